This is an optimization exercise on Yosys and OpenROAD, whose aim is small area, a short achievable clock period and few clock cycles, not a production implementation. At most, simulation tests tie the RTL to the original design; equivalence was not proved. The runs stand in the order in which they began. Some may have run side by side, so a run need not build on the results above it, and the first need not be the original design. Some runs may be left out. An edit can pass the tests and still lose a function that they never use. Function not checked in runs 3 to 12, 14 to 16, 19, 23 to 28, 57 to 61, 65 and 66: the RTL went through the layout flow alone. Power and IR drop assume default switching activity.

[design/flow/design.v]
module ALU (op_1, op_2, opcode, result);
  input [3:0] opcode;
  input [255:0] op_1, op_2;
  output reg [255:0] result;
  localparam VADD = 4'b0000;
  localparam VDOT = 4'b0001;
  localparam SMUL = 4'b0010;
  localparam SST = 4'b0011;
  localparam VLD = 4'b0100;
  localparam VST = 4'b0101;
  localparam SLL = 4'b0110;
  localparam SLH = 4'b0111;
  localparam J   = 4'b1000;
  localparam NOP = 4'b1111;
  always @(*)
    case(opcode)
      VADD:
        begin
          result = float_add(op_1, op_2);
        end
      VDOT:
        begin
          result = float_mult(op_1, op_2);
        end
      SMUL:
        begin
          result = float_mult(op_1, op_2);
        end
      SST:
        begin
          result = op_1 + op_2;
        end
      VLD:
        begin
          result = op_1 + op_2;
        end
      VST:
        begin
          result = op_1 + op_2;
        end
      SLL:
        begin
          result = {240'd0, ScalarLoadLow(op_1[15:0], op_2[7:0])};
        end
      SLH:
        begin
          result = {240'd0, ScalarLoadHigh(op_1[15:0], op_2[7:0])};
        end     
      J:
        begin
          result = op_1 + op_2;
        end                                     
      default:  
        begin 
          result = 255'd0;
        end
    endcase
function [15:0] float_add;
  input [15:0] float_1, float_2;
  parameter inf_exponent =  5'b11111,
            inf_mantissa = 10'b0;
  parameter hidden_bit_high = 1'b1,
            hidden_bit_low  = 1'b0;
  parameter sign_bit     = 15,
            exponent_msb = 14,
            exponent_lsb = 10, 
            mantissa_msb = 9,
            mantissa_lsb = 0;
  parameter GRS_zero_fill = 15'b0,
            overflow_bit  = 26,
            hidden_bit    = 25,
            sum_msb       = 24,
            sum_lsb       = 15,
            guard_bit     = 14,
            round_bit     = 13,
            sticky_msb    = 12,
	          sticky_lsb    = 0;
  reg [4:0] exp_1, exp_2, exp_shifted, exp_diff;
  reg [25:0] mantissa_1, mantissa_2;  
  reg [26:0] mantissa_sum;            
  reg sign, overflow;
  reg [3:0] leadingZeros;
  begin
    overflow = 0;
    exp_shifted = 0;
    mantissa_sum = 0;
    exp_1 = float_1[exponent_msb : exponent_lsb];
    exp_2 = float_2[exponent_msb : exponent_lsb];
    if (exp_1 == inf_exponent) begin
      overflow = 1;
      sign = float_1[sign_bit];
    end else if (exp_2 == inf_exponent) begin
      overflow = 1;
      sign = float_2[sign_bit];
    end else begin
      exp_diff = exp_1 - exp_2;
      mantissa_1 = {(|exp_1 ? hidden_bit_high : hidden_bit_low), float_1[mantissa_msb : mantissa_lsb], GRS_zero_fill};
      mantissa_2 = {(|exp_2 ? hidden_bit_high : hidden_bit_low), float_2[mantissa_msb : mantissa_lsb], GRS_zero_fill};   
      if (exp_2 > exp_1) begin      
        exp_shifted = exp_2;
        mantissa_1 = mantissa_1 >> exp_diff;
        sign = float_2[sign_bit];
        mantissa_sum = (float_1[sign_bit] ~^ float_2[sign_bit]) ? mantissa_1 + mantissa_2 : mantissa_2 - mantissa_1;
      end else begin
        exp_shifted = exp_1;
        mantissa_2 = mantissa_2 >> exp_diff;
        sign = float_1[sign_bit];
        mantissa_sum = (float_1[sign_bit] ~^ float_2[sign_bit]) ? mantissa_1 + mantissa_2 : mantissa_1 - mantissa_2;  
      end
      if (~|mantissa_sum[overflow_bit : sum_lsb]) begin  
        exp_shifted = 0;
        mantissa_sum = mantissa_sum;
      end else if (mantissa_sum[overflow_bit]) begin  
        mantissa_sum = mantissa_sum >> 1;
        exp_shifted  = exp_shifted + 1;
        if (&exp_shifted) begin  
          overflow = 1;
        end else begin
          overflow = overflow;
        end
      end else if (~mantissa_sum[hidden_bit]) begin  
        leadingZeros = numLeadingZeros(mantissa_sum[sum_msb : sum_lsb]);
        mantissa_sum[hidden_bit : round_bit] = mantissa_sum[hidden_bit : round_bit] << leadingZeros;
        exp_shifted  = exp_shifted - leadingZeros;
      end else begin
        mantissa_sum = mantissa_sum;
        exp_shifted  = exp_shifted;
        overflow = overflow;
      end
      if (~overflow) begin
        if (mantissa_sum[guard_bit] & (|mantissa_sum[round_bit : sticky_lsb] | mantissa_sum[sum_lsb])) begin
          mantissa_sum = mantissa_sum + 1;
          exp_shifted  = |mantissa_sum[sum_msb : sum_lsb] ? exp_shifted : exp_shifted + 1;  
          if (&exp_shifted) begin  
            overflow = 1;
          end else begin
            overflow = overflow;
          end
        end
      end
      if (~|mantissa_sum[overflow_bit : sum_lsb]) begin  
        exp_shifted = 0;
        mantissa_sum = mantissa_sum;
      end else if (mantissa_sum[overflow_bit]) begin  
        mantissa_sum = mantissa_sum >> 1;
        exp_shifted  = exp_shifted + 1;
        if (&exp_shifted) begin  
          overflow = 1;
        end else begin
          overflow = overflow;
        end
      end else if (~mantissa_sum[hidden_bit]) begin  
        leadingZeros = numLeadingZeros(mantissa_sum[sum_msb : sum_lsb]);
        mantissa_sum[hidden_bit : round_bit] = mantissa_sum[hidden_bit : round_bit] << leadingZeros;
        exp_shifted  = exp_shifted - leadingZeros;
      end else begin
        mantissa_sum = mantissa_sum;
        exp_shifted  = exp_shifted;
        overflow = overflow;
      end
    end
    float_add = overflow ? {sign, inf_exponent, inf_mantissa} : {sign, exp_shifted, mantissa_sum[sum_msb : sum_lsb]};
  end
endfunction
function [3:0] numLeadingZeros;
  input [10:0] mantissa;
  casex(mantissa)
    11'b1xxxxxxxxxx: numLeadingZeros = 4'd0;
    11'b01xxxxxxxxx: numLeadingZeros = 4'd1;
    11'b001xxxxxxxx: numLeadingZeros = 4'd2;
    11'b0001xxxxxxx: numLeadingZeros = 4'd3;
    11'b00001xxxxxx: numLeadingZeros = 4'd4;
    11'b000001xxxxx: numLeadingZeros = 4'd5;
    11'b0000001xxxx: numLeadingZeros = 4'd6;
    11'b00000001xxx: numLeadingZeros = 4'd7;
    11'b000000001xx: numLeadingZeros = 4'd8;
    11'b0000000001x: numLeadingZeros = 4'd9;
    11'b00000000001: numLeadingZeros = 4'd10;
    default:         numLeadingZeros = 4'd0;
  endcase
endfunction
function [15:0] float_mult;
  input [15:0] float_1, float_2;
  parameter sign_bit     = 15,
            exponent_msb = 14,
            exponent_lsb = 10, 
            mantissa_msb = 9,
            mantissa_lsb = 0,
            overflow     = 21,
            hidden       = 20,
            exponent_bias   = 5'b01111,
            hidden_bit      = 1'b1;
  reg [4:0] exp_1, exp_2;
  reg [5:0] exp_sum;
  reg [10:0] mantissa_1, mantissa_2;  
  reg [21:0] mantissa_prod;
  reg sign;
  reg [3:0] leadingZeros;
  reg [1:0] signs;
  begin
    exp_1 = float_1[exponent_msb : exponent_lsb];
    exp_2 = float_2[exponent_msb : exponent_lsb];
    mantissa_1 = {hidden_bit, float_1[mantissa_msb : mantissa_lsb]};
    mantissa_2 = {hidden_bit, float_2[mantissa_msb : mantissa_lsb]};
    if((~|exp_1 && ~|mantissa_1[9:0]) || (~|exp_2 && ~|mantissa_2[9:0])) begin
      sign = 0;
      exp_sum = 6'b110001;
      mantissa_prod = 0;
    end else begin
      signs[1] = float_1[sign_bit];
      signs[0] = float_2[sign_bit];
      sign = ^(signs);
      mantissa_prod = mantissa_1 * mantissa_2;
      if (mantissa_prod[overflow]) begin
        mantissa_prod = mantissa_prod >> 1;
        if(exp_1>exponent_bias)begin
          exp_1 = exp_1 - exponent_bias;
          if(exp_2>exponent_bias)begin
            exp_2 = exp_2 - exponent_bias;
            exp_sum = exp_1 + exp_2+1;
          end else begin
            exp_sum = exp_1 - exp_2;
          end
        end else begin
          if(exp_2>exponent_bias)begin
            exp_2 = exp_2 - exponent_bias;
            exp_sum = exp_2 - exp_1;
          end else begin
            exp_sum = 6'b110001;
          end
        end
      end else begin
        if(exp_1>exponent_bias)begin
          exp_1 = exp_1 - exponent_bias;
          if(exp_2>exponent_bias)begin
            exp_2 = exp_2 - exponent_bias;
            exp_sum = exp_1 + exp_2;
          end else begin
            exp_sum = exp_1 - exp_2;
          end
        end else begin
          if(exp_2>exponent_bias)begin
            exp_2 = exp_2 - exponent_bias;
            exp_sum = exp_2 - exp_1;
          end else begin
            exp_sum = 6'b110001;
          end
        end
      end
    end
    exp_sum = exp_sum + exponent_bias;
    if (exp_sum[5])  
        exp_sum[4:0] = 5'b11111;
    float_mult = {sign, exp_sum[4:0], mantissa_prod[19 : 10]};
  end
endfunction
function [15:0] ScalarLoadLow;
  input [15:0] op_1;  
  input [7:0] op_2;   
  reg [15:0] masked;
  begin
    masked = op_1 & 16'hFF00;  
    ScalarLoadLow = masked | {8'h00, op_2};
  end
endfunction
function [15:0] ScalarLoadHigh;
  input [15:0] op_1;  
  input [7:0] op_2;   
  reg [15:0] masked;
  begin
    masked = op_1 & 16'h00FF;  
    ScalarLoadHigh = masked | {op_2, 8'h00};
  end
endfunction
endmodule
module decode(instr, cycleCount, functype, v_en,  s_en,
               offset, dstAddr, addr1, addr2, immediate, jumpOffset);
input [15:0] instr;
output reg v_en, s_en;
output reg [2:0] addr1, addr2, dstAddr;
output [3:0] functype;
output reg [4:0] cycleCount;
output reg [5:0] offset;
output reg [7:0] immediate;
output reg [11:0] jumpOffset;
localparam VADD = 4'b0000;
localparam VDOT = 4'b0001;
localparam SMUL = 4'b0010;
localparam SST = 4'b0011;
localparam VLD = 4'b0100;
localparam VST = 4'b0101;
localparam SLL = 4'b0110;
localparam SLH = 4'b0111;
localparam J = 4'b1000;
localparam NOP = 4'b1111;
assign functype = instr[15:12];
always @(*) begin  
  v_en = 1'b0;
  s_en = 1'b0;
  addr1 = 3'b000;
  addr2 = 3'b000;
  dstAddr = 3'b000;
  cycleCount = 4'h0;  
  offset = 6'd0;
  immediate = 8'h00;
  jumpOffset = 12'h000;
  case(functype)  
    VADD:
      begin
        cycleCount = 5'd15;      
        v_en = 1'b1;
        addr1 = instr[8:6];
        addr2 = instr[5:3];
        dstAddr = instr[11:9];
      end
    VDOT:
      begin
        s_en = 1'b1;             
        dstAddr = instr[11:9];    
        addr1 = instr[8:6];       
        addr2 = instr[5:3];       
        cycleCount = 4'd15;      
      end
    VLD:
      begin
        v_en = 1'b1;
        addr1 =  instr[8:6];
        dstAddr = instr[11:9];
        cycleCount = 5'd16;  
        offset = instr[5:0];
      end
    VST:
      begin
        addr1 = instr[8:6];    
        addr2 = instr[11:9];   
        cycleCount = 4'd15; 
        offset = instr[5:0];
      end
    SST:
      begin
        addr1 = instr[8:6];    
        addr2 = instr[11:9];   
        offset = instr[5:0];
      end
    SMUL:
      begin
        v_en = 1'b1;             
        dstAddr = instr[11:9];   
        addr1 = instr[8:6];      
        addr2 = instr[5:3];      
        cycleCount = 5'd15;      
      end
    SLL:
      begin
        s_en = 1'b1;
        addr1 = instr[11:9];
        dstAddr = instr[11:9];
        immediate = instr[7:0];
      end
    SLH:
      begin
        s_en = 1'b1;
        addr1 = instr[11:9];
        dstAddr = instr[11:9];
        immediate = instr[7:0];
      end
    J:
      begin
        jumpOffset = instr[11:0];
      end
    default: begin end  
  endcase
end
endmodule
module picker(functype, vectorData1, vectorData2, scalarData1,
               scalarData2, immediate, offset, jumpOffset, PC, op1, op2);
  input [3:0] functype;
  input [5:0] offset;
  input [7:0] immediate;
  input [11:0] jumpOffset;
  input [15:0] scalarData1, scalarData2;
  input [255:0] vectorData1, vectorData2;
  input [15:0] PC;
  output reg [255:0] op1, op2;
  localparam VADD = 4'b0000;
  localparam VDOT = 4'b0001;
  localparam SMUL = 4'b0010;
  localparam SST  = 4'b0011;
  localparam VLD  = 4'b0100;
  localparam VST  = 4'b0101;
  localparam SLL  = 4'b0110;
  localparam SLH  = 4'b0111;
  localparam J    = 4'b1000;
  localparam NOP  = 4'b1111;
  always @(*) begin
  case(functype)  
    VADD:
      begin
        op1 = vectorData1;
        op2 = vectorData2;
      end
    VLD:
      begin
        op1 = {240'd0, scalarData1};
        op2 = {240'd0, {{10{offset[5]}}, offset}};  
      end
    VDOT:
      begin
        op1 = vectorData1;
        op2 = vectorData2;
      end
    VST:
      begin
        op1 = {240'd0, scalarData1};
        op2 = {240'd0, {{10{offset[5]}}, offset}};  
      end
    SST:
      begin
        op1 = {240'd0, scalarData1};
        op2 = {240'd0, {{10{offset[5]}}, offset}};  
      end
    SMUL:
      begin
        op1 = vectorData1;                         
        op2 = {240'd0, scalarData2};               
      end
    SLL:
      begin
        op1 = {240'd0, scalarData1};
        op2 = {248'd0, immediate};
      end
    SLH:
      begin
        op1 = {240'd0, scalarData1};
        op2 = {248'd0, immediate};
      end
    J:
      begin
        op1 = {240'd0, PC};
        op2 = {240'd0, {{4{jumpOffset[11]}}, jumpOffset}};
      end
    default:
      begin
        op1 = 255'd0;
        op2 = 255'd0;
      end
  endcase
end
endmodule
module ScalarRegFile (clk, rst, rd_addr_1, rd_addr_2, wr_dst, wr_data, wr_en, data_1, data_2);
input clk, wr_en, rst;
input [2:0] rd_addr_1, rd_addr_2, wr_dst;
input [15:0] wr_data;
output [15:0] data_1, data_2;
wire [15:0] regTable [0:7];
assign data_1 = regTable[rd_addr_1];
assign data_2 = regTable[rd_addr_2];
genvar g;
generate
  for (g = 0; g < 8; g = g + 1) begin : entry
    reg [15:0] q;
    assign regTable[g] = q;
    always @(posedge clk)
      if (rst)  
        q <= 16'h0000;
      else if (wr_en && wr_dst == g)
        q <= wr_data;
  end
endgenerate
endmodule
module VectorRegFile (clk, rst, rd_addr_1, rd_addr_2, wr_dst, wr_data, wr_en, data_1, data_2);
input clk, wr_en, rst;
input [2:0] rd_addr_1, rd_addr_2, wr_dst;
input [255:0] wr_data;
output [255:0] data_1, data_2;
wire [255:0] regTable [0:7];
assign data_1 = regTable[rd_addr_1];
assign data_2 = regTable[rd_addr_2];
genvar g;
generate
  for (g = 0; g < 8; g = g + 1) begin : entry
    reg [255:0] q;
    assign regTable[g] = q;
    always @(posedge clk)
      if (rst)  
        q <= 256'd0;
      else if (wr_en && wr_dst == g)
        q <= wr_data;
  end
endgenerate
endmodule
module CVP14(output [15:0] Addr, output RD, output WR, output V, output [15:0] dataOut, 
            input Reset, input Clk1, input [15:0] DataIn);
localparam Fetch = 4'd0;
localparam Decode = 4'd1;
localparam Execute = 4'd2;
localparam WriteBack = 4'd3;
localparam Load = 4'd4;
localparam Store = 4'd5;
localparam Jump = 4'd6;
localparam ScalarMultiply = 4'd7;
localparam VectorDot = 4'd8;
localparam VectorAdd = 4'd9;
localparam VADD = 4'b0000;
localparam VDOT = 4'b0001;
localparam SMUL = 4'b0010;
localparam SST = 4'b0011;
localparam VLD = 4'b0100;
localparam VST = 4'b0101;
localparam SLL = 4'b0110;
localparam SLH = 4'b0111;
localparam J = 4'b1000;
localparam NOP = 4'b1111;
localparam INFINITY = 16'h7C00;
reg flow, overflow, read, write;
reg [3:0] state;
reg [3:0] func;
reg [4:0] cycles;
reg [15:0] scalarToLoad, nextInstrAddr, memAddr, data, instrIn;
reg [15:0] op1, op2;
reg [255:0] vectorToLoad;
reg n_flow, n_overflow, n_read, n_write;
reg [3:0] nextState;
reg [3:0] n_func;
reg [4:0] n_cycles;
reg [15:0] n_scalarToLoad, n_nextInstrAddr, n_memAddr, n_data, n_instrIn;
reg [15:0] n_op1, n_op2;
reg [255:0] n_vectorToLoad;
reg vector_en, scalar_en;
reg [2:0] wrAddr;
reg [15:0] scalarWrData;
reg [255:0] vectorWrData;
wire wr_vector, wr_scalar;
wire [2:0] addr1, addr2, addrDst;
wire [3:0] code;
wire [4:0] count;
wire [5:0] offset;
wire [7:0] immediate;
wire [11:0] jumpOffset;
wire [15:0] scalarData1, scalarData2;
wire [255:0] data1, data2, vectorData1, vectorData2, result;
wire [15:0] lane1, lane2, storeLane;
VectorRegFile vrf(.clk(Clk1),
                  .rst(Reset),
                  .rd_addr_1(addr1), 
                  .rd_addr_2(addr2), 
                  .wr_dst(wrAddr),
                  .wr_data(vectorWrData), 
                  .wr_en(vector_en), 
                  .data_1(vectorData1), 
                  .data_2(vectorData2));
ScalarRegFile srf(.clk(Clk1),
                  .rst(Reset),
                  .rd_addr_1(addr1), 
                  .rd_addr_2(addr2), 
                  .wr_dst(wrAddr),
                  .wr_data(scalarWrData), 
                  .wr_en(scalar_en), 
                  .data_1(scalarData1), 
                  .data_2(scalarData2));
ALU alu(.op_1({240'd0, op1}), 
        .op_2({240'd0, op2}), 
        .opcode(func), 
        .result(result));
decode instr(.instr(instrIn),  
              .v_en(wr_vector),  
              .s_en(wr_scalar),
              .dstAddr(addrDst),
              .addr1(addr1), 
              .addr2(addr2),
              .immediate(immediate), 
              .offset(offset),
              .cycleCount(count),
              .jumpOffset(jumpOffset),
              .functype(code));
picker ofOps(.functype(code),   
             .vectorData1(vectorData1),
             .vectorData2(vectorData2),
             .scalarData1(scalarData1),
             .scalarData2(scalarData2),
             .immediate(immediate),
             .offset(offset),
             .jumpOffset(jumpOffset),
             .PC(memAddr),
             .op1(data1),  
             .op2(data2));  
assign lane1 = data1[{cycles[3:0] + 4'd1, 4'd0} +: 16];
assign lane2 = data2[{cycles[3:0] + 4'd1, 4'd0} +: 16];
assign storeLane = vectorData2[{cycles[3:0], 4'd0} +: 16];
assign RD = read;
assign WR = write;
assign V = flow;
assign Addr = memAddr;
assign dataOut = data;          
always @(posedge Clk1)
  if(Reset) begin
    state <= Fetch;
    nextInstrAddr <= 16'h0000;
    flow <= 1'b0;
    overflow <= 1'b0;
    read <= 1'b0;
    write <= 1'b0;
    memAddr <= 16'h0000;
    data <= 16'h0000;
  end else begin
    state <= nextState;
    nextInstrAddr <= n_nextInstrAddr;
    flow <= n_flow;
    overflow <= n_overflow;
    read <= n_read;
    write <= n_write;
    memAddr <= n_memAddr;
    data <= n_data;
  end
always @(posedge Clk1) begin
  instrIn <= n_instrIn;
  cycles <= n_cycles;
  op1 <= n_op1;
  op2 <= n_op2;
  func <= n_func;
  vectorToLoad <= n_vectorToLoad;
  scalarToLoad <= n_scalarToLoad;
end
always @(*) begin
  nextState = Fetch;
  n_nextInstrAddr = nextInstrAddr;
  n_memAddr = memAddr;
  n_flow = flow;
  n_overflow = overflow;
  n_instrIn = instrIn;
  n_cycles = cycles;
  n_op1 = op1;
  n_op2 = op2;
  n_func = func;
  n_vectorToLoad = vectorToLoad;
  n_scalarToLoad = scalarToLoad;
  n_read = 1'b0;
  n_write = 1'b0;
  n_data = 16'h0000;
  vector_en = 1'b0;
  scalar_en = 1'b0;
  wrAddr = 3'd0;
  vectorWrData = 256'd0;
  scalarWrData = 16'd0;
  case(state)
    Fetch: begin
      n_memAddr = nextInstrAddr;
      n_nextInstrAddr = nextInstrAddr + 16'd1;
      n_flow = overflow;
      n_read = 1'b1;
      nextState = Decode;
    end
    Decode: begin
      n_instrIn = DataIn; 
      n_cycles = 5'd0;  
      nextState = Execute;
    end
    Execute: begin
      n_op1 = data1[15:0];
      n_op2 = data2[15:0];  
      n_overflow = 1'b0;  
      n_func = code;
      if(code == VADD)
        nextState = VectorAdd;      
      else if(code == VDOT)
        nextState = VectorDot;
      else if(code == SMUL)
        nextState = ScalarMultiply;  
      else if(code == J)
        nextState = Jump;
      else if(code == VLD)
        nextState = Load;
      else if(code == VST || code == SST)
        nextState = Store;
      else  
        nextState = WriteBack;
    end
    VectorAdd: begin
      n_op1 = lane1;
      n_op2 = lane2;
      if(result[15:0] == INFINITY) begin  
        n_overflow = 1'b1;
        scalar_en = 1'b1;
        wrAddr = 3'd7;
        scalarWrData = memAddr;
        n_nextInstrAddr = 16'hfff0;  
      end
      if(cycles > 0)
        n_vectorToLoad = vectorToLoad | ({240'd0, result[15:0]} << {cycles[3:0], 4'd0});
      else
        n_vectorToLoad = {240'd0, result[15:0]};
      if(cycles == count)
        nextState = WriteBack;
      else begin
        n_cycles = cycles + 5'd1;
        nextState = VectorAdd;  
      end
    end
    VectorDot: begin
      n_op1 = lane1;
      n_op2 = lane2;
      if(result[15:0] == INFINITY) begin  
        n_overflow = 1'b1;
        scalar_en = 1'b1;
        wrAddr = 3'd7;
        scalarWrData = memAddr;
        n_nextInstrAddr = 16'hfff0;  
      end
      if(cycles > 0)
        n_scalarToLoad = float_add(scalarToLoad, result[15:0]);
      else
        n_scalarToLoad = result[15:0];
      if(cycles == count)
        nextState = WriteBack;
      else begin
        n_cycles = cycles + 5'd1;
        nextState = VectorDot;  
      end
    end
    ScalarMultiply: begin
      n_op1 = lane1;  
      if(cycles > 0)
        n_vectorToLoad = vectorToLoad | ({240'd0, result[15:0]} << {cycles[3:0], 4'd0});
      else
        n_vectorToLoad = {240'd0, result[15:0]};  
      if(result[15:0] == INFINITY) begin  
        n_overflow = 1'b1;
        scalar_en = 1'b1;
        wrAddr = 3'd7;
        scalarWrData = memAddr;
        n_nextInstrAddr = 16'hfff0;  
      end
      if(cycles == count)
        nextState = WriteBack;
      else begin
        n_cycles = cycles + 5'd1;
        nextState = ScalarMultiply;  
      end
    end
    Jump: begin
      n_nextInstrAddr = result[15:0];
      nextState = Fetch;
    end
    Load: begin  
      n_memAddr = result[15:0] + {11'd0, cycles};
      n_read = 1'b1;
      if(cycles > 0)  
        n_vectorToLoad = vectorToLoad | ({240'd0, DataIn} << {cycles[3:0] - 4'd1, 4'd0});
      else
        n_vectorToLoad = 256'd0;  
      if(cycles == count)
        nextState = WriteBack;
      else begin
        nextState = Load;
        n_cycles = cycles + 5'd1;
      end
    end
    Store: begin  
      n_memAddr = result[15:0] + {11'd0, cycles};
      n_write = 1'b1;
      if(cycles == 0 && code == SST)
        n_data = scalarData2;
      else
        n_data = storeLane;
      if(cycles == count)
        nextState = Fetch;
      else begin
        nextState = Store;
        n_cycles = cycles + 5'd1;
      end
    end
    WriteBack: begin
      if(wr_vector) begin
        vector_en = 1'b1;
        wrAddr = addrDst;
        vectorWrData = vectorToLoad;
      end else if(wr_scalar) begin
        scalar_en = 1'b1;
        wrAddr = addrDst;
        if(code == VDOT)
          scalarWrData = scalarToLoad;
        else
          scalarWrData = result[15:0];
      end
      nextState = Fetch;
    end
    default:
      nextState = Fetch;
  endcase
end
function [15:0] float_add;
  input [15:0] float_1, float_2;
  parameter inf_exponent =  5'b11111,
            inf_mantissa = 10'b0;
  parameter hidden_bit_high = 1'b1,
            hidden_bit_low  = 1'b0;
  parameter sign_bit     = 15,
            exponent_msb = 14,
            exponent_lsb = 10, 
            mantissa_msb = 9,
            mantissa_lsb = 0;
  parameter GRS_zero_fill = 15'b0,
            overflow_bit  = 26,
            hidden_bit    = 25,
            sum_msb       = 24,
            sum_lsb       = 15,
            guard_bit     = 14,
            round_bit     = 13,
            sticky_msb    = 12,
	          sticky_lsb    = 0;
  reg [4:0] exp_1, exp_2, exp_shifted, exp_diff;
  reg [25:0] mantissa_1, mantissa_2;  
  reg [26:0] mantissa_sum;            
  reg sign, overflow;
  reg [3:0] leadingZeros;
  begin
    overflow = 0;
    mantissa_sum = 0;
    exp_shifted  = 0;
    exp_1 = float_1[exponent_msb : exponent_lsb];
    exp_2 = float_2[exponent_msb : exponent_lsb];
    if (exp_1 == inf_exponent) begin
      overflow = 1;
      sign = float_1[sign_bit];
    end else if (exp_2 == inf_exponent) begin
      overflow = 1;
      sign = float_2[sign_bit];
    end else begin
      exp_diff = exp_1 - exp_2;
      mantissa_1 = {(|exp_1 ? hidden_bit_high : hidden_bit_low), float_1[mantissa_msb : mantissa_lsb], GRS_zero_fill};
      mantissa_2 = {(|exp_2 ? hidden_bit_high : hidden_bit_low), float_2[mantissa_msb : mantissa_lsb], GRS_zero_fill};   
      if (exp_2 > exp_1) begin      
        exp_shifted = exp_2;
        mantissa_1 = mantissa_1 >> exp_diff;
        sign = float_2[sign_bit];
        mantissa_sum = (float_1[sign_bit] ~^ float_2[sign_bit]) ? mantissa_1 + mantissa_2 : mantissa_2 - mantissa_1;
      end else begin
        exp_shifted = exp_1;
        mantissa_2 = mantissa_2 >> exp_diff;
        sign = float_1[sign_bit];
        mantissa_sum = (float_1[sign_bit] ~^ float_2[sign_bit]) ? mantissa_1 + mantissa_2 : mantissa_1 - mantissa_2;  
      end
      if (~|mantissa_sum[overflow_bit : sum_lsb]) begin  
        exp_shifted = 0;
        mantissa_sum = mantissa_sum;
      end else if (mantissa_sum[overflow_bit]) begin  
        mantissa_sum = mantissa_sum >> 1;
        exp_shifted  = exp_shifted + 1;
        if (&exp_shifted) begin  
          overflow = 1;
        end else begin
          overflow = overflow;
        end
      end else if (~mantissa_sum[hidden_bit]) begin  
        leadingZeros = numLeadingZeros(mantissa_sum[sum_msb : sum_lsb]);
        mantissa_sum[hidden_bit : round_bit] = mantissa_sum[hidden_bit : round_bit] << leadingZeros;
        exp_shifted  = exp_shifted - leadingZeros;
      end else begin
        mantissa_sum = mantissa_sum;
        exp_shifted  = exp_shifted;
        overflow = overflow;
      end
      if (~overflow) begin
        if (mantissa_sum[guard_bit] & (|mantissa_sum[round_bit : sticky_lsb] | mantissa_sum[sum_lsb])) begin
          mantissa_sum = mantissa_sum + 1;
          exp_shifted  = |mantissa_sum[sum_msb : sum_lsb] ? exp_shifted : exp_shifted + 1;  
          if (&exp_shifted) begin  
            overflow = 1;
          end else begin
            overflow = overflow;
          end
        end
      end
      if (~|mantissa_sum[overflow_bit : sum_lsb]) begin  
        exp_shifted = 0;
        mantissa_sum = mantissa_sum;
      end else if (mantissa_sum[overflow_bit]) begin  
        mantissa_sum = mantissa_sum >> 1;
        exp_shifted  = exp_shifted + 1;
        if (&exp_shifted) begin  
          overflow = 1;
        end else begin
          overflow = overflow;
        end
      end else if (~mantissa_sum[hidden_bit]) begin  
        leadingZeros = numLeadingZeros(mantissa_sum[sum_msb : sum_lsb]);
        mantissa_sum[hidden_bit : round_bit] = mantissa_sum[hidden_bit : round_bit] << leadingZeros;
        exp_shifted  = exp_shifted - leadingZeros;
      end else begin
        mantissa_sum = mantissa_sum;
        exp_shifted  = exp_shifted;
        overflow = overflow;
      end
    end
    float_add = overflow ? {sign, inf_exponent, inf_mantissa} : {sign, exp_shifted, mantissa_sum[sum_msb : sum_lsb]};
  end
endfunction
function [3:0] numLeadingZeros;
  input [10:0] mantissa;
  casex(mantissa)
    11'b1xxxxxxxxxx: numLeadingZeros = 4'd0;
    11'b01xxxxxxxxx: numLeadingZeros = 4'd1;
    11'b001xxxxxxxx: numLeadingZeros = 4'd2;
    11'b0001xxxxxxx: numLeadingZeros = 4'd3;
    11'b00001xxxxxx: numLeadingZeros = 4'd4;
    11'b000001xxxxx: numLeadingZeros = 4'd5;
    11'b0000001xxxx: numLeadingZeros = 4'd6;
    11'b00000001xxx: numLeadingZeros = 4'd7;
    11'b000000001xx: numLeadingZeros = 4'd8;
    11'b0000000001x: numLeadingZeros = 4'd9;
    11'b00000000001: numLeadingZeros = 4'd10;
    default:  numLeadingZeros = 4'd0;
  endcase
endfunction
endmodule
[design/flow/run.sh]
#!/bin/bash
# synth_recipe.tcl (not shown) runs the flow's synth.tcl, then flattens the netlist and writes it again
# the make line also repeats each setting of config.mk as NAME=value (left out here)
make -C /OpenROAD-flow-scripts/flow DESIGN_CONFIG=/design/flow/config.mk WORK_HOME=/design/flow/orfs CLKGATE_MAP_FILE= SYNTH_SCRIPT=/design/flow/synth_recipe.tcl finish
[design/flow/config.mk]
export PLATFORM = sky130hd
export DESIGN_NAME = CVP14
export DESIGN_NICKNAME = CVP14
export VERILOG_FILES = /design/flow/design.v
export SDC_FILE = /design/flow/constraint.sdc
export NUM_CORES = 8
export LEC_CHECK = 0
export CAP_MARGIN = 30
export CORE_MARGIN = 2
export CORE_UTILIZATION = 40
export SLEW_MARGIN = 30
[design/flow/constraint.sdc]
create_clock -name core_clock -period 20.0 [get_ports {Clk1}]
set_input_delay 4.0000 -clock core_clock [delete_from_list [all_inputs] [get_ports {Clk1}]]
set_output_delay 4.0000 -clock core_clock [all_outputs]
set_load 0.01 [all_outputs]
==> run summary, run 1 <==
status=finished clean; layout cells sized above 1=8.150%; relative max-transition margin=12.23%; critical path's slowest cell=fa_2; final worst-path cycle share=95.89%; crit path kind=register to register; initial antenna violation count=92; Post-synth EDFFs=329; num ports=53; pin count of the biggest net entering global routing=188; Max Freq=52.14 MHz; placed cell area=160,600 µm²; Routed Wire Length=846.5 mm; Synthesis Warnings=6; final non-filler cell total=26,370; Post-synth ARST share=0%; clock slew at reported path FFs=0.06 ns; CP Capture Type=register; Via Count=177,600; most frequent cells in the layout=nand2_1, a21oi_1, dfxtp_1, nor2_1, buf_4; crit-path max FO=17; Final min period=19.18 ns; Final Max Tran Viols=0; CP top delay family=compound AO/OA/AOI/OAI gates; WP buf/inv=10; largest area contributor in the netlist=dfxtp_1; final setup violation count=0; num rows=228; Hold Buf Count CTS=0; placed cells=25,710; DRC Markers=0; CP peak stage delay=0.59 ns; Clock Skew=0.08125 ns; final instance area=171,300 µm²; crit-path most repeated cell=nor2_1; clk sinks=2,561; Initial DRC Count=32,930; core area=385,700 µm²; via count of the first global-routing pass=157,000; DPL Wire Length=498.6 mm; HP Class=register to register; Final nets=21,190; CP arrival=19.88 ns; IO Port Bufs=52; most common cell after layout, fill and taps aside=nand2_1; Final Wtd Congestion=0.9993; P&R area growth vs syn=10.44%; total grt overflow=0; Clock Tree Root=clkbuf_16; Starting Density=40.21%; final hold vios=0; Most flops, register=vrf.entry.q; Synth area leaders=dfxtp_1, nand2_1, a21oi_1; type of origin of the critical path=register; first-pass GRT wire length=1184 mm; Distinct cells, synth=151; Avg WL per Cell=32.10 µm; max reg flops=2,048; max_cap viols=0; drt first pass iters=7; GRT Overall Usage=41.08%; top_reg_cell synth=dfxtp_1; Mapped Area=155,100 µm²; Clock Latency Late Sink=0.99 ns; post-synthesis sequential area ratio=35.19%; Vias per Instance=6.733; Worst EP required=20.70 ns; Syn Inst Count=21,960; die width=626.6 µm; H-tree depth=5; CTS Buffer Depth=4; Die Y=626.6 µm; share of the synthesized area in the top cell type=28.81%; ANT nets after route=0; top flop regs=vrf.entry.q: 2048 flops, vectorToLoad: 256 flops, srf.entry.q: 128 flops; utilization after layout=44.40%; die area=392,700 µm²; CTS Buf Count=296; CTS tree=built; Avg Cell Area, Syn=7.063 µm²; Worst-Margin Slew=1.317 ns; #FFs+latches synth=2,561; fillers=39,280
[per-layer routing]
layer  part of all wire, %  routed length [µm]  up-vias  track usage, %
li1                      -                   -    74340               -
met1                    35              298700    83690           50.38
met2                    40              336100    15390           57.32
met3                    16              134300     4061           16.11
met4                   9.1               76880       70           31.55
met5                 0.060                 506        -               0
[cells by family (layout without fill, tap and decap cells)]
group	count (synthesis)	count (layout)	share of synthesized area, %
AO/OA/AOI/OAI	6647	6647	26.38
XOR/XNOR	154	154	0.8795
multiplexers	403	403	3.985
adder cells (fa/ha/maj)	326	326	3.090
buffers and inverters	2432	1569	5.951
AND/OR/NAND/NOR	9432	9432	24.53
flip-flops	2561	2561	35.19
other	0	102	0
[cell usage after synthesis (all sizes together) (35+ instances only)]
cell and n:
nand4 57, nand2 6665, nor3 168, a311oi 139, o22ai 137, clkbuf 1838
o22a 68, xor2 54, a21o 87, or2 52, fa 95, edfxtp 329
a22oi 192, ha 231, a22o 59, a221o 49, a21oi 3674, inv 301
o32a 69, mux4 166, nor4 57, buf 290, a31oi 158, o21ai 628
a211oi 380, a221oi 372, and3 84, nand2b 53, o31ai 35, o211ai 146
and2 114, or3 37, nand3 514, mux2i 208, nor2 1524, dfxtp 2232
o32ai 89, xnor2 100, o221ai 64
[final timing paths]
check,startpoint,end,slack (ns),cells past startpoint
setup / recovery,op1[10]$_DFFE_PP_,scalarToLoad[14]$_DFFE_PP_,0.82,90
hold / removal,vrf.entry[2].q[97]$_SDFFE_PP0P_,vrf.entry[2].q[97]$_SDFFE_PP0P_,0.46,2
setup reg to reg,op1[10]$_DFFE_PP_,scalarToLoad[14]$_DFFE_PP_,0.82,90
hold reg to reg,vrf.entry[2].q[97]$_SDFFE_PP0P_,vrf.entry[2].q[97]$_SDFFE_PP0P_,0.46,2
[timing repair]
| item | CTS | global route |
|---|---|---|
| resized for setup | 0 | 81 |
| setup buffers | 0 | 8 |
| setup endpoints to repair | 0 | 15 |
[worst min-delay path: cells and delay by family (launching register included)]
family,cells,cell delay (ns)
simple gates,1,0.05
flops,1,0.31
compound gates,1,0.05
[layout make-up]
cell class                      count  area [µm²]  area share (%)
Tap cell                         5175        6475           3.781
Timing Repair Buffer              724        6331           3.697
Clock inverter                     98        1039          0.6064
Inverter                          304        1162          0.6787
Antenna cell                      102       255.2          0.1490
Clock buffer                      443        8742           5.105
Multi-Input combinational cell  16960       92700           54.12
Sequential cell                  2561       54560           31.86
[per-stage QoR]
stage                     setup TNS [ns]  hold WS (ns)  setup WS [ns]
after floorplan                        0        0.4244          1.336
after global placement                 0        0.4465        0.01379
after detailed placement               0        0.4563         0.2561
after CTS                              0        0.4643         0.1737
after global routing             -0.3719        0.4802        -0.1768
final                                  0        0.4628         0.8216
Testbench counts, summed over its fixed seeds: cycles 141,848.
Power of run 1 is not shown: the default activity estimate is doubtful for this run.
## Run 2: large edit since run 1, in outline
design/flow/design.v: 915 -> 421 lines; modules unchanged: 0
  fadd_s1: new, 17 lines, not shown
  fadd_s2: new, 80 lines, not shown
  fmul_s1: new, 27 lines, not shown
  fmul_s2: new, 6 lines
  ScalarRegFile: edited, 21 -> 36 lines, not shown
  VectorRegFile: edited, 21 -> 16 lines, not shown
  CVP14: edited, 424 -> 239 lines, shown in part
  removed: ALU, decode, picker
==> module fmul_s2 as of run 2 <==
module fmul_s2(input [23:0] p, output [15:0] y);
  wire zero = p[23], sign = p[22];
  wire [4:0] x1 = p[21:17], x0 = p[16:12];
  wire [11:0] ph = p[11:0];    
  assign y = zero ? 16'd0 : (ph[11] ? {sign, x1, ph[10:1]} : {sign, x0, ph[9:0]});
endmodule
==> module CVP14 as of run 2, first 22 of 239 lines <==
module CVP14(output [15:0] Addr, output RD, output WR, output V, output [15:0] dataOut,
             input Reset, input Clk1, input [15:0] DataIn);
localparam MU_IDLE = 2'd0, MU_VLD = 2'd1, MU_VSTW = 2'd2, MU_VSTR = 2'd3;
localparam AU_VADD = 2'd0, AU_VDOT = 2'd1, AU_SMUL = 2'd2;
reg [3:0] ph;                        
reg [7:0] zf;                        
reg [15:0] addr_q, dout_q;
reg rd_q, wr_q, v_q;
reg [15:0] ir, ib, ir_pc, fpc;
reg ir_v, ib_v, f_act;               
reg [1:0] mu_st;
reg [3:0] mu_cnt;
reg [15:0] base;
reg [2:0] mu_reg;
reg ld_now;                          
reg [15:0] ld1, ld2;
reg ld1_v, ld2_v;
reg [2:0] ld1_r, ld2_r;
reg au_busy, au_fin, vdot_wait, rd_act, ovf;
reg [1:0] au_op;
reg [2:0] au_ra, au_rb, au_rd;
reg [15:0] au_pc;
==> run 2 against run 1 <==
Against the previous run: final area decreased by 43%; largest cell class is now registers; wire length is 74% lower; sequential share of layout area increased by 26 points; flip-flop and latch count grew 78; utilization is 2.0 points higher; die area decreased by 45%; final cell count down 61%; count of clock-buffer cells in the layout shrank 47; highest routed layer unchanged; synthesized area is 46% lower; first-iteration DRC count down 84%.
==> run summary, run 2 <==
status=finished clean; Most flops, register=vrf.entry.q; CP arrival=9.27 ns; worst hold slack=0.2781 ns; worst reg2reg path startpoint=fa_p[8]$_DFFE_PP_; share of the synthesized area in the top cell type=55.57%; Synthesis Warnings=5; Final min period=8.556 ns; H-tree depth=5; #FFs+latches synth=2,639; most frequent cells in the layout=dfxtp_1, nand2_1, nor2_1, a21oi_1, edfxtp_1; num tapcells=2,805; Avg Cell Area, Syn=11.82 µm²; Non-CTS buffers=168; clk tree area frac=9.119%; most common cell after layout, fill and taps aside=dfxtp_1; Final Wtd Congestion=0.9068; Synth area leaders=dfxtp_1, edfxtp_1, nand2_1; sequential cell area=55,840 µm²; pin count of the biggest net entering global routing=84; CTS Buf Count=274; start point of the critical path=fa_p[8]$_DFFE_PP_; max reg flops=2,048; count leader, synth=dfxtp_1; final setup violation count=0; fraction of area in multi-input gates=27.54%; DRC Markers=0; final non-filler cell total=10,240; Starting Density=40.21%; compound-gate portion of the synthesized area=9.299%; layout cells sized above 1=10.35%; Clock Tree Root=clkbuf_16; crit path kind=register to register; critical path's slowest cell=edfxtp_1; Worst EP required=20.71 ns; CTS Buffer Depth=4; Commonest cells post-synth=dfxtp_1, nand2_1, nor2_1; Multi-input gate area=26,780 µm²; clk sinks=2,639; Endpoint, Worst Hold=vrf.entry[3].q[231]$_DFF_P_; multi-input logic cell count=3,936; Distinct cells, synth=101; placed cells=9,761; HP Class=register to register; Via Count=53,650; Vias per Instance=5.240; final instance area=97,260 µm²; cts repair resizes=0; flop-to-flop setup slack=11.44 ns; Final nets=7,534; final hold vios=0; utilization after layout=46.41%; CP peak stage delay=0.61 ns; Post-synth ARST share=0%; Avg WL per Cell=21.51 µm; IO Port Bufs=52; Hold Crit Start=vrf.entry[3].q[247]$_DFF_P_; Post-synth EDFFs=300; setup ws final=11.44 ns; Die Y=463.0 µm; crit-path max FO=13; Final Max Tran Viols=0; Worst-Margin Slew=1.088 ns; relative max-transition margin=27.48%; die width=463.0 µm; top_reg_cell synth=dfxtp_1; setup repair bufs after CTS=0; simple-gate area share of the yosys netlist=10.90%; num rows=168; DPL Wire Length=144.6 mm; Worst Reg-to-Reg Cells=27
-- run 2: cell count changes after synthesis, moves of 108 or more --
| cell | delta |
|---|---|
| buf_1 | -217 |
| a31oi_1 | -109 |
| a22oi_1 | -158 |
| nand3_1 | -269 |
| clkbuf_1 | -1538 |
| nand2_1 | -5828 |
| mux4_2 | -118 |
| a211oi_1 | -290 |
| a221oi_1 | -335 |
| o21ai_0 | -368 |
| nor2_1 | -1036 |
| o211ai_1 | -127 |
| o22ai_1 | -108 |
| a21oi_1 | -3362 |
-- run 2: critical path: cells and delay by family, from the launching register on --
family | cells | cell delay [ns]
flops | 1 | 0.61
mux | 1 | 0.59
simple gates | 4 | 2.01
buf+inv | 5 | 0.98
xor+xnor | 1 | 0.12
compound gates | 12 | 2.61
fa+ha+maj | 4 | 1.49
-- run 2: metal layers --
metal  routed length, µm  global-route usage, %  vias up
met5                  33                      0        -
met4               11610                  10.47        4
met3               15570                  3.731      582
met2               95750                  30.46     2227
met1               97220                  27.23    25930
li1                    -                      -    24910
-- run 2: power groups by stage --
stage,registers [mW],clock network [mW],logic (mW)
final,5.70,4.98,2.56
after global routing,5.71,5.29,2.82
after CTS,5.70,5.07,2.55
after detailed placement,5.82,0,2.51
after global placement,5.81,0,2.49
after floorplan,5.76,0,1.80
-- run 2: logic make-up after synthesis --
family	Yosys count
flops	2639
simple gates	2033
compound gates	1170
buf+inv	554
mux	303
fa+ha+maj	284
xor+xnor	146
Testbench counts for the RTL of run 2, summed over its fixed seeds: cycles 124,561.
## Run 3: large edit since run 2, in outline
design/flow/design.v: 421 -> 506 lines; modules unchanged: 4
  ScalarRegFile: edited, 36 -> 36 lines, not shown
  VectorRegFile: edited, 16 -> 17 lines
  CVP14: edited, 239 -> 323 lines, shown in part
==> module VectorRegFile as of run 3 <==
module VectorRegFile (clk, we_l, wd_l, we_a, wd_a, heads);
  input clk;
  input [7:0] we_l, we_a;
  input [15:0] wd_l, wd_a;
  output [127:0] heads;
  genvar g;
  generate
    for (g = 0; g < 8; g = g + 1) begin : entry
      reg [255:0] q;
      wire [255:0] rot = {q[15:0], q[255:16]};
      wire [15:0] w = we_l[g] ? wd_l : (we_a[g] ? wd_a : rot[223:208]);
      always @(posedge clk)
        q <= {rot[255:224], w, rot[207:0]};
      assign heads[16*g +: 16] = q[15:0];
    end
  endgenerate
endmodule
==> module CVP14, changes in run 3, first 19 of 376 lines <==
@@ -1,28 +1,50 @@
 module CVP14(output [15:0] Addr, output RD, output WR, output V, output [15:0] dataOut,
              input Reset, input Clk1, input [15:0] DataIn);
+localparam QD = 4;                   
 localparam MU_IDLE = 2'd0, MU_VLD = 2'd1, MU_VSTW = 2'd2, MU_VSTR = 2'd3;
 localparam AU_VADD = 2'd0, AU_VDOT = 2'd1, AU_SMUL = 2'd2;
+function ok_add;
+  input [15:0] x;
+  ok_add = (x[14:0] == 15'd0) | (x[14:10] >= 5'd10 && x[14:10] <= 5'd27);
+endfunction
+function ok_mul;
+  input [15:0] x;
+  ok_mul = (x[14:10] <= 5'd22);
+endfunction
 reg [3:0] ph;                        
 reg [7:0] zf;                        
+reg [7:0] sa, sm;                    
 reg [15:0] addr_q, dout_q;
-reg rd_q, wr_q, v_q;
==> run 3 against run 2 <==
Against the previous run: worst setup slack worse by 0.59 ns; hold slack got worse by 0.015 ns; die area grew 13%; utilization decreased by 0.41 points; critical endpoint is now sa[1]$_SDFF_PP1_; final area rose by 11%.
==> run summary, run 3 <==
largest area contributor in the netlist=dfxtp_1; Commonest cells post-synth=dfxtp_1, nand2_1, nor2_1; Worst EP required=20.83 ns; most frequent cells in the layout=dfxtp_1, nand2_1, nor2_1, a21oi_1, edfxtp_1; Post-synth EDFFs=310; inverters=309; IO Port Bufs=52; Routed met3 length=16.08 mm; H-tree depth=5; core area=235,600 µm²; routed metal-1 wire length=117.9 mm; Synth area leaders=dfxtp_1, edfxtp_1, nand2_1; Die Y=491.3 µm; Initial DRC Count=5,644; Most flops, register=vrf.entry.q; final worst-path cycle share=45.71%; CTS Buffer Depth=4; #FFs+latches synth=2,741; cts repair resizes=0; DRC Markers=0; grt met1 use=28.95%; fraction of area in multi-input gates=31.76%; Post-synth ARST share=0%; worst hold slack=0.2632 ns; placed cells=11,430; die width=491.3 µm; num ports=53; metal2 WL=116.7 mm; fillers=21,480; Hold Buf Count CTS=0; WP buf/inv=2; status=finished clean; count leader, synth=dfxtp_1; total grt overflow=0; Multi-input gate area=34,420 µm²; setup repair bufs after CTS=0; Routed Wire Length=260.0 mm; Final Max Tran Viols=0; HP Class=register to register; max_cap viols=0; GR Layer Usage met3=3.438%; post-synthesis sequential area ratio=61.04%; RSZ-0062 raised after global routing=no; Vias per Instance=5.321; most used routing layer=met2; DPL Wire Length=174.5 mm; clock slew at reported path FFs=0.06 ns; GRT Overall Usage=20.95%; top_reg_cell synth=dfxtp_1; Seq area share=53.49%; crit path kind=register to register; CP top delay family=compound AO/OA/AOI/OAI gates; layout cells sized above 1=10.41%; sequential cell area=57,980 µm²; Clock Skew=0.09013 ns; Avg WL per Cell=21.79 µm; CP peak stage delay=0.88 ns; drt first pass iters=8; Via Count=63,500; final hold vios=0; Clock Tree Root=clkbuf_16; Max Freq=109.4 MHz; Non-CTS buffers=183; critical path's slowest cell=a32oi_1; Synthesis Warnings=6; non-clk buf share=1.412%; max reg flops=2,048; Clock Latency Late Sink=0.93 ns; pin count of the biggest net entering global routing=74; number of diodes=23; TNS Setup=0 ns; type of origin of the critical path=register; met2 GRT Util=32.84%; Final Wtd Congestion=0.8954; die area=241,300 µm²; relative max-transition margin=30.41%; CTS Buf Count=281; multi-input logic cell count=5,048; num rows=178; Top Layer Used=met5; Final min period=9.142 ns; via count of the first global-routing pass=61,370; top flop regs=vrf.entry.q: 2048 flops, fq: 128 flops, srf.entry.q: 128 flops; num tapcells=3,150; FF+latch count=2,741; crit-path max FO=14; Final nets=8,935; Syn Inst Count=8,553; P&R area growth vs syn=14.13%; clk tree area frac=8.578%; CTS tree=built; clk sinks=2,741; Worst-Margin Slew=1.038 ns; Distinct cells, synth=111; final setup violation count=0; Mapped Area=94,970 µm²; initial antenna violation count=14; Avg Cell Area, Syn=11.10 µm²; final non-filler cell total=11,930; CP Capture Type=register; Starting Density=40.31%; clock buf count=381
## run 3: cell count changes in the layout (fill, tap and decap cells not counted), sizes merged, moves of 82 or more
| cell | before | now |
|---|---|---|
| a211oi | 83 | 225 |
| a21oi | 310 | 442 |
| nand2 | 834 | 960 |
| nor2 | 487 | 594 |
| dfxtp | 2339 | 2431 |
| inv | 220 | 308 |
| xnor2 | 81 | 163 |
## run 3: final timing paths
path	cells past startpoint	slack (ns)	endpoint	start
max	30	10.86	sa[1]$_SDFF_PP1_	fa_p[8]$_DFF_P_
min	0	0.26	vrf.entry[2].q[73]$_DFF_P_	vrf.entry[2].q[89]$_DFF_P_
max reg2reg	30	10.86	sa[1]$_SDFF_PP1_	fa_p[8]$_DFF_P_
min reg2reg	0	0.26	vrf.entry[2].q[73]$_DFF_P_	vrf.entry[2].q[89]$_DFF_P_
## run 3: cell families after synthesis
family / Yosys count / synth area share (%)
and+or+nand+nor: 2424 / 11.58
AOI/OAI and AO/OA: 1642 / 11.40
adders and majority gates: 353 / 5.378
xor gates and xnor gates: 272 / 2.508
DFF: 2741 / 61.04
buffers and inverters: 764 / 3.084
muxes: 357 / 5.004
## run 3: metrics by stage
stage	setup slack (ns)	cell area, µm²	util [%]
6_report	10.86	108400	46.00
2_1_floorplan	12.66	94970	-
3_3_place_gp	10.90	98860	41.96
3_5_place_dp	10.82	98980	42.01
5_1_grt	10.26	108400	45.99
4_1_cts	10.87	108300	45.95
Power of run 3 is not shown: the default activity estimate is doubtful for this run.
==> run 4, diff against run 3 <==
--- a/design/flow/config.mk
+++ b/design/flow/config.mk
@@ -6,6 +6,6 @@
 export NUM_CORES = 8
 export LEC_CHECK = 0
-export CAP_MARGIN = 30
+export CAP_MARGIN = 80
 export CORE_MARGIN = 2
 export CORE_UTILIZATION = 40
-export SLEW_MARGIN = 30
+export SLEW_MARGIN = 80
==> run 4 against run 3 <==
Against the previous run: register-to-register slack improved by 1.2 ns; maximum frequency increased by 16%; first-iteration DRC count decreased by 3.9%; die area unchanged; final area increased by 11%; flip-flop and latch count unchanged; clock skew decreased by 0.0090 ns; critical path depth increased by 5; via count increased by 4.2%; synthesized cell count unchanged.
==> run summary, run 4 <==
status=finished clean; Via Count=66,160; H-tree depth=5; Mapped Area=94,970 µm²; initial antenna violation count=6; critical path's slowest cell=or4_1; Avg WL per Cell=21.54 µm; worst reg2reg path startpoint=fa_p[9]$_DFF_P_; Clock Latency Late Sink=0.96 ns; Commonest cells post-synth=dfxtp_1, nand2_1, nor2_1; Worst-Margin Slew=0.3344 ns; CTS Buf Count=282; die area=241,300 µm²; met2 GRT Util=34.56%; Final Wtd Congestion=0.8954; Starting Density=40.31%; most frequent cells in the layout=dfxtp_1, nand2_1, nor2_1, a21oi_1, edfxtp_1; setup repair bufs after CTS=0; top flop regs=vrf.entry.q: 2048 flops, fq: 128 flops, srf.entry.q: 128 flops; most used routing layer=met2; ANT nets after route=0; type of origin of the critical path=register; core area=235,600 µm²; Worst Reg-to-Reg Cells=35; num rows=178; Post-synth ARST share=0%; crit path to=sa[0]$_SDFF_PP1_; DPL Wire Length=191.9 mm; largest area contributor in the netlist=dfxtp_1; via count of the first global-routing pass=64,990; P&R area growth vs syn=26.52%; die width=491.3 µm; Final Max Tran Viols=0; DRC Markers=0; start point of the critical path=fa_p[9]$_DFF_P_; Most flops, register=vrf.entry.q; fillers=20,230; Clock Tree Root=clkbuf_16; cts repair resizes=0; Routed met3 length=15.37 mm; HP Class=register to register; CTS Buffer Depth=4; RSZ-0062 raised after global routing=no; CP arrival=8.73 ns; Endpoint, Worst Hold=vrf.entry[3].q[5]$_DFF_P_; flop-to-flop setup slack=12.09 ns; clock slew at reported path FFs=0.07 ns; top_reg_cell synth=dfxtp_1; relative max-transition margin=77.58%; CP Capture Type=register; crit path kind=register to register; routed metal-1 wire length=120.8 mm; final setup violation count=0; crit-path most repeated cell=buf_2; Hold Buf Count CTS=0; Synthesis Warnings=6; worst hold slack=0.2727 ns; Worst Hold Depth=0; RR Endpoint=sa[0]$_SDFF_PP1_; #FFs+latches synth=2,741; Distinct cells, synth=111; Initial DRC Count=5,425; Vias per Instance=5.299; TNS Setup=0 ns; Die Y=491.3 µm; final hold vios=0; share of the synthesized area in the top cell type=51.24%; Top Layer Used=met4; Hold Crit Start=vrf.entry[3].q[21]$_DFF_P_; Post-synth EDFFs=310; grt met1 use=29.64%
run 4: cell counts after synthesis:
No cell type changed its count.
run 4: worst max-delay path, delay by kind of cell, from the launching register on:
kind | cells | cell delay, ns
and+or+nand+nor | 11 | 2.61
DFF | 1 | 0.41
xor gates and xnor gates | 1 | 0.13
adders and majority gates | 4 | 1.40
AOI/OAI and AO/OA | 12 | 2.14
buffers and inverters | 7 | 1.15
run 4: metrics by stage:
stage               std cells  instance area, µm²  worst slack (ns)  utilization (%)
finish                  12480              120200             12.09            50.99
global route            12480              120100             11.62            50.99
CTS                     12400              118500             12.10            50.28
detailed placement      11920              109300             12.10            46.37
global placement        11420               98860             10.90            41.96
floorplan                8553               94970             12.66                -
run 4: logic make-up (layout without fill, tap and decap cells):
family / Yosys count / count (layout) / synth area share (%)
xor+xnor: 272 / 272 / 2.508
buf+inv: 764 / 1530 / 3.084
other cells: 0 / 15 / 0
mux: 357 / 357 / 5.004
compound gates: 1642 / 1642 / 11.40
simple gates: 2424 / 2424 / 11.58
fa+ha+maj: 353 / 353 / 5.378
flops: 2741 / 2741 / 61.04
run 4: final cells by class:
| cell class | count | area [µm²] | share of cell area [%] |
|---|---|---|---|
| clock buffer | 386 | 8080 | 6.725 |
| timing repair buffer | 739 | 6873 | 5.720 |
| sequential | 2741 | 58150 | 48.40 |
| clock inverter | 96 | 1135 | 0.9445 |
| tap | 3150 | 3941 | 3.280 |
| inverter | 309 | 1234 | 1.027 |
| antenna | 15 | 37.54 | 0.03124 |
| multi-input combinational | 5048 | 40700 | 33.87 |
Power of run 4 is not shown: the default activity estimate is doubtful for this run.
==> run 5: too many edits to list; what changed since run 4 <==
design/flow/design.v: 506 -> 548 lines; modules unchanged: 1
  fadd_a: new, 15 lines, not shown
  fadd_b: new, 20 lines, not shown
  fadd_c: new, 77 lines, not shown
  fmul_a: new, 31 lines, not shown
  fmul_b: new, 4 lines
  fmul_c: new, 6 lines, not shown
  VectorRegFile: edited, 17 -> 17 lines, not shown
  CVP14: edited, 323 -> 342 lines, not shown
  removed: fadd_s1, fadd_s2, fmul_s1, fmul_s2
==> module fmul_b as of run 5 <==
module fmul_b(input [66:0] p, output [23:0] q);
  wire [21:0] prod = {p[54:42], 9'd0} + {2'd0, p[41:28], 6'd0} + {5'd0, p[27:14], 3'd0} + {8'd0, p[13:0]};
  assign q = {p[66:55], prod[21:10]};
endmodule
--- a/design/flow/config.mk
+++ b/design/flow/config.mk
@@ -6,6 +6,6 @@
 export NUM_CORES = 8
 export LEC_CHECK = 0
-export CAP_MARGIN = 80
+export CAP_MARGIN = 30
 export CORE_MARGIN = 2
 export CORE_UTILIZATION = 40
-export SLEW_MARGIN = 80
+export SLEW_MARGIN = 30
==> run 5 against run 4 <==
Against the previous run: flip-flop and latch count grew 238; count of clock-buffer cells in the layout grew 5; register-to-register slack gained 1.4 ns; synthesized area grew 5.7%; die area grew 5.6%; final cell count shrank 5.4%; worst setup slack gained 1.4 ns; hold slack gained 0.0029 ns; first-iteration DRC count grew 5.0%; sequential share of layout area grew 7.0 points; largest cell class unchanged; maximum frequency grew 21%.
==> run summary, run 5 <==
status=finished clean; drt first pass iters=6; top_reg_cell synth=dfxtp_1; Hold Crit Start=vrf.entry[6].q[64]$_DFF_P_; Post-synth EDFFs=389; Vias per Instance=5.276; CTS Buffer Depth=4; relative max-transition margin=22.81%; Final Max Tran Viols=0; Max Freq=153.0 MHz; initial antenna violation count=13; ANT nets after route=0; Avg Cell Area, Syn=12.29 µm²; routed metal-1 wire length=122.3 mm; Routed Wire Length=267.8 mm; WP buf/inv=3; Final nets=8,608; crit path to=ca_p[0]$_DFF_P_; Endpoint, Worst Hold=vrf.entry[6].q[48]$_DFF_P_; most common cell after layout, fill and taps aside=dfxtp_1; Top Layer Used=met4; type of origin of the critical path=register; Die Y=504.9 µm; core area=249,100 µm²; Distinct cells, synth=95; pin count of the biggest net entering global routing=152; die width=504.9 µm; count leader, synth=dfxtp_1; placed cells=11,270; Initial DRC Count=5,698; first-pass GRT wire length=397.9 mm; RSZ-0062 raised after global routing=no; Commonest cells post-synth=dfxtp_1, nand2_1, nor2_1; post-synthesis sequential area ratio=63.31%; utilization after layout=46.01%; die area=254,900 µm²; setup repair bufs after CTS=0; CP Capture Type=register; num ports=53; Worst Hold Depth=0; Worst EP required=20.78 ns; Final Wtd Congestion=0.9133; CP arrival=7.32 ns; TNS Setup=0 ns; HP Class=register to register; metal2 WL=119.8 mm; CP peak stage delay=0.70 ns; Mapped Area=100,400 µm²; cell count along the critical path=17; sequential cell area=63,540 µm²; largest area contributor in the netlist=dfxtp_1; RR Endpoint=ca_p[0]$_DFF_P_; clk sinks=2,979; total grt overflow=0; final worst-path cycle share=32.69%; #FFs+latches synth=2,979; Clock Tree Root=clkbuf_16; crit-path max FO=45; P&R area growth vs syn=14.21%; Avg WL per Cell=22.69 µm; Multi-input gate area=34,740 µm²; clock slew at reported path FFs=0.06 ns; Hold Buf Count CTS=0; Synth area leaders=dfxtp_1, edfxtp_1, mux2_2; CP top delay family=compound AO/OA/AOI/OAI gates; final setup violation count=0; cts repair resizes=0; fillers=22,380; GRT Overall Usage=20.53%; top flop regs=vrf.entry.q: 2048 flops, fq: 192 flops, srf.entry.q: 128 flops; Syn Inst Count=8,164
run 5: metal layers:
metal  vias up  track usage, %
met1     30690           28.74
met5         -               0
met4         0           7.498
li1      28990               -
met3       464           3.390
met2      2130           31.94
run 5: logic make-up after synthesis:
kind of cell / after synthesis / share of synthesized area [%]
simple gates: 1832 / 8.368
buf+inv: 618 / 2.378
compound gates: 1341 / 8.888
xor+xnor: 303 / 2.644
mux: 752 / 9.709
flops: 2979 / 63.31
fa+ha+maj: 339 / 4.705
run 5: power groups by stage:
stage | sequential, mW | combinational [mW] | clock, mW
after floorplan | 7.21 | 4.46 | 0
after global placement | 7.54 | 6.29 | 0
after detailed placement | 7.55 | 6.38 | 0
after CTS | 7.43 | 6.43 | 5.72
after global routing | 7.49 | 7.04 | 5.98
final | 7.42 | 6.47 | 5.62
run 5: final cells by class:
type	instances	area share [%]
Inverter	243	0.7958
Timing Repair Buffer	154	1.157
Clock buffer	391	7.367
Antenna cell	11	0.02402
Multi-Input combinational cell	4567	30.31
Clock inverter	130	1.274
Tap cell	3330	3.635
Sequential cell	2979	55.44
run 5: through the flow:
step                area, µm²  hold slack, ns  setup WS, ns
finish                 114600          0.2756         13.46
global route           114600          0.2702         13.04
CTS                    114600          0.2674         13.38
detailed placement     104600          0.3121         13.44
global placement       104500          0.3097         13.56
floorplan              100400          0.3096         14.49
==> run 6, diff against run 5 <==
--- a/design/flow/config.mk
+++ b/design/flow/config.mk
@@ -6,6 +6,6 @@
 export NUM_CORES = 8
 export LEC_CHECK = 0
-export CAP_MARGIN = 30
+export CAP_MARGIN = 80
 export CORE_MARGIN = 2
 export CORE_UTILIZATION = 40
-export SLEW_MARGIN = 30
+export SLEW_MARGIN = 80
==> run 6 against run 5 <==
Against the previous run: die area unchanged; wire length rose by 2.3%; synthesized cell count is the same; largest cell class unchanged; synthesized area stayed put; sequential power is 1% lower; worst setup slack better by 0.53 ns; critical path depth increased by 11; clock skew fell by 0.0038 ns; register-to-register slack better by 0.53 ns.
==> run summary, run 6 <==
status=finished clean; Syn Inst Count=8,164; clk sinks=2,979; Clock Tree Root=clkbuf_16; Worst EP required=20.77 ns; post-synthesis sequential area ratio=63.31%; Distinct cells, synth=95; layout cells sized above 1=24.66%; start point of the critical path=q[0][15]$_DFFE_PP_; RR Endpoint=fpc[15]$_SDFF_PP0_; max reg flops=2,048; HP Class=register to register; Worst Hold Depth=0; DPL Wire Length=195.1 mm; cell count along the critical path=28; Worst Reg-to-Reg Cells=28; die area=254,900 µm²; total grt overflow=0; final setup violation count=0; Final Max Tran Viols=0; flop-to-flop setup slack=13.99 ns; crit path to=fpc[15]$_SDFF_PP0_; Non-CTS buffers=663; Multi-input gate area=39,260 µm²; largest class=registers; top flop regs=vrf.entry.q: 2048 flops, fq: 192 flops, srf.entry.q: 128 flops; Final Wtd Congestion=0.9133; Endpoint, Worst Hold=vrf.entry[0].q[144]$_DFF_P_; TNS Setup=0 ns; final instance area=124,700 µm²; num ports=53; P&R area growth vs syn=24.22%; final worst-path cycle share=30.06%; crit-path most repeated cell=ha_1; Hold Crit Start=vrf.entry[0].q[160]$_DFF_P_; sequential cell area=63,760 µm²; Synthesis Warnings=8; setup ws final=13.99 ns; max_cap viols=0; final hold vios=0; placed cells=11,730; RSZ-0062 raised after global routing=no; pre-CTS WS=13.36 ns; CP peak stage delay=0.53 ns; CP top delay family=simple AND/OR/NAND/NOR gates; top_reg_cell synth=dfxtp_1; CTS Buf Count=306; Starting Density=40.28%; setup repair bufs after CTS=0; inverters=243; most common cell after layout, fill and taps aside=dfxtp_1; most frequent cells in the layout=dfxtp_1, nand2_1, nor2_1, edfxtp_1, mux2_2; Initial DRC Count=5,372; number of diodes=8; Via Count=64,550; via count of the first global-routing pass=63,990; first-pass GRT wire length=407.5 mm; placed cell area=113,200 µm²; Post-synth EDFFs=389; Avg Cell Area, Syn=12.29 µm²; utilization after layout=50.04%; initial antenna violation count=12; WP buf/inv=8; worst hold slack=0.2778 ns; drt first pass iters=6; Hold Buf Count CTS=0; num tapcells=3,330; critical path's slowest cell=or4_1; type of origin of the critical path=register; share of the synthesized area in the top cell type=51.67%; cts repair resizes=0; Clock Latency Late Sink=0.92 ns; multi-input logic cell count=4,567; CTS tree=built; DRC Markers=0; crit-path max FO=20; CP Capture Type=register; Final nets=9,117; count leader, synth=dfxtp_1; CTS Buffer Depth=4; clk tree area frac=8.138%; final non-filler cell total=12,330; #FFs+latches synth=2,979; core area=249,100 µm²; ANT nets after route=0; largest area contributor in the netlist=dfxtp_1; Worst-Margin Slew=0.3135 ns; non-clk buf share=5.103%; GRT Overall Usage=20.92%; crit path kind=register to register; pin count of the biggest net entering global routing=46; Die Y=504.9 µm; clock buf count=434; Final min period=6.011 ns; Most flops, register=vrf.entry.q; Commonest cells post-synth=dfxtp_1, nand2_1, nor2_1; FF+latch count=2,979; Synth area leaders=dfxtp_1, edfxtp_1, mux2_2; Routed Wire Length=273.9 mm; H-tree depth=5; Clock Skew=0.06981 ns; num rows=183
## run 6: cell count changes in the layout (fill, tap and decap cells not counted), moves of 43 or more
cell,before,now
buf_16,0,43
buf_2,0,154
buf_8,3,60
buf_4,97,53
dfxtp_4,1,49
nor2_1,486,413
buf_1,0,111
dfxtp_1,2584,2508
a21oi_1,284,232
o21ai_0,261,191
clkdlybuf4s18_2,0,51
buf_6,2,54
## run 6: kinds of logic after synthesis
kind of cell	Yosys count	share of synthesized area, %
compound gates	1341	8.888
xor+xnor	303	2.644
fa+ha+maj	339	4.705
buf+inv	618	2.378
flops	2979	63.31
mux	752	9.709
simple gates	1832	8.368
## run 6: power by group
part | switching [mW] | internal [mW] | total [mW]
sequential | 0.498 | 6.85 | 7.34
clock | 2.27 | 3.40 | 5.68
combinational | 4.93 | 3.39 | 8.32
## run 6: routing by layer
metal | routed length, µm | GRT usage, % | up-vias
li1 | - | - | 30070
met1 | 122400 | 28.79 | 31770
met2 | 124500 | 32.94 | 2201
met3 | 16760 | 3.536 | 511
met4 | 10140 | 7.913 | 0
met5 | 0 | 0 | -
## run 6: worst reg2reg max path: cells and delay by family (launching register included)
family	cells	cell delay, ns
xor gates and xnor gates	1	0.20
AOI/OAI and AO/OA	7	1.12
buffers and inverters	8	1.48
adders and majority gates	4	1.11
and+or+nand+nor	8	1.54
DFF	1	0.44
==> run 7, diff against run 6 <==
--- a/design/flow/design.v
+++ b/design/flow/design.v
@@ -208,5 +208,5 @@
              input Reset, input Clk1, input [15:0] DataIn);
 localparam QD = 4;                   
-localparam FQ = 12;                  
+localparam FQ = 11;                  
 localparam MU_IDLE = 2'd0, MU_VLD = 2'd1, MU_VSTW = 2'd2, MU_VSTR = 2'd3;
 localparam AU_VADD = 2'd0, AU_VDOT = 2'd1, AU_SMUL = 2'd2;
@@ -215,11 +215,17 @@
   ok_add = (x[14:0] == 15'd0) | (x[14:10] >= 5'd10 && x[14:10] <= 5'd27);
 endfunction
-function ok_mul;
+function [4:0] emax;
+  input [4:0] m;
   input [15:0] x;
-  ok_mul = (x[14:10] <= 5'd22);
+  emax = (x[14:10] > m) ? x[14:10] : m;
+endfunction
+function ok_mul;
+  input [4:0] ea, eb;
+  ok_mul = (ea != 5'd31) & (eb != 5'd31) & ({1'b0, ea} + {1'b0, eb} <= 6'd44);
 endfunction
 reg [3:0] ph;                        
 reg [7:0] zf;                        
-reg [7:0] sa, sm;                    
+reg [7:0] sa;                        
+reg [4:0] mx [0:7];                  
 reg [15:0] addr_q, dout_q;
 reg rd_q, wr_q, v_q, vflag;
@@ -235,5 +241,6 @@
 reg [2:0] mu_reg;
 reg ld_now, ld_last;                 
-reg l_oka, l_okm;
+reg l_oka;
+reg [4:0] l_mx;
 reg [15:0] ld1;
 reg ld1_v;
@@ -252,9 +259,15 @@
 reg [23:0] mb_p;
 reg [15:0] wres;
-reg a_oka, a_okm;
+reg a_oka;
+reg [4:0] a_mx;
+reg f5_v, f5_oka;                    
+reg [2:0] f5_rd;
+reg [4:0] f5_mx;
 reg us_busy, us_fin, us_vdot, ovf;
 reg [15:0] us_pc;
 reg [15:0] fq [0:FQ-1];
 reg [3:0] fq_wp, fq_rp, fq_cnt;
+reg [15:0] np;                       
+reg np_v;
 reg [15:0] acc;
 reg [4:0] acc_k;
@@ -264,4 +277,5 @@
 reg [45:0] ca_p;
 reg [23:0] cb_p;
+integer k;
 wire [3:0] op = ir[15:12];
 wire is_vadd = (op == 4'd0);
@@ -284,9 +298,17 @@
 function pend_w;
   input [2:0] r;
-  pend_w = (rd_busy & (rd_op != AU_VDOT) & (rd_rd == r)) |
-           (sv[1] & (sop[1] != AU_VDOT) & (srd[1] == r)) |
-           (sv[2] & (sop[2] != AU_VDOT) & (srd[2] == r)) |
-           (sv[3] & (sop[3] != AU_VDOT) & (srd[3] == r)) |
-           (s4_vec & (srd[4] == r));
+  pend_w = rd_busy & (rd_op != AU_VDOT) & (rd_rd == r);
+endfunction
+function au_wpend;
+  input [2:0] r;
+  au_wpend = (rd_busy & (rd_op != AU_VDOT) & (rd_rd == r)) |
+             (sv[1] & (sop[1] != AU_VDOT) & (srd[1] == r)) |
+             (sv[2] & (sop[2] != AU_VDOT) & (srd[2] == r)) |
+             (sv[3] & (sop[3] != AU_VDOT) & (srd[3] == r)) |
+             (s4_vec & (srd[4] == r)) | (f5_v & (f5_rd == r));
+endfunction
+function flags_pend;
+  input [2:0] r;
+  flags_pend = au_wpend(r);
 endfunction
 function pend_s;
@@ -296,10 +318,14 @@
 wire mu_free = (mu_st == MU_IDLE);
 wire vld_act = (mu_st == MU_VLD) | ld_now;            
-wire au_haz = (vld_act & (mu_reg == f_a | (mu_reg == f_b & ~is_smul) | (mu_reg == f_d & ~is_vdot))) |
+wire au_haz = (vld_act & (mu_reg == f_a | (mu_reg == f_b & ~is_smul))) |
               ((mu_st == MU_VSTW) & (mu_reg == f_d) & ~is_vdot);
 wire wait_rd_d = vdot_wait & (rd_ra == f_d | rd_rb == f_d);
+wire issue_safe = is_vadd ? (sa[f_a] & sa[f_b]) :
+                  is_vdot ? ok_mul(mx[f_a], mx[f_b]) :
+                            ok_mul(mx[f_a], ry[14:10]);
 reg issue_ok;
 always @(*) begin
-  if (is_au)       issue_ok = ~rd_busy & ~au_haz & (~is_vdot | ~vd_pend) & (~is_smul | ~pend_s(f_b));
+  if (is_au)       issue_ok = ~rd_busy & ~au_haz & (~is_vdot | ~vd_pend) & (~is_smul | ~pend_s(f_b)) &
+                              (issue_safe | ~(flags_pend(f_a) | (~is_smul & flags_pend(f_b))));
   else if (is_vld) issue_ok = mu_free & ~pend_s(f_a) & ~pend_w(f_d) & ~wait_rd_d;
   else if (is_vst) issue_ok = mu_free & ~ld_now & ~pend_s(f_a) & ~pend_w(f_d);
@@ -310,7 +336,4 @@
 wire au_issue = issue & is_au;
 wire mu_issue = issue & is_mu;
-wire issue_safe = is_vadd ? (sa[f_a] & sa[f_b]) :
-                  is_vdot ? (sm[f_a] & sm[f_b]) :
-                            (sm[f_a] & (ry[14:10] <= 5'd22));
 wire sll_vd = issue & is_sll & vd_pend & (vd_rd == f_d);
 wire slh_vd = issue & is_slh & vd_pend & (vd_rd == f_d);
@@ -391,20 +414,22 @@
   if (s4_vec) begin
     a_oka <= (a_oka | sfirst[4]) & ok_add(wres);
-    a_okm <= (a_okm | sfirst[4]) & ok_mul(wres);
+    a_mx <= emax(sfirst[4] ? 5'd0 : a_mx, wres);
   end
 end
 wire push = sv[4] & (sop[4] == AU_VDOT);
 wire fq_has = (fq_cnt != 4'd0);
-wire step = vd_pend & fq_has & (acc_st == 2'd0) & (acc_k != 5'd16);
-wire [15:0] fq_head = fq[fq_rp];
+wire step = vd_pend & np_v & (acc_st == 2'd0) & (acc_k != 5'd16);
+wire np_load_q = step & fq_has;                        
+wire np_load_p = push & (step ? ~fq_has : ~np_v);       
+wire fq_push = push & ~np_load_p;
 wire [45:0] ca_pn;
 wire [23:0] cb_pn;
 wire [15:0] cc_y;
-fadd_a uc1(.a(acc), .b(fq_head), .p(ca_pn));
+fadd_a uc1(.a(acc), .b(np), .p(ca_pn));
 fadd_b uc2(.p(ca_p), .q(cb_pn));
 fadd_c uc3(.p(cb_p), .y(cc_y));
 always @(posedge Clk1) begin
   if (Reset) begin
-    vd_pend <= 1'b0; acc_st <= 2'd0; vd_wr <= 1'b0;
+    vd_pend <= 1'b0; acc_st <= 2'd0; vd_wr <= 1'b0; np_v <= 1'b0;
   end else begin
     if (sll_vd | r7_vd) vd_wlo <= 1'b0;
@@ -412,10 +437,12 @@
     if (au_issue & is_vdot) begin
       vd_pend <= 1'b1; vd_rd <= f_d; vd_wlo <= 1'b1; vd_whi <= 1'b1;
-      acc_k <= 5'd0; fq_cnt <= 4'd0; fq_wp <= 4'd0; fq_rp <= 4'd0;
+      acc_k <= 5'd0; fq_cnt <= 4'd0; fq_wp <= 4'd0; fq_rp <= 4'd0; np_v <= 1'b0;
     end else begin
-      if (push) fq_wp <= (fq_wp == FQ - 1) ? 4'd0 : fq_wp + 4'd1;
-      if (step) fq_rp <= (fq_rp == FQ - 1) ? 4'd0 : fq_rp + 4'd1;
-      fq_cnt <= fq_cnt + {3'd0, push} - {3'd0, step};
+      if (fq_push) fq_wp <= (fq_wp == FQ - 1) ? 4'd0 : fq_wp + 4'd1;
+      if (np_load_q) fq_rp <= (fq_rp == FQ - 1) ? 4'd0 : fq_rp + 4'd1;
+      fq_cnt <= fq_cnt + {3'd0, fq_push} - {3'd0, np_load_q};
       if (step) acc_k <= acc_k + 5'd1;
+      if (np_load_q | np_load_p) np_v <= 1'b1;
+      else if (step) np_v <= 1'b0;
     end
     acc_st <= {acc_st[0], step & (acc_k != 5'd0)};
@@ -425,8 +452,10 @@
 end
 always @(posedge Clk1) begin
-  if (push) fq[fq_wp] <= wres;
+  if (fq_push) fq[fq_wp] <= wres;
+  if (np_load_q) np <= fq[fq_rp];
+  else if (np_load_p) np <= wres;
   ca_p <= ca_pn;
   cb_p <= cb_pn;
-  if (step & (acc_k == 5'd0)) acc <= fq_head;
+  if (step & (acc_k == 5'd0)) acc <= np;
   else if (acc_st[1]) acc <= cc_y;
 end
@@ -474,5 +503,9 @@
 wire [15:0] n_mu_addr = n_first ? addr_now : base + {12'd0, n_eoff};
 wire flush = redirect | (issue & is_j);
-wire [15:0] target = redirect ? 16'hFFF0 : (ir_pc + {{4{ir[11]}}, ir[11:0]});
+wire [15:0] jt = ir_pc + {{4{ir[11]}}, ir[11:0]};
+wire [15:0] jt1 = ir_pc + {{4{ir[11]}}, ir[11:0]} + 16'd1;
+wire [15:0] target = redirect ? 16'hFFF0 : jt;
+wire [15:0] target1 = redirect ? 16'hFFF1 : jt1;
+wire [15:0] fpc1 = fpc + 16'd1;
 wire arrive = f_act & ~flush;
 wire [2:0] qn_pop = qn - {2'd0, issue};
@@ -484,13 +517,15 @@
   if (Reset) begin
     ph <= 4'd0;
-    zf <= 8'hFF; sa <= 8'hFF; sm <= 8'hFF;
+    zf <= 8'hFF; sa <= 8'hFF;
+    for (k = 0; k < 8; k = k + 1) mx[k] <= 5'd0;
     qn <= 3'd0; ir_pc <= 16'd0; fpc <= 16'd1; f_act <= 1'b1;
     addr_q <= 16'd0; rd_q <= 1'b1; wr_q <= 1'b0; v_q <= 1'b0; vflag <= 1'b0;
     mu_st <= MU_IDLE; ld_now <= 1'b0; ld_last <= 1'b0; ld1_v <= 1'b0;
+    f5_v <= 1'b0;
   end else begin
     ph <= ph + 4'd1;
     qn <= n_qn;
     ir_pc <= flush ? target : (issue ? ir_pc + 16'd1 : ir_pc);
-    fpc <= fetch_addr + {15'd0, n_f_act};
+    fpc <= flush ? (n_f_act ? target1 : target) : (n_f_act ? fpc1 : fpc);
     f_act <= n_f_act;
     addr_q <= n_mu_port ? n_mu_addr : fetch_addr;
@@ -504,31 +539,36 @@
     if (ld_now) begin
       l_oka <= l_oka & ok_add(DataIn);
-      l_okm <= l_okm & ok_mul(DataIn);
+      l_mx <= emax(l_mx, DataIn);
     end
     if (ld_last) begin
       zf[mu_reg] <= 1'b0;
-      sa[mu_reg] <= l_oka & ok_add(DataIn);
-      sm[mu_reg] <= l_okm & ok_mul(DataIn);
-    end
-    if (s4_vec & slast[4]) begin
-      if (~((rd_busy & (rd_op != AU_VDOT) & (rd_rd == srd[4])) |
-            (sv[1] & (sop[1] != AU_VDOT) & (srd[1] == srd[4])) |
-            (sv[2] & (sop[2] != AU_VDOT) & (srd[2] == srd[4])) |
-            (sv[3] & (sop[3] != AU_VDOT) & (srd[3] == srd[4])))) begin
-        sa[srd[4]] <= (a_oka | sfirst[4]) & ok_add(wres);
-        sm[srd[4]] <= (a_okm | sfirst[4]) & ok_mul(wres);
+      if (~au_wpend(mu_reg)) begin
+        sa[mu_reg] <= l_oka & ok_add(DataIn);
+        mx[mu_reg] <= emax(l_mx, DataIn);
       end
     end
+    f5_v <= s4_vec & slast[4];
+    f5_rd <= srd[4];
+    f5_oka <= (a_oka | sfirst[4]) & ok_add(wres);
+    f5_mx <= emax(sfirst[4] ? 5'd0 : a_mx, wres);
+    if (f5_v & ~((rd_busy & (rd_op != AU_VDOT) & (rd_rd == f5_rd)) |
+                 (sv[1] & (sop[1] != AU_VDOT) & (srd[1] == f5_rd)) |
+                 (sv[2] & (sop[2] != AU_VDOT) & (srd[2] == f5_rd)) |
+                 (sv[3] & (sop[3] != AU_VDOT) & (srd[3] == f5_rd)) |
+                 (s4_vec & (srd[4] == f5_rd)) |
+                 (vld_act & (mu_reg == f5_rd)) | (ld1_v & (ld1_r == f5_rd)))) begin
+      sa[f5_rd] <= f5_oka;
+      mx[f5_rd] <= f5_mx;
+    end
     if (read_last & (rd_op != AU_VDOT)) zf[rd_rd] <= 1'b0;
     if (mu_issue & is_vld) begin
-      sa[f_d] <= 1'b0; sm[f_d] <= 1'b0;
-      l_oka <= 1'b1; l_okm <= 1'b1;
+      sa[f_d] <= 1'b0; mx[f_d] <= 5'd31;
+      l_oka <= 1'b1; l_mx <= 5'd0;
     end
     if (au_issue & ~is_vdot) begin
-      sa[f_d] <= 1'b0; sm[f_d] <= 1'b0;
+      sa[f_d] <= 1'b0; mx[f_d] <= 5'd31;
     end
   end
 end
-integer k;
 always @(posedge Clk1) begin
   for (k = 0; k < QD; k = k + 1)
--- a/design/flow/config.mk
+++ b/design/flow/config.mk
@@ -6,6 +6,6 @@
 export NUM_CORES = 8
 export LEC_CHECK = 0
-export CAP_MARGIN = 80
+export CAP_MARGIN = 30
 export CORE_MARGIN = 2
 export CORE_UTILIZATION = 40
-export SLEW_MARGIN = 80
+export SLEW_MARGIN = 30
==> run 7 against run 6 <==
Against the previous run: critical path depth fell by 1; hold slack got worse by 0.0051 ns; clock power rose by 3%; synthesized area rose by 5.0%; via count rose by 4.1%; sequential share of layout area rose by 2.8 points; utilization fell by 4.2 points; largest cell class unchanged; highest routed layer is now met5.
==> run summary, run 7 <==
first-pass GRT wire length=432.8 mm; crit-path most repeated cell=ha_1; final non-filler cell total=12,600; pin count of the biggest net entering global routing=82; largest family of logic cells by synthesized area=multiplexers; Synthesis Warnings=8; Sw Ratio=36.48%; most common cell after layout, fill and taps aside=dfxtp_1; via count of the first global-routing pass=66,290; P_clk=5.84 mW; pre-CTS WS=12.00 ns; HP Class=register to register; largest area contributor in the netlist=dfxtp_1; Syn Inst Count=8,782; H-tree depth=5; share of the synthesized area in the top cell type=49.97%; top flop regs=vrf.entry.q: 2048 flops, fq: 176 flops, srf.entry.q: 128 flops; final worst-path cycle share=40.34%; Initial DRC Count=6,336; compound-gate portion of the synthesized area=9.126%; top_reg_cell synth=dfxtp_1; CTS Buffer Depth=4; Reg power frac=37.0%; Avg WL per Cell=23.25 µm; CP arrival=8.91 ns; critical path's slowest cell=edfxtp_1; Distinct cells, synth=101; Avg Cell Area, Syn=12.00 µm²; DPL Wire Length=195.4 mm; relative max-transition margin=29.55%; total grt overflow=0; Worst EP required=20.84 ns; Final min period=8.068 ns; Hold Buf Count CTS=0; Final Wtd Congestion=0.9442; final instance area=120,300 µm²; initial antenna violation count=18; core area=262,300 µm²; ANT nets after route=0; num rows=188; Post-synth ARST share=0%; placed cell area=109,800 µm²; DRC Markers=0; layout cells sized above 1=13.71%; Commonest cells post-synth=dfxtp_1, nand2_1, nor2_1; die area=267,500 µm²; TNS Setup=0 ns; clock slew at reported path FFs=0.06 ns; P&R area growth vs syn=14.19%; Max Freq=124.0 MHz; Clock Skew=0.09752 ns; Die Y=517.2 µm; status=finished clean; Via Count=67,200; max reg flops=2,048; drt first pass iters=10; CP peak stage delay=0.77 ns; worst hold slack=0.2726 ns; Final Max Tran Viols=0; CTS tree=built; num ports=53; crit path kind=register to register; Seq power=7.65 mW; Starting Density=40.17%; Routed Wire Length=293.0 mm; CTS Buf Count=315; final hold vios=0; Most flops, register=vrf.entry.q; GRT Overall Usage=21.50%; internal power=13.15 mW; Post-synth EDFFs=406
[run 7: critical path: cells and delay by family (launching register included)]
family                   cells  cell delay (ns)
adder cells (fa/ha/maj)      5             1.43
multiplexers                 1             0.74
buffers and inverters        4             1.53
AO/OA/AOI/OAI                8             1.71
XOR/XNOR                     2             0.30
AND/OR/NAND/NOR              7             1.41
flip-flops                   1             0.77
[run 7: worst paths after layout]
path,start,endpoint,slack [ns],depth (start not counted)
max,q[0][3]$_DFFE_PN_,fpc[6]$_SDFFE_PP0P_,11.93,27
min,vrf.entry[6].q[170]$_DFF_P_,vrf.entry[6].q[154]$_DFF_P_,0.27,0
max reg2reg,q[0][3]$_DFFE_PN_,fpc[6]$_SDFFE_PP0P_,11.93,27
min reg2reg,vrf.entry[6].q[170]$_DFF_P_,vrf.entry[6].q[154]$_DFF_P_,0.27,0
[run 7: through the flow]
stage | utilization, % | power [mW]
finish | 45.87 | 20.70
global route | 45.87 | 21.77
detailed placement | 41.88 | 14.90
global placement | 41.86 | 14.77
CTS | 45.86 | 20.76
floorplan | - | 12.45
[run 7: metal layers]
layer  vias up  track usage, %  share of wire [%]
met3       564           3.812                6.3
li1      31150               -                  -
met1     33210           29.41                 45
met2      2276           33.76                 45
met4         6           8.440                3.8
met5         -               0              0.015
[run 7: layout make-up]
class,instances,area (µm²)
Inverter,290,1089
Fill cell,23550,142000
Tap cell,3515,4398
Sequential cell,3036,64850
Timing Repair Buffer,187,1563
Multi-Input combinational cell,5022,37980
Antenna cell,2,5.005
Clock inverter,121,1326
Clock buffer,427,9099
==> run 8, diff against run 7 <==
--- a/design/flow/config.mk
+++ b/design/flow/config.mk
@@ -6,6 +6,6 @@
 export NUM_CORES = 8
 export LEC_CHECK = 0
-export CAP_MARGIN = 30
+export CAP_MARGIN = 80
 export CORE_MARGIN = 2
 export CORE_UTILIZATION = 40
-export SLEW_MARGIN = 30
+export SLEW_MARGIN = 80
==> run 8 against run 7 <==
Against the previous run: final area grew 7.5%; global-route usage rose by 0.55 points; synthesized area unchanged; utilization is 3.4 points higher; synthesized cell count unchanged; maximum frequency up 2.5%.
==> run summary, run 8 <==
DRC Markers=0; Clock Latency Late Sink=0.99 ns; crit-path most repeated cell=ha_1; Initial DRC Count=6,156; Hold Buf Count CTS=0; drt first pass iters=6; Power Combinational=8.91 mW; #FFs+latches synth=3,036; Clock Skew=0.1083 ns; final hold vios=0; P_clk=5.79 mW; final instance area=129,300 µm²; ANT nets after route=0; post-synthesis sequential area ratio=61.54%; Clock Tree Root=clkbuf_16; Post-synth ARST share=0%; CTS Buffer Depth=4; crit path kind=register to register; Worst EP required=20.81 ns; final setup violation count=0; relative max-transition margin=77.02%; Mapped Area=105,400 µm²; Die Y=517.2 µm; Routed Wire Length=299.3 mm; most frequent cells in the layout=dfxtp_1, nand2_1, nor2_1, edfxtp_1; first-pass GRT wire length=446.2 mm; pin count of the biggest net entering global routing=37; die area=267,500 µm²; Sw Ratio=36.75%; IO Port Bufs=52; status=finished clean; final worst-path cycle share=39.36%; Combinational Power Share=40.1%; type of origin of the critical path=register; Commonest cells post-synth=dfxtp_1, nand2_1, nor2_1; total grt overflow=0; max_cap viols=0; Vias per Instance=5.304; largest area contributor in the netlist=dfxtp_1; pre-CTS WS=12.21 ns; share of the synthesized area in the top cell type=49.97%; setup ws final=12.13 ns; clk sinks=3,036; most common cell after layout, fill and taps aside=dfxtp_1; critical path's slowest cell=or4b_1; Starting Density=40.17%; HP Class=register to register; layout cells sized above 1=23.47%; Most flops, register=vrf.entry.q; Largest Pwr Group=combinational cells; Total Power=22.24 mW; count leader, synth=dfxtp_1; die width=517.2 µm; Post-synth EDFFs=406; placed cells=12,520; setup repair bufs after CTS=0; clock slew at reported path FFs=0.07 ns; WP buf/inv=10; CP peak stage delay=0.51 ns; placed cell area=117,800 µm²; initial antenna violation count=12; TNS Setup=0 ns; DPL Wire Length=215.3 mm; worst hold slack=0.2617 ns; crit-path max FO=19; Reg power frac=33.9%; fillers=22,660; Synth area leaders=dfxtp_1, edfxtp_1, mux4_2; CTS Buf Count=314; sequential cell area=65,080 µm²; CP Capture Type=register; Max Freq=127.0 MHz; GRT Overall Usage=22.05%; Seq power=7.54 mW; Final nets=9,729; Avg WL per Cell=22.84 µm; CTS tree=built; Worst-Margin Slew=0.3435 ns; via count of the first global-routing pass=68,990; Switch Pwr=8.174 mW; final non-filler cell total=13,100; CP top delay family=compound AO/OA/AOI/OAI gates; Multi-input gate area=41,640 µm²; Avg Cell Area, Syn=12.00 µm²; internal power=14.07 mW; Via Count=69,510; utilization after layout=49.31%; core area=262,300 µm²; Distinct cells, synth=101; num rows=188; CP arrival=8.69 ns; top flop regs=vrf.entry.q: 2048 flops, fq: 176 flops, srf.entry.q: 128 flops; RSZ-0062 raised after global routing=no; Final Wtd Congestion=0.9442; Clk pwr share=26.0%; max reg flops=2,048; num ports=53; top_reg_cell synth=dfxtp_1; cts repair resizes=0; P&R area growth vs syn=22.74%; Final Max Tran Viols=0; H-tree depth=5
## run 8: cells by family (layout without fill, tap and decap cells)
| group | Yosys count | after routing | share of synthesized area [%] |
|---|---|---|---|
| other cells | 0 | 5 | 0 |
| fa+ha+maj | 360 | 360 | 4.745 |
| xor+xnor | 372 | 372 | 3.092 |
| mux | 733 | 733 | 9.516 |
| buf+inv | 724 | 1526 | 2.654 |
| compound gates | 1451 | 1451 | 9.126 |
| simple gates | 2106 | 2106 | 9.322 |
| flops | 3036 | 3036 | 61.54 |
## run 8: worst paths after layout
check | from | end | slack (ns) | depth (start not counted)
setup reg to reg | q[0][14]$_DFFE_PN_ | fpc[8]$_SDFFE_PP0P_ | 12.13 | 34
hold reg to reg | vrf.entry[6].q[74]$_DFF_P_ | vrf.entry[6].q[58]$_DFF_P_ | 0.26 | 0
setup / recovery | q[0][14]$_DFFE_PN_ | fpc[8]$_SDFFE_PP0P_ | 12.13 | 34
hold / removal | vrf.entry[6].q[74]$_DFF_P_ | vrf.entry[6].q[58]$_DFF_P_ | 0.26 | 0
## run 8: area by class of cell
class	instances	area share, %
flip-flops and latches	3036	50.33
multi-input cells	5022	32.20
clock buffers	428	7.037
repair buffers	687	5.197
well taps	3515	3.401
clock inverters	121	0.9588
inverters	290	0.8689
diodes	5	0.009675
## run 8: per-layer routing
| metal | global-route usage (%) | routed length [µm] |
|---|---|---|
| met1 | 30.07 | 132300 |
| met2 | 34.58 | 135600 |
| met3 | 3.785 | 18430 |
| met4 | 9.191 | 12970 |
| met5 | 0 | 30 |
==> run 9, diff against run 8 <==
--- a/design/flow/design.v
+++ b/design/flow/design.v
@@ -220,7 +220,11 @@
   emax = (x[14:10] > m) ? x[14:10] : m;
 endfunction
+function [4:0] lim_of;
+  input [4:0] m;
+  lim_of = (m == 5'd31) ? 5'd0 : ((m <= 5'd14) ? 5'd30 : 5'd44 - m);   
+endfunction
 function ok_mul;
-  input [4:0] ea, eb;
-  ok_mul = (ea != 5'd31) & (eb != 5'd31) & ({1'b0, ea} + {1'b0, eb} <= 6'd44);
+  input [4:0] lim, e;
+  ok_mul = (lim != 5'd0) & (e <= lim);
 endfunction
 reg [3:0] ph;                        
@@ -228,4 +232,5 @@
 reg [7:0] sa;                        
 reg [4:0] mx [0:7];                  
+reg [4:0] lm [0:7];                  
 reg [15:0] addr_q, dout_q;
 reg rd_q, wr_q, v_q, vflag;
@@ -246,4 +251,8 @@
 reg ld1_v;
 reg [2:0] ld1_r;
+reg sl_v, sl_safe;
+reg [1:0] sl_op;
+reg [2:0] sl_ra, sl_rb, sl_rd;
+reg [15:0] sl_sc;
 reg rd_busy, rd_act, vdot_wait, rd_us;
 reg [1:0] rd_op;
@@ -261,4 +270,7 @@
 reg a_oka;
 reg [4:0] a_mx;
+reg ldf_v, ldf_oka;                  
+reg [2:0] ldf_r;
+reg [4:0] ldf_mx;
 reg f5_v, f5_oka;                    
 reg [2:0] f5_rd;
@@ -308,27 +320,37 @@
              (s4_vec & (srd[4] == r)) | (f5_v & (f5_rd == r));
 endfunction
+function sl_w;
+  input [2:0] r;
+  sl_w = sl_v & (sl_op != AU_VDOT) & (sl_rd == r);
+endfunction
+function sl_r;
+  input [2:0] r;
+  sl_r = sl_v & ((sl_ra == r) | ((sl_op != AU_SMUL) & (sl_rb == r)));
+endfunction
 function flags_pend;
   input [2:0] r;
-  flags_pend = au_wpend(r);
+  flags_pend = au_wpend(r) | sl_w(r) | (ldf_v & (ldf_r == r));
 endfunction
 function pend_s;
   input [2:0] r;
-  pend_s = vd_pend & (vd_rd == r);
+  pend_s = (vd_pend & (vd_rd == r)) | (sl_v & (sl_op == AU_VDOT) & (sl_rd == r));
 endfunction
 wire mu_free = (mu_st == MU_IDLE);
 wire vld_act = (mu_st == MU_VLD) | ld_now;            
-wire au_haz = (vld_act & (mu_reg == f_a | (mu_reg == f_b & ~is_smul))) |
-              ((mu_st == MU_VSTW) & (mu_reg == f_d) & ~is_vdot);
+wire sl_haz = (vld_act & (mu_reg == sl_ra | (mu_reg == sl_rb & (sl_op != AU_SMUL)))) |
+              ((mu_st == MU_VSTW) & (mu_reg == sl_rd) & (sl_op != AU_VDOT));
 wire wait_rd_d = vdot_wait & (rd_ra == f_d | rd_rb == f_d);
+wire sl_start = sl_v & ~rd_busy & ~sl_haz & ((sl_op != AU_VDOT) | ~vd_pend);
 wire issue_safe = is_vadd ? (sa[f_a] & sa[f_b]) :
-                  is_vdot ? ok_mul(mx[f_a], mx[f_b]) :
-                            ok_mul(mx[f_a], ry[14:10]);
+                  is_vdot ? ok_mul(lm[f_a], mx[f_b]) :
+                            ok_mul(lm[f_a], ry[14:10]);
 reg issue_ok;
 always @(*) begin
-  if (is_au)       issue_ok = ~rd_busy & ~au_haz & (~is_vdot | ~vd_pend) & (~is_smul | ~pend_s(f_b)) &
+  if (is_au)       issue_ok = (~sl_v | sl_start) & (~is_smul | ~pend_s(f_b)) &
                               (issue_safe | ~(flags_pend(f_a) | (~is_smul & flags_pend(f_b))));
-  else if (is_vld) issue_ok = mu_free & ~pend_s(f_a) & ~pend_w(f_d) & ~wait_rd_d;
-  else if (is_vst) issue_ok = mu_free & ~ld_now & ~pend_s(f_a) & ~pend_w(f_d);
+  else if (is_vld) issue_ok = mu_free & ~pend_s(f_a) & ~pend_w(f_d) & ~wait_rd_d & ~sl_r(f_d) & ~sl_w(f_d);
+  else if (is_vst) issue_ok = mu_free & ~ld_now & ~pend_s(f_a) & ~pend_w(f_d) & ~sl_w(f_d);
   else if (is_sst) issue_ok = mu_free & ~pend_s(f_a) & ~pend_s(f_d);
+  else if (is_sll | is_slh) issue_ok = ~(sl_v & (sl_op == AU_VDOT) & (sl_rd == f_d));
   else issue_ok = 1'b1;
 end
@@ -349,6 +371,6 @@
 wire [7:0] we_a = s4_vec ? (8'd1 << srd[4]) : 8'd0;
 VectorRegFile vrf(.clk(Clk1), .we_l(we_l), .wd_l(ld1), .we_a(we_a), .wd_a(wres), .heads(heads));
-wire [2:0] sel_a = rd_busy ? rd_ra : f_a;
-wire [2:0] sel_b = rd_busy ? rd_rb : f_b;
+wire [2:0] sel_a = rd_busy ? rd_ra : sl_ra;
+wire [2:0] sel_b = rd_busy ? rd_rb : sl_rb;
 wire [2:0] sel_c = mu_free ? f_d : mu_reg;
 wire [15:0] va = zf[sel_a] ? 16'd0 : heads[16*sel_a +: 16];
@@ -356,9 +378,10 @@
 wire [15:0] vc = zf[sel_c] ? 16'd0 : heads[16*sel_c +: 16];
 wire [1:0] i_op = is_vadd ? AU_VADD : (is_vdot ? AU_VDOT : AU_SMUL);
-wire first_read = (au_issue & (~is_vdot | ph == 4'd0)) | (vdot_wait & ph == 4'd0);
+wire sl_vdot = (sl_op == AU_VDOT);
+wire first_read = (sl_start & (~sl_vdot | ph == 4'd0)) | (vdot_wait & ph == 4'd0);
 wire read_now = first_read | rd_act;
 wire read_last = rd_act & (rd_cnt == 4'd15);
-wire [1:0] cur_op = au_issue ? i_op : rd_op;
-wire [2:0] cur_rd = au_issue ? f_d : rd_rd;
+wire [1:0] cur_op = sl_start ? sl_op : rd_op;
+wire [2:0] cur_rd = sl_start ? sl_rd : rd_rd;
 wire [45:0] fa_pn;
 wire [23:0] fb_pn;
@@ -374,5 +397,5 @@
 always @(posedge Clk1) begin
   if (Reset) begin
-    rd_busy <= 1'b0; rd_act <= 1'b0; vdot_wait <= 1'b0;
+    rd_busy <= 1'b0; rd_act <= 1'b0; vdot_wait <= 1'b0; sl_v <= 1'b0;
     sv <= 4'd0;
     us_busy <= 1'b0; us_fin <= 1'b0; ovf <= 1'b0;
@@ -380,12 +403,17 @@
     if (us_fin) begin us_fin <= 1'b0; us_busy <= 1'b0; end
     else if (sv[4] & slast[4] & sus[4]) us_fin <= 1'b1;
+    if (sl_start) sl_v <= 1'b0;
     if (au_issue) begin
-      rd_busy <= 1'b1;
-      rd_op <= i_op; rd_ra <= f_a; rd_rb <= f_b; rd_rd <= f_d; rd_us <= ~issue_safe;
-      vdot_wait <= is_vdot & (ph != 4'd0);
+      sl_v <= 1'b1;
+      sl_op <= i_op; sl_ra <= f_a; sl_rb <= f_b; sl_rd <= f_d; sl_safe <= issue_safe; sl_sc <= ry;
       if (~issue_safe) begin
         us_busy <= 1'b1; us_vdot <= is_vdot; us_pc <= ir_pc; ovf <= 1'b0;
       end
     end
+    if (sl_start) begin
+      rd_busy <= 1'b1;
+      rd_op <= sl_op; rd_ra <= sl_ra; rd_rb <= sl_rb; rd_rd <= sl_rd; rd_us <= ~sl_safe;
+      vdot_wait <= sl_vdot & (ph != 4'd0);
+    end
     if (vdot_wait & ph == 4'd0) vdot_wait <= 1'b0;
     if (first_read) begin rd_act <= 1'b1; rd_cnt <= 4'd1; end
@@ -400,9 +428,9 @@
     x1 <= va;
     if (cur_op != AU_SMUL) y1 <= vb;
-    else if (au_issue) y1 <= ry;
+    else if (sl_start) y1 <= sl_sc;
   end
   sfirst <= {sfirst[3:1], first_read};
   slast <= {slast[3:1], read_last};
-  sus <= {sus[3:1], au_issue ? ~issue_safe : rd_us};
+  sus <= {sus[3:1], sl_start ? ~sl_safe : rd_us};
   sop[1] <= cur_op; sop[2] <= sop[1]; sop[3] <= sop[2]; sop[4] <= sop[3];
   srd[1] <= cur_rd; srd[2] <= srd[1]; srd[3] <= srd[2]; srd[4] <= srd[3];
@@ -435,6 +463,6 @@
     if (sll_vd | r7_vd) vd_wlo <= 1'b0;
     if (slh_vd | r7_vd) vd_whi <= 1'b0;
-    if (au_issue & is_vdot) begin
-      vd_pend <= 1'b1; vd_rd <= f_d; vd_wlo <= 1'b1; vd_whi <= 1'b1;
+    if (sl_start & sl_vdot) begin
+      vd_pend <= 1'b1; vd_rd <= sl_rd; vd_wlo <= 1'b1; vd_whi <= 1'b1;
       acc_k <= 5'd0; fq_cnt <= 4'd0; fq_wp <= 4'd0; fq_rp <= 4'd0; np_v <= 1'b0;
     end else begin
@@ -509,7 +537,9 @@
 wire [15:0] fpc1 = fpc + 16'd1;
 wire arrive = f_act & ~flush;
-wire [2:0] qn_pop = qn - {2'd0, issue};
-wire [2:0] n_qn = flush ? 3'd0 : qn_pop + {2'd0, arrive};
-wire n_f_act = ~n_mu_port & (n_qn != QD);
+wire [2:0] qn_a = qn + {2'd0, arrive};                
+wire [2:0] qn_b = qn - {2'd0, ~arrive};               
+wire [2:0] n_qn = flush ? 3'd0 : (issue ? qn_b : qn_a);
+wire room_a = (qn_a != QD);
+wire n_f_act = ~n_mu_port & (issue | flush | room_a);
 wire [15:0] fetch_addr = flush ? target : fpc;
 wire n_vflag = redirect | (vflag & ~issue);
@@ -518,5 +548,6 @@
     ph <= 4'd0;
     zf <= 8'hFF; sa <= 8'hFF;
-    for (k = 0; k < 8; k = k + 1) mx[k] <= 5'd0;
+    for (k = 0; k < 8; k = k + 1) begin mx[k] <= 5'd0; lm[k] <= 5'd30; end
+    ldf_v <= 1'b0;
     qn <= 3'd0; ir_pc <= 16'd0; fpc <= 16'd1; f_act <= 1'b1;
     addr_q <= 16'd0; rd_q <= 1'b1; wr_q <= 1'b0; v_q <= 1'b0; vflag <= 1'b0;
@@ -541,10 +572,13 @@
       l_mx <= emax(l_mx, DataIn);
     end
-    if (ld_last) begin
-      zf[mu_reg] <= 1'b0;
-      if (~au_wpend(mu_reg)) begin
-        sa[mu_reg] <= l_oka & ok_add(DataIn);
-        mx[mu_reg] <= emax(l_mx, DataIn);
-      end
+    if (ld_last) zf[mu_reg] <= 1'b0;
+    ldf_v <= ld_last & ~au_wpend(mu_reg) & ~sl_w(mu_reg);
+    ldf_r <= mu_reg;
+    ldf_oka <= l_oka & ok_add(DataIn);
+    ldf_mx <= emax(l_mx, DataIn);
+    if (ldf_v & ~au_wpend(ldf_r) & ~sl_w(ldf_r)) begin
+      sa[ldf_r] <= ldf_oka;
+      mx[ldf_r] <= ldf_mx;
+      lm[ldf_r] <= lim_of(ldf_mx);
     end
     f5_v <= s4_vec & slast[4];
@@ -557,21 +591,24 @@
                  (sv[3] & (sop[3] != AU_VDOT) & (srd[3] == f5_rd)) |
                  (s4_vec & (srd[4] == f5_rd)) |
-                 (vld_act & (mu_reg == f5_rd)) | (ld1_v & (ld1_r == f5_rd)))) begin
+                 (vld_act & (mu_reg == f5_rd)) | (ld1_v & (ld1_r == f5_rd)) | sl_w(f5_rd))) begin
       sa[f5_rd] <= f5_oka;
       mx[f5_rd] <= f5_mx;
+      lm[f5_rd] <= lim_of(f5_mx);
     end
     if (read_last & (rd_op != AU_VDOT)) zf[rd_rd] <= 1'b0;
     if (mu_issue & is_vld) begin
-      sa[f_d] <= 1'b0; mx[f_d] <= 5'd31;
+      sa[f_d] <= 1'b0; mx[f_d] <= 5'd31; lm[f_d] <= 5'd0;
       l_oka <= 1'b1; l_mx <= 5'd0;
     end
     if (au_issue & ~is_vdot) begin
-      sa[f_d] <= 1'b0; mx[f_d] <= 5'd31;
+      sa[f_d] <= 1'b0; mx[f_d] <= 5'd31; lm[f_d] <= 5'd0;
     end
   end
 end
+wire [QD-1:0] at_a = arrive ? (1 << qn) : {QD{1'b0}};
+wire [QD-1:0] at_b = arrive ? (1 << (qn - 3'd1)) : {QD{1'b0}};
 always @(posedge Clk1) begin
   for (k = 0; k < QD; k = k + 1)
-    if (arrive && k == qn_pop) q[k] <= DataIn;
+    if (issue ? at_b[k] : at_a[k]) q[k] <= DataIn;
     else if (issue && k < QD - 1) q[k] <= q[k + 1];
 end
--- a/design/flow/config.mk
+++ b/design/flow/config.mk
@@ -6,6 +6,6 @@
 export NUM_CORES = 8
 export LEC_CHECK = 0
-export CAP_MARGIN = 80
+export CAP_MARGIN = 30
 export CORE_MARGIN = 2
 export CORE_UTILIZATION = 40
-export SLEW_MARGIN = 80
+export SLEW_MARGIN = 30
==> run 9 against run 8 <==
Against the previous run: non-clock buffer count is 497 lower; count of clock-buffer cells in the layout shrank 10; maximum frequency grew 4.3%; synthesized area up 2.9%; utilization shrank 3.7 points; critical endpoint is now q[1][0]$_DFFE_PP_; highest routed layer unchanged.
==> run summary, run 9 <==
status=finished clean; CTS Buf Count=307; compound-gate portion of the synthesized area=9.305%; CP Capture Type=register; drt first pass iters=9; Worst Hold Depth=0; setup ws final=12.45 ns; HP Class=register to register; top_reg_cell synth=dfxtp_1; Routed Wire Length=298.2 mm; cts repair resizes=0; placed cells=12,290; CTS tree=built; Final min period=7.551 ns; WP buf/inv=4; final non-filler cell total=12,840; Starting Density=40.11%; relative max-transition margin=27.71%; Post-Synth XOR/XNOR Area=3.369%; DPL Wire Length=199.7 mm; layout cells sized above 1=13.41%; flop-to-flop setup slack=12.45 ns; Synth area leaders=dfxtp_1, edfxtp_1, mux4_2; final setup violation count=0; Final Max Tran Viols=0; crit path kind=register to register; most used routing layer=met2; IO Port Bufs=52; Initial DRC Count=6,107; die width=524.6 µm; most common cell after layout, fill and taps aside=dfxtp_1; type of origin of the critical path=register; mux contribution to synthesized area=9.736%; pre-CTS WS=12.42 ns; Hold Crit Start=vrf.entry[6].q[238]$_DFF_P_; met2 GRT Util=33.28%; total grt overflow=0; Post-synth EDFFs=440; CP arrival=8.11 ns; H-tree depth=5; CTS Buffer Depth=4; post-synthesis sequential area ratio=61.53%; Post-synth ARST share=0%; clock slew at reported path FFs=0.06 ns; Final nets=9,415; CP top delay family=compound AO/OA/AOI/OAI gates; GR Layer Usage met3=3.652%; setup repair bufs after CTS=0; P&R area growth vs syn=13.67%; worst hold slack=0.2632 ns; via count of the first global-routing pass=67,940; Avg WL per Cell=23.23 µm; placed cell area=113,000 µm²; critical path's slowest cell=nand3_1; simple-gate area share of the yosys netlist=8.770%; largest area contributor in the netlist=dfxtp_1; initial antenna violation count=12; RR Endpoint=q[1][0]$_DFFE_PP_; Max Freq=132.4 MHz; share of the synthesized area in the top cell type=49.34%; count leader, synth=dfxtp_1; grt met1 use=28.82%; most frequent cells in the layout=dfxtp_1, nand2_1, nor2_1, edfxtp_1, a21oi_1; Clock Tree Root=clkbuf_16; crit-path max FO=39; Vias per Instance=5.361; final hold vios=0; Die Y=524.6 µm; Endpoint, Worst Hold=vrf.entry[6].q[222]$_DFF_P_; #FFs+latches synth=3,112; first-pass GRT wire length=443.4 mm
## run 9: changes by cell type after synthesis, sizes merged, moves of 24 or more
cell and change:
a21oi +33, o221ai +24, inv -25, mux2i +52, dfxtp +42, xor2 +29
nor3b -24, nor4 +25, edfxtp +34, a221oi -28
## run 9: report_power, final
part / switching (mW) / leakage (nW) / total [mW] / internal, mW
sequential: 0.620 / 25.7 / 7.73 / 7.11
combinational: 3.96 / 17.9 / 6.29 / 2.33
clock: 2.42 / 4.94 / 5.76 / 3.34
total: 6.99 / 48.5 / 19.8 / 12.8
## run 9: cells by family after synthesis
kind of cell / count (synthesis)
AO/OA/AOI/OAI: 1517
XOR/XNOR: 417
adder cells (fa/ha/maj): 369
buffers and inverters: 719
flip-flops: 3112
multiplexers: 788
AND/OR/NAND/NOR: 2063
## run 9: how the worst max path moves through the flow
stage                                        end  slack (ns)  cells after the start
after floorplan           sl_op[0]$_SDFFCE_PP0P_       13.34                     22
after global placement         q[3][9]$_DFFE_PP_       12.46                     20
after CTS                      q[3][8]$_DFFE_PP_       12.41                     20
final                          q[1][0]$_DFFE_PP_       12.45                     20
after detailed placement       q[3][0]$_DFFE_PP_       12.42                     20
after global routing           q[1][4]$_DFFE_PP_       12.09                     20
## run 9: layout make-up
type / instances / area (µm²)
fillers: 24170 / 147100
flip-flops and latches: 3112 / 66710
multi-input cells: 5154 / 39290
clock buffers: 418 / 8725
well taps: 3570 / 4467
repair buffers: 190 / 1640
clock inverters: 127 / 1398
inverters: 263 / 988.4
diodes: 5 / 12.51
==> run 10, diff against run 9 <==
--- a/design/flow/config.mk
+++ b/design/flow/config.mk
@@ -6,6 +6,6 @@
 export NUM_CORES = 8
 export LEC_CHECK = 0
-export CAP_MARGIN = 30
+export CAP_MARGIN = 80
 export CORE_MARGIN = 2
 export CORE_UTILIZATION = 40
-export SLEW_MARGIN = 30
+export SLEW_MARGIN = 80
==> run 10 against run 9 <==
Against the previous run: still clean on timing, DRC and antenna; sequential power fell by 2%; flip-flop and latch count did not move; utilization rose by 3.9 points; power rose by 7.8%; critical endpoint is now q[2][0]$_DFFE_PP_; largest power group is now combinational cells.
==> run summary, run 10 <==
top_reg_cell synth=dfxtp_1; cell count along the critical path=29; final hold vios=0; share of the synthesized area in the top cell type=49.34%; P&R area growth vs syn=23.28%; largest area contributor in the netlist=dfxtp_1; Worst Reg-to-Reg Cells=29; Worst-Margin Slew=0.3579 ns; #FFs+latches synth=3,112; Final min period=7.001 ns; final setup violation count=0; Hold Buf Count CTS=0; RSZ-0062 raised after global routing=no; CTS Buf Count=308; start point of the critical path=q[0][13]$_DFFE_PN_; via count of the first global-routing pass=71,920; DPL Wire Length=219.9 mm; setup repair bufs after CTS=0; CP peak stage delay=0.45 ns; crit path kind=register to register; layout cells sized above 1=23.98%; Sw Ratio=35.79%; CP arrival=7.56 ns; most used routing layer=met2; Final Max Tran Viols=0; Max Freq=142.8 MHz; ANT nets after route=0; CP top delay family=buffers and inverters; Final nets=10,020; total grt overflow=0; Starting Density=40.11%; type of origin of the critical path=register; core area=270,300 µm²; Commonest cells post-synth=dfxtp_1, nand2_1, nor2_1; clk sinks=3,112; Clock Skew=0.07446 ns; CP Capture Type=register; utilization after layout=49.45%; Post-synth EDFFs=440; worst reg2reg path startpoint=q[0][13]$_DFFE_PN_; Worst Hold Depth=0; crit-path most repeated cell=buf_2; Synth area leaders=dfxtp_1, edfxtp_1, mux4_2; most frequent cells in the layout=dfxtp_1, nand2_1, edfxtp_1, nor2_1, mux2_2; crit-path max FO=27; Largest Pwr Group=combinational cells; Avg WL per Cell=22.79 µm; Initial DRC Count=5,890; Worst EP required=20.56 ns; WP buf/inv=13; clock slew at reported path FFs=0.06 ns; Seq power=7.60 mW; status=finished clean; crit path to=q[2][0]$_DFFE_PP_; drt first pass iters=10; relative max-transition margin=76.14%; Avg Cell Area, Syn=12.07 µm²; met2 GRT Util=34.28%; initial antenna violation count=12; Via Count=71,740; CTS Buffer Depth=4; max_cap viols=0; Hold Crit Start=vrf.entry[5].q[143]$_DFF_P_; first-pass GRT wire length=457.6 mm; Combinational Power Share=36.9%; die width=524.6 µm; Power Combinational=7.87 mW; Switch Pwr=7.630 mW; GRT Overall Usage=21.65%; die area=275,200 µm²; Mapped Area=108,400 µm²; post-synthesis sequential area ratio=61.53%; Die Y=524.6 µm; Distinct cells, synth=102; TNS Setup=0 ns; Routed Wire Length=306.3 mm; DRC Markers=0; Clock Tree Root=clkbuf_16; most common cell after layout, fill and taps aside=dfxtp_1; max reg flops=2,048; Syn Inst Count=8,985; critical path's slowest cell=edfxtp_1; final instance area=133,700 µm²; flop-to-flop setup slack=13.00 ns; placed cell area=121,900 µm²; Reg power frac=35.7%; num ports=53; RR Endpoint=q[2][0]$_DFFE_PP_; count leader, synth=dfxtp_1; Endpoint, Worst Hold=vrf.entry[5].q[127]$_DFF_P_; Clk pwr share=27.4%; GR Layer Usage met3=3.696%; Vias per Instance=5.336; num rows=191; HP Class=register to register; H-tree depth=5; CTS tree=built; Post-synth ARST share=0%; pin count of the biggest net entering global routing=34; P_clk=5.85 mW; Final Wtd Congestion=0.9170; IO Port Bufs=52
[run 10: cells by family after synthesis]
logic type / Yosys count / share of synthesized area, %
simple gates: 2063 / 8.770
buf+inv: 719 / 2.590
fa+ha+maj: 369 / 4.702
mux: 788 / 9.736
flops: 3112 / 61.53
compound gates: 1517 / 9.305
xor+xnor: 417 / 3.369
[run 10: area by class of cell]
type / instances / area, µm² / share of cell area [%]
Timing Repair Buffer: 789 / 7213 / 5.397
Antenna cell: 2 / 5.005 / 0.003745
Multi-Input combinational cell: 5154 / 43680 / 32.68
Inverter: 263 / 1021 / 0.7639
Sequential cell: 3112 / 66940 / 50.08
Clock buffer: 424 / 8871 / 6.637
Clock inverter: 130 / 1456 / 1.090
Tap cell: 3570 / 4467 / 3.342
[run 10: metal layers]
layer / part of all wire (%) / vias up
li1: - / 33190
met1: 44 / 35410
met2: 45 / 2460
met3: 6.2 / 674
met4: 4.5 / 6
met5: 0.014 / -
[run 10: metrics by stage]
stage / power, mW / cells / hold WS (ns) / setup slack [ns]
after floorplan: 11.92 / 8985 / 0.3096 / 13.34
after global placement: 13.98 / 12280 / 0.3095 / 12.46
after detailed placement: 15.19 / 12860 / 0.3121 / 13.05
after CTS: 21.04 / 13410 / 0.2512 / 13.00
after global routing: 22.33 / 13440 / 0.2517 / 12.69
final: 21.32 / 13440 / 0.2663 / 13.00
==> run 11, diff against run 10 <==
--- a/design/flow/design.v
+++ b/design/flow/design.v
@@ -251,5 +251,6 @@
 reg ld1_v;
 reg [2:0] ld1_r;
-reg sl_v, sl_safe;
+reg sl_v, sl_wlo, sl_whi;
+reg [15:0] sl_pc;
 reg [1:0] sl_op;
 reg [2:0] sl_ra, sl_rb, sl_rd;
@@ -306,5 +307,5 @@
 wire [127:0] heads;
 wire redirect = us_fin & ovf;
-wire blocking = us_busy & ~(us_fin & ~ovf);           
+wire blocking_us = us_busy & ~(us_fin & ~ovf);        
 wire s4_vec = sv[4] & (sop[4] != AU_VDOT);
 function pend_w;
@@ -330,9 +331,10 @@
 function flags_pend;
   input [2:0] r;
-  flags_pend = au_wpend(r) | sl_w(r) | (ldf_v & (ldf_r == r));
+  flags_pend = au_wpend(r) | ((vld_act | ldf_v) & (mu_reg == r)) | (ldf_v & (ldf_r == r));
 endfunction
 function pend_s;
   input [2:0] r;
-  pend_s = (vd_pend & (vd_rd == r)) | (sl_v & (sl_op == AU_VDOT) & (sl_rd == r));
+  pend_s = (vd_pend & (vd_wlo | vd_whi) & (vd_rd == r)) |
+           (sl_v & (sl_op == AU_VDOT) & (sl_wlo | sl_whi) & (sl_rd == r));
 endfunction
 wire mu_free = (mu_st == MU_IDLE);
@@ -341,16 +343,16 @@
               ((mu_st == MU_VSTW) & (mu_reg == sl_rd) & (sl_op != AU_VDOT));
 wire wait_rd_d = vdot_wait & (rd_ra == f_d | rd_rb == f_d);
-wire sl_start = sl_v & ~rd_busy & ~sl_haz & ((sl_op != AU_VDOT) | ~vd_pend);
-wire issue_safe = is_vadd ? (sa[f_a] & sa[f_b]) :
-                  is_vdot ? ok_mul(lm[f_a], mx[f_b]) :
-                            ok_mul(lm[f_a], ry[14:10]);
+wire sl_safe = (sl_op == AU_VADD) ? (sa[sl_ra] & sa[sl_rb]) :
+               (sl_op == AU_VDOT) ? ok_mul(lm[sl_ra], mx[sl_rb]) :
+                                    ok_mul(lm[sl_ra], sl_sc[14:10]);
+wire sl_fp = flags_pend(sl_ra) | ((sl_op != AU_SMUL) & flags_pend(sl_rb));
+wire blocking = blocking_us | (sl_v & ~sl_safe);
+wire sl_start = sl_v & ~rd_busy & ~sl_haz & ((sl_op != AU_VDOT) | ~vd_pend) & (sl_safe | ~sl_fp);
 reg issue_ok;
 always @(*) begin
-  if (is_au)       issue_ok = (~sl_v | sl_start) & (~is_smul | ~pend_s(f_b)) &
-                              (issue_safe | ~(flags_pend(f_a) | (~is_smul & flags_pend(f_b))));
+  if (is_au)       issue_ok = (~sl_v | sl_start) & (~is_smul | ~pend_s(f_b));
   else if (is_vld) issue_ok = mu_free & ~pend_s(f_a) & ~pend_w(f_d) & ~wait_rd_d & ~sl_r(f_d) & ~sl_w(f_d);
   else if (is_vst) issue_ok = mu_free & ~ld_now & ~pend_s(f_a) & ~pend_w(f_d) & ~sl_w(f_d);
   else if (is_sst) issue_ok = mu_free & ~pend_s(f_a) & ~pend_s(f_d);
-  else if (is_sll | is_slh) issue_ok = ~(sl_v & (sl_op == AU_VDOT) & (sl_rd == f_d));
   else issue_ok = 1'b1;
 end
@@ -360,4 +362,6 @@
 wire sll_vd = issue & is_sll & vd_pend & (vd_rd == f_d);
 wire slh_vd = issue & is_slh & vd_pend & (vd_rd == f_d);
+wire sll_sl = issue & is_sll & sl_v & (sl_op == AU_VDOT) & (sl_rd == f_d);
+wire slh_sl = issue & is_slh & sl_v & (sl_op == AU_VDOT) & (sl_rd == f_d);
 wire r7_en = redirect & ~(us_vdot & vd_rd == 3'd7);
 wire r7_vd = r7_en & vd_pend & (vd_rd == 3'd7);
@@ -404,14 +408,17 @@
     else if (sv[4] & slast[4] & sus[4]) us_fin <= 1'b1;
     if (sl_start) sl_v <= 1'b0;
+    if (sll_sl) sl_wlo <= 1'b0;
+    if (slh_sl) sl_whi <= 1'b0;
     if (au_issue) begin
       sl_v <= 1'b1;
-      sl_op <= i_op; sl_ra <= f_a; sl_rb <= f_b; sl_rd <= f_d; sl_safe <= issue_safe; sl_sc <= ry;
-      if (~issue_safe) begin
-        us_busy <= 1'b1; us_vdot <= is_vdot; us_pc <= ir_pc; ovf <= 1'b0;
-      end
+      sl_op <= i_op; sl_ra <= f_a; sl_rb <= f_b; sl_rd <= f_d; sl_sc <= ry; sl_pc <= ir_pc;
+      sl_wlo <= 1'b1; sl_whi <= 1'b1;
     end
     if (sl_start) begin
       rd_busy <= 1'b1;
       rd_op <= sl_op; rd_ra <= sl_ra; rd_rb <= sl_rb; rd_rd <= sl_rd; rd_us <= ~sl_safe;
+      if (~sl_safe) begin
+        us_busy <= 1'b1; us_vdot <= sl_vdot; us_pc <= sl_pc; ovf <= 1'b0;
+      end
       vdot_wait <= sl_vdot & (ph != 4'd0);
     end
@@ -464,5 +471,5 @@
     if (slh_vd | r7_vd) vd_whi <= 1'b0;
     if (sl_start & sl_vdot) begin
-      vd_pend <= 1'b1; vd_rd <= sl_rd; vd_wlo <= 1'b1; vd_whi <= 1'b1;
+      vd_pend <= 1'b1; vd_rd <= sl_rd; vd_wlo <= sl_wlo & ~sll_sl; vd_whi <= sl_whi & ~slh_sl;
       acc_k <= 5'd0; fq_cnt <= 4'd0; fq_wp <= 4'd0; fq_rp <= 4'd0; np_v <= 1'b0;
     end else begin
@@ -601,6 +608,6 @@
       l_oka <= 1'b1; l_mx <= 5'd0;
     end
-    if (au_issue & ~is_vdot) begin
-      sa[f_d] <= 1'b0; mx[f_d] <= 5'd31; lm[f_d] <= 5'd0;
+    if (sl_start & ~sl_vdot) begin
+      sa[sl_rd] <= 1'b0; mx[sl_rd] <= 5'd31; lm[sl_rd] <= 5'd0;
     end
   end
--- a/design/flow/config.mk
+++ b/design/flow/config.mk
@@ -6,6 +6,6 @@
 export NUM_CORES = 8
 export LEC_CHECK = 0
-export CAP_MARGIN = 80
+export CAP_MARGIN = 30
 export CORE_MARGIN = 2
 export CORE_UTILIZATION = 40
-export SLEW_MARGIN = 80
+export SLEW_MARGIN = 30
==> run 11 against run 10 <==
Against the previous run: largest power group is now registers; worst setup slack better by 0.047 ns; clock skew grew 0.019 ns; still clean on timing, DRC and antenna; final area down 6.9%.
==> run summary, run 11 <==
status=finished clean; non-clk buf share=1.370%; Worst-Margin Slew=1.064 ns; most used routing layer=met2; inverters=268; critical path's slowest cell=dfxtp_1; TNS Setup=0 ns; Sw Ratio=34.17%; pin count of the biggest net entering global routing=152; Final Wtd Congestion=0.9168; crit path to=fpc[7]$_SDFFE_PP0P_; CTS Buffer Depth=4; Avg Cell Area, Syn=11.90 µm²; clock slew at reported path FFs=0.07 ns; CTS Buf Count=308; CP Capture Type=register; final setup violation count=0; Clock Tree Root=clkbuf_16; Multi-input gate area=39,770 µm²; Synth area leaders=dfxtp_1, edfxtp_1, mux4_2; Switch Pwr=6.500 mW; DPL Wire Length=197.8 mm; Non-CTS buffers=197; Endpoint, Worst Hold=vrf.entry[6].q[69]$_DFF_P_; Commonest cells post-synth=dfxtp_1, nand2_1, nor2_1; Clock Latency Late Sink=0.89 ns; setup repair bufs after CTS=0; num rows=192; CP arrival=7.64 ns; Worst Hold Depth=0; crit-path max FO=33; drt first pass iters=7; top_reg_cell synth=dfxtp_1; CP peak stage delay=0.75 ns; Routed met3 length=20.26 mm; Avg WL per Cell=22.99 µm; via count of the first global-routing pass=69,010; relative max-transition margin=28.58%; cts repair resizes=0; post-synthesis sequential area ratio=61.34%; clock buf count=423; fillers=24,210; GRT Overall Usage=21.06%; flop-to-flop setup slack=13.05 ns; Most flops, register=vrf.entry.q; layout cells sized above 1=13.69%; core area=273,100 µm²; Combinational Power Share=29.0%; internal power=12.52 mW; metal2 WL=135.9 mm; routed metal-1 wire length=133.9 mm; most frequent cells in the layout=dfxtp_1, nand2_1, nor2_1, edfxtp_1, a21oi_1; FF+latch count=3,129; Starting Density=40.12%; count leader, synth=dfxtp_1; Syn Inst Count=9,211; Distinct cells, synth=92; HP Class=register to register; Worst EP required=20.69 ns; placed cell area=114,100 µm²; H-tree depth=5; num tapcells=3,589; Clock Skew=0.09353 ns; Mapped Area=109,600 µm²; Final min period=6.954 ns; most common cell after layout, fill and taps aside=dfxtp_1; met2 GRT Util=33.35%; RSZ-0062 raised after global routing=no; max_cap viols=0; multi-input logic cell count=5,319; share of the synthesized area in the top cell type=48.82%; grt met1 use=29.04%; CTS tree=built; Final nets=9,613; initial antenna violation count=22; num ports=53; ANT nets after route=0; final hold vios=0; final instance area=124,500 µm²; Hold Crit Start=vrf.entry[6].q[85]$_DFF_P_; P&R area growth vs syn=13.62%; CP top delay family=simple AND/OR/NAND/NOR gates; Reg power frac=40.2%; Initial DRC Count=6,291; crit path kind=register to register; Synthesis Warnings=9; largest area contributor in the netlist=dfxtp_1; WP buf/inv=3; Seq area share=53.99%; GR Layer Usage met3=3.603%; largest class=registers; Hold Buf Count CTS=0; DRC Markers=0; die area=278,100 µm²; Vias per Instance=5.399; die width=527.4 µm; fraction of area in multi-input gates=31.94%; max reg flops=2,048; cell count along the critical path=24; IO Port Bufs=52; Final Max Tran Viols=0; Routed Wire Length=300.2 mm
==> run 11: changes by cell type after synthesis, sizes merged, moves of 26 or more <==
cell / delta
mux2i: -134
nor2: +94
a311oi: +67
a21oi: +60
a211oi: -52
nor3: +50
a222oi: -49
nand3: +48
nor3b: +47
clkbuf: +36
o221ai: -32
o211ai: +27
o21ai: -26
==> run 11: kinds of logic (layout without fill, tap and decap cells) <==
family / after synthesis / in the layout / share of synthesized area, %
XOR/XNOR: 409 / 409 / 3.269
other: 0 / 7 / 0
multiplexers: 689 / 689 / 8.988
AND/OR/NAND/NOR: 2312 / 2312 / 9.840
flip-flops: 3129 / 3129 / 61.34
AO/OA/AOI/OAI: 1537 / 1537 / 9.173
adder cells (fa/ha/maj): 372 / 372 / 4.686
buffers and inverters: 763 / 1016 / 2.702
==> run 11: per-stage QoR <==
step / cells / util [%] / hold slack [ns] / power (mW) / setup slack, ns
floorplan: 9211 / - / 0.3096 / 11.30 / 13.76
global placement: 12490 / 41.72 / 0.3097 / 13.14 / 13.05
detailed placement: 12500 / 41.79 / 0.3121 / 13.25 / 12.94
CTS: 13050 / 45.55 / 0.2388 / 19.11 / 12.95
global route: 13050 / 45.57 / 0.2335 / 19.94 / 12.57
finish: 13060 / 45.58 / 0.2501 / 19.02 / 13.05
==> run 11: power groups by stage <==
stage	sequential (mW)	clock, mW	combinational [mW]
after floorplan	7.44	0	3.86
after global placement	7.77	0	5.38
after detailed placement	7.78	0	5.47
after CTS	7.65	5.96	5.50
after global routing	7.71	6.21	6.02
final	7.65	5.85	5.52
==> run 12, diff against run 11 <==
--- a/design/flow/config.mk
+++ b/design/flow/config.mk
@@ -6,6 +6,6 @@
 export NUM_CORES = 8
 export LEC_CHECK = 0
-export CAP_MARGIN = 30
+export CAP_MARGIN = 80
 export CORE_MARGIN = 2
 export CORE_UTILIZATION = 40
-export SLEW_MARGIN = 30
+export SLEW_MARGIN = 80
==> run 12 against run 11 <==
Against the previous run: synthesized area unchanged; critical path depth decreased by 1; largest cell class unchanged; combinational power is 26% higher; flip-flop and latch count unchanged.
==> run summary, run 12 <==
Endpoint, Worst Hold=vrf.entry[6].q[53]$_DFF_P_; Hold Buf Count CTS=0; Combinational Power Share=34.2%; ANT nets after route=0; largest area contributor in the netlist=dfxtp_1; DRC Markers=0; Initial DRC Count=6,739; Clk pwr share=28.7%; Post-Synth XOR/XNOR Area=3.269%; drt first pass iters=8; relative max-transition margin=78.88%; mux contribution to synthesized area=8.988%; Post-Synth Adder-Cell Area=4.686%; CP arrival=7.25 ns; top_reg_cell synth=dfxtp_1; num rows=192; cts repair resizes=0; Clock Skew=0.09862 ns; worst hold slack=0.2616 ns; TNS Setup=0 ns; status=finished clean; CTS Buf Count=308; simple-gate area share of the yosys netlist=9.840%; final setup violation count=0; final instance area=134,700 µm²; Starting Density=40.12%; first-pass GRT wire length=459.4 mm; count leader, synth=dfxtp_1; clock slew at reported path FFs=0.07 ns; Avg WL per Cell=22.44 µm; RR Endpoint=addr_q[15]$_SDFF_PP0_; core area=273,100 µm²; P&R area growth vs syn=22.92%; clk sinks=3,129; CTS Buffer Depth=4; initial antenna violation count=13; placed cells=13,060; P_clk=5.82 mW; Post-synth EDFFs=457; Die Y=527.4 µm; utilization after layout=49.31%; final worst-path cycle share=32.61%; CP peak stage delay=0.56 ns; Sw Ratio=34.47%; Max Freq=153.3 MHz; Avg Cell Area, Syn=11.90 µm²; Clock Tree Root=clkbuf_16; die width=527.4 µm; Switch Pwr=6.990 mW; Worst Reg-to-Reg Cells=23; H-tree depth=5; via count of the first global-routing pass=71,910; CTS tree=built; largest family of logic cells by synthesized area=simple AND/OR/NAND/NOR gates; CP Capture Type=register; crit-path max FO=11; pin count of the biggest net entering global routing=49; setup ws final=13.48 ns; Most flops, register=vrf.entry.q; HP Class=register to register; most frequent cells in the layout=dfxtp_1, nand2_1, nor2_1, edfxtp_1, a21oi_1; Final Wtd Congestion=0.9168; Worst EP required=20.73 ns; Hold Crit Start=vrf.entry[6].q[69]$_DFF_P_; crit-path most repeated cell=clkdlybuf4s50_1; final non-filler cell total=13,650; internal power=13.29 mW; Largest Pwr Group=registers; Total Power=20.28 mW; Seq power=7.53 mW; RSZ-0062 raised after global routing=no
==> run 12: how the worst max path moves through the flow <==
stage / start / to / slack [ns] / depth (start not counted)
after floorplan: Reset / register / 13.76 / 4
final: q[0][14]$_DFFE_PP_ / addr_q[15]$_SDFF_PP0_ / 13.48 / 23
after global placement: register / fpc[7]$_SDFFE_PP0P_ / 13.05 / 24
after detailed placement: Reset / lm[5][2]$_SDFFE_PP0P_ / 13.48 / 13
after global routing: q[0][14]$_DFFE_PP_ / addr_q[15]$_SDFF_PP0_ / 13.16 / 23
after CTS: q[0][14]$_DFFE_PP_ / addr_q[15]$_SDFF_PP0_ / 13.52 / 23
==> run 12: routing by layer <==
metal  track usage, %  vias to the layer above  wire length (µm)
li1                 -                    33810                 -
met1            29.66                    35970            136100
met2            34.41                     2533            140800
met3            3.349                      572             19140
met4            7.310                        2             10340
met5                0                        -                13
==> run 12: kinds of logic after synthesis <==
logic type / count (synthesis)
buffers and inverters: 763
AND/OR/NAND/NOR: 2312
adder cells (fa/ha/maj): 372
flip-flops: 3129
multiplexers: 689
AO/OA/AOI/OAI: 1537
XOR/XNOR: 409
==> run 12: area by class of cell <==
class	count	area (µm²)
inverters	268	1025
repair buffers	790	7820
fillers	23320	138500
diodes	3	7.507
flip-flops and latches	3129	67450
well taps	3589	4491
clock inverters	123	1271
multi-input cells	5319	43630
clock buffers	430	9002
--- run 13: outline of the changes from run 12 ---
design/flow/design.v: 632 -> 548 lines; modules unchanged: 8
  CVP14: edited, 426 -> 342 lines, shown in part
==> module CVP14, changes in run 13, first 29 of 388 lines <==
@@ -2,5 +2,5 @@
              input Reset, input Clk1, input [15:0] DataIn);
 localparam QD = 4;                   
-localparam FQ = 11;                  
+localparam FQ = 12;                  
 localparam MU_IDLE = 2'd0, MU_VLD = 2'd1, MU_VSTW = 2'd2, MU_VSTR = 2'd3;
 localparam AU_VADD = 2'd0, AU_VDOT = 2'd1, AU_SMUL = 2'd2;
@@ -9,22 +9,11 @@
   ok_add = (x[14:0] == 15'd0) | (x[14:10] >= 5'd10 && x[14:10] <= 5'd27);
 endfunction
-function [4:0] emax;
-  input [4:0] m;
-  input [15:0] x;
-  emax = (x[14:10] > m) ? x[14:10] : m;
-endfunction
-function [4:0] lim_of;
-  input [4:0] m;
-  lim_of = (m == 5'd31) ? 5'd0 : ((m <= 5'd14) ? 5'd30 : 5'd44 - m);   
-endfunction
 function ok_mul;
-  input [4:0] lim, e;
-  ok_mul = (lim != 5'd0) & (e <= lim);
+  input [15:0] x;
+  ok_mul = (x[14:10] <= 5'd22);
 endfunction
 reg [3:0] ph;                        
 reg [7:0] zf;                        
-reg [7:0] sa;                        
-reg [4:0] mx [0:7];                  
--- a/design/flow/config.mk
+++ b/design/flow/config.mk
@@ -6,6 +6,6 @@
 export NUM_CORES = 8
 export LEC_CHECK = 0
-export CAP_MARGIN = 80
+export CAP_MARGIN = 30
 export CORE_MARGIN = 2
 export CORE_UTILIZATION = 40
-export SLEW_MARGIN = 80
+export SLEW_MARGIN = 30
==> run 13 against run 12 <==
Against the previous run: global-route usage fell by 0.91 points; largest cell class unchanged; register-to-register slack is essentially flat; sequential share of layout area increased by 5.1 points; critical path type unchanged; clock power fell by 2%.
==> run summary, run 13 <==
via count of the first global-routing pass=61,930; WP buf/inv=2; final non-filler cell total=11,920; Worst Reg-to-Reg Cells=21; RR Endpoint=fpc[15]$_SDFF_PP0_; initial antenna violation count=17; Routed Wire Length=269.1 mm; Starting Density=40.29%; CP peak stage delay=0.73 ns; num rows=183; fillers=22,480; top flop regs=vrf.entry.q: 2048 flops, fq: 192 flops, srf.entry.q: 128 flops; clock buf count=417; sequential cell area=63,540 µm²; Initial DRC Count=4,848; share of the synthesized area in the top cell type=51.65%; most common cell after layout, fill and taps aside=dfxtp_1; post-synthesis sequential area ratio=63.29%; worst reg2reg path startpoint=mu_st[1]$_SDFFE_PP0P_; Die Y=504.9 µm; Vias per Instance=5.266; num tapcells=3,330; Most flops, register=vrf.entry.q; crit-path max FO=23; fraction of area in multi-input gates=30.24%; die width=504.9 µm; Clock Latency Late Sink=0.95 ns; status=finished clean; inverters=249; Commonest cells post-synth=dfxtp_1, nand2_1, nor2_1; clk sinks=2,979; CP arrival=7.37 ns; Post-synth ARST share=0%; layout cells sized above 1=14.19%; P&R area growth vs syn=14.64%; routed metal-1 wire length=120.5 mm; Seq area share=55.22%; max reg flops=2,048; Clock Tree Root=clkbuf_16; utilization after layout=46.19%; CTS Buffer Depth=4; Final Wtd Congestion=0.9204; Post-synth EDFFs=389; multi-input logic cell count=4,643; metal2 WL=121.5 mm; flop-to-flop setup slack=13.46 ns; Hold Buf Count CTS=0; largest area contributor in the netlist=dfxtp_1; setup repair bufs after CTS=0; DPL Wire Length=177.7 mm; CP Capture Type=register; crit-path most repeated cell=ha_1; Worst EP required=20.83 ns; Non-CTS buffers=178; final setup violation count=0; type of origin of the critical path=register; pin count of the biggest net entering global routing=61; Endpoint, Worst Hold=vrf.entry[4].q[131]$_DFF_P_; Top Layer Used=met5; relative max-transition margin=31.28%; Routed met3 length=16.90 mm; non-clk buf share=1.311%; first-pass GRT wire length=399.7 mm; cts repair resizes=0; Worst-Margin Slew=1.028 ns; CTS Buf Count=310; die area=255,000 µm²; Hold Crit Start=vrf.entry[4].q[147]$_DFF_P_; H-tree depth=5; CP top delay family=simple AND/OR/NAND/NOR gates; Via Count=62,780
==> run 13: cell types whose count changed in the layout (fill, tap and decap cells not counted), moves of 61 or more <==
cell,before,now
a21oi_1,373,298
buf_1,102,0
buf_2,184,0
buf_6,67,5
clkdlybuf4s18_2,85,0
edfxtp_1,457,389
mux4_2,201,140
xor2_1,199,118
==> run 13: cell families (layout without fill, tap and decap cells) <==
kind of cell	count (synthesis)	after routing	share of synthesized area [%]
AO/OA/AOI/OAI	1318	1318	8.694
flip-flops	2979	2979	63.29
XOR/XNOR	298	298	2.600
adder cells (fa/ha/maj)	339	339	4.704
AND/OR/NAND/NOR	2007	2007	9.154
buffers and inverters	629	962	2.433
other	0	8	0
multiplexers	681	681	9.122
==> run 13: how the worst max path moves through the flow <==
stage | from | endpoint | cells after the start
6_report | mu_st[1]$_SDFFE_PP0P_ | fpc[15]$_SDFF_PP0_ | 21
4_1_cts | mu_st[1]$_SDFFE_PP0P_ | fpc[15]$_SDFF_PP0_ | 21
3_5_place_dp | DataIn[3] | sa[3]$_SDFF_PP1_ | 8
5_1_grt | mu_st[1]$_SDFFE_PP0P_ | fpc[15]$_SDFF_PP0_ | 21
3_3_place_gp | DataIn[3] | sa[6]$_SDFF_PP1_ | 8
2_1_floorplan | Reset | us_pc[0]$_DFFE_PP_ | 4
==> run 13: where the power goes <==
part           switching (mW)  total [mW]  internal [mW]  leakage, nW
logic                    4.46        7.05           2.59         15.7
clock network            2.30        5.69           3.39         4.94
registers               0.568        7.41           6.84         24.5
Testbench counts for the RTL of run 13, summed over its fixed seeds: cycles 98,196.
==> run 14: too many edits to list; what changed since run 13 <==
design/flow/design.v: 548 -> 637 lines; modules unchanged: 8
  CVP14: edited, 342 -> 431 lines, shown in part
==> module CVP14, changes in run 14, first 40 of 386 lines <==
@@ -2,5 +2,5 @@
              input Reset, input Clk1, input [15:0] DataIn);
 localparam QD = 4;                   
-localparam FQ = 12;                  
+localparam FQ = 11;                  
 localparam MU_IDLE = 2'd0, MU_VLD = 2'd1, MU_VSTW = 2'd2, MU_VSTR = 2'd3;
 localparam AU_VADD = 2'd0, AU_VDOT = 2'd1, AU_SMUL = 2'd2;
@@ -9,11 +9,22 @@
   ok_add = (x[14:0] == 15'd0) | (x[14:10] >= 5'd10 && x[14:10] <= 5'd27);
 endfunction
-function ok_mul;
+function [4:0] emax;
+  input [4:0] m;
   input [15:0] x;
-  ok_mul = (x[14:10] <= 5'd22);
+  emax = (x[14:10] > m) ? x[14:10] : m;
+endfunction
+function [4:0] lim_of;
+  input [4:0] m;
+  lim_of = (m == 5'd31) ? 5'd0 : ((m <= 5'd14) ? 5'd30 : 5'd44 - m);   
+endfunction
+function ok_mul;
+  input [4:0] lim, e;
+  ok_mul = (lim != 5'd0) & (e <= lim);
 endfunction
 reg [3:0] ph;                        
 reg [7:0] zf;                        
-reg [7:0] sa, sm;                    
+reg [7:0] sa;                        
+reg [4:0] mx [0:7];                  
+reg [4:0] lm [0:7];                  
 reg [15:0] addr_q, dout_q;
 reg rd_q, wr_q, v_q, vflag;
@@ -29,8 +40,15 @@
 reg [2:0] mu_reg;
 reg ld_now, ld_last;                 
-reg l_oka, l_okm;
+reg l_oka;
+reg [4:0] l_mx;
 reg [15:0] ld1;
==> run 14 against run 13 <==
Against the previous run: synthesized area increased by 9.7%; sequential power shrank 1%; combinational power is 37% lower; power down 12%; synthesized cell count is 13% higher; via count is 14% higher; wire length up 13%; sequential share of layout area down 1.5 points; clock power increased by 4.4%; global-route usage grew 0.68 points; still clean; die area up 9.6%; register-to-register slack improved by 0.18 ns.
==> run summary, run 14 <==
layout cells sized above 1=13.20%; largest class=registers; utilization after layout=45.77%; WP buf/inv=2; Die Y=528.6 µm; final hold vios=0; Starting Density=40.23%; Post-synth EDFFs=460; Avg WL per Cell=23.07 µm; largest area contributor in the netlist=dfxtp_1; clk sinks=3,132; Max Freq=157.3 MHz; H-tree depth=5; Final Max Tran Viols=0; status=finished clean; num tapcells=3,589; most frequent cells in the layout=dfxtp_1, nand2_1, nor2_1, edfxtp_1, mux2_2; setup repair bufs after CTS=0; Reg power frac=41.4%; DPL Wire Length=203.7 mm; max_cap viols=0; critical path's slowest cell=and3_1; total grt overflow=0; relative max-transition margin=28.37%; die area=279,400 µm²; share of the synthesized area in the top cell type=48.59%; drt first pass iters=9; CP arrival=7.08 ns; die width=528.6 µm; Worst-Margin Slew=1.070 ns; Non-CTS buffers=192; Clock Skew=0.07265 ns; CP Capture Type=register; count leader, synth=dfxtp_1; via count of the first global-routing pass=70,890; first-pass GRT wire length=453.6 mm; Post-synth ARST share=0%; P&R area growth vs syn=13.76%; most common cell after layout, fill and taps aside=dfxtp_1; Vias per Instance=5.431; TNS Setup=0 ns; max reg flops=2,048; sequential cell area=67,310 µm²; IO Port Bufs=52; Most flops, register=vrf.entry.q; top flop regs=vrf.entry.q: 2048 flops, fq: 176 flops, srf.entry.q: 128 flops; CTS tree=built; Multi-input gate area=40,220 µm²; non-clk buf share=1.325%; Clk pwr share=33.6%; placed cells=12,650; Final nets=9,765; Switch Pwr=5.736 mW; Final min period=6.357 ns; final setup violation count=0; Via Count=71,800; CTS Buf Count=310; pin count of the biggest net entering global routing=74; placed cell area=114,600 µm²; Mapped Area=110,100 µm²; setup ws final=13.64 ns; P_clk=5.94 mW; Clock Tree Root=clkbuf_16; final non-filler cell total=13,220; final instance area=125,200 µm²; crit-path max FO=61; Initial DRC Count=7,216; DRC Markers=0; post-synthesis sequential area ratio=61.14%; GRT Overall Usage=21.29%; multi-input logic cell count=5,467; final worst-path cycle share=31.79%; RSZ-0062 raised after global routing=no; Final Wtd Congestion=0.8970; Commonest cells post-synth=dfxtp_1, nand2_1, nor2_1; CP peak stage delay=0.70 ns; #FFs+latches synth=3,132; met2 GRT Util=33.87%; clock buf count=437; num ports=53; cts repair resizes=0; worst hold slack=0.2787 ns; Synthesis Warnings=9; inverters=272; Seq power=7.31 mW; initial antenna violation count=16; Largest Pwr Group=registers; fillers=24,470; Distinct cells, synth=97; Routed Wire Length=305.0 mm; Synth area leaders=dfxtp_1, edfxtp_1, ha_1; type of origin of the critical path=register; Seq area share=53.75%; ANT nets after route=0; grt met1 use=28.82%; CTS Buffer Depth=4; Clock Latency Late Sink=0.89 ns; Syn Inst Count=9,356; num rows=192; Combinational Power Share=25.0%; top_reg_cell synth=dfxtp_1; Sw Ratio=32.46%
## run 14: changes by cell type in the layout (fill, tap and decap cells not counted), moves of 32 or more
cell | previous run | this run
dfxtp_1 | 2586 | 2668
a21oi_1 | 298 | 335
a222oi_1 | 1 | 44
o21ai_0 | 272 | 312
ha_1 | 275 | 307
edfxtp_1 | 389 | 460
nor2_1 | 490 | 567
nand2_1 | 746 | 950
xor2_1 | 118 | 211
## run 14: path summary, 6_finish.rpt
path	endpoint	from	depth (start not counted)
setup / recovery	fpc[3]$_SDFFE_PP0P_	q[0][7]$_DFFE_PP_	18
hold / removal	vrf.entry[6].q[149]$_DFF_P_	vrf.entry[6].q[165]$_DFF_P_	0
setup reg to reg	fpc[3]$_SDFFE_PP0P_	q[0][7]$_DFFE_PP_	18
hold reg to reg	vrf.entry[6].q[149]$_DFF_P_	vrf.entry[6].q[165]$_DFF_P_	0
## run 14: logic make-up (layout without fill, tap and decap cells)
family	Yosys count	in the layout	share of synthesized area [%]
DFF	3132	3132	61.14
and+or+nand+nor	2442	2442	10.26
AOI/OAI and AO/OA	1571	1571	9.678
buffers and inverters	757	1024	2.698
muxes	675	675	8.322
xor gates and xnor gates	407	407	3.238
adders and majority gates	372	372	4.665
other	0	7	0
## run 14: layer usage
metal / wire length [µm] / vias to the layer above
met3: 21020 / 665
met5: 27 / -
met2: 138100 / 2758
met4: 12230 / 4
li1: - / 33230
met1: 133600 / 35140
==> run 15, diff against run 14 <==
--- a/design/flow/design.v
+++ b/design/flow/design.v
@@ -504,42 +504,39 @@
 wire [15:0] addr_now = rx + {{9{soff[6]}}, soff};
 wire [15:0] base_now = rx + {{10{ir[5]}}, ir[5:0]};
-reg n_mu_port, n_mu_rd, n_mu_wr, n_ld, n_ld_last, n_first;
-reg [15:0] n_dout;
-reg [3:0] n_eoff, n_mu_cnt;
-reg [1:0] n_mu_st;
+reg c_port, c_rd, c_wr, c_ld, c_ld_last;
+reg [3:0] c_eoff, c_cnt;
+reg [1:0] c_st;
 always @(*) begin
-  n_mu_port = 1'b0; n_mu_rd = 1'b0; n_mu_wr = 1'b0; n_ld = 1'b0; n_ld_last = 1'b0;
-  n_first = 1'b0; n_eoff = 4'd0; n_dout = vc;
-  n_mu_st = mu_st; n_mu_cnt = mu_cnt;
+  c_port = 1'b0; c_rd = 1'b0; c_wr = 1'b0; c_ld = 1'b0; c_ld_last = 1'b0;
+  c_eoff = 4'd0; c_st = mu_st; c_cnt = mu_cnt;
   case (mu_st)
-    MU_IDLE:
-      if (mu_issue) begin
-        n_first = 1'b1;
-        if (is_vld) begin
-          n_mu_port = 1'b1; n_mu_rd = 1'b1; n_ld = 1'b1;
-          n_mu_st = MU_VLD; n_mu_cnt = 4'd1;
-        end else if (is_sst) begin
-          n_mu_port = 1'b1; n_mu_wr = 1'b1; n_dout = ry;
-        end else if (ph == 4'd0) begin
-          n_mu_port = 1'b1; n_mu_wr = 1'b1; n_mu_st = MU_VSTR;
-        end else
-          n_mu_st = MU_VSTW;
-      end
     MU_VLD: begin
-      n_mu_port = 1'b1; n_mu_rd = 1'b1; n_ld = 1'b1; n_eoff = ph + 4'd1;
-      n_mu_cnt = mu_cnt + 4'd1;
-      if (mu_cnt == 4'd15) begin n_mu_st = MU_IDLE; n_ld_last = 1'b1; end
+      c_port = 1'b1; c_rd = 1'b1; c_ld = 1'b1; c_eoff = ph + 4'd1;
+      c_cnt = mu_cnt + 4'd1;
+      if (mu_cnt == 4'd15) begin c_st = MU_IDLE; c_ld_last = 1'b1; end
     end
     MU_VSTW:
       if (ph == 4'd0) begin
-        n_mu_port = 1'b1; n_mu_wr = 1'b1; n_mu_st = MU_VSTR;
+        c_port = 1'b1; c_wr = 1'b1; c_st = MU_VSTR;
       end
     MU_VSTR: begin
-      n_mu_port = 1'b1; n_mu_wr = 1'b1; n_eoff = ph;
-      if (ph == 4'd15) n_mu_st = MU_IDLE;
+      c_port = 1'b1; c_wr = 1'b1; c_eoff = ph;
+      if (ph == 4'd15) c_st = MU_IDLE;
     end
+    default: ;
   endcase
 end
-wire [15:0] n_mu_addr = n_first ? addr_now : base + {12'd0, n_eoff};
+wire [15:0] c_addr = base + {12'd0, c_eoff};
+wire i_port = is_vld | is_sst | (is_vst & (ph == 4'd0));
+wire [1:0] i_st = is_vld ? MU_VLD : (is_vst ? ((ph == 4'd0) ? MU_VSTR : MU_VSTW) : MU_IDLE);
+wire n_mu_port = mu_issue ? i_port : c_port;
+wire n_mu_rd = mu_issue ? is_vld : c_rd;
+wire n_mu_wr = mu_issue ? (is_sst | is_vst) : c_wr;
+wire n_ld = mu_issue ? is_vld : c_ld;
+wire n_ld_last = ~mu_issue & c_ld_last;
+wire [1:0] n_mu_st = mu_issue ? i_st : c_st;
+wire [3:0] n_mu_cnt = mu_issue ? 4'd1 : c_cnt;
+wire [15:0] n_dout = (mu_issue & is_sst) ? ry : vc;
+wire [15:0] n_mu_addr = mu_issue ? addr_now : c_addr;
 wire flush = redirect | (issue & is_j);
 wire [15:0] jt = ir_pc + {{4{ir[11]}}, ir[11:0]};
@@ -553,5 +550,7 @@
 wire [2:0] n_qn = flush ? 3'd0 : (issue ? qn_b : qn_a);
 wire room_a = (qn_a != QD);
-wire n_f_act = ~n_mu_port & (issue | flush | room_a);
+wire f_if_issue = ~c_port & ~(is_mu & i_port);        
+wire f_no_issue = ~c_port & (redirect | room_a);
+wire n_f_act = issue ? f_if_issue : f_no_issue;
 wire [15:0] fetch_addr = flush ? target : fpc;
 wire n_vflag = redirect | (vflag & ~issue);
==> run 15 against run 14 <==
Against the previous run: wire length shrank 4.3%; flip-flop and latch count is the same; synthesized cell count shrank 2.2%; critical path type is now input port to register; utilization shrank 0.15 points; critical path depth shrank 11.
==> run summary, run 15 <==
status=finished clean; worst reg2reg path startpoint=q[0][15]$_DFFE_PP_; crit path kind=input port to register; core area=273,100 µm²; die area=278,100 µm²; RSZ-0062 raised after global routing=no; Worst Reg-to-Reg Cells=18; Post-synth EDFFs=460; DPL Wire Length=193.7 mm; Routed met3 length=18.33 mm; Synthesis Warnings=9; CP peak stage delay=0.79 ns; Worst VDD drop=101.7 µV; Hold Crit Start=vrf.entry[5].q[91]$_DFF_P_; final worst-path cycle share=34.97%; Mapped Area=109,500 µm²; Commonest cells post-synth=dfxtp_1, nand2_1, nor2_1; num ports=53; CTS Buffer Depth=4; clk sinks=3,132; post-synthesis sequential area ratio=61.44%; flop-to-flop setup slack=14.35 ns; CTS Buf Count=307; most common cell after layout, fill and taps aside=dfxtp_1; setup ws final=13.01 ns; drt first pass iters=7; Clock Skew=0.07191 ns; WP buf/inv=4; clock slew at reported path FFs=0.06 ns; DRC Markers=0; Post-synth ARST share=0%; first-pass GRT wire length=437.5 mm; Final nets=9,563; Routed Wire Length=291.9 mm; critical path's slowest cell=buf_4; Distinct cells, synth=89; type of origin of the critical path=input port; IO Port Bufs=52; final hold vios=0; Worst-Margin Slew=1.070 ns; GRT Overall Usage=20.51%; num rows=192; layout cells sized above 1=13.35%; Final min period=6.994 ns; Starting Density=40.11%; routed metal-1 wire length=130.4 mm; largest area contributor in the netlist=dfxtp_1; Final Wtd Congestion=0.9097; Worst Hold Depth=0; most frequent cells in the layout=dfxtp_1, nand2_1, nor2_1, edfxtp_1, a21oi_1; Avg WL per Cell=22.43 µm; CP top delay family=buffers and inverters; pre-CTS WS=12.27 ns; CP Capture Type=register; sequential cell area=67,310 µm²; Final Max Tran Viols=0; die width=527.3 µm; P&R area growth vs syn=13.75%; Avg Cell Area, Syn=11.97 µm²; CTS tree=built; Synth area leaders=dfxtp_1, edfxtp_1, mux4_2; most used routing layer=met2; Multi-input gate area=39,830 µm²; crit-path max FO=75; worst hold slack=0.2788 ns; Endpoint, Worst Hold=vrf.entry[5].q[75]$_DFF_P_; total grt overflow=0; grt met1 use=28.02%; fillers=24,130; Most flops, register=vrf.entry.q; CP arrival=7.73 ns; Via Count=69,850; metal2 WL=132.1 mm; pin count of the biggest net entering global routing=76; share of the synthesized area in the top cell type=48.83%; top flop regs=vrf.entry.q: 2048 flops, fq: 176 flops, srf.entry.q: 128 flops; GR Layer Usage met3=3.460%; max reg flops=2,048; via count of the first global-routing pass=68,650; Top Layer Used=met4; Max Freq=143.0 MHz; Clock Tree Root=clkbuf_16; utilization after layout=45.62%; initial antenna violation count=20; crit-path most repeated cell=buf_4; HP Class=register to register; max_cap viols=0; Vias per Instance=5.367; setup repair bufs after CTS=0; Worst EP required=20.73 ns; Die Y=527.3 µm; count leader, synth=dfxtp_1; #FFs+latches synth=3,132; top_reg_cell synth=dfxtp_1; Hold Buf Count CTS=0; relative max-transition margin=28.08%; Initial DRC Count=5,997; final setup violation count=0; RR Endpoint=fpc[4]$_SDFFE_PP0P_; met2 GRT Util=32.62%; Syn Inst Count=9,150; TNS Setup=0 ns
-- run 15: cells by family after synthesis --
kind of cell    count (synthesis)  synth area share, %
fa+ha+maj                     372                4.687
flops                        3132                61.44
mux                           777                9.634
compound gates               1525                9.122
simple gates                 2206                9.302
buf+inv                       729                2.546
xor+xnor                      409                3.270
-- run 15: stage by stage --
stage / cells / power, mW / area [µm²]
after global routing: 13010 / 18.20 / 124600
after global placement: 12440 / 11.55 / 113900
after detailed placement: 12450 / 11.63 / 114000
final: 13010 / 17.44 / 124600
after CTS: 13000 / 17.53 / 124500
after floorplan: 9150 / 10.09 / 109500
-- run 15: final cells by class --
type                            count  area share, %
Sequential cell                  3132          54.02
Multi-Input combinational cell   5289          31.96
Clock buffer                      436          7.236
Tap cell                         3589          3.604
Timing Repair Buffer              177          1.228
Clock inverter                    120          1.142
Inverter                          266         0.8013
Antenna cell                        5        0.01004
-- run 15: where the power goes --
part           total, mW  switching (mW)  internal (mW)
combinational       4.15            2.66           1.49
clock               5.89            2.43           3.46
sequential          7.40           0.413           6.98
total               17.4            5.50           11.9
-- run 15: worst max path at each step --
stage	endpoint	cells past startpoint	start	slack, ns
floorplan	register	4	Reset	12.94
global placement	register	7	Reset	12.32
detailed placement	register	7	Reset	12.27
CTS	register	7	Reset	13.19
global route	register	7	Reset	12.92
finish	register	7	Reset	13.01
==> run 16, diff against run 15 <==
--- a/design/flow/config.mk
+++ b/design/flow/config.mk
@@ -6,6 +6,6 @@
 export NUM_CORES = 8
 export LEC_CHECK = 0
-export CAP_MARGIN = 30
+export CAP_MARGIN = 50
 export CORE_MARGIN = 2
 export CORE_UTILIZATION = 40
-export SLEW_MARGIN = 30
+export SLEW_MARGIN = 50
==> run 16 against run 15 <==
Against the previous run: sequential share of layout area fell by 0.25 points; count of clock-buffer cells in the layout decreased by 28; via count about the same; clock power rose by 0.7%; wire length up 0.32%; largest power group unchanged; combinational power is 1% higher; synthesized area unchanged; power is 0.37% higher; critical path type unchanged.
==> run summary, run 16 <==
status=finished clean; pre-CTS WS=12.73 ns; relative max-transition margin=48.19%; Post-synth EDFFs=460; Total Power=17.51 mW; Sw Ratio=31.67%; IO Port Bufs=52; Starting Density=40.11%; Seq power=7.39 mW; final setup violation count=0; H-tree depth=5; DPL Wire Length=194.6 mm; CP arrival=6.98 ns; Post-Synth Adder-Cell Area=4.687%; DRC Markers=0; largest area contributor in the netlist=dfxtp_1; critical path's slowest cell=buf_6; Synth area leaders=dfxtp_1, edfxtp_1, mux4_2; mux contribution to synthesized area=9.634%; first-pass GRT wire length=439.1 mm; CTS Buf Count=308; Clock Tree Root=clkbuf_16; Max Freq=159.8 MHz; drt first pass iters=6; worst hold slack=0.2532 ns; pin count of the biggest net entering global routing=76; CTS Buffer Depth=4; total grt overflow=0; Reg power frac=42.2%; HP Class=register to register; CP top delay family=buffers and inverters; Combinational Power Share=23.9%; P&R area growth vs syn=14.32%; Top Layer Used=met5; Clock Skew=0.09964 ns; setup repair bufs after CTS=0; CP Capture Type=register; Via Count=69,830; utilization after layout=45.85%; top_reg_cell synth=dfxtp_1; via count of the first global-routing pass=68,890; placed cells=12,470; final worst-path cycle share=31.30%; share of the synthesized area in the top cell type=48.83%; Final Wtd Congestion=0.9097; crit-path max FO=75; internal power=11.96 mW; max reg flops=2,048; metal2 WL=133.2 mm; clk sinks=3,132; RSZ-0062 raised after global routing=no; ANT nets after route=0; Vias per Instance=5.353; Post-synth ARST share=0%; compound-gate portion of the synthesized area=9.122%; Final Max Tran Viols=0; Distinct cells, synth=89; Avg WL per Cell=22.45 µm; Worst VDD drop=117.7 µV; Hold Buf Count CTS=0; Switch Pwr=5.544 mW; Routed Wire Length=292.8 mm; type of origin of the critical path=input port; final instance area=125,200 µm²; CTS tree=built; cell count along the critical path=7; Worst Reg-to-Reg Cells=18; P_clk=5.93 mW; die width=527.3 µm; final hold vios=0; GRT Overall Usage=20.60%
-- run 16: cell counts after synthesis --
No cell type changed its count.
-- run 16: path summary, 6_finish.rpt --
path	from	to
worst min-delay path	vrf.entry[5].q[235]$_DFF_P_	vrf.entry[5].q[219]$_DFF_P_
worst max-delay path	Reset	register
worst max register to register	q[0][15]$_DFFE_PP_	fpc[5]$_SDFFE_PP0P_
worst min register to register	vrf.entry[5].q[235]$_DFF_P_	vrf.entry[5].q[219]$_DFF_P_
-- run 16: kinds of logic after synthesis --
group | after synthesis
flops | 3132
simple gates | 2206
compound gates | 1525
mux | 777
buf+inv | 729
xor+xnor | 409
fa+ha+maj | 372
-- run 16: per-layer routing --
layer	GRT usage, %	vias to the layer above
li1	-	32460
met1	28.28	34390
met2	32.91	2429
met3	3.314	561
met4	7.152	2
met5	0	-
-- run 16: worst reg2reg max path, cell delays in order, from the launching register on --
cell and delay, ns:
edfxtp_1 0.59, a211oi_1 0.52, nand2_1 0.09, nor4_1 0.51, nor2_1 0.15, and4b_1 0.23
buf_4 0.24, nor2_2 0.36, buf_4 0.33, nand2_1 0.24, inv_1 0.11, ha_1 0.14
ha_1 0.23, or4_1 0.67, nand2b_1 0.26, nand2_1 0.46, nor2_1 0.13, xor2_1 0.17
a221oi_1 0.24
-- run 16: layout make-up --
type / count / area (µm²)
inverter: 266 / 999.7
tap: 3589 / 4491
timing repair buffer: 211 / 1838
fill: 24280 / 147900
clock inverter: 142 / 1742
clock buffer: 408 / 8753
multi-input combinational: 5289 / 40060
antenna: 8 / 20.02
sequential: 3132 / 67330
==> run 17, diff against run 16 <==
--- a/design/flow/design.v
+++ b/design/flow/design.v
@@ -228,4 +228,6 @@
   ok_mul = (lim != 5'd0) & (e <= lim);
 endfunction
+reg rst;
+always @(posedge Clk1) rst <= Reset;
 reg [3:0] ph;                        
 reg [7:0] zf;                        
@@ -249,5 +251,5 @@
 reg [4:0] l_mx;
 reg [15:0] ld1;
-reg ld1_v;
+reg ld1_v, ld_first, ld1_first, ld1_last;
 reg [2:0] ld1_r;
 reg sl_v, sl_wlo, sl_whi;
@@ -332,5 +334,5 @@
 function flags_pend;
   input [2:0] r;
-  flags_pend = au_wpend(r) | ((vld_act | ldf_v) & (mu_reg == r)) | (ldf_v & (ldf_r == r));
+  flags_pend = au_wpend(r) | (vld_act & (mu_reg == r)) | (ld1_v & (ld1_r == r)) | (ldf_v & (ldf_r == r));
 endfunction
 function pend_s;
@@ -368,5 +370,5 @@
 wire r7_en = redirect & ~(us_vdot & vd_rd == 3'd7);
 wire r7_vd = r7_en & vd_pend & (vd_rd == 3'd7);
-ScalarRegFile srf(.clk(Clk1), .rst(Reset),
+ScalarRegFile srf(.clk(Clk1), .rst(rst),
                   .ra1(f_a), .ra2(is_smul ? f_b : f_d), .rd1(rx), .rd2(ry),
                   .bw_en(issue & (is_sll | is_slh)), .bw_hi(is_slh), .bw_dst(f_d), .bw_data(ir[7:0]),
@@ -402,5 +404,5 @@
 fmul_c um3(.p(mb_p), .y(mc_y));
 always @(posedge Clk1) begin
-  if (Reset) begin
+  if (rst) begin
     rd_busy <= 1'b0; rd_act <= 1'b0; vdot_wait <= 1'b0; sl_v <= 1'b0;
     sv <= 4'd0;
@@ -470,5 +472,5 @@
 fadd_c uc3(.p(cb_p), .y(cc_y));
 always @(posedge Clk1) begin
-  if (Reset) begin
+  if (rst) begin
     vd_pend <= 1'b0; acc_st <= 2'd0; vd_wr <= 1'b0; np_v <= 1'b0;
   end else begin
@@ -556,5 +558,5 @@
 wire n_vflag = redirect | (vflag & ~issue);
 always @(posedge Clk1) begin
-  if (Reset) begin
+  if (rst) begin
     ph <= 4'd0;
     zf <= 8'hFF; sa <= 8'hFF;
@@ -563,5 +565,5 @@
     qn <= 3'd0; ir_pc <= 16'd0; fpc <= 16'd1; f_act <= 1'b1;
     addr_q <= 16'd0; rd_q <= 1'b1; wr_q <= 1'b0; v_q <= 1'b0; vflag <= 1'b0;
-    mu_st <= MU_IDLE; ld_now <= 1'b0; ld_last <= 1'b0; ld1_v <= 1'b0;
+    mu_st <= MU_IDLE; ld_now <= 1'b0; ld_last <= 1'b0; ld1_v <= 1'b0; ld1_last <= 1'b0;
     f5_v <= 1'b0;
   end else begin
@@ -579,13 +581,15 @@
     ld_now <= n_ld; ld_last <= n_ld_last;
     ld1_v <= ld_now; ld1_r <= mu_reg;
-    if (ld_now) begin
-      l_oka <= l_oka & ok_add(DataIn);
-      l_mx <= emax(l_mx, DataIn);
+    ld_first <= mu_issue & is_vld;
+    ld1_first <= ld_first; ld1_last <= ld_last;
+    if (ld1_v) begin
+      l_oka <= (l_oka | ld1_first) & ok_add(ld1);
+      l_mx <= emax(ld1_first ? 5'd0 : l_mx, ld1);
     end
     if (ld_last) zf[mu_reg] <= 1'b0;
-    ldf_v <= ld_last & ~au_wpend(mu_reg) & ~sl_w(mu_reg);
-    ldf_r <= mu_reg;
-    ldf_oka <= l_oka & ok_add(DataIn);
-    ldf_mx <= emax(l_mx, DataIn);
+    ldf_v <= ld1_last & ~au_wpend(ld1_r) & ~sl_w(ld1_r);
+    ldf_r <= ld1_r;
+    ldf_oka <= (l_oka | ld1_first) & ok_add(ld1);
+    ldf_mx <= emax(ld1_first ? 5'd0 : l_mx, ld1);
     if (ldf_v & ~au_wpend(ldf_r) & ~sl_w(ldf_r)) begin
       sa[ldf_r] <= ldf_oka;
@@ -610,5 +614,4 @@
     if (mu_issue & is_vld) begin
       sa[f_d] <= 1'b0; mx[f_d] <= 5'd31; lm[f_d] <= 5'd0;
-      l_oka <= 1'b1; l_mx <= 5'd0;
     end
     if (sl_start & ~sl_vdot) begin
==> run 17 against run 16 <==
Against the previous run: highest routed layer is now met4; sequential share of layout area about the same; flip-flop and latch count up 7; clock skew up 0.0038 ns; via count decreased by 0.59%; synthesized cell count decreased by 0.52%; utilization increased by 0.11 points; die area up 0.28%; largest power group unchanged; sequential power increased by 1%; combinational power up 9.3%; final cell count down 0.29%; largest cell class unchanged; power rose by 2.6%.
==> run summary, run 17 <==
CTS Buffer Depth=4; Initial DRC Count=6,292; count leader, synth=dfxtp_1; CP Capture Type=output pin; core area=273,400 µm²; grt met1 use=29.31%; Clock Tree Root=clkbuf_16; pin count of the biggest net entering global routing=124; type of origin of the critical path=register; share of the synthesized area in the top cell type=48.73%; Avg WL per Cell=22.66 µm; final worst-path cycle share=28.72%; #FFs+latches synth=3,139; status=finished clean; num rows=192; DPL Wire Length=198.7 mm; Post-synth EDFFs=465; max reg flops=2,048; Commonest cells post-synth=dfxtp_1, nand2_1, nor2_1; Reg power frac=41.6%; Max Freq=174.1 MHz; clk sinks=3,139; most common cell after layout, fill and taps aside=dfxtp_1; top flop regs=vrf.entry.q: 2048 flops, fq: 176 flops, srf.entry.q: 128 flops; Mapped Area=109,900 µm²; metal2 WL=130.4 mm; Die Y=528.1 µm; Synthesis Warnings=9; Post-synth ARST share=0%; clock slew at reported path FFs=0.06 ns; relative max-transition margin=50.03%; Final min period=5.743 ns; pre-CTS WS=14.49 ns; CP peak stage delay=0.54 ns; setup ws final=14.26 ns; crit path kind=register to output pin; Top Layer Used=met4; Most flops, register=vrf.entry.q; H-tree depth=5; placed cell area=115,000 µm²; Via Count=69,420; max_cap viols=0; Total Power=17.97 mW; P&R area growth vs syn=14.37%; Worst EP required=16.00 ns; final hold vios=0; Syn Inst Count=9,102; GRT Overall Usage=20.73%; CTS Buf Count=308; drt first pass iters=9; largest area contributor in the netlist=dfxtp_1; most used routing layer=met2; num ports=53; Vias per Instance=5.337; Avg Cell Area, Syn=12.07 µm²; final setup violation count=0; Final nets=9,550; Clk pwr share=33.0%; first-pass GRT wire length=442.1 mm; Sw Ratio=32.20%; critical path's slowest cell=clkdlybuf4s50_1; routed metal-1 wire length=134.7 mm; Routed met3 length=19.35 mm; crit-path max FO=1; internal power=12.18 mW; Distinct cells, synth=114; HP Class=register to register; GR Layer Usage met3=3.599%; met2 GRT Util=31.87%; most frequent cells in the layout=dfxtp_1, nand2_1, nor2_1, edfxtp_1, a21oi_1; worst hold slack=0.2927 ns
## run 17: power by group through the flow
stage / Combinational (mW) / Sequential (mW) / Clock, mW
after floorplan: 3.06 / 7.41 / 0
after global placement: 4.41 / 7.60 / 0
after detailed placement: 4.54 / 7.60 / 0
after CTS: 4.57 / 7.47 / 6.03
after global routing: 4.96 / 7.52 / 6.30
final: 4.58 / 7.47 / 5.92
## run 17: cell families (layout without fill, tap and decap cells)
logic type | count (synthesis) | after routing | synth area share (%)
other | 0 | 6 | 0
muxes | 749 | 749 | 9.394
adders and majority gates | 368 | 368 | 4.629
buffers and inverters | 735 | 1045 | 2.678
and+or+nand+nor | 2189 | 2189 | 9.336
DFF | 3139 | 3139 | 61.44
xor gates and xnor gates | 427 | 427 | 3.404
AOI/OAI and AO/OA | 1495 | 1495 | 9.122
## run 17: worst paths after layout
kind	start	to	slack, ns	depth (start not counted)
hold reg to reg	vrf.entry[6].q[41]$_DFF_P_	vrf.entry[6].q[25]$_DFF_P_	0.29	0
setup reg to reg	q[0][11]$_DFFE_PP_	fpc[7]$_SDFFE_PP0P_	14.49	19
setup / recovery	dout_q[1]$_DFF_P_	dataOut[1]	14.26	1
hold / removal	vrf.entry[6].q[41]$_DFF_P_	vrf.entry[6].q[25]$_DFF_P_	0.29	0
## run 17: layout make-up
cell class	instances	area (µm²)
clock buffers	410	8795
clock inverters	148	1680
multi-input cells	5228	40160
repair buffers	232	2026
inverters	255	957.2
diodes	6	15.01
well taps	3589	4491
fillers	24300	147700
flip-flops and latches	3139	67520
Testbench counts for the RTL of run 17, summed over its fixed seeds: cycles 88,620.
==> run 18, diff against run 17 <==
--- a/design/flow/config.mk
+++ b/design/flow/config.mk
@@ -6,6 +6,6 @@
 export NUM_CORES = 8
 export LEC_CHECK = 0
-export CAP_MARGIN = 50
+export CAP_MARGIN = 30
 export CORE_MARGIN = 2
 export CORE_UTILIZATION = 40
-export SLEW_MARGIN = 50
+export SLEW_MARGIN = 30
==> run 18 against run 17 <==
Against the previous run: clock power barely moved; global-route usage barely moved; maximum frequency rose by 0.24%; still clean; flip-flop and latch count did not move; hold slack improved by 0.0062 ns; final cell count fell by 0.25%; critical endpoint is now Addr[14]; register-to-register slack got worse by 0.20 ns; largest power group unchanged; die area did not move; sequential share of layout area rose by 0.24 points; utilization fell by 0.21 points; synthesized area did not move; non-clock buffer count fell by 34.
==> run summary, run 18 <==
metal2 WL=130.0 mm; CTS Buffer Depth=4; initial antenna violation count=10; final setup violation count=0; Worst-Margin Slew=1.079 ns; Top Layer Used=met5; final instance area=125,100 µm²; clock slew at reported path FFs=0.06 ns; count leader, synth=dfxtp_1; setup ws final=14.27 ns; P&R area growth vs syn=13.84%; type of origin of the critical path=register; final worst-path cycle share=28.65%; DRC Markers=0; DPL Wire Length=198.1 mm; Mapped Area=109,900 µm²; Routed Wire Length=295.2 mm; CP arrival=1.73 ns; placed cells=12,400; max reg flops=2,048; top flop regs=vrf.entry.q: 2048 flops, fq: 176 flops, srf.entry.q: 128 flops; IO Port Bufs=52; cts repair resizes=0; Hold Buf Count CTS=0; Post-synth EDFFs=465; non-clk buf share=1.392%; CP Capture Type=output pin; Max Freq=174.5 MHz; Worst EP required=16.00 ns; Distinct cells, synth=114; core area=273,400 µm²; Total Power=17.94 mW; routed metal-1 wire length=135.2 mm; largest area contributor in the netlist=dfxtp_1; GRT Overall Usage=20.71%; clk sinks=3,139; Avg WL per Cell=22.75 µm; pin count of the biggest net entering global routing=124; Syn Inst Count=9,102; Post-synth ARST share=0%; status=finished clean; WP buf/inv=1; drt first pass iters=7; Initial DRC Count=6,327; placed cell area=114,400 µm²; Vias per Instance=5.350; most frequent cells in the layout=dfxtp_1, nand2_1, nor2_1, edfxtp_1, a21oi_1; top_reg_cell synth=dfxtp_1; HP Class=register to register; Seq area share=53.98%; worst hold slack=0.2988 ns; utilization after layout=45.75%; num rows=192; #FFs+latches synth=3,139; Avg Cell Area, Syn=12.07 µm²; Die Y=528.1 µm; die width=528.1 µm; final non-filler cell total=12,970; layout cells sized above 1=13.97%; crit path kind=register to output pin; CP peak stage delay=0.56 ns; ANT nets after route=0; die area=278,900 µm²; RSZ-0062 raised after global routing=no; Worst VDD drop=130.9 µV; post-synthesis sequential area ratio=61.44%; final hold vios=0; CTS tree=built; largest class=registers; Clock Tree Root=clkbuf_16; FF+latch count=3,139
## run 18: changes by cell type in the layout (fill, tap and decap cells not counted), sizes merged
cell      previous run  this run
clkbuf             412       443
bufinv              27        21
diode                6         8
inv                269       268
clkinvlp            14        13
clkinv              93        68
buf                178       145
## run 18: final timing paths
path / from / end / slack [ns] / cells after the start
hold reg to reg: vrf.entry[1].q[63]$_DFF_P_ / vrf.entry[1].q[47]$_DFF_P_ / 0.30 / 0
hold / removal: vrf.entry[1].q[63]$_DFF_P_ / vrf.entry[1].q[47]$_DFF_P_ / 0.30 / 0
setup reg to reg: rd_busy$_SDFFE_PP0P_ / fpc[7]$_SDFFE_PP0P_ / 14.29 / 17
setup / recovery: addr_q[14]$_SDFF_PP0_ / Addr[14] / 14.27 / 1
## run 18: layer usage
metal	GRT usage [%]	vias up
met5	0	-
met4	7.389	2
met3	3.804	492
met2	31.86	2259
met1	29.08	34380
li1	-	32270
## run 18: logic make-up (layout without fill, tap and decap cells)
logic type               count (synthesis)  in the layout  synth area share (%)
AO/OA/AOI/OAI                         1495           1495                 9.122
XOR/XNOR                               427            427                 3.404
adder cells (fa/ha/maj)                368            368                 4.629
buffers and inverters                  735           1010                 2.678
flip-flops                            3139           3139                 61.44
multiplexers                           749            749                 9.394
other                                    0              8                     0
AND/OR/NAND/NOR                       2189           2189                 9.336
## run 18: where the power goes
part	internal, mW	total, mW	switching (mW)
registers	7.06	7.48	0.418
logic	1.63	4.52	2.90
clock network	3.50	5.94	2.44
total	12.2	17.9	5.75
==> run 19, diff against run 18 <==
--- a/design/flow/design.v
+++ b/design/flow/design.v
@@ -291,6 +291,4 @@
 reg vd_pend, vd_wlo, vd_whi, vd_wr;
 reg [2:0] vd_rd;
-reg [45:0] ca_p;
-reg [23:0] cb_p;
 integer k;
 wire [3:0] op = ir[15:12];
@@ -397,5 +395,6 @@
 wire [23:0] mb_pn;
 wire [15:0] fc_y, mc_y;
-fadd_a ua1(.a(x1), .b(y1), .p(fa_pn));
+wire acc_go;
+fadd_a ua1(.a(acc_go ? acc : x1), .b(acc_go ? np : y1), .p(fa_pn));
 fadd_b ua2(.p(fa_p), .q(fb_pn));
 fadd_c ua3(.p(fb_p), .y(fc_y));
@@ -461,14 +460,10 @@
 wire push = sv[4] & (sop[4] == AU_VDOT);
 wire fq_has = (fq_cnt != 4'd0);
-wire step = vd_pend & np_v & (acc_st == 2'd0) & (acc_k != 5'd16);
+wire step = vd_pend & np_v & (acc_st == 2'd0) & (acc_k != 5'd16) &
+            ((acc_k == 5'd0) | ~(sv[1] & (sop[1] == AU_VADD)));
+assign acc_go = step & (acc_k != 5'd0);
 wire np_load_q = step & fq_has;                        
 wire np_load_p = push & (step ? ~fq_has : ~np_v);       
 wire fq_push = push & ~np_load_p;
-wire [45:0] ca_pn;
-wire [23:0] cb_pn;
-wire [15:0] cc_y;
-fadd_a uc1(.a(acc), .b(np), .p(ca_pn));
-fadd_b uc2(.p(ca_p), .q(cb_pn));
-fadd_c uc3(.p(cb_p), .y(cc_y));
 always @(posedge Clk1) begin
   if (rst) begin
@@ -497,8 +492,6 @@
   if (np_load_q) np <= fq[fq_rp];
   else if (np_load_p) np <= wres;
-  ca_p <= ca_pn;
-  cb_p <= cb_pn;
   if (step & (acc_k == 5'd0)) acc <= np;
-  else if (acc_st[1]) acc <= cc_y;
+  else if (acc_st[1]) acc <= fc_y;
 end
 wire [3:0] eoff0 = is_vld ? ph + 4'd1 : 4'd0;
--- a/design/flow/config.mk
+++ b/design/flow/config.mk
@@ -6,6 +6,8 @@
 export NUM_CORES = 8
 export LEC_CHECK = 0
-export CAP_MARGIN = 30
+export CAP_MARGIN = 50
 export CORE_MARGIN = 2
 export CORE_UTILIZATION = 40
-export SLEW_MARGIN = 30
+export CTS_BUF_LIST = sky130_fd_sc_hd__clkbuf_8
+export CTS_CLUSTER_SIZE = 30
+export SLEW_MARGIN = 50
==> run 19 against run 18 <==
Against the previous run: still clean on timing, DRC and antenna; register-to-register slack got worse by 0.48 ns; power fell by 5.6%; worst setup slack got worse by 0.47 ns; critical path depth rose by 17; count of clock-buffer cells in the layout rose by 134; final cell count fell by 1.6%; wire length fell by 1.1%; first-iteration DRC count rose by 0.43%; utilization rose by 0.28 points; largest power group unchanged.
==> run summary, run 19 <==
die width=515.8 µm; Combinational Power Share=26.3%; setup ws final=13.81 ns; Total Power=16.95 mW; Mapped Area=104,800 µm²; Top Layer Used=met5; sequential cell area=66,130 µm²; final worst-path cycle share=30.97%; Hold Crit Start=vrf.entry[5].q[221]$_DFF_P_; internal power=11.30 mW; share of the synthesized area in the top cell type=49.76%; CTS tree=built; Via Count=67,240; Synthesis Warnings=9; num ports=53; Distinct cells, synth=105; GRT Overall Usage=21.47%; Final Max Tran Viols=0; Avg WL per Cell=22.88 µm; Clk pwr share=30.9%; Worst EP required=20.83 ns; Worst Hold Depth=0; crit path kind=register to register; most common cell after layout, fill and taps aside=dfxtp_1; most used routing layer=met2; RR Endpoint=fa_p[0]$_DFF_P_; placed cells=11,930; Vias per Instance=5.268; Worst Reg-to-Reg Cells=18; CP Capture Type=register; cts repair resizes=0; critical path's slowest cell=buf_4; CP top delay family=compound AO/OA/AOI/OAI gates; status=finished clean; final non-filler cell total=12,770; final hold vios=0; top flop regs=vrf.entry.q: 2048 flops, fq: 176 flops, srf.entry.q: 128 flops; clk sinks=3,070; Worst-Margin Slew=0.8213 ns; Post-synth ARST share=0%; pin count of the biggest net entering global routing=97; post-synthesis sequential area ratio=63.09%; Seq power=7.26 mW; CTS Buffer Depth=4; clock slew at reported path FFs=0.07 ns; HP Class=register to register; layout cells sized above 1=16.07%; Die Y=515.8 µm; Routed met3 length=19.36 mm; P&R area growth vs syn=14.27%; Clock Skew=0.08693 ns; Sw Ratio=33.31%; Final min period=6.195 ns; routed metal-1 wire length=133.6 mm; DPL Wire Length=195.7 mm; Clock Latency Late Sink=1.00 ns; grt met1 use=30.49%; final setup violation count=0; WP buf/inv=3; metal2 WL=130.3 mm; RSZ-0062 raised after global routing=no; CTS Buf Count=459; Commonest cells post-synth=dfxtp_1, nand2_1, nor2_1; Largest Pwr Group=registers; Clock Tree Root=clkbuf_8; fillers=23,570; Power Combinational=4.45 mW; Reg power frac=42.9%; max reg flops=2,048; max_cap viols=0; final instance area=119,700 µm²
[run 19: kinds of logic (layout without fill, tap and decap cells)]
logic type / count (synthesis) / in the layout / synth area share (%)
compound gates: 1350 / 1350 / 8.613
flops: 3070 / 3070 / 63.09
mux: 697 / 697 / 9.040
other cells: 0 / 5 / 0
fa+ha+maj: 321 / 321 / 4.255
simple gates: 2142 / 2142 / 9.392
xor+xnor: 367 / 367 / 3.067
buf+inv: 693 / 1317 / 2.543
[run 19: worst max path at each step]
| stage | startpoint | endpoint | slack [ns] | depth (start not counted) |
|---|---|---|---|---|
| after floorplan | acc_k[0]$_SDFFCE_PP0P_ | fa_p[0]$_DFF_P_ | 14.58 | 23 |
| after global placement | vd_pend$_SDFFE_PP0P_ | fa_p[0]$_DFF_P_ | 13.92 | 18 |
| after detailed placement | vd_pend$_SDFFE_PP0P_ | fa_p[0]$_DFF_P_ | 13.90 | 18 |
| after CTS | vd_pend$_SDFFE_PP0P_ | fa_p[0]$_DFF_P_ | 13.91 | 18 |
| after global routing | vd_pend$_SDFFE_PP0P_ | fa_p[0]$_DFF_P_ | 13.38 | 18 |
| final | vd_pend$_SDFFE_PP0P_ | fa_p[0]$_DFF_P_ | 13.81 | 18 |
[run 19: final cells by class]
cell class | instances | share of cell area (%)
Antenna cell | 5 | 0.01045
Multi-Input combinational cell | 4877 | 30.62
Clock buffer | 576 | 6.620
Tap cell | 3496 | 3.653
Clock inverter | 250 | 1.397
Inverter | 247 | 0.7742
Timing Repair Buffer | 244 | 1.698
Sequential cell | 3070 | 55.23
==> run 20, diff against run 19 <==
--- a/design/flow/design.v
+++ b/design/flow/design.v
@@ -188,9 +188,10 @@
   endgenerate
 endmodule
-module VectorRegFile (clk, we_l, wd_l, we_a, wd_a, heads);
+module VectorRegFile (clk, we_l, wd_l, we_a, wd_a, heads, taps);
   input clk;
   input [7:0] we_l, we_a;
   input [15:0] wd_l, wd_a;
   output [127:0] heads;
+  output [127:0] taps;                 
   genvar g;
   generate
@@ -202,4 +203,5 @@
               we_a[g] ? wd_a : rot[191:176], rot[175:0]};
       assign heads[16*g +: 16] = q[15:0];
+      assign taps[16*g +: 16] = q[143:128];
     end
   endgenerate
@@ -220,11 +222,7 @@
   emax = (x[14:10] > m) ? x[14:10] : m;
 endfunction
-function [4:0] lim_of;
-  input [4:0] m;
-  lim_of = (m == 5'd31) ? 5'd0 : ((m <= 5'd14) ? 5'd30 : 5'd44 - m);   
-endfunction
 function ok_mul;
-  input [4:0] lim, e;
-  ok_mul = (lim != 5'd0) & (e <= lim);
+  input [4:0] ea, eb;
+  ok_mul = (ea != 5'd31) & (eb != 5'd31) & ({1'b0, ea} + {1'b0, eb} <= 6'd44);
 endfunction
 reg rst;
@@ -234,5 +232,4 @@
 reg [7:0] sa;                        
 reg [4:0] mx [0:7];                  
-reg [4:0] lm [0:7];                  
 reg [15:0] addr_q, dout_q;
 reg rd_q, wr_q, v_q, vflag;
@@ -247,4 +244,5 @@
 reg [15:0] base;
 reg [2:0] mu_reg;
+reg mu_tap;                          
 reg ld_now, ld_last;                 
 reg l_oka;
@@ -260,4 +258,5 @@
 reg [15:0] sl_sc;
 reg rd_busy, rd_act, vdot_wait, rd_us;
+reg rd_tap;                          
 reg [1:0] rd_op;
 reg [2:0] rd_ra, rd_rb, rd_rd;
@@ -281,5 +280,4 @@
 reg [4:0] f5_mx;
 reg us_busy, us_fin, us_vdot, ovf;
-reg [15:0] us_pc;
 reg [15:0] fq [0:FQ-1];
 reg [3:0] fq_wp, fq_rp, fq_cnt;
@@ -291,4 +289,6 @@
 reg vd_pend, vd_wlo, vd_whi, vd_wr;
 reg [2:0] vd_rd;
+reg [45:0] ca_p;
+reg [23:0] cb_p;
 integer k;
 wire [3:0] op = ir[15:12];
@@ -306,5 +306,5 @@
 wire [2:0] f_d = ir[11:9], f_a = ir[8:6], f_b = ir[5:3];
 wire [15:0] rx, ry;
-wire [127:0] heads;
+wire [127:0] heads, taps;
 wire redirect = us_fin & ovf;
 wire blocking_us = us_busy & ~(us_fin & ~ovf);        
@@ -342,9 +342,9 @@
 wire vld_act = (mu_st == MU_VLD) | ld_now;            
 wire sl_haz = (vld_act & (mu_reg == sl_ra | (mu_reg == sl_rb & (sl_op != AU_SMUL)))) |
-              ((mu_st == MU_VSTW) & (mu_reg == sl_rd) & (sl_op != AU_VDOT));
-wire wait_rd_d = vdot_wait & (rd_ra == f_d | rd_rb == f_d);
+              (((mu_st == MU_VSTW) | ((mu_st == MU_VSTR) & mu_tap)) & (mu_reg == sl_rd) & (sl_op != AU_VDOT));
+wire wait_rd_d = (vdot_wait | (rd_busy & rd_tap)) & (rd_ra == f_d | rd_rb == f_d);
 wire sl_safe = (sl_op == AU_VADD) ? (sa[sl_ra] & sa[sl_rb]) :
-               (sl_op == AU_VDOT) ? ok_mul(lm[sl_ra], mx[sl_rb]) :
-                                    ok_mul(lm[sl_ra], sl_sc[14:10]);
+               (sl_op == AU_VDOT) ? ok_mul(mx[sl_ra], mx[sl_rb]) :
+                                    ok_mul(mx[sl_ra], sl_sc[14:10]);
 wire sl_fp = flags_pend(sl_ra) | ((sl_op != AU_SMUL) & flags_pend(sl_rb));
 wire sl_ok = sl_known & sl_safe_q;
@@ -373,21 +373,24 @@
                   .ww_lo(vd_wr & vd_wlo & ~sll_vd & ~r7_vd), .ww_hi(vd_wr & vd_whi & ~slh_vd & ~r7_vd),
                   .ww_dst(vd_rd), .ww_data(acc),
-                  .r7_en(r7_en), .r7_data(us_pc));
+                  .r7_en(r7_en), .r7_data(sl_pc));    
 wire [7:0] we_l = ld1_v ? (8'd1 << ld1_r) : 8'd0;
 wire [7:0] we_a = s4_vec ? (8'd1 << srd[4]) : 8'd0;
-VectorRegFile vrf(.clk(Clk1), .we_l(we_l), .wd_l(ld1), .we_a(we_a), .wd_a(wres), .heads(heads));
+VectorRegFile vrf(.clk(Clk1), .we_l(we_l), .wd_l(ld1), .we_a(we_a), .wd_a(wres), .heads(heads), .taps(taps));
 wire [2:0] sel_a = rd_busy ? rd_ra : sl_ra;
 wire [2:0] sel_b = rd_busy ? rd_rb : sl_rb;
 wire [2:0] sel_c = mu_free ? f_d : mu_reg;
-wire [15:0] va = zf[sel_a] ? 16'd0 : heads[16*sel_a +: 16];
-wire [15:0] vb = zf[sel_b] ? 16'd0 : heads[16*sel_b +: 16];
-wire [15:0] vc = zf[sel_c] ? 16'd0 : heads[16*sel_c +: 16];
+wire tap_now;
+wire [15:0] va = zf[sel_a] ? 16'd0 : (tap_now ? taps[16*sel_a +: 16] : heads[16*sel_a +: 16]);
+wire [15:0] vb = zf[sel_b] ? 16'd0 : (tap_now ? taps[16*sel_b +: 16] : heads[16*sel_b +: 16]);
+wire c_tap = (mu_st == MU_VSTR) ? mu_tap : ph[3];
+wire [15:0] vc = zf[sel_c] ? 16'd0 : (c_tap ? taps[16*sel_c +: 16] : heads[16*sel_c +: 16]);
 wire [1:0] i_op = is_vadd ? AU_VADD : (is_vdot ? AU_VDOT : AU_SMUL);
 wire sl_vdot = (sl_op == AU_VDOT);
-wire first_read = (sl_start & (~sl_vdot | ph == 4'd0)) | (vdot_wait & ph == 4'd0);
+wire first_read = (sl_start & (~sl_vdot | ph[2:0] == 3'd0)) | (vdot_wait & ph[2:0] == 3'd0);
 wire read_now = first_read | rd_act;
 wire read_last = rd_act & (rd_cnt == 4'd15);
 wire [1:0] cur_op = sl_start ? sl_op : rd_op;
 wire [2:0] cur_rd = sl_start ? sl_rd : rd_rd;
+assign tap_now = first_read ? (ph[3] & (cur_op == AU_VDOT)) : rd_tap;
 wire [45:0] fa_pn;
 wire [23:0] fb_pn;
@@ -395,6 +398,5 @@
 wire [23:0] mb_pn;
 wire [15:0] fc_y, mc_y;
-wire acc_go;
-fadd_a ua1(.a(acc_go ? acc : x1), .b(acc_go ? np : y1), .p(fa_pn));
+fadd_a ua1(.a(x1), .b(y1), .p(fa_pn));
 fadd_b ua2(.p(fa_p), .q(fb_pn));
 fadd_c ua3(.p(fb_p), .y(fc_y));
@@ -404,5 +406,5 @@
 always @(posedge Clk1) begin
   if (rst) begin
-    rd_busy <= 1'b0; rd_act <= 1'b0; vdot_wait <= 1'b0; sl_v <= 1'b0;
+    rd_busy <= 1'b0; rd_act <= 1'b0; vdot_wait <= 1'b0; sl_v <= 1'b0; rd_tap <= 1'b0;
     sv <= 4'd0;
     us_busy <= 1'b0; us_fin <= 1'b0; ovf <= 1'b0;
@@ -425,10 +427,10 @@
       rd_op <= sl_op; rd_ra <= sl_ra; rd_rb <= sl_rb; rd_rd <= sl_rd; rd_us <= ~sl_safe_q;
       if (~sl_safe_q) begin
-        us_busy <= 1'b1; us_vdot <= sl_vdot; us_pc <= sl_pc; ovf <= 1'b0;
+        us_busy <= 1'b1; us_vdot <= sl_vdot; ovf <= 1'b0;
       end
-      vdot_wait <= sl_vdot & (ph != 4'd0);
+      vdot_wait <= sl_vdot & (ph[2:0] != 3'd0);
     end
-    if (vdot_wait & ph == 4'd0) vdot_wait <= 1'b0;
-    if (first_read) begin rd_act <= 1'b1; rd_cnt <= 4'd1; end
+    if (vdot_wait & ph[2:0] == 3'd0) vdot_wait <= 1'b0;
+    if (first_read) begin rd_act <= 1'b1; rd_cnt <= 4'd1; rd_tap <= ph[3] & (cur_op == AU_VDOT); end
     else if (rd_act) begin rd_cnt <= rd_cnt + 4'd1; if (rd_cnt == 4'd15) rd_act <= 1'b0; end
     if (read_last) rd_busy <= 1'b0;
@@ -460,10 +462,14 @@
 wire push = sv[4] & (sop[4] == AU_VDOT);
 wire fq_has = (fq_cnt != 4'd0);
-wire step = vd_pend & np_v & (acc_st == 2'd0) & (acc_k != 5'd16) &
-            ((acc_k == 5'd0) | ~(sv[1] & (sop[1] == AU_VADD)));
-assign acc_go = step & (acc_k != 5'd0);
+wire step = vd_pend & np_v & (acc_st == 2'd0) & (acc_k != 5'd16);
 wire np_load_q = step & fq_has;                        
 wire np_load_p = push & (step ? ~fq_has : ~np_v);       
 wire fq_push = push & ~np_load_p;
+wire [45:0] ca_pn;
+wire [23:0] cb_pn;
+wire [15:0] cc_y;
+fadd_a uc1(.a(acc), .b(np), .p(ca_pn));
+fadd_b uc2(.p(ca_p), .q(cb_pn));
+fadd_c uc3(.p(cb_p), .y(cc_y));
 always @(posedge Clk1) begin
   if (rst) begin
@@ -492,6 +498,8 @@
   if (np_load_q) np <= fq[fq_rp];
   else if (np_load_p) np <= wres;
+  ca_p <= ca_pn;
+  cb_p <= cb_pn;
   if (step & (acc_k == 5'd0)) acc <= np;
-  else if (acc_st[1]) acc <= fc_y;
+  else if (acc_st[1]) acc <= cc_y;
 end
 wire [3:0] eoff0 = is_vld ? ph + 4'd1 : 4'd0;
@@ -512,10 +520,10 @@
     end
     MU_VSTW:
-      if (ph == 4'd0) begin
+      if (ph[2:0] == 3'd0) begin
         c_port = 1'b1; c_wr = 1'b1; c_st = MU_VSTR;
       end
     MU_VSTR: begin
-      c_port = 1'b1; c_wr = 1'b1; c_eoff = ph;
-      if (ph == 4'd15) c_st = MU_IDLE;
+      c_port = 1'b1; c_wr = 1'b1; c_eoff = {ph[3] ^ mu_tap, ph[2:0]};
+      if (ph[2:0] == 3'd7 && (ph[3] ^ mu_tap)) c_st = MU_IDLE;
     end
     default: ;
@@ -523,6 +531,6 @@
 end
 wire [15:0] c_addr = base + {12'd0, c_eoff};
-wire i_port = is_vld | is_sst | (is_vst & (ph == 4'd0));
-wire [1:0] i_st = is_vld ? MU_VLD : (is_vst ? ((ph == 4'd0) ? MU_VSTR : MU_VSTW) : MU_IDLE);
+wire i_port = is_vld | is_sst | (is_vst & (ph[2:0] == 3'd0));
+wire [1:0] i_st = is_vld ? MU_VLD : (is_vst ? ((ph[2:0] == 3'd0) ? MU_VSTR : MU_VSTW) : MU_IDLE);
 wire n_mu_port = mu_issue ? i_port : c_port;
 wire n_mu_rd = mu_issue ? is_vld : c_rd;
@@ -554,5 +562,5 @@
     ph <= 4'd0;
     zf <= 8'hFF; sa <= 8'hFF;
-    for (k = 0; k < 8; k = k + 1) begin mx[k] <= 5'd0; lm[k] <= 5'd30; end
+    for (k = 0; k < 8; k = k + 1) begin mx[k] <= 5'd0; end
     ldf_v <= 1'b0;
     qn <= 3'd0; ir_pc <= 16'd0; fpc <= 16'd1; f_act <= 1'b1;
@@ -588,5 +596,4 @@
       sa[ldf_r] <= ldf_oka;
       mx[ldf_r] <= ldf_mx;
-      lm[ldf_r] <= lim_of(ldf_mx);
     end
     f5_v <= s4_vec & slast[4];
@@ -602,12 +609,11 @@
       sa[f5_rd] <= f5_oka;
       mx[f5_rd] <= f5_mx;
-      lm[f5_rd] <= lim_of(f5_mx);
     end
     if (read_last & (rd_op != AU_VDOT)) zf[rd_rd] <= 1'b0;
     if (mu_issue & is_vld) begin
-      sa[f_d] <= 1'b0; mx[f_d] <= 5'd31; lm[f_d] <= 5'd0;
+      sa[f_d] <= 1'b0; mx[f_d] <= 5'd31;
     end
     if (sl_start & ~sl_vdot) begin
-      sa[sl_rd] <= 1'b0; mx[sl_rd] <= 5'd31; lm[sl_rd] <= 5'd0;
+      sa[sl_rd] <= 1'b0; mx[sl_rd] <= 5'd31;
     end
   end
@@ -622,4 +628,5 @@
 always @(posedge Clk1) begin
   if (mu_issue) begin base <= base_now; mu_reg <= f_d; end
+  if (mu_st != MU_VSTR) mu_tap <= ph[3];
   dout_q <= n_dout;
   ld1 <= DataIn;
==> design/flow/config.mk (replaced) <==
export PLATFORM = sky130hd
export DESIGN_NAME = CVP14
export DESIGN_NICKNAME = CVP14
export VERILOG_FILES = /design/flow/design.v
export SDC_FILE = /design/flow/constraint.sdc
export NUM_CORES = 8
export LEC_CHECK = 0
export CAP_MARGIN = 30
export CORE_MARGIN = 2
export CORE_UTILIZATION = 40
export SLEW_MARGIN = 30
==> run 20 against run 19 <==
Against the previous run: maximum frequency up 7.1%; critical endpoint is now dataOut[13]; first-iteration DRC count increased by 16%; register-to-register slack improved by 0.41 ns; flip-flop and latch count increased by 15; worst setup slack improved by 0.41 ns; sequential power up 1%.
==> run summary, run 20 <==
Final min period=5.785 ns; CTS Buffer Depth=4; DRC Markers=0; Clock Skew=0.08555 ns; utilization after layout=45.49%; Post-Synth XOR/XNOR Area=3.267%; final setup violation count=0; share of the synthesized area in the top cell type=46.96%; setup repair bufs after CTS=0; RR Endpoint=x1[6]$_SDFFCE_PP0P_; #FFs+latches synth=3,085; most common cell after layout, fill and taps aside=dfxtp_1; CP arrival=1.78 ns; GRT Overall Usage=22.36%; Vias per Instance=5.454; clock slew at reported path FFs=0.06 ns; Commonest cells post-synth=dfxtp_1, nand2_1, nor2_1; placed cells=13,660; Avg WL per Cell=23.13 µm; die area=285,100 µm²; TNS Setup=0 ns; Worst EP required=16.00 ns; total grt overflow=0; Avg Cell Area, Syn=10.88 µm²; clk sinks=3,085; Most flops, register=vrf.entry.q; Final Wtd Congestion=0.9176; max reg flops=2,048; first-pass GRT wire length=485.8 mm; top_reg_cell synth=dfxtp_1; Synthesis Warnings=8; Starting Density=40.21%; Mapped Area=112,300 µm²; num ports=53; H-tree depth=5; Syn Inst Count=10,330; critical path's slowest cell=clkdlybuf4s50_1; most frequent cells in the layout=dfxtp_1, nand2_1, nor2_1, edfxtp_1, a21oi_1; Clk pwr share=32.8%; Via Count=77,590; Worst Hold Depth=0; die width=534.0 µm; crit path to=dataOut[13]; CTS Buf Count=310; flop-to-flop setup slack=14.22 ns; Worst Reg-to-Reg Cells=12; crit-path max FO=1; largest family of logic cells by synthesized area=simple AND/OR/NAND/NOR gates; RSZ-0062 raised after global routing=no; relative max-transition margin=27.35%; initial antenna violation count=15; status=finished clean; via count of the first global-routing pass=74,960; HP Class=register to register; Distinct cells, synth=105; final hold vios=0; Post-synth ARST share=0%; Switch Pwr=6.045 mW; layout cells sized above 1=10.99%; Final nets=10,630; final worst-path cycle share=28.93%; compound-gate portion of the synthesized area=10.01%; Final Max Tran Viols=0; cell count along the critical path=1; Post-Synth Adder-Cell Area=4.506%; P&R area growth vs syn=13.13%; post-synthesis sequential area ratio=58.98%; Hold Crit Start=vrf.entry[7].q[216]$_DFF_P_; Endpoint, Worst Hold=vrf.entry[7].q[200]$_DFF_P_; internal power=11.77 mW; Sw Ratio=33.94%
[run 20: cell count changes after synthesis, moves of 48 or more]
cell      change
nand3_1     +200
clkbuf_1    +105
nand2_1     +608
a222oi_1     -48
a31oi_1      +50
a311oi_1     +49
mux4_2       -87
a21oi_1     +146
nor2_1      +166
[run 20: per-stage QoR]
| stage | setup WS (ns) | power [mW] | area, µm² | hold WS, ns |
|---|---|---|---|---|
| after global routing | 13.94 | 18.54 | 127100 | 0.2964 |
| after detailed placement | 14.36 | 12.02 | 116700 | 0.3121 |
| final | 14.22 | 17.81 | 127100 | 0.2790 |
| after floorplan | 15.46 | 10.16 | 112300 | 0.3096 |
| after CTS | 14.09 | 17.85 | 127100 | 0.2770 |
| after global placement | 14.49 | 11.95 | 116600 | 0.3095 |
[run 20: area by class of cell]
cell class,instances,area (µm²)
antenna,2,5.005
multi-input combinational,6365,42950
clock buffer,430,8852
fill,25370,152300
inverter,266,1002
clock inverter,132,1494
sequential,3085,66280
tap,3724,4659
timing repair buffer,222,1837
[run 20: routing by layer]
metal  up-vias  part of all wire, %  GRT usage [%]
met5         -                0.021              0
met4        10                  4.2          9.192
met3       755                  6.5          3.422
met2      3108                   46          36.20
met1     37800                   44          29.84
li1      35920                    -              -
[run 20: power by group through the flow]
stage                     logic [mW]  registers, mW  clock network, mW
after floorplan                 2.93           7.23                  0
after global placement          4.46           7.48                  0
after detailed placement        4.52           7.50                  0
after CTS                       4.55           7.36               5.94
after global routing            4.95           7.41               6.18
final                           4.61           7.36               5.84
Testbench counts for the RTL of run 20, summed over its fixed seeds: cycles 82,567.
==> run 21, diff against run 20 <==
--- a/design/flow/config.mk
+++ b/design/flow/config.mk
@@ -6,6 +6,6 @@
 export NUM_CORES = 8
 export LEC_CHECK = 0
-export CAP_MARGIN = 30
+export CAP_MARGIN = 50
 export CORE_MARGIN = 2
 export CORE_UTILIZATION = 40
-export SLEW_MARGIN = 30
+export SLEW_MARGIN = 50
==> run 21 against run 20 <==
Against the previous run: die area stayed put; sequential power about the same; synthesized area stayed put; flip-flop and latch count is the same; highest routed layer unchanged; wire length is 0.33% higher.
==> run summary, run 21 <==
pre-CTS WS=14.61 ns; Clk pwr share=32.7%; placed cells=13,690; Reg power frac=41.0%; Worst VDD drop=182.6 µV; drt first pass iters=7; share of the synthesized area in the top cell type=46.96%; Syn Inst Count=10,330; HP Class=register to register; Final Max Tran Viols=0; Avg WL per Cell=23.16 µm; CP arrival=1.81 ns; TNS Setup=0 ns; setup repair bufs after CTS=0; P&R area growth vs syn=13.77%; Avg Cell Area, Syn=10.88 µm²; final instance area=127,800 µm²; Sw Ratio=33.85%; Clock Latency Late Sink=0.92 ns; Total Power=17.90 mW; top flop regs=vrf.entry.q: 2048 flops, fq: 176 flops, srf.entry.q: 128 flops; utilization after layout=45.75%; worst hold slack=0.2822 ns; DRC Markers=0; final setup violation count=0; Switch Pwr=6.060 mW; total grt overflow=0; Power Combinational=4.70 mW; placed cell area=117,200 µm²; num rows=194; Clock Tree Root=clkbuf_16; Seq power=7.35 mW; Synthesis Warnings=8; final worst-path cycle share=29.06%; Commonest cells post-synth=dfxtp_1, nand2_1, nor2_1; final non-filler cell total=14,260; H-tree depth=5; CTS Buf Count=308; most common cell after layout, fill and taps aside=dfxtp_1; #FFs+latches synth=3,085; Distinct cells, synth=105; Final Wtd Congestion=0.9176; largest area contributor in the netlist=dfxtp_1; top_reg_cell synth=dfxtp_1; CP Capture Type=output pin; CP top delay family=buffers and inverters; clock slew at reported path FFs=0.06 ns; Post-Synth XOR/XNOR Area=3.267%; Routed Wire Length=330.2 mm; Max Freq=172.1 MHz; num ports=53; Clock Skew=0.09148 ns; CP peak stage delay=0.55 ns; Combinational Power Share=26.3%; core area=279,400 µm²; Worst EP required=16.00 ns; critical path's slowest cell=clkdlybuf4s50_1; final hold vios=0; status=finished clean; pin count of the biggest net entering global routing=137; setup ws final=14.19 ns; Starting Density=40.21%; relative max-transition margin=47.76%; layout cells sized above 1=12.04%; IO Port Bufs=52; Vias per Instance=5.452; crit path kind=register to output pin; count leader, synth=dfxtp_1; Worst-Margin Slew=0.7836 ns; Most flops, register=vrf.entry.q; die area=285,100 µm²; Post-Synth Adder-Cell Area=4.506%; initial antenna violation count=18; ANT nets after route=0; CTS Buffer Depth=4; Final nets=10,660; Largest Pwr Group=registers; Final min period=5.811 ns; P_clk=5.85 mW; DPL Wire Length=220.7 mm; max reg flops=2,048; Synth area leaders=dfxtp_1, edfxtp_1, nand2_1; Initial DRC Count=7,478; WP buf/inv=1; Mapped Area=112,300 µm²; mux contribution to synthesized area=7.148%; max_cap viols=0; largest family of logic cells by synthesized area=simple AND/OR/NAND/NOR gates; fillers=25,350; most frequent cells in the layout=dfxtp_1, nand2_1, nor2_1, edfxtp_1, a21oi_1; type of origin of the critical path=register; simple-gate area share of the yosys netlist=12.99%; CTS tree=built; via count of the first global-routing pass=75,480; Post-synth ARST share=0%; RSZ-0062 raised after global routing=no; Via Count=77,730; first-pass GRT wire length=488.2 mm; Post-synth EDFFs=450; post-synthesis sequential area ratio=58.98%; clk sinks=3,085; internal power=11.84 mW
run 21: changes by cell type in the layout (fill, tap and decap cells not counted), sizes merged:
| cell | delta |
|---|---|
| clkbuf | +2 |
| diode | +4 |
| clkinvlp | -1 |
| buf | +29 |
| clkinv | +7 |
| inv | -9 |
run 21: cell type report:
cell class / instances / area (µm²) / area share (%)
diodes: 6 / 15.01 / 0.01175
clock buffers: 432 / 8982 / 7.028
clock inverters: 129 / 1430 / 1.119
inverters: 266 / 1005 / 0.7861
multi-input cells: 6365 / 43200 / 33.80
flip-flops and latches: 3085 / 66310 / 51.88
well taps: 3724 / 4659 / 3.645
repair buffers: 251 / 2208 / 1.728
run 21: path summary, 6_finish.rpt:
kind                              start                   endpoint  slack (ns)  cells after the start
max                  dout_q[13]$_DFF_P_                dataOut[13]       14.19                      1
min          vrf.entry[5].q[19]$_DFF_P_  vrf.entry[5].q[3]$_DFF_P_        0.28                      0
max reg2reg      sl_op[1]$_SDFFCE_PP0P_        x1[6]$_SDFFCE_PP0P_       14.69                     14
min reg2reg  vrf.entry[5].q[19]$_DFF_P_  vrf.entry[5].q[3]$_DFF_P_        0.28                      0
run 21: per-layer routing:
metal	global-route usage, %	up-vias	share of wire (%)
li1	-	35990	-
met1	30.02	37900	44
met2	36.09	3102	45
met3	3.251	738	6.5
met4	10.11	6	4.6
met5	0	-	0.0088
==> run 22, diff against run 21 <==
--- a/design/flow/config.mk
+++ b/design/flow/config.mk
@@ -8,4 +8,4 @@
 export CAP_MARGIN = 50
 export CORE_MARGIN = 2
-export CORE_UTILIZATION = 40
+export CORE_UTILIZATION = 55
 export SLEW_MARGIN = 50
==> run 22 against run 21 <==
Against the previous run: die area fell by 27%; first-iteration DRC count rose by 4.9%; utilization rose by 17 points; sequential share of layout area rose by 0.48 points; sequential power fell by 0.7%; critical path type unchanged; critical endpoint is now dataOut[12].
==> run summary, run 22 <==
worst hold slack=0.2661 ns; Avg WL per Cell=24.43 µm; RSZ-0062 raised after global routing=no; ANT nets after route=0; grt met1 use=40.56%; Syn Inst Count=10,330; sequential cell area=66,290 µm²; die width=456.0 µm; Clock Latency Late Sink=0.98 ns; Die Y=456.0 µm; num ports=53; Avg Cell Area, Syn=10.88 µm²; post-synthesis sequential area ratio=58.98%; Commonest cells post-synth=dfxtp_1, nand2_1, nor2_1; TNS Setup=0 ns; clk sinks=3,085; RR Endpoint=x1[3]$_SDFFCE_PP0P_; GRT Overall Usage=30.31%; cell count along the critical path=1; Routed met3 length=23.60 mm; H-tree depth=5; Combinational Power Share=26.5%; crit-path max FO=1; status=finished clean; WP buf/inv=1; Clock Tree Root=clkbuf_16; Max Freq=171.3 MHz; metal2 WL=144.4 mm; drt first pass iters=6; #FFs+latches synth=3,085; Synthesis Warnings=8; type of origin of the critical path=register; Clock Skew=0.1215 ns; CP arrival=1.84 ns; routed metal-1 wire length=137.5 mm; layout cells sized above 1=12.02%; relative max-transition margin=43.83%; max reg flops=2,048; Final nets=10,680; final worst-path cycle share=29.19%; most common cell after layout, fill and taps aside=dfxtp_1; DRC Markers=0; flop-to-flop setup slack=14.53 ns; CP Capture Type=output pin; Vias per Instance=5.897; Endpoint, Worst Hold=vrf.entry[2].q[130]$_DFF_P_; max_cap viols=0; cts repair resizes=0; Hold Buf Count CTS=0; Switch Pwr=5.986 mW; Worst EP required=16.00 ns; critical path's slowest cell=clkdlybuf4s50_1; HP Class=register to register; Initial DRC Count=7,845; Final Max Tran Viols=0; Post-synth EDFFs=450; met2 GRT Util=47.56%; crit path to=dataOut[12]; Post-synth ARST share=0%; Most flops, register=vrf.entry.q; CP peak stage delay=0.53 ns; Synth area leaders=dfxtp_1, edfxtp_1, nand2_1; via count of the first global-routing pass=75,140; Final Wtd Congestion=0.9212; crit path kind=register to output pin; Multi-input gate area=43,180 µm²; top flop regs=vrf.entry.q: 2048 flops, fq: 176 flops, srf.entry.q: 128 flops; CP top delay family=buffers and inverters; Routed Wire Length=322.9 mm; num rows=165; share of the synthesized area in the top cell type=46.96%
run 22: cell types whose count changed in the layout (fill, tap and decap cells not counted), sizes merged:
cell | before | now
clkbuf | 432 | 450
inv | 279 | 280
clkinvlp | 12 | 9
clkinv | 87 | 71
clkdlybuf4s18 | 0 | 1
bufinv | 17 | 22
buf | 199 | 204
run 22: cells by family (layout without fill, tap and decap cells):
family,after synthesis,in the layout,synth area share (%)
and+or+nand+nor,3241,3241,12.99
DFF,3085,3085,58.98
AOI/OAI and AO/OA,1682,1682,10.01
buffers and inverters,876,1089,3.095
muxes,658,658,7.148
xor gates and xnor gates,419,419,3.267
adders and majority gates,365,365,4.506
other,0,6,0
run 22: power by group through the flow:
stage               Clock, mW  Combinational [mW]  Sequential [mW]
CTS                      5.99                4.65             7.29
floorplan                   0                2.93             7.23
global placement            0                4.52             7.43
global route             6.23                5.07             7.34
finish                   5.89                4.75             7.30
detailed placement          0                4.62             7.43
run 22: through the flow:
step                      instance area (µm²)  utilization, %  instances
after global placement                 115200           56.88      12600
after CTS                              126400           62.39      13200
after detailed placement               115900           57.22      12640
after floorplan                        112300               -      10330
final                                  126600           62.51      13220
after global routing                   126600           62.50      13210
run 22: final cells by class:
type                    count  area share, %
inverters                 266         0.7946
clock buffers             445          7.306
multi-input cells        6365          34.11
repair buffers            262          1.797
flip-flops and latches   3085          52.36
diodes                      6        0.01186
well taps                2672          2.641
clock inverters           116         0.9785
==> run 23, diff against run 22 <==
--- a/design/flow/design.v
+++ b/design/flow/design.v
@@ -210,5 +210,5 @@
              input Reset, input Clk1, input [15:0] DataIn);
 localparam QD = 4;                   
-localparam FQ = 11;                  
+localparam FQ = 9;                   
 localparam MU_IDLE = 2'd0, MU_VLD = 2'd1, MU_VSTW = 2'd2, MU_VSTR = 2'd3;
 localparam AU_VADD = 2'd0, AU_VDOT = 2'd1, AU_SMUL = 2'd2;
@@ -344,4 +344,12 @@
               (((mu_st == MU_VSTW) | ((mu_st == MU_VSTR) & mu_tap)) & (mu_reg == sl_rd) & (sl_op != AU_VDOT));
 wire wait_rd_d = (vdot_wait | (rd_busy & rd_tap)) & (rd_ra == f_d | rd_rb == f_d);
+wire [4:0] sl_mxa = mx[sl_ra];
+wire [4:0] sl_mxb = (sl_op == AU_SMUL) ? sl_sc[14:10] : mx[sl_rb];
+wire [4:0] sl_mxab = (sl_mxa > sl_mxb) ? sl_mxa : sl_mxb;
+wire [5:0] sl_sum = {1'b0, sl_mxa} + {1'b0, sl_mxb};
+wire [5:0] sl_add3 = {1'b0, sl_mxab} + 6'd3;
+wire [4:0] sl_bound = ~sl_safe_q ? 5'd31 :
+                      (sl_op == AU_VADD) ? (sl_add3[5] ? 5'd31 : sl_add3[4:0]) :
+                      ((sl_sum >= 6'd14 && sl_sum - 6'd14 > {1'b0, sl_mxab}) ? sl_sum[4:0] - 5'd14 : sl_mxab);
 wire sl_safe = (sl_op == AU_VADD) ? (sa[sl_ra] & sa[sl_rb]) :
                (sl_op == AU_VDOT) ? ok_mul(mx[sl_ra], mx[sl_rb]) :
@@ -615,5 +623,5 @@
     end
     if (sl_start & ~sl_vdot) begin
-      sa[sl_rd] <= 1'b0; mx[sl_rd] <= 5'd31;
+      sa[sl_rd] <= 1'b0; mx[sl_rd] <= sl_bound;
     end
   end
--- a/design/flow/config.mk
+++ b/design/flow/config.mk
@@ -8,4 +8,4 @@
 export CAP_MARGIN = 50
 export CORE_MARGIN = 2
-export CORE_UTILIZATION = 55
+export CORE_UTILIZATION = 40
 export SLEW_MARGIN = 50
==> run 23 against run 22 <==
Against the previous run: sequential power down 1%; largest power group unchanged; maximum frequency is 9.9% lower; count of clock-buffer cells in the layout decreased by 35; first-iteration DRC count decreased by 17%; via count fell by 7.3%; power decreased by 2.1%; die area up 36%; combinational power is 1% lower.
==> run summary, run 23 <==
via count of the first global-routing pass=70,930; DPL Wire Length=211.5 mm; final non-filler cell total=13,280; Die Y=531.4 µm; Max Freq=154.3 MHz; CP arrival=7.03 ns; CTS tree=built; Largest Pwr Group=registers; count leader, synth=dfxtp_1; Starting Density=40.24%; Worst-Margin Slew=0.7820 ns; GRT Overall Usage=21.60%; Most flops, register=vrf.entry.q; top_reg_cell synth=dfxtp_1; Syn Inst Count=9,288; die width=531.4 µm; post-synthesis sequential area ratio=59.05%; fillers=24,710; num ports=53; Reg power frac=41.0%; most common cell after layout, fill and taps aside=dfxtp_1; CP top delay family=compound AO/OA/AOI/OAI gates; Avg WL per Cell=23.69 µm; Synth area leaders=dfxtp_1, edfxtp_1, mux4_2; Clk pwr share=32.3%; Post-synth ARST share=0%; crit-path max FO=10; Multi-input gate area=43,080 µm²; placed cells=12,740; relative max-transition margin=47.68%; final instance area=126,600 µm²; clock slew at reported path FFs=0.06 ns; clk sinks=3,053; ANT nets after route=0; Clock Latency Late Sink=0.87 ns; crit path kind=register to register; Final Max Tran Viols=0; TNS Setup=0 ns; Combinational Power Share=26.7%; Initial DRC Count=6,539; layout cells sized above 1=15.14%; met2 GRT Util=33.76%; Final Wtd Congestion=0.8881; CP peak stage delay=0.58 ns; most used routing layer=met2; final worst-path cycle share=32.40%; GR Layer Usage met3=3.710%; Mapped Area=111,300 µm²; cts repair resizes=0; setup ws final=13.52 ns; max reg flops=2,048; HP Class=register to register; Via Count=72,250; Clock Skew=0.08648 ns; grt met1 use=29.76%; num rows=193; Final min period=6.480 ns; final setup violation count=0; Routed Wire Length=314.5 mm; Post-synth EDFFs=458; share of the synthesized area in the top cell type=46.69%; IO Port Bufs=52; Final nets=9,739; Power Combinational=4.70 mW; RSZ-0062 raised after global routing=no; utilization after layout=45.78%; Hold Buf Count CTS=0; top flop regs=vrf.entry.q: 2048 flops, fq: 144 flops, srf.entry.q: 128 flops; setup repair bufs after CTS=0; die area=282,400 µm²; CTS Buffer Depth=4; P_clk=5.67 mW; max_cap viols=0; placed cell area=116,500 µm²; Synthesis Warnings=8; critical path's slowest cell=mux4_2; core area=276,500 µm²; Sw Ratio=32.85%; total grt overflow=0; #FFs+latches synth=3,053; most frequent cells in the layout=dfxtp_1, nand2_1, nor2_1, edfxtp_1, a21oi_1; type of origin of the critical path=register; Switch Pwr=5.771 mW; largest area contributor in the netlist=dfxtp_1; Seq power=7.20 mW; DRC Markers=0; crit-path most repeated cell=o21ai_0; internal power=11.80 mW; Distinct cells, synth=102; initial antenna violation count=25; P&R area growth vs syn=13.76%; status=finished clean; Commonest cells post-synth=dfxtp_1, nand2_1, nor2_1; WP buf/inv=1; Total Power=17.57 mW; Worst EP required=20.55 ns; CTS Buf Count=294; Avg Cell Area, Syn=11.98 µm²; worst hold slack=0.2897 ns; CP Capture Type=register; drt first pass iters=6; first-pass GRT wire length=464.7 mm
[run 23: changes by cell type in the layout (fill, tap and decap cells not counted), moves of 100 or more]
cell / delta
nand3_1: -285
a311oi_1: -110
nand2_1: -693
mux4_2: +183
mux2i_1: +108
nor2_1: -100
[run 23: worst paths after layout]
| kind | cells after the start | end | from | slack (ns) |
|---|---|---|---|---|
| worst max register to register | 21 | mx[1][3]$_DFFE_PP_ | register | 13.52 |
| worst max-delay path | 21 | mx[1][3]$_DFFE_PP_ | register | 13.52 |
| worst min-delay path | 0 | vrf.entry[3].q[47]$_DFF_P_ | vrf.entry[3].q[63]$_DFF_P_ | 0.29 |
| worst min register to register | 0 | vrf.entry[3].q[47]$_DFF_P_ | vrf.entry[3].q[63]$_DFF_P_ | 0.29 |
[run 23: layout make-up]
type                       count  share of cell area, %
timing repair buffer         252                  1.676
inverter                     284                 0.8451
antenna                        8                0.01582
clock buffer                 410                  6.788
clock inverter               116                  1.057
multi-input combinational   5450                  34.03
tap                         3705                  3.662
sequential                  3053                  51.93
[run 23: cell families after synthesis]
logic type      Yosys count  synth area share [%]
compound gates         1528                 8.974
xor+xnor                434                 3.416
fa+ha+maj               386                 4.793
buf+inv                 785                 2.807
flops                  3053                 59.05
mux                     967                 12.03
simple gates           2135                 8.925
[run 23: layer usage]
metal | up-vias | part of all wire (%)
met4 | 4 | 3.8
met3 | 600 | 7.2
met1 | 35750 | 44
met5 | - | 0.0086
met2 | 2803 | 45
li1 | 33100 | -
==> run 24, diff against run 23 <==
--- a/design/flow/design.v
+++ b/design/flow/design.v
@@ -356,4 +356,8 @@
                                     ok_mul(mx[sl_ra], sl_sc[14:10]);
 wire sl_fp = flags_pend(sl_ra) | ((sl_op != AU_SMUL) & flags_pend(sl_rb));
+wire d_safe = is_vadd ? (sa[f_a] & sa[f_b]) :
+              is_vdot ? ok_mul(mx[f_a], mx[f_b]) :
+                        ok_mul(mx[f_a], ry[14:10]);
+wire d_fp = flags_pend(f_a) | (~is_smul & flags_pend(f_b));
 wire sl_ok = sl_known & sl_safe_q;
 wire blocking = blocking_us | (sl_v & ~sl_ok);
@@ -421,7 +425,7 @@
     else if (sv[4] & slast[4] & sus[4]) us_fin <= 1'b1;
     if (sl_start) sl_v <= 1'b0;
-    sl_known <= sl_v & ~sl_start;
-    sl_safe_q <= sl_safe;
-    sl_fp_q <= sl_fp;
+    sl_known <= au_issue | (sl_v & ~sl_start);
+    sl_safe_q <= au_issue ? d_safe : sl_safe;
+    sl_fp_q <= au_issue ? d_fp : sl_fp;
     if (sll_sl) sl_wlo <= 1'b0;
     if (slh_sl) sl_whi <= 1'b0;
==> run 24 against run 23 <==
Against the previous run: synthesized cell count up 14%; power up 5.7%; combinational power increased by 13%; clock skew is 0.016 ns higher; wire length up 13%; die area is 3.1% higher; non-clock buffer count grew 27; critical path type is now register to output pin; clock power rose by 4.6%; maximum frequency is 9.9% higher; sequential share of layout area down 1.6 points; via count up 13%; count of clock-buffer cells in the layout is 6 higher.
==> run summary, run 24 <==
clk sinks=3,059; pre-CTS WS=14.27 ns; flop-to-flop setup slack=14.26 ns; max_cap viols=0; grt met1 use=30.69%; Final Wtd Congestion=0.9167; Clock Tree Root=clkbuf_16; setup ws final=14.10 ns; CP top delay family=buffers and inverters; Clock Latency Late Sink=0.96 ns; clock slew at reported path FFs=0.06 ns; num rows=196; DRC Markers=0; final worst-path cycle share=29.50%; cts repair resizes=0; metal2 WL=159.1 mm; top flop regs=vrf.entry.q: 2048 flops, fq: 144 flops, srf.entry.q: 128 flops; met2 GRT Util=36.86%; CTS Buffer Depth=4; max reg flops=2,048; Worst VDD drop=107.8 µV; simple-gate area share of the yosys netlist=12.66%; P&R area growth vs syn=14.02%; Synthesis Warnings=8; Initial DRC Count=8,073; core area=285,200 µm²; Hold Buf Count CTS=0; Starting Density=40.24%; Distinct cells, synth=99; Post-synth EDFFs=458; CP peak stage delay=0.60 ns; GRT Overall Usage=23.55%; DPL Wire Length=241.3 mm; num ports=53; pin count of the biggest net entering global routing=95; WP buf/inv=1; #FFs+latches synth=3,059; TNS Setup=0 ns; final setup violation count=0; Endpoint, Worst Hold=vrf.entry[2].q[47]$_DFF_P_; top_reg_cell synth=dfxtp_1; most used routing layer=met2; most common cell after layout, fill and taps aside=dfxtp_1; Post-Synth Adder-Cell Area=4.801%; crit-path max FO=1; GR Layer Usage met3=5.113%; Vias per Instance=5.573; placed cells=14,020; ANT nets after route=0; HP Class=register to register; initial antenna violation count=26; IO Port Bufs=52; compound-gate portion of the synthesized area=9.835%; Worst Hold Depth=0; critical path's slowest cell=clkdlybuf4s50_1; Total Power=18.57 mW; Syn Inst Count=10,570; crit path kind=register to output pin; drt first pass iters=6; final non-filler cell total=14,610; H-tree depth=5; mux contribution to synthesized area=8.691%; total grt overflow=0; Worst Reg-to-Reg Cells=21; type of origin of the critical path=register; Post-Synth XOR/XNOR Area=3.716%; count leader, synth=dfxtp_1; Routed Wire Length=354.4 mm; status=finished clean; Avg Cell Area, Syn=10.86 µm²; via count of the first global-routing pass=78,990
run 24: changes by cell type after synthesis, moves of 58 or more:
| cell | change |
|---|---|
| nand2_1 | +676 |
| nand3_1 | +220 |
| a311oi_1 | +95 |
| a21oi_1 | +108 |
| mux2i_1 | -60 |
| mux4_2 | -134 |
| clkbuf_1 | +109 |
| nor2_1 | +70 |
| a211oi_1 | -115 |
| a22oi_1 | +58 |
run 24: worst max path at each step:
stage | from | endpoint | slack [ns] | cells after the start
2_1_floorplan | register | mx[3][2]$_DFFE_PP_ | 15.04 | 20
3_3_place_gp | register | mx[3][2]$_DFFE_PP_ | 14.28 | 21
3_5_place_dp | register | mx[3][2]$_DFFE_PP_ | 14.27 | 21
4_1_cts | dout_q[11]$_DFF_P_ | dataOut[11] | 14.02 | 1
5_1_grt | register | mx[5][1]$_DFFE_PP_ | 13.79 | 20
6_report | dout_q[11]$_DFF_P_ | dataOut[11] | 14.10 | 1
run 24: layout make-up:
| class | instances | share of cell area, % |
|---|---|---|
| timing repair buffer | 279 | 1.809 |
| clock inverter | 148 | 1.492 |
| multi-input combinational | 6632 | 35.29 |
| inverter | 291 | 0.8347 |
| tap | 3762 | 3.597 |
| antenna | 22 | 0.04207 |
| sequential | 3059 | 50.33 |
| clock buffer | 416 | 6.607 |
run 24: power by group:
| group | internal (mW) | switching [mW] | leakage [nW] |
|---|---|---|---|
| Sequential | 6.84 | 0.471 | 25.4 |
| Combinational | 1.90 | 3.44 | 19.8 |
| Clock | 3.38 | 2.55 | 5.16 |
==> run 25, diff against run 24 <==
--- a/design/flow/design.v
+++ b/design/flow/design.v
@@ -253,4 +253,5 @@
 reg sl_v, sl_wlo, sl_whi;
 reg sl_known, sl_safe_q, sl_fp_q;    
+reg [4:0] sl_bnd_q;                  
 reg [15:0] sl_pc;
 reg [1:0] sl_op;
@@ -344,4 +345,7 @@
               (((mu_st == MU_VSTW) | ((mu_st == MU_VSTR) & mu_tap)) & (mu_reg == sl_rd) & (sl_op != AU_VDOT));
 wire wait_rd_d = (vdot_wait | (rd_busy & rd_tap)) & (rd_ra == f_d | rd_rb == f_d);
+wire sl_safe = (sl_op == AU_VADD) ? (sa[sl_ra] & sa[sl_rb]) :
+               (sl_op == AU_VDOT) ? ok_mul(mx[sl_ra], mx[sl_rb]) :
+                                    ok_mul(mx[sl_ra], sl_sc[14:10]);
 wire [4:0] sl_mxa = mx[sl_ra];
 wire [4:0] sl_mxb = (sl_op == AU_SMUL) ? sl_sc[14:10] : mx[sl_rb];
@@ -349,15 +353,8 @@
 wire [5:0] sl_sum = {1'b0, sl_mxa} + {1'b0, sl_mxb};
 wire [5:0] sl_add3 = {1'b0, sl_mxab} + 6'd3;
-wire [4:0] sl_bound = ~sl_safe_q ? 5'd31 :
+wire [4:0] sl_bound = ~sl_safe ? 5'd31 :
                       (sl_op == AU_VADD) ? (sl_add3[5] ? 5'd31 : sl_add3[4:0]) :
                       ((sl_sum >= 6'd14 && sl_sum - 6'd14 > {1'b0, sl_mxab}) ? sl_sum[4:0] - 5'd14 : sl_mxab);
-wire sl_safe = (sl_op == AU_VADD) ? (sa[sl_ra] & sa[sl_rb]) :
-               (sl_op == AU_VDOT) ? ok_mul(mx[sl_ra], mx[sl_rb]) :
-                                    ok_mul(mx[sl_ra], sl_sc[14:10]);
 wire sl_fp = flags_pend(sl_ra) | ((sl_op != AU_SMUL) & flags_pend(sl_rb));
-wire d_safe = is_vadd ? (sa[f_a] & sa[f_b]) :
-              is_vdot ? ok_mul(mx[f_a], mx[f_b]) :
-                        ok_mul(mx[f_a], ry[14:10]);
-wire d_fp = flags_pend(f_a) | (~is_smul & flags_pend(f_b));
 wire sl_ok = sl_known & sl_safe_q;
 wire blocking = blocking_us | (sl_v & ~sl_ok);
@@ -404,5 +401,5 @@
 wire [1:0] cur_op = sl_start ? sl_op : rd_op;
 wire [2:0] cur_rd = sl_start ? sl_rd : rd_rd;
-assign tap_now = first_read ? (ph[3] & (cur_op == AU_VDOT)) : rd_tap;
+assign tap_now = rd_act ? rd_tap : (ph[3] & (vdot_wait | sl_vdot));
 wire [45:0] fa_pn;
 wire [23:0] fb_pn;
@@ -425,7 +422,8 @@
     else if (sv[4] & slast[4] & sus[4]) us_fin <= 1'b1;
     if (sl_start) sl_v <= 1'b0;
-    sl_known <= au_issue | (sl_v & ~sl_start);
-    sl_safe_q <= au_issue ? d_safe : sl_safe;
-    sl_fp_q <= au_issue ? d_fp : sl_fp;
+    sl_known <= sl_v & ~sl_start;
+    sl_safe_q <= sl_safe;
+    sl_bnd_q <= sl_bound;
+    sl_fp_q <= sl_fp;
     if (sll_sl) sl_wlo <= 1'b0;
     if (slh_sl) sl_whi <= 1'b0;
@@ -627,5 +625,5 @@
     end
     if (sl_start & ~sl_vdot) begin
-      sa[sl_rd] <= 1'b0; mx[sl_rd] <= sl_bound;
+      sa[sl_rd] <= 1'b0; mx[sl_rd] <= sl_bnd_q;
     end
   end
==> run 25 against run 24 <==
Against the previous run: still clean; hold slack lost 0.0077 ns; die area shrank 2.7%; clock skew grew 0.0059 ns; largest cell class unchanged; largest power group unchanged; highest routed layer unchanged.
==> run summary, run 25 <==
status=finished clean; Syn Inst Count=9,805; start point of the critical path=dout_q[1]$_DFF_P_; fillers=25,190; DRC Markers=0; Synthesis Warnings=8; CTS Buffer Depth=4; final hold vios=0; final non-filler cell total=13,790; Post-synth ARST share=0%; Routed Wire Length=330.2 mm; Clock Tree Root=clkbuf_16; ANT nets after route=0; Hold Crit Start=ca_p[41]$_DFF_P_; total grt overflow=0; Most flops, register=vrf.entry.q; mux contribution to synthesized area=8.286%; Post-Synth XOR/XNOR Area=3.413%; worst hold slack=0.2783 ns; GR Layer Usage met3=3.740%; internal power=12.01 mW; most frequent cells in the layout=dfxtp_1, nand2_1, nor2_1, edfxtp_1, a21oi_1; max_cap viols=0; pin count of the biggest net entering global routing=150; Clock Skew=0.1085 ns; sequential cell area=65,900 µm²; Final min period=5.737 ns; Avg Cell Area, Syn=11.39 µm²; final setup violation count=0; Worst EP required=16.00 ns; Combinational Power Share=27.4%; Commonest cells post-synth=dfxtp_1, nand2_1, nor2_1; Worst Hold Depth=0; Distinct cells, synth=104; post-synthesis sequential area ratio=58.99%; initial antenna violation count=28; num rows=193; largest area contributor in the netlist=dfxtp_1; final worst-path cycle share=28.69%; die width=532.3 µm; Final Wtd Congestion=0.9064; placed cell area=116,700 µm²; HP Class=register to register; setup ws final=14.26 ns; crit-path max FO=1; CP peak stage delay=0.54 ns; DPL Wire Length=221.1 mm; Starting Density=40.31%; first-pass GRT wire length=487.6 mm; CP top delay family=buffers and inverters; relative max-transition margin=48.28%; Initial DRC Count=7,644; utilization after layout=46.03%; Mapped Area=111,600 µm²; drt first pass iters=6; max reg flops=2,048; Switch Pwr=6.142 mW; Total Power=18.15 mW; crit path kind=register to output pin; Post-synth EDFFs=463; crit path to=dataOut[1]; met2 GRT Util=36.03%; Via Count=76,380; Die Y=532.3 µm; H-tree depth=5; via count of the first global-routing pass=74,580; Synth area leaders=dfxtp_1, edfxtp_1, nand2_1; Max Freq=174.3 MHz; #FFs+latches synth=3,058; clk sinks=3,058; setup repair bufs after CTS=0; CP Capture Type=output pin; TNS Setup=0 ns; cts repair resizes=0; Post-Synth Adder-Cell Area=4.777%; Clk pwr share=32.6%; Multi-input gate area=43,190 µm²; num ports=53; Endpoint, Worst Hold=cb_p[19]$_DFF_P_; RR Endpoint=sl_bnd_q[2]$_SDFFCE_PN1N_; grt met1 use=30.26%; RSZ-0062 raised after global routing=no; Hold Buf Count CTS=0; largest family of logic cells by synthesized area=simple AND/OR/NAND/NOR gates; Worst Reg-to-Reg Cells=19; count leader, synth=dfxtp_1; GRT Overall Usage=22.59%; final instance area=127,500 µm²; Final Max Tran Viols=0; top_reg_cell synth=dfxtp_1; critical path's slowest cell=clkdlybuf4s50_1; die area=283,300 µm²; Vias per Instance=5.537; Avg WL per Cell=23.94 µm; Worst VDD drop=118.0 µV; CTS tree=built; CTS Buf Count=310; Worst-Margin Slew=0.7711 ns; top flop regs=vrf.entry.q: 2048 flops, fq: 144 flops, srf.entry.q: 128 flops; core area=277,000 µm²; flop-to-flop setup slack=14.29 ns; clock slew at reported path FFs=0.07 ns
run 25: kinds of logic (layout without fill, tap and decap cells):
logic type               Yosys count  after routing
AO/OA/AOI/OAI                   1587           1587
XOR/XNOR                         435            435
adder cells (fa/ha/maj)          386            386
buffers and inverters            822           1094
flip-flops                      3058           3058
multiplexers                     671            671
other                              0             12
AND/OR/NAND/NOR                 2846           2846
run 25: layout make-up:
type                    instances  share of cell area [%]
clock inverters               120                   1.158
well taps                    3705                   3.636
repair buffers                258                   1.756
flip-flops and latches       3058                   51.69
clock buffers                 445                   7.052
inverters                     271                  0.8097
diodes                         12                 0.02355
multi-input cells            5925                   33.88
run 25: power groups by stage:
stage / sequential, mW / clock [mW] / combinational [mW]
finish: 7.26 / 5.91 / 4.98
global route: 7.30 / 6.25 / 5.36
CTS: 7.25 / 6.01 / 4.90
detailed placement: 7.38 / 0 / 4.87
global placement: 7.40 / 0 / 4.75
floorplan: 7.13 / 0 / 3.24
run 25: layer usage:
layer  share of wire (%)  wire length (µm)
met5               0.019                64
met2                  46            150400
met1                  43            142100
met3                 7.0             23210
met4                 4.4             14450
==> run 26, diff against run 25 <==
--- a/design/flow/design.v
+++ b/design/flow/design.v
@@ -353,6 +353,5 @@
 wire [5:0] sl_sum = {1'b0, sl_mxa} + {1'b0, sl_mxb};
 wire [5:0] sl_add3 = {1'b0, sl_mxab} + 6'd3;
-wire [4:0] sl_bound = ~sl_safe ? 5'd31 :
-                      (sl_op == AU_VADD) ? (sl_add3[5] ? 5'd31 : sl_add3[4:0]) :
+wire [4:0] sl_bound = (sl_op == AU_VADD) ? (sl_add3[5] ? 5'd31 : sl_add3[4:0]) :
                       ((sl_sum >= 6'd14 && sl_sum - 6'd14 > {1'b0, sl_mxab}) ? sl_sum[4:0] - 5'd14 : sl_mxab);
 wire sl_fp = flags_pend(sl_ra) | ((sl_op != AU_SMUL) & flags_pend(sl_rb));
@@ -625,5 +624,5 @@
     end
     if (sl_start & ~sl_vdot) begin
-      sa[sl_rd] <= 1'b0; mx[sl_rd] <= sl_bnd_q;
+      sa[sl_rd] <= 1'b0; mx[sl_rd] <= sl_safe_q ? sl_bnd_q : 5'd31;
     end
   end
@@ -637,5 +636,5 @@
 end
 always @(posedge Clk1) begin
-  if (mu_issue) begin base <= base_now; mu_reg <= f_d; end
+  if (mu_free) begin base <= base_now; mu_reg <= f_d; end
   if (mu_st != MU_VSTR) mu_tap <= ph[3];
   dout_q <= n_dout;
==> run 26 against run 25 <==
Against the previous run: largest cell class unchanged; non-clock buffer count down 18; synthesized cell count decreased by 0.99%; power shrank 1.5%; still clean on timing, DRC and antenna.
==> run summary, run 26 <==
status=finished clean; Final Wtd Congestion=0.9236; CTS Buf Count=306; most common cell after layout, fill and taps aside=dfxtp_1; type of origin of the critical path=register; Post-synth EDFFs=460; CP top delay family=compound AO/OA/AOI/OAI gates; Final min period=6.094 ns; top flop regs=vrf.entry.q: 2048 flops, fq: 144 flops, srf.entry.q: 128 flops; Vias per Instance=5.445; Non-CTS buffers=240; sequential cell area=65,860 µm²; #FFs+latches synth=3,058; max_cap viols=0; Via Count=74,410; Final nets=10,120; CTS tree=built; Die Y=530.9 µm; clk sinks=3,058; number of diodes=8; routed metal-1 wire length=140.1 mm; Post-Synth Adder-Cell Area=4.822%; Clock Latency Late Sink=0.86 ns; simple-gate area share of the yosys netlist=11.23%; Clock Skew=0.07944 ns; RSZ-0062 raised after global routing=no; Synth area leaders=dfxtp_1, edfxtp_1, nand2_1; count leader, synth=dfxtp_1; clk tree area frac=7.978%; first-pass GRT wire length=470.6 mm; largest family of logic cells by synthesized area=simple AND/OR/NAND/NOR gates; DPL Wire Length=212.5 mm; crit path kind=register to register; fillers=24,980; Mapped Area=111,100 µm²; crit-path max FO=36; Switch Pwr=5.936 mW; Top Layer Used=met4; initial antenna violation count=9; pin count of the biggest net entering global routing=107; Multi-input gate area=42,730 µm²; final instance area=126,500 µm²; internal power=11.94 mW; Synthesis Warnings=8; clock buf count=439; mux contribution to synthesized area=8.945%; compound-gate portion of the synthesized area=9.562%; GRT Overall Usage=22.01%; final worst-path cycle share=30.47%; core area=276,300 µm²; CP arrival=6.76 ns; share of the synthesized area in the top cell type=46.83%; top_reg_cell synth=dfxtp_1; Power Combinational=4.84 mW; final hold vios=0; Avg WL per Cell=23.22 µm; met2 GRT Util=34.47%; total grt overflow=0; Distinct cells, synth=101; setup repair bufs after CTS=0; post-synthesis sequential area ratio=59.27%; Routed Wire Length=317.4 mm; critical path's slowest cell=o41ai_1; Worst EP required=20.66 ns; ANT nets after route=0; P&R area growth vs syn=13.92%; DRC Markers=0; Sw Ratio=33.20%; Initial DRC Count=6,613; Max Freq=164.1 MHz; max reg flops=2,048; Worst-Margin Slew=0.8364 ns; placed cell area=116,200 µm²; clock slew at reported path FFs=0.06 ns; Seq area share=52.05%; Clock Tree Root=clkbuf_16; Clk pwr share=32.0%; relative max-transition margin=43.90%; multi-input logic cell count=5,831; most frequent cells in the layout=dfxtp_1, nand2_1, nor2_1, edfxtp_1; H-tree depth=5; num ports=53; final setup violation count=0; Largest Pwr Group=registers; HP Class=register to register; grt met1 use=30.32%; non-clk buf share=1.682%; layout cells sized above 1=13.43%; via count of the first global-routing pass=72,430; num rows=193; die area=281,900 µm²; fraction of area in multi-input gates=33.78%; FF+latch count=3,058; die width=530.9 µm; P_clk=5.72 mW; num tapcells=3,705; largest class=registers; TNS Setup=0 ns; most used routing layer=met2; CP peak stage delay=0.61 ns; Most flops, register=vrf.entry.q; Commonest cells post-synth=dfxtp_1, nand2_1, nor2_1
[run 26: changes by cell type in the layout (fill, tap and decap cells not counted), sizes merged, moves of 35 or more]
cell / previous run / this run
mux2i: 185 / 277
a211oi: 98 / 157
nor2: 577 / 541
a221oi: 97 / 50
a22oi: 61 / 96
nor3: 209 / 123
a21oi: 359 / 300
xnor2: 239 / 199
[run 26: metrics by stage]
stage	util, %	total power [mW]	cells	hold WS [ns]	setup WS (ns)
global route	45.79	18.65	13670	0.2943	13.54
finish	45.80	17.88	13670	0.3003	13.91
CTS	45.73	17.92	13650	0.2977	13.96
global placement	41.80	12.05	13070	0.3096	13.52
detailed placement	42.08	12.20	13100	0.3121	14.01
floorplan	-	10.40	9708	0.3096	15.22
[run 26: path summary, 6_finish.rpt]
check	start	endpoint	slack, ns	depth (start not counted)
setup / recovery	q[0][9]$_DFFE_PP_	fpc[3]$_SDFFE_PP0P_	13.91	20
hold / removal	sus[3]$_DFF_P_	sus[4]$_DFF_P_	0.30	0
setup reg to reg	q[0][9]$_DFFE_PP_	fpc[3]$_SDFFE_PP0P_	13.91	20
hold reg to reg	sus[3]$_DFF_P_	sus[4]$_DFF_P_	0.30	0
[run 26: logic make-up (layout without fill, tap and decap cells)]
logic type      Yosys count  after routing
buf+inv                 819           1065
flops                  3058           3058
compound gates         1567           1567
fa+ha+maj               388            388
mux                     751            751
xor+xnor                419            419
other cells               0              8
simple gates           2706           2706
==> run 27, diff against run 26 <==
--- a/design/flow/design.v
+++ b/design/flow/design.v
@@ -236,5 +236,5 @@
 reg [15:0] q [0:QD-1];
 reg [2:0] qn;                        
-reg [15:0] ir_pc, fpc;
+reg [15:0] ir_pc, fpc, fpc1;         
 reg f_act;                           
 wire [15:0] ir = q[0];
@@ -254,4 +254,6 @@
 reg sl_known, sl_safe_q, sl_fp_q;    
 reg [4:0] sl_bnd_q;                  
+reg [4:0] sl_mxa_q, sl_mxb_q;        
+reg sl_b1, sl_bv;
 reg [15:0] sl_pc;
 reg [1:0] sl_op;
@@ -348,6 +350,6 @@
                (sl_op == AU_VDOT) ? ok_mul(mx[sl_ra], mx[sl_rb]) :
                                     ok_mul(mx[sl_ra], sl_sc[14:10]);
-wire [4:0] sl_mxa = mx[sl_ra];
-wire [4:0] sl_mxb = (sl_op == AU_SMUL) ? sl_sc[14:10] : mx[sl_rb];
+wire [4:0] sl_mxa = sl_mxa_q;
+wire [4:0] sl_mxb = sl_mxb_q;
 wire [4:0] sl_mxab = (sl_mxa > sl_mxb) ? sl_mxa : sl_mxb;
 wire [5:0] sl_sum = {1'b0, sl_mxa} + {1'b0, sl_mxb};
@@ -423,10 +425,14 @@
     sl_known <= sl_v & ~sl_start;
     sl_safe_q <= sl_safe;
+    sl_mxa_q <= mx[sl_ra];
+    sl_mxb_q <= (sl_op == AU_SMUL) ? sl_sc[14:10] : mx[sl_rb];
     sl_bnd_q <= sl_bound;
+    sl_b1 <= sl_v & ~sl_start;
+    sl_bv <= sl_b1 & sl_v & ~sl_start;
     sl_fp_q <= sl_fp;
     if (sll_sl) sl_wlo <= 1'b0;
     if (slh_sl) sl_whi <= 1'b0;
-    if (au_issue) begin
-      sl_v <= 1'b1;
+    if (au_issue) sl_v <= 1'b1;
+    if (~sl_v & ~blocking_us) begin
       sl_op <= i_op; sl_ra <= f_a; sl_rb <= f_b; sl_rd <= f_d; sl_sc <= ry; sl_pc <= ir_pc;
       sl_wlo <= 1'b1; sl_whi <= 1'b1;
@@ -556,5 +562,6 @@
 wire [15:0] target = redirect ? 16'hFFF0 : jt;
 wire [15:0] target1 = redirect ? 16'hFFF1 : jt1;
-wire [15:0] fpc1 = fpc + 16'd1;
+wire [15:0] target2 = target1 + 16'd1;
+wire [15:0] fpc2 = fpc1 + 16'd1;
 wire arrive = f_act & ~flush;
 wire [2:0] qn_a = qn + {2'd0, arrive};                
@@ -573,5 +580,5 @@
     for (k = 0; k < 8; k = k + 1) begin mx[k] <= 5'd0; end
     ldf_v <= 1'b0;
-    qn <= 3'd0; ir_pc <= 16'd0; fpc <= 16'd1; f_act <= 1'b1;
+    qn <= 3'd0; ir_pc <= 16'd0; fpc <= 16'd1; fpc1 <= 16'd2; f_act <= 1'b1;
     addr_q <= 16'd0; rd_q <= 1'b1; wr_q <= 1'b0; v_q <= 1'b0; vflag <= 1'b0;
     mu_st <= MU_IDLE; ld_now <= 1'b0; ld_last <= 1'b0; ld1_v <= 1'b0; ld1_last <= 1'b0;
@@ -582,4 +589,5 @@
     ir_pc <= flush ? target : (issue ? ir_pc + 16'd1 : ir_pc);
     fpc <= flush ? (n_f_act ? target1 : target) : (n_f_act ? fpc1 : fpc);
+    fpc1 <= flush ? (n_f_act ? target2 : target1) : (n_f_act ? fpc2 : fpc1);
     f_act <= n_f_act;
     addr_q <= n_mu_port ? n_mu_addr : fetch_addr;
@@ -624,5 +632,5 @@
     end
     if (sl_start & ~sl_vdot) begin
-      sa[sl_rd] <= 1'b0; mx[sl_rd] <= sl_safe_q ? sl_bnd_q : 5'd31;
+      sa[sl_rd] <= 1'b0; mx[sl_rd] <= (sl_safe_q & sl_bv) ? sl_bnd_q : 5'd31;
     end
   end
==> run 27 against run 26 <==
Against the previous run: clock power rose by 6.6%; sequential share of layout area shrank 0.70 points; critical path depth fell by 19; die area rose by 1.7%; critical endpoint is now RD; largest power group unchanged.
==> run summary, run 27 <==
worst hold slack=0.2834 ns; Most flops, register=vrf.entry.q; Syn Inst Count=10,060; crit path kind=register to output pin; critical path's slowest cell=clkdlybuf4s50_1; status=finished clean; Worst Hold Depth=0; GR Layer Usage met3=3.725%; Avg Cell Area, Syn=11.23 µm²; ANT nets after route=0; layout cells sized above 1=13.42%; number of diodes=9; FF+latch count=3,085; multi-input logic cell count=6,124; Worst EP required=16.00 ns; Max Freq=172.1 MHz; Via Count=77,240; final worst-path cycle share=29.05%; fillers=25,540; placed cell area=118,300 µm²; clock buf count=431; die area=286,800 µm²; count leader, synth=dfxtp_1; Final Max Tran Viols=0; Post-synth ARST share=0%; pre-CTS WS=14.15 ns; GRT Overall Usage=22.43%; drt first pass iters=8; Post-synth EDFFs=471; Clock Tree Root=clkbuf_16; worst reg2reg path startpoint=q[0][7]$_DFFE_PP_; grt met1 use=29.57%; setup ws final=14.19 ns; RR Endpoint=fpc[6]$_SDFFE_PP0P_; cts repair resizes=0; CP arrival=1.81 ns; initial antenna violation count=16; Worst-Margin Slew=0.8008 ns; Synthesis Warnings=8; Total Power=19.76 mW; most common cell after layout, fill and taps aside=dfxtp_1; final instance area=129,500 µm²; Vias per Instance=5.484; inverters=301; RSZ-0062 raised after global routing=no; Avg WL per Cell=23.47 µm; core area=281,600 µm²; IO Port Bufs=52; H-tree depth=5; CP top delay family=buffers and inverters; flop-to-flop setup slack=14.20 ns; Final min period=5.810 ns; Starting Density=40.14%; internal power=12.76 mW; final setup violation count=0; share of the synthesized area in the top cell type=46.31%; top_reg_cell synth=dfxtp_1; max reg flops=2,048; via count of the first global-routing pass=75,640; Endpoint, Worst Hold=vrf.entry[1].q[203]$_DFF_P_; die width=535.5 µm; Hold Crit Start=vrf.entry[1].q[219]$_DFF_P_; post-synthesis sequential area ratio=58.82%; utilization after layout=46.00%; Final nets=10,480; Worst VDD drop=135.0 µV; num ports=53; Seq area share=51.36%; type of origin of the critical path=register; num rows=195; CP Capture Type=output pin; Combinational Power Share=31.1%; crit-path max FO=1; DRC Markers=0; placed cells=13,500; largest class=registers; Distinct cells, synth=109; final hold vios=0; Non-CTS buffers=254; clk sinks=3,085; P&R area growth vs syn=14.60%; Switch Pwr=7.009 mW; clk tree area frac=8.445%; relative max-transition margin=46.61%; non-clk buf share=1.772%; start point of the critical path=rd_q$_SDFF_PP1_; most frequent cells in the layout=dfxtp_1, nand2_1, nor2_1, edfxtp_1, a21oi_1; largest area contributor in the netlist=dfxtp_1; met2 GRT Util=36.26%; Worst Reg-to-Reg Cells=18; Clock Skew=0.1317 ns; CTS Buf Count=312; total grt overflow=0; Initial DRC Count=7,506; CTS tree=built; Die Y=535.5 µm; Routed Wire Length=330.6 mm; Mapped Area=113,000 µm²; Clk pwr share=30.8%; WP buf/inv=1; DPL Wire Length=220.6 mm; final non-filler cell total=14,080
-- run 27: cell count changes in the layout (fill, tap and decap cells not counted), sizes merged, moves of 18 or more --
cell / previous run / this run
a311oi: 108 / 133
nand2: 1128 / 1213
o21ai: 336 / 377
nor2: 541 / 613
mux2i: 277 / 210
xnor2: 199 / 226
inv: 284 / 321
a22o: 45 / 26
a21oi: 300 / 391
o22ai: 35 / 53
-- run 27: worst max path at each step --
stage | cells after the start | endpoint
finish | 1 | RD
global route | 19 | fpc1[3]$_SDFFE_PP0P_
CTS | 1 | RD
detailed placement | 19 | fpc1[3]$_SDFFE_PP0P_
global placement | 17 | fpc[7]$_SDFFE_PP0P_
floorplan | 21 | fpc[3]$_SDFFE_PP0P_
-- run 27: kinds of logic after synthesis --
family,after synthesis,synth area share (%)
multiplexers,694,8.321
flip-flops,3085,58.82
AO/OA/AOI/OAI,1725,10.17
adder cells (fa/ha/maj),389,4.750
buffers and inverters,852,2.915
XOR/XNOR,435,3.378
AND/OR/NAND/NOR,2881,11.64
-- run 27: power by group through the flow --
| stage | clock [mW] | sequential (mW) | combinational (mW) |
|---|---|---|---|
| floorplan | 0 | 7.39 | 3.92 |
| global placement | 0 | 7.67 | 5.82 |
| detailed placement | 0 | 7.66 | 5.99 |
| CTS | 6.19 | 7.53 | 6.03 |
| global route | 6.44 | 7.58 | 6.58 |
| finish | 6.10 | 7.53 | 6.14 |
-- run 27: routing by layer --
layer	up-vias	wire, µm
met5	-	0
met1	37980	141500
met3	727	22980
met4	0	15230
li1	35500	-
met2	3034	150900
==> run 28, diff against run 27 <==
--- a/design/flow/design.v
+++ b/design/flow/design.v
@@ -235,9 +235,9 @@
 reg rd_q, wr_q, v_q, vflag;
 reg [15:0] q [0:QD-1];
-reg [2:0] qn;                        
+reg [QD:0] qs;                       
 reg [15:0] ir_pc, fpc, fpc1;         
 reg f_act;                           
 wire [15:0] ir = q[0];
-wire ir_v = (qn != 3'd0);
+wire ir_v = ~qs[0];
 reg [1:0] mu_st;
 reg [3:0] mu_cnt;
@@ -520,5 +520,8 @@
 wire [3:0] eoff0 = is_vld ? ph + 4'd1 : 4'd0;
 wire [6:0] soff = {ir[5], ir[5:0]} + {3'd0, eoff0};
-wire [15:0] addr_now = rx + {{9{soff[6]}}, soff};
+wire [7:0] an_lo = {1'b0, rx[6:0]} + {1'b0, soff};
+wire [8:0] an_hm = rx[15:7] - 9'd1, an_hp = rx[15:7] + 9'd1;
+wire [8:0] an_hi = soff[6] ? (an_lo[7] ? rx[15:7] : an_hm) : (an_lo[7] ? an_hp : rx[15:7]);
+wire [15:0] addr_now = {an_hi, an_lo[6:0]};
 wire [15:0] base_now = rx + {{10{ir[5]}}, ir[5:0]};
 reg c_port, c_rd, c_wr, c_ld, c_ld_last;
@@ -565,8 +568,8 @@
 wire [15:0] fpc2 = fpc1 + 16'd1;
 wire arrive = f_act & ~flush;
-wire [2:0] qn_a = qn + {2'd0, arrive};                
-wire [2:0] qn_b = qn - {2'd0, ~arrive};               
-wire [2:0] n_qn = flush ? 3'd0 : (issue ? qn_b : qn_a);
-wire room_a = (qn_a != QD);
+wire [QD:0] qs_a = arrive ? {qs[QD-1:0], 1'b0} : qs;           
+wire [QD:0] qs_b = arrive ? qs : {1'b0, qs[QD:1]};             
+wire [QD:0] n_qs = flush ? {{QD{1'b0}}, 1'b1} : (issue ? qs_b : qs_a);
+wire room_a = ~qs_a[QD];
 wire f_if_issue = ~c_port & ~(is_mu & i_port);        
 wire f_no_issue = ~c_port & (redirect | room_a);
@@ -580,5 +583,5 @@
     for (k = 0; k < 8; k = k + 1) begin mx[k] <= 5'd0; end
     ldf_v <= 1'b0;
-    qn <= 3'd0; ir_pc <= 16'd0; fpc <= 16'd1; fpc1 <= 16'd2; f_act <= 1'b1;
+    qs <= {{QD{1'b0}}, 1'b1}; ir_pc <= 16'd0; fpc <= 16'd1; fpc1 <= 16'd2; f_act <= 1'b1;
     addr_q <= 16'd0; rd_q <= 1'b1; wr_q <= 1'b0; v_q <= 1'b0; vflag <= 1'b0;
     mu_st <= MU_IDLE; ld_now <= 1'b0; ld_last <= 1'b0; ld1_v <= 1'b0; ld1_last <= 1'b0;
@@ -586,5 +589,5 @@
   end else begin
     ph <= ph + 4'd1;
-    qn <= n_qn;
+    qs <= n_qs;
     ir_pc <= flush ? target : (issue ? ir_pc + 16'd1 : ir_pc);
     fpc <= flush ? (n_f_act ? target1 : target) : (n_f_act ? fpc1 : fpc);
@@ -636,6 +639,6 @@
   end
 end
-wire [QD-1:0] at_a = arrive ? (1 << qn) : {QD{1'b0}};
-wire [QD-1:0] at_b = arrive ? (1 << (qn - 3'd1)) : {QD{1'b0}};
+wire [QD-1:0] at_a = arrive ? qs[QD-1:0] : {QD{1'b0}};
+wire [QD-1:0] at_b = arrive ? qs[QD:1] : {QD{1'b0}};
 always @(posedge Clk1) begin
   for (k = 0; k < QD; k = k + 1)
==> run 28 against run 27 <==
Against the previous run: still clean; flip-flop and latch count grew 2; register-to-register slack gained 0.37 ns; non-clock buffer count shrank 3; worst setup slack gained 0.069 ns; final area shrank 0.92%; global-route usage shrank 0.81 points; utilization shrank 0.42 points; clock skew shrank 0.049 ns; sequential power shrank 2%; critical endpoint is now dataOut[7]; highest routed layer is now met5.
==> run summary, run 28 <==
cell count along the critical path=1; pin count of the biggest net entering global routing=68; IO Port Bufs=52; critical path's slowest cell=clkdlybuf4s50_1; status=finished clean; CTS Buffer Depth=4; Starting Density=40.09%; setup repair bufs after CTS=0; TNS Setup=0 ns; Final Max Tran Viols=0; Routed met3 length=22.06 mm; via count of the first global-routing pass=74,950; Combinational Power Share=28.5%; #FFs+latches synth=3,087; Synth area leaders=dfxtp_1, edfxtp_1, nand2_1; cts repair resizes=0; Clock Skew=0.08321 ns; RSZ-0062 raised after global routing=no; Post-synth EDFFs=471; die width=535.2 µm; multi-input logic cell count=6,038; Top Layer Used=met5; type of origin of the critical path=register; HP Class=register to register; most frequent cells in the layout=dfxtp_1, nand2_1, nor2_1, edfxtp_1, mux2_2; Largest Pwr Group=registers; Mapped Area=112,900 µm²; final setup violation count=0; Commonest cells post-synth=dfxtp_1, nand2_1, nor2_1; Power Combinational=5.20 mW; share of the synthesized area in the top cell type=46.39%; Non-CTS buffers=251; placed cell area=118,100 µm²; Sw Ratio=33.80%; sequential cell area=66,540 µm²; worst reg2reg path startpoint=sl_op[1]$_SDFFCE_PP0P_; CP arrival=1.74 ns; max reg flops=2,048; utilization after layout=45.58%; layout cells sized above 1=13.43%; GRT Overall Usage=21.62%; setup ws final=14.26 ns; num tapcells=3,743; total grt overflow=0; Final min period=5.741 ns; Switch Pwr=6.181 mW; Avg WL per Cell=22.78 µm; Multi-input gate area=43,820 µm²; clock buf count=422; Worst VDD drop=111.2 µV; RR Endpoint=x1[13]$_SDFFCE_PP0P_; number of diodes=9; GR Layer Usage met3=3.543%; relative max-transition margin=48.26%; Worst-Margin Slew=0.7761 ns; inverters=282; largest area contributor in the netlist=dfxtp_1; FF+latch count=3,087; Hold Buf Count CTS=0; num rows=195; Total Power=18.29 mW; fraction of area in multi-input gates=34.15%; Final nets=10,360; initial antenna violation count=15; final hold vios=0; internal power=12.10 mW; DRC Markers=0; top_reg_cell synth=dfxtp_1; P&R area growth vs syn=13.68%; CTS tree=built; Distinct cells, synth=97
run 28: cell types whose count changed in the layout (fill, tap and decap cells not counted), sizes merged, moves of 18 or more:
cell / previous run / this run
mux2: 320 / 338
a21oi: 391 / 341
nor2: 613 / 536
a21o: 81 / 56
o31ai: 18 / 37
o21ai: 377 / 353
mux2i: 210 / 238
inv: 321 / 289
run 28: cells by family (layout without fill, tap and decap cells):
group,count (synthesis),count (layout),share of synthesized area [%]
fa+ha+maj,378,378,4.633
xor+xnor,432,432,3.365
compound gates,1639,1639,9.734
simple gates,2839,2839,11.54
other cells,0,9,0
mux,750,750,8.953
buf+inv,845,1075,2.857
flops,3087,3087,58.92
run 28: worst min-delay path by stage:
stage | from | end | slack (ns) | cells past startpoint
floorplan | ca_p[39]$_DFF_P_ | cb_p[17]$_DFF_P_ | 0.31 | 0
global placement | vrf.entry[2].q[211]$_DFF_P_ | vrf.entry[2].q[195]$_DFF_P_ | 0.31 | 0
detailed placement | vrf.entry[0].q[113]$_DFF_P_ | vrf.entry[0].q[97]$_DFF_P_ | 0.31 | 0
CTS | vrf.entry[1].q[177]$_DFF_P_ | vrf.entry[1].q[161]$_DFF_P_ | 0.26 | 0
global route | vrf.entry[1].q[177]$_DFF_P_ | vrf.entry[1].q[161]$_DFF_P_ | 0.27 | 0
finish | vrf.entry[1].q[177]$_DFF_P_ | vrf.entry[1].q[161]$_DFF_P_ | 0.26 | 0
==> run 29, diff against run 28 <==
--- a/design/flow/design.v
+++ b/design/flow/design.v
@@ -355,6 +355,9 @@
 wire [5:0] sl_sum = {1'b0, sl_mxa} + {1'b0, sl_mxb};
 wire [5:0] sl_add3 = {1'b0, sl_mxab} + 6'd3;
-wire [4:0] sl_bound = (sl_op == AU_VADD) ? (sl_add3[5] ? 5'd31 : sl_add3[4:0]) :
-                      ((sl_sum >= 6'd14 && sl_sum - 6'd14 > {1'b0, sl_mxab}) ? sl_sum[4:0] - 5'd14 : sl_mxab);
+wire [5:0] sl_m14 = sl_sum - 6'd14;
+wire [4:0] sl_bound = (sl_mxab == 5'd31) ? 5'd31 :
+                      (sl_op == AU_VADD) ? ((sl_add3 >= 6'd31) ? 5'd31 : sl_add3[4:0]) :
+                      (sl_sum < 6'd14 || sl_m14 <= {1'b0, sl_mxab}) ? sl_mxab :
+                      (sl_m14 >= 6'd31) ? 5'd31 : sl_m14[4:0];
 wire sl_fp = flags_pend(sl_ra) | ((sl_op != AU_SMUL) & flags_pend(sl_rb));
 wire sl_ok = sl_known & sl_safe_q;
==> design/flow/flow/run.sh (new file) <==
#!/bin/bash
# Layout flow: the standard flow (standard.sh, all steps), except that the
# buffers buffer_ports puts on every input and output port are
# sky130_fd_sc_hd__buf_4 cells instead of the resizer's default choice.
# The make output goes to standard.log; ORFS keeps each step's log under orfs/logs.
set -e
export BUFFER_PORTS_ARGS="-buffer_cell sky130_fd_sc_hd__buf_4"
bash standard.sh > standard.log 2>&1
==> design/flow/standard.sh (new file) <==
#!/bin/bash
# synth_recipe.tcl (not shown) runs the flow's synth.tcl, then flattens the netlist and writes it again
# the make line also repeats each setting of config.mk as NAME=value (left out here)
make -C /OpenROAD-flow-scripts/flow DESIGN_CONFIG=/design/flow/config.mk WORK_HOME=/design/flow/orfs CLKGATE_MAP_FILE= SYNTH_SCRIPT=/design/flow/synth_recipe.tcl "${@:-finish}"
removed: design/flow/run.sh
==> run 29 against run 28 <==
Against the previous run: synthesized area is 0.35% lower; clock power is 3% higher; still clean on timing, DRC and antenna; largest cell class unchanged; sequential power is 0.7% higher; final cell count is 0.49% lower; synthesized cell count is 0.72% lower; power is 1.4% higher; largest power group unchanged; final area hardly changed; non-clock buffer count is 11 higher.
==> run summary, run 29 <==
DPL Wire Length=213.0 mm; final instance area=128,300 µm²; Multi-input gate area=43,430 µm²; type of origin of the critical path=register; Total Power=18.54 mW; RR Endpoint=addr_q[14]$_SDFF_PP0_; final hold vios=0; CP peak stage delay=0.56 ns; Clock Latency Late Sink=0.90 ns; Final Wtd Congestion=0.8888; share of the synthesized area in the top cell type=46.55%; Clock Tree Root=clkbuf_16; non-clk buf share=1.723%; inverters=280; largest area contributor in the netlist=dfxtp_1; relative max-transition margin=47.87%; GRT Overall Usage=21.80%; top_reg_cell synth=dfxtp_1; core area=279,600 µm²; setup ws final=14.35 ns; layout cells sized above 1=14.15%; clock buf count=438; clock slew at reported path FFs=0.06 ns; CP top delay family=flip-flops; via count of the first global-routing pass=73,800; Commonest cells post-synth=dfxtp_1, nand2_1, nor2_1; die area=285,500 µm²; Post-Synth XOR/XNOR Area=3.402%; metal2 WL=142.3 mm; Vias per Instance=5.448; final non-filler cell total=13,880; GR Layer Usage met3=3.844%; pre-CTS WS=14.75 ns; multi-input logic cell count=5,972; final setup violation count=0; Final min period=5.647 ns; most used routing layer=met2; utilization after layout=45.88%; CTS tree=built; Worst-Margin Slew=0.7809 ns; HP Class=register to register; CTS Buf Count=307; Post-synth ARST share=0%; critical path's slowest cell=dfxtp_1; #FFs+latches synth=3,087; Hold Buf Count CTS=0; crit path kind=register to output pin; Endpoint, Worst Hold=vrf.entry[6].q[60]$_DFF_P_; largest class=registers; Top Layer Used=met5; FF+latch count=3,087; placed cell area=117,700 µm²; num tapcells=3,724; Avg Cell Area, Syn=11.37 µm²; sequential cell area=66,550 µm²; flop-to-flop setup slack=14.87 ns; simple-gate area share of the yosys netlist=11.33%; Clock Skew=0.1012 ns; die width=534.3 µm; max_cap viols=0; first-pass GRT wire length=475.8 mm; count leader, synth=dfxtp_1; CTS Buffer Depth=4; RSZ-0062 raised after global routing=no; Most flops, register=vrf.entry.q; met2 GRT Util=33.89%; Starting Density=40.23%; TNS Setup=0 ns; mux contribution to synthesized area=9.009%; status=finished clean; fraction of area in multi-input gates=33.85%
-- run 29: changes by cell type in the layout (fill, tap and decap cells not counted), moves of 25 or more --
cell | previous run | this run
a22o_1 | 35 | 69
a311oi_1 | 137 | 101
and2_1 | 68 | 101
buf_4 | 174 | 214
clkdlybuf4s50_1 | 52 | 0
mux2i_1 | 224 | 252
nand2_1 | 1227 | 1152
nand2b_1 | 79 | 54
nor2_1 | 522 | 552
-- run 29: worst max-delay path by stage --
stage,start,endpoint,depth (start not counted)
2_1_floorplan,q[0][6]$_DFFE_PP_,addr_q[14]$_SDFF_PP0_,22
3_3_place_gp,q[0][15]$_DFFE_PP_,addr_q[14]$_SDFF_PP0_,17
3_5_place_dp,q[0][15]$_DFFE_PP_,addr_q[14]$_SDFF_PP0_,17
4_1_cts,dout_q[13]$_DFF_P_,dataOut[13],1
5_1_grt,dout_q[13]$_DFF_P_,dataOut[13],1
6_report,dout_q[13]$_DFF_P_,dataOut[13],1
-- run 29: logic make-up (layout without fill, tap and decap cells) --
group,Yosys count,after routing
other,0,4
XOR/XNOR,437,437
multiplexers,755,755
flip-flops,3087,3087
AND/OR/NAND/NOR,2783,2783
AO/OA/AOI/OAI,1615,1615
adder cells (fa/ha/maj),382,382
buffers and inverters,839,1097
-- run 29: power by group --
part           switching, mW  leakage, nW  total (mW)  internal (mW)
registers              0.455         25.7        7.41           6.95
logic                   3.40         19.4        5.26           1.87
clock network           2.43         5.13        5.87           3.44
total                   6.28         50.2        18.5           12.3
Testbench counts for the RTL of run 29, summed over its fixed seeds: cycles 81,953.
==> run 30, diff against run 29 <==
--- a/design/flow/config.mk
+++ b/design/flow/config.mk
@@ -9,3 +9,5 @@
 export CORE_MARGIN = 2
 export CORE_UTILIZATION = 40
+export CTS_CLUSTER_DIAMETER = 100
+export CTS_CLUSTER_SIZE = 30
 export SLEW_MARGIN = 50
==> run 30 against run 29 <==
Against the previous run: maximum frequency rose by 0.83%; register-to-register slack barely moved; wire length fell by 1.6%; first-iteration DRC count fell by 0.19%; flip-flop and latch count did not move; worst setup slack improved by 0.046 ns; power fell by 14%.
==> run summary, run 30 <==
status=finished clean; H-tree depth=4; Worst-Margin Slew=0.7810 ns; Synthesis Warnings=8; num rows=194; Commonest cells post-synth=dfxtp_1, nand2_1, nor2_1; Combinational Power Share=32.9%; Syn Inst Count=9,898; Clock Tree Root=clkbuf_16; utilization after layout=43.68%; CP arrival=1.60 ns; start point of the critical path=dout_q[13]$_DFF_P_; type of origin of the critical path=register; total grt overflow=0; final worst-path cycle share=28.00%; worst reg2reg path startpoint=q[0][15]$_DFFE_PP_; Avg Cell Area, Syn=11.37 µm²; CTS Buffer Depth=4; clk sinks=3,087; HP Class=register to register; P_clk=3.36 mW; Max Freq=178.6 MHz; CP Capture Type=output pin; share of the synthesized area in the top cell type=46.55%; CTS Buf Count=141; via count of the first global-routing pass=71,510; final setup violation count=0; most frequent cells in the layout=dfxtp_1, nand2_1, nor2_1, edfxtp_1, a21oi_1; flop-to-flop setup slack=14.86 ns; RR Endpoint=addr_q[14]$_SDFF_PP0_; Post-synth EDFFs=471; P&R area growth vs syn=8.568%; WP buf/inv=1; CP top delay family=flip-flops; Seq power=7.40 mW; Largest Pwr Group=registers; Post-synth ARST share=0%; Synth area leaders=dfxtp_1, edfxtp_1, nand2_1; first-pass GRT wire length=466.4 mm; GRT Overall Usage=21.40%; TNS Setup=0 ns; largest area contributor in the netlist=dfxtp_1; Hold Crit Start=vrf.entry[2].q[174]$_DFF_P_; count leader, synth=dfxtp_1; Final nets=10,140; CP peak stage delay=0.57 ns; layout cells sized above 1=11.36%; Initial DRC Count=7,322; Final Wtd Congestion=0.8888; Worst Reg-to-Reg Cells=17; die width=534.3 µm; fillers=25,730; core area=279,600 µm²; critical path's slowest cell=dfxtp_1; crit-path max FO=1; Switch Pwr=5.826 mW; max reg flops=2,048; top flop regs=vrf.entry.q: 2048 flops, fq: 144 flops, srf.entry.q: 128 flops; Final Max Tran Viols=0; Final min period=5.600 ns; sequential cell area=66,550 µm²; clock slew at reported path FFs=0.11 ns; cell count along the critical path=1; Clk pwr share=21.0%; Hold Buf Count CTS=0; internal power=10.19 mW; Reg power frac=46.2%; Clock Skew=0.1030 ns; num ports=53; Routed Wire Length=315.4 mm; Power Combinational=5.26 mW
## run 30: cells by family after synthesis
family,Yosys count,synth area share [%]
adder cells (fa/ha/maj),382,4.691
buffers and inverters,839,2.864
AND/OR/NAND/NOR,2783,11.33
flip-flops,3087,59.13
AO/OA/AOI/OAI,1615,9.575
multiplexers,755,9.009
XOR/XNOR,437,3.402
## run 30: stage by stage
stage | total power, mW | hold WS [ns] | std cells | worst slack [ns] | cell area, µm²
floorplan | 10.76 | 0.3096 | 9898 | 14.21 | 112500
global placement | 12.54 | 0.3095 | 13260 | 14.52 | 116900
detailed placement | 12.69 | 0.3121 | 13320 | 14.75 | 117700
CTS | 16.02 | 0.2211 | 13530 | 14.27 | 121900
global route | 16.77 | 0.2326 | 13540 | 14.34 | 122100
finish | 16.01 | 0.2412 | 13550 | 14.40 | 122100
## run 30: layout make-up
class | instances | share of cell area (%)
Antenna cell | 7 | 0.01434
Clock inverter | 32 | 0.3944
Tap cell | 3724 | 3.815
Inverter | 280 | 0.8647
Timing Repair Buffer | 263 | 1.830
Clock buffer | 183 | 3.044
Multi-Input combinational cell | 5972 | 35.55
Sequential cell | 3087 | 54.49
## run 30: metal layers
layer	global-route usage [%]	wire, µm
met2	33.68	141500
met1	30.14	142600
met4	7.250	11120
met5	0	20
met3	3.073	20110
## run 30: worst register-to-register path: cells and delay by family, from the launching register on
kind / cells / cell delay, ns
compound gates: 8 / 1.77
xor+xnor: 1 / 0.16
fa+ha+maj: 2 / 0.89
buf+inv: 1 / 0.07
flops: 1 / 0.57
simple gates: 5 / 1.56
==> run 31, diff against run 30 <==
--- a/design/flow/config.mk
+++ b/design/flow/config.mk
@@ -9,5 +9,5 @@
 export CORE_MARGIN = 2
 export CORE_UTILIZATION = 40
-export CTS_CLUSTER_DIAMETER = 100
-export CTS_CLUSTER_SIZE = 30
+export CTS_CLUSTER_DIAMETER = 60
+export CTS_CLUSTER_SIZE = 25
 export SLEW_MARGIN = 50
==> run 31 against run 30 <==
Against the previous run: still clean on timing, DRC and antenna; synthesized cell count did not move; clock power rose by 22%; final area rose by 1.5%; first-iteration DRC count rose by 3.0%; worst setup slack got worse by 0.062 ns; critical path type unchanged; largest power group unchanged.
==> run summary, run 31 <==
Initial DRC Count=7,538; cts repair resizes=0; Clock Tree Root=clkbuf_16; largest class=registers; Clock Latency Late Sink=0.90 ns; largest area contributor in the netlist=dfxtp_1; Most flops, register=vrf.entry.q; worst hold slack=0.2908 ns; CTS Buf Count=188; CTS tree=built; Avg Cell Area, Syn=11.37 µm²; utilization after layout=44.32%; simple-gate area share of the yosys netlist=11.33%; ANT nets after route=0; die area=285,500 µm²; Post-Synth Adder-Cell Area=4.691%; num ports=53; Worst Hold Depth=0; final hold vios=0; count leader, synth=dfxtp_1; Syn Inst Count=9,898; final instance area=123,900 µm²; core area=279,600 µm²; crit-path max FO=1; Hold Crit Start=vrf.entry[3].q[188]$_DFF_P_; layout cells sized above 1=12.29%; Max Freq=176.6 MHz; top_reg_cell synth=dfxtp_1; num rows=194; max reg flops=2,048; share of the synthesized area in the top cell type=46.55%; FF+latch count=3,087; inverters=280; Final nets=10,190; Distinct cells, synth=95; critical path's slowest cell=dfxtp_1; flop-to-flop setup slack=14.80 ns; fillers=25,570; Seq area share=53.69%; CP top delay family=flip-flops; P&R area growth vs syn=10.17%; DPL Wire Length=213.0 mm; post-synthesis sequential area ratio=59.13%; DRC Markers=0; max_cap viols=0; RSZ-0062 raised after global routing=no; status=finished clean; Total Power=16.75 mW; die width=534.3 µm; most common cell after layout, fill and taps aside=dfxtp_1; non-clk buf share=1.790%; Die Y=534.3 µm; Via Count=74,760; Non-CTS buffers=262; Post-synth ARST share=0%; placed cell area=117,700 µm²; via count of the first global-routing pass=72,060; Clock Skew=0.1028 ns; fraction of area in multi-input gates=35.03%; Worst EP required=16.00 ns; Worst Reg-to-Reg Cells=17; pre-CTS WS=14.75 ns; drt first pass iters=6; most frequent cells in the layout=dfxtp_1, nand2_1, nor2_1, edfxtp_1, a21oi_1; Synthesis Warnings=8; CP peak stage delay=0.56 ns; top flop regs=vrf.entry.q: 2048 flops, fq: 144 flops, srf.entry.q: 128 flops; sequential cell area=66,550 µm²; pin count of the biggest net entering global routing=129; total grt overflow=0; initial antenna violation count=18
run 31: cell count changes in the layout (fill, tap and decap cells not counted), moves of 5 or more:
cell and delta:
clkinv_2 +10, inv_12 +5, inv_8 +6, inv_4 +6, clkbuf_1 -11, clkinv_4 +11
clkbuf_16 +53
run 31: power by group:
| group | internal [mW] | switching [mW] | total, mW |
|---|---|---|---|
| registers | 6.94 | 0.454 | 7.40 |
| logic | 1.87 | 3.39 | 5.26 |
| clock network | 1.90 | 2.19 | 4.09 |
run 31: routing by layer:
metal | up-vias | share of wire (%) | global-route usage, %
li1 | 34510 | - | -
met5 | - | 0.0063 | 0
met1 | 36850 | 45 | 30.13
met2 | 2820 | 45 | 33.79
met3 | 583 | 6.6 | 3.154
met4 | 2 | 3.5 | 7.685
run 31: worst max-delay path by stage:
stage	to	depth (start not counted)	startpoint
5_1_grt	dataOut[13]	1	dout_q[13]$_DFF_P_
3_5_place_dp	addr_q[14]$_SDFF_PP0_	17	q[0][15]$_DFFE_PP_
6_report	dataOut[13]	1	dout_q[13]$_DFF_P_
2_1_floorplan	addr_q[14]$_SDFF_PP0_	22	q[0][6]$_DFFE_PP_
3_3_place_gp	addr_q[14]$_SDFF_PP0_	17	q[0][15]$_DFFE_PP_
4_1_cts	dataOut[13]	1	dout_q[13]$_DFF_P_
run 31: logic make-up after synthesis:
kind of cell             after synthesis
AO/OA/AOI/OAI                       1615
XOR/XNOR                             437
adder cells (fa/ha/maj)              382
buffers and inverters                839
flip-flops                          3087
multiplexers                         755
AND/OR/NAND/NOR                     2783
==> run 32, diff against run 31 <==
--- a/design/flow/config.mk
+++ b/design/flow/config.mk
@@ -9,5 +9,5 @@
 export CORE_MARGIN = 2
 export CORE_UTILIZATION = 40
-export CTS_CLUSTER_DIAMETER = 60
-export CTS_CLUSTER_SIZE = 25
+export CTS_CLUSTER_DIAMETER = 150
+export CTS_CLUSTER_SIZE = 20
 export SLEW_MARGIN = 50
==> run 32 against run 31 <==
Against the previous run: hold slack worse by 0.042 ns; non-clock buffer count unchanged; flip-flop and latch count unchanged; sequential share of layout area up 0.48 points; die area unchanged; synthesized cell count unchanged; critical path depth unchanged; via count about the same; wire length up 0.11%; sequential power about the same; clock power down about 10%; power down 2.5%; critical path type unchanged; largest cell class unchanged.
==> run summary, run 32 <==
CP peak stage delay=0.56 ns; largest family of logic cells by synthesized area=simple AND/OR/NAND/NOR gates; layout cells sized above 1=11.46%; Starting Density=40.23%; Distinct cells, synth=95; Post-synth EDFFs=471; placed cell area=117,700 µm²; top flop regs=vrf.entry.q: 2048 flops, fq: 144 flops, srf.entry.q: 128 flops; pin count of the biggest net entering global routing=129; largest area contributor in the netlist=dfxtp_1; Max Freq=177.0 MHz; setup ws final=14.35 ns; CP top delay family=flip-flops; critical path's slowest cell=dfxtp_1; TNS Setup=0 ns; type of origin of the critical path=register; Total Power=16.33 mW; final non-filler cell total=13,590; via count of the first global-routing pass=72,110; Post-synth ARST share=0%; num ports=53; Avg WL per Cell=23.32 µm; Hold Buf Count CTS=0; count leader, synth=dfxtp_1; pre-CTS WS=14.75 ns; utilization after layout=43.93%; share of the synthesized area in the top cell type=46.55%; Die Y=534.3 µm; RSZ-0062 raised after global routing=no; num rows=194; P&R area growth vs syn=9.194%; DPL Wire Length=213.0 mm; crit-path max FO=1; first-pass GRT wire length=468.9 mm; die width=534.3 µm; Routed Wire Length=316.8 mm; most frequent cells in the layout=dfxtp_1, nand2_1, nor2_1, edfxtp_1, a21oi_1; final instance area=122,800 µm²; Final Max Tran Viols=0; CTS Buf Count=181; Mapped Area=112,500 µm²; Initial DRC Count=7,582; post-synthesis sequential area ratio=59.13%; Most flops, register=vrf.entry.q; compound-gate portion of the synthesized area=9.575%; Final nets=10,180; mux contribution to synthesized area=9.009%; Final Wtd Congestion=0.8888; Worst EP required=16.00 ns; setup repair bufs after CTS=0; top_reg_cell synth=dfxtp_1; WP buf/inv=1; clock slew at reported path FFs=0.08 ns; Worst VDD drop=104.2 µV; clk sinks=3,087; CTS Buffer Depth=4; Clock Tree Root=clkbuf_16; H-tree depth=4; GRT Overall Usage=21.53%; Clock Skew=0.09693 ns; Commonest cells post-synth=dfxtp_1, nand2_1, nor2_1; die area=285,500 µm²; CP Capture Type=output pin; #FFs+latches synth=3,087; drt first pass iters=6; Syn Inst Count=9,898; max reg flops=2,048; HP Class=register to register; Avg Cell Area, Syn=11.37 µm²; status=finished clean; initial antenna violation count=17
[run 32: cell counts after synthesis]
No cell type changed its count.
[run 32: cell type report]
type	count	area [µm²]	area share, %
antenna	3	7.507	0.006112
clock buffer	252	4817	3.922
clock inverter	7	110.1	0.08964
inverter	280	1056	0.8597
multi-input combinational	5972	43430	35.36
sequential	3087	66550	54.17
tap	3724	4659	3.793
timing repair buffer	262	2211	1.800
[run 32: worst paths after layout]
| path | startpoint | to | slack [ns] | cells after the start |
|---|---|---|---|---|
| setup / recovery | dout_q[13]$_DFF_P_ | dataOut[13] | 14.35 | 1 |
| hold / removal | vrf.entry[6].q[172]$_DFF_P_ | vrf.entry[6].q[156]$_DFF_P_ | 0.25 | 0 |
| setup reg to reg | q[0][15]$_DFFE_PP_ | addr_q[14]$_SDFF_PP0_ | 14.87 | 17 |
| hold reg to reg | vrf.entry[6].q[172]$_DFF_P_ | vrf.entry[6].q[156]$_DFF_P_ | 0.25 | 0 |
[run 32: power by group]
part           total (mW)  leakage (nW)  switching (mW)  internal [mW]
sequential           7.40          25.7           0.457           6.94
clock                3.68          2.38            1.99           1.68
combinational        5.25          19.4            3.38           1.87
[run 32: metal layers]
| layer | routed length [µm] | track usage, % | share of wire (%) |
|---|---|---|---|
| met1 | 141300 | 30.14 | 45 |
| met2 | 141300 | 33.62 | 45 |
| met3 | 21700 | 3.259 | 6.8 |
| met4 | 12520 | 8.078 | 4.0 |
| met5 | 20 | 0 | 0.0063 |
==> run 33, diff against run 32 <==
--- a/design/flow/config.mk
+++ b/design/flow/config.mk
@@ -9,5 +9,5 @@
 export CORE_MARGIN = 2
 export CORE_UTILIZATION = 40
-export CTS_CLUSTER_DIAMETER = 150
-export CTS_CLUSTER_SIZE = 20
+export CTS_CLUSTER_DIAMETER = 120
+export CTS_CLUSTER_SIZE = 24
 export SLEW_MARGIN = 50
==> run 33 against run 32 <==
Against the previous run: largest power group unchanged; count of clock-buffer cells in the layout down 33; register-to-register slack about the same; highest routed layer is now met4; wire length down 0.31%; power down 1.6%; hold slack better by 0.016 ns; sequential power about the same; clock skew about the same; via count down 0.56%; final cell count down 0.18%.
==> run summary, run 33 <==
status=finished clean; via count of the first global-routing pass=71,630; clk sinks=3,087; setup ws final=14.38 ns; final hold vios=0; CP top delay family=flip-flops; Final nets=10,160; CTS tree=built; cell count along the critical path=1; Synthesis Warnings=8; DRC Markers=0; placed cells=13,320; CTS Buf Count=155; largest area contributor in the netlist=dfxtp_1; final instance area=122,200 µm²; Commonest cells post-synth=dfxtp_1, nand2_1, nor2_1; RR Endpoint=addr_q[14]$_SDFF_PP0_; Hold Buf Count CTS=0; Post-synth ARST share=0%; WP buf/inv=1; Hold Crit Start=vrf.entry[0].q[156]$_DFF_P_; pin count of the biggest net entering global routing=129; layout cells sized above 1=11.28%; initial antenna violation count=18; flop-to-flop setup slack=14.87 ns; Avg Cell Area, Syn=11.37 µm²; Endpoint, Worst Hold=vrf.entry[0].q[140]$_DFF_P_; worst reg2reg path startpoint=q[0][15]$_DFFE_PP_; Total Power=16.07 mW; cts repair resizes=0; Final min period=5.617 ns; Max Freq=178.0 MHz; Clock Tree Root=clkbuf_16; Multi-input gate area=43,420 µm²; total grt overflow=0; critical path's slowest cell=dfxtp_1; num rows=194; placed cell area=117,700 µm²; count leader, synth=dfxtp_1; GRT Overall Usage=21.44%; Avg WL per Cell=23.29 µm; Final Max Tran Viols=0; drt first pass iters=7; Post-synth EDFFs=471; type of origin of the critical path=register; post-synthesis sequential area ratio=59.13%; Synth area leaders=dfxtp_1, edfxtp_1, nand2_1; Clock Skew=0.09702 ns; Routed Wire Length=315.8 mm; relative max-transition margin=47.28%; Mapped Area=112,500 µm²; worst hold slack=0.2650 ns; core area=279,600 µm²; P&R area growth vs syn=8.635%; start point of the critical path=dout_q[13]$_DFF_P_; IO Port Bufs=52; Distinct cells, synth=95; HP Class=register to register; Clock Latency Late Sink=0.87 ns; setup repair bufs after CTS=0; CP peak stage delay=0.57 ns; die area=285,500 µm²; top_reg_cell synth=dfxtp_1; Worst EP required=16.00 ns; share of the synthesized area in the top cell type=46.55%; final non-filler cell total=13,560; Worst VDD drop=102.8 µV; final worst-path cycle share=28.08%; TNS Setup=0 ns; H-tree depth=4; Vias per Instance=5.480
-- run 33: changes by cell type in the layout (fill, tap and decap cells not counted), moves of 2 or more --
cell | previous run | this run
clkinv_2 | 2 | 4
inv_16 | 3 | 0
clkbuf_1 | 70 | 60
clkinv_4 | 0 | 2
clkbuf_16 | 182 | 159
diode_2 | 3 | 8
-- run 33: per-layer routing --
metal,global-route usage (%),up-vias,wire [µm]
met5,0,-,0
met4,7.614,0,11750
met3,3.172,555,21650
met2,33.64,2702,141200
met1,30.10,36670,141200
li1,-,34400,-
-- run 33: final cells by class --
| type | count | area share [%] |
|---|---|---|
| multi-input combinational | 5972 | 35.53 |
| clock buffer | 219 | 3.440 |
| inverter | 280 | 0.8641 |
| clock inverter | 9 | 0.05938 |
| antenna | 8 | 0.01638 |
| sequential | 3087 | 54.45 |
| tap | 3724 | 3.813 |
| timing repair buffer | 263 | 1.822 |
-- run 33: cell families (layout without fill, tap and decap cells) --
kind of cell / count (synthesis) / count (layout) / share of synthesized area [%]
buffers and inverters: 839 / 771 / 2.864
XOR/XNOR: 437 / 437 / 3.402
AO/OA/AOI/OAI: 1615 / 1615 / 9.575
other: 0 / 8 / 0
multiplexers: 755 / 755 / 9.009
adder cells (fa/ha/maj): 382 / 382 / 4.691
flip-flops: 3087 / 3087 / 59.13
AND/OR/NAND/NOR: 2783 / 2783 / 11.33
-- run 33: power breakdown --
part	switching, mW	leakage [nW]	total, mW	internal, mW
registers	0.453	25.7	7.40	6.94
clock network	1.93	2.07	3.41	1.48
logic	3.39	19.4	5.26	1.87
total	5.78	47.1	16.1	10.3
==> run 34, diff against run 33 <==
--- a/design/flow/config.mk
+++ b/design/flow/config.mk
@@ -9,5 +9,5 @@
 export CORE_MARGIN = 2
 export CORE_UTILIZATION = 40
-export CTS_CLUSTER_DIAMETER = 120
-export CTS_CLUSTER_SIZE = 24
+export CTS_CLUSTER_DIAMETER = 80
+export CTS_CLUSTER_SIZE = 20
 export SLEW_MARGIN = 50
==> run 34 against run 33 <==
Against the previous run: maximum frequency decreased by 0.74%; sequential power is essentially flat; worst setup slack worse by 0.042 ns.
==> run summary, run 34 <==
Die Y=534.3 µm; Final nets=10,200; CP Capture Type=output pin; Final Max Tran Viols=0; final hold vios=0; Worst-Margin Slew=0.7838 ns; Clock Tree Root=clkbuf_16; IO Port Bufs=52; die area=285,500 µm²; CP peak stage delay=0.56 ns; Combinational Power Share=31.8%; top_reg_cell synth=dfxtp_1; Max Freq=176.7 MHz; pin count of the biggest net entering global routing=129; Distinct cells, synth=95; setup repair bufs after CTS=0; non-clk buf share=1.812%; Clk pwr share=23.6%; Synth area leaders=dfxtp_1, edfxtp_1, nand2_1; num rows=194; multi-input logic cell count=5,972; Avg Cell Area, Syn=11.37 µm²; clock slew at reported path FFs=0.09 ns; largest class=registers; HP Class=register to register; ANT nets after route=0; Worst VDD drop=109.2 µV; number of diodes=9; largest area contributor in the netlist=dfxtp_1; num ports=53; H-tree depth=4; pre-CTS WS=14.75 ns; Synthesis Warnings=8; count leader, synth=dfxtp_1; total grt overflow=0; Multi-input gate area=43,420 µm²; max reg flops=2,048; clk tree area frac=4.502%; Final Wtd Congestion=0.8888; clock buf count=260; status=finished clean; Most flops, register=vrf.entry.q; type of origin of the critical path=register; Routed Wire Length=316.8 mm; WP buf/inv=1; clk sinks=3,087; Total Power=16.58 mW; Starting Density=40.23%; DPL Wire Length=213.0 mm; Final min period=5.659 ns; Seq area share=53.88%; share of the synthesized area in the top cell type=46.55%; CTS Buf Count=194; Worst Hold Depth=0; crit path kind=register to output pin; core area=279,600 µm²; setup ws final=14.34 ns; Mapped Area=112,500 µm²; final non-filler cell total=13,620; sequential cell area=66,550 µm²; GRT Overall Usage=21.53%; die width=534.3 µm; utilization after layout=44.17%; CTS Buffer Depth=4; crit-path max FO=1; Clock Skew=0.1249 ns; Commonest cells post-synth=dfxtp_1, nand2_1, nor2_1; via count of the first global-routing pass=72,300; CP arrival=1.66 ns; drt first pass iters=6; FF+latch count=3,087; first-pass GRT wire length=469.3 mm; Initial DRC Count=7,347; max_cap viols=0; initial antenna violation count=20; P&R area growth vs syn=9.786%; Post-synth ARST share=0%; Hold Buf Count CTS=0; top flop regs=vrf.entry.q: 2048 flops, fq: 144 flops, srf.entry.q: 128 flops; Non-CTS buffers=263; Syn Inst Count=9,898; critical path's slowest cell=dfxtp_1; post-synthesis sequential area ratio=59.13%; Clock Latency Late Sink=0.90 ns; cts repair resizes=0; layout cells sized above 1=11.81%; Switch Pwr=5.916 mW; TNS Setup=0 ns; inverters=280; CTS tree=built; internal power=10.66 mW; CP top delay family=flip-flops; placed cells=13,320; final setup violation count=0; cell count along the critical path=1; fillers=25,640; Worst EP required=16.00 ns; Reg power frac=44.6%; fraction of area in multi-input gates=35.16%; RSZ-0062 raised after global routing=no; Avg WL per Cell=23.25 µm; flop-to-flop setup slack=14.79 ns
run 34: cell counts after synthesis:
Identical to the previous run, type by type.
run 34: routing by layer:
layer	GRT usage [%]	up-vias	share of wire, %
li1	-	34490	-
met3	3.201	649	6.5
met2	33.69	2827	45
met4	8.108	2	3.9
met1	30.11	37030	45
met5	0	-	0.0063
run 34: cells by family (layout without fill, tap and decap cells):
kind of cell | after synthesis | in the layout | share of synthesized area (%)
flops | 3087 | 3087 | 59.13
simple gates | 2783 | 2783 | 11.33
compound gates | 1615 | 1615 | 9.575
buf+inv | 839 | 832 | 2.864
mux | 755 | 755 | 9.009
xor+xnor | 437 | 437 | 3.402
fa+ha+maj | 382 | 382 | 4.691
other cells | 0 | 9 | 0
run 34: worst paths after layout:
check,from,end
worst max-delay path,dout_q[13]$_DFF_P_,dataOut[13]
worst min-delay path,sus[1]$_DFF_P_,sus[2]$_DFF_P_
worst min register to register,sus[1]$_DFF_P_,sus[2]$_DFF_P_
worst max register to register,q[0][15]$_DFFE_PP_,addr_q[14]$_SDFF_PP0_
run 34: stage by stage:
step	hold slack [ns]	instance area, µm²
finish	0.2809	123500
global route	0.2686	123500
CTS	0.2632	123300
detailed placement	0.3121	117700
global placement	0.3095	116900
floorplan	0.3096	112500
run 34: power groups by stage:
stage	registers, mW	logic, mW	clock network (mW)
final	7.40	5.26	3.91
after floorplan	7.29	3.47	0
after CTS	7.40	5.18	4.01
after global routing	7.45	5.68	4.22
after global placement	7.57	4.97	0
after detailed placement	7.54	5.15	0
==> run 35, diff against run 34 <==
--- a/design/flow/design.v
+++ b/design/flow/design.v
@@ -210,5 +210,6 @@
              input Reset, input Clk1, input [15:0] DataIn);
 localparam QD = 4;                   
-localparam FQ = 9;                   
+localparam CK = 3;                   
+localparam FQ = 11;                  
 localparam MU_IDLE = 2'd0, MU_VLD = 2'd1, MU_VSTW = 2'd2, MU_VSTR = 2'd3;
 localparam AU_VADD = 2'd0, AU_VDOT = 2'd1, AU_SMUL = 2'd2;
@@ -292,4 +293,6 @@
 reg vd_pend, vd_wlo, vd_whi, vd_wr;
 reg [2:0] vd_rd;
+reg nx_v, nx_wlo, nx_whi;             
+reg [2:0] nx_rd;
 reg [45:0] ca_p;
 reg [23:0] cb_p;
@@ -340,4 +343,5 @@
   input [2:0] r;
   pend_s = (vd_pend & (vd_wlo | vd_whi) & (vd_rd == r)) |
+           (nx_v & (nx_wlo | nx_whi) & (nx_rd == r)) |
            (sl_v & (sl_op == AU_VDOT) & (sl_wlo | sl_whi) & (sl_rd == r));
 endfunction
@@ -363,5 +367,6 @@
 wire sl_ok = sl_known & sl_safe_q;
 wire blocking = blocking_us | (sl_v & ~sl_ok);
-wire sl_start = sl_v & sl_known & ~rd_busy & ~sl_haz & ((sl_op != AU_VDOT) | ~vd_pend) & (sl_safe_q | ~sl_fp_q);
+wire vd_chain = vd_pend & ~nx_v & ~vd_wr & (acc_k >= 5'd16 - CK) & sl_safe_q;
+wire sl_start = sl_v & sl_known & ~rd_busy & ~sl_haz & ((sl_op != AU_VDOT) | ~vd_pend | vd_chain) & (sl_safe_q | ~sl_fp_q);
 reg issue_ok;
 always @(*) begin
@@ -377,8 +382,11 @@
 wire sll_vd = issue & is_sll & vd_pend & (vd_rd == f_d);
 wire slh_vd = issue & is_slh & vd_pend & (vd_rd == f_d);
+wire sll_nx = issue & is_sll & nx_v & (nx_rd == f_d);
+wire slh_nx = issue & is_slh & nx_v & (nx_rd == f_d);
 wire sll_sl = issue & is_sll & sl_v & (sl_op == AU_VDOT) & (sl_rd == f_d);
 wire slh_sl = issue & is_slh & sl_v & (sl_op == AU_VDOT) & (sl_rd == f_d);
 wire r7_en = redirect & ~(us_vdot & vd_rd == 3'd7);
 wire r7_vd = r7_en & vd_pend & (vd_rd == 3'd7);
+wire r7_nx = r7_en & nx_v & (nx_rd == 3'd7);
 ScalarRegFile srf(.clk(Clk1), .rst(rst),
                   .ra1(f_a), .ra2(is_smul ? f_b : f_d), .rd1(rx), .rd2(ry),
@@ -492,9 +500,17 @@
 always @(posedge Clk1) begin
   if (rst) begin
-    vd_pend <= 1'b0; acc_st <= 2'd0; vd_wr <= 1'b0; np_v <= 1'b0;
+    vd_pend <= 1'b0; acc_st <= 2'd0; vd_wr <= 1'b0; np_v <= 1'b0; nx_v <= 1'b0;
   end else begin
     if (sll_vd | r7_vd) vd_wlo <= 1'b0;
     if (slh_vd | r7_vd) vd_whi <= 1'b0;
-    if (sl_start & sl_vdot) begin
+    if (sll_nx | r7_nx) nx_wlo <= 1'b0;
+    if (slh_nx | r7_nx) nx_whi <= 1'b0;
+    if (sl_start & sl_vdot & vd_pend) begin
+      nx_v <= 1'b1; nx_rd <= sl_rd; nx_wlo <= sl_wlo & ~sll_sl; nx_whi <= sl_whi & ~slh_sl;
+    end
+    if (vd_wr & nx_v) begin
+      nx_v <= 1'b0; vd_rd <= nx_rd; vd_wlo <= nx_wlo & ~sll_nx & ~r7_nx; vd_whi <= nx_whi & ~slh_nx & ~r7_nx;
+    end
+    if (sl_start & sl_vdot & ~vd_pend) begin
       vd_pend <= 1'b1; vd_rd <= sl_rd; vd_wlo <= sl_wlo & ~sll_sl; vd_whi <= sl_whi & ~slh_sl;
       acc_k <= 5'd0; fq_cnt <= 4'd0; fq_wp <= 4'd0; fq_rp <= 4'd0; np_v <= 1'b0;
@@ -504,4 +520,5 @@
       fq_cnt <= fq_cnt + {3'd0, fq_push} - {3'd0, np_load_q};
       if (step) acc_k <= acc_k + 5'd1;
+      else if (vd_wr) acc_k <= 5'd0;
       if (np_load_q | np_load_p) np_v <= 1'b1;
       else if (step) np_v <= 1'b0;
@@ -509,5 +526,5 @@
     acc_st <= {acc_st[0], step & (acc_k != 5'd0)};
     vd_wr <= acc_st[1] & (acc_k == 5'd16);
-    if (vd_wr) vd_pend <= 1'b0;
+    if (vd_wr & ~nx_v) vd_pend <= 1'b0;
   end
 end
--- a/design/flow/config.mk
+++ b/design/flow/config.mk
@@ -9,5 +9,5 @@
 export CORE_MARGIN = 2
 export CORE_UTILIZATION = 40
-export CTS_CLUSTER_DIAMETER = 80
-export CTS_CLUSTER_SIZE = 20
+export CTS_CLUSTER_DIAMETER = 120
+export CTS_CLUSTER_SIZE = 24
 export SLEW_MARGIN = 50
==> run 35 against run 34 <==
Against the previous run: power fell by 4.7%; clock power is about 10% lower; still clean; maximum frequency grew 3.2%; utilization down 0.50 points; critical path depth rose by 15; final cell count up 1.3%; worst setup slack improved by 0.18 ns; synthesized cell count increased by 2.0%; sequential share of layout area is 0.46 points higher.
==> run summary, run 35 <==
RR Endpoint=base[15]$_DFFE_PP_; simple-gate area share of the yosys netlist=11.02%; Final nets=10,340; status=finished clean; Multi-input gate area=44,440 µm²; max_cap viols=0; GRT Overall Usage=21.77%; Starting Density=40.20%; compound-gate portion of the synthesized area=10.49%; post-synthesis sequential area ratio=59.00%; CTS tree=built; final non-filler cell total=13,810; mux contribution to synthesized area=8.705%; IO Port Bufs=52; Initial DRC Count=6,897; met2 GRT Util=34.32%; initial antenna violation count=26; most used routing layer=met2; Post-Synth XOR/XNOR Area=3.384%; Final Max Tran Viols=0; Syn Inst Count=10,100; most common cell after layout, fill and taps aside=dfxtp_1; Post-synth ARST share=0%; setup repair bufs after CTS=0; HP Class=register to register; Vias per Instance=5.546; DPL Wire Length=225.3 mm; metal2 WL=147.2 mm; CP peak stage delay=0.73 ns; count leader, synth=dfxtp_1; Routed met3 length=22.76 mm; final hold vios=0; worst hold slack=0.2611 ns; utilization after layout=43.67%; DRC Markers=0; Power Combinational=4.89 mW; Hold Buf Count CTS=0; core area=285,200 µm²; CTS Buffer Depth=4; final instance area=124,500 µm²; top flop regs=vrf.entry.q: 2048 flops, fq: 176 flops, srf.entry.q: 128 flops; Clock Latency Late Sink=0.90 ns; Reg power frac=46.8%; CP top delay family=compound AO/OA/AOI/OAI gates; crit-path max FO=43; final setup violation count=0; CTS Buf Count=160; largest area contributor in the netlist=dfxtp_1; Final min period=5.481 ns; fillers=26,170; die area=290,900 µm²; Combinational Power Share=31.0%; total grt overflow=0; Hold Crit Start=vrf.entry[3].q[122]$_DFF_P_; CP Capture Type=register; via count of the first global-routing pass=74,070; sequential cell area=67,680 µm²; final worst-path cycle share=27.40%; Top Layer Used=met5; Routed Wire Length=327.1 mm; Worst EP required=20.60 ns; Largest Pwr Group=registers; Avg Cell Area, Syn=11.35 µm²; H-tree depth=4; pin count of the biggest net entering global routing=130; Most flops, register=vrf.entry.q; Avg WL per Cell=23.69 µm; P&R area growth vs syn=8.634%; Clock Skew=0.09866 ns; most frequent cells in the layout=dfxtp_1, nand2_1, nor2_1, edfxtp_1, a21oi_1; Mapped Area=114,600 µm²
-- run 35: layout make-up --
cell class | instances | area share [%]
Antenna cell | 30 | 0.06028
Clock buffer | 216 | 3.435
Clock inverter | 14 | 0.1577
Inverter | 293 | 0.8871
Multi-Input combinational cell | 6116 | 35.68
Sequential cell | 3125 | 54.34
Tap cell | 3762 | 3.779
Timing Repair Buffer | 249 | 1.659
-- run 35: worst reg2reg max path, cell delays in order (launching register included) --
cell	delay (ns)
edfxtp_1	0.70
buf_4	0.64
clkinv_1	0.76
o21ai_0	0.38
o211ai_1	0.13
o21a_1	0.19
ha_1	0.29
a21o_1	0.17
a21oi_1	0.24
nor2b_1	0.08
o21a_1	0.19
nor3_1	0.24
o31ai_1	0.17
o41ai_1	0.58
o2111ai_1	0.22
a21oi_1	0.21
xnor2_1	0.08
-- run 35: worst min-delay path by stage --
stage	end	slack (ns)
after floorplan	cb_p[17]$_DFF_P_	0.31
after detailed placement	vrf.entry[4].q[81]$_DFF_P_	0.31
final	vrf.entry[3].q[106]$_DFF_P_	0.26
after global routing	vrf.entry[3].q[106]$_DFF_P_	0.25
after global placement	vrf.entry[7].q[84]$_DFF_P_	0.31
after CTS	vrf.entry[3].q[106]$_DFF_P_	0.26
-- run 35: cells by family after synthesis --
kind of cell,after synthesis
adders and majority gates,378
buffers and inverters,858
DFF,3125
AOI/OAI and AO/OA,1805
and+or+nand+nor,2757
xor gates and xnor gates,443
muxes,733
Testbench counts for the RTL of run 35, summed over its fixed seeds: cycles 77,450.
==> run 36, diff against run 35 <==
--- a/design/flow/config.mk
+++ b/design/flow/config.mk
@@ -8,5 +8,5 @@
 export CAP_MARGIN = 50
 export CORE_MARGIN = 2
-export CORE_UTILIZATION = 40
+export CORE_UTILIZATION = 60
 export CTS_CLUSTER_DIAMETER = 120
 export CTS_CLUSTER_SIZE = 24
==> run 36 against run 35 <==
Against the previous run: wire length shrank 2.6%; critical endpoint is now Addr[7]; still clean; count of clock-buffer cells in the layout shrank 12; synthesized area is the same; clock skew shrank 0.030 ns; final area shrank 1.5%.
==> run summary, run 36 <==
Final Max Tran Viols=0; crit path kind=register to output pin; Commonest cells post-synth=dfxtp_1, nand2_1, nor2_1; max_cap viols=0; pre-CTS WS=14.94 ns; CTS Buffer Depth=3; Post-synth EDFFs=508; Starting Density=60.35%; clk sinks=3,125; CP arrival=1.55 ns; count leader, synth=dfxtp_1; clock slew at reported path FFs=0.11 ns; Synthesis Warnings=8; pin count of the biggest net entering global routing=93; DRC Markers=0; H-tree depth=4; Die Y=441.1 µm; status=finished clean; GRT Overall Usage=32.25%; Post-synth ARST share=0%; simple-gate area share of the yosys netlist=11.02%; type of origin of the critical path=register; P&R area growth vs syn=6.998%; Final min period=5.553 ns; worst hold slack=0.2961 ns; CP peak stage delay=0.49 ns; crit-path max FO=1; WP buf/inv=1; Via Count=76,790; via count of the first global-routing pass=73,250; num rows=160; Endpoint, Worst Hold=mb_p[23]$_DFF_P_; Hold Buf Count CTS=0; RR Endpoint=addr_q[14]$_SDFF_PP0_; Syn Inst Count=10,100; num ports=53; initial antenna violation count=40; mux contribution to synthesized area=8.705%; Worst VDD drop=199.8 µV; cell count along the critical path=1; worst reg2reg path startpoint=q[0][14]$_DFFE_PP_; die area=194,600 µm²; relative max-transition margin=47.83%; Vias per Instance=6.135; largest area contributor in the netlist=dfxtp_1; IO Port Bufs=52; setup ws final=14.45 ns; ANT nets after route=0; Hold Crit Start=ma_p[66]$_DFF_P_; final hold vios=0; core area=190,000 µm²; Routed Wire Length=318.7 mm; flop-to-flop setup slack=14.90 ns; Final Wtd Congestion=0.9466; Clock Skew=0.06901 ns; RSZ-0062 raised after global routing=no; Worst EP required=16.00 ns; die width=441.1 µm; layout cells sized above 1=11.01%; Total Power=15.57 mW; Final nets=10,320; fillers=14,740; total grt overflow=0; post-synthesis sequential area ratio=59.00%; Post-Synth XOR/XNOR Area=3.384%; Max Freq=180.1 MHz; CTS tree=built; DPL Wire Length=219.1 mm; Worst-Margin Slew=0.7744 ns; most common cell after layout, fill and taps aside=dfxtp_1; crit path to=Addr[7]
## run 36: cell types whose count changed in the layout (fill, tap and decap cells not counted), sizes merged
cell / delta
buf: -17
diode: -13
clkbuf: -10
clkinv: +2
bufinv: +1
clkdlybuf4s18: +1
## run 36: through the flow
| step | instances | cell area [µm²] | util [%] |
|---|---|---|---|
| after floorplan | 10100 | 114600 | - |
| after global placement | 12240 | 117500 | 61.83 |
| after detailed placement | 12270 | 118100 | 62.15 |
| after CTS | 12490 | 122400 | 64.43 |
| after global routing | 12510 | 122600 | 64.56 |
| final | 12520 | 122700 | 64.57 |
## run 36: metal layers
metal	up-vias	global-route usage [%]	routed length, µm
met5	-	0	68
met4	10	14.61	15020
met3	714	5.125	23700
met2	3310	50.75	145200
met1	37590	44.06	134700
li1	35170	-	-
## run 36: final cells by class
class	count	area [µm²]	share of cell area, %
well taps	2511	3142	2.561
multi-input cells	6116	44420	36.21
repair buffers	235	1954	1.593
flip-flops and latches	3125	67670	55.17
inverters	293	1101	0.8976
clock buffers	204	3956	3.225
diodes	17	42.54	0.03468
clock inverters	17	379.1	0.3091
## run 36: where the power goes
part | total, mW | internal [mW] | switching (mW) | leakage [nW]
Sequential | 7.39 | 6.97 | 0.424 | 26.0
Clock | 3.39 | 1.43 | 1.96 | 2.07
Combinational | 4.80 | 1.65 | 3.15 | 19.5
Total | 15.6 | 10.0 | 5.53 | 47.6
==> run 37, diff against run 36 <==
--- a/design/flow/config.mk
+++ b/design/flow/config.mk
@@ -8,5 +8,5 @@
 export CAP_MARGIN = 50
 export CORE_MARGIN = 2
-export CORE_UTILIZATION = 60
+export CORE_UTILIZATION = 50
 export CTS_CLUSTER_DIAMETER = 120
 export CTS_CLUSTER_SIZE = 24
==> run 37 against run 36 <==
Against the previous run: still clean on timing, DRC and antenna; count of clock-buffer cells in the layout down 3; wire length grew 1.9%; combinational power increased by 0.8%; synthesized cell count is the same; utilization fell by 10 points; non-clock buffer count rose by 23; die area up 20%; final cell count up 4.1%; synthesized area did not move.
==> run summary, run 37 <==
status=finished clean; Clock Skew=0.07956 ns; Combinational Power Share=31.0%; HP Class=register to register; max reg flops=2,048; Worst VDD drop=107.6 µV; Seq power=7.37 mW; cts repair resizes=0; Avg WL per Cell=24.91 µm; share of the synthesized area in the top cell type=45.70%; DPL Wire Length=224.0 mm; fillers=19,570; Synth area leaders=dfxtp_1, edfxtp_1, nand2_1; setup repair bufs after CTS=0; Top Layer Used=met5; ANT nets after route=0; Post-synth ARST share=0%; routed metal-1 wire length=142.0 mm; final instance area=123,500 µm²; num rows=175; first-pass GRT wire length=479.9 mm; Distinct cells, synth=97; Via Count=76,280; internal power=10.05 mW; Syn Inst Count=10,100; Initial DRC Count=7,552; layout cells sized above 1=11.25%; Post-synth EDFFs=508; Starting Density=50.35%; Routed met3 length=20.26 mm; Worst EP required=16.00 ns; Max Freq=182.2 MHz; clock slew at reported path FFs=0.10 ns; Commonest cells post-synth=dfxtp_1, nand2_1, nor2_1; Final Wtd Congestion=0.9339; cell count along the critical path=1; post-synthesis sequential area ratio=59.00%; IO Port Bufs=52; crit path kind=register to output pin; metal2 WL=149.7 mm; utilization after layout=54.24%; CTS tree=built; max_cap viols=0; Routed Wire Length=324.8 mm; CP peak stage delay=0.49 ns; most common cell after layout, fill and taps aside=dfxtp_1; Vias per Instance=5.851; Clock Latency Late Sink=0.89 ns; P&R area growth vs syn=7.728%; CP Capture Type=output pin; worst reg2reg path startpoint=q[0][14]$_DFFE_PP_; top flop regs=vrf.entry.q: 2048 flops, fq: 176 flops, srf.entry.q: 128 flops; final non-filler cell total=13,040; CTS Buf Count=149; relative max-transition margin=43.95%; H-tree depth=4; core area=227,700 µm²; pin count of the biggest net entering global routing=129; Power Combinational=4.84 mW; type of origin of the critical path=register; GRT Overall Usage=27.33%; Switch Pwr=5.576 mW; placed cells=12,790; top_reg_cell synth=dfxtp_1; die width=482.8 µm; Final min period=5.489 ns; setup ws final=14.51 ns; pre-CTS WS=14.85 ns; Hold Crit Start=vrf.entry[2].q[78]$_DFF_P_; RR Endpoint=addr_q[14]$_SDFF_PP0_; Clk pwr share=21.8%
-- run 37: changes by cell type in the layout (fill, tap and decap cells not counted), moves of 2 or more --
cell	before	now
nand2_1	1141	1139
o21ai_0	364	368
dfxtp_1	2601	2603
clkbuf_1	54	50
clkinv_2	2	0
nand2_2	11	13
buf_6	21	33
clkinv_8	0	2
a31oi_1	97	95
o21ai_1	11	6
buf_4	200	214
nand3_2	15	13
dfxtp_2	14	12
-- run 37: cell families (layout without fill, tap and decap cells) --
group	Yosys count	after routing	share of synthesized area (%)
multiplexers	733	733	8.705
other	0	17	0
AND/OR/NAND/NOR	2757	2757	11.02
adder cells (fa/ha/maj)	378	378	4.564
buffers and inverters	858	769	2.835
flip-flops	3125	3125	59.00
XOR/XNOR	443	443	3.384
AO/OA/AOI/OAI	1805	1805	10.49
-- run 37: layout make-up --
class / count / area, µm² / share of cell area (%)
Timing Repair Buffer: 258 / 2142 / 1.734
Clock buffer: 201 / 3955 / 3.202
Multi-Input combinational cell: 6116 / 44430 / 35.97
Tap cell: 3009 / 3765 / 3.048
Clock inverter: 17 / 401.6 / 0.3252
Inverter: 293 / 1102 / 0.8925
Sequential cell: 3125 / 67670 / 54.79
Antenna cell: 17 / 42.54 / 0.03444
-- run 37: routing by layer --
| layer | vias up | track usage (%) |
|---|---|---|
| met5 | - | 0 |
| met4 | 4 | 10.33 |
| met3 | 613 | 3.601 |
| met2 | 2793 | 44.09 |
| met1 | 37620 | 37.54 |
| li1 | 35250 | - |
==> run 38, diff against run 37 <==
--- a/design/flow/config.mk
+++ b/design/flow/config.mk
@@ -8,5 +8,5 @@
 export CAP_MARGIN = 50
 export CORE_MARGIN = 2
-export CORE_UTILIZATION = 50
+export CORE_UTILIZATION = 70
 export CTS_CLUSTER_DIAMETER = 120
 export CTS_CLUSTER_SIZE = 24
==> run 38 against run 37 <==
Against the previous run: still clean on timing, DRC and antenna; clock skew shrank 0.014 ns; first-iteration DRC count grew 47%; sequential power is essentially flat; synthesized cell count is the same; non-clock buffer count shrank 25; wire length grew 0.12%; largest power group unchanged.
==> run summary, run 38 <==
final instance area=122,100 µm²; Max Freq=187.0 MHz; DRC Markers=0; status=finished clean; Commonest cells post-synth=dfxtp_1, nand2_1, nor2_1; worst reg2reg path startpoint=q[0][6]$_DFFE_PP_; RSZ-0062 raised after global routing=no; Mapped Area=114,600 µm²; relative max-transition margin=48.30%; Clock Tree Root=clkbuf_16; die area=167,000 µm²; top_reg_cell synth=dfxtp_1; GR Layer Usage met3=8.155%; multi-input logic cell count=6,116; Syn Inst Count=10,100; final non-filler cell total=12,170; TNS Setup=0 ns; setup repair bufs after CTS=0; via count of the first global-routing pass=76,330; initial antenna violation count=25; Avg WL per Cell=26.72 µm; clk tree area frac=3.524%; utilization after layout=75.04%; max reg flops=2,048; most used routing layer=met2; met2 GRT Util=58.15%; fraction of area in multi-input gates=36.34%; Clock Skew=0.06530 ns; Die Y=408.7 µm; final worst-path cycle share=26.74%; DPL Wire Length=216.2 mm; die width=408.7 µm; Starting Density=70.43%; Final Max Tran Viols=0; share of the synthesized area in the top cell type=45.70%; IO Port Bufs=52; FF+latch count=3,125; largest area contributor in the netlist=dfxtp_1; type of origin of the critical path=register; HP Class=register to register; Clock Latency Late Sink=0.86 ns; CTS Buffer Depth=3; Most flops, register=vrf.entry.q; inverters=293; clk sinks=3,125; number of diodes=9; num rows=148; Worst Reg-to-Reg Cells=17; #FFs+latches synth=3,125; largest class=registers; grt met1 use=52.62%; total grt overflow=0; Endpoint, Worst Hold=vrf.entry[4].q[68]$_DFF_P_; first-pass GRT wire length=481.8 mm; P&R area growth vs syn=6.545%; Routed Wire Length=325.2 mm; setup ws final=14.65 ns; count leader, synth=dfxtp_1; num ports=53; CTS tree=built; Via Count=79,840; layout cells sized above 1=10.91%; pre-CTS WS=14.77 ns; post-synthesis sequential area ratio=59.00%; Worst VDD drop=230.4 µV; Hold Buf Count CTS=0; sequential cell area=67,670 µm²; max_cap viols=0; Synthesis Warnings=8; clock slew at reported path FFs=0.11 ns; cts repair resizes=0
-- run 38: cell counts after synthesis --
No cell type changed its count.
-- run 38: critical path, cell delays in order (launching register included) --
cell	delay [ns]
edfxtp_1	0.37
buf_4	0.38
buf_4	0.50
clkinv_1	0.64
nand2_1	0.22
a2bb2oi_1	0.08
o32ai_1	0.12
o21ai_0	0.28
ha_1	0.43
inv_1	0.10
o21ai_0	0.15
a2111oi_1	0.53
nor2_1	0.25
nor4_1	0.47
a21oi_1	0.18
xnor2_1	0.19
a21oi_1	0.10
a211oi_1	0.24
-- run 38: power by group --
part           internal (mW)  switching [mW]
clock                   1.41            2.00
combinational           1.65            3.26
sequential              6.97           0.419
-- run 38: logic make-up (layout without fill, tap and decap cells) --
| kind of cell | Yosys count | count (layout) | synth area share (%) |
|---|---|---|---|
| flip-flops | 3125 | 3125 | 59.00 |
| adder cells (fa/ha/maj) | 378 | 378 | 4.564 |
| XOR/XNOR | 443 | 443 | 3.384 |
| other | 0 | 9 | 0 |
| buffers and inverters | 858 | 745 | 2.835 |
| multiplexers | 733 | 733 | 8.705 |
| AO/OA/AOI/OAI | 1805 | 1805 | 10.49 |
| AND/OR/NAND/NOR | 2757 | 2757 | 11.02 |
-- run 38: layer usage --
layer | part of all wire [%] | vias up | wire, µm
met5 | 0.039 | - | 128
met4 | 4.9 | 20 | 15780
met3 | 11 | 1005 | 35590
met2 | 45 | 4942 | 144800
met1 | 40 | 38710 | 128900
li1 | - | 35160 | -
==> run 39, diff against run 38 <==
==> design/flow/flow/run.sh (replaced) <==
#!/bin/bash
# Layout flow: the standard flow (standard.sh, all steps), except that
# - the buffers buffer_ports puts on every input and output port are
#   sky130_fd_sc_hd__buf_4 cells instead of the resizer's default choice;
# - after the resizer step of placement, outflops.tcl moves each flip-flop
#   that drives an output port's buffer next to that buffer (detailed
#   placement then legalizes both), so the flip-flop does not drive a long
#   wire to the edge of the die.
# The make output goes to standard.log; ORFS keeps each step's log under orfs/logs.
set -e
export BUFFER_PORTS_ARGS="-buffer_cell sky130_fd_sc_hd__buf_4"
export POST_RESIZE_TCL="$PWD/flow/outflops.tcl"
bash standard.sh > standard.log 2>&1
==> design/flow/flow/outflops.tcl (new file) <==
# Move every flip-flop that drives an output port's buffer (and nothing
# else) onto that buffer's location; detailed placement legalizes them.
set block [ord::get_db_block]
set moved 0
foreach port [get_ports *] {
  if { [get_property $port direction] != "output" } { continue }
  set pnet [get_nets -of_objects $port]
  set drv [get_pins -of_objects $pnet -filter "direction == output"]
  if { [llength $drv] != 1 } { puts "outflops: [get_full_name $port] has no single driver"; continue }
  set buf [get_cells -of_objects $drv]
  set bin [get_pins -of_objects $buf -filter "direction == input"]
  if { [llength $bin] != 1 } { continue }
  set inet [get_nets -of_objects $bin]
  set pins [get_pins -of_objects $inet]
  if { [llength $pins] != 2 } { puts "outflops: [get_full_name $port] buffer input net has [llength $pins] pins"; continue }
  set fdrv [get_pins -of_objects $inet -filter "direction == output"]
  set ff [get_cells -of_objects $fdrv]
  set finst [$block findInst [get_full_name $ff]]
  set binst [$block findInst [get_full_name $buf]]
  set m [[$finst getMaster] getName]
  if { ![string match "*dfxtp*" $m] } { puts "outflops: [get_full_name $ff] is $m, skipped"; continue }
  set loc [$binst getLocation]
  $finst setLocation [lindex $loc 0] [lindex $loc 1]
  incr moved
}
puts "outflops: moved $moved flip-flops next to their output buffers"
--- a/design/flow/config.mk
+++ b/design/flow/config.mk
@@ -8,5 +8,5 @@
 export CAP_MARGIN = 50
 export CORE_MARGIN = 2
-export CORE_UTILIZATION = 70
+export CORE_UTILIZATION = 60
 export CTS_CLUSTER_DIAMETER = 120
 export CTS_CLUSTER_SIZE = 24
==> run 39 against run 38 <==
Against the previous run: the run now fails in placement repair; synthesized area unchanged; synthesized cell count unchanged.
==> run summary, run 39 <==
Post-synth ARST share=0%; Synth area leaders=dfxtp_1, edfxtp_1, nand2_1; Post-Synth Adder-Cell Area=4.564%; Exit stage=placement repair; Syn Inst Count=10,100; Post-Synth XOR/XNOR Area=3.384%; num ports=53; post-synthesis sequential area ratio=59.00%; Final Wtd Congestion=0.9466; top_reg_cell synth=dfxtp_1; Commonest cells post-synth=dfxtp_1, nand2_1, nor2_1; status=stopped before the end; Post-synth EDFFs=508; largest area contributor in the netlist=dfxtp_1; num rows=160; Synthesis Warnings=8; Avg Cell Area, Syn=11.35 µm²; count leader, synth=dfxtp_1; mux contribution to synthesized area=8.705%; Die Y=441.1 µm; compound-gate portion of the synthesized area=10.49%; IO Port Bufs=52; error msg=[ERROR STA-0100] unsupported object type Port.; #FFs+latches synth=3,125; Starting Density=60.35%; die width=441.1 µm; Distinct cells, synth=97; largest family of logic cells by synthesized area=simple AND/OR/NAND/NOR gates; share of the synthesized area in the top cell type=45.70%; Mapped Area=114,600 µm²; simple-gate area share of the yosys netlist=11.02%
-- run 39: cell counts after synthesis --
No cell type changed its count.
-- run 39: logic make-up after synthesis --
kind of cell,after synthesis
buf+inv,858
simple gates,2757
xor+xnor,443
fa+ha+maj,378
flops,3125
mux,733
compound gates,1805
-- run 39: how the worst max path moves through the flow --
stage,startpoint,end,cells after the start
after floorplan,q[0][6]$_DFFE_PP_,base[14]$_DFFE_PP_,19
after global placement,q[0][15]$_DFFE_PP_,addr_q[14]$_SDFF_PP0_,17
-- run 39: metrics by stage --
step                    instance area (µm²)  std cells  worst slack (ns)  hold WS, ns
after floorplan                      114600      10100             14.99       0.3096
after global placement               117500      12240             14.88       0.3096
==> run 40, diff against run 39 <==
==> design/flow/flow/outflops.tcl (replaced) <==
# Move every flip-flop that drives an output port's buffer (and nothing
# else) onto that buffer's location; detailed placement legalizes them.
set block [ord::get_db_block]
set moved 0
foreach bterm [$block getBTerms] {
  if { [$bterm getIoType] != "OUTPUT" } { continue }
  set net [$bterm getNet]
  set drv {}
  foreach it [$net getITerms] { if { [$it isOutputSignal] } { lappend drv $it } }
  if { [llength $drv] != 1 } { puts "outflops: [$bterm getName] has no single driver"; continue }
  set buf [[lindex $drv 0] getInst]
  set bin {}
  foreach it [$buf getITerms] { if { [$it isInputSignal] } { lappend bin $it } }
  if { [llength $bin] != 1 } { puts "outflops: [$buf getName] is not a buffer"; continue }
  set inet [[lindex $bin 0] getNet]
  if { [llength [$inet getITerms]] != 2 || [llength [$inet getBTerms]] != 0 } {
    puts "outflops: [$bterm getName]: the buffer's input net has other loads"; continue
  }
  set ff {}
  foreach it [$inet getITerms] { if { [$it isOutputSignal] } { set ff [$it getInst] } }
  if { $ff == {} } { continue }
  set m [[$ff getMaster] getName]
  if { ![string match "*dfxtp*" $m] } { puts "outflops: [$ff getName] is $m, skipped"; continue }
  set loc [$buf getLocation]
  $ff setLocation [lindex $loc 0] [lindex $loc 1]
  incr moved
}
puts "outflops: moved $moved flip-flops next to their output buffers"
==> run 40 against run 39 <==
Against the previous run: the run now finishes clean; synthesized area unchanged; synthesized cell count unchanged.
==> run summary, run 40 <==
status=finished clean; Reg power frac=47.4%; max reg flops=2,048; setup ws final=14.69 ns; HP Class=register to register; Power Combinational=4.80 mW; Final Wtd Congestion=0.9466; Clk pwr share=21.7%; Avg WL per Cell=25.50 µm; clk sinks=3,125; Via Count=76,840; Die Y=441.1 µm; Distinct cells, synth=97; DPL Wire Length=219.4 mm; Clock Skew=0.04737 ns; Commonest cells post-synth=dfxtp_1, nand2_1, nor2_1; Mapped Area=114,600 µm²; pre-CTS WS=14.86 ns; H-tree depth=4; CP arrival=1.31 ns; Seq power=7.39 mW; type of origin of the critical path=register; num ports=53; TNS Setup=0 ns; WP buf/inv=1; via count of the first global-routing pass=73,160; top_reg_cell synth=dfxtp_1; PwrDens=127.0 nW/µm²; Clock Latency Late Sink=0.87 ns; IO Port Bufs=52; core area=190,000 µm²; total grt overflow=0; Final Max Tran Viols=0; cts repair resizes=0; Synthesis Warnings=8; Worst VDD drop=176.1 µV; final instance area=122,600 µm²; first-pass GRT wire length=470.5 mm; Largest Pwr Group=registers; Synth area leaders=dfxtp_1, edfxtp_1, nand2_1; Switch Pwr=5.545 mW; top flop regs=vrf.entry.q: 2048 flops, fq: 176 flops, srf.entry.q: 128 flops; Most flops, register=vrf.entry.q; Worst EP required=16.00 ns; die area=194,600 µm²; Clock Tree Root=clkbuf_16; CP Capture Type=output pin; relative max-transition margin=44.41%; Final min period=5.306 ns; Post-synth ARST share=0%; Final nets=10,310; placed cell area=118,100 µm²; largest area contributor in the netlist=dfxtp_1; Post-synth EDFFs=508; most frequent cells in the layout=dfxtp_1, nand2_1, nor2_1, edfxtp_1, a21oi_1; drt first pass iters=8; crit-path max FO=1; setup repair bufs after CTS=0; P_clk=3.39 mW; Total Power=15.57 mW; RSZ-0062 raised after global routing=no; CP peak stage delay=0.35 ns; Combinational Power Share=30.8%; initial antenna violation count=38; num rows=160; max_cap viols=0; final worst-path cycle share=26.53%; final hold vios=0; clock slew at reported path FFs=0.12 ns; Starting Density=60.35%; critical path's slowest cell=dfxtp_1; crit path kind=register to output pin; DRC Markers=0; CTS tree=built; count leader, synth=dfxtp_1; die width=441.1 µm; GRT Overall Usage=32.30%; worst hold slack=0.3021 ns; most common cell after layout, fill and taps aside=dfxtp_1; #FFs+latches synth=3,125; post-synthesis sequential area ratio=59.00%; Hold Buf Count CTS=0; internal power=10.03 mW; Avg Cell Area, Syn=11.35 µm²; CP Cell Sequence=buf_4; CTS Buf Count=148; pin count of the biggest net entering global routing=93; CTS Buffer Depth=3; leakage=47.55 nW; Syn Inst Count=10,100; ANT nets after route=0; final setup violation count=0; Vias per Instance=6.137; share of the synthesized area in the top cell type=45.70%; Initial DRC Count=8,056; layout cells sized above 1=10.98%; Sw Ratio=35.61%; Routed Wire Length=319.3 mm; CP top delay family=flip-flops; P&R area growth vs syn=6.972%; Max Freq=188.5 MHz; Worst-Margin Slew=0.8339 ns
run 40: cell counts after synthesis:
Identical to the previous run, type by type.
run 40: final cells by class:
class,count,area (µm²)
tap,2511,3142
inverter,293,1101
clock inverter,16,361.6
sequential,3125,67670
antenna,22,55.05
clock buffer,204,3956
multi-input combinational,6116,44420
fill,14770,67340
timing repair buffer,234,1934
run 40: final timing paths:
| check | start | cells past startpoint | slack (ns) | to |
|---|---|---|---|---|
| worst max-delay path | addr_q[8]$_SDFF_PP0_ | 1 | 14.69 | Addr[8] |
| worst min-delay path | fa_p[44]$_DFF_P_ | 0 | 0.30 | fb_p[22]$_DFF_P_ |
| worst max register to register | q[0][14]$_DFFE_PP_ | 19 | 14.73 | addr_q[14]$_SDFF_PP0_ |
| worst min register to register | fa_p[44]$_DFF_P_ | 0 | 0.30 | fb_p[22]$_DFF_P_ |
run 40: per-layer routing:
metal	up-vias	share of wire (%)	wire (µm)	track usage [%]
li1	35230	-	-	-
met1	37670	43	136300	44.55
met2	3252	46	145500	50.89
met3	682	7.1	22560	4.672
met4	8	4.6	14820	14.22
met5	-	0.018	59	0
run 40: logic make-up after synthesis:
family	synth area share [%]
AOI/OAI and AO/OA	10.49
xor gates and xnor gates	3.384
adders and majority gates	4.564
buffers and inverters	2.835
DFF	59.00
muxes	8.705
and+or+nand+nor	11.02
run 40: through the flow:
stage                     std cells  utilization (%)
final                         12520            64.55
after global placement        12240            61.83
after global routing          12520            64.54
after detailed placement      12270            62.15
after floorplan               10100                -
after CTS                     12490            64.42
==> run 41, diff against run 40 <==
==> design/flow/flow/run.sh (replaced) <==
#!/bin/bash
# Layout flow: the standard flow (standard.sh, all steps), except that
# - the buffers buffer_ports puts on every input and output port are
#   sky130_fd_sc_hd__buf_4 cells instead of the resizer's default choice;
# - after the resizer step of placement, outflops.tcl moves the buffer of
#   each output port that a flip-flop drives next to that flip-flop
#   (detailed placement then legalizes both), so the buffer, not the
#   flip-flop, drives the long wire to the edge of the die.
# The make output goes to standard.log; ORFS keeps each step's log under orfs/logs.
set -e
export BUFFER_PORTS_ARGS="-buffer_cell sky130_fd_sc_hd__buf_4"
export POST_RESIZE_TCL="$PWD/flow/outflops.tcl"
bash standard.sh > standard.log 2>&1
--- a/design/flow/flow/outflops.tcl
+++ b/design/flow/flow/outflops.tcl
@@ -1,4 +1,5 @@
-# Move every flip-flop that drives an output port's buffer (and nothing
-# else) onto that buffer's location; detailed placement legalizes them.
+# Move the buffer of every output port that a flip-flop drives (and
+# nothing else) onto that flip-flop's location; detailed placement
+# legalizes them.
 set block [ord::get_db_block]
 set moved 0
@@ -22,7 +23,7 @@
   set m [[$ff getMaster] getName]
   if { ![string match "*dfxtp*" $m] } { puts "outflops: [$ff getName] is $m, skipped"; continue }
-  set loc [$buf getLocation]
-  $ff setLocation [lindex $loc 0] [lindex $loc 1]
+  set loc [$ff getLocation]
+  $buf setLocation [lindex $loc 0] [lindex $loc 1]
   incr moved
 }
-puts "outflops: moved $moved flip-flops next to their output buffers"
+puts "outflops: moved $moved output buffers next to their flip-flops"
==> run 41 against run 40 <==
Against the previous run: critical path type unchanged; maximum frequency down 0.59%; flip-flop and latch count unchanged; still clean on timing, DRC and antenna; non-clock buffer count down 1; global-route usage about the same; clock skew shrank 0.0049 ns; power hardly changed; via count fell by 0.28%; critical path depth is the same; hold slack got worse by 0.011 ns; critical endpoint is now Addr[7]; final area barely moved; worst setup slack lost 0.032 ns.
==> run summary, run 41 <==
Final Max Tran Viols=0; initial antenna violation count=36; top flop regs=vrf.entry.q: 2048 flops, fq: 176 flops, srf.entry.q: 128 flops; num rows=160; DRC Markers=0; top_reg_cell synth=dfxtp_1; Avg WL per Cell=25.47 µm; Vias per Instance=6.122; Max Freq=187.4 MHz; most common cell after layout, fill and taps aside=dfxtp_1; share of the synthesized area in the top cell type=45.70%; utilization after layout=64.57%; Hold Buf Count CTS=0; GRT Overall Usage=32.27%; crit path to=Addr[7]; Non-CTS buffers=233; CP peak stage delay=0.32 ns; final instance area=122,700 µm²; max_cap viols=0; die width=441.1 µm; type of origin of the critical path=register; Syn Inst Count=10,100; num tapcells=2,511; worst reg2reg path startpoint=q[0][15]$_DFFE_PP_; die area=194,600 µm²; non-clk buf share=1.570%; cts repair resizes=0; Clock Tree Root=clkbuf_16; CTS Buffer Depth=3; total grt overflow=0; final worst-path cycle share=26.69%; Via Count=76,630; Clock Skew=0.04247 ns; final hold vios=0; TNS Setup=0 ns; CTS Buf Count=149; fillers=14,720; Distinct cells, synth=97; start point of the critical path=addr_q[7]$_SDFF_PP0_; critical path's slowest cell=dfxtp_1; RR Endpoint=addr_q[14]$_SDFF_PP0_; CP arrival=1.34 ns; clk tree area frac=3.558%; num ports=53; crit path kind=register to output pin; max reg flops=2,048; sequential cell area=67,670 µm²; multi-input logic cell count=6,116; inverters=293; Post-synth ARST share=0%; worst hold slack=0.2908 ns; layout cells sized above 1=10.98%; IO Port Bufs=52; first-pass GRT wire length=470.2 mm; most frequent cells in the layout=dfxtp_1, nand2_1, nor2_1, edfxtp_1, a21oi_1; status=finished clean; largest class=registers; Worst Reg-to-Reg Cells=19; Worst VDD drop=191.6 µV; fraction of area in multi-input gates=36.21%; Seq area share=55.17%; flop-to-flop setup slack=14.75 ns; Clock Latency Late Sink=0.86 ns; clk sinks=3,125; clock slew at reported path FFs=0.11 ns; Starting Density=60.35%; cell count along the critical path=1; #FFs+latches synth=3,125; WP buf/inv=1; final non-filler cell total=12,520; Initial DRC Count=7,573; clock buf count=203; Routed Wire Length=318.8 mm; Die Y=441.1 µm; number of diodes=19; Final min period=5.337 ns; via count of the first global-routing pass=73,050; post-synthesis sequential area ratio=59.00%; Synthesis Warnings=8; CP Capture Type=output pin; Worst-Margin Slew=0.7901 ns; P&R area growth vs syn=6.995%; CTS tree=built; setup ws final=14.66 ns; CP Cell Sequence=buf_4; core area=190,000 µm²; placed cell area=118,100 µm²; FF+latch count=3,125; Post-synth EDFFs=508; HP Class=register to register; Final nets=10,310; Hold Crit Start=vrf.entry[6].q[45]$_DFF_P_; Total Power=15.58 mW; drt first pass iters=8; Most flops, register=vrf.entry.q; CP top delay family=flip-flops; placed cells=12,270; ANT nets after route=0; DPL Wire Length=219.4 mm; Avg Cell Area, Syn=11.35 µm²; crit-path max FO=1; Mapped Area=114,600 µm²
run 41: cell types whose count changed in the layout (fill, tap and decap cells not counted), sizes merged:
cell    before  now
diode       22   19
clkbuf     209  207
clkinv      15   16
run 41: logic make-up after synthesis:
kind of cell | after synthesis | synth area share, %
flip-flops | 3125 | 59.00
XOR/XNOR | 443 | 3.384
multiplexers | 733 | 8.705
adder cells (fa/ha/maj) | 378 | 4.564
AO/OA/AOI/OAI | 1805 | 10.49
AND/OR/NAND/NOR | 2757 | 11.02
buffers and inverters | 858 | 2.835
run 41: where the power goes:
part / internal, mW / switching (mW)
sequential: 6.96 / 0.423
clock: 1.43 / 1.98
combinational: 1.64 / 3.15
run 41: worst min path at each step:
stage | slack [ns] | to
floorplan | 0.31 | cb_p[17]$_DFF_P_
global placement | 0.31 | vrf.entry[4].q[202]$_DFF_P_
detailed placement | 0.31 | slast[3]$_DFF_P_
CTS | 0.29 | vrf.entry[6].q[29]$_DFF_P_
global route | 0.31 | vrf.entry[6].q[29]$_DFF_P_
finish | 0.29 | vrf.entry[6].q[29]$_DFF_P_
run 41: per-layer routing:
| layer | vias to the layer above | wire (µm) | GRT usage, % |
|---|---|---|---|
| met3 | 670 | 22960 | 4.829 |
| met4 | 10 | 15140 | 15.05 |
| met2 | 3284 | 145000 | 50.60 |
| li1 | 35190 | - | - |
| met5 | - | 69 | 0 |
| met1 | 37470 | 135600 | 44.27 |
==> run 42, diff against run 41 <==
==> design/flow/flow/run.sh (replaced) <==
#!/bin/bash
# Layout flow: the standard flow (standard.sh, all steps), except that
# - the buffers buffer_ports puts on every input and output port are
#   sky130_fd_sc_hd__buf_4 cells instead of the resizer's default choice;
# - repair_timing (after placement, CTS and global routing) works to a setup
#   slack margin of 15 ns: at the design's 20 ns clock every path has far
#   more slack than that needs, so without the margin repair_timing leaves
#   the paths that set the period achieved as they are.
# The make output goes to standard.log; ORFS keeps each step's log under orfs/logs.
set -e
export BUFFER_PORTS_ARGS="-buffer_cell sky130_fd_sc_hd__buf_4"
export SETUP_SLACK_MARGIN=15
bash standard.sh > standard.log 2>&1
removed: design/flow/flow/outflops.tcl
==> run 42 against run 41 <==
Against the previous run: still clean; die area unchanged; synthesized cell count unchanged; power up 1.2%; critical path type unchanged; highest routed layer unchanged.
==> run summary, run 42 <==
status=finished clean; sequential cell area=67,710 µm²; Final Wtd Congestion=0.9610; Worst-Margin Slew=0.7753 ns; Avg WL per Cell=25.53 µm; Clock Latency Late Sink=0.87 ns; Hold Buf Count CTS=0; CP Capture Type=output pin; Synth area leaders=dfxtp_1, edfxtp_1, nand2_1; Switch Pwr=5.680 mW; total grt overflow=0; Sw Ratio=36.03%; DRC Markers=0; worst hold slack=0.2943 ns; Clock Tree Root=clkbuf_16; final setup violation count=0; fillers=14,690; share of the synthesized area in the top cell type=45.70%; pin count of the biggest net entering global routing=87; num ports=53; CP top delay family=flip-flops; Clk pwr share=21.6%; WP buf/inv=1; CP peak stage delay=0.39 ns; P&R area growth vs syn=7.279%; Worst EP required=16.00 ns; initial antenna violation count=20; utilization after layout=64.74%; Distinct cells, synth=97; Starting Density=60.35%; PwrDens=128.2 nW/µm²; placed cells=12,280; CP arrival=1.37 ns; critical path's slowest cell=dfxtp_2; clk sinks=3,125; Power Combinational=4.96 mW; Multi-input gate area=44,440 µm²; DPL Wire Length=220.3 mm; crit-path max FO=1; Final Max Tran Viols=0; final worst-path cycle share=26.84%; Initial DRC Count=8,691; ANT nets after route=0; routed metal-1 wire length=139.3 mm; most frequent cells in the layout=dfxtp_1, nand2_1, nor2_1, edfxtp_1, a21oi_1; layout cells sized above 1=11.49%; drt first pass iters=6; met2 GRT Util=49.79%; first-pass GRT wire length=470.4 mm; Synthesis Warnings=8; Routed Wire Length=320.0 mm; max reg flops=2,048; core area=190,000 µm²; Reg power frac=46.9%; Mapped Area=114,600 µm²; Total Power=15.77 mW; Post-synth ARST share=0%; Most flops, register=vrf.entry.q; RSZ-0062 raised after global routing=yes; die area=194,600 µm²; Worst VDD drop=205.6 µV; grt met1 use=46.13%; top_reg_cell synth=dfxtp_1; H-tree depth=4; pre-CTS WS=15.08 ns; Commonest cells post-synth=dfxtp_1, nand2_1, nor2_1; #FFs+latches synth=3,125; via count of the first global-routing pass=72,220; placed cell area=118,200 µm²; Post-synth EDFFs=508; Routed met3 length=24.27 mm; relative max-transition margin=47.76%; max_cap viols=0; internal power=10.09 mW; die width=441.1 µm; metal2 WL=142.7 mm; Seq power=7.39 mW; TNS Setup=0 ns; num rows=160; HP Class=register to register; leakage=47.70 nW; top flop regs=vrf.entry.q: 2048 flops, fq: 176 flops, srf.entry.q: 128 flops; Final min period=5.369 ns; Max Freq=186.3 MHz; GRT Overall Usage=32.38%; post-synthesis sequential area ratio=59.00%; Via Count=76,820; most used routing layer=met2; largest area contributor in the netlist=dfxtp_1; Clock Skew=0.05558 ns; P_clk=3.41 mW; CTS tree=built; count leader, synth=dfxtp_1; IO Port Bufs=52; Die Y=441.1 µm; Final nets=10,330; CTS Buf Count=149; Combinational Power Share=31.5%; clock slew at reported path FFs=0.11 ns; Vias per Instance=6.130; setup repair bufs after CTS=0; Avg Cell Area, Syn=11.35 µm²
==> run 42: cell counts after synthesis <==
Identical to the previous run, type by type.
==> run 42: worst register-to-register path: cells and delay by family, from the launching register on <==
kind	cells	cell delay [ns]
and+or+nand+nor	3	0.63
DFF	1	0.59
adders and majority gates	1	0.40
AOI/OAI and AO/OA	5	1.79
buffers and inverters	1	0.15
muxes	2	1.13
==> run 42: cell families (layout without fill, tap and decap cells) <==
family	count (synthesis)	after routing	synth area share, %
adder cells (fa/ha/maj)	378	378	4.564
multiplexers	733	733	8.705
XOR/XNOR	443	443	3.384
other	0	13	0
buffers and inverters	858	767	2.835
AND/OR/NAND/NOR	2757	2757	11.02
flip-flops	3125	3125	59.00
AO/OA/AOI/OAI	1805	1805	10.49
==> run 42: worst paths after layout <==
check	start	endpoint	slack, ns	depth (start not counted)
setup / recovery	addr_q[14]$_SDFF_PP0_	Addr[14]	14.63	1
hold / removal	vrf.entry[4].q[66]$_DFF_P_	vrf.entry[4].q[50]$_DFF_P_	0.29	0
setup reg to reg	y1[12]$_DFFE_PP_	fa_p[0]$_DFF_P_	15.23	12
hold reg to reg	vrf.entry[4].q[66]$_DFF_P_	vrf.entry[4].q[50]$_DFF_P_	0.29	0
==> run 42: area by class of cell <==
type | count | share of cell area, %
flip-flops and latches | 3125 | 55.06
clock buffers | 207 | 3.244
multi-input cells | 6116 | 36.14
diodes | 13 | 0.02645
clock inverters | 18 | 0.3306
inverters | 293 | 0.8983
repair buffers | 249 | 1.755
well taps | 2511 | 2.554
==> run 43, diff against run 42 <==
--- a/design/flow/flow/run.sh
+++ b/design/flow/flow/run.sh
@@ -3,4 +3,8 @@
 # - the buffers buffer_ports puts on every input and output port are
 #   sky130_fd_sc_hd__buf_4 cells instead of the resizer's default choice;
+# - after the resizer step of placement, outflops.tcl moves each flip-flop
+#   that drives an output port's buffer next to that buffer (detailed
+#   placement then legalizes both), so the flip-flop does not drive a long
+#   wire to the edge of the die.
 # - repair_timing (after placement, CTS and global routing) works to a setup
 #   slack margin of 15 ns: at the design's 20 ns clock every path has far
@@ -10,4 +14,5 @@
 set -e
 export BUFFER_PORTS_ARGS="-buffer_cell sky130_fd_sc_hd__buf_4"
+export POST_RESIZE_TCL="$PWD/flow/outflops.tcl"
 export SETUP_SLACK_MARGIN=15
 bash standard.sh > standard.log 2>&1
==> design/flow/flow/outflops.tcl (new file) <==
# Move every flip-flop that drives an output port's buffer (and nothing
# else) onto that buffer's location; detailed placement legalizes them.
set block [ord::get_db_block]
set moved 0
foreach bterm [$block getBTerms] {
  if { [$bterm getIoType] != "OUTPUT" } { continue }
  set net [$bterm getNet]
  set drv {}
  foreach it [$net getITerms] { if { [$it isOutputSignal] } { lappend drv $it } }
  if { [llength $drv] != 1 } { puts "outflops: [$bterm getName] has no single driver"; continue }
  set buf [[lindex $drv 0] getInst]
  set bin {}
  foreach it [$buf getITerms] { if { [$it isInputSignal] } { lappend bin $it } }
  if { [llength $bin] != 1 } { puts "outflops: [$buf getName] is not a buffer"; continue }
  set inet [[lindex $bin 0] getNet]
  if { [llength [$inet getITerms]] != 2 || [llength [$inet getBTerms]] != 0 } {
    puts "outflops: [$bterm getName]: the buffer's input net has other loads"; continue
  }
  set ff {}
  foreach it [$inet getITerms] { if { [$it isOutputSignal] } { set ff [$it getInst] } }
  if { $ff == {} } { continue }
  set m [[$ff getMaster] getName]
  if { ![string match "*dfxtp*" $m] } { puts "outflops: [$ff getName] is $m, skipped"; continue }
  set loc [$buf getLocation]
  $ff setLocation [lindex $loc 0] [lindex $loc 1]
  incr moved
}
puts "outflops: moved $moved flip-flops next to their output buffers"
==> run 43 against run 42 <==
Against the previous run: global-route usage grew 0.17 points; first-iteration DRC count decreased by 3.4%; utilization down 0.059 points; largest power group unchanged; largest cell class unchanged; critical path type unchanged; maximum frequency increased by 0.77%; combinational power is essentially flat; wire length is 0.38% higher.
==> run summary, run 43 <==
num rows=160; RSZ-0062 raised after global routing=yes; clock slew at reported path FFs=0.12 ns; Post-synth EDFFs=508; Clock Skew=0.07503 ns; Total Power=15.74 mW; total grt overflow=0; P&R area growth vs syn=7.181%; CTS Buffer Depth=3; Die Y=441.1 µm; routed metal-1 wire length=139.8 mm; Final Max Tran Viols=0; Distinct cells, synth=97; most used routing layer=met2; Largest Pwr Group=registers; drt first pass iters=6; post-synthesis sequential area ratio=59.00%; Hold Buf Count CTS=0; GR Layer Usage met3=4.669%; share of the synthesized area in the top cell type=45.70%; die width=441.1 µm; metal2 WL=143.5 mm; Post-synth ARST share=0%; Final nets=10,330; Top Layer Used=met5; grt met1 use=46.45%; Final min period=5.328 ns; Final Wtd Congestion=0.9610; final hold vios=0; Post-Synth XOR/XNOR Area=3.384%; TNS Setup=0 ns; Most flops, register=vrf.entry.q; Clock Latency Late Sink=0.87 ns; max reg flops=2,048; Vias per Instance=6.139; first-pass GRT wire length=473.7 mm; via count of the first global-routing pass=72,480; pin count of the biggest net entering global routing=87; fillers=14,590; top flop regs=vrf.entry.q: 2048 flops, fq: 176 flops, srf.entry.q: 128 flops; crit-path max FO=1; start point of the critical path=addr_q[5]$_SDFF_PP0_; Max Freq=187.7 MHz; Clk pwr share=21.5%; CTS Buf Count=149; PwrDens=128.1 nW/µm²; largest area contributor in the netlist=dfxtp_1; Power Combinational=4.96 mW; Routed Wire Length=321.2 mm; #FFs+latches synth=3,125; Post-Synth Adder-Cell Area=4.564%; CP peak stage delay=0.34 ns; DPL Wire Length=220.3 mm; Syn Inst Count=10,100; Hold Crit Start=vrf.entry[5].q[158]$_DFF_P_; layout cells sized above 1=11.44%; IO Port Bufs=52; clk sinks=3,125; internal power=10.08 mW; critical path's slowest cell=dfxtp_2; Clock Tree Root=clkbuf_16; initial antenna violation count=16; Sw Ratio=35.99%; mux contribution to synthesized area=8.705%; utilization after layout=64.68%; status=finished clean; Routed met3 length=24.06 mm; leakage=47.66 nW; Worst EP required=16.00 ns; most frequent cells in the layout=dfxtp_1, nand2_1, nor2_1, edfxtp_1, a21oi_1; max_cap viols=0
-- run 43: repair_timing --
item,4_1_cts,5_1_grt
endpoints found under the setup margin,37,60
resized for setup,67,12
hold endpoints to repair,0,0
pin swaps,0,0
buffers inserted,0,4
-- run 43: final cells by class --
type | count | area (µm²) | area share (%)
sequential | 3125 | 67710 | 55.11
multi-input combinational | 6116 | 44440 | 36.17
clock buffer | 207 | 3968 | 3.229
tap | 2511 | 3142 | 2.557
timing repair buffer | 247 | 2145 | 1.745
inverter | 293 | 1101 | 0.8961
clock inverter | 18 | 346.6 | 0.2821
antenna | 8 | 20.02 | 0.01629
-- run 43: per-stage QoR --
step	instances	cell area [µm²]	setup slack (ns)
detailed placement	12280	118200	14.89
floorplan	10100	114600	15.14
global placement	12250	117500	15.12
finish	12530	122900	14.67
global route	12520	122900	14.63
CTS	12510	122600	14.62
-- run 43: logic make-up (layout without fill, tap and decap cells) --
group | Yosys count | count (layout)
AND/OR/NAND/NOR | 2757 | 2757
other | 0 | 8
adder cells (fa/ha/maj) | 378 | 378
AO/OA/AOI/OAI | 1805 | 1805
multiplexers | 733 | 733
buffers and inverters | 858 | 765
XOR/XNOR | 443 | 443
flip-flops | 3125 | 3125
-- run 43: worst paths after layout --
check                                end  slack [ns]  cells past startpoint
max                              Addr[5]       14.67                      1
min          vrf.entry[5].q[142]$_DFF_P_        0.30                      0
max reg2reg              ca_p[0]$_DFF_P_       15.28                     10
min reg2reg  vrf.entry[5].q[142]$_DFF_P_        0.30                      0
==> run 44, diff against run 43 <==
--- a/design/flow/flow/run.sh
+++ b/design/flow/flow/run.sh
@@ -3,8 +3,8 @@
 # - the buffers buffer_ports puts on every input and output port are
 #   sky130_fd_sc_hd__buf_4 cells instead of the resizer's default choice;
-# - after the resizer step of placement, outflops.tcl moves each flip-flop
-#   that drives an output port's buffer next to that buffer (detailed
-#   placement then legalizes both), so the flip-flop does not drive a long
-#   wire to the edge of the die.
+# - after the resizer step of placement, outflops.tcl moves the buffer of
+#   each output port that a flip-flop drives next to that flip-flop
+#   (detailed placement then legalizes both), so the buffer, not the
+#   flip-flop, drives the long wire to the edge of the die.
 # - repair_timing (after placement, CTS and global routing) works to a setup
 #   slack margin of 15 ns: at the design's 20 ns clock every path has far
--- a/design/flow/flow/outflops.tcl
+++ b/design/flow/flow/outflops.tcl
@@ -1,4 +1,5 @@
-# Move every flip-flop that drives an output port's buffer (and nothing
-# else) onto that buffer's location; detailed placement legalizes them.
+# Move the buffer of every output port that a flip-flop drives (and
+# nothing else) onto that flip-flop's location; detailed placement
+# legalizes them.
 set block [ord::get_db_block]
 set moved 0
@@ -22,7 +23,7 @@
   set m [[$ff getMaster] getName]
   if { ![string match "*dfxtp*" $m] } { puts "outflops: [$ff getName] is $m, skipped"; continue }
-  set loc [$buf getLocation]
-  $ff setLocation [lindex $loc 0] [lindex $loc 1]
+  set loc [$ff getLocation]
+  $buf setLocation [lindex $loc 0] [lindex $loc 1]
   incr moved
 }
-puts "outflops: moved $moved flip-flops next to their output buffers"
+puts "outflops: moved $moved output buffers next to their flip-flops"
==> run 44 against run 43 <==
Against the previous run: combinational power about the same; synthesized cell count unchanged; count of clock-buffer cells in the layout unchanged; final cell count unchanged; final area about the same; utilization about the same; non-clock buffer count decreased by 2; critical path depth unchanged; largest cell class unchanged.
==> run summary, run 44 <==
PwrDens=128.3 nW/µm²; Clock Skew=0.08185 ns; Hold Crit Start=slast[3]$_DFF_P_; core area=190,000 µm²; ANT nets after route=0; IO Port Bufs=52; post-synthesis sequential area ratio=59.00%; GR Layer Usage met3=4.992%; Die Y=441.1 µm; most used routing layer=met2; compound-gate portion of the synthesized area=10.49%; CP peak stage delay=0.34 ns; via count of the first global-routing pass=72,400; cell count along the critical path=1; Starting Density=60.35%; Distinct cells, synth=97; share of the synthesized area in the top cell type=45.70%; status=finished clean; Most flops, register=vrf.entry.q; TNS Setup=0 ns; #FFs+latches synth=3,125; final instance area=122,900 µm²; relative max-transition margin=47.76%; Total Power=15.78 mW; Worst-Margin Slew=0.7754 ns; CTS Buffer Depth=3; die width=441.1 µm; die area=194,600 µm²; pin count of the biggest net entering global routing=87; critical path's slowest cell=dfxtp_2; Final min period=5.319 ns; CP top delay family=flip-flops; Vias per Instance=6.125; DPL Wire Length=220.3 mm; H-tree depth=4; top flop regs=vrf.entry.q: 2048 flops, fq: 176 flops, srf.entry.q: 128 flops; crit path kind=register to output pin; RSZ-0062 raised after global routing=yes; final hold vios=0; Worst Reg-to-Reg Cells=17; setup repair bufs after CTS=0; Post-synth EDFFs=508; top_reg_cell synth=dfxtp_1; first-pass GRT wire length=472.4 mm; Final nets=10,330; clk sinks=3,125; CTS tree=built; met2 GRT Util=49.49%; grt met1 use=46.19%; P&R area growth vs syn=7.222%; final setup violation count=0; setup ws final=14.68 ns; CP Capture Type=output pin; drt first pass iters=9; placed cell area=118,200 µm²; Initial DRC Count=8,260; num rows=160; cts repair resizes=59; HP Class=register to register; CTS Buf Count=150; Via Count=76,710; largest area contributor in the netlist=dfxtp_1; Final Max Tran Viols=0; type of origin of the critical path=register; simple-gate area share of the yosys netlist=11.02%; Endpoint, Worst Hold=slast[4]$_DFF_P_; initial antenna violation count=18; Hold Buf Count CTS=0; clock slew at reported path FFs=0.11 ns; worst hold slack=0.2976 ns; Clock Tree Root=clkbuf_16
run 44: worst max-delay path by stage:
stage	startpoint	endpoint	slack [ns]
floorplan	q[0][7]$_DFFE_PP_	base[14]$_DFFE_PP_	15.14
global placement	mu_st[1]$_SDFFE_PP0P_	y1[8]$_DFFE_PP_	15.12
detailed placement	q[0][15]$_DFFE_PP_	addr_q[14]$_SDFF_PP0_	15.11
CTS	addr_q[9]$_SDFF_PP0_	Addr[9]	14.64
global route	addr_q[5]$_SDFF_PP0_	Addr[5]	14.64
finish	addr_q[9]$_SDFF_PP0_	Addr[9]	14.68
run 44: cells by family after synthesis:
group,Yosys count
flops,3125
simple gates,2757
compound gates,1805
buf+inv,858
mux,733
xor+xnor,443
fa+ha+maj,378
run 44: cell type report:
type	count	area, µm²	share of cell area (%)
Antenna cell	10	25.02	0.02036
Clock buffer	207	4031	3.280
Clock inverter	18	362.8	0.2952
Inverter	293	1105	0.8988
Multi-Input combinational cell	6116	44420	36.14
Sequential cell	3125	67710	55.09
Tap cell	2511	3142	2.556
Timing Repair Buffer	245	2125	1.728
run 44: metal layers:
metal  vias to the layer above  wire, µm
met2                      3333    141800
met3                       643     24490
met4                         2     14890
li1                      35250         -
met5                         -         9
met1                     37480    139500
run 44: where the power goes:
part / total, mW / leakage (nW) / switching (mW) / internal [mW]
Combinational: 4.96 / 19.5 / 3.28 / 1.68
Clock: 3.43 / 2.10 / 1.98 / 1.45
Sequential: 7.39 / 26.1 / 0.421 / 6.97
Total: 15.8 / 47.7 / 5.68 / 10.1
==> run 45, diff against run 44 <==
--- a/design/flow/config.mk
+++ b/design/flow/config.mk
@@ -9,5 +9,5 @@
 export CORE_MARGIN = 2
 export CORE_UTILIZATION = 60
-export CTS_CLUSTER_DIAMETER = 120
-export CTS_CLUSTER_SIZE = 24
+export CTS_CLUSTER_DIAMETER = 100
+export CTS_CLUSTER_SIZE = 30
 export SLEW_MARGIN = 50
==> run 45 against run 44 <==
Against the previous run: clock power down 11%; clock skew decreased by 0.011 ns; flip-flop and latch count did not move; die area is the same; non-clock buffer count up 2; largest power group unchanged; synthesized cell count stayed put; still clean; largest cell class unchanged.
==> run summary, run 45 <==
share of the synthesized area in the top cell type=45.70%; clock slew at reported path FFs=0.12 ns; ANT nets after route=0; Distinct cells, synth=97; setup repair bufs after CTS=0; Hold Buf Count CTS=0; relative max-transition margin=45.96%; clk sinks=3,125; Vias per Instance=6.109; sequential cell area=67,710 µm²; P&R area growth vs syn=6.508%; DRC Markers=0; Worst Hold Depth=0; Combinational Power Share=32.2%; non-clk buf share=1.752%; cts repair resizes=59; Clock Latency Late Sink=0.86 ns; Post-synth EDFFs=508; Worst VDD drop=193.0 µV; initial antenna violation count=17; crit path kind=register to output pin; pin count of the biggest net entering global routing=87; CTS tree=built; leakage=47.28 nW; HP Class=register to register; max_cap viols=0; CP Cell Sequence=buf_6; clock buf count=165; type of origin of the critical path=register; Worst-Margin Slew=0.8021 ns; Post-synth ARST share=0%; num ports=53; Final min period=5.310 ns; worst hold slack=0.2736 ns; first-pass GRT wire length=469.4 mm; internal power=9.809 mW; multi-input logic cell count=6,116; Avg WL per Cell=25.53 µm; die width=441.1 µm; Most flops, register=vrf.entry.q; fillers=14,740; max reg flops=2,048; Clock Tree Root=clkbuf_16; layout cells sized above 1=11.21%; IO Port Bufs=52; critical path's slowest cell=dfxtp_2; Synth area leaders=dfxtp_1, edfxtp_1, nand2_1; Clock Skew=0.07110 ns; CP arrival=1.31 ns; largest area contributor in the netlist=dfxtp_1; Via Count=76,290; Switch Pwr=5.596 mW; final setup violation count=0; num tapcells=2,511; total grt overflow=0; Routed Wire Length=318.9 mm; Synthesis Warnings=8; Mapped Area=114,600 µm²; inverters=293; H-tree depth=3; Reg power frac=48.0%; crit-path max FO=1; CTS Buf Count=119; Syn Inst Count=10,100; clk tree area frac=2.909%; Seq area share=55.46%; FF+latch count=3,125; Sw Ratio=36.33%; core area=190,000 µm²; Worst Reg-to-Reg Cells=10; PwrDens=126.2 nW/µm²; most common cell after layout, fill and taps aside=dfxtp_1; flop-to-flop setup slack=15.18 ns; Clk pwr share=19.9%; via count of the first global-routing pass=71,720; Total Power=15.41 mW; cell count along the critical path=1; CP peak stage delay=0.34 ns; Final Wtd Congestion=0.9610; count leader, synth=dfxtp_1; Commonest cells post-synth=dfxtp_1, nand2_1, nor2_1; setup ws final=14.69 ns; Initial DRC Count=8,335; DPL Wire Length=220.3 mm; largest class=registers; final instance area=122,100 µm²; Max Freq=188.3 MHz; WP buf/inv=1; Multi-input gate area=44,430 µm²; pre-CTS WS=15.11 ns; CP Capture Type=output pin; Final nets=10,300; number of diodes=11; fraction of area in multi-input gates=36.38%; drt first pass iters=6; GRT Overall Usage=32.24%; die area=194,600 µm²; status=finished clean; top flop regs=vrf.entry.q: 2048 flops, fq: 176 flops, srf.entry.q: 128 flops; final hold vios=0; final worst-path cycle share=26.55%; top_reg_cell synth=dfxtp_1
==> run 45: cell count changes in the layout (fill, tap and decap cells not counted), sizes merged <==
cell and change:
buf +2, clkbuf -42, diode +1, clkinv -2, clkinvlp +1, inv +3
==> run 45: layer usage <==
metal	vias up	global-route usage, %	wire length, µm
li1	35140	-	-
met1	37280	45.97	138200
met2	3299	49.64	141400
met3	566	4.849	25090
met4	2	12.67	14230
met5	-	0	13
==> run 45: kinds of logic after synthesis <==
logic type / Yosys count / synth area share, %
flip-flops: 3125 / 59.00
AND/OR/NAND/NOR: 2757 / 11.02
AO/OA/AOI/OAI: 1805 / 10.49
buffers and inverters: 858 / 2.835
multiplexers: 733 / 8.705
XOR/XNOR: 443 / 3.384
adder cells (fa/ha/maj): 378 / 4.564
==> run 45: per-stage QoR <==
stage,instances,utilization (%)
floorplan,10100,-
global placement,12250,61.85
detailed placement,12280,62.19
CTS,12470,64.15
global route,12490,64.27
finish,12490,64.27
==> run 45: worst paths after layout <==
path | to | start
max | WR | wr_q$_SDFF_PP0_
min | vrf.entry[0].q[138]$_DFF_P_ | vrf.entry[0].q[154]$_DFF_P_
max reg2reg | fpc1[14]$_SDFFE_PP0P_ | q[0][1]$_DFFE_PP_
min reg2reg | vrf.entry[0].q[138]$_DFF_P_ | vrf.entry[0].q[154]$_DFF_P_
==> run 45: power by group through the flow <==
stage	sequential [mW]	clock, mW	combinational, mW
floorplan	7.30	0	3.09
global placement	7.53	0	4.65
detailed placement	7.51	0	4.79
CTS	7.38	3.11	4.83
global route	7.43	3.31	5.28
finish	7.39	3.06	4.95
==> run 46, diff against run 45 <==
--- a/design/flow/flow/run.sh
+++ b/design/flow/flow/run.sh
@@ -11,4 +11,5 @@
 #   more slack than that needs, so without the margin repair_timing leaves
 #   the paths that set the period achieved as they are.
+# - CTS puts buffers on the clock tree's wires every 80 um (CTS_BUF_DISTANCE).
 # The make output goes to standard.log; ORFS keeps each step's log under orfs/logs.
 set -e
@@ -16,3 +17,4 @@
 export POST_RESIZE_TCL="$PWD/flow/outflops.tcl"
 export SETUP_SLACK_MARGIN=15
+export CTS_BUF_DISTANCE=80
 bash standard.sh > standard.log 2>&1
--- a/design/flow/config.mk
+++ b/design/flow/config.mk
@@ -9,5 +9,5 @@
 export CORE_MARGIN = 2
 export CORE_UTILIZATION = 60
-export CTS_CLUSTER_DIAMETER = 100
-export CTS_CLUSTER_SIZE = 30
+export CTS_CLUSTER_DIAMETER = 120
+export CTS_CLUSTER_SIZE = 24
 export SLEW_MARGIN = 50
==> run 46 against run 45 <==
Against the previous run: still clean on timing, DRC and antenna; wire length up 0.57%; register-to-register slack better by 0.08 ns; power grew 3.0%; sequential power is essentially flat; via count up 0.83%; worst setup slack lost 0.12 ns; final area increased by 0.83%; global-route usage up 0.093 points; flip-flop and latch count unchanged; largest power group unchanged; highest routed layer unchanged.
==> run summary, run 46 <==
status=finished clean; utilization after layout=64.81%; fillers=14,600; initial antenna violation count=17; Clock Tree Root=clkbuf_16; Worst Reg-to-Reg Cells=10; Routed met3 length=24.28 mm; share of the synthesized area in the top cell type=45.70%; internal power=10.21 mW; cts repair resizes=59; number of diodes=11; count leader, synth=dfxtp_1; P&R area growth vs syn=7.392%; metal2 WL=141.4 mm; num ports=53; clk sinks=3,125; #FFs+latches synth=3,125; largest area contributor in the netlist=dfxtp_1; top flop regs=vrf.entry.q: 2048 flops, fq: 176 flops, srf.entry.q: 128 flops; Initial DRC Count=8,184; die area=194,600 µm²; CTS tree=built; Clk pwr share=22.2%; Syn Inst Count=10,100; Most flops, register=vrf.entry.q; Die Y=441.1 µm; layout cells sized above 1=11.53%; most frequent cells in the layout=dfxtp_1, nand2_1, nor2_1, edfxtp_1, a21oi_1; Worst EP required=16.00 ns; Post-synth EDFFs=508; H-tree depth=4; final worst-path cycle share=27.14%; DRC Markers=0; final non-filler cell total=12,540; final hold vios=0; Hold Buf Count CTS=0; max reg flops=2,048; Final min period=5.428 ns; Post-synth ARST share=0%; pre-CTS WS=15.11 ns; WP buf/inv=1; sequential cell area=67,710 µm²; placed cells=12,280; routed metal-1 wire length=139.2 mm; Starting Density=60.35%; met2 GRT Util=49.57%; worst hold slack=0.2745 ns; Endpoint, Worst Hold=vrf.entry[2].q[106]$_DFF_P_; Worst Hold Depth=0; Worst VDD drop=195.2 µV; final setup violation count=0; FF+latch count=3,125; CP Capture Type=output pin; Synthesis Warnings=8; CP top delay family=flip-flops; final instance area=123,100 µm²; GRT Overall Usage=32.33%; placed cell area=118,200 µm²; top_reg_cell synth=dfxtp_1; clk tree area frac=3.703%; Switch Pwr=5.661 mW; largest class=registers; Multi-input gate area=44,430 µm²; DPL Wire Length=220.3 mm; multi-input logic cell count=6,116; Max Freq=184.2 MHz; die width=441.1 µm; Worst-Margin Slew=0.7895 ns; fraction of area in multi-input gates=36.09%; Clock Latency Late Sink=0.99 ns; drt first pass iters=6
==> run 46: cell counts after synthesis <==
Identical to the previous run, type by type.
==> run 46: cell families (layout without fill, tap and decap cells) <==
kind of cell    count (synthesis)  count (layout)  synth area share, %
simple gates                 2757            2757                11.02
fa+ha+maj                     378             378                4.564
buf+inv                       858             773                2.835
compound gates               1805            1805                10.49
other cells                     0              11                    0
flops                        3125            3125                59.00
mux                           733             733                8.705
xor+xnor                      443             443                3.384
==> run 46: power by group through the flow <==
| stage | clock [mW] | sequential [mW] | combinational (mW) |
|---|---|---|---|
| after floorplan | 0 | 7.30 | 3.09 |
| after global placement | 0 | 7.53 | 4.65 |
| after detailed placement | 0 | 7.51 | 4.79 |
| after CTS | 3.58 | 7.38 | 4.83 |
| after global routing | 3.78 | 7.43 | 5.28 |
| final | 3.52 | 7.39 | 4.96 |
==> run 46: worst max-delay path by stage <==
stage / slack, ns / startpoint / end / cells after the start
after floorplan: 15.14 / q[0][7]$_DFFE_PP_ / base[14]$_DFFE_PP_ / 20
after global placement: 15.12 / mu_st[1]$_SDFFE_PP0P_ / y1[8]$_DFFE_PP_ / 10
after detailed placement: 15.11 / q[0][15]$_DFFE_PP_ / addr_q[14]$_SDFF_PP0_ / 19
after CTS: 14.55 / dout_q[4]$_DFF_P_ / dataOut[4] / 1
after global routing: 14.54 / dout_q[10]$_DFF_P_ / dataOut[10] / 1
final: 14.57 / addr_q[14]$_SDFF_PP0_ / Addr[14] / 1
==> run 47, diff against run 46 <==
--- a/design/flow/flow/run.sh
+++ b/design/flow/flow/run.sh
@@ -11,5 +11,5 @@
 #   more slack than that needs, so without the margin repair_timing leaves
 #   the paths that set the period achieved as they are.
-# - CTS puts buffers on the clock tree's wires every 80 um (CTS_BUF_DISTANCE).
+# - CTS puts buffers on the clock tree's wires every 150 um (CTS_BUF_DISTANCE).
 # The make output goes to standard.log; ORFS keeps each step's log under orfs/logs.
 set -e
@@ -17,4 +17,4 @@
 export POST_RESIZE_TCL="$PWD/flow/outflops.tcl"
 export SETUP_SLACK_MARGIN=15
-export CTS_BUF_DISTANCE=80
+export CTS_BUF_DISTANCE=150
 bash standard.sh > standard.log 2>&1
==> run 47 against run 46 <==
Against the previous run: synthesized area unchanged; critical path depth did not move; maximum frequency rose by 2.8%; flip-flop and latch count unchanged; combinational power barely moved; final cell count hardly changed; sequential power is essentially flat; highest routed layer unchanged; count of clock-buffer cells in the layout fell by 11; power fell by 0.42%; first-iteration DRC count up 1.4%.
==> run summary, run 47 <==
count leader, synth=dfxtp_1; RR Endpoint=base[14]$_DFFE_PP_; share of the synthesized area in the top cell type=45.70%; Synthesis Warnings=8; #FFs+latches synth=3,125; Via Count=76,900; CP Cell Sequence=buf_6; Clock Tree Root=clkbuf_16; post-synthesis sequential area ratio=59.00%; leakage=47.70 nW; num ports=53; setup ws final=14.72 ns; Final Max Tran Viols=0; Clock Latency Late Sink=0.82 ns; final hold vios=0; Commonest cells post-synth=dfxtp_1, nand2_1, nor2_1; clk sinks=3,125; most frequent cells in the layout=dfxtp_1, nand2_1, nor2_1, edfxtp_1, a21oi_1; worst reg2reg path startpoint=q[0][6]$_DFFE_PP_; WP buf/inv=1; utilization after layout=64.73%; pin count of the biggest net entering global routing=87; final instance area=123,000 µm²; Final min period=5.279 ns; final setup violation count=0; pre-CTS WS=15.11 ns; Post-synth ARST share=0%; critical path's slowest cell=dfxtp_2; max_cap viols=0; Hold Crit Start=vrf.entry[2].q[122]$_DFF_P_; core area=190,000 µm²; Avg Cell Area, Syn=11.35 µm²; Starting Density=60.35%; status=finished clean; Post-synth EDFFs=508; initial antenna violation count=18; Worst VDD drop=195.7 µV; Initial DRC Count=8,302; fillers=14,610; cell count along the critical path=1; Max Freq=189.4 MHz; Endpoint, Worst Hold=vrf.entry[2].q[106]$_DFF_P_; CP peak stage delay=0.34 ns; CTS tree=built; first-pass GRT wire length=472.8 mm; CP arrival=1.28 ns; CTS Buf Count=154; H-tree depth=4; placed cells=12,280; num rows=160; Die Y=441.1 µm; CP top delay family=flip-flops; final non-filler cell total=12,530; RSZ-0062 raised after global routing=yes; HP Class=register to register; CTS Buffer Depth=4; Worst-Margin Slew=0.7844 ns; Synth area leaders=dfxtp_1, edfxtp_1, nand2_1; Most flops, register=vrf.entry.q; relative max-transition margin=47.15%; P&R area growth vs syn=7.266%; type of origin of the critical path=register; Total Power=15.81 mW; Avg WL per Cell=25.60 µm; Worst EP required=16.00 ns; die width=441.1 µm; flop-to-flop setup slack=15.24 ns; Vias per Instance=6.136; die area=194,600 µm²; layout cells sized above 1=11.46%; crit path to=Addr[9]
-- run 47: cell counts after synthesis --
No cell type changed its count.
-- run 47: what timing repair did --
item | in CTS | in global routing
hold endpoints to repair | 0 | 0
endpoints found under the setup margin | 35 | 62
gates resized for setup | 59 | 20
buffers inserted | 0 | 2
-- run 47: final cells by class --
| cell class | count | area (µm²) | area share (%) |
|---|---|---|---|
| antenna | 14 | 35.03 | 0.02849 |
| clock buffer | 211 | 4131 | 3.360 |
| clock inverter | 16 | 286.5 | 0.2330 |
| inverter | 293 | 1105 | 0.8984 |
| multi-input combinational | 6116 | 44430 | 36.13 |
| sequential | 3125 | 67710 | 55.06 |
| tap | 2511 | 3142 | 2.555 |
| timing repair buffer | 246 | 2136 | 1.737 |
-- run 47: logic make-up (layout without fill, tap and decap cells) --
kind of cell             Yosys count  in the layout  share of synthesized area, %
XOR/XNOR                         443            443                         3.384
other                              0             14                             0
AND/OR/NAND/NOR                 2757           2757                         11.02
adder cells (fa/ha/maj)          378            378                         4.564
AO/OA/AOI/OAI                   1805           1805                         10.49
multiplexers                     733            733                         8.705
buffers and inverters            858            766                         2.835
flip-flops                      3125           3125                         59.00
-- run 47: power by group --
group,internal [mW],total (mW),switching [mW]
clock network,1.48,3.46,1.98
registers,6.97,7.39,0.421
logic,1.68,4.96,3.28
-- run 47: per-layer routing --
layer	GRT usage, %	share of wire (%)
met3	4.562	7.4
met2	49.40	44
met5	0	0.0041
met4	13.67	4.8
met1	46.18	44
==> run 48, diff against run 47 <==
--- a/design/flow/flow/run.sh
+++ b/design/flow/flow/run.sh
@@ -11,5 +11,4 @@
 #   more slack than that needs, so without the margin repair_timing leaves
 #   the paths that set the period achieved as they are.
-# - CTS puts buffers on the clock tree's wires every 150 um (CTS_BUF_DISTANCE).
 # The make output goes to standard.log; ORFS keeps each step's log under orfs/logs.
 set -e
@@ -17,4 +16,3 @@
 export POST_RESIZE_TCL="$PWD/flow/outflops.tcl"
 export SETUP_SLACK_MARGIN=15
-export CTS_BUF_DISTANCE=150
 bash standard.sh > standard.log 2>&1
--- a/design/flow/config.mk
+++ b/design/flow/config.mk
@@ -6,4 +6,5 @@
 export NUM_CORES = 8
 export LEC_CHECK = 0
+export ABC_AREA = 1
 export CAP_MARGIN = 50
 export CORE_MARGIN = 2
==> run 48 against run 47 <==
Against the previous run: still clean on timing, DRC and antenna; combinational power rose by 25%; final cell count grew 15%; worst setup slack lost 0.070 ns; global-route usage up 2.0 points; final area shrank 1.2%; synthesized cell count rose by 19%.
==> run summary, run 48 <==
largest area contributor in the netlist=dfxtp_1; crit path kind=register to output pin; type of origin of the critical path=register; Final nets=12,240; Post-synth EDFFs=508; Clock Latency Late Sink=0.85 ns; Clock Tree Root=clkbuf_16; CTS Buf Count=148; HP Class=register to register; share of the synthesized area in the top cell type=46.10%; Worst Reg-to-Reg Cells=12; CTS Buffer Depth=3; TNS Setup=0 ns; Most flops, register=vrf.entry.q; Commonest cells post-synth=dfxtp_1, nand2_1, o21ai_0; Worst Hold Depth=0; Synthesis Warnings=8; Starting Density=60.45%; max reg flops=2,048; initial antenna violation count=19; first-pass GRT wire length=498.8 mm; final setup violation count=0; critical path's slowest cell=dfxtp_2; via count of the first global-routing pass=80,320; Worst-Margin Slew=0.8135 ns; Die Y=439.2 µm; IO Port Bufs=52; Worst EP required=16.00 ns; Final min period=5.349 ns; worst reg2reg path startpoint=mu_st[0]$_SDFFE_PP0P_; Hold Crit Start=vrf.entry[5].q[28]$_DFF_P_; layout cells sized above 1=5.694%; most common cell after layout, fill and taps aside=dfxtp_1; status=finished clean; RR Endpoint=y1[13]$_DFFE_PP_; die width=439.2 µm; die area=192,900 µm²; Distinct cells, synth=74; pin count of the biggest net entering global routing=125; start point of the critical path=dout_q[13]$_DFF_P_; crit path to=dataOut[13]; most frequent cells in the layout=dfxtp_1, nand2_1, o21ai_0, inv_1, nor2_1; Max Freq=187.0 MHz; leakage=49.15 nW; top flop regs=vrf.entry.q: 2048 flops, fq: 176 flops, srf.entry.q: 128 flops; num ports=53; total grt overflow=0; final hold vios=0; relative max-transition margin=45.77%; CP Cell Sequence=buf_8; final instance area=121,500 µm²; max_cap viols=0; final worst-path cycle share=26.74%; Final Max Tran Viols=0; num rows=159; Synth area leaders=dfxtp_1, edfxtp_1, nand2_1; Vias per Instance=5.895; placed cells=14,180; clock slew at reported path FFs=0.10 ns; Avg Cell Area, Syn=9.480 µm²; Hold Buf Count CTS=0; GRT Overall Usage=34.27%; crit-path max FO=1; CTS tree=built; post-synthesis sequential area ratio=59.52%; ANT nets after route=0; top_reg_cell synth=dfxtp_1; clk sinks=3,125; fillers=15,080; DPL Wire Length=236.1 mm; Post-synth ARST share=0%
==> run 48: timing repair <==
| action | in CTS | in global routing |
|---|---|---|
| setup endpoints to repair | 36 | 73 |
| gates resized for setup | 66 | 11 |
| buffers inserted | 0 | 3 |
==> run 48: per-layer routing <==
metal	part of all wire, %	track usage [%]	vias up	wire [µm]
met2	44	52.88	3949	149300
met4	5.3	16.30	12	17830
met3	8.8	7.087	850	29800
met1	42	46.24	40450	140400
met5	0.024	0	-	80
li1	-	-	39680	-
==> run 48: report_power, final <==
| group | internal, mW | switching [mW] | total [mW] |
|---|---|---|---|
| combinational | 1.83 | 4.38 | 6.21 |
| clock | 1.41 | 1.96 | 3.37 |
| sequential | 7.11 | 0.477 | 7.58 |
| total | 10.3 | 6.82 | 17.2 |
==> run 48: cell families (layout without fill, tap and decap cells) <==
kind of cell    Yosys count  after routing  share of synthesized area, %
simple gates           3759           3759                         13.74
buf+inv                1687           1606                         5.745
mux                      21             21                        0.1872
fa+ha+maj               378            378                         4.604
xor+xnor                358            358                         2.759
other cells               0              5                             0
flops                  3125           3125                         59.52
compound gates         2660           2660                         13.44
==> run 48: area by class of cell <==
cell class                 count  area (µm²)  area share [%]
sequential                  3125       67710           55.72
clock buffer                 200        3920           3.226
multi-input combinational   7176       40060           32.97
inverter                    1172        4420           3.638
tap                         2495        3122           2.569
timing repair buffer         219        1946           1.601
clock inverter                15       317.8          0.2616
antenna                        5       12.51         0.01030
==> run 49, diff against run 48 <==
--- a/design/flow/flow/run.sh
+++ b/design/flow/flow/run.sh
@@ -11,4 +11,5 @@
 #   more slack than that needs, so without the margin repair_timing leaves
 #   the paths that set the period achieved as they are.
+# - CTS puts buffers on the clock tree's wires every 150 um (CTS_BUF_DISTANCE).
 # The make output goes to standard.log; ORFS keeps each step's log under orfs/logs.
 set -e
@@ -16,3 +17,4 @@
 export POST_RESIZE_TCL="$PWD/flow/outflops.tcl"
 export SETUP_SLACK_MARGIN=15
+export CTS_BUF_DISTANCE=150
 bash standard.sh > standard.log 2>&1
==> run 49 against run 48 <==
Against the previous run: via count increased by 0.10%; power increased by 0.11%; synthesized area unchanged; largest power group unchanged.
==> run summary, run 49 <==
Sw Ratio=39.64%; grt met1 use=46.33%; crit-path max FO=1; RSZ-0062 raised after global routing=yes; internal power=10.37 mW; most common cell after layout, fill and taps aside=dfxtp_1; Via Count=85,020; Synthesis Warnings=8; CP Cell Sequence=buf_8; Final nets=12,240; Avg WL per Cell=23.45 µm; status=finished clean; compound-gate portion of the synthesized area=13.44%; pre-CTS WS=14.99 ns; Worst-Margin Slew=0.8277 ns; final non-filler cell total=14,410; Top Layer Used=met5; fillers=15,080; IO Port Bufs=52; type of origin of the critical path=register; mux contribution to synthesized area=0.1872%; met2 GRT Util=53.02%; Routed met3 length=30.31 mm; Max Freq=188.2 MHz; GR Layer Usage met3=6.371%; Post-synth ARST share=0%; Mapped Area=113,600 µm²; worst hold slack=0.2903 ns; critical path's slowest cell=dfxtp_2; pin count of the biggest net entering global routing=125; setup ws final=14.69 ns; Worst Reg-to-Reg Cells=21; final instance area=121,500 µm²; Synth area leaders=dfxtp_1, edfxtp_1, nand2_1; placed cell area=116,900 µm²; metal2 WL=149.2 mm; first-pass GRT wire length=498.9 mm; simple-gate area share of the yosys netlist=13.74%; Most flops, register=vrf.entry.q; Vias per Instance=5.902; final hold vios=0; clock slew at reported path FFs=0.10 ns; largest family of logic cells by synthesized area=simple AND/OR/NAND/NOR gates; clk sinks=3,125; drt first pass iters=12; placed cells=14,180; share of the synthesized area in the top cell type=46.10%; Initial DRC Count=9,528; Commonest cells post-synth=dfxtp_1, nand2_1, o21ai_0; final worst-path cycle share=26.56%; Clock Tree Root=clkbuf_16; CP arrival=1.31 ns; Syn Inst Count=11,990; via count of the first global-routing pass=80,350; H-tree depth=4; die area=192,900 µm²; Distinct cells, synth=74; relative max-transition margin=44.48%; Final Max Tran Viols=0; post-synthesis sequential area ratio=59.52%; Post-synth EDFFs=508; crit path to=dataOut[13]; Die Y=439.2 µm; GRT Overall Usage=34.10%; utilization after layout=64.61%; worst reg2reg path startpoint=q[0][6]$_DFFE_PP_; core area=188,000 µm²; cell count along the critical path=1; total grt overflow=0; Reg power frac=44.2%; Multi-input gate area=40,060 µm²
==> run 49: cell counts after synthesis <==
No cell type changed its count.
==> run 49: how the worst min path moves through the flow <==
stage | to | cells past startpoint | slack (ns)
final | vrf.entry[5].q[12]$_DFF_P_ | 0 | 0.29
after global routing | vrf.entry[5].q[12]$_DFF_P_ | 0 | 0.30
after CTS | vrf.entry[5].q[12]$_DFF_P_ | 0 | 0.28
after detailed placement | vrf.entry[0].q[3]$_DFF_P_ | 0 | 0.31
after global placement | vrf.entry[4].q[20]$_DFF_P_ | 0 | 0.31
after floorplan | cb_p[17]$_DFF_P_ | 0 | 0.31
==> run 49: area by class of cell <==
type | count | area share [%]
Sequential cell | 3125 | 55.74
Multi-Input combinational cell | 7176 | 32.98
Inverter | 1172 | 3.639
Clock buffer | 204 | 3.309
Tap cell | 2495 | 2.570
Timing Repair Buffer | 219 | 1.599
Clock inverter | 11 | 0.1607
Antenna cell | 4 | 0.008240
==> run 49: power by group through the flow <==
| stage | combinational (mW) | clock [mW] | sequential [mW] |
|---|---|---|---|
| after global routing | 6.71 | 3.63 | 7.63 |
| after detailed placement | 5.96 | 0 | 7.71 |
| after global placement | 5.72 | 0 | 7.73 |
| after CTS | 6.01 | 3.42 | 7.58 |
| after floorplan | 3.92 | 0 | 7.48 |
| final | 6.21 | 3.38 | 7.58 |
==> run 49: what timing repair did <==
action                                  4_1_cts  5_1_grt
gates cloned                                  0        0
hold buffers                                  0        0
gates resized for setup                      66        9
endpoints found under the setup margin       36       68
setup buffers                                 0        3
==> run 50, diff against run 49 <==
--- a/design/flow/config.mk
+++ b/design/flow/config.mk
@@ -9,5 +9,5 @@
 export CAP_MARGIN = 50
 export CORE_MARGIN = 2
-export CORE_UTILIZATION = 60
+export CORE_UTILIZATION = 50
 export CTS_CLUSTER_DIAMETER = 120
 export CTS_CLUSTER_SIZE = 24
==> run 50 against run 49 <==
Against the previous run: critical path depth is the same; final cell count grew 3.7%; largest cell class unchanged; via count shrank 1.4%; global-route usage shrank 5.4 points; hold slack gained 0.0010 ns; maximum frequency grew 0.95%; power shrank 0.53%; combinational power shrank 2%; non-clock buffer count is the same; highest routed layer unchanged.
==> run summary, run 50 <==
status=finished clean; Avg WL per Cell=22.84 µm; Via Count=83,830; Die Y=480.8 µm; max_cap viols=0; #FFs+latches synth=3,125; routed metal-1 wire length=146.2 mm; GRT Overall Usage=28.65%; Endpoint, Worst Hold=vrf.entry[5].q[58]$_DFF_P_; CTS Buffer Depth=4; HP Class=register to register; type of origin of the critical path=register; max reg flops=2,048; top flop regs=vrf.entry.q: 2048 flops, fq: 176 flops, srf.entry.q: 128 flops; Final min period=5.263 ns; utilization after layout=53.86%; Routed met3 length=22.88 mm; Worst VDD drop=133.5 µV; RR Endpoint=y1[14]$_DFFE_PP_; Hold Buf Count CTS=0; Routed Wire Length=341.1 mm; P&R area growth vs syn=7.400%; share of the synthesized area in the top cell type=46.10%; most frequent cells in the layout=dfxtp_1, nand2_1, o21ai_0, inv_1, nor2_1; layout cells sized above 1=5.540%; ANT nets after route=0; Worst Hold Depth=0; CP Cell Sequence=buf_6; Most flops, register=vrf.entry.q; flop-to-flop setup slack=15.12 ns; top_reg_cell synth=dfxtp_1; CP peak stage delay=0.33 ns; Avg Cell Area, Syn=9.480 µm²; final hold vios=0; WP buf/inv=1; pin count of the biggest net entering global routing=179; final setup violation count=0; largest area contributor in the netlist=dfxtp_1; Worst EP required=16.00 ns; core area=226,600 µm²; leakage=49.14 nW; critical path's slowest cell=dfxtp_2; num rows=175; Total Power=17.09 mW; DPL Wire Length=238.4 mm; PwrDens=140.0 nW/µm²; drt first pass iters=9; Mapped Area=113,600 µm²; Syn Inst Count=11,990; TNS Setup=0 ns; setup repair bufs after CTS=0; Synthesis Warnings=8; CTS tree=built; Vias per Instance=5.613; worst reg2reg path startpoint=mu_st[0]$_SDFFE_PP0P_; via count of the first global-routing pass=78,340; crit-path max FO=1; Max Freq=190.0 MHz; IO Port Bufs=52; Worst Reg-to-Reg Cells=13; Clock Tree Root=clkbuf_16; count leader, synth=dfxtp_1; cell count along the critical path=1; Initial DRC Count=8,411; Clock Skew=0.06829 ns; Final Wtd Congestion=0.9991; Post-synth ARST share=0%; DRC Markers=0; RSZ-0062 raised after global routing=yes; first-pass GRT wire length=502.4 mm; worst hold slack=0.2914 ns
run 50: cell count changes in the layout (fill, tap and decap cells not counted), sizes merged:
cell | before | now
bufinv | 0 | 1
clkbuf | 206 | 208
clkinvlp | 2 | 1
diode | 4 | 12
inv | 1153 | 1157
run 50: logic make-up after synthesis:
logic type / Yosys count / synth area share, %
XOR/XNOR: 358 / 2.759
AO/OA/AOI/OAI: 2660 / 13.44
AND/OR/NAND/NOR: 3759 / 13.74
adder cells (fa/ha/maj): 378 / 4.604
flip-flops: 3125 / 59.52
buffers and inverters: 1687 / 5.745
multiplexers: 21 / 0.1872
run 50: area by class of cell:
cell class                      count  area [µm²]  area share (%)
Sequential cell                  3125       67700           55.47
Multi-Input combinational cell   7176       39850           32.65
Inverter                         1172        4412           3.615
Clock buffer                      206        4080           3.343
Tap cell                         3009        3765           3.085
Timing Repair Buffer              219        1989           1.630
Clock inverter                     15       221.5          0.1814
Antenna cell                       12       30.03         0.02460
run 50: power by group:
part | internal [mW] | total (mW) | switching [mW] | leakage [nW]
combinational | 1.79 | 6.06 | 4.26 | 20.9
sequential | 7.11 | 7.58 | 0.476 | 26.2
clock | 1.47 | 3.45 | 1.98 | 2.07
run 50: metal layers:
layer / GRT usage (%) / up-vias
met5: 0 / -
met4: 12.43 / 10
li1: - / 39680
met2: 46.15 / 3121
met1: 38.51 / 40310
met3: 4.037 / 704
run 50: metrics by stage:
stage               instances  setup slack, ns
floorplan               11990            15.61
global placement        14650            14.44
detailed placement      14690            15.04
CTS                     14910            14.70
global route            14930            14.70
finish                  14930            14.74
==> run 51, diff against run 50 <==
--- a/design/flow/config.mk
+++ b/design/flow/config.mk
@@ -9,5 +9,5 @@
 export CAP_MARGIN = 50
 export CORE_MARGIN = 2
-export CORE_UTILIZATION = 50
+export CORE_UTILIZATION = 70
 export CTS_CLUSTER_DIAMETER = 120
 export CTS_CLUSTER_SIZE = 24
==> run 51 against run 50 <==
Against the previous run: still clean on timing, DRC and antenna; first-iteration DRC count increased by 50%; sequential power hardly changed; final area is 0.99% lower; critical endpoint is now dataOut[15].
==> run summary, run 51 <==
Post-synth EDFFs=508; FF+latch count=3,125; clock slew at reported path FFs=0.10 ns; Final Max Tran Viols=0; Worst VDD drop=231.0 µV; CP Cell Sequence=buf_8; Max Freq=188.2 MHz; Worst-Margin Slew=0.8473 ns; leakage=49.04 nW; count leader, synth=dfxtp_1; largest area contributor in the netlist=dfxtp_1; Multi-input gate area=39,990 µm²; placed cells=13,820; worst hold slack=0.2754 ns; clk sinks=3,125; Distinct cells, synth=74; die width=406.9 µm; utilization after layout=75.09%; final instance area=120,900 µm²; type of origin of the critical path=register; fraction of area in multi-input gates=33.09%; first-pass GRT wire length=513.0 mm; #FFs+latches synth=3,125; IO Port Bufs=52; fillers=10,620; Synthesis Warnings=8; crit-path max FO=1; Clock Skew=0.08485 ns; relative max-transition margin=43.27%; number of diodes=6; GRT Overall Usage=40.84%; RSZ-0062 raised after global routing=yes; initial antenna violation count=18; Commonest cells post-synth=dfxtp_1, nand2_1, o21ai_0; GR Layer Usage met3=8.626%; pin count of the biggest net entering global routing=130; DPL Wire Length=232.2 mm; clk tree area frac=3.517%; placed cell area=116,100 µm²; ANT nets after route=0; num tapcells=2,160; final worst-path cycle share=26.57%; final non-filler cell total=14,060; Total Power=17.18 mW; share of the synthesized area in the top cell type=46.10%; die area=165,600 µm²; Final Wtd Congestion=1.007; final setup violation count=0; inverters=1,173; Seq area share=56.02%; max reg flops=2,048; total grt overflow=0; H-tree depth=4; layout cells sized above 1=5.447%; top_reg_cell synth=dfxtp_1; Non-CTS buffers=198; status=finished clean; Post-synth ARST share=0%; CP Capture Type=output pin; non-clk buf share=1.459%; Final min period=5.314 ns; num rows=147; Synth area leaders=dfxtp_1, edfxtp_1, nand2_1; HP Class=register to register; Syn Inst Count=11,990; WP buf/inv=1; max_cap viols=0; final hold vios=0; sequential cell area=67,710 µm²; post-synthesis sequential area ratio=59.52%; top flop regs=vrf.entry.q: 2048 flops, fq: 176 flops, srf.entry.q: 128 flops; Final nets=12,220; CTS Buf Count=152; Clock Latency Late Sink=0.83 ns; drt first pass iters=9; critical path's slowest cell=dfxtp_2; most common cell after layout, fill and taps aside=dfxtp_1; Die Y=406.9 µm; Worst EP required=16.00 ns; Avg WL per Cell=24.66 µm; Clock Tree Root=clkbuf_16; P&R area growth vs syn=6.341%; CP peak stage delay=0.36 ns; most used routing layer=met2; via count of the first global-routing pass=85,090; core area=160,900 µm²; PwrDens=142.2 nW/µm²; Vias per Instance=6.285; CTS Buffer Depth=4; clock buf count=213; Via Count=88,380; Starting Density=70.62%; num ports=53; Most flops, register=vrf.entry.q; setup repair bufs after CTS=0; grt met1 use=53.29%; CTS tree=built; DRC Markers=0; largest class=registers; Avg Cell Area, Syn=9.480 µm²; CP top delay family=flip-flops; CP arrival=1.31 ns
-- run 51: path summary, 6_finish.rpt --
check	start	end	slack, ns	cells after the start
max	dout_q[15]$_DFF_P_	dataOut[15]	14.69	1
min	vrf.entry[4].q[154]$_DFF_P_	vrf.entry[4].q[138]$_DFF_P_	0.28	0
max reg2reg	q[0][7]$_DFFE_PP_	addr_q[14]$_SDFF_PP0_	15.32	22
min reg2reg	vrf.entry[4].q[154]$_DFF_P_	vrf.entry[4].q[138]$_DFF_P_	0.28	0
-- run 51: cells by family after synthesis --
group	count (synthesis)	share of synthesized area (%)
buffers and inverters	1687	5.745
multiplexers	21	0.1872
flip-flops	3125	59.52
AO/OA/AOI/OAI	2660	13.44
AND/OR/NAND/NOR	3759	13.74
adder cells (fa/ha/maj)	378	4.604
XOR/XNOR	358	2.759
-- run 51: power by group --
part           leakage, nW  switching, mW  total, mW  internal [mW]
Clock                 2.05           2.00       3.45           1.45
Combinational         20.8           4.32       6.12           1.79
Sequential            26.2          0.504       7.61           7.11
-- run 51: repair_timing --
item                       CTS  global route
resized for setup           65            12
hold buffers                 0             0
setup endpoints to repair   35            51
gates cloned                 0             1
-- run 51: per-layer routing --
| layer | wire length [µm] | vias up |
|---|---|---|
| li1 | - | 39630 |
| met5 | 92 | - |
| met1 | 132100 | 41720 |
| met2 | 154300 | 5625 |
| met3 | 38040 | 1390 |
| met4 | 22270 | 14 |
==> run 52, diff against run 51 <==
--- a/design/flow/config.mk
+++ b/design/flow/config.mk
@@ -9,5 +9,5 @@
 export CAP_MARGIN = 50
 export CORE_MARGIN = 2
-export CORE_UTILIZATION = 70
+export CORE_UTILIZATION = 45
 export CTS_CLUSTER_DIAMETER = 120
 export CTS_CLUSTER_SIZE = 24
==> run 52 against run 51 <==
Against the previous run: still clean on timing, DRC and antenna; sequential power down 0.5%; clock power increased by 1%; final area increased by 1.6%; critical path type unchanged; largest cell class unchanged.
==> run summary, run 52 <==
Commonest cells post-synth=dfxtp_1, nand2_1, o21ai_0; placed cell area=117,900 µm²; type of origin of the critical path=register; Mapped Area=113,600 µm²; setup ws final=14.74 ns; total grt overflow=0; most used routing layer=met2; max reg flops=2,048; final instance area=122,800 µm²; post-synthesis sequential area ratio=59.52%; Avg WL per Cell=22.81 µm; num ports=53; TNS Setup=0 ns; Post-synth EDFFs=508; max_cap viols=0; relative max-transition margin=47.95%; Worst VDD drop=129.0 µV; Vias per Instance=5.450; CP peak stage delay=0.33 ns; status=finished clean; crit-path max FO=1; WP buf/inv=1; Worst-Margin Slew=0.7808 ns; Final Wtd Congestion=0.9386; Final min period=5.261 ns; Final Max Tran Viols=0; Worst Reg-to-Reg Cells=12; clock slew at reported path FFs=0.09 ns; CP Cell Sequence=buf_6; via count of the first global-routing pass=78,540; Total Power=17.29 mW; pin count of the biggest net entering global routing=172; utilization after layout=48.89%; final non-filler cell total=15,290; Multi-input gate area=39,940 µm²; most frequent cells in the layout=dfxtp_1, nand2_1, o21ai_0, inv_1, nor2_1; Post-synth ARST share=0%; first-pass GRT wire length=512.5 mm; H-tree depth=4; RR Endpoint=y1[12]$_DFFE_PP_; crit path kind=register to output pin; initial antenna violation count=26; CTS Buffer Depth=4; Synth area leaders=dfxtp_1, edfxtp_1, nand2_1; cell count along the critical path=1; Starting Density=45.25%; most common cell after layout, fill and taps aside=dfxtp_1; DPL Wire Length=244.3 mm; flop-to-flop setup slack=15.20 ns; Most flops, register=vrf.entry.q; Max Freq=190.1 MHz; Synthesis Warnings=8; IO Port Bufs=52; P&R area growth vs syn=8.054%; CTS tree=built; CP arrival=1.26 ns; grt met1 use=35.97%; DRC Markers=0; Via Count=83,310; crit path to=dataOut[2]; share of the synthesized area in the top cell type=46.10%; final setup violation count=0; CP Capture Type=output pin; #FFs+latches synth=3,125; CP top delay family=flip-flops; core area=251,200 µm²; RSZ-0062 raised after global routing=yes; Clock Skew=0.05592 ns; die area=256,600 µm²; Clock Tree Root=clkbuf_16; start point of the critical path=dout_q[2]$_DFF_P_
run 52: changes by cell type in the layout (fill, tap and decap cells not counted), moves of 6 or more:
cell	previous run	this run
buf_4	139	163
clkbuf_1	57	37
o21ai_0	1231	1217
buf_6	47	59
o21ai_2	3	12
buf_2	2	9
clkbuf_16	155	162
a31oi_2	0	6
nor3_4	8	2
o311ai_0	36	30
run 52: logic make-up after synthesis:
logic type / Yosys count / synth area share, %
compound gates: 2660 / 13.44
flops: 3125 / 59.52
fa+ha+maj: 378 / 4.604
xor+xnor: 358 / 2.759
mux: 21 / 0.1872
buf+inv: 1687 / 5.745
simple gates: 3759 / 13.74
run 52: metal layers:
layer | vias to the layer above | wire [µm]
met5 | - | 107
met4 | 16 | 15320
met3 | 616 | 21030
met2 | 2759 | 158200
met1 | 40170 | 154100
li1 | 39750 | -
run 52: timing repair:
action                                 CTS  global route
setup buffers                            0             5
endpoints found under the hold margin    0             0
gates resized for setup                 60            18
setup endpoints to repair               35            79
hold buffers                             0             0
run 52: power by group:
group	switching (mW)	leakage [nW]	internal [mW]
Clock	1.98	2.15	1.52
Sequential	0.468	26.2	7.11
Combinational	4.41	21.0	1.81
Total	6.85	49.3	10.4
run 52: final cells by class:
class | count | area share [%]
well taps | 3348 | 3.411
inverters | 1172 | 3.607
clock buffers | 199 | 3.414
repair buffers | 240 | 1.692
diodes | 9 | 0.01834
clock inverters | 17 | 0.2007
flip-flops and latches | 3125 | 55.13
multi-input cells | 7176 | 32.52
==> run 53, diff against run 52 <==
--- a/design/flow/config.mk
+++ b/design/flow/config.mk
@@ -9,6 +9,7 @@
 export CAP_MARGIN = 50
 export CORE_MARGIN = 2
-export CORE_UTILIZATION = 45
+export CORE_UTILIZATION = 50
 export CTS_CLUSTER_DIAMETER = 120
 export CTS_CLUSTER_SIZE = 24
+export PLACE_DENSITY = 0.75
 export SLEW_MARGIN = 50
==> run 53 against run 52 <==
Against the previous run: wire length shrank 9.2%; maximum frequency grew 0.35%; sequential share of layout area up 0.32 points; count of clock-buffer cells in the layout up 8; die area is 9.9% lower; final cell count fell by 2.3%; first-iteration DRC count rose by 33%; critical endpoint is now dataOut[6]; highest routed layer unchanged.
==> run summary, run 53 <==
P&R area growth vs syn=7.427%; compound-gate portion of the synthesized area=13.44%; Post-Synth Adder-Cell Area=4.604%; max_cap viols=0; core area=226,600 µm²; Vias per Instance=5.615; DPL Wire Length=216.8 mm; CP peak stage delay=0.33 ns; Commonest cells post-synth=dfxtp_1, nand2_1, o21ai_0; Worst VDD drop=107.1 µV; ANT nets after route=0; worst hold slack=0.2992 ns; IO Port Bufs=52; Worst EP required=16.00 ns; Die Y=480.8 µm; CTS Buf Count=155; num ports=53; TNS Setup=0 ns; Syn Inst Count=11,990; WP buf/inv=1; fillers=19,740; count leader, synth=dfxtp_1; final hold vios=0; CP arrival=1.24 ns; top_reg_cell synth=dfxtp_1; largest area contributor in the netlist=dfxtp_1; Seq power=7.56 mW; sequential cell area=67,700 µm²; HP Class=register to register; crit-path max FO=1; Via Count=83,840; final non-filler cell total=14,930; status=finished clean; Distinct cells, synth=74; Hold Buf Count CTS=0; P_clk=3.44 mW; Multi-input gate area=39,940 µm²; Post-Synth XOR/XNOR Area=2.759%; top flop regs=vrf.entry.q: 2048 flops, fq: 176 flops, srf.entry.q: 128 flops; layout cells sized above 1=5.550%; pin count of the biggest net entering global routing=97; Clk pwr share=20.3%; via count of the first global-routing pass=76,720; CTS tree=built; num rows=175; GRT Overall Usage=26.48%; CTS Buffer Depth=4; Avg Cell Area, Syn=9.480 µm²; final setup violation count=0; flop-to-flop setup slack=15.33 ns; setup ws final=14.76 ns; CP Capture Type=output pin; placed cell area=117,300 µm²; type of origin of the critical path=register; Routed Wire Length=316.5 mm; Synth area leaders=dfxtp_1, edfxtp_1, nand2_1; max reg flops=2,048; Max Freq=190.7 MHz; die area=231,100 µm²; clk sinks=3,125; DRC Markers=0; most common cell after layout, fill and taps aside=dfxtp_1; Clock Skew=0.06519 ns; PwrDens=139.3 nW/µm²; Power Combinational=6.00 mW; leakage=49.23 nW; #FFs+latches synth=3,125; Largest Pwr Group=registers; clock slew at reported path FFs=0.09 ns; final worst-path cycle share=26.21%; H-tree depth=4
-- run 53: cell count changes in the layout (fill, tap and decap cells not counted), moves of 8 or more --
cell      before   now
nor2_1       800   808
buf_4        163   148
clkbuf_1      37    47
nor2_2        28    20
inv_1       1086  1095
-- run 53: final cells by class --
type                            instances  share of cell area (%)
Clock buffer                          207                   3.424
Clock inverter                         14                  0.1609
Multi-Input combinational cell       7176                   32.71
Timing Repair inverter                  1                0.004099
Sequential cell                      3125                   55.45
Inverter                             1172                   3.621
Tap cell                             3009                   3.084
Antenna cell                           12                 0.02460
Timing Repair Buffer                  215                   1.516
-- run 53: routing by layer --
layer	global-route usage (%)	vias up	wire [µm]
met5	0	-	115
met2	40.45	4168	137400
met3	5.275	788	31250
met4	13.04	14	17310
li1	-	39670	-
met1	35.88	39200	130500
-- run 53: what timing repair did --
item | CTS | global route
buffers inserted | 0 | 3
cloned | 0 | 1
setup endpoints to repair | 35 | 44
resized for setup | 64 | 9
pin swaps | 0 | 0
-- run 53: path summary, 6_finish.rpt --
check / startpoint / end / cells after the start
min: vrf.entry[3].q[47]$_DFF_P_ / vrf.entry[3].q[31]$_DFF_P_ / 0
max reg2reg: q[0][6]$_DFFE_PP_ / base[12]$_DFFE_PP_ / 21
max: dout_q[6]$_DFF_P_ / dataOut[6] / 1
min reg2reg: vrf.entry[3].q[47]$_DFF_P_ / vrf.entry[3].q[31]$_DFF_P_ / 0
==> run 54, diff against run 53 <==
--- a/design/flow/design.v
+++ b/design/flow/design.v
@@ -237,5 +237,5 @@
 reg [15:0] q [0:QD-1];
 reg [QD:0] qs;                       
-reg [15:0] ir_pc, fpc, fpc1;         
+reg [15:0] ir_pc, fpc;               
 reg f_act;                           
 wire [15:0] ir = q[0];
@@ -435,11 +435,6 @@
     if (sl_start) sl_v <= 1'b0;
     sl_known <= sl_v & ~sl_start;
-    sl_safe_q <= sl_safe;
-    sl_mxa_q <= mx[sl_ra];
-    sl_mxb_q <= (sl_op == AU_SMUL) ? sl_sc[14:10] : mx[sl_rb];
-    sl_bnd_q <= sl_bound;
     sl_b1 <= sl_v & ~sl_start;
     sl_bv <= sl_b1 & sl_v & ~sl_start;
-    sl_fp_q <= sl_fp;
     if (sll_sl) sl_wlo <= 1'b0;
     if (slh_sl) sl_whi <= 1'b0;
@@ -466,9 +461,14 @@
 end
 always @(posedge Clk1) begin
+  x1 <= va;
   if (read_now) begin
-    x1 <= va;
     if (cur_op != AU_SMUL) y1 <= vb;
     else if (sl_start) y1 <= sl_sc;
   end
+  sl_safe_q <= sl_safe;
+  sl_mxa_q <= mx[sl_ra];
+  sl_mxb_q <= (sl_op == AU_SMUL) ? sl_sc[14:10] : mx[sl_rb];
+  sl_bnd_q <= sl_bound;
+  sl_fp_q <= sl_fp;
   sfirst <= {sfirst[3:1], first_read};
   slast <= {slast[3:1], read_last};
@@ -585,6 +585,5 @@
 wire [15:0] target = redirect ? 16'hFFF0 : jt;
 wire [15:0] target1 = redirect ? 16'hFFF1 : jt1;
-wire [15:0] target2 = target1 + 16'd1;
-wire [15:0] fpc2 = fpc1 + 16'd1;
+wire [15:0] fpc_inc = fpc + 16'd1;
 wire arrive = f_act & ~flush;
 wire [QD:0] qs_a = arrive ? {qs[QD-1:0], 1'b0} : qs;           
@@ -603,5 +602,5 @@
     for (k = 0; k < 8; k = k + 1) begin mx[k] <= 5'd0; end
     ldf_v <= 1'b0;
-    qs <= {{QD{1'b0}}, 1'b1}; ir_pc <= 16'd0; fpc <= 16'd1; fpc1 <= 16'd2; f_act <= 1'b1;
+    qs <= {{QD{1'b0}}, 1'b1}; ir_pc <= 16'd0; fpc <= 16'd1; f_act <= 1'b1;
     addr_q <= 16'd0; rd_q <= 1'b1; wr_q <= 1'b0; v_q <= 1'b0; vflag <= 1'b0;
     mu_st <= MU_IDLE; ld_now <= 1'b0; ld_last <= 1'b0; ld1_v <= 1'b0; ld1_last <= 1'b0;
@@ -611,6 +610,5 @@
     qs <= n_qs;
     ir_pc <= flush ? target : (issue ? ir_pc + 16'd1 : ir_pc);
-    fpc <= flush ? (n_f_act ? target1 : target) : (n_f_act ? fpc1 : fpc);
-    fpc1 <= flush ? (n_f_act ? target2 : target1) : (n_f_act ? fpc2 : fpc1);
+    fpc <= flush ? (n_f_act ? target1 : target) : (n_f_act ? fpc_inc : fpc);
     f_act <= n_f_act;
     addr_q <= n_mu_port ? n_mu_addr : fetch_addr;
@@ -619,9 +617,7 @@
     vflag <= n_vflag;
     v_q <= n_vflag & ~n_mu_port & n_f_act;    
-    mu_st <= n_mu_st; mu_cnt <= n_mu_cnt;
+    mu_st <= n_mu_st;
     ld_now <= n_ld; ld_last <= n_ld_last;
-    ld1_v <= ld_now; ld1_r <= mu_reg;
-    ld_first <= mu_issue & is_vld;
-    ld1_first <= ld_first; ld1_last <= ld_last;
+    ld1_v <= ld_now; ld1_last <= ld_last;
     if (ld1_v) begin
       l_oka <= (l_oka | ld1_first) & ok_add(ld1);
@@ -630,7 +626,4 @@
     if (ld_last) zf[mu_reg] <= 1'b0;
     ldf_v <= ld1_last & ~au_wpend(ld1_r) & ~sl_w(ld1_r);
-    ldf_r <= ld1_r;
-    ldf_oka <= (l_oka | ld1_first) & ok_add(ld1);
-    ldf_mx <= emax(ld1_first ? 5'd0 : l_mx, ld1);
     if (ldf_v & ~au_wpend(ldf_r) & ~sl_w(ldf_r)) begin
       sa[ldf_r] <= ldf_oka;
@@ -638,7 +631,4 @@
     end
     f5_v <= s4_vec & slast[4];
-    f5_rd <= srd[4];
-    f5_oka <= (a_oka | sfirst[4]) & ok_add(wres);
-    f5_mx <= emax(sfirst[4] ? 5'd0 : a_mx, wres);
     if (f5_v & ~((rd_busy & (rd_op != AU_VDOT) & (rd_rd == f5_rd)) |
                  (sv[1] & (sop[1] != AU_VDOT) & (srd[1] == f5_rd)) |
@@ -669,4 +659,14 @@
   if (mu_free) begin base <= base_now; mu_reg <= f_d; end
   if (mu_st != MU_VSTR) mu_tap <= ph[3];
+  mu_cnt <= n_mu_cnt;
+  ld1_r <= mu_reg;
+  ld_first <= mu_issue & is_vld;
+  ld1_first <= ld_first;
+  ldf_r <= ld1_r;
+  ldf_oka <= (l_oka | ld1_first) & ok_add(ld1);
+  ldf_mx <= emax(ld1_first ? 5'd0 : l_mx, ld1);
+  f5_rd <= srd[4];
+  f5_oka <= (a_oka | sfirst[4]) & ok_add(wres);
+  f5_mx <= emax(sfirst[4] ? 5'd0 : a_mx, wres);
   dout_q <= n_dout;
   ld1 <= DataIn;
==> run 54 against run 53 <==
Against the previous run: worst setup slack got worse by 0.042 ns; synthesized cell count fell by 2.6%; hold slack got worse by 0.0081 ns; count of clock-buffer cells in the layout fell by 7; synthesized area fell by 1.9%; critical path type unchanged; largest cell class unchanged; largest power group unchanged.
==> run summary, run 54 <==
status=finished clean; critical path's slowest cell=dfxtp_2; pin count of the biggest net entering global routing=89; Clock Latency Late Sink=0.82 ns; pre-CTS WS=15.16 ns; type of origin of the critical path=register; Post-synth ARST share=0%; via count of the first global-routing pass=79,650; CTS tree=built; flop-to-flop setup slack=15.30 ns; die width=476.3 µm; Avg WL per Cell=22.46 µm; Worst Reg-to-Reg Cells=19; Most flops, register=vrf.entry.q; Total Power=17.14 mW; max_cap viols=0; H-tree depth=4; Final nets=11,950; Die Y=476.3 µm; DRC Markers=0; relative max-transition margin=49.83%; Top Layer Used=met5; Routed met3 length=24.81 mm; met2 GRT Util=44.79%; total grt overflow=0; utilization after layout=54.01%; CTS Buf Count=154; fillers=19,310; Synth area leaders=dfxtp_1, edfxtp_1, nand2_1; Initial DRC Count=9,053; Post-synth EDFFs=448; HP Class=register to register; Post-Synth XOR/XNOR Area=2.662%; RSZ-0062 raised after global routing=yes; first-pass GRT wire length=491.3 mm; CP top delay family=flip-flops; Distinct cells, synth=79; clock slew at reported path FFs=0.09 ns; most frequent cells in the layout=dfxtp_1, nand2_1, o21ai_0, inv_1, nor2_1; Mapped Area=111,500 µm²; Avg Cell Area, Syn=9.555 µm²; PwrDens=142.9 nW/µm²; most used routing layer=met2; Commonest cells post-synth=dfxtp_1, nand2_1, o21ai_0; worst reg2reg path startpoint=q[0][7]$_DFFE_PP_; Worst-Margin Slew=0.7447 ns; Worst Hold Depth=0; top_reg_cell synth=dfxtp_1; simple-gate area share of the yosys netlist=13.51%; Starting Density=50.22%; final worst-path cycle share=26.42%; largest family of logic cells by synthesized area=compound AO/OA/AOI/OAI gates; GRT Overall Usage=27.97%; final setup violation count=0; clk sinks=3,109; max reg flops=2,048; leakage=48.25 nW; compound-gate portion of the synthesized area=13.58%; Endpoint, Worst Hold=vrf.entry[5].q[7]$_DFF_P_; setup repair bufs after CTS=0; Final Max Tran Viols=0; placed cell area=115,100 µm²; Routed Wire Length=327.8 mm; most common cell after layout, fill and taps aside=dfxtp_1; drt first pass iters=7; Clock Tree Root=clkbuf_16; post-synthesis sequential area ratio=59.83%; setup ws final=14.72 ns; P&R area growth vs syn=7.549%; core area=222,100 µm²; Clock Skew=0.06156 ns
## run 54: changes by cell type in the layout (fill, tap and decap cells not counted), moves of 14 or more
cell,change
nand3_1,-185
a311oi_1,+97
a31oi_1,-90
inv_1,-80
nor2_1,+74
edfxtp_1,-60
dfxtp_1,+36
o22ai_1,-34
a21oi_1,-18
a211oi_2,-16
o21bai_1,-16
o21ai_0,+14
## run 54: power by group
group          switching [mW]  internal [mW]  leakage (nW)
registers               0.561           7.04          26.0
logic                    4.27           1.83          20.2
clock network            1.96           1.48          2.11
## run 54: worst max-delay path by stage
stage                                      to  cells past startpoint          startpoint  slack (ns)
after floorplan            q[1][10]$_DFFE_PP_                      2          DataIn[10]       15.61
after global placement    fpc[5]$_SDFFE_PP0P_                     20  sl_rb[0]$_DFFE_PP_       15.05
after detailed placement   base[15]$_DFFE_PP_                     17   q[0][8]$_DFFE_PP_       15.16
after CTS                          dataOut[2]                      1   dout_q[2]$_DFF_P_       14.69
after global routing               dataOut[2]                      1   dout_q[2]$_DFF_P_       14.68
final                              dataOut[2]                      1   dout_q[2]$_DFF_P_       14.72
## run 54: cell type report
class	count	area (µm²)	area share [%]
Sequential cell	3109	66790	55.68
Clock buffer	200	4079	3.401
Multi-Input combinational cell	6988	39110	32.60
Timing Repair Buffer	212	1847	1.540
Inverter	1087	4123	3.437
Tap cell	2975	3722	3.103
Antenna cell	7	17.52	0.01460
Clock inverter	17	264.0	0.2201
Testbench counts for the RTL of run 54, summed over its fixed seeds: cycles 77,450.
==> run 55, diff against run 54 <==
--- a/design/flow/flow/run.sh
+++ b/design/flow/flow/run.sh
@@ -6,5 +6,6 @@
 #   each output port that a flip-flop drives next to that flip-flop
 #   (detailed placement then legalizes both), so the buffer, not the
-#   flip-flop, drives the long wire to the edge of the die.
+#   flip-flop, drives the long wire to the edge of the die; the flip-flop
+#   becomes a dfxtp_4 and the buffer a buf_8.
 # - repair_timing (after placement, CTS and global routing) works to a setup
 #   slack margin of 15 ns: at the design's 20 ns clock every path has far
--- a/design/flow/flow/outflops.tcl
+++ b/design/flow/flow/outflops.tcl
@@ -1,6 +1,9 @@
 # Move the buffer of every output port that a flip-flop drives (and
-# nothing else) onto that flip-flop's location; detailed placement
-# legalizes them.
+# nothing else) onto that flip-flop's location, and make the flip-flop a
+# dfxtp_4 and the buffer a buf_8; detailed placement legalizes them.
 set block [ord::get_db_block]
+set db [ord::get_db]
+set ff4 [$db findMaster sky130_fd_sc_hd__dfxtp_4]
+set buf8 [$db findMaster sky130_fd_sc_hd__buf_8]
 set moved 0
 foreach bterm [$block getBTerms] {
@@ -25,4 +28,6 @@
   set loc [$ff getLocation]
   $buf setLocation [lindex $loc 0] [lindex $loc 1]
+  $ff swapMaster $ff4
+  $buf swapMaster $buf8
   incr moved
 }
==> run 55 against run 54 <==
Against the previous run: synthesized area is the same; global-route usage rose by 0.14 points; first-iteration DRC count up 0.30%; non-clock buffer count shrank 4; critical path type unchanged.
==> run summary, run 55 <==
status=finished clean; first-pass GRT wire length=493.6 mm; die area=226,800 µm²; final hold vios=0; setup ws final=14.69 ns; Routed Wire Length=329.4 mm; routed metal-1 wire length=136.6 mm; Non-CTS buffers=208; crit-path max FO=1; Initial DRC Count=9,080; Clock Tree Root=clkbuf_16; #FFs+latches synth=3,109; via count of the first global-routing pass=79,860; Worst-Margin Slew=0.8009 ns; num rows=173; leakage=48.32 nW; count leader, synth=dfxtp_1; CP Capture Type=output pin; sequential cell area=66,880 µm²; max_cap viols=0; layout cells sized above 1=5.847%; Worst Hold Depth=0; Vias per Instance=5.656; met2 GRT Util=44.95%; Top Layer Used=met5; top_reg_cell synth=dfxtp_1; WP buf/inv=1; Via Count=82,550; Max Freq=188.5 MHz; Most flops, register=vrf.entry.q; CP arrival=1.31 ns; core area=222,100 µm²; worst hold slack=0.2993 ns; RR Endpoint=addr_q[7]$_SDFF_PP0_; Routed met3 length=26.08 mm; Commonest cells post-synth=dfxtp_1, nand2_1, o21ai_0; fillers=19,190; flop-to-flop setup slack=15.37 ns; initial antenna violation count=17; CP top delay family=flip-flops; number of diodes=8; top flop regs=vrf.entry.q: 2048 flops, fq: 176 flops, srf.entry.q: 128 flops; HP Class=register to register; Distinct cells, synth=79; CP peak stage delay=0.36 ns; Multi-input gate area=39,140 µm²; final worst-path cycle share=26.53%; clock slew at reported path FFs=0.09 ns; Final Wtd Congestion=0.9969; Avg WL per Cell=22.57 µm; Synthesis Warnings=8; clock buf count=205; Mapped Area=111,500 µm²; clk sinks=3,109; share of the synthesized area in the top cell type=47.77%; most common cell after layout, fill and taps aside=dfxtp_1; num tapcells=2,975; Post-synth EDFFs=448; inverters=1,087; CTS Buf Count=154; DRC Markers=0; grt met1 use=37.35%; non-clk buf share=1.627%; type of origin of the critical path=register; total grt overflow=0; critical path's slowest cell=dfxtp_4; DPL Wire Length=229.9 mm; GR Layer Usage met3=4.241%; Seq area share=55.63%; Final nets=11,940; fraction of area in multi-input gates=32.55%; RSZ-0062 raised after global routing=yes; PwrDens=143.0 nW/µm²; Post-synth ARST share=0%; crit path kind=register to output pin; P&R area growth vs syn=7.795%; worst reg2reg path startpoint=q[0][13]$_DFFE_PP_; GRT Overall Usage=28.11%; CTS Buffer Depth=4; largest class=registers; clk tree area frac=3.653%; TNS Setup=0 ns; multi-input logic cell count=6,988; drt first pass iters=8; Final min period=5.306 ns; metal2 WL=148.1 mm; Total Power=17.19 mW; FF+latch count=3,109; Endpoint, Worst Hold=vrf.entry[5].q[80]$_DFF_P_; relative max-transition margin=45.76%; largest area contributor in the netlist=dfxtp_1; num ports=53; Final Max Tran Viols=0; final setup violation count=0; ANT nets after route=0; pin count of the biggest net entering global routing=89; CTS tree=built; H-tree depth=4; Clock Skew=0.05808 ns; Clock Latency Late Sink=0.82 ns; Avg Cell Area, Syn=9.555 µm²; Hold Crit Start=vrf.entry[5].q[96]$_DFF_P_
-- run 55: cell counts after synthesis --
No cell type changed its count.
-- run 55: power by group --
part | internal (mW) | switching (mW)
logic | 1.84 | 4.28
registers | 7.05 | 0.569
clock network | 1.50 | 1.96
-- run 55: what timing repair did --
action,CTS,global route
pin swaps,0,2
setup buffers,0,11
resized for setup,0,14
setup endpoints to repair,35,60
-- run 55: per-stage QoR --
step | std cells | util, % | cell area (µm²)
2_1_floorplan | 11670 | - | 111500
3_3_place_gp | 14310 | 51.57 | 114500
3_5_place_dp | 14350 | 52.02 | 115500
4_1_cts | 14570 | 53.99 | 119900
5_1_grt | 14600 | 54.13 | 120200
6_report | 14600 | 54.13 | 120200
-- run 55: cell families after synthesis --
group,after synthesis,share of synthesized area (%)
mux,22,0.2008
simple gates,3650,13.51
xor+xnor,339,2.662
fa+ha+maj,378,4.692
compound gates,2599,13.58
buf+inv,1575,5.527
flops,3109,59.83
-- run 55: how the worst max path moves through the flow --
stage	start	end	cells past startpoint
2_1_floorplan	DataIn[10]	q[1][10]$_DFFE_PP_	2
3_3_place_gp	sl_rb[0]$_DFFE_PP_	fpc[5]$_SDFFE_PP0P_	20
3_5_place_dp	q[0][6]$_DFFE_PP_	base[15]$_DFFE_PP_	18
4_1_cts	dout_q[12]$_DFF_P_	dataOut[12]	1
5_1_grt	dout_q[3]$_DFF_P_	dataOut[3]	1
6_report	dout_q[2]$_DFF_P_	dataOut[2]	1
==> run 56, diff against run 55 <==
--- a/design/flow/flow/run.sh
+++ b/design/flow/flow/run.sh
@@ -6,6 +6,5 @@
 #   each output port that a flip-flop drives next to that flip-flop
 #   (detailed placement then legalizes both), so the buffer, not the
-#   flip-flop, drives the long wire to the edge of the die; the flip-flop
-#   becomes a dfxtp_4 and the buffer a buf_8.
+#   flip-flop, drives the long wire to the edge of the die.
 # - repair_timing (after placement, CTS and global routing) works to a setup
 #   slack margin of 15 ns: at the design's 20 ns clock every path has far
--- a/design/flow/flow/outflops.tcl
+++ b/design/flow/flow/outflops.tcl
@@ -1,9 +1,6 @@
 # Move the buffer of every output port that a flip-flop drives (and
-# nothing else) onto that flip-flop's location, and make the flip-flop a
-# dfxtp_4 and the buffer a buf_8; detailed placement legalizes them.
+# nothing else) onto that flip-flop's location; detailed placement
+# legalizes them.
 set block [ord::get_db_block]
-set db [ord::get_db]
-set ff4 [$db findMaster sky130_fd_sc_hd__dfxtp_4]
-set buf8 [$db findMaster sky130_fd_sc_hd__buf_8]
 set moved 0
 foreach bterm [$block getBTerms] {
@@ -28,6 +25,4 @@
   set loc [$ff getLocation]
   $buf setLocation [lindex $loc 0] [lindex $loc 1]
-  $ff swapMaster $ff4
-  $buf swapMaster $buf8
   incr moved
 }
--- a/design/flow/config.mk
+++ b/design/flow/config.mk
@@ -9,5 +9,5 @@
 export CAP_MARGIN = 50
 export CORE_MARGIN = 2
-export CORE_UTILIZATION = 50
+export CORE_UTILIZATION = 55
 export CTS_CLUSTER_DIAMETER = 120
 export CTS_CLUSTER_SIZE = 24
==> run 56 against run 55 <==
Against the previous run: final cell count decreased by 2.2%; synthesized cell count unchanged; wire length decreased by 1.2%; sequential share of layout area increased by 0.33 points; hold slack improved by 0.011 ns; critical path depth unchanged; global-route usage increased by 2.5 points; largest cell class unchanged.
==> run summary, run 56 <==
status=finished clean; CTS Buf Count=154; DRC Markers=0; final instance area=119,300 µm²; Final min period=5.244 ns; Avg Cell Area, Syn=9.555 µm²; Worst EP required=16.00 ns; CTS Buffer Depth=4; GR Layer Usage met3=4.781%; Avg WL per Cell=22.81 µm; DPL Wire Length=227.4 mm; max reg flops=2,048; Vias per Instance=5.756; die area=206,400 µm²; utilization after layout=59.11%; PwrDens=143.0 nW/µm²; type of origin of the critical path=register; via count of the first global-routing pass=77,830; CTS tree=built; num rows=165; Total Power=17.07 mW; die width=454.3 µm; Post-synth EDFFs=448; Worst VDD drop=130.6 µV; GRT Overall Usage=30.64%; leakage=48.20 nW; crit path kind=register to output pin; Most flops, register=vrf.entry.q; #FFs+latches synth=3,109; CP arrival=1.24 ns; P&R area growth vs syn=7.014%; Top Layer Used=met5; Distinct cells, synth=79; final worst-path cycle share=26.22%; Hold Buf Count CTS=0; metal2 WL=146.6 mm; WP buf/inv=1; start point of the critical path=dout_q[2]$_DFF_P_; core area=201,900 µm²; Clock Latency Late Sink=0.79 ns; fillers=16,740; most used routing layer=met2; relative max-transition margin=43.00%; pin count of the biggest net entering global routing=133; post-synthesis sequential area ratio=59.83%; Synth area leaders=dfxtp_1, edfxtp_1, nand2_1; largest area contributor in the netlist=dfxtp_1; CP top delay family=flip-flops; Starting Density=55.24%; drt first pass iters=8; CP Capture Type=output pin; Post-synth ARST share=0%; worst hold slack=0.3107 ns; top flop regs=vrf.entry.q: 2048 flops, fq: 176 flops, srf.entry.q: 128 flops; worst reg2reg path startpoint=q[0][6]$_DFFE_PP_; CP Cell Sequence=buf_6; first-pass GRT wire length=480.9 mm; max_cap viols=0; Via Count=82,130; final setup violation count=0; H-tree depth=4; setup ws final=14.76 ns; Clock Skew=0.05724 ns; grt met1 use=40.01%; placed cell area=114,700 µm²; pre-CTS WS=14.83 ns; num ports=53; Clock Tree Root=clkbuf_16; initial antenna violation count=20; crit-path max FO=1; share of the synthesized area in the top cell type=47.77%
==> run 56: cell counts after synthesis <==
No cell type changed its count.
==> run 56: cell families after synthesis <==
logic type | Yosys count | synth area share (%)
buf+inv | 1575 | 5.527
mux | 22 | 0.2008
simple gates | 3650 | 13.51
compound gates | 2599 | 13.58
flops | 3109 | 59.83
fa+ha+maj | 378 | 4.692
xor+xnor | 339 | 2.662
==> run 56: path summary, 6_finish.rpt <==
kind                                      to  slack (ns)  cells after the start
hold / removal    vrf.entry[5].q[93]$_DFF_P_        0.31                      0
setup / recovery                  dataOut[2]       14.76                      1
hold reg to reg   vrf.entry[5].q[93]$_DFF_P_        0.31                      0
setup reg to reg          base[15]$_DFFE_PP_       15.07                     20
==> run 56: final cells by class <==
type | instances | area, µm² | area share, %
antenna | 4 | 10.01 | 0.008387
inverter | 1087 | 4109 | 3.443
timing repair buffer | 203 | 1767 | 1.480
multi-input combinational | 6988 | 39130 | 32.78
clock buffer | 193 | 4021 | 3.369
clock inverter | 13 | 192.7 | 0.1614
sequential | 3109 | 66780 | 55.95
tap | 2672 | 3343 | 2.801
==> run 56: what timing repair did <==
item / in CTS / in global routing
endpoints found under the setup margin: 41 / 65
setup buffers: 3 / 11
resized for setup: 57 / 20
pin swaps: 0 / 1
==> run 56: power breakdown <==
| part | switching, mW | internal (mW) | leakage, nW |
|---|---|---|---|
| Clock | 1.93 | 1.44 | 2.04 |
| Sequential | 0.506 | 7.04 | 26.0 |
| Combinational | 4.31 | 1.83 | 20.2 |
==> run 57, diff against run 56 <==
--- a/design/flow/design.v
+++ b/design/flow/design.v
@@ -166,4 +166,7 @@
   input r7_en;
   input [15:0] r7_data;
+  wire [15:0] wd = rst ? 16'h0000 :
+                   (ww_lo | ww_hi) ? ww_data :
+                   r7_en ? r7_data : {bw_data, bw_data};
   wire [15:0] regs [0:7];
   assign rd1 = regs[ra1];
@@ -174,15 +177,11 @@
       reg [15:0] q;
       assign regs[g] = q;
-      always @(posedge clk)
-        if (rst)
-          q <= 16'h0000;
-        else begin
-          if (ww_lo && ww_dst == g)              q[7:0] <= ww_data[7:0];
-          else if (g == 7 && r7_en)              q[7:0] <= r7_data[7:0];
-          else if (bw_en && !bw_hi && bw_dst == g) q[7:0] <= bw_data;
-          if (ww_hi && ww_dst == g)              q[15:8] <= ww_data[15:8];
-          else if (g == 7 && r7_en)              q[15:8] <= r7_data[15:8];
-          else if (bw_en && bw_hi && bw_dst == g)  q[15:8] <= bw_data;
-        end
+      wire r7 = (g == 7) & r7_en;
+      wire en_lo = rst | (ww_lo & (ww_dst == g)) | r7 | (bw_en & ~bw_hi & (bw_dst == g));
+      wire en_hi = rst | (ww_hi & (ww_dst == g)) | r7 | (bw_en & bw_hi & (bw_dst == g));
+      always @(posedge clk) begin
+        if (en_lo) q[7:0] <= wd[7:0];
+        if (en_hi) q[15:8] <= wd[15:8];
+      end
     end
   endgenerate
@@ -313,5 +312,5 @@
 wire [15:0] rx, ry;
 wire [127:0] heads, taps;
-wire redirect = us_fin & ovf;
+wire redirect = us_fin & ovf & ~vd_wr;
 wire blocking_us = us_busy & ~(us_fin & ~ovf);        
 wire s4_vec = sv[4] & (sop[4] != AU_VDOT);
@@ -375,4 +374,5 @@
   else if (is_vst) issue_ok = mu_free & ~ld_now & ~pend_s(f_a) & ~pend_w(f_d) & ~sl_w(f_d);
   else if (is_sst) issue_ok = mu_free & ~pend_s(f_a) & ~pend_s(f_d);
+  else if (is_sll | is_slh) issue_ok = ~vd_wr;       
   else issue_ok = 1'b1;
 end
@@ -431,5 +431,5 @@
     us_busy <= 1'b0; us_fin <= 1'b0; ovf <= 1'b0;
   end else begin
-    if (us_fin) begin us_fin <= 1'b0; us_busy <= 1'b0; end
+    if (us_fin & ~(ovf & vd_wr)) begin us_fin <= 1'b0; us_busy <= 1'b0; end
     else if (sv[4] & slast[4] & sus[4]) us_fin <= 1'b1;
     if (sl_start) sl_v <= 1'b0;
==> run 57 against run 56 <==
Against the previous run: non-clock buffer count down 1; count of clock-buffer cells in the layout up 6; clock power about the same; flip-flop and latch count unchanged; utilization up 0.33 points; via count down 3.6%; synthesized area down 0.79%; clock skew up 0.017 ns; combinational power up 5.4%; critical endpoint is now dataOut[12].
==> run summary, run 57 <==
placed cells=13,540; worst reg2reg path startpoint=q[0][13]$_DFFE_PP_; Post-Synth XOR/XNOR Area=2.673%; pre-CTS WS=15.26 ns; Total Power=17.69 mW; die area=204,800 µm²; CP peak stage delay=0.34 ns; Avg WL per Cell=22.45 µm; CTS tree=built; placed cell area=114,200 µm²; critical path's slowest cell=dfxtp_2; Most flops, register=vrf.entry.q; Syn Inst Count=11,130; leakage=48.09 nW; Vias per Instance=5.748; Synthesis Warnings=8; drt first pass iters=6; top flop regs=vrf.entry.q: 2048 flops, fq: 176 flops, srf.entry.q: 128 flops; die width=452.5 µm; WP buf/inv=1; Routed Wire Length=309.3 mm; H-tree depth=4; crit path kind=register to output pin; total grt overflow=0; num rows=164; simple-gate area share of the yosys netlist=12.44%; Post-synth ARST share=0%; count leader, synth=dfxtp_1; HP Class=register to register; Starting Density=55.36%; Final min period=5.276 ns; Via Count=79,170; Hold Buf Count CTS=0; most common cell after layout, fill and taps aside=dfxtp_1; via count of the first global-routing pass=75,710; Clock Skew=0.07420 ns; Final Wtd Congestion=1.010; Worst Hold Depth=0; P&R area growth vs syn=7.359%; setup repair bufs after CTS=0; Post-Synth Adder-Cell Area=4.718%; Synth area leaders=dfxtp_1, edfxtp_1, nand2_1; Commonest cells post-synth=dfxtp_1, nand2_1, o21ai_0; Hold Crit Start=vrf.entry[3].q[71]$_DFF_P_; Max Freq=189.5 MHz; Final nets=11,440; share of the synthesized area in the top cell type=45.83%; status=finished clean; final hold vios=0; CP Cell Sequence=buf_6; CP top delay family=flip-flops; Final Max Tran Viols=0; Worst-Margin Slew=0.8357 ns; CTS Buffer Depth=4; final worst-path cycle share=26.38%; relative max-transition margin=44.12%; TNS Setup=0 ns; #FFs+latches synth=3,109; utilization after layout=59.44%; largest area contributor in the netlist=dfxtp_1; Worst EP required=16.00 ns; CP Capture Type=output pin; Worst Reg-to-Reg Cells=26; final non-filler cell total=13,770; ANT nets after route=0; worst hold slack=0.2816 ns; type of origin of the critical path=register; most frequent cells in the layout=dfxtp_1, nand2_1, o21ai_0, inv_1, nor2_1; compound-gate portion of the synthesized area=13.10%; pin count of the biggest net entering global routing=129; initial antenna violation count=12
run 57: changes by cell type after synthesis, moves of 60 or more:
cell,previous run,this run
clkbuf_1,362,261
o21ai_0,1244,1184
a311oi_1,121,22
edfxtp_1,448,576
nand2_1,2064,1867
dfxtp_1,2661,2533
nor2_1,898,679
run 57: worst reg2reg max path: stages, from the launching register on:
cell and delay, ns:
edfxtp_1 0.57, nor2_1 0.24, inv_1 0.10, nor2_2 0.34, inv_1 0.17, nor2_1 0.14
ha_1 0.18, inv_1 0.06, fa_1 0.40, nor2_1 0.14, nor2_1 0.08, nor2_1 0.10
nor2_1 0.09, ha_1 0.37, nand2_1 0.09, inv_1 0.06, nand4_1 0.12, o211ai_1 0.19
nand2_1 0.13, inv_1 0.14, nand4_1 0.15, o22ai_2 0.24, nand2_1 0.08, or2_0 0.20
nand3_1 0.06, nand3_1 0.07, a21oi_1 0.16
run 57: power breakdown:
group	internal, mW	total, mW	switching [mW]
Clock	1.47	3.40	1.93
Sequential	7.21	7.82	0.615
Combinational	2.02	6.47	4.45
run 57: area by class of cell:
class,count,area [µm²]
multi-input cells,6493,37160
diodes,10,25.02
fillers,16290,81070
flip-flops and latches,3109,68070
repair buffers,202,1804
well taps,2656,3323
clock inverters,17,211.5
inverters,1088,4108
clock buffers,199,4086
run 57: routing by layer:
layer | share of wire, % | vias to the layer above | track usage [%]
li1 | - | 36980 | -
met1 | 42 | 37810 | 40.04
met2 | 45 | 3576 | 46.52
met3 | 7.8 | 794 | 4.318
met4 | 5.3 | 8 | 13.56
met5 | 0.017 | - | 0
==> run 58, diff against run 57 <==
--- a/design/flow/config.mk
+++ b/design/flow/config.mk
@@ -9,5 +9,5 @@
 export CAP_MARGIN = 50
 export CORE_MARGIN = 2
-export CORE_UTILIZATION = 55
+export CORE_UTILIZATION = 50
 export CTS_CLUSTER_DIAMETER = 120
 export CTS_CLUSTER_SIZE = 24
==> run 58 against run 57 <==
Against the previous run: register-to-register slack about the same; non-clock buffer count stayed put; hold slack better by 0.0063 ns; sequential power is essentially flat; clock power hardly changed; highest routed layer unchanged.
==> run summary, run 58 <==
Top Layer Used=met5; CP Capture Type=output pin; relative max-transition margin=48.88%; top flop regs=vrf.entry.q: 2048 flops, fq: 176 flops, srf.entry.q: 128 flops; worst hold slack=0.2879 ns; placed cell area=114,500 µm²; most frequent cells in the layout=dfxtp_1, nand2_1, o21ai_0, inv_1, nor2_1; Worst EP required=16.00 ns; Post-synth ARST share=0%; worst reg2reg path startpoint=q[0][8]$_DFFE_PP_; CP peak stage delay=0.33 ns; RR Endpoint=base[15]$_DFFE_PP_; CTS Buf Count=154; post-synthesis sequential area ratio=61.46%; Final nets=11,440; H-tree depth=4; Endpoint, Worst Hold=vrf.entry[4].q[64]$_DFF_P_; num ports=53; GR Layer Usage met3=4.356%; Vias per Instance=5.626; via count of the first global-routing pass=76,240; leakage=48.05 nW; DRC Markers=0; placed cells=13,840; Reg power frac=44.2%; Worst Hold Depth=0; #FFs+latches synth=3,109; die width=474.4 µm; Final Wtd Congestion=1.004; PwrDens=149.1 nW/µm²; Combinational Power Share=36.5%; ANT nets after route=0; CTS tree=built; clock slew at reported path FFs=0.10 ns; Final Max Tran Viols=0; HP Class=register to register; pre-CTS WS=15.33 ns; Via Count=79,200; Worst VDD drop=96.38 µV; CP top delay family=flip-flops; first-pass GRT wire length=460.0 mm; Syn Inst Count=11,130; share of the synthesized area in the top cell type=45.83%; Clock Tree Root=clkbuf_16; status=finished clean; final instance area=119,200 µm²; Max Freq=190.7 MHz; cell count along the critical path=1; WP buf/inv=1; Hold Crit Start=vrf.entry[4].q[80]$_DFF_P_; Most flops, register=vrf.entry.q; Clock Latency Late Sink=0.81 ns; TNS Setup=0 ns; final worst-path cycle share=26.22%; final non-filler cell total=14,080; DPL Wire Length=214.5 mm; Avg WL per Cell=21.76 µm; most used routing layer=met2; Avg Cell Area, Syn=9.946 µm²; Distinct cells, synth=89; die area=225,100 µm²; grt met1 use=35.65%; routed metal-1 wire length=126.7 mm; Synth area leaders=dfxtp_1, edfxtp_1, nand2_1; start point of the critical path=dout_q[14]$_DFF_P_; final setup violation count=0; Total Power=17.78 mW; RSZ-0062 raised after global routing=yes; Mapped Area=110,700 µm²; flop-to-flop setup slack=15.29 ns; type of origin of the critical path=register; critical path's slowest cell=dfxtp_2; crit-path max FO=1; count leader, synth=dfxtp_1; metal2 WL=136.1 mm; Worst-Margin Slew=0.7668 ns; Routed met3 length=26.45 mm; IO Port Bufs=52; GRT Overall Usage=26.55%; total grt overflow=0; Commonest cells post-synth=dfxtp_1, nand2_1, o21ai_0; internal power=10.72 mW; Starting Density=50.31%; max reg flops=2,048; met2 GRT Util=41.81%; Initial DRC Count=9,398; Routed Wire Length=306.3 mm; Synthesis Warnings=8; Post-synth EDFFs=576; fillers=18,750; Die Y=474.4 µm; P&R area growth vs syn=7.728%; CTS Buffer Depth=4; Final min period=5.244 ns; Switch Pwr=7.051 mW; setup ws final=14.76 ns; Sw Ratio=39.67%; CP Cell Sequence=buf_6; Clk pwr share=19.3%; utilization after layout=54.20%; core area=219,900 µm²; max_cap viols=0
-- run 58: kinds of logic (layout without fill, tap and decap cells) --
family / count (synthesis) / after routing / share of synthesized area (%)
muxes: 17 / 17 / 0.1538
adders and majority gates: 377 / 377 / 4.718
xor gates and xnor gates: 336 / 336 / 2.673
buffers and inverters: 1523 / 1514 / 5.453
other: 0 / 3 / 0
DFF: 3109 / 3109 / 61.46
and+or+nand+nor: 3258 / 3258 / 12.44
AOI/OAI and AO/OA: 2505 / 2505 / 13.10
-- run 58: power groups by stage --
| stage | Sequential, mW | Clock (mW) | Combinational [mW] |
|---|---|---|---|
| after global routing | 7.91 | 3.67 | 7.10 |
| after global placement | 7.98 | 0 | 5.99 |
| after floorplan | 7.60 | 0 | 4.32 |
| after detailed placement | 7.98 | 0 | 6.26 |
| final | 7.85 | 3.43 | 6.49 |
| after CTS | 7.85 | 3.46 | 6.31 |
-- run 58: cell type report --
cell class                 instances  area (µm²)  share of cell area (%)
antenna                            3       7.507                0.006298
clock buffer                     212        4199                   3.523
clock inverter                    12       172.7                  0.1449
inverter                        1088        4106                   3.445
multi-input combinational       6493       37110                   31.13
sequential                      3109       68080                   57.11
tap                             2958        3701                   3.105
timing repair buffer             202        1827                   1.532
-- run 58: timing repair --
action	in CTS	in global routing
resized for setup	60	9
setup buffers	0	0
hold buffers	0	0
endpoints found under the setup margin	35	40
==> run 59, diff against run 58 <==
--- a/design/flow/config.mk
+++ b/design/flow/config.mk
@@ -9,5 +9,5 @@
 export CAP_MARGIN = 50
 export CORE_MARGIN = 2
-export CORE_UTILIZATION = 50
+export CORE_UTILIZATION = 60
 export CTS_CLUSTER_DIAMETER = 120
 export CTS_CLUSTER_SIZE = 24
==> run 59 against run 58 <==
Against the previous run: power shrank 0.29%; final area shrank 0.81%; first-iteration DRC count shrank 5.1%; register-to-register slack gained 0.09 ns; hold slack gained 0.014 ns; largest cell class unchanged; maximum frequency shrank 0.67%; non-clock buffer count shrank 12; largest power group unchanged; final cell count shrank 3.7%; synthesized area is the same; synthesized cell count is the same; critical path depth is the same; clock skew shrank 0.020 ns.
==> run summary, run 59 <==
GRT Overall Usage=32.52%; final instance area=118,200 µm²; relative max-transition margin=45.99%; Multi-input gate area=37,110 µm²; pin count of the biggest net entering global routing=135; Most flops, register=vrf.entry.q; most common cell after layout, fill and taps aside=dfxtp_1; first-pass GRT wire length=463.9 mm; status=finished clean; layout cells sized above 1=6.384%; fillers=14,360; ANT nets after route=0; worst hold slack=0.3020 ns; clock slew at reported path FFs=0.10 ns; Final nets=11,430; PwrDens=149.9 nW/µm²; RSZ-0062 raised after global routing=yes; core area=183,100 µm²; CP Capture Type=output pin; utilization after layout=64.58%; Reg power frac=44.2%; Die Y=433.4 µm; Final min period=5.280 ns; Worst-Margin Slew=0.8101 ns; TNS Setup=0 ns; Initial DRC Count=8,919; Synth area leaders=dfxtp_1, edfxtp_1, nand2_1; Mapped Area=110,700 µm²; Clock Tree Root=clkbuf_16; Worst EP required=16.00 ns; drt first pass iters=6; DRC Markers=0; critical path's slowest cell=dfxtp_2; num ports=53; setup ws final=14.72 ns; total grt overflow=0; clk sinks=3,109; placed cells=13,340; crit-path max FO=1; internal power=10.67 mW; die area=187,900 µm²; pre-CTS WS=15.30 ns; Vias per Instance=5.839; share of the synthesized area in the top cell type=45.83%; final non-filler cell total=13,560; Distinct cells, synth=89; final setup violation count=0; top flop regs=vrf.entry.q: 2048 flops, fq: 176 flops, srf.entry.q: 128 flops; Clk pwr share=19.0%; Combinational Power Share=36.9%; Largest Pwr Group=registers; Post-synth ARST share=0%; most frequent cells in the layout=dfxtp_1, nand2_1, o21ai_0, inv_1, nor2_1; CP top delay family=flip-flops; setup repair bufs after CTS=0; count leader, synth=dfxtp_1; sequential cell area=68,070 µm²; Worst VDD drop=116.3 µV; type of origin of the critical path=register; CTS Buffer Depth=4; CTS Buf Count=152; leakage=47.88 nW; max reg flops=2,048; placed cell area=113,700 µm²; H-tree depth=4; num rows=157; Clock Skew=0.04890 ns; Total Power=17.72 mW; Synthesis Warnings=8; #FFs+latches synth=3,109; crit path kind=register to output pin
-- run 59: cell counts after synthesis --
Identical to the previous run, type by type.
-- run 59: cell families after synthesis --
kind of cell             synth area share, %
multiplexers                          0.1538
AND/OR/NAND/NOR                        12.44
XOR/XNOR                               2.673
AO/OA/AOI/OAI                          13.10
adder cells (fa/ha/maj)                4.718
flip-flops                             61.46
buffers and inverters                  5.453
-- run 59: metal layers --
| metal | part of all wire (%) | up-vias | wire (µm) | track usage [%] |
|---|---|---|---|---|
| met2 | 45 | 3722 | 141400 | 51.98 |
| li1 | - | 36930 | - | - |
| met1 | 41 | 37740 | 128300 | 43.89 |
| met4 | 5.2 | 2 | 16260 | 14.66 |
| met5 | 0.0042 | - | 13 | 0 |
| met3 | 8.3 | 793 | 25920 | 4.908 |
-- run 59: area by class of cell --
class	instances	area share, %
antenna	7	0.01482
clock buffer	200	3.442
clock inverter	11	0.1122
inverter	1088	3.473
multi-input combinational	6493	31.39
sequential	3109	57.57
tap	2464	2.608
timing repair buffer	190	1.387
-- run 59: worst paths after layout --
path                                 end                         from  cells past startpoint  slack, ns
max                           dataOut[0]            dout_q[0]$_DFF_P_                      1      14.72
min          vrf.entry[4].q[209]$_DFF_P_  vrf.entry[4].q[225]$_DFF_P_                      0       0.30
max reg2reg           base[15]$_DFFE_PP_            q[0][8]$_DFFE_PP_                     20      15.38
min reg2reg  vrf.entry[4].q[209]$_DFF_P_  vrf.entry[4].q[225]$_DFF_P_                      0       0.30
==> run 60, diff against run 59 <==
--- a/design/flow/design.v
+++ b/design/flow/design.v
@@ -111,12 +111,8 @@
   assign y = (spec | ovf) ? {sign, 5'b11111, 10'd0} : {sign, E, F};
 endmodule
-module fmul_a(input [15:0] a, input [15:0] b, output [66:0] p);
+module fmul_a(input [15:0] a, input [15:0] b, output [36:0] p);
   wire [4:0] ea = a[14:10], eb = b[14:10];
   wire zero = (ea == 5'd0 && a[9:0] == 10'd0) || (eb == 5'd0 && b[9:0] == 10'd0);
   wire [10:0] ma = {1'b1, a[9:0]}, mb = {1'b1, b[9:0]};
-  wire [13:0] pp0 = ma * mb[2:0];
-  wire [13:0] pp1 = ma * mb[5:3];
-  wire [13:0] pp2 = ma * mb[8:6];
-  wire [12:0] pp3 = ma * mb[10:9];
   wire ga = ea > 5'd15, gb = eb > 5'd15;
   wire [4:0] ea1 = ea - 5'd15, eb1 = eb - 5'd15;
@@ -140,15 +136,36 @@
   wire [4:0] x0 = t0[5] ? 5'b11111 : t0[4:0];
   wire [4:0] x1 = t1[5] ? 5'b11111 : t1[4:0];
-  assign p = {zero, a[15] ^ b[15], x1, x0, pp3, pp2, pp1, pp0};
+  wire [21:0] r0  = mb[0]  ? {11'd0, ma}        : 22'd0;
+  wire [21:0] r1  = mb[1]  ? {10'd0, ma, 1'd0}  : 22'd0;
+  wire [21:0] r2  = mb[2]  ? {9'd0, ma, 2'd0}   : 22'd0;
+  wire [21:0] r3  = mb[3]  ? {8'd0, ma, 3'd0}   : 22'd0;
+  wire [21:0] r4  = mb[4]  ? {7'd0, ma, 4'd0}   : 22'd0;
+  wire [21:0] r5  = mb[5]  ? {6'd0, ma, 5'd0}   : 22'd0;
+  wire [21:0] r6  = mb[6]  ? {5'd0, ma, 6'd0}   : 22'd0;
+  wire [21:0] r7  = mb[7]  ? {4'd0, ma, 7'd0}   : 22'd0;
+  wire [21:0] r8  = mb[8]  ? {3'd0, ma, 8'd0}   : 22'd0;
+  wire [21:0] r9  = mb[9]  ? {2'd0, ma, 9'd0}   : 22'd0;
+  wire [21:0] r10 =          {1'd0, ma, 10'd0};
+  wire [21:0] a0 = ((r0) ^ (r1) ^ (r2)),  a1 = ((((r0) & (r1)) | ((r0) & (r2)) | ((r1) & (r2))) << 1);
+  wire [21:0] a2 = ((r3) ^ (r4) ^ (r5)),  a3 = ((((r3) & (r4)) | ((r3) & (r5)) | ((r4) & (r5))) << 1);
+  wire [21:0] a4 = ((r6) ^ (r7) ^ (r8)),  a5 = ((((r6) & (r7)) | ((r6) & (r8)) | ((r7) & (r8))) << 1);
+  wire [21:0] b0 = ((a0) ^ (a1) ^ (a2)),  b1 = ((((a0) & (a1)) | ((a0) & (a2)) | ((a1) & (a2))) << 1);
+  wire [21:0] b2 = ((a3) ^ (a4) ^ (a5)),  b3 = ((((a3) & (a4)) | ((a3) & (a5)) | ((a4) & (a5))) << 1);
+  wire [21:0] c0 = ((b0) ^ (b1) ^ (b2)),  c1 = ((((b0) & (b1)) | ((b0) & (b2)) | ((b1) & (b2))) << 1);
+  wire [21:0] c2 = ((b3) ^ (r9) ^ (r10)), c3 = ((((b3) & (r9)) | ((b3) & (r10)) | ((r9) & (r10))) << 1);
+  wire [21:0] d0 = ((c0) ^ (c1) ^ (c2)),  d1 = ((((c0) & (c1)) | ((c0) & (c2)) | ((c1) & (c2))) << 1);
+  wire [21:0] e0 = ((d0) ^ (d1) ^ (c3)),  e1 = ((((d0) & (d1)) | ((d0) & (c3)) | ((d1) & (c3))) << 1);
+  wire [10:0] lo = {1'b0, e0[9:0]} + {1'b0, e1[9:0]};
+  assign p = {zero, a[15] ^ b[15], x1, x0, lo[10], e0[21:10], e1[21:10]};
 endmodule
-module fmul_b(input [66:0] p, output [23:0] q);
-  wire [21:0] prod = {p[54:42], 9'd0} + {2'd0, p[41:28], 6'd0} + {5'd0, p[27:14], 3'd0} + {8'd0, p[13:0]};
-  assign q = {p[66:55], prod[21:10]};
+module fmul_b(input [36:0] p, output [15:0] q);
+  wire zero = p[36], sign = p[35];
+  wire [4:0] x1 = p[34:30], x0 = p[29:25];
+  wire cin = p[24];
+  wire [11:0] ph = p[23:12] + p[11:0] + {11'd0, cin};    
+  assign q = zero ? 16'd0 : (ph[11] ? {sign, x1, ph[10:1]} : {sign, x0, ph[9:0]});
 endmodule
-module fmul_c(input [23:0] p, output [15:0] y);
-  wire zero = p[23], sign = p[22];
-  wire [4:0] x1 = p[21:17], x0 = p[16:12];
-  wire [11:0] ph = p[11:0];    
-  assign y = zero ? 16'd0 : (ph[11] ? {sign, x1, ph[10:1]} : {sign, x0, ph[9:0]});
+module fmul_c(input [15:0] p, output [15:0] y);
+  assign y = p;
 endmodule
 module ScalarRegFile (clk, rst, ra1, ra2, rd1, rd2,
@@ -271,6 +288,6 @@
 reg [45:0] fa_p;
 reg [23:0] fb_p;
-reg [66:0] ma_p;
-reg [23:0] mb_p;
+reg [36:0] ma_p;
+reg [15:0] mb_p;
 reg [15:0] wres;
 reg a_oka;
@@ -416,6 +433,6 @@
 wire [45:0] fa_pn;
 wire [23:0] fb_pn;
-wire [66:0] ma_pn;
-wire [23:0] mb_pn;
+wire [36:0] ma_pn;
+wire [15:0] mb_pn;
 wire [15:0] fc_y, mc_y;
 fadd_a ua1(.a(x1), .b(y1), .p(fa_pn));
--- a/design/flow/config.mk
+++ b/design/flow/config.mk
@@ -9,5 +9,5 @@
 export CAP_MARGIN = 50
 export CORE_MARGIN = 2
-export CORE_UTILIZATION = 60
+export CORE_UTILIZATION = 50
 export CTS_CLUSTER_DIAMETER = 120
 export CTS_CLUSTER_SIZE = 24
==> run 60 against run 59 <==
Against the previous run: clock skew rose by 0.028 ns; critical path depth unchanged; register-to-register slack lost 0.11 ns; synthesized area down 1.3%; flip-flop and latch count is 36 lower; combinational power is essentially flat; global-route usage decreased by 5.8 points; sequential power shrank 1%; synthesized cell count is 0.84% lower.
==> run summary, run 60 <==
Switch Pwr=7.005 mW; placed cell area=112,900 µm²; top flop regs=vrf.entry.q: 2048 flops, fq: 176 flops, srf.entry.q: 128 flops; Sw Ratio=39.87%; Die Y=471.3 µm; num ports=53; WP buf/inv=1; num rows=171; DPL Wire Length=210.7 mm; utilization after layout=54.10%; share of the synthesized area in the top cell type=45.78%; DRC Markers=0; IO Port Bufs=52; top_reg_cell synth=dfxtp_1; layout cells sized above 1=5.922%; largest area contributor in the netlist=dfxtp_1; Worst-Margin Slew=0.7751 ns; relative max-transition margin=48.26%; Routed Wire Length=306.1 mm; final non-filler cell total=13,870; Clock Latency Late Sink=0.82 ns; Worst VDD drop=185.3 µV; placed cells=13,640; max_cap viols=0; Starting Density=50.28%; CP Capture Type=output pin; total grt overflow=0; final instance area=117,500 µm²; type of origin of the critical path=register; pre-CTS WS=15.08 ns; flop-to-flop setup slack=15.27 ns; Commonest cells post-synth=dfxtp_1, nand2_1, o21ai_0; Vias per Instance=5.649; Final min period=5.251 ns; Largest Pwr Group=registers; RSZ-0062 raised after global routing=yes; clock slew at reported path FFs=0.10 ns; PwrDens=149.5 nW/µm²; worst hold slack=0.2780 ns; die width=471.3 µm; compound-gate portion of the synthesized area=12.68%; sequential cell area=67,350 µm²; CTS tree=built; Reg power frac=44.0%; initial antenna violation count=21; status=finished clean; Max Freq=190.4 MHz; CTS Buf Count=150; critical path's slowest cell=dfxtp_2; pin count of the biggest net entering global routing=111; most common cell after layout, fill and taps aside=dfxtp_1; CP arrival=1.25 ns; Total Power=17.57 mW; Synthesis Warnings=8; internal power=10.56 mW; #FFs+latches synth=3,073; Post-synth EDFFs=576; Worst EP required=16.00 ns; die area=222,100 µm²; Power Combinational=6.51 mW; Clock Skew=0.07658 ns; CTS Buffer Depth=4; simple-gate area share of the yosys netlist=12.36%; Combinational Power Share=37.1%; Final nets=11,340; via count of the first global-routing pass=74,780; Initial DRC Count=8,880; Final Wtd Congestion=0.9736; Seq power=7.72 mW; first-pass GRT wire length=456.8 mm; mux contribution to synthesized area=0.1226%; Multi-input gate area=36,150 µm²; fillers=18,410; TNS Setup=0 ns; Syn Inst Count=11,030; Most flops, register=vrf.entry.q; drt first pass iters=8; Avg Cell Area, Syn=9.898 µm²; final worst-path cycle share=26.25%; Clk pwr share=19.0%; H-tree depth=4; final setup violation count=0; max reg flops=2,048; core area=217,200 µm²; P&R area growth vs syn=7.611%; GRT Overall Usage=26.68%; Post-Synth XOR/XNOR Area=2.518%; crit path kind=register to output pin; Post-synth ARST share=0%; Final Max Tran Viols=0; CP top delay family=flip-flops; HP Class=register to register; ANT nets after route=0; count leader, synth=dfxtp_1; clk sinks=3,073; final hold vios=0; setup ws final=14.75 ns; largest family of logic cells by synthesized area=compound AO/OA/AOI/OAI gates; post-synthesis sequential area ratio=61.63%; Mapped Area=109,200 µm²; leakage=47.83 nW; Synth area leaders=dfxtp_1, edfxtp_1, nand2_1
-- run 60: changes by cell type after synthesis, moves of 39 or more --
| cell | previous run | this run |
|---|---|---|
| a21oi_1 | 530 | 479 |
| clkbuf_1 | 261 | 317 |
| fa_1 | 67 | 106 |
| ha_1 | 310 | 267 |
| inv_1 | 1003 | 1110 |
| o21ai_0 | 1184 | 1236 |
| o21ai_1 | 92 | 31 |
-- run 60: cell type report --
type	instances	area share, %
flip-flops and latches	3073	57.32
repair buffers	203	1.541
diodes	9	0.01917
inverters	1164	3.722
well taps	2854	3.039
clock inverters	10	0.1225
multi-input cells	6355	30.77
clock buffers	204	3.466
-- run 60: path summary, 6_finish.rpt --
check	startpoint	to	cells after the start
worst min register to register	vrf.entry[3].q[46]$_DFF_P_	vrf.entry[3].q[30]$_DFF_P_	0
worst max register to register	q[0][7]$_DFFE_PP_	addr_q[7]$_SDFF_PP0_	20
worst min-delay path	vrf.entry[3].q[46]$_DFF_P_	vrf.entry[3].q[30]$_DFF_P_	0
worst max-delay path	dout_q[10]$_DFF_P_	dataOut[10]	1
-- run 60: metal layers --
layer  routed length [µm]  track usage [%]  part of all wire (%)
met1               131200            37.03                    43
met2               134900            41.58                    44
met3                25410            4.064                   8.3
met4                14450            11.37                   4.7
met5                   58                0                 0.019
-- run 60: what timing repair did --
item,CTS,global route
gates resized for setup,60,14
setup endpoints to repair,35,47
hold buffers,0,0
buffers inserted,0,2
==> run 61, diff against run 60 <==
--- a/design/flow/config.mk
+++ b/design/flow/config.mk
@@ -9,5 +9,5 @@
 export CAP_MARGIN = 50
 export CORE_MARGIN = 2
-export CORE_UTILIZATION = 50
+export CORE_UTILIZATION = 55
 export CTS_CLUSTER_DIAMETER = 120
 export CTS_CLUSTER_SIZE = 24
==> run 61 against run 60 <==
Against the previous run: still clean on timing, DRC and antenna; final area decreased by 0.32%; utilization rose by 5.3 points; hold slack worse by 0.016 ns; via count fell by 0.24%; clock skew increased by 0.0028 ns; sequential share of layout area up 0.19 points; final cell count is 1.5% lower; critical path type unchanged; largest power group unchanged.
==> run summary, run 61 <==
Clock Skew=0.07939 ns; max_cap viols=0; Via Count=78,170; initial antenna violation count=13; Most flops, register=vrf.entry.q; routed metal-1 wire length=129.6 mm; Post-synth EDFFs=576; num rows=163; crit-path max FO=1; Seq power=7.74 mW; Final nets=11,340; layout cells sized above 1=5.856%; pre-CTS WS=15.11 ns; most used routing layer=met2; CTS tree=built; final hold vios=0; max reg flops=2,048; grt met1 use=41.17%; first-pass GRT wire length=455.2 mm; Max Freq=189.2 MHz; top flop regs=vrf.entry.q: 2048 flops, fq: 176 flops, srf.entry.q: 128 flops; final setup violation count=0; TNS Setup=0 ns; share of the synthesized area in the top cell type=45.78%; Total Power=17.51 mW; Mapped Area=109,200 µm²; Die Y=449.6 µm; most frequent cells in the layout=dfxtp_1, nand2_1, o21ai_0, inv_1, nor2_1; CP Cell Sequence=buf_6; final worst-path cycle share=26.42%; Worst VDD drop=96.91 µV; CTS Buffer Depth=4; Clock Latency Late Sink=0.81 ns; Distinct cells, synth=78; pin count of the biggest net entering global routing=165; total grt overflow=0; Clock Tree Root=clkbuf_16; Initial DRC Count=9,780; #FFs+latches synth=3,073; Reg power frac=44.2%; internal power=10.54 mW; H-tree depth=4; critical path's slowest cell=dfxtp_2; most common cell after layout, fill and taps aside=dfxtp_1; placed cell area=112,500 µm²; core area=197,200 µm²; leakage=47.77 nW; Routed met3 length=29.50 mm; Routed Wire Length=304.8 mm; met2 GRT Util=43.92%; Final Wtd Congestion=0.9666; final instance area=117,100 µm²; die width=449.6 µm; Switch Pwr=6.978 mW; die area=202,100 µm²; Largest Pwr Group=registers; largest area contributor in the netlist=dfxtp_1; final non-filler cell total=13,660; placed cells=13,420; Starting Density=55.36%; GRT Overall Usage=29.23%; worst hold slack=0.2615 ns; HP Class=register to register; metal2 WL=130.9 mm; DRC Markers=0; status=finished clean; Worst EP required=16.00 ns; post-synthesis sequential area ratio=61.63%; Post-synth ARST share=0%; Top Layer Used=met5; relative max-transition margin=42.95%; Hold Buf Count CTS=0; Worst-Margin Slew=0.8558 ns; Synth area leaders=dfxtp_1, edfxtp_1, nand2_1; setup ws final=14.72 ns; Final Max Tran Viols=0; Clk pwr share=19.0%; GR Layer Usage met3=5.423%; clock slew at reported path FFs=0.09 ns; Commonest cells post-synth=dfxtp_1, nand2_1, o21ai_0; num ports=53; count leader, synth=dfxtp_1; CP arrival=1.28 ns; Power Combinational=6.45 mW; Synthesis Warnings=8; Combinational Power Share=36.8%; CTS Buf Count=150; Sw Ratio=39.84%; RSZ-0062 raised after global routing=yes; CP peak stage delay=0.35 ns; P_clk=3.32 mW; Vias per Instance=5.723; utilization after layout=59.39%; Final min period=5.285 ns; ANT nets after route=0; DPL Wire Length=210.3 mm; fillers=16,270; IO Port Bufs=52; Avg WL per Cell=22.32 µm; CP Capture Type=output pin; PwrDens=149.5 nW/µm²; drt first pass iters=9
-- run 61: layout make-up --
| type | instances | area (µm²) | share of cell area [%] |
|---|---|---|---|
| tap | 2640 | 3303 | 2.820 |
| inverter | 1164 | 4379 | 3.739 |
| multi-input combinational | 6355 | 36120 | 30.84 |
| antenna | 5 | 12.51 | 0.01068 |
| timing repair buffer | 202 | 1715 | 1.465 |
| clock buffer | 207 | 4010 | 3.424 |
| clock inverter | 13 | 216.5 | 0.1848 |
| sequential | 3073 | 67360 | 57.51 |
-- run 61: path summary, 6_finish.rpt --
check / from / to / slack (ns) / cells after the start
max: dout_q[12]$_DFF_P_ / dataOut[12] / 14.72 / 1
min: vrf.entry[5].q[90]$_DFF_P_ / vrf.entry[5].q[74]$_DFF_P_ / 0.26 / 0
max reg2reg: q[0][7]$_DFFE_PP_ / addr_q[7]$_SDFF_PP0_ / 15.34 / 19
min reg2reg: vrf.entry[5].q[90]$_DFF_P_ / vrf.entry[5].q[74]$_DFF_P_ / 0.26 / 0
-- run 61: kinds of logic after synthesis --
family | count (synthesis) | synth area share [%]
simple gates | 3238 | 12.36
mux | 13 | 0.1226
compound gates | 2418 | 12.68
flops | 3073 | 61.63
fa+ha+maj | 373 | 5.003
xor+xnor | 313 | 2.518
buf+inv | 1603 | 5.686
-- run 61: timing repair --
| action | CTS | global route |
|---|---|---|
| endpoints found under the setup margin | 35 | 51 |
| setup buffers | 0 | 3 |
| gates resized for setup | 60 | 12 |
| gates cloned | 0 | 0 |
==> run 62, diff against run 61 <==
--- a/design/flow/design.v
+++ b/design/flow/design.v
@@ -46,19 +46,14 @@
   wire all14_0 = s14 & s13 & and121 & s0;
   wire all14_1 = s14 & s13 & and121;
-  wire [4:0] Ep1 = E0 + 5'd1, Ep2 = E0 + 5'd2, Ep3 = E0 + 5'd3;
-  wire e28 = (E0 >= 5'd28), e29 = (E0 >= 5'd29), e30 = (E0 == 5'd30);
   wire cZ = (U == 12'd0);
   wire cO = U[11];
-  wire cN = ~U[11] & U[10];
-  wire [9:0] frO = U[10:1];
-  wire condO = U[0] & (s14 | or13_1 | U[1]);
-  wire cyO = U[0] & all14_1;
-  wire all1O = &frO, zeroO = (frO == 10'd0);
-  wire [9:0] frOi = frO + 10'd1;
-  wire [9:0] frN = U[9:0];
-  wire condN = s14 & (or13_0 | U[0]);
-  wire cyN = all14_0;
-  wire all1N = &frN, zeroN = (frN == 10'd0);
-  wire [9:0] frNi = frN + 10'd1;
+  wire [9:0] fr = cO ? U[10:1] : U[9:0];
+  wire cond = cO ? (U[0] & (s14 | or13_1 | U[1])) : (s14 & (or13_0 | U[0]));
+  wire cy = cO ? (U[0] & all14_1) : all14_0;
+  wire all1 = &fr, zero = (fr == 10'd0);
+  wire [9:0] fri = fr + 10'd1;
+  wire [1:0] inc = (cy & all1) ? 2'd2 : ((cond & zero & ~cy) ? 2'd1 : 2'd0);
+  wire [5:0] Eon = {1'b0, E0} + {5'd0, cO} + {4'd0, inc};
+  wire [9:0] Fon = (cy & all1) ? 10'd0 : (cy ? fri : fr);
   reg [3:0] lz;
   always @(*)
@@ -79,30 +74,11 @@
   wire condL = U[9] & s13 & (or12_0 | s14);
   wire bumpL = condL & (U[8:0] == 9'd0) & ~s14;
-  reg [4:0] EL;
-  always @(*)
-    casez (U[9:0])
-      10'b1?????????: EL = bumpL ? E0 : E0 - 5'd1;
-      10'b01????????: EL = E0 - 5'd2;
-      10'b001???????: EL = E0 - 5'd3;
-      10'b0001??????: EL = E0 - 5'd4;
-      10'b00001?????: EL = E0 - 5'd5;
-      10'b000001????: EL = E0 - 5'd6;
-      10'b0000001???: EL = E0 - 5'd7;
-      10'b00000001??: EL = E0 - 5'd8;
-      10'b000000001?: EL = E0 - 5'd9;
-      default:        EL = E0 - 5'd10;
-    endcase
+  wire [4:0] EL = E0 - {1'b0, lz} + {4'd0, bumpL};
   reg [4:0] E; reg [9:0] F; reg ovf;
   always @(*) begin
     if (cZ) begin
       E = all14_0 ? 5'd22 : 5'd0; F = 10'd0; ovf = 1'b0;
-    end else if (cO) begin
-      if (cyO & all1O) begin E = Ep3; F = 10'd0; ovf = e28; end
-      else if (condO & zeroO & ~cyO) begin E = Ep2; F = frO; ovf = e29; end
-      else begin E = Ep1; F = cyO ? frOi : frO; ovf = e30; end
-    end else if (cN) begin
-      if (cyN & all1N) begin E = Ep2; F = 10'd0; ovf = e29; end
-      else if (condN & zeroN & ~cyN) begin E = Ep1; F = frN; ovf = e30; end
-      else begin E = E0; F = cyN ? frNi : frN; ovf = 1'b0; end
+    end else if (cO | U[10]) begin
+      E = Eon[4:0]; F = Fon; ovf = (Eon >= 6'd31);
     end else begin
       E = EL; F = frL; ovf = 1'b0;
==> run 62 against run 61 <==
Against the previous run: non-clock buffer count increased by 4; clock power about the same; die area fell by 1.3%; sequential power about the same; wire length decreased by 0.57%; flip-flop and latch count unchanged; critical endpoint is now dataOut[7]; largest cell class unchanged; largest power group unchanged.
==> run summary, run 62 <==
most used routing layer=met2; core area=194,800 µm²; Synth area leaders=dfxtp_1, edfxtp_1, nand2_1; final instance area=115,800 µm²; Clock Skew=0.07903 ns; Clk pwr share=19.1%; TNS Setup=0 ns; Final min period=5.281 ns; Final Wtd Congestion=1.022; CP peak stage delay=0.34 ns; final hold vios=0; Sw Ratio=39.83%; first-pass GRT wire length=446.8 mm; grt met1 use=40.18%; die area=199,500 µm²; Worst-Margin Slew=0.8589 ns; Avg Cell Area, Syn=9.975 µm²; status=finished clean; P&R area growth vs syn=7.506%; PwrDens=150.8 nW/µm²; most frequent cells in the layout=dfxtp_1, nand2_1, o21ai_0, inv_1, nor2_1; layout cells sized above 1=6.107%; num ports=53; worst hold slack=0.2730 ns; Die Y=446.6 µm; Avg WL per Cell=22.61 µm; utilization after layout=59.47%; RR Endpoint=base[15]$_DFFE_PP_; Syn Inst Count=10,800; post-synthesis sequential area ratio=62.44%; Routed Wire Length=303.1 mm; total grt overflow=0; max reg flops=2,048; Initial DRC Count=9,768; Multi-input gate area=34,740 µm²; internal power=10.51 mW; relative max-transition margin=42.35%; Total Power=17.47 mW; CTS Buffer Depth=4; setup ws final=14.72 ns; RSZ-0062 raised after global routing=yes; Switch Pwr=6.960 mW; CP Capture Type=output pin; GR Layer Usage met3=5.568%; CTS tree=built; GRT Overall Usage=29.61%; num rows=162; final setup violation count=0; Final Max Tran Viols=0; Clock Tree Root=clkbuf_16; Synthesis Warnings=8; Combinational Power Share=36.7%; CTS Buf Count=151; WP buf/inv=1; placed cells=13,170; Power Combinational=6.41 mW; worst reg2reg path startpoint=q[0][6]$_DFFE_PP_; Via Count=76,830; Mapped Area=107,800 µm²; leakage=47.48 nW; share of the synthesized area in the top cell type=46.39%; DPL Wire Length=209.3 mm; critical path's slowest cell=dfxtp_2; met2 GRT Util=45.50%; HP Class=register to register; via count of the first global-routing pass=72,990; fillers=15,720; Routed met3 length=28.95 mm; most common cell after layout, fill and taps aside=dfxtp_1; pin count of the biggest net entering global routing=96; crit path to=dataOut[7]; flop-to-flop setup slack=15.24 ns; Worst VDD drop=107.5 µV; count leader, synth=dfxtp_1; initial antenna violation count=18; Endpoint, Worst Hold=cb_p[20]$_DFF_P_; Most flops, register=vrf.entry.q; CP Cell Sequence=buf_6; Final nets=11,090; Top Layer Used=met5; sequential cell area=67,360 µm²; Worst EP required=16.00 ns; routed metal-1 wire length=124.7 mm; placed cell area=111,200 µm²; clock slew at reported path FFs=0.10 ns; die width=446.6 µm; Post-synth EDFFs=576; top flop regs=vrf.entry.q: 2048 flops, fq: 176 flops, srf.entry.q: 128 flops; Worst Reg-to-Reg Cells=16; drt first pass iters=9; CP arrival=1.28 ns; pre-CTS WS=15.01 ns; P_clk=3.35 mW; max_cap viols=0; Clock Latency Late Sink=0.81 ns; Distinct cells, synth=80; crit path kind=register to output pin; #FFs+latches synth=3,073; final non-filler cell total=13,400; CP top delay family=flip-flops; H-tree depth=4; Worst Hold Depth=0
-- run 62: cell count changes after synthesis, moves of 20 or more --
cell / previous run / this run
ha_1: 267 / 247
nand3_1: 348 / 299
o21ai_0: 1236 / 1210
nand2_1: 1851 / 1804
nor3_1: 116 / 79
o22ai_1: 95 / 170
a22oi_1: 41 / 14
buf_2: 68 / 89
xor2_1: 208 / 170
nor2_1: 680 / 646
a221oi_1: 38 / 6
-- run 62: cells by family (layout without fill, tap and decap cells) --
group | Yosys count | count (layout) | synth area share (%)
flip-flops | 3073 | 3073 | 62.44
AND/OR/NAND/NOR | 3062 | 3062 | 11.81
AO/OA/AOI/OAI | 2399 | 2399 | 12.63
buffers and inverters | 1624 | 1595 | 5.861
adder cells (fa/ha/maj) | 355 | 355 | 4.874
XOR/XNOR | 276 | 276 | 2.243
multiplexers | 14 | 14 | 0.1347
other | 0 | 6 | 0
-- run 62: layout make-up --
type                    instances  area share (%)
flip-flops and latches       3073           58.15
multi-input cells            6106           29.99
inverters                    1180           3.837
clock buffers                 199           3.499
well taps                    2624           2.834
repair buffers                206           1.546
clock inverters                10          0.1350
diodes                          6         0.01296
-- run 62: what timing repair did --
| item | 4_1_cts | 5_1_grt |
|---|---|---|
| resized for setup | 59 | 12 |
| setup buffers | 0 | 7 |
| endpoints found under the setup margin | 35 | 38 |
| pin swaps | 0 | 0 |
Testbench counts for the RTL of run 62, summed over its fixed seeds: cycles 77,442.
==> run 63, diff against run 62 <==
--- a/design/flow/config.mk
+++ b/design/flow/config.mk
@@ -9,5 +9,5 @@
 export CAP_MARGIN = 50
 export CORE_MARGIN = 2
-export CORE_UTILIZATION = 55
+export CORE_UTILIZATION = 50
 export CTS_CLUSTER_DIAMETER = 120
 export CTS_CLUSTER_SIZE = 24
==> run 63 against run 62 <==
Against the previous run: register-to-register slack improved by 0.03 ns; flip-flop and latch count did not move; critical path depth did not move; die area rose by 9.9%; non-clock buffer count rose by 5; clock skew fell by 0.011 ns; hold slack improved by 0.022 ns; maximum frequency rose by 0.12%; via count fell by 0.68%; final area rose by 0.42%; count of clock-buffer cells in the layout fell by 6; synthesized cell count did not move; largest power group unchanged.
==> run summary, run 63 <==
layout cells sized above 1=6.234%; worst reg2reg path startpoint=sl_op[1]$_SDFFCE_PP0P_; ANT nets after route=0; HP Class=register to register; CTS tree=built; Largest Pwr Group=registers; pin count of the biggest net entering global routing=90; most frequent cells in the layout=dfxtp_1, nand2_1, o21ai_0, inv_1, nor2_1; Clk pwr share=18.9%; TNS Setup=0 ns; start point of the critical path=dout_q[10]$_DFF_P_; Synthesis Warnings=8; final worst-path cycle share=26.37%; CP Capture Type=output pin; Switch Pwr=7.188 mW; status=finished clean; internal power=10.52 mW; Most flops, register=vrf.entry.q; crit path to=dataOut[10]; CP peak stage delay=0.33 ns; P&R area growth vs syn=7.960%; top_reg_cell synth=dfxtp_1; Commonest cells post-synth=dfxtp_1, nand2_1, o21ai_0; post-synthesis sequential area ratio=62.44%; P_clk=3.34 mW; setup ws final=14.73 ns; Final Max Tran Viols=0; initial antenna violation count=20; Total Power=17.71 mW; Final Wtd Congestion=1.005; GRT Overall Usage=27.59%; Worst VDD drop=109.0 µV; final non-filler cell total=13,640; most common cell after layout, fill and taps aside=dfxtp_1; Avg Cell Area, Syn=9.975 µm²; Worst Reg-to-Reg Cells=13; Syn Inst Count=10,800; clk sinks=3,073; RSZ-0062 raised after global routing=yes; crit-path max FO=1; largest area contributor in the netlist=dfxtp_1; Post-synth EDFFs=576; relative max-transition margin=46.67%; Mapped Area=107,800 µm²; Initial DRC Count=8,604; Synth area leaders=dfxtp_1, edfxtp_1, nand2_1; clock slew at reported path FFs=0.10 ns; Max Freq=189.6 MHz; Clock Latency Late Sink=0.81 ns; Die Y=468.2 µm; placed cells=13,400; first-pass GRT wire length=456.5 mm; Vias per Instance=5.595; CP arrival=1.27 ns; Via Count=76,300; total grt overflow=0; final setup violation count=0; Distinct cells, synth=80; Final min period=5.274 ns; Power Combinational=6.70 mW; share of the synthesized area in the top cell type=46.39%; IO Port Bufs=52; Worst EP required=16.00 ns; DPL Wire Length=216.4 mm; Post-Synth Adder-Cell Area=4.874%; via count of the first global-routing pass=72,670; top flop regs=vrf.entry.q: 2048 flops, fq: 176 flops, srf.entry.q: 128 flops; Sw Ratio=40.59%; Avg WL per Cell=22.77 µm; type of origin of the critical path=register; #FFs+latches synth=3,073
-- run 63: area by class of cell --
cell class                      instances  area, µm²
Tap cell                             2838       3551
Inverter                             1180       4449
Antenna cell                           21      52.55
Timing Repair Buffer                  211       1876
Fill cell                           18320      98070
Clock buffer                          193       3958
Clock inverter                         16      252.7
Sequential cell                      3073      67360
Multi-Input combinational cell       6106      34840
-- run 63: worst min-delay path by stage --
| stage | startpoint | end | slack [ns] | cells past startpoint |
|---|---|---|---|---|
| after floorplan | ca_p[39]$_DFF_P_ | cb_p[17]$_DFF_P_ | 0.31 | 0 |
| after global placement | vrf.entry[1].q[54]$_DFF_P_ | vrf.entry[1].q[38]$_DFF_P_ | 0.31 | 0 |
| after detailed placement | fa_p[44]$_DFF_P_ | fb_p[22]$_DFF_P_ | 0.31 | 0 |
| after CTS | vrf.entry[2].q[84]$_DFF_P_ | vrf.entry[2].q[68]$_DFF_P_ | 0.30 | 0 |
| after global routing | vrf.entry[2].q[84]$_DFF_P_ | vrf.entry[2].q[68]$_DFF_P_ | 0.30 | 0 |
| final | vrf.entry[3].q[106]$_DFF_P_ | vrf.entry[3].q[90]$_DFF_P_ | 0.29 | 0 |
-- run 63: timing repair --
item                                    in CTS  in global routing
pin swaps                                    0                  0
buffers inserted                             0                  4
endpoints found under the setup margin      35                 41
resized for setup                           59                 13
-- run 63: routing by layer --
layer	global-route usage (%)	vias to the layer above	part of all wire (%)
met5	0	-	0.036
met4	12.81	14	5.4
li1	-	35580	-
met2	43.07	3523	44
met3	4.877	752	9.1
met1	37.37	36440	41
==> run 64, diff against run 63 <==
--- a/design/flow/config.mk
+++ b/design/flow/config.mk
@@ -10,4 +10,5 @@
 export CORE_MARGIN = 2
 export CORE_UTILIZATION = 50
+export CTS_BUF_LIST = sky130_fd_sc_hd__clkbuf_8 sky130_fd_sc_hd__clkbuf_16
 export CTS_CLUSTER_DIAMETER = 120
 export CTS_CLUSTER_SIZE = 24
==> run 64 against run 63 <==
Against the previous run: sequential power hardly changed; count of clock-buffer cells in the layout down 41; power down 0.11%; clock power hardly changed.
==> run summary, run 64 <==
Post-synth ARST share=0%; Endpoint, Worst Hold=vrf.entry[3].q[90]$_DFF_P_; first-pass GRT wire length=456.5 mm; flop-to-flop setup slack=15.29 ns; met2 GRT Util=43.03%; H-tree depth=4; WP buf/inv=1; final hold vios=0; Most flops, register=vrf.entry.q; start point of the critical path=dout_q[10]$_DFF_P_; Max Freq=189.8 MHz; Synthesis Warnings=8; Final Wtd Congestion=1.005; Mapped Area=107,800 µm²; num rows=170; final worst-path cycle share=26.35%; Starting Density=50.26%; top flop regs=vrf.entry.q: 2048 flops, fq: 176 flops, srf.entry.q: 128 flops; Clock Tree Root=clkbuf_16; count leader, synth=dfxtp_1; status=finished clean; pre-CTS WS=15.07 ns; P&R area growth vs syn=7.940%; Worst EP required=16.00 ns; Final Max Tran Viols=0; Hold Buf Count CTS=0; Initial DRC Count=8,549; Clock Latency Late Sink=0.81 ns; Syn Inst Count=10,800; Final nets=11,100; worst reg2reg path startpoint=q[0][6]$_DFFE_PP_; placed cells=13,400; clock slew at reported path FFs=0.10 ns; Top Layer Used=met5; TNS Setup=0 ns; most frequent cells in the layout=dfxtp_1, nand2_1, o21ai_0, inv_1, nor2_1; share of the synthesized area in the top cell type=46.39%; DRC Markers=0; CTS Buf Count=151; CP top delay family=flip-flops; Die Y=468.2 µm; pin count of the biggest net entering global routing=90; die width=468.2 µm; HP Class=register to register; placed cell area=111,700 µm²; top_reg_cell synth=dfxtp_1; post-synthesis sequential area ratio=62.44%; Avg WL per Cell=22.81 µm; Worst Hold Depth=0; GRT Overall Usage=27.59%; Via Count=76,430; type of origin of the critical path=register; leakage=47.70 nW; Routed Wire Length=310.8 mm; drt first pass iters=9; GR Layer Usage met3=4.883%; initial antenna violation count=21; routed metal-1 wire length=129.4 mm; CTS tree=built; Final min period=5.270 ns; Routed met3 length=27.59 mm; RSZ-0062 raised after global routing=yes; max_cap viols=0; final setup violation count=0; Commonest cells post-synth=dfxtp_1, nand2_1, o21ai_0; RR Endpoint=base[15]$_DFFE_PP_; CP Cell Sequence=buf_6; CP Capture Type=output pin; cell count along the critical path=1; ANT nets after route=0; Worst Reg-to-Reg Cells=17
[run 64: cell types whose count changed in the layout (fill, tap and decap cells not counted), sizes merged]
cell,previous run,this run
clkbuf,193,152
inv,1170,1211
diode,21,12
[run 64: cell type report]
class,count,area [µm²]
inverters,1180,4449
repair buffers,211,1876
flip-flops and latches,3073,67360
clock buffers,152,3804
clock inverters,57,406.6
well taps,2838,3551
multi-input cells,6106,34840
fillers,18320,98090
diodes,12,30.03
[run 64: kinds of logic after synthesis]
logic type,share of synthesized area [%]
AO/OA/AOI/OAI,12.63
XOR/XNOR,2.243
adder cells (fa/ha/maj),4.874
buffers and inverters,5.861
flip-flops,62.44
multiplexers,0.1347
AND/OR/NAND/NOR,11.81
[run 64: worst register-to-register path, cell delays in order (launching register included)]
cell and delay (ns):
edfxtp_1 0.37, buf_4 0.23, inv_2 0.18, nand3_2 0.48, o22ai_1 0.37, a211oi_1 0.08, a22oi_1 0.50, ha_1 0.35
a31oi_1 0.25, o21ai_0 0.20, a21boi_0 0.37, o21ai_0 0.21, a21boi_0 0.32, o21ai_0 0.18, a21oi_1 0.16, nor2_1 0.06
nor2_1 0.11, xor2_1 0.07
[run 64: report_power, final]
part	switching (mW)	total [mW]	internal [mW]	leakage, nW
clock	1.92	3.32	1.40	2.20
sequential	0.559	7.67	7.12	26.0
combinational	4.71	6.70	1.98	19.5
total	7.19	17.7	10.5	47.7
[run 64: what timing repair did]
| item | CTS | global route |
|---|---|---|
| endpoints found under the setup margin | 35 | 41 |
| buffers inserted | 0 | 4 |
| gates resized for setup | 59 | 13 |
==> run 65, diff against run 64 <==
--- a/design/flow/design.v
+++ b/design/flow/design.v
@@ -249,5 +249,4 @@
 reg [4:0] sl_mxa_q, sl_mxb_q;        
 reg sl_b1, sl_bv;
-reg [15:0] sl_pc;
 reg [1:0] sl_op;
 reg [2:0] sl_ra, sl_rb, sl_rd;
@@ -387,5 +386,5 @@
                   .ww_lo(vd_wr & vd_wlo & ~sll_vd & ~r7_vd), .ww_hi(vd_wr & vd_whi & ~slh_vd & ~r7_vd),
                   .ww_dst(vd_rd), .ww_data(acc),
-                  .r7_en(r7_en), .r7_data(sl_pc));    
+                  .r7_en(r7_en), .r7_data(ir_pc - 16'd1));
 wire [7:0] we_l = ld1_v ? (8'd1 << ld1_r) : 8'd0;
 wire [7:0] we_a = s4_vec ? (8'd1 << srd[4]) : 8'd0;
@@ -434,5 +433,5 @@
     if (au_issue) sl_v <= 1'b1;
     if (~sl_v & ~blocking_us) begin
-      sl_op <= i_op; sl_ra <= f_a; sl_rb <= f_b; sl_rd <= f_d; sl_sc <= ry; sl_pc <= ir_pc;
+      sl_op <= i_op; sl_ra <= f_a; sl_rb <= f_b; sl_rd <= f_d; sl_sc <= ry;
       sl_wlo <= 1'b1; sl_whi <= 1'b1;
     end
--- a/design/flow/config.mk
+++ b/design/flow/config.mk
@@ -10,5 +10,4 @@
 export CORE_MARGIN = 2
 export CORE_UTILIZATION = 50
-export CTS_BUF_LIST = sky130_fd_sc_hd__clkbuf_8 sky130_fd_sc_hd__clkbuf_16
 export CTS_CLUSTER_DIAMETER = 120
 export CTS_CLUSTER_SIZE = 24
==> run 65 against run 64 <==
Against the previous run: sequential power fell by 0.7%; still clean; wire length is 6.0% lower; critical path type unchanged; worst setup slack got worse by 0.0062 ns; clock power hardly changed.
==> run summary, run 65 <==
post-synthesis sequential area ratio=62.20%; pin count of the biggest net entering global routing=193; Multi-input gate area=35,030 µm²; GRT Overall Usage=25.92%; TNS Setup=0 ns; CP peak stage delay=0.33 ns; Hold Buf Count CTS=0; Distinct cells, synth=76; Worst Hold Depth=0; fillers=18,270; Syn Inst Count=10,810; flop-to-flop setup slack=15.25 ns; top flop regs=vrf.entry.q: 2048 flops, fq: 176 flops, srf.entry.q: 128 flops; Avg Cell Area, Syn=9.937 µm²; via count of the first global-routing pass=72,660; IO Port Bufs=52; Hold Crit Start=vrf.entry[5].q[74]$_DFF_P_; P&R area growth vs syn=7.676%; FF+latch count=3,057; clk tree area frac=3.625%; PwrDens=150.0 nW/µm²; most frequent cells in the layout=dfxtp_1, nand2_1, o21ai_0, inv_1, nor2_1; CP top delay family=flip-flops; type of origin of the critical path=register; CP Cell Sequence=buf_6; CTS Buf Count=150; WP buf/inv=1; clock slew at reported path FFs=0.09 ns; crit path kind=register to output pin; DRC Markers=0; RSZ-0062 raised after global routing=yes; final hold vios=0; CP arrival=1.28 ns; Final nets=11,080; Worst EP required=16.00 ns; Mapped Area=107,400 µm²; core area=214,000 µm²; layout cells sized above 1=5.754%; die width=467.5 µm; num ports=53; Clock Tree Root=clkbuf_16; RR Endpoint=base[15]$_DFFE_PP_; Final Max Tran Viols=0; Avg WL per Cell=21.48 µm; Clock Latency Late Sink=0.82 ns; num rows=170; Final min period=5.276 ns; Clock Skew=0.07681 ns; Final Wtd Congestion=0.9906; CTS tree=built; Endpoint, Worst Hold=vrf.entry[5].q[58]$_DFF_P_; crit path to=dataOut[13]; total grt overflow=0; final worst-path cycle share=26.38%; fraction of area in multi-input gates=30.30%; Commonest cells post-synth=dfxtp_1, nand2_1, o21ai_0; die area=218,500 µm²; critical path's slowest cell=dfxtp_2; Non-CTS buffers=196; relative max-transition margin=48.55%; status=finished clean; start point of the critical path=dout_q[13]$_DFF_P_; inverters=1,123; Post-synth ARST share=0%; max_cap viols=0; H-tree depth=4; drt first pass iters=6; multi-input logic cell count=6,173; Via Count=76,320; largest class=registers; Worst VDD drop=118.0 µV
==> run 65: changes by cell type after synthesis, moves of 16 or more <==
cell      change
edfxtp_1     -16
nand2_1      +46
nor3_1       +31
a221oi_1     +31
o22ai_1      -39
o21ai_0      -20
inv_1        -44
==> run 65: power by group <==
group / internal (mW) / switching (mW)
sequential: 7.04 / 0.578
combinational: 1.98 / 4.42
clock: 1.44 / 1.89
==> run 65: logic make-up after synthesis <==
group | count (synthesis) | share of synthesized area, %
buffers and inverters | 1577 | 5.703
XOR/XNOR | 272 | 2.225
flip-flops | 3057 | 62.20
AO/OA/AOI/OAI | 2381 | 12.69
AND/OR/NAND/NOR | 3149 | 12.13
multiplexers | 15 | 0.1433
adder cells (fa/ha/maj) | 356 | 4.903
==> run 65: repair_timing <==
item	in CTS	in global routing
setup endpoints to repair	36	72
buffers inserted	0	7
gates resized for setup	64	11
cloned	0	0
==> run 65: through the flow <==
stage / power [mW] / instance area, µm² / cells / setup WS, ns / util (%)
after detailed placement: 13.93 / 111100 / 13370 / 15.00 / 51.90
after global routing: 18.26 / 115600 / 13600 / 14.70 / 54.04
after global placement: 13.69 / 110500 / 13330 / 14.98 / 51.63
final: 17.34 / 115600 / 13600 / 14.72 / 54.04
after floorplan: 11.63 / 107400 / 10810 / 15.62 / -
after CTS: 17.21 / 115400 / 13580 / 14.70 / 53.94
==> run 65: per-layer routing <==
layer,vias up,wire length [µm],global-route usage [%]
met2,3459,130900,41.02
met4,12,11560,9.506
met5,-,83,0
met1,36540,125400,36.06
li1,35590,-,-
met3,723,24190,3.914
==> run 66, diff against run 65 <==
--- a/design/flow/config.mk
+++ b/design/flow/config.mk
@@ -9,5 +9,5 @@
 export CAP_MARGIN = 50
 export CORE_MARGIN = 2
-export CORE_UTILIZATION = 50
+export CORE_UTILIZATION = 55
 export CTS_CLUSTER_DIAMETER = 120
 export CTS_CLUSTER_SIZE = 24
==> run 66 against run 65 <==
Against the previous run: critical path depth is the same; critical path type unchanged; via count shrank 0.53%; still clean; die area shrank 9.0%; maximum frequency shrank 0.41%; synthesized area is the same; count of clock-buffer cells in the layout grew 1; non-clock buffer count grew 18; synthesized cell count is the same.
==> run summary, run 66 <==
setup repair bufs after CTS=0; Max Freq=188.8 MHz; CP Cell Sequence=buf_6; CTS tree=built; Initial DRC Count=8,414; final setup violation count=0; DRC Markers=0; max_cap viols=0; Routed Wire Length=300.3 mm; core area=194,400 µm²; most frequent cells in the layout=dfxtp_1, nand2_1, o21ai_0, inv_1, nor2_1; clock slew at reported path FFs=0.10 ns; Starting Density=55.25%; Via Count=75,920; die area=198,800 µm²; CP top delay family=flip-flops; clock buf count=197; Final nets=11,100; pin count of the biggest net entering global routing=106; total grt overflow=0; IO Port Bufs=52; non-clk buf share=1.580%; top flop regs=vrf.entry.q: 2048 flops, fq: 176 flops, srf.entry.q: 128 flops; Avg Cell Area, Syn=9.937 µm²; inverters=1,123; crit path kind=register to output pin; H-tree depth=4; number of diodes=12; fraction of area in multi-input gates=30.38%; fillers=15,720; die width=445.9 µm; first-pass GRT wire length=445.2 mm; layout cells sized above 1=6.093%; CP arrival=1.30 ns; Syn Inst Count=10,810; final hold vios=0; num tapcells=2,542; DPL Wire Length=207.6 mm; multi-input logic cell count=6,173; Post-Synth XOR/XNOR Area=2.225%; final non-filler cell total=13,340; crit-path max FO=1; Hold Buf Count CTS=0; Post-Synth Adder-Cell Area=4.903%; clk sinks=3,057; Distinct cells, synth=76; Vias per Instance=5.692; top_reg_cell synth=dfxtp_1; count leader, synth=dfxtp_1; clk tree area frac=3.706%; TNS Setup=0 ns; P&R area growth vs syn=7.581%; Non-CTS buffers=214; FF+latch count=3,057; num ports=53; Mapped Area=107,400 µm²; HP Class=register to register; share of the synthesized area in the top cell type=46.55%; initial antenna violation count=22; Post-synth ARST share=0%; CTS Buf Count=152; WP buf/inv=1; GRT Overall Usage=29.35%; Seq area share=57.88%; critical path's slowest cell=dfxtp_4; status=finished clean; post-synthesis sequential area ratio=62.20%; Final Wtd Congestion=0.9726; largest class=registers; cts repair resizes=66; largest family of logic cells by synthesized area=compound AO/OA/AOI/OAI gates
run 66: cell counts after synthesis:
Identical to the previous run, type by type.
run 66: power by group:
group	leakage (nW)	switching (mW)	internal (mW)
combinational	19.3	4.42	1.99
sequential	25.8	0.588	7.04
clock	2.07	1.93	1.44
run 66: metrics by stage:
stage	setup slack [ns]	instance area, µm²	total power [mW]
after floorplan	15.62	107400	11.63
after global placement	15.02	110200	13.72
after detailed placement	14.97	110700	13.95
after CTS	14.66	115200	17.27
after global routing	14.66	115500	18.31
final	14.70	115500	17.42
run 66: path summary, 6_finish.rpt:
check                              startpoint                           to  slack, ns  cells past startpoint
setup reg to reg           q[0][11]$_DFFE_PP_         fpc[13]$_SDFFE_PP0P_      15.30                     20
setup / recovery            dout_q[8]$_DFF_P_                   dataOut[8]      14.70                      1
hold / removal    vrf.entry[3].q[170]$_DFF_P_  vrf.entry[3].q[154]$_DFF_P_       0.27                      0
hold reg to reg   vrf.entry[3].q[170]$_DFF_P_  vrf.entry[3].q[154]$_DFF_P_       0.27                      0
run 66: cell families after synthesis:
group / count (synthesis)
XOR/XNOR: 272
adder cells (fa/ha/maj): 356
buffers and inverters: 1577
AND/OR/NAND/NOR: 3149
AO/OA/AOI/OAI: 2381
multiplexers: 15
flip-flops: 3057
run 66: layer usage:
layer	vias up	global-route usage, %	share of wire, %
met4	14	12.71	4.8
met2	3395	47.19	45
li1	35660	-	-
met5	-	0	0.031
met3	705	4.278	7.9
met1	36140	39.65	42
==> run 67, diff against run 66 <==
--- a/design/flow/design.v
+++ b/design/flow/design.v
@@ -1,3 +1,3 @@
-module fadd_a(input [15:0] a, input [15:0] b, output [45:0] p);
+module fadd_a(input [15:0] a, input [15:0] b, output [36:0] p);
   wire [4:0] ea = a[14:10], eb = b[14:10];
   wire sa = a[15], sb = b[15];
@@ -12,25 +12,26 @@
   wire spec = (&ea) | (&eb);
   wire sign = spec ? ((&ea) ? sa : sb) : (swap ? sb : sa);
-  assign p = {spec, sign, E0, sub, mbig, al, sub & (|al[14:0])};
+  assign p = {spec, sign, E0, sub, mbig, al[25:13], al[1:0], |al[12:2], &al[12:1], sub & (|al[14:0])};
 endmodule
-module fadd_b(input [45:0] p, output [23:0] q);
-  wire spec = p[45], sign = p[44];
-  wire [4:0] E0 = p[43:39];
-  wire sub = p[38];
-  wire [10:0] mbig = p[37:27];
-  wire [25:0] al = p[26:1];
+module fadd_b(input [36:0] p, output [23:0] q);
+  wire spec = p[36], sign = p[35];
+  wire [4:0] E0 = p[34:30];
+  wire sub = p[29];
+  wire [10:0] mbig = p[28:18];
+  wire [10:0] ah = p[17:7];               
+  wire x14 = p[6], x13 = p[5], x1 = p[4], x0 = p[3];
+  wire or122 = p[2], and121 = p[1];       
   wire borrow = p[0];
-  wire [14:0] x = al[14:0];
-  wire [11:0] yv = {sub, al[25:15] ^ {11{sub}}};
+  wire [11:0] yv = {sub, ah ^ {11{sub}}};
   wire [12:0] sum = {1'b0, mbig, 1'b1} + {yv, sub & ~borrow};
   wire [11:0] hi = sum[12:1];
-  wire z13 = (x[12:0] == 13'd0);
-  wire o13 = (x[12:0] == 13'h1FFF);
-  wire c14 = ~x[13] & z13;
-  wire s13 = sub ? (~x[13] ^ z13) : x[13];
-  wire s14 = sub ? (~x[14] ^ c14) : x[14];
-  wire or121 = sub ? ~(z13 | o13) : (|x[12:1]);
-  wire and121 = sub ? ((x[12:0] == 13'd1) | (x[12:0] == 13'd2)) : (&x[12:1]);
-  assign q = {spec, sign, E0, hi, s14, s13, or121, and121, x[0]};
+  wire z13 = ~(or122 | x1 | x0);          
+  wire o13 = and121 & x0;                 
+  wire c14 = ~x13 & z13;
+  wire s13 = sub ? (~x13 ^ z13) : x13;
+  wire s14 = sub ? (~x14 ^ c14) : x14;
+  wire or121 = sub ? ~(z13 | o13) : (or122 | x1);
+  wire and121o = sub ? (~or122 & (x1 ^ x0)) : and121;    
+  assign q = {spec, sign, E0, hi, s14, s13, or121, and121o, x0};
 endmodule
 module fadd_c(input [23:0] p, output [15:0] y);
@@ -261,5 +262,5 @@
 reg [2:0] srd [1:4];
 reg [15:0] x1, y1;
-reg [45:0] fa_p;
+reg [36:0] fa_p;
 reg [23:0] fb_p;
 reg [36:0] ma_p;
@@ -286,5 +287,5 @@
 reg nx_v, nx_wlo, nx_whi;             
 reg [2:0] nx_rd;
-reg [45:0] ca_p;
+reg [36:0] ca_p;
 reg [23:0] cb_p;
 integer k;
@@ -406,5 +407,5 @@
 wire [2:0] cur_rd = sl_start ? sl_rd : rd_rd;
 assign tap_now = rd_act ? rd_tap : (ph[3] & (vdot_wait | sl_vdot));
-wire [45:0] fa_pn;
+wire [36:0] fa_pn;
 wire [23:0] fb_pn;
 wire [36:0] ma_pn;
@@ -484,5 +485,5 @@
 wire np_load_p = push & (step ? ~fq_has : ~np_v);       
 wire fq_push = push & ~np_load_p;
-wire [45:0] ca_pn;
+wire [36:0] ca_pn;
 wire [23:0] cb_pn;
 wire [15:0] cc_y;
@@ -574,8 +575,5 @@
 wire flush = redirect | (issue & is_j);
 wire [15:0] jt = ir_pc + {{4{ir[11]}}, ir[11:0]};
-wire [15:0] jt1 = ir_pc + {{4{ir[11]}}, ir[11:0]} + 16'd1;
 wire [15:0] target = redirect ? 16'hFFF0 : jt;
-wire [15:0] target1 = redirect ? 16'hFFF1 : jt1;
-wire [15:0] fpc_inc = fpc + 16'd1;
 wire arrive = f_act & ~flush;
 wire [QD:0] qs_a = arrive ? {qs[QD-1:0], 1'b0} : qs;           
@@ -602,5 +600,5 @@
     qs <= n_qs;
     ir_pc <= flush ? target : (issue ? ir_pc + 16'd1 : ir_pc);
-    fpc <= flush ? (n_f_act ? target1 : target) : (n_f_act ? fpc_inc : fpc);
+    fpc <= fetch_addr + {15'd0, n_f_act};
     f_act <= n_f_act;
     addr_q <= n_mu_port ? n_mu_addr : fetch_addr;
==> run 67 against run 66 <==
Against the previous run: global-route usage up 0.57 points; clock power decreased by 3%; highest routed layer unchanged; worst setup slack worse by 0.020 ns; critical path type unchanged; still clean.
==> run summary, run 67 <==
Reg power frac=44.0%; mux contribution to synthesized area=0.1163%; DPL Wire Length=209.7 mm; core area=192,400 µm²; num rows=161; GRT Overall Usage=29.92%; top flop regs=vrf.entry.q: 2048 flops, fq: 176 flops, srf.entry.q: 128 flops; compound-gate portion of the synthesized area=12.43%; Post-synth ARST share=0%; CP top delay family=flip-flops; GR Layer Usage met3=4.779%; Mapped Area=106,500 µm²; IO Port Bufs=52; relative max-transition margin=45.98%; Final Max Tran Viols=0; CTS tree=built; CTS Buffer Depth=4; Worst-Margin Slew=0.7977 ns; met2 GRT Util=46.66%; crit path kind=register to output pin; share of the synthesized area in the top cell type=46.61%; sequential cell area=66,510 µm²; Routed Wire Length=302.2 mm; CP Capture Type=output pin; pre-CTS WS=15.07 ns; fillers=15,630; worst reg2reg path startpoint=q[0][8]$_DFFE_PP_; Clk pwr share=19.1%; Starting Density=55.35%; setup ws final=14.68 ns; final instance area=114,600 µm²; final hold vios=0; Seq power=7.56 mW; Avg WL per Cell=22.91 µm; P_clk=3.28 mW; #FFs+latches synth=3,039; post-synthesis sequential area ratio=62.40%; CP peak stage delay=0.36 ns; clock slew at reported path FFs=0.09 ns; layout cells sized above 1=6.286%; Worst VDD drop=106.3 µV; Distinct cells, synth=78; placed cell area=110,000 µm²; Final nets=10,980; Via Count=75,610; drt first pass iters=9; type of origin of the critical path=register; largest area contributor in the netlist=dfxtp_1; total grt overflow=0; most used routing layer=met2; Worst Reg-to-Reg Cells=17; Post-synth EDFFs=560; start point of the critical path=dout_q[7]$_DFF_P_; Routed met3 length=24.81 mm; RR Endpoint=base[15]$_DFFE_PP_; max reg flops=2,048; WP buf/inv=1; Hold Buf Count CTS=0; Top Layer Used=met5; final setup violation count=0; via count of the first global-routing pass=72,250; final worst-path cycle share=26.59%; Avg Cell Area, Syn=9.986 µm²; clk sinks=3,039; first-pass GRT wire length=449.1 mm; num ports=53; metal2 WL=134.2 mm; largest family of logic cells by synthesized area=compound AO/OA/AOI/OAI gates; Max Freq=188.1 MHz; DRC Markers=0; flop-to-flop setup slack=15.16 ns; worst hold slack=0.2754 ns; max_cap viols=0; placed cells=12,960; Hold Crit Start=vrf.entry[0].q[24]$_DFF_P_; Power Combinational=6.33 mW; most frequent cells in the layout=dfxtp_1, nand2_1, o21ai_0, inv_1, nor2_1; utilization after layout=59.54%; leakage=46.96 nW; grt met1 use=40.88%; H-tree depth=4; Multi-input gate area=34,570 µm²; CP Cell Sequence=buf_12; Initial DRC Count=8,479; Worst EP required=16.00 ns; crit-path max FO=1; Final Wtd Congestion=0.9870; pin count of the biggest net entering global routing=174; CP arrival=1.32 ns; initial antenna violation count=22; Post-Synth Adder-Cell Area=4.956%; die width=444.0 µm; Worst Hold Depth=0; Switch Pwr=6.836 mW; Sw Ratio=39.81%; status=finished clean; Clock Skew=0.05822 ns; Combinational Power Share=36.9%; Final min period=5.317 ns; Die Y=444.0 µm; Endpoint, Worst Hold=vrf.entry[0].q[8]$_DFF_P_; TNS Setup=0 ns
[run 67: cell count changes after synthesis, moves of 16 or more]
cell,change
o21ai_0,-48
dfxtp_1,-18
a21oi_1,-31
o22ai_1,+20
clkbuf_1,-16
nor2_1,-42
nor3_1,-23
nand3_1,+21
o2111ai_1,+28
nand2_1,-18
a221oi_1,-29
o211ai_1,-30
[run 67: worst reg2reg max path, delay by kind of cell (launching register included)]
family | cells | cell delay, ns
buffers and inverters | 3 | 1.03
AOI/OAI and AO/OA | 9 | 2.23
DFF | 1 | 0.33
xor gates and xnor gates | 1 | 0.14
adders and majority gates | 1 | 0.37
and+or+nand+nor | 3 | 0.50
[run 67: timing repair]
item / CTS / global route
gates resized for setup: 63 / 13
setup endpoints to repair: 35 / 54
setup buffers: 0 / 18
[run 67: worst max path at each step]
stage,endpoint,slack (ns),cells past startpoint
2_1_floorplan,q[0][0]$_DFFE_PP_,15.62,2
3_3_place_gp,q[0][1]$_DFFE_PP_,15.06,17
3_5_place_dp,base[15]$_DFFE_PP_,15.07,19
4_1_cts,dataOut[7],14.65,1
5_1_grt,dataOut[7],14.66,1
6_report,dataOut[7],14.68,1
[run 67: cell type report]
class | count | area share, %
sequential | 3039 | 58.06
multi-input combinational | 6051 | 30.18
inverter | 1140 | 3.754
clock buffer | 194 | 3.440
tap | 2526 | 2.759
timing repair buffer | 224 | 1.662
clock inverter | 11 | 0.1300
antenna | 6 | 0.01311
Testbench counts for the RTL of run 67, summed over its fixed seeds: cycles 77,442.
==> run 68, diff against run 67 <==
--- a/design/flow/config.mk
+++ b/design/flow/config.mk
@@ -9,5 +9,5 @@
 export CAP_MARGIN = 50
 export CORE_MARGIN = 2
-export CORE_UTILIZATION = 55
+export CORE_UTILIZATION = 50
 export CTS_CLUSTER_DIAMETER = 120
 export CTS_CLUSTER_SIZE = 24
==> run 68 against run 67 <==
Against the previous run: sequential power is essentially flat; largest power group unchanged; final area rose by 0.27%; critical path type unchanged; still clean; synthesized cell count unchanged; highest routed layer unchanged.
==> run summary, run 68 <==
crit-path max FO=1; crit path kind=register to output pin; Hold Crit Start=vrf.entry[7].q[149]$_DFF_P_; metal2 WL=131.8 mm; Max Freq=188.7 MHz; Avg Cell Area, Syn=9.986 µm²; pre-CTS WS=15.26 ns; initial antenna violation count=15; PwrDens=148.8 nW/µm²; start point of the critical path=dout_q[0]$_DFF_P_; Syn Inst Count=10,660; Top Layer Used=met5; drt first pass iters=6; via count of the first global-routing pass=72,240; Switch Pwr=6.748 mW; Post-synth EDFFs=560; multi-input logic cell count=6,051; num tapcells=2,821; CTS Buffer Depth=4; worst hold slack=0.3070 ns; Non-CTS buffers=212; Final Wtd Congestion=0.9691; CTS tree=built; met2 GRT Util=41.74%; count leader, synth=dfxtp_1; CP top delay family=flip-flops; Worst EP required=16.00 ns; CP Cell Sequence=buf_12; WP buf/inv=1; Final min period=5.299 ns; Most flops, register=vrf.entry.q; share of the synthesized area in the top cell type=46.61%; most used routing layer=met2; Multi-input gate area=34,450 µm²; Final nets=10,970; flop-to-flop setup slack=15.30 ns; Total Power=17.09 mW; Routed Wire Length=296.0 mm; num ports=53; RR Endpoint=dout_q[8]$_DFF_P_; Synth area leaders=dfxtp_1, edfxtp_1, nand2_1; die area=216,700 µm²; max reg flops=2,048; placed cell area=110,200 µm²; Seq area share=57.90%; number of diodes=9; type of origin of the critical path=register; P&R area growth vs syn=7.871%; fillers=18,120; Endpoint, Worst Hold=vrf.entry[7].q[133]$_DFF_P_; Worst-Margin Slew=0.7934 ns; HP Class=register to register; Hold Buf Count CTS=0; GRT Overall Usage=26.49%; pin count of the biggest net entering global routing=173; CP peak stage delay=0.35 ns; core area=211,900 µm²; Via Count=75,250; critical path's slowest cell=dfxtp_2; top flop regs=vrf.entry.q: 2048 flops, fq: 176 flops, srf.entry.q: 128 flops; TNS Setup=0 ns; Vias per Instance=5.581; Post-synth ARST share=0%; layout cells sized above 1=6.242%; RSZ-0062 raised after global routing=yes; first-pass GRT wire length=440.9 mm; clock slew at reported path FFs=0.09 ns; internal power=10.35 mW; top_reg_cell synth=dfxtp_1; Mapped Area=106,500 µm²; final hold vios=0; post-synthesis sequential area ratio=62.40%; final instance area=114,900 µm²; Worst VDD drop=112.5 µV; fraction of area in multi-input gates=29.99%; CP arrival=1.30 ns; CTS Buf Count=150; sequential cell area=66,510 µm²; Clk pwr share=19.3%; Initial DRC Count=8,537; Die Y=465.5 µm; Reg power frac=44.1%; FF+latch count=3,039; clk sinks=3,039; Routed met3 length=24.59 mm; DPL Wire Length=205.8 mm; Starting Density=50.26%; relative max-transition margin=47.11%; Clock Latency Late Sink=0.81 ns; status=finished clean; num rows=169; setup ws final=14.70 ns; non-clk buf share=1.648%; Synthesis Warnings=8; clk tree area frac=3.634%; Distinct cells, synth=78; worst reg2reg path startpoint=mu_st[1]$_SDFFE_PP0P_; #FFs+latches synth=3,039; final worst-path cycle share=26.49%; max_cap viols=0; most common cell after layout, fill and taps aside=dfxtp_1; GR Layer Usage met3=4.342%
[run 68: cell count changes in the layout (fill, tap and decap cells not counted), moves of 4 or more]
cell | before | now
buf_2 | 9 | 1
dfxtp_1 | 2426 | 2430
o41ai_4 | 7 | 0
buf_6 | 44 | 49
o311ai_0 | 14 | 19
inv_2 | 28 | 37
inv_1 | 1092 | 1084
dfxtp_2 | 52 | 48
o41ai_1 | 13 | 20
buf_4 | 165 | 151
a21oi_1 | 422 | 427
[run 68: timing repair]
item,in CTS,in global routing
cloned,0,0
gates resized for setup,58,15
endpoints found under the setup margin,35,51
setup buffers,0,12
[run 68: cell families (layout without fill, tap and decap cells)]
kind of cell             after synthesis  after routing  synth area share, %
buffers and inverters               1574           1563                5.753
AND/OR/NAND/NOR                     3095           3095                12.06
XOR/XNOR                             277            277                2.285
multiplexers                          12             12               0.1163
other                                  1             11             0.003522
flip-flops                          3039           3039                62.40
AO/OA/AOI/OAI                       2308           2308                12.43
adder cells (fa/ha/maj)              357            357                4.956
[run 68: power groups by stage]
stage	Sequential (mW)	Clock (mW)	Combinational [mW]
after floorplan	7.34	0	4.03
after global placement	7.66	0	5.78
after detailed placement	7.67	0	6.03
after CTS	7.53	3.34	6.09
after global routing	7.60	3.56	6.81
final	7.54	3.31	6.24
[run 68: through the flow]
step                std cells  util, %
finish                  13480    54.21
detailed placement      13240    52.01
global route            13480    54.21
global placement        13220    51.77
CTS                     13450    54.06
floorplan               10660        -
==> run 69, diff against run 68 <==
--- a/design/flow/config.mk
+++ b/design/flow/config.mk
@@ -12,4 +12,4 @@
 export CTS_CLUSTER_DIAMETER = 120
 export CTS_CLUSTER_SIZE = 24
-export PLACE_DENSITY = 0.75
+export PLACE_DENSITY = 0.85
 export SLEW_MARGIN = 50
==> run 69 against run 68 <==
Against the previous run: still clean on timing, DRC and antenna; flip-flop and latch count did not move; clock skew about the same; global-route usage barely moved; first-iteration DRC count increased by 26%; critical path depth unchanged; power increased by 0.86%; hold slack got worse by 0.019 ns; sequential share of layout area hardly changed; highest routed layer unchanged.
==> run summary, run 69 <==
status=finished clean; crit-path max FO=1; Commonest cells post-synth=dfxtp_1, nand2_1, o21ai_0; CP peak stage delay=0.36 ns; non-clk buf share=1.602%; worst hold slack=0.2881 ns; die width=465.5 µm; Worst EP required=16.00 ns; final non-filler cell total=13,490; Final min period=5.329 ns; max reg flops=2,048; top flop regs=vrf.entry.q: 2048 flops, fq: 176 flops, srf.entry.q: 128 flops; utilization after layout=54.21%; CTS Buf Count=148; initial antenna violation count=21; Final Max Tran Viols=0; DPL Wire Length=201.1 mm; first-pass GRT wire length=442.0 mm; ANT nets after route=0; P&R area growth vs syn=7.864%; drt first pass iters=9; Post-Synth XOR/XNOR Area=2.285%; Post-synth EDFFs=560; Mapped Area=106,500 µm²; cell count along the critical path=1; core area=211,900 µm²; leakage=46.92 nW; IO Port Bufs=52; fillers=17,100; CP arrival=1.33 ns; critical path's slowest cell=dfxtp_2; CP Cell Sequence=buf_6; inverters=1,140; final worst-path cycle share=26.64%; Starting Density=50.26%; post-synthesis sequential area ratio=62.40%; Max Freq=187.7 MHz; Initial DRC Count=10,760; H-tree depth=4; layout cells sized above 1=6.289%; pin count of the biggest net entering global routing=102; RR Endpoint=base[15]$_DFFE_PP_; CP top delay family=flip-flops; Worst-Margin Slew=0.8505 ns; num ports=53; multi-input logic cell count=6,051; largest class=registers; setup ws final=14.67 ns; start point of the critical path=dout_q[12]$_DFF_P_; num tapcells=2,821; clock buf count=198; largest family of logic cells by synthesized area=compound AO/OA/AOI/OAI gates; RSZ-0062 raised after global routing=yes; num rows=169; max_cap viols=0; relative max-transition margin=43.03%; Clock Latency Late Sink=0.84 ns; CP Capture Type=output pin; Total Power=17.24 mW; Worst Reg-to-Reg Cells=17; CTS Buffer Depth=4; Syn Inst Count=10,660; FF+latch count=3,039; Clock Tree Root=clkbuf_16; PwrDens=150.1 nW/µm²; WP buf/inv=1; final hold vios=0; Final Wtd Congestion=0.9958; clock slew at reported path FFs=0.10 ns; type of origin of the critical path=register; Synthesis Warnings=8
-- run 69: metal layers --
metal / vias to the layer above / wire length (µm) / GRT usage, %
met3: 1264 / 33990 / 6.111
met4: 10 / 21550 / 15.79
met5: - / 66 / 0
met1: 36140 / 111700 / 33.80
met2: 4865 / 130900 / 41.23
li1: 35140 / - / -
-- run 69: what timing repair did --
action | CTS | global route
endpoints found under the hold margin | 0 | 0
buffers inserted | 0 | 14
endpoints found under the setup margin | 36 | 44
resized for setup | 65 | 15
gates cloned | 0 | 0
-- run 69: worst min-delay path by stage --
| stage | startpoint | endpoint | cells past startpoint |
|---|---|---|---|
| 6_report | vrf.entry[7].q[39]$_DFF_P_ | vrf.entry[7].q[23]$_DFF_P_ | 0 |
| 5_1_grt | vrf.entry[6].q[31]$_DFF_P_ | vrf.entry[6].q[15]$_DFF_P_ | 0 |
| 4_1_cts | vrf.entry[6].q[31]$_DFF_P_ | vrf.entry[6].q[15]$_DFF_P_ | 0 |
| 3_5_place_dp | vrf.entry[1].q[157]$_DFF_P_ | vrf.entry[1].q[141]$_DFF_P_ | 0 |
| 3_3_place_gp | vrf.entry[5].q[184]$_DFF_P_ | vrf.entry[5].q[168]$_DFF_P_ | 0 |
| 2_1_floorplan | ca_p[30]$_DFF_P_ | cb_p[17]$_DFF_P_ | 0 |
-- run 69: report_power, final --
group	total [mW]	internal [mW]	switching (mW)
combinational	6.37	1.97	4.39
clock	3.31	1.41	1.90
sequential	7.57	6.98	0.586
==> run 70, diff against run 69 <==
--- a/design/flow/flow/run.sh
+++ b/design/flow/flow/run.sh
@@ -11,5 +11,5 @@
 #   more slack than that needs, so without the margin repair_timing leaves
 #   the paths that set the period achieved as they are.
-# - CTS puts buffers on the clock tree's wires every 150 um (CTS_BUF_DISTANCE).
+# - CTS puts buffers on the clock tree's wires every 120 um (CTS_BUF_DISTANCE).
 # The make output goes to standard.log; ORFS keeps each step's log under orfs/logs.
 set -e
@@ -17,4 +17,4 @@
 export POST_RESIZE_TCL="$PWD/flow/outflops.tcl"
 export SETUP_SLACK_MARGIN=15
-export CTS_BUF_DISTANCE=150
+export CTS_BUF_DISTANCE=120
 bash standard.sh > standard.log 2>&1
--- a/design/flow/config.mk
+++ b/design/flow/config.mk
@@ -12,4 +12,4 @@
 export CTS_CLUSTER_DIAMETER = 120
 export CTS_CLUSTER_SIZE = 24
-export PLACE_DENSITY = 0.85
+export PLACE_DENSITY = 0.75
 export SLEW_MARGIN = 50
==> run 70 against run 69 <==
Against the previous run: still clean; synthesized cell count unchanged; final area about the same; wire length decreased by 0.52%; worst setup slack got worse by 0.13 ns; via count decreased by 2.7%; global-route usage increased by 0.083 points; clock skew decreased by 0.00061 ns.
==> run summary, run 70 <==
placed cell area=110,200 µm²; Combinational Power Share=36.4%; initial antenna violation count=17; num ports=53; worst reg2reg path startpoint=mu_st[1]$_SDFFE_PP0P_; Mapped Area=106,500 µm²; count leader, synth=dfxtp_1; Initial DRC Count=8,791; largest area contributor in the netlist=dfxtp_1; CP peak stage delay=0.36 ns; Final min period=5.455 ns; num tapcells=2,821; clock slew at reported path FFs=0.09 ns; P&R area growth vs syn=7.858%; DPL Wire Length=205.8 mm; Synth area leaders=dfxtp_1, edfxtp_1, nand2_1; die area=216,700 µm²; Avg Cell Area, Syn=9.986 µm²; Seq area share=57.91%; internal power=10.36 mW; GRT Overall Usage=26.60%; CP top delay family=flip-flops; Most flops, register=vrf.entry.q; Sw Ratio=39.50%; Worst VDD drop=112.9 µV; final worst-path cycle share=27.28%; Vias per Instance=5.590; #FFs+latches synth=3,039; Reg power frac=44.1%; final setup violation count=0; HP Class=register to register; Power Combinational=6.24 mW; sequential cell area=66,510 µm²; CTS tree=built; largest family of logic cells by synthesized area=compound AO/OA/AOI/OAI gates; Clk pwr share=19.5%; crit path kind=register to output pin; Final nets=10,960; fillers=18,100; status=finished clean; IO Port Bufs=52; Max Freq=183.3 MHz; setup repair bufs after CTS=0; share of the synthesized area in the top cell type=46.61%; first-pass GRT wire length=441.6 mm; Worst-Margin Slew=0.8014 ns; clk sinks=3,039; CTS Buffer Depth=5; largest class=registers; leakage=46.87 nW; cell count along the critical path=1; Syn Inst Count=10,660; die width=465.5 µm; TNS Setup=0 ns; most used routing layer=met2; DRC Markers=0; flop-to-flop setup slack=15.32 ns; Routed Wire Length=296.7 mm; clk tree area frac=3.678%; WP buf/inv=1; Final Wtd Congestion=0.9691; relative max-transition margin=46.42%; post-synthesis sequential area ratio=62.40%; met2 GRT Util=41.94%; mux contribution to synthesized area=0.1163%; RR Endpoint=dout_q[8]$_DFF_P_; inverters=1,140; Worst EP required=16.00 ns; Hold Buf Count CTS=0; Starting Density=50.26%; total grt overflow=0
## run 70: changes by cell type in the layout (fill, tap and decap cells not counted), sizes merged
cell      change
buf          -12
bufinv        -1
clkbuf        -1
clkinv        +2
clkinvlp      -1
inv           +5
## run 70: layer usage
layer  part of all wire [%]  wire length, µm  vias to the layer above
li1                       -                -                    35140
met1                     41           122800                    35960
met2                     45           132100                     3485
met3                    8.5            25270                      764
met4                    5.5            16420                       10
met5                  0.032               96                        -
## run 70: metrics by stage
stage	cells	util (%)	hold slack, ns	worst slack (ns)	power (mW)
after floorplan	10660	-	0.3096	15.62	11.37
after global placement	13220	51.77	0.3096	15.01	13.44
after detailed placement	13240	52.01	0.3121	15.26	13.69
after CTS	13460	54.08	0.3054	14.50	17.00
after global routing	13470	54.19	0.3189	14.51	18.00
final	13480	54.21	0.3108	14.55	17.12
## run 70: how the worst min path moves through the flow
stage,from,to,slack (ns),depth (start not counted)
after global placement,vrf.entry[2].q[238]$_DFF_P_,vrf.entry[2].q[222]$_DFF_P_,0.31,0
after global routing,vrf.entry[3].q[62]$_DFF_P_,vrf.entry[3].q[46]$_DFF_P_,0.32,0
after floorplan,ca_p[30]$_DFF_P_,cb_p[17]$_DFF_P_,0.31,0
final,vrf.entry[7].q[149]$_DFF_P_,vrf.entry[7].q[133]$_DFF_P_,0.31,0
after CTS,vrf.entry[3].q[30]$_DFF_P_,vrf.entry[3].q[14]$_DFF_P_,0.31,0
after detailed placement,vrf.entry[0].q[184]$_DFF_P_,vrf.entry[0].q[168]$_DFF_P_,0.31,0
==> run 71, diff against run 70 <==
--- a/design/flow/flow/run.sh
+++ b/design/flow/flow/run.sh
@@ -11,5 +11,5 @@
 #   more slack than that needs, so without the margin repair_timing leaves
 #   the paths that set the period achieved as they are.
-# - CTS puts buffers on the clock tree's wires every 120 um (CTS_BUF_DISTANCE).
+# - CTS puts buffers on the clock tree's wires every 200 um (CTS_BUF_DISTANCE).
 # The make output goes to standard.log; ORFS keeps each step's log under orfs/logs.
 set -e
@@ -17,4 +17,4 @@
 export POST_RESIZE_TCL="$PWD/flow/outflops.tcl"
 export SETUP_SLACK_MARGIN=15
-export CTS_BUF_DISTANCE=120
+export CTS_BUF_DISTANCE=200
 bash standard.sh > standard.log 2>&1
==> run 71 against run 70 <==
Against the previous run: still clean; critical path depth unchanged; clock power barely moved; die area unchanged; utilization about the same; sequential share of layout area is essentially flat; register-to-register slack improved by 0.04 ns; worst setup slack improved by 0.10 ns; non-clock buffer count up 8; first-iteration DRC count shrank 5.3%; count of clock-buffer cells in the layout is 2 lower; synthesized area did not move; critical path type unchanged; largest cell class unchanged; largest power group unchanged.
==> run summary, run 71 <==
status=finished clean; Vias per Instance=5.568; count leader, synth=dfxtp_1; num ports=53; Max Freq=186.9 MHz; die area=216,700 µm²; Post-synth EDFFs=560; Final Wtd Congestion=0.9691; PwrDens=148.9 nW/µm²; max_cap viols=0; top_reg_cell synth=dfxtp_1; simple-gate area share of the yosys netlist=12.06%; worst reg2reg path startpoint=mu_st[1]$_SDFFE_PP0P_; initial antenna violation count=19; Hold Crit Start=vrf.entry[7].q[149]$_DFF_P_; share of the synthesized area in the top cell type=46.61%; largest family of logic cells by synthesized area=compound AO/OA/AOI/OAI gates; CP Capture Type=output pin; CTS tree=built; setup ws final=14.65 ns; Multi-input gate area=34,450 µm²; IO Port Bufs=52; P&R area growth vs syn=7.844%; DPL Wire Length=205.8 mm; Synth area leaders=dfxtp_1, edfxtp_1, nand2_1; top flop regs=vrf.entry.q: 2048 flops, fq: 176 flops, srf.entry.q: 128 flops; pre-CTS WS=15.26 ns; Clock Latency Late Sink=0.86 ns; CP top delay family=flip-flops; drt first pass iters=9; Total Power=17.10 mW; final setup violation count=0; Worst EP required=16.00 ns; CTS Buffer Depth=4; Mapped Area=106,500 µm²; Post-synth ARST share=0%; relative max-transition margin=46.76%; Synthesis Warnings=8; fillers=18,090; Initial DRC Count=8,321; CP arrival=1.35 ns; final non-filler cell total=13,480; setup repair bufs after CTS=0; CP Cell Sequence=buf_12; num rows=169; pin count of the biggest net entering global routing=173; first-pass GRT wire length=441.4 mm; Via Count=75,060; Die Y=465.5 µm; Most flops, register=vrf.entry.q; most common cell after layout, fill and taps aside=dfxtp_1; final worst-path cycle share=26.76%; GRT Overall Usage=26.55%; Worst-Margin Slew=0.7986 ns; clock slew at reported path FFs=0.09 ns; start point of the critical path=dout_q[0]$_DFF_P_; total grt overflow=0; final instance area=114,800 µm²; core area=211,900 µm²; via count of the first global-routing pass=72,230; die width=465.5 µm; RSZ-0062 raised after global routing=yes; placed cell area=110,200 µm²; type of origin of the critical path=register; layout cells sized above 1=6.234%; leakage=46.89 nW; final hold vios=0; TNS Setup=0 ns; sequential cell area=66,510 µm²; crit path kind=register to output pin; post-synthesis sequential area ratio=62.40%
-- run 71: changes by cell type in the layout (fill, tap and decap cells not counted) --
cell	previous run	this run
buf_12	6	5
buf_8	4	5
diode_2	15	7
clkbuf_16	155	153
buf_4	142	150
-- run 71: final timing paths --
path | to | slack, ns | cells past startpoint
min reg2reg | vrf.entry[7].q[133]$_DFF_P_ | 0.31 | 0
max | dataOut[0] | 14.65 | 1
min | vrf.entry[7].q[133]$_DFF_P_ | 0.31 | 0
max reg2reg | dout_q[8]$_DFF_P_ | 15.36 | 11
-- run 71: routing by layer --
metal | up-vias | share of wire, % | global-route usage (%)
met3 | 752 | 8.3 | 4.636
met4 | 16 | 5.7 | 13.49
met5 | - | 0.051 | 0
met1 | 35680 | 42 | 35.34
li1 | 35130 | - | -
met2 | 3493 | 44 | 41.71
-- run 71: layout make-up --
type                       count  area share, %
sequential                  3039          57.91
multi-input combinational   6051          30.00
inverter                    1140          3.733
clock buffer                 195          3.471
tap                         2821          3.074
timing repair buffer         211          1.630
clock inverter                16         0.1634
antenna                        7        0.01525
-- run 71: kinds of logic after synthesis --
family	count (synthesis)
simple gates	3095
flops	3039
compound gates	2308
buf+inv	1574
fa+ha+maj	357
xor+xnor	277
mux	12
other cells	1
-- run 71: power by group --
part	total (mW)	leakage (nW)	internal (mW)	switching (mW)
logic	6.24	19.2	1.94	4.30
registers	7.54	25.6	6.98	0.567
clock network	3.31	2.03	1.43	1.89
total	17.1	46.9	10.3	6.75

## afterwards: timing with drivers on the ports
No port has a modelled driver above. Below, the same layouts with a new extraction and two added sets of constraints.
Step 1 assumes that a clkbuf_16 drives the clock port and a buf_2 every other input.
Step 2, shift: input delay + t, output delay - t, t = (earliest + latest rising clock arrival at the registers) / 2. This alone moves slack from input paths to output paths.
Slacks: no drivers / after step 1 / after step 2; pairs: no drivers / after step 1.
| run | t (ns) | setup slack, ns | latest minus earliest clock arrival (ns) | worst register clock-pin slew, ns | worst slew at a driven data input, ns |
|---|---|---|---|---|---|
| run 1 | 1.056 | 0.822 / 0.822 / 0.822 | 0.081 / 0.081 | 0.08 / 0.08 | 0.17 |
| run 2 | 0.962 | 11.444 / 11.444 / 11.444 | 0.114 / 0.113 | 0.07 / 0.07 | 0.06 |
| run 3 | 0.975 | 10.858 / 10.858 / 10.858 | 0.099 / 0.099 | 0.07 / 0.07 | 0.06 |
| run 4 | 0.990 | 12.092 / 12.092 / 12.092 | 0.102 / 0.101 | 0.07 / 0.07 | 0.05 |
| run 5 | 0.992 | 13.462 / 13.462 / 13.462 | 0.098 / 0.097 | 0.07 / 0.07 | 0.11 |
| run 6 | 0.989 | 13.989 / 13.989 / 13.260 | 0.097 / 0.098 | 0.07 / 0.07 | 0.10 |
| run 7 | 1.018 | 11.932 / 11.932 / 11.932 | 0.125 / 0.126 | 0.07 / 0.07 | 0.09 |
| run 8 | 1.006 | 12.128 / 12.128 / 12.128 | 0.141 / 0.141 | 0.07 / 0.07 | 0.08 |
| run 9 | 0.925 | 12.449 / 12.449 / 12.449 | 0.090 / 0.089 | 0.07 / 0.07 | 0.04 |
| run 10 | 0.930 | 12.999 / 12.999 / 12.999 | 0.089 / 0.089 | 0.07 / 0.07 | 0.04 |
| run 11 | 0.928 | 13.046 / 13.046 / 12.877 | 0.094 / 0.095 | 0.07 / 0.07 | 0.05 |
| run 12 | 0.940 | 13.477 / 13.477 / 13.343 | 0.101 / 0.100 | 0.07 / 0.07 | 0.05 |
| run 13 | 0.991 | 13.464 / 13.464 / 13.433 | 0.101 / 0.100 | 0.07 / 0.07 | 0.09 |
| run 14 | 0.936 | 13.643 / 13.643 / 12.789 | 0.088 / 0.088 | 0.07 / 0.07 | 0.04 |
| run 15 | 0.919 | 13.006 / 13.045 / 12.126 | 0.078 / 0.079 | 0.07 / 0.07 | 0.04 |
| run 16 | 0.910 | 13.741 / 13.780 / 12.869 | 0.111 / 0.111 | 0.07 / 0.07 | 0.04 |
| run 17 | 0.926 | 14.257 / 14.167 / 14.486 | 0.106 / 0.107 | 0.07 / 0.07 | 0.04 |
| run 18 | 0.920 | 14.271 / 14.182 / 14.288 | 0.094 / 0.094 | 0.07 / 0.07 | 0.05 |
| run 19 | 1.043 | 13.806 / 13.806 / 13.806 | 0.092 / 0.092 | 0.07 / 0.07 | 0.05 |
| run 20 | 0.988 | 14.215 / 14.122 / 14.221 | 0.093 / 0.093 | 0.07 / 0.07 | 0.15 |
| run 21 | 0.973 | 14.189 / 14.094 / 14.688 | 0.094 / 0.094 | 0.07 / 0.07 | 0.16 |
| run 22 | 1.005 | 14.162 / 14.074 / 14.527 | 0.122 / 0.122 | 0.07 / 0.07 | 0.06 |
| run 23 | 0.917 | 13.520 / 13.520 / 13.520 | 0.088 / 0.088 | 0.07 / 0.07 | 0.06 |
| run 24 | 1.004 | 14.101 / 14.004 / 14.258 | 0.110 / 0.110 | 0.07 / 0.07 | 0.09 |
| run 25 | 0.947 | 14.263 / 14.170 / 14.289 | 0.115 / 0.114 | 0.07 / 0.07 | 0.17 |
| run 26 | 0.909 | 13.906 / 13.906 / 13.906 | 0.091 / 0.091 | 0.07 / 0.07 | 0.04 |
| run 27 | 0.974 | 14.190 / 14.098 / 14.204 | 0.133 / 0.133 | 0.07 / 0.07 | 0.05 |
| run 28 | 0.940 | 14.259 / 14.168 / 14.575 | 0.087 / 0.087 | 0.07 / 0.07 | 0.05 |
| run 29 | 0.934 | 14.353 / 14.267 / 14.874 | 0.103 / 0.103 | 0.07 / 0.07 | 0.08 |
| run 30 | 0.921 | 14.400 / 14.309 / 14.855 | 0.103 / 0.103 | 0.12 / 0.12 | 0.09 |
| run 31 | 0.940 | 14.338 / 14.249 / 14.797 | 0.107 / 0.107 | 0.10 / 0.10 | 0.08 |
| run 32 | 0.930 | 14.349 / 14.260 / 14.866 | 0.098 / 0.098 | 0.10 / 0.10 | 0.09 |
| run 33 | 0.908 | 14.383 / 14.298 / 14.869 | 0.105 / 0.106 | 0.12 / 0.12 | 0.09 |
| run 34 | 0.925 | 14.341 / 14.253 / 14.788 | 0.134 / 0.135 | 0.09 / 0.09 | 0.08 |
| run 35 | 0.933 | 14.519 / 14.519 / 14.519 | 0.115 / 0.115 | 0.12 / 0.12 | 0.20 |
| run 36 | 0.932 | 14.447 / 14.361 / 14.905 | 0.071 / 0.070 | 0.11 / 0.11 | 0.20 |
| run 37 | 0.930 | 14.511 / 14.423 / 14.844 | 0.085 / 0.085 | 0.11 / 0.11 | 0.24 |
| run 38 | 0.907 | 14.652 / 14.570 / 14.652 | 0.073 / 0.073 | 0.11 / 0.11 | 0.21 |
| run 40 | 0.927 | 14.694 / 14.608 / 14.734 | 0.056 / 0.056 | 0.12 / 0.12 | 0.21 |
| run 41 | 0.930 | 14.663 / 14.577 / 14.753 | 0.051 / 0.050 | 0.12 / 0.12 | 0.20 |
| run 42 | 0.926 | 14.631 / 14.548 / 15.132 | 0.061 / 0.061 | 0.11 / 0.11 | 0.20 |
| run 43 | 0.913 | 14.672 / 14.588 / 15.121 | 0.083 / 0.083 | 0.12 / 0.12 | 0.22 |
| run 44 | 0.914 | 14.681 / 14.589 / 15.122 | 0.084 / 0.084 | 0.11 / 0.11 | 0.20 |
| run 45 | 0.902 | 14.690 / 14.615 / 15.181 | 0.071 / 0.071 | 0.12 / 0.12 | 0.23 |
| run 46 | 1.037 | 14.572 / 14.479 / 15.157 | 0.099 / 0.100 | 0.11 / 0.11 | 0.22 |
| run 47 | 0.875 | 14.721 / 14.628 / 15.149 | 0.081 / 0.081 | 0.12 / 0.12 | 0.23 |
| run 48 | 0.918 | 14.651 / 14.563 / 15.071 | 0.068 / 0.067 | 0.11 / 0.11 | 0.09 |
| run 49 | 0.875 | 14.687 / 14.598 / 15.143 | 0.067 / 0.068 | 0.11 / 0.11 | 0.09 |
| run 50 | 0.871 | 14.737 / 14.643 / 15.124 | 0.069 / 0.069 | 0.12 / 0.12 | 0.05 |
| run 51 | 0.873 | 14.686 / 14.599 / 15.071 | 0.090 / 0.091 | 0.11 / 0.11 | 0.09 |
| run 52 | 0.870 | 14.739 / 14.651 / 15.204 | 0.062 / 0.062 | 0.11 / 0.11 | 0.04 |
| run 53 | 0.862 | 14.757 / 14.667 / 15.327 | 0.070 / 0.070 | 0.11 / 0.11 | 0.05 |
| run 54 | 0.883 | 14.715 / 14.624 / 15.187 | 0.066 / 0.066 | 0.11 / 0.11 | 0.07 |
| run 55 | 0.881 | 14.694 / 14.600 / 15.158 | 0.063 / 0.063 | 0.11 / 0.11 | 0.07 |
| run 56 | 0.856 | 14.756 / 14.670 / 15.071 | 0.077 / 0.076 | 0.11 / 0.11 | 0.07 |
| run 57 | 0.872 | 14.724 / 14.634 / 15.254 | 0.077 / 0.076 | 0.11 / 0.11 | 0.06 |
| run 58 | 0.859 | 14.756 / 14.665 / 15.288 | 0.077 / 0.077 | 0.12 / 0.12 | 0.07 |
| run 59 | 0.865 | 14.720 / 14.634 / 15.376 | 0.051 / 0.051 | 0.12 / 0.12 | 0.04 |
| run 60 | 0.875 | 14.749 / 14.654 / 14.996 | 0.083 / 0.083 | 0.12 / 0.12 | 0.04 |
| run 61 | 0.855 | 14.715 / 14.630 / 15.263 | 0.079 / 0.079 | 0.11 / 0.11 | 0.04 |
| run 62 | 0.869 | 14.719 / 14.621 / 15.236 | 0.103 / 0.103 | 0.11 / 0.11 | 0.06 |
| run 63 | 0.879 | 14.726 / 14.623 / 15.270 | 0.068 / 0.068 | 0.11 / 0.11 | 0.05 |
| run 64 | 0.879 | 14.730 / 14.628 / 15.286 | 0.068 / 0.069 | 0.11 / 0.11 | 0.05 |
| run 65 | 0.870 | 14.724 / 14.632 / 15.092 | 0.082 / 0.082 | 0.11 / 0.11 | 0.09 |
| run 66 | 0.869 | 14.703 / 14.612 / 14.958 | 0.070 / 0.070 | 0.11 / 0.11 | 0.18 |
| run 67 | 0.871 | 14.683 / 14.597 / 15.155 | 0.061 / 0.061 | 0.11 / 0.11 | 0.05 |
| run 68 | 0.863 | 14.701 / 14.618 / 15.301 | 0.073 / 0.073 | 0.11 / 0.11 | 0.07 |
| run 69 | 0.887 | 14.671 / 14.585 / 15.121 | 0.075 / 0.075 | 0.11 / 0.11 | 0.06 |
| run 70 | 1.008 | 14.545 / 14.462 / 15.316 | 0.073 / 0.074 | 0.11 / 0.11 | 0.07 |
| run 71 | 0.906 | 14.649 / 14.565 / 15.319 | 0.075 / 0.076 | 0.11 / 0.11 | 0.07 |
After both steps setup and hold are still met in every run listed. The setup slack of run 15, which loses most, moves by +0.039 ns with the drivers and by -0.880 ns with both steps.
